This is an optimization exercise on Yosys and OpenROAD, whose aim is small area, a short achievable clock period and few clock cycles, not a production implementation.
RTL that was checked went through simulation tests only; none was proved equivalent to the original.
Order is by start time. A run may have started before the one above it ended, and the first run may already hold edits.
Not every run is shown, and edits may drop behaviour that the tests do not exercise.
Function not checked in runs 15, 19, 20, 25 and 26: the RTL went through the layout flow alone.
The clock input has no modelled driver; a real chip could not lean on it and would need a root buffer or a full tree.
Power is estimated from default activity; no workload was simulated.

`design/flow/config.mk`:
```
export PLATFORM = sky130hd
export DESIGN_NAME = lcd_ctrl
export DESIGN_NICKNAME = lcd_ctrl
export VERILOG_FILES = /design/flow/design.v
export SDC_FILE = /design/flow/constraint.sdc
export NUM_CORES = 4
export LEC_CHECK = 0
export CAP_MARGIN = 20
export CORE_MARGIN = 2
export CORE_UTILIZATION = 40
export SLEW_MARGIN = 20
```
`design/flow/constraint.sdc`:
```
create_clock -name core_clock -period 4.5 [get_ports {clk}]
set_input_delay 0.9000 -clock core_clock [delete_from_list [all_inputs] [get_ports {clk}]]
set_output_delay 0.9000 -clock core_clock [all_outputs]
set_load 0.01 [all_outputs]
```
`design/flow/design.v`:
```
module lcd_ctrl(clk, reset, datain, cmd, cmd_valid, dataout, output_valid, busy);
input           clk;
input           reset;
input   [7:0]   datain;
input   [2:0]   cmd;
input           cmd_valid;
output reg [7:0]   dataout;
output reg         output_valid;
output reg         busy;
reg cur_state,next_state;  
reg [5:0] img_counter;     
reg [2:0] row,col;         
reg [2:0] row_t,col_t;         
reg [5:0] out_pos;          
reg [2:0] cmd_reg;         
reg [7:0] data_buff[35:0];  
localparam REFLASH     = 3'd0;
localparam LOAD_DATA   = 3'd1;
localparam SHIFT_RIGHT = 3'd2;
localparam SHIFT_LEFT  = 3'd3;
localparam SHIFT_UP    = 3'd4;
localparam SHIFT_DOWN  = 3'd5;
localparam WAIT_CMD = 1'b0;
localparam PROCESS  = 1'b1;
always @ ( posedge clk or posedge reset ) begin    
    if (reset)  
        cur_state <= WAIT_CMD;
    else
        cur_state <= next_state;
end 
always @ ( * ) begin     
    case ( cur_state )
        WAIT_CMD : begin
            if ( cmd_valid )
                next_state = PROCESS;
            else
                next_state = WAIT_CMD;
        end
        PROCESS : begin
            if ( ( cmd_reg == REFLASH ) && img_counter[5:3] == 3'd2 && img_counter[2:0] == 3'd2 )
                next_state = WAIT_CMD;
            else
                next_state = PROCESS;
        end
    endcase
end
always @ (*) begin   
    row_t = row + img_counter[5:3];
    col_t = col + img_counter[2:0];
    out_pos = row_t * 6'd6 + col_t;
end
always @ ( posedge clk or posedge reset ) begin   
    if (reset) begin
        row <= 3'd2;
        col <= 3'd2;
        dataout <= 8'd0;
        output_valid <= 1'd0;
        busy <= 1'd0;
        cmd_reg <= REFLASH;
        img_counter <= 6'd0;
    end
    else begin
        if ( cur_state == WAIT_CMD ) begin
            if ( cmd_valid ) begin
                cmd_reg <= cmd;
                busy <= 1'd1;
            end
            img_counter <= 6'd0;
            output_valid <= 1'd0;
        end
        else begin
            case ( cmd_reg )
                REFLASH : begin
                    dataout <= data_buff[out_pos];
                    if ( img_counter[2:0] == 3'd2 ) begin
                        img_counter[5:3] <= img_counter[5:3] + 1'd1;
                        img_counter[2:0] <= 3'd0;
                    end
                    else begin
                        img_counter <= img_counter + 6'd1;
                    end
                    if ( img_counter[5:3] == 3'd2 && img_counter[2:0] == 3'd2 ) begin
                        busy <= 1'd0;
                    end
                    output_valid <= 1'd1;
                end
                LOAD_DATA : begin
                    if (img_counter == 6'd35) begin
                        img_counter <= 6'd0;
                        cmd_reg <= REFLASH;
                    end
                    else
                        img_counter <= img_counter + 6'd1;
                    data_buff[img_counter] <= datain;
                    row <= 3'd2;
                    col <= 3'd2;
                end
                SHIFT_RIGHT : begin
                    if ( col != 3'd3 )
                        col <= col + 3'd1;
                    cmd_reg <= REFLASH;
                end
                SHIFT_LEFT : begin
                    if ( col != 3'd0 )
                        col <= col - 3'd1;
                    cmd_reg <= REFLASH;
                end
                SHIFT_UP : begin
                    if ( row != 3'd0 )
                        row <= row - 3'd1;
                    cmd_reg <= REFLASH;
                end
                default : begin  
                    if ( row != 3'd3 )
                        row <= row + 3'd1;
                    cmd_reg <= REFLASH;
                end
            endcase
        end
    end
end
endmodule
```
`design/flow/run.sh`:
```
#!/bin/bash
# synth_recipe.tcl (not shown) runs the flow's synth.tcl, then flattens the netlist and writes it again
# the make line also repeats each setting of config.mk as NAME=value (left out here)
make -C /OpenROAD-flow-scripts/flow DESIGN_CONFIG=/design/flow/config.mk WORK_HOME=/design/flow/orfs CLKGATE_MAP_FILE= SYNTH_SCRIPT=/design/flow/synth_recipe.tcl finish
```
==> out/metrics.cfg, run 1 <==
[flow_run]
drv_cap=0

[clocking]
clock_latency_ns=0.53
cts_buffers=35
cts_tree=built
cts-root-buf=clkbuf_16
clk_pin_slew_ns=0.06
h-tree-depth=2
clock_sinks=314
clock_path_buffers=3
ctsHoldBuffers=0

[detailed_routing]
vias=8573
routed_wl_um=39100
ant_nets=0
drt_iter0_drc=1042
vias_per_cell=5.78
wl_per_cell_um=26.4
drt_first_pass_iters=5
remaining_drc_errors=0

[synthesis]
syn-cell-area_mm2=0.0136
synth_edf_count=288
syn_nets=956
synth_top_cell_area_share_pct=63.4
ys_warn_count=2
syn_avg_cell_area_um2=14.8
synth_cell_type_count=77
seq_area_frac_synth_pct=68.2
synth-async-reset-ratio_pct=8.28
yosysTopAreaCell=edfxtp_1
ys_ff_latch=314
synth_cells=923
synth_ff_type=edfxtp_1
synth_area_leaders=edfxtp_1 (63%), dfrtp_1 (4.4%), mux4_2 (4.1%)

[floorplanning]
fp.dieH_um=189
coreArea_mm2=0.0335
dieArea_mm2=0.0356
row_count=67
start_util_pct=40.7
io_pins=24
die_w_um=189

[worst_setup_path]
reg2reg_from=img_counter[0]$_DFFE_PP0P_
critical-path-max-stage-delay_ns=0.66
worst-path-max-fanout=22
regToRegSetupSlack_ns=0.15
crit_slowest_cell=nor3b_1
crit_path_cell_trace=ha_4 > inv_1 > fa_1 > xor2_1 > xnor2_1 > fa_2 > buf_4 > nor3b_1 > a21boi_2 > a31o_1 > or4_4 > nor4b_1 > buf_4 > o21ai_1
rr_endpoint=dataout[7]$_DFFE_PP0P_
crit_path_end_kind=register
path_common_cell=buf_4
worstSetupPathType=reg2reg
r2r_cells=14
startpoint_type=register
crit_required_ns=4.90
critical_path_arrival_ns=4.75

[hold_path]
hp-class=reg2reg
hold-path-cell-count=1
hold_start=busy$_DFFE_PP0P_
hold_path_end=busy$_DFFE_PP0P_

[place]
dp_hpwl_um=26400
gp_congestion=0.930
portBuffers=23

[timing]
finalMaxSlewViolations=0
period_share_pct=96.7
rsz0062_at_grt=false
worst_clock_skew_ns=0.0208
setup_viol=0
final-hold-violation-count=0
max_freq_ghz=0.230
slew-limit-headroom_pct=39.5
tightest_slew_ns=0.905
period_minus_slack_ns=4.35

[global_routing]
grt_pass1_wl_um=57500
grt_pass1_vias=8386
track_usage_pct=22.2
antenna_found_initial=0
overflow=0
grt_start_max_net_pins=39

[layout]
area_growth_pct=17.5
final_util_pct=47.8
drive_above_1_share_pct=20.0
largest_reg_flops=288
diodes=0
reg.largest.list=data_buff (288), dataout (8), img_counter (6)
top_register=data_buff
nets=1046

[run_status]
status=no timing/DRC/antenna violations

## area by class of cell
type	instances	area, um^2
Timing Repair Buffer	98	831
Sequential cell	314	9300
Multi-Input combinational cell	547	4140
Tap cell	448	561
Clock buffer	43	958
Inverter	17	63.8
Clock inverter	16	164
Fill cell	2954	17500
## cells in the mapped netlist, drive strengths merged, types with 10 or more instances
cell type	n
mux2i	18
clkbuf	37
nand2	84
dfrtp	24
nand4	18
o21ai	46
mux2	21
ha	13
edfxtp	288
a22oi	17
and2	14
and3	18
a31oi	10
nor3	21
nand3	39
mux4	25
a21oi	28
inv	16
xnor2	11
nor2	46
## kinds of logic (layout without fill, tap and decap cells)
family	Yosys count	after routing	synth area share [%]
compound gates	165	165	8.28
xor+xnor	16	16	1.39
fa+ha+maj	19	19	2.07
buf+inv	62	174	2.05
flops	314	314	68.2
mux	64	64	7.21
simple gates	283	283	10.8
## how the worst max path moves through the flow
stage | startpoint | cells past startpoint | slack (ns) | endpoint
2_1_floorplan | row[1]$_DFFE_PP1P_ | 13 | 0.38 | dataout[1]$_DFFE_PP0P_
3_3_place_gp | row[1]$_DFFE_PP1P_ | 14 | -0.09 | dataout[3]$_DFFE_PP0P_
3_5_place_dp | row[1]$_DFFE_PP1P_ | 15 | -0.03 | dataout[3]$_DFFE_PP0P_
4_1_cts | row[1]$_DFFE_PP1P_ | 16 | 0.009 | dataout[2]$_DFFE_PP0P_
5_1_grt | img_counter[0]$_DFFE_PP0P_ | 14 | 0.02 | dataout[7]$_DFFE_PP0P_
6_report | img_counter[0]$_DFFE_PP0P_ | 14 | 0.15 | dataout[7]$_DFFE_PP0P_
## layout by cell type, fill, tap and decap left out, types with 7 or more instances in the layout
master and n:
a21oi_1 23, a22o_1 7, a22oi_1 16, a31oi_1 10, a32oi_1 8, and2_1 13
and3_1 18, buf_4 72, clkbuf_16 37, clkdlybuf4s50_1 23, clkinv_1 8, dfrtp_1 24
edfxtp_1 288, ha_1 11, inv_1 16, mux2_2 20, mux2i_1 18, mux4_2 25
nand2_1 84, nand3_1 37, nand4_1 17, nor2_1 43, nor2b_1 8, nor3_1 20
nor4_1 7, o21ai_0 26, o21ai_1 20, xnor2_1 8
## critical path, delay by kind of cell, from the launching register on
family | cells | cell delay, ns
simple gates | 3 | 1.13
fa+ha+maj | 3 | 1.09
xor+xnor | 2 | 0.60
compound gates | 3 | 0.49
flops | 1 | 0.46
buf+inv | 3 | 0.46
## through the flow
step	instances	hold WS (ns)	worst slack, ns	area [um^2]	setup TNS [ns]
after floorplan	923	0.488	0.377	13600	0
after global placement	1417	0.469	-0.0944	14800	-0.0944
after detailed placement	1417	0.487	-0.0312	14800	-0.0312
after CTS	1476	0.501	0.00870	15900	0
after global routing	1483	0.527	0.0161	16000	0
final	1483	0.498	0.147	16000	0
## metal layers
metal / vias up / track usage (%) / part of all wire [%]
met3: 70 / 3.67 / 8.2
met4: 0 / 6.52 / 2.6
li1: 3789 / - / -
met2: 425 / 34.3 / 46
met1: 4289 / 32.4 / 43
met5: - / 0 / 0
## timing repair
item | CTS | global route
setup buffers | 0 | 7
endpoints found under the setup margin | 1 | 8
pin swaps | 0 | 1
resized for setup | 1 | 10
Testbench counts, summed over its fixed seeds: cycles 184,460.
Power of run 1 is not shown: default switching activity piles up to over one toggle a cycle in this logic, so the estimate is an artifact.
==> run 2: changes to the inputs <==
==> design/flow/design.v (replaced) <==
module lcd_ctrl(clk, reset, datain, cmd, cmd_valid, dataout, output_valid, busy);
input           clk;
input           reset;
input   [7:0]   datain;
input   [2:0]   cmd;
input           cmd_valid;
output reg [7:0]   dataout;
output reg         output_valid;
output reg         busy;
localparam REFLASH     = 3'd0;
localparam LOAD_DATA   = 3'd1;
localparam SHIFT_RIGHT = 3'd2;
localparam SHIFT_LEFT  = 3'd3;
localparam SHIFT_UP    = 3'd4;
localparam SHIFT_DOWN  = 3'd5;
reg [7:0] ring [0:35];
reg       loading;       
reg [5:0] wpos;          
reg [1:0] row, col;      
reg       active;        
reg [1:0] jr, jc;        
reg [5:0] rd;            
reg       pend;          
reg       lpend;         
wire accept  = cmd_valid & ~busy;
wire is_load = accept & (cmd == LOAD_DATA);
wire is_move = accept & (cmd != LOAD_DATA);
reg [6:0] wadd;
always @(*) begin
    wadd = 7'd35;
    if (is_move) begin
        case (cmd)
            SHIFT_RIGHT: if (col != 2'd3) wadd = 7'd36;
            SHIFT_LEFT : if (col != 2'd0) wadd = 7'd34;
            SHIFT_UP   : if (row != 2'd0) wadd = 7'd29;
            SHIFT_DOWN : if (row != 2'd3) wadd = 7'd41;
            default    : wadd = 7'd35;
        endcase
    end
end
wire [6:0] wsum = {1'b0, wpos} + wadd;
reg [5:0] wpos_next;
always @(*) begin
    if (is_load)
        wpos_next = 6'd14;
    else if (wsum >= 7'd72)
        wpos_next = wsum - 7'd72;
    else if (wsum >= 7'd36)
        wpos_next = wsum - 7'd36;
    else
        wpos_next = wsum[5:0];
end
wire last    = active & (jr == 2'd2) & (jc == 2'd2);
wire free    = ~active | last;
wire ld_rdy  = lpend & (wpos == 6'd30);
wire start   = free & (pend | ld_rdy | is_move);
reg       active_n;
reg [1:0] jr_n, jc_n;
reg [5:0] rd_n;
always @(*) begin
    active_n = active;
    jr_n = jr;
    jc_n = jc;
    rd_n = rd;
    if (active) begin
        if (jc == 2'd2) begin
            jc_n = 2'd0;
            jr_n = jr + 2'd1;
            rd_n = (rd >= 6'd33) ? rd - 6'd33 : rd + 6'd3;
        end else
            jc_n = jc + 2'd1;
        if (last)
            active_n = 1'b0;
    end
    if (start) begin
        active_n = 1'b1;
        jr_n = 2'd0;
        jc_n = 2'd0;
        rd_n = wpos_next;
    end
end
function safe_f(input [1:0] r, input [1:0] c, input [5:0] p);
    reg [6:0] q;
    reg [3:0] k;
    integer d;
    begin
        safe_f = 1'b1;
        for (d = 0; d < 3; d = d + 1) begin
            if (r + d <= 2) begin
                k = 3 * d + 2 - c;
                q = p + 3 * d;
                if (q >= 36) q = q - 36;
                if (k >= 1 && q + k > 36) safe_f = 1'b0;
            end
        end
    end
endfunction
wire pend_n  = (pend | (is_move & ~free)) & ~(free & pend);
wire lpend_n = is_load | (lpend & ~(free & ld_rdy));
wire loading_n = is_load | (loading & (wpos != 6'd15));
wire busy_n  = accept | loading_n | pend_n | lpend_n |
               (active_n & ~safe_f(jr_n, jc_n, rd_n));
always @(posedge clk or posedge reset) begin
    if (reset) begin
        active       <= 1'b0;
        pend         <= 1'b0;
        lpend        <= 1'b0;
        loading      <= 1'b0;
        busy         <= 1'b0;
        output_valid <= 1'b0;
    end else begin
        active       <= active_n;
        pend         <= pend_n;
        lpend        <= lpend_n;
        loading      <= loading_n;
        busy         <= busy_n;
        output_valid <= active;
    end
end
always @(posedge clk) begin
    jr   <= jr_n;
    jc   <= jc_n;
    rd   <= rd_n;
    wpos <= wpos_next;
    dataout <= ring[rd];
    if (is_load) begin
        row <= 2'd2;
        col <= 2'd2;
    end else if (is_move) begin
        case (cmd)
            SHIFT_RIGHT: if (col != 2'd3) col <= col + 2'd1;
            SHIFT_LEFT : if (col != 2'd0) col <= col - 2'd1;
            SHIFT_UP   : if (row != 2'd0) row <= row - 2'd1;
            SHIFT_DOWN : if (row != 2'd3) row <= row + 2'd1;
            default    : ;
        endcase
    end
end
integer i;
always @(posedge clk) begin
    for (i = 0; i < 35; i = i + 1)
        ring[i] <= ring[i + 1];
    ring[35] <= loading ? datain : ring[0];
end
endmodule
==> run 2 against run 1 <==
- now fails the layout checks on negative setup slack
- via count up 2.1%
- final cell count up 8.0%
- wire length down 19%
- first-iteration DRC count down 25%
- fmax down 32%
- critical endpoint is now busy$_DFF_PP0_
==> out/metrics.cfg, run 2 <==
[run_status]
status=complete, but fails checks
layout.failed_checks=negative setup slack

[worst_setup_path]
crit_required_ns=4.94
critical-path-max-stage-delay_ns=0.47
worst-path-max-fanout=5
crit_cells=32
startpoint_type=primary input
reg2reg_from=col[1]$_SDFFE_PP1P_
crit_end=busy$_DFF_PP0_
r2r_cells=31
rr_endpoint=busy$_DFF_PP0_
crit_slowest_cell=or4b_4
regToRegSetupSlack_ns=-1.82
crit_buf_inv=4
critical_path_arrival_ns=6.82
worstSetupPathType=in2reg
cpLargestDelayFamily=compound AO/OA/AOI/OAI gates
critPathLaunch=cmd_valid
crit_path_end_kind=register

[layout]
area_growth_pct=28.7
fillCellCount=2537
top_register=ring
design_area_mm2=0.0144
final_common_cell=dfxtp_1
drive_above_1_share_pct=25.3
largest_reg_flops=288
final_cell_mix=dfxtp_1 (314), buf_4 (181), nor2_1 (56)
nets=1266
reg.largest.list=ring (288), dataout (8)

[synthesis]
yosysMostFrequentCell=dfxtp_1
synth_edf_count=0
syn-cell-area_mm2=0.0112
synth-async-reset-ratio_pct=1.86
ys_warn_count=2
synth_ff_type=dfxtp_1
synth_top_cell_area_share_pct=56.6
syn_nets=1055
synth_area_leaders=dfxtp_1 (57%), ha_1 (4.5%), a22oi_1 (3.6%)
syn_avg_cell_area_um2=11.2
yosysTopAreaCell=dfxtp_1
synth_common_cells=dfxtp_1 (316), nor2_1 (60), a22oi_1 (54), nand2_1 (52), ha_1 (40)
seq_area_frac_synth_pct=57.9
synth_cells=997
synth_cell_type_count=78
ys_ff_latch=322

[global_routing]
grt_pass1_vias=8790
grt_start_max_net_pins=18
track_usage_pct=21.7
antenna_found_initial=0
grt_pass1_wl_um=48800
overflow=0

[floorplanning]
dieArea_mm2=0.0293
coreArea_mm2=0.0276
start_util_pct=40.4
row_count=61
die_w_um=171
io_pins=24
fp.dieH_um=171

[hold_path]
hp-class=reg2reg

[clocking]
clock_sinks=322
h-tree-depth=1
cts_buffers=29
clk_pin_slew_ns=0.07
clock_latency_ns=0.56
cts_tree=built
clock_path_buffers=3
cts-root-buf=clkbuf_16

[detailed_routing]
wl_per_cell_um=19.8
ant_nets=0
remaining_drc_errors=0
vias=8752
vias_per_cell=5.46
drt_first_pass_iters=5
routed_wl_um=31700
drt_iter0_drc=782

[timing]
finalMaxSlewViolations=0
slew-limit-headroom_pct=14.7
period_minus_slack_ns=6.38
setup_tns_ns=-1.88
setup_viol=1
worst_clock_skew_ns=0.0162
max_freq_ghz=0.157
setup_slack_ns=-1.88
period_share_pct=142
final-hold-violation-count=0
tightest_slew_ns=1.28
timing.hold.ws_ns=0.346
rsz0062_at_grt=true

[place]
gp_congestion=0.853
dp_hpwl_um=21900
portBuffers=23
place_area_mm2=0.0131

[flow_run]
drv_cap=0

==> run 2: metal layers <==
layer  vias to the layer above  share of wire, %  global-route usage [%]
met1                      4243                46                    30.0
met3                        62               7.1                    4.77
met2                       283                44                    34.1
met4                         0               2.3                    6.04
met5                         -                 0                       0
li1                       4164                 -                       -
==> run 2: timing repair <==
item,4_1_cts,5_1_grt
endpoints found under the setup margin,1,1
resized for setup,41,16
pin swaps,29,16
endpoints found under the hold margin,0,0
hold buffers,0,0
buffers inserted,11,3
==> run 2: logic make-up (layout without fill, tap and decap cells) <==
kind of cell             after synthesis  in the layout  share of synthesized area, %
AO/OA/AOI/OAI                        274            274                          19.2
adder cells (fa/ha/maj)               44             44                          5.19
AND/OR/NAND/NOR                      249            249                          11.3
flip-flops                           322            322                          57.9
other                                  0              1                             0
buffers and inverters                 63            289                          2.24
XOR/XNOR                              20             20                          1.63
multiplexers                          25             25                          2.49
==> run 2: stage by stage <==
stage	cells	utilization, %	worst slack (ns)
after floorplan	997	-	-2.28
after global placement	1540	47.6	-2.77
after detailed placement	1540	47.6	-2.96
after CTS	1597	51.6	-1.81
after global routing	1601	52.0	-2.17
final	1602	52.1	-1.88
==> run 2: worst min path at each step <==
stage	start	to	slack, ns	cells past startpoint
2_1_floorplan	ring[11][1]$_DFF_P_	ring[10][1]$_DFF_P_	0.33	0
3_3_place_gp	ring[29][6]$_DFF_P_	ring[28][6]$_DFF_P_	0.33	0
3_5_place_dp	ring[11][2]$_DFF_P_	ring[10][2]$_DFF_P_	0.34	0
4_1_cts	ring[4][5]$_DFF_P_	ring[3][5]$_DFF_P_	0.35	0
5_1_grt	ring[4][5]$_DFF_P_	ring[3][5]$_DFF_P_	0.35	0
6_report	ring[4][5]$_DFF_P_	ring[3][5]$_DFF_P_	0.35	0
==> run 2: final cells by class <==
cell class | instances | area (um^2) | area share (%)
Timing Repair Buffer | 207 | 1630 | 11.3
Antenna cell | 1 | 2.50 | 0.0174
Multi-Input combinational cell | 612 | 4730 | 32.9
Clock inverter | 9 | 139 | 0.966
Sequential cell | 322 | 6480 | 45.0
Clock buffer | 37 | 796 | 5.53
Inverter | 36 | 138 | 0.957
Tap cell | 378 | 473 | 3.29
==> run 2: worst register-to-register path: cells and delay by family, from the launching register on <==
family | cells | cell delay (ns)
AO/OA/AOI/OAI | 15 | 2.67
adder cells (fa/ha/maj) | 5 | 1.27
AND/OR/NAND/NOR | 5 | 1.16
buffers and inverters | 4 | 0.42
XOR/XNOR | 2 | 0.35
flip-flops | 1 | 0.34
Testbench counts for the RTL of run 2, summed over its fixed seeds: cycles 142,024.
Power of run 2 is not shown: the default activity estimate is doubtful for this run.
==> run 3: changes to the inputs <==
==> design/flow/design.v (replaced) <==
module lcd_ctrl(clk, reset, datain, cmd, cmd_valid, dataout, output_valid, busy);
input           clk;
input           reset;
input   [7:0]   datain;
input   [2:0]   cmd;
input           cmd_valid;
output reg [7:0]   dataout;
output reg         output_valid;
output reg         busy;
localparam REFLASH     = 3'd0;
localparam LOAD_DATA   = 3'd1;
localparam SHIFT_RIGHT = 3'd2;
localparam SHIFT_LEFT  = 3'd3;
localparam SHIFT_UP    = 3'd4;
localparam SHIFT_DOWN  = 3'd5;
reg [7:0] ring [0:35];
reg       loading;       
reg       mv_r;          
reg [2:0] cmd_r;         
reg [3:0] wq;            
reg [1:0] wm;            
reg [1:0] row, col;      
reg       active;        
reg [1:0] jr, jc;        
reg [3:0] rq;            
reg       pend;          
reg       lpend;         
wire [7:0] tap [0:11];
genvar t;
generate
    for (t = 0; t < 12; t = t + 1) begin : taps
        assign tap[t] = ring[3 * t];
    end
endgenerate
wire accept  = cmd_valid & ~busy;
wire is_load = accept & (cmd == LOAD_DATA);
function [3:0] qdec(input [3:0] q);
    qdec = (q == 4'd0) ? 4'd11 : q - 4'd1;
endfunction
function [3:0] qinc(input [3:0] q);
    qinc = (q == 4'd11) ? 4'd0 : q + 4'd1;
endfunction
wire [3:0] q_m2 = qdec(qdec(wq));
wire [3:0] q_p2 = qinc(qinc(wq));
reg  [3:0] nq;
reg  [1:0] nm;
always @(*) begin
    nq = (wm == 2'd0) ? qdec(wq) : wq;
    nm = (wm == 2'd0) ? 2'd2 : wm - 2'd1;
    if (mv_r) begin
        case (cmd_r)
            SHIFT_RIGHT: if (col != 2'd3) begin
                nq = wq;
                nm = wm;
            end
            SHIFT_LEFT : if (col != 2'd0) begin
                nq = (wm == 2'd2) ? wq : qdec(wq);
                nm = (wm == 2'd2) ? 2'd0 : wm + 2'd1;
            end
            SHIFT_UP   : if (row != 2'd0)
                nq = (wm == 2'd0) ? qdec(q_m2) : q_m2;
            SHIFT_DOWN : if (row != 2'd3)
                nq = (wm == 2'd0) ? qdec(q_p2) : q_p2;
            default    : ;
        endcase
    end
end
wire [3:0] wq_n = is_load ? 4'd4 : nq;    
wire [1:0] wm_n = is_load ? 2'd2 : nm;
wire last    = active & (jr == 2'd2) & (jc == 2'd2);
wire free    = ~active | last;
wire aligned = (nm == 2'd0);
wire ld_rdy  = lpend & (wq == 4'd9) & (wm == 2'd1);
wire ld_end  = (wq == 4'd5) & (wm == 2'd0);
wire start   = free & (ld_rdy | ((pend | mv_r) & aligned));
reg       active_n;
reg [1:0] jr_n, jc_n;
reg [3:0] rq_n;
always @(*) begin
    active_n = active;
    jr_n = jr;
    jc_n = jc;
    rq_n = rq;
    if (active) begin
        if (jc == 2'd2) begin
            jc_n = 2'd0;
            jr_n = jr + 2'd1;
            rq_n = qinc(rq);
        end else
            jc_n = jc + 2'd1;
        if (last)
            active_n = 1'b0;
    end
    if (start) begin
        active_n = 1'b1;
        jr_n = 2'd0;
        jc_n = 2'd0;
        rq_n = nq;
    end
end
function safe_f(input [1:0] r, input [1:0] c, input [3:0] q);
    reg [3:0] qq;
    reg [3:0] k;
    integer d;
    begin
        safe_f = 1'b1;
        qq = q;
        for (d = 0; d < 3; d = d + 1) begin
            if (r + d <= 2) begin
                k = 3 * d + 2 - c;
                if (k >= 1 && 3 * qq + k > 36) safe_f = 1'b0;
            end
            qq = qinc(qq);
        end
    end
endfunction
wire pend_n    = (pend | mv_r) & ~start;
wire lpend_n   = is_load | (lpend & ~ld_rdy);
wire loading_n = is_load | (loading & ~ld_end);
wire safe_start = ~((nq == 4'd8) | (nq == 4'd9) | (nq == 4'd10));
wire [1:0] jr_c = (jc == 2'd2) ? jr + 2'd1 : jr;
wire [1:0] jc_c = (jc == 2'd2) ? 2'd0 : jc + 2'd1;
wire [3:0] rq_c = (jc == 2'd2) ? qinc(rq) : rq;
wire safe_go = safe_f(jr_c, jc_c, rq_c);
wire busy_n    = accept | loading_n | pend_n | lpend_n |
                 (start ? ~safe_start : (active & ~last & ~safe_go));
always @(posedge clk or posedge reset) begin
    if (reset) begin
        active       <= 1'b0;
        pend         <= 1'b0;
        lpend        <= 1'b0;
        loading      <= 1'b0;
        mv_r         <= 1'b0;
        busy         <= 1'b0;
        output_valid <= 1'b0;
    end else begin
        active       <= active_n;
        pend         <= pend_n;
        lpend        <= lpend_n;
        loading      <= loading_n;
        mv_r         <= accept & (cmd != LOAD_DATA);
        busy         <= busy_n;
        output_valid <= active;
    end
end
always @(posedge clk) begin
    cmd_r <= cmd;
    jr    <= jr_n;
    jc    <= jc_n;
    rq    <= rq_n;
    wq    <= wq_n;
    wm    <= wm_n;
    dataout <= tap[rq];
    if (is_load) begin
        row <= 2'd2;
        col <= 2'd2;
    end else if (mv_r) begin
        case (cmd_r)
            SHIFT_RIGHT: if (col != 2'd3) col <= col + 2'd1;
            SHIFT_LEFT : if (col != 2'd0) col <= col - 2'd1;
            SHIFT_UP   : if (row != 2'd0) row <= row - 2'd1;
            SHIFT_DOWN : if (row != 2'd3) row <= row + 2'd1;
            default    : ;
        endcase
    end
end
integer i;
always @(posedge clk) begin
    for (i = 0; i < 35; i = i + 1)
        ring[i] <= ring[i + 1];
    ring[35] <= loading ? datain : ring[0];
end
endmodule
==> run 3 against run 2 <==
- now clean on timing, DRC and antenna
- clock skew up 0.0034 ns
- final cell count down 23%
- area after synthesis down 10%
- fmax up 49%
- critical path type is now reg2reg
==> out/metrics.cfg, run 3 <==
[layout]
diodes=0
largest_reg_flops=288
final_common_cell=dfxtp_1
multiInputGateArea_mm2=0.00329
seq_area_mm2=0.00656
fillCellCount=2289
final_cell_mix=dfxtp_1 (313), nand2_1 (50), ha_1 (38)
nets=938
reg.largest.list=ring (288), dataout (8)
drive_above_1_share_pct=12.8
area_growth_pct=18.3
top_register=ring

[worst_setup_path]
crit_path_end_kind=register
worstSetupPathType=reg2reg
crit_required_ns=4.92
startpoint_type=register
critical_path_arrival_ns=4.71
worst-path-max-fanout=5

[global_routing]
grt_pass1_vias=5703
grt_start_max_net_pins=24
grt_pass1_wl_um=30300
overflow=0
track_usage_pct=14.3
antenna_found_initial=0

[timing]
final-hold-violation-count=0
period_minus_slack_ns=4.29
worst_clock_skew_ns=0.0196
setup_viol=0
period_share_pct=95.3
max_freq_ghz=0.233
finalMaxSlewViolations=0
tightest_slew_ns=0.954
setup_slack_ns=0.211
slew-limit-headroom_pct=36.4

[place]
pre_cts_ws_ns=0.0249
gp_congestion=0.781
dp_hpwl_um=12000
portBuffers=23

[synthesis]
synth-async-reset-ratio_pct=2.16
synth_edf_count=4
synth_area_leaders=dfxtp_1 (62%), ha_1 (5.1%), a22oi_1 (2.0%)
synth_cell_type_count=75
synth_top_cell_area_share_pct=62.3
syn_avg_cell_area_um2=12.2
seq_area_frac_synth_pct=65.2
syn-cell-area_mm2=0.0101
synth_common_cells=dfxtp_1 (313), nand2_1 (50), ha_1 (41), a21oi_1 (35), nor2_1 (34)
ys_ff_latch=324
synth_ff_type=dfxtp_1
yosysMostFrequentCell=dfxtp_1
synth_cells=826
yosysTopAreaCell=dfxtp_1
ys_warn_count=2
syn_nets=891

[floorplanning]
die_w_um=163
coreArea_mm2=0.0250
dieArea_mm2=0.0264
fp.dieH_um=163
row_count=58
start_util_pct=40.3
io_pins=24

[clocking]
cts_buffers=30
clock_path_buffers=3
clock_sinks=324
clk_pin_slew_ns=0.07
post_cts_buffers=0
cts_tree=built
cts-root-buf=clkbuf_16
h-tree-depth=1
clock_latency_ns=0.55

[detailed_routing]
vias_per_cell=4.83
drt_iter0_drc=339
remaining_drc_errors=0
wl_per_cell_um=15.1
drt_first_pass_iters=4
routed_wl_um=18500
ant_nets=0
vias=5923

[flow_run]
drv_cap=0

[run_status]
status=no timing/DRC/antenna violations

[hold_path]
hp-class=reg2reg

==> run 3: cell types whose count changed in the layout (fill, tap and decap cells not counted), moves of 11 or more <==
| cell | before | now |
|---|---|---|
| nor2_1 | 56 | 34 |
| nor3_1 | 20 | 9 |
| nand4_1 | 17 | 4 |
| a221oi_1 | 38 | 6 |
| buf_4 | 181 | 26 |
| a22o_1 | 37 | 2 |
| nand3_1 | 28 | 13 |
| a22oi_1 | 54 | 27 |
==> run 3: through the flow <==
stage	cells	TNS, ns	cell area [um^2]	util [%]	hold WS (ns)
2_1_floorplan	826	0	10100	-	0.310
3_3_place_gp	1171	0	10800	43.2	0.310
3_5_place_dp	1171	0	10800	43.2	0.312
4_1_cts	1227	0	11900	47.5	0.305
5_1_grt	1227	-0.0167	11900	47.6	0.315
6_report	1227	0	11900	47.6	0.308
==> run 3: logic make-up (layout without fill, tap and decap cells) <==
logic type	Yosys count	in the layout	share of synthesized area (%)
compound gates	177	177	12.3
xor+xnor	15	15	1.31
fa+ha+maj	51	51	7.09
buf+inv	67	138	2.75
flops	324	324	65.2
mux	18	18	2.04
simple gates	174	174	9.23
==> run 3: critical path, stage by stage, from the launching register on <==
cell and delay, ns:
edfxtp_1 0.39, ha_2 0.23, nor2b_1 0.15, a211oi_1 0.25
a21o_1 0.17, ha_2 0.22, nand3b_1 0.13, o21ai_4 0.09
inv_1 0.08, ha_1 0.20, nand2b_1 0.16, mux2i_1 0.16
ha_1 0.29, ha_1 0.31, a21o_1 0.17, a21oi_2 0.15
xor2_1 0.15, a311oi_1 0.11, or4b_1 0.54, a21oi_2 0.15
o31ai_2 0.07
==> run 3: layout make-up <==
class	count	share of cell area (%)
clock buffer	40	7.40
clock inverter	16	1.70
inverter	33	1.04
multi-input combinational	435	27.6
sequential	324	55.2
tap	330	3.47
timing repair buffer	49	3.58
==> run 3: timing repair <==
| action | CTS | global route |
|---|---|---|
| endpoints found under the setup margin | 0 | 1 |
| endpoints found under the hold margin | 0 | 0 |
| resized for setup | 0 | 11 |
| hold buffers | 0 | 0 |
==> run 3: per-layer routing <==
metal,track usage (%),wire length (um),up-vias
li1,-,-,2985
met1,21.0,9660,2816
met2,21.5,7880,95
met3,2.44,696,27
met4,4.26,297,0
met5,0,0,-
==> run 3: worst paths after layout <==
kind | end | startpoint | cells past startpoint | slack, ns
max | busy$_DFF_PP0_ | rq[0]$_DFFE_PP_ | 20 | 0.21
min | ring[12][7]$_DFF_P_ | ring[13][7]$_DFF_P_ | 0 | 0.31
max reg2reg | busy$_DFF_PP0_ | rq[0]$_DFFE_PP_ | 20 | 0.21
min reg2reg | ring[12][7]$_DFF_P_ | ring[13][7]$_DFF_P_ | 0 | 0.31
max in group asynchronous | mv_r$_DFF_PP0_ | reset | 2 | 3.71
min in group asynchronous | output_valid$_DFF_PP0_ | reset | 2 | 0.58
Testbench counts for the RTL of run 3, summed over its fixed seeds: cycles 148,278.
Power of run 3 is not shown: the default activity estimate is doubtful for this run.
==> run 4: changes to the inputs <==
--- a/design/flow/design.v
+++ b/design/flow/design.v
@@ -99,20 +99,9 @@
     end
 end
 function safe_f(input [1:0] r, input [1:0] c, input [3:0] q);
-    reg [3:0] qq;
-    reg [3:0] k;
-    integer d;
-    begin
-        safe_f = 1'b1;
-        qq = q;
-        for (d = 0; d < 3; d = d + 1) begin
-            if (r + d <= 2) begin
-                k = 3 * d + 2 - c;
-                if (k >= 1 && 3 * qq + k > 36) safe_f = 1'b0;
-            end
-            qq = qinc(qq);
-        end
-    end
+    safe_f = ~(((r != 2'd2) & (c != 2'd2) & (q == 4'd10)) |
+               ((r == 2'd0) & (c != 2'd2) & (q == 4'd8)) |
+               ((r == 2'd0) & (q == 4'd9)));
 endfunction
 wire pend_n    = (pend | mv_r) & ~start;
 wire lpend_n   = is_load | (lpend & ~ld_rdy);
==> run 4 against run 3 <==
- still clean on timing, DRC and antenna
- utilization hardly changed
- largest cell class unchanged
- clock skew is 0.011 ns lower
- global-route usage about the same
- highest routed layer unchanged
- via count shrank 14%
==> out/metrics.cfg, run 4 <==
[place]
dp_hpwl_um=10400
portBuffers=23
place_area_mm2=0.00950
pre_cts_ws_ns=1.57
gp_congestion=0.828

[layout]
reg.largest.list=ring (288), dataout (8)
area_growth_pct=16.0
top_register=ring
multiInputGateArea_mm2=0.00228
design_area_mm2=0.0105
fillCellCount=1940
nets=762
final_cell_mix=dfxtp_1 (313), nor2_1 (40), nand2_1 (35)
final_util_pct=47.6
drive_above_1_share_pct=9.69
largest_reg_flops=288
final_common_cell=dfxtp_1
diodes=0
seq_area_mm2=0.00656

[synthesis]
syn_avg_cell_area_um2=12.9
synth_common_cells=dfxtp_1 (313), nor2_1 (40), nand2_1 (35), o21ai_0 (26), a21oi_1 (22)
ys_warn_count=2
synth_top_cell_area_share_pct=69.4
syn-cell-area_mm2=0.00903
yosysMostFrequentCell=dfxtp_1
synth_ff_type=dfxtp_1
ys_ff_latch=324
synth_cell_type_count=73
synth_edf_count=4
synth_area_leaders=dfxtp_1 (69%), ha_1 (2.4%), dfrtp_1 (1.9%)
syn_nets=734
synth-async-reset-ratio_pct=2.16
yosysTopAreaCell=dfxtp_1
synth_cells=703
seq_area_frac_synth_pct=72.6

[detailed_routing]
drt_first_pass_iters=7
drt_iter0_drc=444
wl_per_cell_um=16.2
routed_wl_um=16800
vias=5090
remaining_drc_errors=0
vias_per_cell=4.93
ant_nets=0

[clocking]
clk_pin_slew_ns=0.07
post_cts_buffers=0
clock_latency_ns=0.53
cts_buffers=29
clock_sinks=324
cts_tree=built
cts_resized=0
ctsHoldBuffers=0
clock_path_buffers=3
h-tree-depth=1
cts-root-buf=clkbuf_16

[worst_setup_path]
crit_path_cell_trace=inv_1 > ha_1 > o311ai_0 > o31a_1 > o21a_1 > a21oi_1 > nor3_2 > mux2i_1
crit_slowest_cell=dfxtp_1
crit_required_ns=4.78
cpLargestDelayFamily=compound AO/OA/AOI/OAI gates
crit_path_end_kind=register
crit_buf_inv=1
critical-path-max-stage-delay_ns=0.75
worstSetupPathType=reg2reg
critical_path_arrival_ns=3.23
startpoint_type=register
worst-path-max-fanout=20

[timing]
rsz0062_at_grt=false
setup_viol=0
final-hold-violation-count=0
period_share_pct=65.7
setup_slack_ns=1.54
tightest_slew_ns=0.923
period_minus_slack_ns=2.96
worst_clock_skew_ns=0.00891
setup_tns_ns=0
slew-limit-headroom_pct=38.4
max_freq_ghz=0.338
finalMaxSlewViolations=0

[floorplanning]
fp.dieH_um=154
row_count=54
coreArea_mm2=0.0220
dieArea_mm2=0.0238
die_w_um=154
start_util_pct=41.0
io_pins=24

[global_routing]
grt_pass1_vias=5109
grt_start_max_net_pins=26
overflow=0
grt_pass1_wl_um=27500
track_usage_pct=14.3
antenna_found_initial=0

[pwr]
total_power_mw=8.46
power.leakage_nw=4.20
ir_drop_mv=0.402
power.density_mw_per_mm2=807

[flow_run]
drv_cap=0

[run_status]
status=no timing/DRC/antenna violations

[hold_path]
hp-class=reg2reg

==> run 4: cell types whose count changed in the layout (fill, tap and decap cells not counted), sizes merged, moves of 6 or more <==
cell    delta
buf       -25
ha        -24
nand2     -15
a21oi     -14
a22oi     -13
a222oi    +12
fa        -10
inv        -8
xnor2      -8
a21o       -7
a32oi      -7
nand2b     -6
nor2       +6
nor3b      +6
==> run 4: kinds of logic (layout without fill, tap and decap cells) <==
kind of cell / after synthesis / count (layout) / synth area share, %
xor gates and xnor gates: 3 / 3 / 0.291
DFF: 324 / 324 / 72.6
buffers and inverters: 48 / 98 / 2.24
adders and majority gates: 17 / 17 / 2.35
and+or+nand+nor: 156 / 156 / 9.13
AOI/OAI and AO/OA: 142 / 142 / 11.8
muxes: 13 / 13 / 1.55
==> run 4: power by group <==
| group | internal [mW] | total [mW] | switching (mW) |
|---|---|---|---|
| clock network | 1.46 | 2.47 | 1.01 |
| logic | 0.691 | 1.71 | 1.02 |
| registers | 3.82 | 4.28 | 0.460 |
==> run 4: final cells by class <==
type | count | area share [%]
clock buffers | 40 | 7.89
clock inverters | 13 | 1.46
inverters | 21 | 0.752
multi-input cells | 331 | 21.7
flip-flops and latches | 324 | 62.6
well taps | 280 | 3.34
repair buffers | 24 | 2.27
==> run 4: path summary, 6_finish.rpt <==
| check | startpoint | endpoint | depth (start not counted) | slack, ns |
|---|---|---|---|---|
| hold reg to reg | ring[23][1]$_DFF_P_ | ring[22][1]$_DFF_P_ | 0 | 0.33 |
| setup / recovery | wq[0]$_SDFF_PP0_ | rq[3]$_DFFE_PP_ | 8 | 1.54 |
| setup reg to reg | wq[0]$_SDFF_PP0_ | rq[3]$_DFFE_PP_ | 8 | 1.54 |
| max in group asynchronous | reset | mv_r$_DFF_PP0_ | 2 | 3.69 |
| min in group asynchronous | reset | output_valid$_DFF_PP0_ | 2 | 0.59 |
| hold / removal | ring[23][1]$_DFF_P_ | ring[22][1]$_DFF_P_ | 0 | 0.33 |
==> run 4: through the flow <==
step	std cells	hold slack, ns
floorplan	703	0.310
global route	1033	0.330
CTS	1033	0.325
detailed placement	980	0.312
global placement	980	0.311
finish	1033	0.325
==> run 4: metal layers <==
layer / up-vias / wire length [um] / track usage, %
met5: - / 0 / 0
met4: 0 / 320 / 4.19
met2: 93 / 7390 / 21.9
met3: 24 / 661 / 2.55
li1: 2543 / - / -
met1: 2430 / 8400 / 20.7
Testbench counts for the RTL of run 4, summed over its fixed seeds: cycles 148,278.
==> run 5: changes to the inputs <==
--- a/design/flow/config.mk
+++ b/design/flow/config.mk
@@ -7,5 +7,6 @@
 export LEC_CHECK = 0
 export CAP_MARGIN = 20
 export CORE_MARGIN = 2
-export CORE_UTILIZATION = 40
+export CORE_UTILIZATION = 60
+export CTS_BUF_LIST = sky130_fd_sc_hd__clkbuf_4 sky130_fd_sc_hd__clkbuf_8
 export SLEW_MARGIN = 20
==> run 5 against run 4 <==
- non-clock buffer count is 2 higher
- critical path depth unchanged
- sequential share of layout area grew 0.76 points
- register-to-register slack better by 0.04 ns
- die area is 33% lower
- largest cell class unchanged
- largest power group unchanged
==> out/metrics.cfg, run 5 <==
[run_status]
status=no timing/DRC/antenna violations

[timing]
worst_clock_skew_ns=0.0187
setup_viol=0
finalMaxSlewViolations=0
setup_slack_ns=1.59
period_share_pct=64.7
slew-limit-headroom_pct=31.1
tightest_slew_ns=1.03
max_freq_ghz=0.343
setup_tns_ns=0
final-hold-violation-count=0
period_minus_slack_ns=2.91
rsz0062_at_grt=false

[global_routing]
grt_start_max_net_pins=25
grt_pass1_wl_um=27600
track_usage_pct=21.8
grt_pass1_vias=5454
overflow=0
antenna_found_initial=0

[detailed_routing]
drt_iter0_drc=472
routed_wl_um=16800
vias_per_cell=5.47
vias=5259
remaining_drc_errors=0
ant_nets=0
wl_per_cell_um=17.4
drt_first_pass_iters=6

[pwr]
power.density_mw_per_mm2=805
power.internal_mw=5.85
combPwrFrac_pct=20.6
pwr-share-clk_pct=28.1
power_switching_mw=2.49
ir_drop_mv=0.472
p_sw_share_pct=29.9
power.leakage_nw=4.23
seqPwrFrac_pct=51.3

[worst_setup_path]
worst-path-max-fanout=20
crit_path_end_kind=register
critical_path_arrival_ns=3.20
crit_required_ns=4.78
crit_path_cell_trace=inv_1 > ha_1 > o311ai_0 > o31a_1 > o21a_1 > a21oi_1 > nor3_2 > mux2i_1
startpoint_type=register
critical-path-max-stage-delay_ns=0.71
crit_slowest_cell=dfxtp_1
worstSetupPathType=reg2reg

[clocking]
ctsHoldBuffers=0
cts_buffers=46
clock_latency_ns=0.54
clock_sinks=324
h-tree-depth=2
post_cts_buffers=0
clk_pin_slew_ns=0.06
cts-root-buf=clkbuf_8
cts_tree=built
cts_resized=0
clock_path_buffers=3

[hold_path]
hp-class=reg2reg

[layout]
drive_above_1_share_pct=13.0
nets=781
final_cell_mix=dfxtp_1 (313), clkbuf_8 (56), nor2_1 (40)
fillCellCount=1020
reg.largest.list=ring (288), dataout (8)
final_common_cell=dfxtp_1
diodes=0
final_util_pct=70.7
top_register=ring
area_growth_pct=14.7
largest_reg_flops=288

[place]
dp_hpwl_um=10400
pre_cts_ws_ns=1.67
gp_congestion=0.897
portBuffers=23

[synthesis]
synth-async-reset-ratio_pct=2.16
yosysMostFrequentCell=dfxtp_1
synth_area_leaders=dfxtp_1 (69%), ha_1 (2.4%), dfrtp_1 (1.9%)
ys_ff_latch=324
syn_nets=734
seq_area_frac_synth_pct=72.6
synth_cells=703
synth_cell_type_count=73
synth_ff_type=dfxtp_1
synth_top_cell_area_share_pct=69.4
synth_common_cells=dfxtp_1 (313), nor2_1 (40), nand2_1 (35), o21ai_0 (26), a21oi_1 (22)
synth_edf_count=4
yosysTopAreaCell=dfxtp_1
ys_warn_count=2
syn_avg_cell_area_um2=12.9
syn-cell-area_mm2=0.00903

[flow_run]
drv_cap=0

[floorplanning]
fp.dieH_um=127
row_count=44
die_w_um=127
coreArea_mm2=0.0146
io_pins=24
start_util_pct=61.7
dieArea_mm2=0.0161

## run 5: cell counts after synthesis
No cell type changed its count.
## run 5: path summary, 6_finish.rpt
kind / slack (ns) / depth (start not counted) / to / startpoint
setup / recovery: 1.59 / 8 / rq[3]$_DFFE_PP_ / wq[0]$_SDFF_PP0_
hold / removal: 0.32 / 0 / ring[22][3]$_DFF_P_ / ring[23][3]$_DFF_P_
setup reg to reg: 1.59 / 8 / rq[3]$_DFFE_PP_ / wq[0]$_SDFF_PP0_
hold reg to reg: 0.32 / 0 / ring[22][3]$_DFF_P_ / ring[23][3]$_DFF_P_
max in group asynchronous: 3.68 / 2 / active$_DFF_PP0_ / reset
min in group asynchronous: 0.59 / 2 / pend$_DFF_PP0_ / reset
## run 5: kinds of logic after synthesis
group / Yosys count / synth area share [%]
flops: 324 / 72.6
xor+xnor: 3 / 0.291
buf+inv: 48 / 2.24
mux: 13 / 1.55
simple gates: 156 / 9.13
compound gates: 142 / 11.8
fa+ha+maj: 17 / 2.35
## run 5: area by class of cell
class / count / area, um^2 / share of cell area, %
Sequential cell: 324 / 6560 / 63.3
Tap cell: 184 / 230 / 2.22
Clock buffer: 67 / 853 / 8.24
Inverter: 21 / 78.8 / 0.761
Multi-Input combinational cell: 331 / 2270 / 21.9
Timing Repair Buffer: 26 / 253 / 2.44
Clock inverter: 9 / 111 / 1.08
## run 5: per-layer routing
| layer | global-route usage, % | up-vias | share of wire [%] |
|---|---|---|---|
| li1 | - | 2583 | - |
| met2 | 35.0 | 129 | 47 |
| met1 | 30.1 | 2525 | 47 |
| met5 | 0 | - | 0 |
| met3 | 4.22 | 22 | 4.7 |
| met4 | 7.11 | 0 | 1.6 |
## run 5: per-stage QoR
| stage | area (um^2) | std cells | hold WS [ns] | total power [mW] |
|---|---|---|---|---|
| after global routing | 10400 | 962 | 0.305 | 8.81 |
| final | 10400 | 962 | 0.317 | 8.34 |
| after floorplan | 9030 | 703 | 0.310 | 5.38 |
| after detailed placement | 9390 | 886 | 0.312 | 6.03 |
| after global placement | 9390 | 886 | 0.311 | 5.98 |
| after CTS | 10400 | 962 | 0.314 | 8.40 |
## run 5: power by group through the flow
stage	Combinational, mW	Clock [mW]	Sequential [mW]
floorplan	1.27	0	4.11
global placement	1.69	0	4.29
detailed placement	1.71	0	4.32
CTS	1.73	2.39	4.28
global route	1.91	2.52	4.38
finish	1.72	2.34	4.28
## run 5: critical path, delay by kind of cell (launching register included)
kind	cells	cell delay (ns)
AO/OA/AOI/OAI	4	1.10
adder cells (fa/ha/maj)	1	0.28
buffers and inverters	1	0.18
flip-flops	1	0.71
multiplexers	1	0.10
AND/OR/NAND/NOR	1	0.26
==> run 6: changes to the inputs <==
==> design/flow/config.mk (replaced) <==
export PLATFORM = sky130hd
export DESIGN_NAME = lcd_ctrl
export DESIGN_NICKNAME = lcd_ctrl
export VERILOG_FILES = /design/flow/design.v
export SDC_FILE = /design/flow/constraint.sdc
export NUM_CORES = 4
export LEC_CHECK = 0
export ABC_CLOCK_PERIOD_IN_PS = 2000
export CAP_MARGIN = 20
export CORE_MARGIN = 2
export CORE_UTILIZATION = 60
export CTS_CLUSTER_DIAMETER = 100
export CTS_CLUSTER_SIZE = 30
export SETUP_SLACK_MARGIN = 2.5
export SLEW_MARGIN = 20
==> run 6 against run 5 <==
- clock-buffer cell count decreased by 49
- non-clock buffer count increased by 38
- power decreased by 2.0%
- wire length increased by 5.5%
- final area increased by 1.3%
- critical path depth unchanged
- synthesized cell count unchanged
- utilization increased by 0.91 points
- clock skew decreased by 0.0024 ns
- clock power decreased by 38%
- combinational power increased by 44%
- critical endpoint unchanged
- largest power group unchanged
==> out/metrics.cfg, run 6 <==
[synthesis]
syn-cell-area_mm2=0.00903
syn_nets=734
synth_cells=703
syn_avg_cell_area_um2=12.9
yosysMostFrequentCell=dfxtp_1
yosysTopAreaCell=dfxtp_1
synth_area_leaders=dfxtp_1 (69%), ha_1 (2.4%), dfrtp_1 (1.9%)
synth_top_cell_area_share_pct=69.4
synth_cell_type_count=73
synth_edf_count=4
synth_ff_type=dfxtp_1
seq_area_frac_synth_pct=72.6
ys_warn_count=2
ys_ff_latch=324
synth-async-reset-ratio_pct=2.16
synth_common_cells=dfxtp_1 (313), nor2_1 (40), nand2_1 (35), o21ai_0 (26), a21oi_1 (22)

[global_routing]
track_usage_pct=21.7
overflow=0
antenna_found_initial=0
grt_pass1_vias=5344
grt_pass1_wl_um=27900
grt_start_max_net_pins=32

[hold_path]
hold_path_end=ring[3][6]$_DFF_P_
hold-path-cell-count=0
hp-class=reg2reg
hold_start=ring[4][6]$_DFF_P_

[pwr]
power.leakage_nw=4.17
ir_drop_mv=0.511
power.density_mw_per_mm2=779
total_power_mw=8.17

[worst_setup_path]
rr_endpoint=rq[3]$_DFFE_PP_
crit_required_ns=4.74
reg2reg_from=wq[1]$_SDFF_PP0_
worst-path-max-fanout=9
startpoint_type=register
crit_path_end_kind=register
r2r_cells=8
worstSetupPathType=reg2reg
critical_path_arrival_ns=2.46
regToRegSetupSlack_ns=2.28

[floorplanning]
io_pins=24
row_count=44
fp.dieH_um=127
start_util_pct=61.7
die_w_um=127
dieArea_mm2=0.0161
coreArea_mm2=0.0146

[timing]
rsz0062_at_grt=true
setup_slack_ns=2.28
tightest_slew_ns=0.707
worst_clock_skew_ns=0.0163
timing.hold.ws_ns=0.330
setup_viol=0
setup_tns_ns=0
finalMaxSlewViolations=0
slew-limit-headroom_pct=52.9
period_share_pct=49.4
period_minus_slack_ns=2.22
final-hold-violation-count=0
max_freq_ghz=0.450

[detailed_routing]
wl_per_cell_um=18.8
drt_first_pass_iters=6
remaining_drc_errors=0
routed_wl_um=17700
drt_iter0_drc=510
vias=5464
ant_nets=0
vias_per_cell=5.80

[layout]
diodes=0
area_growth_pct=16.1
drive_above_1_share_pct=20.2
final_util_pct=71.7
fillCellCount=1027
final_common_cell=dfxtp_1
largest_reg_flops=288
top_register=ring
nets=787
reg.largest.list=ring (288), dataout (8)
final_cell_mix=dfxtp_1 (302), nor2_1 (39), nand2_1 (35)

[clocking]
clk_pin_slew_ns=0.11
clock_path_buffers=3
h-tree-depth=1
ctsHoldBuffers=0
clock_latency_ns=0.49
clock_sinks=324
cts-root-buf=clkbuf_16
cts_buffers=14
cts_tree=built

[run_status]
status=no timing/DRC/antenna violations

[place]
dp_hpwl_um=10600
pre_cts_ws_ns=1.79
portBuffers=23
gp_congestion=0.891

[flow_run]
drv_cap=0

-- run 6: final cells by class --
type,count,area [um^2],area share [%]
timing repair buffer,64,548,5.22
multi-input combinational,331,2610,24.9
tap,184,230,2.19
inverter,21,92.6,0.882
clock buffer,18,418,3.98
sequential,324,6590,62.8
-- run 6: cells by family after synthesis --
family          share of synthesized area (%)
compound gates                           11.8
flops                                    72.6
simple gates                             9.13
xor+xnor                                0.291
mux                                      1.55
fa+ha+maj                                2.35
buf+inv                                  2.24
-- run 6: worst max path at each step --
stage	depth (start not counted)	startpoint	to	slack [ns]
finish	8	wq[1]$_SDFF_PP0_	rq[3]$_DFFE_PP_	2.28
global route	8	wq[1]$_SDFF_PP0_	rq[3]$_DFFE_PP_	2.16
CTS	7	wq[0]$_SDFF_PP0_	rq[2]$_DFFE_PP_	2.29
detailed placement	6	rq[0]$_DFFE_PP_	dataout[2]$_DFF_P_	1.79
global placement	9	wq[1]$_SDFF_PP0_	busy$_DFF_PP0_	1.88
floorplan	11	wq[0]$_SDFF_PP0_	rq[3]$_DFFE_PP_	2.37
-- run 6: repair_timing --
item | CTS | global route
setup buffers | 29 | 12
pin swaps | 18 | 12
setup endpoints to repair | 34 | 26
resized for setup | 82 | 34
gates cloned | 0 | 0
-- run 6: routing by layer --
metal  up-vias  track usage (%)  part of all wire, %
li1       2561                -                    -
met3        37             2.87                  5.8
met4         0             4.65                  2.3
met5         -                0                    0
met1      2671             31.1                   46
met2       195             35.7                   46
-- run 6: where the power goes --
group	leakage, nW	internal (mW)	switching, mW	total, mW
sequential	2.74	3.82	0.432	4.25
combinational	1.23	1.12	1.35	2.47
clock	0.206	0.659	0.789	1.45
-- run 6: through the flow --
stage	instance area, um^2	cells
final	10500	942
after global routing	10500	942
after CTS	10300	930
after detailed placement	9420	883
after global placement	9420	883
after floorplan	9100	703
-- run 6: worst max-delay path, cell delays in order, from the launching register on --
cell,delay (ns)
dfxtp_4,0.40
clkinvlp_4,0.17
ha_2,0.28
xor2_1,0.17
o31a_1,0.34
o31ai_1,0.24
a21oi_1,0.08
nor3_2,0.19
mux2i_1,0.11
==> run 7: changes to the inputs <==
==> design/flow/design.v (replaced) <==
module lcd_ctrl(clk, reset, datain, cmd, cmd_valid, dataout, output_valid, busy);
input           clk;
input           reset;
input   [7:0]   datain;
input   [2:0]   cmd;
input           cmd_valid;
output reg [7:0]   dataout;
output reg         output_valid;
output reg         busy;
localparam REFLASH     = 3'd0;
localparam LOAD_DATA   = 3'd1;
localparam SHIFT_RIGHT = 3'd2;
localparam SHIFT_LEFT  = 3'd3;
localparam SHIFT_UP    = 3'd4;
localparam SHIFT_DOWN  = 3'd5;
reg [7:0] ring [0:35];
reg       loading;       
reg       mv_r;          
reg [2:0] cmd_r;         
reg [1:0] wa;            
reg [1:0] wb1, wb0;      
reg [1:0] row, col;      
reg       active;        
reg [1:0] jr, jc;        
reg [1:0] ra, rb;        
reg       pend;          
reg       lpend;         
wire accept  = cmd_valid & ~busy;
wire is_load = accept & (cmd == LOAD_DATA);
function [1:0] inc3(input [1:0] x);
    inc3 = (x == 2'd2) ? 2'd0 : x + 2'd1;
endfunction
reg [1:0] ka, k1, k0;
always @(*) begin
    ka = 2'd3; k1 = 2'd2; k0 = 2'd2;
    if (mv_r) begin
        case (cmd_r)
            SHIFT_RIGHT: if (col != 2'd3) begin ka = 2'd0; k1 = 2'd0; k0 = 2'd0; end
            SHIFT_LEFT : if (col != 2'd0) begin ka = 2'd2; k1 = 2'd2; k0 = 2'd1; end
            SHIFT_UP   : if (row != 2'd0) begin ka = 2'd1; k1 = 2'd0; k0 = 2'd2; end
            SHIFT_DOWN : if (row != 2'd3) begin ka = 2'd1; k1 = 2'd1; k0 = 2'd2; end
            default    : ;
        endcase
    end
end
wire [2:0] s0 = wb0 + k0;                        
wire       c0 = (s0 >= 3'd3);
wire [1:0] na  = wa + ka;
wire [1:0] nb0 = c0 ? s0[1:0] - 2'd3 : s0[1:0];
wire [2:0] s1 = wb1 + k1 + c0;                   
wire [1:0] nb1 = (s1 >= 3'd3) ? s1[1:0] - 2'd3 : s1[1:0];
wire [1:0] wa_n  = is_load ? 2'd2 : na;
wire [1:0] wb1_n = is_load ? 2'd1 : nb1;
wire [1:0] wb0_n = is_load ? 2'd2 : nb0;
wire last    = active & (jr == 2'd2) & (jc == 2'd2);
wire free    = ~active | last;
wire aligned = (nb0 == 2'd0);
wire ld_rdy  = lpend & (wa == 2'd0) & (wb1 == 2'd0) & (wb0 == 2'd1);
wire ld_end  = (wa == 2'd3) & (wb1 == 2'd2) & (wb0 == 2'd0);
wire start   = free & (ld_rdy | ((pend | mv_r) & aligned));
wire       nxt_row = (jc == 2'd2);
wire [1:0] jr_c = nxt_row ? jr + 2'd1 : jr;
wire [1:0] jc_c = nxt_row ? 2'd0 : jc + 2'd1;
wire [1:0] ra_c = nxt_row ? ra - 2'd1 : ra;       
wire [1:0] rb_c = nxt_row ? inc3(rb) : rb;        
wire t8_c  = (ra_c == 2'd0) & (rb_c == 2'd2);
wire t9_c  = (ra_c == 2'd3) & (rb_c == 2'd0);
wire t10_c = (ra_c == 2'd2) & (rb_c == 2'd1);
wire unsafe_go = ((jr_c != 2'd2) & (jc_c != 2'd2) & t10_c) |
                 ((jr_c == 2'd0) & (jc_c != 2'd2) & t8_c) |
                 ((jr_c == 2'd0) & t9_c);
wire unsafe_start = ((na == 2'd0) & (nb1 == 2'd2)) |
                    ((na == 2'd3) & (nb1 == 2'd0)) |
                    ((na == 2'd2) & (nb1 == 2'd1));
wire pend_n    = (pend | mv_r) & ~start;
wire lpend_n   = is_load | (lpend & ~ld_rdy);
wire loading_n = is_load | (loading & ~ld_end);
wire busy_n    = accept | loading_n | pend_n | lpend_n |
                 (start ? unsafe_start : (active & ~last & unsafe_go));
always @(posedge clk or posedge reset) begin
    if (reset) begin
        active       <= 1'b0;
        pend         <= 1'b0;
        lpend        <= 1'b0;
        loading      <= 1'b0;
        mv_r         <= 1'b0;
        busy         <= 1'b0;
        output_valid <= 1'b0;
    end else begin
        active       <= start | (active & ~last);
        pend         <= pend_n;
        lpend        <= lpend_n;
        loading      <= loading_n;
        mv_r         <= accept & (cmd != LOAD_DATA);
        busy         <= busy_n;
        output_valid <= active;
    end
end
reg [7:0] rdata;
integer t;
always @(*) begin
    rdata = 8'd0;
    for (t = 0; t < 12; t = t + 1)
        if (ra == ((3 * t) % 4) && rb == (t % 3))
            rdata = rdata | ring[3 * t];
end
always @(posedge clk) begin
    cmd_r <= cmd;
    wa    <= wa_n;
    wb1   <= wb1_n;
    wb0   <= wb0_n;
    dataout <= rdata;
    if (start) begin
        jr <= 2'd0;
        jc <= 2'd0;
        ra <= na;
        rb <= nb1;
    end else if (active) begin
        jr <= jr_c;
        jc <= jc_c;
        ra <= ra_c;
        rb <= rb_c;
    end
    if (is_load) begin
        row <= 2'd2;
        col <= 2'd2;
    end else if (mv_r) begin
        case (cmd_r)
            SHIFT_RIGHT: if (col != 2'd3) col <= col + 2'd1;
            SHIFT_LEFT : if (col != 2'd0) col <= col - 2'd1;
            SHIFT_UP   : if (row != 2'd0) row <= row - 2'd1;
            SHIFT_DOWN : if (row != 2'd3) row <= row + 2'd1;
            default    : ;
        endcase
    end
end
integer i;
always @(posedge clk) begin
    for (i = 0; i < 35; i = i + 1)
        ring[i] <= ring[i + 1];
    ring[35] <= loading ? datain : ring[0];
end
endmodule
==> run 7 against run 6 <==
- clock power shrank 3%
- non-clock buffer count grew 5
- die area shrank 7.6%
- critical path type unchanged
- via count shrank 19%
- synthesized cell count shrank 18%
- flip-flop and latch count is the same
- wire length shrank 18%
- clock skew shrank 0.0055 ns
==> out/metrics.cfg, run 7 <==
[place]
dp_hpwl_um=8510
place_area_mm2=0.00877
portBuffers=23
place_inst=762
gp_congestion=0.872
pre_cts_ws_ns=0.0628

[clocking]
clk_pin_slew_ns=0.11
clock_sinks=324
cts_tree=built
clock_path_buffers=3
clock_latency_ns=0.48
cts-root-buf=clkbuf_16
ctsHoldBuffers=0
h-tree-depth=1
cts_buffers=14

[layout]
fillCellCount=982
largest_reg_flops=288
top_register=ring
final_util_pct=70.0
final_common_cell=dfxtp_1
final_cell_mix=dfxtp_1 (310), buf_4 (37), nand2_1 (25)
nets=668
reg.largest.list=ring (288), dataout (8), cmd_r (3)
design_area_mm2=0.00961
fin_cells=824
diodes=0
area_growth_pct=15.4
drive_above_1_share_pct=17.4

[global_routing]
antenna_found_initial=0
grt_pass1_wl_um=23300
track_usage_pct=20.2
grt_pass1_vias=4405
grt_start_max_net_pins=32
overflow=0

[synthesis]
synth_cell_type_count=57
syn_nets=600
ys_warn_count=2
ys_ff_latch=324
synth_common_cells=dfxtp_1 (313), nand2_1 (26), inv_1 (14), mux2_2 (14), o21ai_0 (14)
syn-cell-area_mm2=0.00833
synth_ff_type=dfxtp_1
synth_top_cell_area_share_pct=75.2
synth_cells=574
seq_area_frac_synth_pct=78.8
synth_edf_count=4
synth_area_leaders=dfxtp_1 (75%), dfrtp_1 (2.1%), mux2_2 (1.9%)
synth-async-reset-ratio_pct=2.16
syn_avg_cell_area_um2=14.5
yosysTopAreaCell=dfxtp_1
yosysMostFrequentCell=dfxtp_1

[timing]
period_minus_slack_ns=4.19
finalMaxSlewViolations=0
timing.hold.ws_ns=0.328
max_freq_ghz=0.239
rsz0062_at_grt=true
slew-limit-headroom_pct=53.9
final-hold-violation-count=0
setup_viol=0
worst_clock_skew_ns=0.0108
setup_slack_ns=0.309
setup_tns_ns=0
period_share_pct=93.1
tightest_slew_ns=0.690

[worst_setup_path]
crit_cells=15
crit_buf_inv=1
startpoint_type=register
crit_slowest_cell=fa_1
crit_end=busy$_DFF_PP0_
critPathLaunch=col[1]$_SDFFE_PP1P_
regToRegSetupSlack_ns=0.31
worst-path-max-fanout=5
crit_path_end_kind=register
rr_endpoint=busy$_DFF_PP0_
critical_path_arrival_ns=4.61
reg2reg_from=col[1]$_SDFFE_PP1P_
crit_path_cell_trace=nor2_1 > nor2_2 > ha_2 > fa_1 > ha_2 > a211oi_2 > fa_2 > fa_1 > inv_2 > ha_4 > and3b_2 > o2bb2ai_2 > or3b_4 > or4b_1 > nand4_1
cpLargestDelayFamily=adder cells
critical-path-max-stage-delay_ns=0.56
r2r_cells=15
crit_required_ns=4.92
worstSetupPathType=reg2reg

[pwr]
ir_drop_mv=0.464
seqPwrFrac_pct=56.8
combPwrFrac_pct=24.4
power.density_mw_per_mm2=781
power_switching_mw=2.15
power.leakage_nw=3.89
pwr-share-clk_pct=18.8
power.internal_mw=5.36
p_sw_share_pct=28.6
total_power_mw=7.51

[floorplanning]
io_pins=24
coreArea_mm2=0.0137
dieArea_mm2=0.0148
die_w_um=122
row_count=43
fp.dieH_um=122
start_util_pct=60.7

[detailed_routing]
wl_per_cell_um=17.6
vias_per_cell=5.34
drt_iter0_drc=333
routed_wl_um=14500
vias=4399
remaining_drc_errors=0
ant_nets=0
drt_first_pass_iters=7

[run_status]
status=no timing/DRC/antenna violations

[hold_path]
hp-class=reg2reg
hold_start=ring[28][4]$_DFF_P_

[flow_run]
drv_cap=0

[run 7: cell count changes in the layout (fill, tap and decap cells not counted), moves of 5 or more]
cell,before,now
nor2_1,39,12
a21oi_1,18,7
nand2_1,35,25
o21ai_0,20,11
dfxtp_1,302,310
a221oi_1,2,8
dfxtp_4,6,0
mux2_2,8,14
a222oi_1,17,12
nor3_1,8,3
nor3_2,5,0
nor3b_1,7,2
[run 7: worst min path at each step]
stage | end | slack [ns] | depth (start not counted)
floorplan | ring[0][0]$_DFF_P_ | 0.31 | 0
global placement | ring[3][1]$_DFF_P_ | 0.31 | 0
detailed placement | ring[10][1]$_DFF_P_ | 0.31 | 0
CTS | ring[27][4]$_DFF_P_ | 0.33 | 0
global route | ring[12][3]$_DFF_P_ | 0.34 | 0
finish | ring[27][4]$_DFF_P_ | 0.33 | 0
[run 7: logic make-up after synthesis]
kind of cell	Yosys count	share of synthesized area, %
adders and majority gates	12	2.07
buffers and inverters	31	1.41
AOI/OAI and AO/OA	93	8.47
and+or+nand+nor	87	5.72
muxes	22	3.00
xor gates and xnor gates	5	0.526
DFF	324	78.8
[run 7: what timing repair did]
item                       4_1_cts  5_1_grt
setup endpoints to repair       37       29
resized for setup               32       23
gates cloned                     0        1
buffers inserted                40        3
pin swaps                        5        4
[run 7: final cells by class]
| cell class | instances | area [um^2] | area share [%] |
|---|---|---|---|
| clock buffers | 17 | 383 | 3.99 |
| repair buffers | 69 | 598 | 6.23 |
| inverters | 14 | 55.1 | 0.573 |
| multi-input cells | 219 | 1770 | 18.4 |
| well taps | 180 | 225 | 2.34 |
| flip-flops and latches | 324 | 6570 | 68.3 |
| clock inverters | 1 | 8.76 | 0.0912 |
[run 7: routing by layer]
| layer | vias to the layer above | track usage [%] | wire length (um) |
|---|---|---|---|
| met5 | - | 0 | 0 |
| met4 | 0 | 6.54 | 478 |
| met3 | 42 | 2.43 | 499 |
| met2 | 105 | 31.7 | 6520 |
| met1 | 2131 | 29.5 | 6980 |
| li1 | 2121 | - | - |
[run 7: power groups by stage]
| stage | Combinational, mW | Sequential [mW] | Clock (mW) |
|---|---|---|---|
| 3_5_place_dp | 1.47 | 4.37 | 0 |
| 2_1_floorplan | 1.13 | 4.14 | 0 |
| 5_1_grt | 2.00 | 4.36 | 1.56 |
| 3_3_place_gp | 1.42 | 4.33 | 0 |
| 6_report | 1.83 | 4.27 | 1.41 |
| 4_1_cts | 1.74 | 4.27 | 1.45 |
Testbench counts for the RTL of run 7, summed over its fixed seeds: cycles 148,278.
==> run 8: changes to the inputs <==
--- a/design/flow/config.mk
+++ b/design/flow/config.mk
@@ -5,7 +5,7 @@
 export SDC_FILE = /design/flow/constraint.sdc
 export NUM_CORES = 4
 export LEC_CHECK = 0
-export ABC_CLOCK_PERIOD_IN_PS = 2000
+export ABC_AREA = 1
 export CAP_MARGIN = 20
 export CORE_MARGIN = 2
 export CORE_UTILIZATION = 60
==> run 8 against run 7 <==
- first-iteration DRC count shrank 32%
- via count grew 1.2%
- power rose by 6.6%
- utilization down 1.0 points
- clock skew grew 0.0069 ns
- synthesized cell count up 16%
- flip-flop and latch count stayed put
- global-route usage about the same
- fmax increased by 17%
- critical path type unchanged
- largest cell class unchanged
- largest power group unchanged
==> out/metrics.cfg, run 8 <==
[timing]
finalMaxSlewViolations=0
period_share_pct=79.4
max_freq_ghz=0.280
setup_tns_ns=0
tightest_slew_ns=0.741
worst_clock_skew_ns=0.0178
setup_slack_ns=0.926
final-hold-violation-count=0
timing.hold.ws_ns=0.332
slew-limit-headroom_pct=50.6
setup_viol=0
period_minus_slack_ns=3.57
rsz0062_at_grt=true

[layout]
largest_reg_flops=288
final_cell_mix=dfxtp_1 (308), nand2_1 (97), inv_1 (52)
seq_area_mm2=0.00657
final_common_cell=dfxtp_1
top_register=ring
final_util_pct=69.0
diodes=0
multiInputGateArea_mm2=0.00165
reg.largest.list=ring (288), dataout (8), cmd_r (3)
area_growth_pct=13.5
fillCellCount=999
nets=748
fin_cells=903
drive_above_1_share_pct=14.1

[synthesis]
synth_cells=665
yosysTopAreaCell=dfxtp_1
synth_common_cells=dfxtp_1 (313), nand2_1 (109), inv_1 (59), nor2_1 (28), nand3_1 (24)
syn-cell-area_mm2=0.00834
ys_ff_latch=324
seq_area_frac_synth_pct=78.7
synth-async-reset-ratio_pct=2.16
synth_ff_type=dfxtp_1
synth_area_leaders=dfxtp_1 (75%), nand2_1 (4.9%), inv_1 (2.7%)
synth_edf_count=4
ys_warn_count=2
synth_top_cell_area_share_pct=75.1
syn_avg_cell_area_um2=12.5
yosysMostFrequentCell=dfxtp_1
syn_nets=691
synth_cell_type_count=37

[worst_setup_path]
startpoint_type=register
critical_path_arrival_ns=3.96
worstSetupPathType=reg2reg
crit_path_end_kind=register
worst-path-max-fanout=3
crit_required_ns=4.89

[detailed_routing]
vias_per_cell=4.93
vias=4450
drt_iter0_drc=228
wl_per_cell_um=15.9
remaining_drc_errors=0
routed_wl_um=14300
drt_first_pass_iters=4
ant_nets=0

[clocking]
clock_sinks=324
clk_pin_slew_ns=0.11
ctsHoldBuffers=0
clock_path_buffers=3
cts_buffers=14
clock_latency_ns=0.48
cts_tree=built
h-tree-depth=1
cts-root-buf=clkbuf_16

[place]
pre_cts_ws_ns=0.666
gp_congestion=0.827
place_inst=866
dp_hpwl_um=8860
portBuffers=23

[floorplanning]
io_pins=24
start_util_pct=60.8
dieArea_mm2=0.0149
row_count=43
fp.dieH_um=122
die_w_um=122
coreArea_mm2=0.0137

[global_routing]
grt_pass1_vias=4564
overflow=0
track_usage_pct=20.2
grt_pass1_wl_um=23200
antenna_found_initial=0
grt_start_max_net_pins=32

[pwr]
ir_drop_mv=0.436
power.density_mw_per_mm2=846
power.leakage_nw=4.14

[flow_run]
drv_cap=0

[run_status]
status=no timing/DRC/antenna violations

[hold_path]
hp-class=reg2reg

run 8: worst max-delay path, cell delays in order (launching register included):
cell and delay [ns]:
dfxtp_2 0.35, or2_4 0.25, nand2_2 0.07, nor2_1 0.04, ha_2 0.16, fa_2 0.58, ha_4 0.17, nor2_4 0.04
nand2_2 0.07, inv_2 0.04, fa_2 0.35, fa_1 0.50, inv_1 0.05, ha_2 0.17, inv_2 0.07, nand3_2 0.09
nand2_2 0.12, nand2_4 0.06, nand2_2 0.07, inv_2 0.03, nand2_1 0.06, nand2_1 0.05, nand2_1 0.06, nand2_1 0.05
run 8: final timing paths:
kind	slack, ns	end	start	cells after the start
worst max-delay path	0.93	busy$_DFF_PP0_	col[1]$_SDFFE_PP1P_	23
worst min-delay path	0.33	ring[31][7]$_DFF_P_	ring[32][7]$_DFF_P_	0
worst max register to register	0.93	busy$_DFF_PP0_	col[1]$_SDFFE_PP1P_	23
worst min register to register	0.33	ring[31][7]$_DFF_P_	ring[32][7]$_DFF_P_	0
max in group asynchronous	3.61	mv_r$_DFF_PP0_	reset	2
min in group asynchronous	0.65	loading$_DFF_PP0_	reset	2
run 8: cells by family after synthesis:
| family | share of synthesized area (%) |
|---|---|
| DFF | 78.7 |
| and+or+nand+nor | 9.45 |
| AOI/OAI and AO/OA | 6.14 |
| buffers and inverters | 3.06 |
| adders and majority gates | 2.07 |
| xor gates and xnor gates | 0.615 |
run 8: metal layers:
metal	GRT usage, %	up-vias	wire length, um
met5	0	-	0
met4	5.24	0	183
met3	2.67	18	541
met2	33.1	69	6850
met1	28.6	2126	6770
li1	-	2237	-
run 8: report_power, final:
part	internal, mW	total (mW)	switching [mW]
combinational	0.739	1.72	0.980
sequential	4.33	4.89	0.561
clock	0.608	1.39	0.783
run 8: cell type report:
cell class,count,area share (%)
clock buffers,16,4.00
multi-input cells,275,17.5
inverters,64,2.67
repair buffers,43,3.96
flip-flops and latches,324,69.4
clock inverters,1,0.0925
well taps,180,2.38
run 8: per-stage QoR:
step	power (mW)	area (um^2)
after floorplan	5.76	8380
after global placement	6.29	8820
after detailed placement	6.36	8820
after CTS	7.94	9370
after global routing	8.51	9470
final	8.01	9470
run 8: repair_timing:
action / in CTS / in global routing
resized for setup: 40 / 22
cloned: 0 / 0
pin swaps: 14 / 2
endpoints found under the setup margin: 41 / 28
setup buffers: 16 / 4
==> run 9: changes to the inputs <==
--- a/design/flow/design.v
+++ b/design/flow/design.v
@@ -16,7 +16,7 @@
 reg [7:0] ring [0:35];
 reg       loading;       
 reg       mv_r;          
-reg [2:0] cmd_r;         
+reg       mr, ml, mu, md;  
 reg [1:0] wa;            
 reg [1:0] wb1, wb0;      
 reg [1:0] row, col;      
@@ -30,31 +30,34 @@
 function [1:0] inc3(input [1:0] x);
     inc3 = (x == 2'd2) ? 2'd0 : x + 2'd1;
 endfunction
-reg [1:0] ka, k1, k0;
-always @(*) begin
-    ka = 2'd3; k1 = 2'd2; k0 = 2'd2;
-    if (mv_r) begin
-        case (cmd_r)
-            SHIFT_RIGHT: if (col != 2'd3) begin ka = 2'd0; k1 = 2'd0; k0 = 2'd0; end
-            SHIFT_LEFT : if (col != 2'd0) begin ka = 2'd2; k1 = 2'd2; k0 = 2'd1; end
-            SHIFT_UP   : if (row != 2'd0) begin ka = 2'd1; k1 = 2'd0; k0 = 2'd2; end
-            SHIFT_DOWN : if (row != 2'd3) begin ka = 2'd1; k1 = 2'd1; k0 = 2'd2; end
-            default    : ;
-        endcase
-    end
-end
-wire [2:0] s0 = wb0 + k0;                        
-wire       c0 = (s0 >= 3'd3);
-wire [1:0] na  = wa + ka;
-wire [1:0] nb0 = c0 ? s0[1:0] - 2'd3 : s0[1:0];
-wire [2:0] s1 = wb1 + k1 + c0;                   
-wire [1:0] nb1 = (s1 >= 3'd3) ? s1[1:0] - 2'd3 : s1[1:0];
+function [1:0] dec3(input [1:0] x);
+    dec3 = (x == 2'd0) ? 2'd2 : x - 2'd1;
+endfunction
+wire acc_mv = accept & (cmd != LOAD_DATA);
+wire mr_n = acc_mv & (cmd == SHIFT_RIGHT) & (col != 2'd3);
+wire ml_n = acc_mv & (cmd == SHIFT_LEFT)  & (col != 2'd0);
+wire mu_n = acc_mv & (cmd == SHIFT_UP)    & (row != 2'd0);
+wire md_n = acc_mv & (cmd == SHIFT_DOWN)  & (row != 2'd3);
+wire mv_n = mu | md;      
+wire m0   = ~(mr | ml | mu | md);
+wire       b0z = (wb0 == 2'd0);
+wire [1:0] wb1_dec = dec3(wb1);
+wire [1:0] wb1_inc = inc3(wb1);
+wire [1:0] na  = ({2{m0}} & (wa - 2'd1)) | ({2{mr}} & wa) |
+                 ({2{ml}} & (wa - 2'd2)) | ({2{mv_n}} & (wa + 2'd1));
+wire [1:0] nb0 = ({2{mr}} & wb0) | ({2{ml}} & inc3(wb0)) |
+                 ({2{~(mr | ml)}} & dec3(wb0));
+wire [1:0] nb1 = ({2{m0}} & (b0z ? wb1_dec : wb1)) |
+                 ({2{mr}} & wb1) |
+                 ({2{ml}} & ((wb0 == 2'd2) ? wb1 : wb1_dec)) |
+                 ({2{mu}} & (b0z ? wb1 : wb1_inc)) |
+                 ({2{md}} & (b0z ? wb1_inc : wb1_dec));
 wire [1:0] wa_n  = is_load ? 2'd2 : na;
 wire [1:0] wb1_n = is_load ? 2'd1 : nb1;
 wire [1:0] wb0_n = is_load ? 2'd2 : nb0;
 wire last    = active & (jr == 2'd2) & (jc == 2'd2);
 wire free    = ~active | last;
-wire aligned = (nb0 == 2'd0);
+wire aligned = mr ? (wb0 == 2'd0) : ml ? (wb0 == 2'd2) : (wb0 == 2'd1);
 wire ld_rdy  = lpend & (wa == 2'd0) & (wb1 == 2'd0) & (wb0 == 2'd1);
 wire ld_end  = (wa == 2'd3) & (wb1 == 2'd2) & (wb0 == 2'd0);
 wire start   = free & (ld_rdy | ((pend | mv_r) & aligned));
@@ -91,7 +94,7 @@
         pend         <= pend_n;
         lpend        <= lpend_n;
         loading      <= loading_n;
-        mv_r         <= accept & (cmd != LOAD_DATA);
+        mv_r         <= acc_mv;
         busy         <= busy_n;
         output_valid <= active;
     end
@@ -105,7 +108,10 @@
             rdata = rdata | ring[3 * t];
 end
 always @(posedge clk) begin
-    cmd_r <= cmd;
+    mr    <= mr_n;
+    ml    <= ml_n;
+    mu    <= mu_n;
+    md    <= md_n;
     wa    <= wa_n;
     wb1   <= wb1_n;
     wb0   <= wb0_n;
@@ -115,7 +121,7 @@
         jc <= 2'd0;
         ra <= na;
         rb <= nb1;
-    end else if (active) begin
+    end else begin
         jr <= jr_c;
         jc <= jc_c;
         ra <= ra_c;
@@ -124,14 +130,11 @@
     if (is_load) begin
         row <= 2'd2;
         col <= 2'd2;
-    end else if (mv_r) begin
-        case (cmd_r)
-            SHIFT_RIGHT: if (col != 2'd3) col <= col + 2'd1;
-            SHIFT_LEFT : if (col != 2'd0) col <= col - 2'd1;
-            SHIFT_UP   : if (row != 2'd0) row <= row - 2'd1;
-            SHIFT_DOWN : if (row != 2'd3) row <= row + 2'd1;
-            default    : ;
-        endcase
+    end else begin
+        if (mr) col <= col + 2'd1;
+        if (ml) col <= col - 2'd1;
+        if (mu) row <= row - 2'd1;
+        if (md) row <= row + 2'd1;
     end
 end
 integer i;
--- a/design/flow/config.mk
+++ b/design/flow/config.mk
@@ -5,7 +5,7 @@
 export SDC_FILE = /design/flow/constraint.sdc
 export NUM_CORES = 4
 export LEC_CHECK = 0
-export ABC_AREA = 1
+export ABC_CLOCK_PERIOD_IN_PS = 2000
 export CAP_MARGIN = 20
 export CORE_MARGIN = 2
 export CORE_UTILIZATION = 60
==> run 9 against run 8 <==
- still clean on timing, DRC and antenna
- critical endpoint is now dataout[3]
- sequential share of layout area up 1.3 points
- final area shrank 2.1%
- fmax grew 84%
- worst hold slack got worse by 0.0055 ns
- flip-flop and latch count is 1 higher
- critical path depth fell by 22
- first-iteration DRC count grew 36%
- largest power group unchanged
- clock-buffer cell count is 1 higher
==> out/metrics.cfg, run 9 <==
[synthesis]
synth_edf_count=0
syn_avg_cell_area_um2=14.2
synth_area_leaders=dfxtp_1 (76%), ha_1 (2.4%), dfrtp_1 (2.1%)
synth_common_cells=dfxtp_1 (318), nand2_1 (33), nor2_1 (20), ha_1 (16), inv_1 (16)
seq_area_frac_synth_pct=77.8
synth_ff_type=dfxtp_1
yosysMostFrequentCell=dfxtp_1
syn_nets=622
ys_ff_latch=325
synth_cell_type_count=58
synth_cells=592
synth_top_cell_area_share_pct=75.7
ys_warn_count=2
syn-cell-area_mm2=0.00841
yosysTopAreaCell=dfxtp_1
synth-async-reset-ratio_pct=2.15

[global_routing]
grt_start_max_net_pins=31
track_usage_pct=19.2
overflow=0
antenna_found_initial=0
grt_pass1_wl_um=22400
grt_pass1_vias=4355

[worst_setup_path]
cpLargestDelayFamily=flip-flops
crit_buf_inv=1
critical-path-max-stage-delay_ns=0.34
worst-path-max-fanout=1
startpoint_type=register
crit_path_end_kind=output pin
crit_slowest_cell=dfxtp_2
crit_required_ns=3.60
crit_path_cell_trace=clkdlybuf4s15_2
worstSetupPathType=reg2out
critical_path_arrival_ns=1.04

[timing]
finalMaxSlewViolations=0
final-hold-violation-count=0
period_minus_slack_ns=1.94
slew-limit-headroom_pct=54.3
tightest_slew_ns=0.686
timing.hold.ws_ns=0.327
max_freq_ghz=0.516
setup_viol=0
period_share_pct=43.1
rsz0062_at_grt=false
worst_clock_skew_ns=0.0109
setup_slack_ns=2.56
setup_tns_ns=0

[detailed_routing]
drt_first_pass_iters=8
drt_iter0_drc=310
wl_met3_um=471
wl_met1_um=6780
vias=4296
remaining_drc_errors=0
wl_met2_um=6260
wl_per_cell_um=17.3
top_layer_used=met4
vias_per_cell=5.38
routed_wl_um=13800
ant_nets=0

[clocking]
cts-root-buf=clkbuf_16
clock_path_buffers=3
h-tree-depth=1
clock_latency_ns=0.48
clock_sinks=325
ctsHoldBuffers=0
cts_buffers=14
clk_pin_slew_ns=0.10
cts_tree=built

[place]
place_area_mm2=0.00874
place_inst=774
pre_cts_ws_ns=2.20
dp_hpwl_um=8340
gp_congestion=0.808
portBuffers=23

[layout]
design_area_mm2=0.00927
reg.largest.list=ring (288), dataout (8)
final_common_cell=dfxtp_1
drive_above_1_share_pct=11.3
nets=648
area_growth_pct=10.2
diodes=0
final_cell_mix=dfxtp_1 (309), nand2_1 (33), nor2_1 (20)
largest_reg_flops=288
fin_cells=799
top_register=ring

[pwr]
power.leakage_nw=3.73
ir_drop_mv=0.452
power.density_mw_per_mm2=771

[run_status]
status=no timing/DRC/antenna violations

[floorplanning]
die_w_um=122
io_pins=24
coreArea_mm2=0.0138
fp.dieH_um=122
start_util_pct=61.0
dieArea_mm2=0.0150
row_count=43

[hold_path]
hp-class=reg2reg

[flow_run]
drv_cap=0

run 9: changes by cell type after synthesis, sizes merged, moves of 10 or more:
cell,previous run,this run
nand2,112,33
inv,64,16
o21ai,29,10
nor2,35,20
a22oi,0,14
clkbuf,1,13
nand3,24,12
a221oi,19,8
a222oi,0,10
mux2,0,10
run 9: power breakdown:
group	internal [mW]	switching (mW)	total (mW)
registers	3.85	0.494	4.35
clock network	0.641	0.786	1.43
logic	0.644	0.730	1.37
total	5.14	2.01	7.15
run 9: what timing repair did:
item,4_1_cts,5_1_grt
pin swaps,2,2
cloned,0,0
endpoints found under the hold margin,0,0
endpoints found under the setup margin,27,24
gates resized for setup,21,31
buffers inserted,6,2
run 9: path summary, 6_finish.rpt:
path,start,end,slack [ns],cells past startpoint
min in group asynchronous,reset,active$_DFF_PP0_,0.64,2
max in group asynchronous,reset,lpend$_DFF_PP0_,3.64,2
worst max register to register,ra[0]$_DFF_P_,dataout[7]$_DFF_P_,2.64,5
worst min-delay path,ring[19][3]$_DFF_P_,ring[18][3]$_DFF_P_,0.33,0
worst max-delay path,dataout[3]$_DFF_P_,dataout[3],2.56,1
worst min register to register,ring[19][3]$_DFF_P_,ring[18][3]$_DFF_P_,0.33,0
run 9: area by class of cell:
class / instances / area [um^2]
flip-flops and latches: 325 / 6560
well taps: 180 / 225
fillers: 1019 / 4510
repair buffers: 31 / 272
clock buffers: 17 / 404
inverters: 16 / 60.1
multi-input cells: 230 / 1750
run 9: per-stage QoR:
step	power (mW)	utilization (%)
final	7.15	67.3
after global routing	7.55	67.3
after CTS	7.11	66.8
after detailed placement	5.65	63.5
after global placement	5.59	63.5
after floorplan	5.14	-
run 9: logic make-up after synthesis:
logic type                 share of synthesized area (%)
and+or+nand+nor                                     5.98
adders and majority gates                           2.38
AOI/OAI and AO/OA                                   9.24
muxes                                               1.93
buffers and inverters                               2.14
DFF                                                 77.8
xor gates and xnor gates                           0.521
run 9: per-layer routing:
layer,up-vias,global-route usage [%]
li1,2080,-
met1,2119,27.4
met2,72,30.8
met3,25,2.65
met4,0,5.53
met5,-,0
Testbench counts for the RTL of run 9, summed over its fixed seeds: cycles 148,278.
==> run 10: changes to the inputs <==
--- a/design/flow/config.mk
+++ b/design/flow/config.mk
@@ -5,7 +5,7 @@
 export SDC_FILE = /design/flow/constraint.sdc
 export NUM_CORES = 4
 export LEC_CHECK = 0
-export ABC_CLOCK_PERIOD_IN_PS = 2000
+export ABC_AREA = 1
 export CAP_MARGIN = 20
 export CORE_MARGIN = 2
 export CORE_UTILIZATION = 60
==> run 10 against run 9 <==
- register-to-register slack worse by 0.05 ns
- combinational power down 4%
- largest cell class unchanged
- critical path type unchanged
- first-iteration DRC count shrank 16%
- final area grew 0.89%
- synthesized cell count is 20% higher
- non-clock buffer count rose by 1
- wire length is 5.5% higher
==> out/metrics.cfg, run 10 <==
[place]
portBuffers=23
gp_congestion=0.826
dp_hpwl_um=9040
pre_cts_ws_ns=1.84

[synthesis]
synth_ff_type=dfxtp_1
synth_cell_type_count=34
synth_area_leaders=dfxtp_1 (75%), nand2_1 (4.8%), nand3_1 (3.4%)
yosysTopAreaCell=dfxtp_1
ys_warn_count=2
synth-async-reset-ratio_pct=2.15
seq_area_frac_synth_pct=77.1
ys_ff_latch=325
synth_edf_count=0
syn_nets=741
yosysMostFrequentCell=dfxtp_1
syn_avg_cell_area_um2=11.9
syn-cell-area_mm2=0.00848
synth_top_cell_area_share_pct=75.1
synth_cells=711
synth_common_cells=dfxtp_1 (318), nand2_1 (108), inv_1 (63), nand3_1 (58), o21ai_0 (32)

[floorplanning]
row_count=43
coreArea_mm2=0.0138
die_w_um=123
fp.dieH_um=123
io_pins=24
dieArea_mm2=0.0151
start_util_pct=61.3

[layout]
reg.largest.list=ring (288), dataout (8)
top_register=ring
diodes=0
area_growth_pct=10.2
fillCellCount=1021
drive_above_1_share_pct=7.21
largest_reg_flops=288
nets=778
final_cell_mix=dfxtp_1 (318), nand2_1 (108), inv_1 (62)
final_common_cell=dfxtp_1
final_util_pct=67.6

[pwr]
power.density_mw_per_mm2=813
ir_drop_mv=0.428
power_switching_mw=2.20
pwr-share-clk_pct=18.5
p_sw_share_pct=28.9
power.internal_mw=5.40
total_power_mw=7.60
power.leakage_nw=4.08
combPwrFrac_pct=17.3
seqPwrFrac_pct=64.2

[worst_setup_path]
worst-path-max-fanout=1
critical_path_arrival_ns=1.06
crit_slowest_cell=dfxtp_1
critical-path-max-stage-delay_ns=0.34
critPathLaunch=dataout[0]$_DFF_P_
crit_required_ns=3.60
startpoint_type=register
r2r_cells=8
crit_path_cell_trace=clkdlybuf4s15_1
crit_end=dataout[0]
regToRegSetupSlack_ns=2.59
cpLargestDelayFamily=flip-flops
rr_endpoint=dataout[3]$_DFF_P_
worstSetupPathType=reg2out
crit_buf_inv=1
reg2reg_from=ra[0]$_DFF_P_
crit_cells=1
crit_path_end_kind=output pin

[timing]
setup_viol=0
rsz0062_at_grt=true
max_freq_ghz=0.509
setup_slack_ns=2.54
finalMaxSlewViolations=0
tightest_slew_ns=0.722
final-hold-violation-count=0
timing.hold.ws_ns=0.328
slew-limit-headroom_pct=51.8
setup_tns_ns=0
worst_clock_skew_ns=0.0123
period_share_pct=43.7
period_minus_slack_ns=1.96

[clocking]
h-tree-depth=1
cts-root-buf=clkbuf_16
clock_sinks=325
clock_latency_ns=0.49
ctsHoldBuffers=0
cts_tree=built
clk_pin_slew_ns=0.11
clock_path_buffers=3
cts_buffers=14

[detailed_routing]
wl_met3_um=704
drt_iter0_drc=259
drt_first_pass_iters=4
vias=4683
wl_per_cell_um=15.7
top_layer_used=met4
ant_nets=0
wl_met2_um=6320
routed_wl_um=14600
wl_met1_um=7160
remaining_drc_errors=0
vias_per_cell=5.04

[flow_run]
drv_cap=0

[global_routing]
grt_pass1_vias=4491
grt_start_max_net_pins=32
track_usage_pct=19.6
overflow=0
grt_pass1_wl_um=22900
antenna_found_initial=0

[run_status]
status=no timing/DRC/antenna violations

[hold_path]
hp-class=reg2reg
hold-path-cell-count=0

-- run 10: cell count changes after synthesis, sizes merged, moves of 8 or more --
cell,before,now
a22o,8,0
mux2,10,0
nand2,33,109
a222oi,10,0
clkbuf,13,3
a22oi,14,0
inv,16,67
o21ai,10,37
nor2,20,35
nand3,12,58
-- run 10: through the flow --
step | cell area, um^2 | cells
final | 9350 | 929
after detailed placement | 8880 | 903
after global routing | 9350 | 929
after floorplan | 8480 | 711
after global placement | 8880 | 903
after CTS | 9290 | 921
-- run 10: how the worst min path moves through the flow --
stage / startpoint / endpoint
final: ring[19][0]$_DFF_P_ / ring[18][0]$_DFF_P_
after global routing: ring[23][0]$_DFF_P_ / ring[22][0]$_DFF_P_
after CTS: ring[19][0]$_DFF_P_ / ring[18][0]$_DFF_P_
after detailed placement: ring[17][4]$_DFF_P_ / ring[16][4]$_DFF_P_
after global placement: ring[2][3]$_DFF_P_ / ring[1][3]$_DFF_P_
after floorplan: ring[1][0]$_DFF_P_ / ring[0][0]$_DFF_P_
-- run 10: layout make-up --
type	count	area [um^2]	area share (%)
clock buffers	16	379	4.06
clock inverters	1	6.26	0.0669
inverters	67	255	2.73
multi-input cells	308	1670	17.9
flip-flops and latches	325	6540	70.0
well taps	180	225	2.41
repair buffers	32	270	2.89
-- run 10: timing repair --
action	4_1_cts	5_1_grt
setup buffers	1	8
pin swaps	0	2
gates resized for setup	25	12
endpoints found under the setup margin	26	16
-- run 10: kinds of logic (layout without fill, tap and decap cells) --
kind of cell | count (synthesis) | count (layout) | synth area share [%]
DFF | 325 | 325 | 77.1
and+or+nand+nor | 219 | 219 | 11.3
buffers and inverters | 78 | 116 | 3.63
AOI/OAI and AO/OA | 71 | 71 | 5.36
adders and majority gates | 16 | 16 | 2.36
xor gates and xnor gates | 2 | 2 | 0.207
-- run 10: power by group through the flow --
stage	registers (mW)	logic (mW)	clock network, mW
CTS	4.89	1.28	1.43
floorplan	4.71	0.894	0
detailed placement	4.93	1.28	0
finish	4.88	1.32	1.40
global route	5.02	1.48	1.54
global placement	4.91	1.24	0
-- run 10: worst register-to-register path, cell delays in order (launching register included) --
cell	delay, ns
dfxtp_1	0.43
inv_1	0.11
ha_2	0.31
nand3_1	0.17
clkinvlp_4	0.25
buf_4	0.22
nand2_1	0.05
o2111a_1	0.17
nand3_1	0.07
-- run 10: routing by layer --
metal / up-vias / global-route usage (%)
met5: - / 0
met4: 0 / 6.39
met3: 24 / 3.64
met2: 90 / 30.0
met1: 2224 / 28.4
li1: 2345 / -
==> run 11: changes to the inputs <==
==> design/flow/config.mk (replaced) <==
export PLATFORM = sky130hd
export DESIGN_NAME = lcd_ctrl
export DESIGN_NICKNAME = lcd_ctrl
export VERILOG_FILES = /design/flow/design.v
export SDC_FILE = /design/flow/constraint.sdc
export NUM_CORES = 4
export LEC_CHECK = 0
export ABC_CLOCK_PERIOD_IN_PS = 1700
export CAP_MARGIN = 20
export CORE_MARGIN = 2
export CORE_UTILIZATION = 60
export CTS_CLUSTER_DIAMETER = 100
export CTS_CLUSTER_SIZE = 30
export SETUP_SLACK_MARGIN = 2.8
export SLEW_MARGIN = 20
==> run 11 against run 10 <==
- flip-flop and latch count stayed put
- clock skew rose by 0.00079 ns
- still clean
- power grew 0.58%
- sequential power down 11%
- clock power about the same
- non-clock buffer count increased by 26
- register-to-register slack improved by 0.09 ns
- first-iteration DRC count rose by 27%
- sequential share of layout area is 2.7 points lower
- synthesized cell count fell by 17%
- clock-buffer cell count increased by 1
==> out/metrics.cfg, run 11 <==
[worst_setup_path]
crit_path_end_kind=output pin
crit_buf_inv=1
critical_path_arrival_ns=1.04
startpoint_type=register
cpLargestDelayFamily=flip-flops
crit_path_cell_trace=buf_2
crit_slowest_cell=dfrtp_1
worst-path-max-fanout=3
critical-path-max-stage-delay_ns=0.41
worstSetupPathType=reg2out
crit_required_ns=3.60

[clocking]
cts-root-buf=clkbuf_16
cts_tree=built
clock_latency_ns=0.48
clock_path_buffers=3
clk_pin_slew_ns=0.11
clock_sinks=325
h-tree-depth=1
cts_buffers=14

[synthesis]
synth_cells=592
yosysMostFrequentCell=dfxtp_1
syn-cell-area_mm2=0.00841
synth_common_cells=dfxtp_1 (318), nand2_1 (33), nor2_1 (20), ha_1 (16), inv_1 (16)
syn_nets=622
synth_area_leaders=dfxtp_1 (76%), ha_1 (2.4%), dfrtp_1 (2.1%)
ys_ff_latch=325
synth-async-reset-ratio_pct=2.15
ys_warn_count=2
seq_area_frac_synth_pct=77.8
synth_cell_type_count=58
synth_edf_count=0
synth_ff_type=dfxtp_1
syn_avg_cell_area_um2=14.2
yosysTopAreaCell=dfxtp_1
synth_top_cell_area_share_pct=75.7

[timing]
max_freq_ghz=0.514
period_share_pct=43.2
timing.hold.ws_ns=0.322
tightest_slew_ns=0.621
period_minus_slack_ns=1.94
rsz0062_at_grt=true
setup_tns_ns=0
final-hold-violation-count=0
worst_clock_skew_ns=0.0131
finalMaxSlewViolations=0
setup_viol=0
slew-limit-headroom_pct=58.4

[detailed_routing]
drt_iter0_drc=330
remaining_drc_errors=0
wl_per_cell_um=17.8
ant_nets=0
vias_per_cell=5.22
vias=4318
routed_wl_um=14800
drt_first_pass_iters=5

[run_status]
status=no timing/DRC/antenna violations

[global_routing]
track_usage_pct=19.2
grt_pass1_vias=4209
antenna_found_initial=0
grt_start_max_net_pins=32
grt_pass1_wl_um=22100
overflow=0

[floorplanning]
coreArea_mm2=0.0138
io_pins=24
row_count=43
die_w_um=122
dieArea_mm2=0.0150
start_util_pct=61.0
fp.dieH_um=122

[layout]
design_area_mm2=0.00976
final_common_cell=dfxtp_1
final_util_pct=70.9
top_register=ring
area_growth_pct=16.1
fillCellCount=954
nets=675
final_cell_mix=dfxtp_1 (303), nand2_1 (32), buf_4 (21)
reg.largest.list=ring (288), dataout (8)
diodes=0
largest_reg_flops=288
drive_above_1_share_pct=20.2

[pwr]
ir_drop_mv=0.437
power.density_mw_per_mm2=783
total_power_mw=7.64
power.leakage_nw=3.92

[place]
portBuffers=23
dp_hpwl_um=8410
gp_congestion=0.800
place_area_mm2=0.00879

[flow_run]
drv_cap=0

[hold_path]
hp-class=reg2reg

run 11: cells by family (layout without fill, tap and decap cells):
| kind of cell | count (synthesis) | count (layout) | synth area share, % |
|---|---|---|---|
| AOI/OAI and AO/OA | 94 | 94 | 9.24 |
| xor gates and xnor gates | 5 | 5 | 0.521 |
| adders and majority gates | 16 | 16 | 2.38 |
| buffers and inverters | 37 | 92 | 2.14 |
| DFF | 325 | 325 | 77.8 |
| muxes | 15 | 15 | 1.93 |
| and+or+nand+nor | 100 | 100 | 5.98 |
run 11: stage by stage:
step	setup slack, ns	instances
6_report	2.56	827
5_1_grt	2.52	827
4_1_cts	2.54	812
3_5_place_dp	2.28	776
3_3_place_gp	2.31	776
2_1_floorplan	2.82	592
run 11: metal layers:
layer	track usage, %	wire length [um]	vias to the layer above	part of all wire [%]
li1	-	-	2134	-
met1	26.3	6850	2072	46
met5	0	0	-	0
met4	4.96	356	0	2.4
met3	3.44	658	26	4.5
met2	31.7	6890	86	47
run 11: repair_timing:
action / in CTS / in global routing
hold buffers: 0 / 0
endpoints found under the setup margin: 29 / 28
pin swaps: 10 / 20
gates resized for setup: 85 / 33
setup buffers: 18 / 15
run 11: layout make-up:
class	instances	area [um^2]	area share (%)
clock inverter	1	5.00	0.0513
multi-input combinational	230	1940	19.9
inverter	16	71.3	0.730
timing repair buffer	58	556	5.69
clock buffer	17	393	4.02
tap	180	225	2.31
sequential	325	6570	67.3
run 11: worst paths after layout:
path | endpoint | cells past startpoint | slack [ns] | from
setup reg to reg | dataout[6]$_DFF_P_ | 7 | 2.68 | ra[0]$_DFF_P_
max in group asynchronous | active$_DFF_PP0_ | 2 | 3.65 | reset
hold / removal | ring[22][3]$_DFF_P_ | 0 | 0.32 | ring[23][3]$_DFF_P_
hold reg to reg | ring[22][3]$_DFF_P_ | 0 | 0.32 | ring[23][3]$_DFF_P_
setup / recovery | busy | 1 | 2.56 | busy$_DFF_PP0_
min in group asynchronous | lpend$_DFF_PP0_ | 2 | 0.63 | reset
run 11: power breakdown:
group / internal, mW / leakage [nW] / switching, mW
sequential: 3.86 / 2.76 / 0.495
combinational: 0.952 / 0.967 / 0.921
clock: 0.625 / 0.197 / 0.789
total: 5.44 / 3.92 / 2.21
==> run 12: changes to the inputs <==
==> design/flow/flow/run.sh (new file) <==
#!/bin/bash
# The standard layout (standard.sh: standard synthesis, floorplan,
# placement, CTS, routing), with two settings changed:
#  - port buffers are buf_2 cells instead of the default delay-buffer choice;
#  - CTS clusters sinks 30 at a time within 100 um and adds no dummy loads.
# All of standard.sh's output goes to standard.log in this folder.
set -euo pipefail
export BUFFER_PORTS_ARGS="-buffer_cell sky130_fd_sc_hd__buf_2"
export CTS_ARGS="-sink_clustering_enable -repair_clock_nets -sink_clustering_size 30 -sink_clustering_max_diameter 100 -dont_use_dummy_load"
bash standard.sh > standard.log 2>&1
==> design/flow/standard.sh (new file) <==
#!/bin/bash
# synth_recipe.tcl (not shown) runs the flow's synth.tcl, then flattens the netlist and writes it again
# the make line also repeats each setting of config.mk as NAME=value (left out here)
make -C /OpenROAD-flow-scripts/flow DESIGN_CONFIG=/design/flow/config.mk WORK_HOME=/design/flow/orfs CLKGATE_MAP_FILE= SYNTH_SCRIPT=/design/flow/synth_recipe.tcl "${@:-finish}"
==> design/flow/config.mk (replaced) <==
export PLATFORM = sky130hd
export DESIGN_NAME = lcd_ctrl
export DESIGN_NICKNAME = lcd_ctrl
export VERILOG_FILES = /design/flow/design.v
export SDC_FILE = /design/flow/constraint.sdc
export NUM_CORES = 4
export LEC_CHECK = 0
export ABC_CLOCK_PERIOD_IN_PS = 2000
export CAP_MARGIN = 20
export CORE_MARGIN = 2
export CORE_UTILIZATION = 60
export CTS_CLUSTER_DIAMETER = 100
export CTS_CLUSTER_SIZE = 30
export SETUP_SLACK_MARGIN = 2.65
export SLEW_MARGIN = 20
removed: design/flow/run.sh
==> run 12 against run 11 <==
- critical path depth unchanged
- flip-flop and latch count unchanged
- clock-buffer cell count decreased by 3
- utilization decreased by 3.7 points
- combinational power decreased by 23%
- wire length decreased by 6.0%
- still clean
- final area decreased by 5.2%
- fmax increased by 1.9%
==> out/metrics.cfg, run 12 <==
[layout]
largest_reg_flops=288
seq_area_mm2=0.00657
top_register=ring
final_cell_mix=dfxtp_1 (302), nand2_1 (33), nor2_1 (20)
final_common_cell=dfxtp_1
drive_above_1_share_pct=16.3
multiInputGateArea_mm2=0.00176
reg.largest.list=ring (288), dataout (8)
area_growth_pct=10.0
diodes=0
fillCellCount=1032
nets=652

[floorplanning]
start_util_pct=61.0
io_pins=24
dieArea_mm2=0.0150
row_count=43
fp.dieH_um=122
coreArea_mm2=0.0138
die_w_um=122

[synthesis]
synth_cell_type_count=58
seq_area_frac_synth_pct=77.8
synth-async-reset-ratio_pct=2.15
synth_ff_type=dfxtp_1
synth_common_cells=dfxtp_1 (318), nand2_1 (33), nor2_1 (20), ha_1 (16), inv_1 (16)
ys_warn_count=2
synth_cells=592
syn_nets=622
yosysTopAreaCell=dfxtp_1
yosysMostFrequentCell=dfxtp_1
syn_avg_cell_area_um2=14.2
synth_edf_count=0
ys_ff_latch=325
synth_area_leaders=dfxtp_1 (76%), ha_1 (2.4%), dfrtp_1 (2.1%)
syn-cell-area_mm2=0.00841
synth_top_cell_area_share_pct=75.7

[worst_setup_path]
critPathLaunch=busy$_DFF_PP0_
crit_cells=1
crit_slowest_cell=dfrtp_1
rr_endpoint=busy$_DFF_PP0_
regToRegSetupSlack_ns=2.67
crit_buf_inv=1
crit_end=busy
worst-path-max-fanout=2
crit_required_ns=3.60
crit_path_cell_trace=buf_2
reg2reg_from=ra[1]$_DFF_P_
crit_path_end_kind=output pin
critical-path-max-stage-delay_ns=0.40
critical_path_arrival_ns=1.01
r2r_cells=7
startpoint_type=register
cpLargestDelayFamily=flip-flops
worstSetupPathType=reg2out

[timing]
setup_tns_ns=0
final-hold-violation-count=0
max_freq_ghz=0.524
period_minus_slack_ns=1.91
period_share_pct=42.4
setup_viol=0
finalMaxSlewViolations=0
slew-limit-headroom_pct=55.3
rsz0062_at_grt=true
timing.hold.ws_ns=0.314
tightest_slew_ns=0.671
worst_clock_skew_ns=0.0193

[pwr]
power.density_mw_per_mm2=770
total_power_mw=7.13
power.leakage_nw=3.75
ir_drop_mv=0.414

[detailed_routing]
drt_first_pass_iters=5
vias_per_cell=5.40
wl_per_cell_um=17.3
vias=4318
routed_wl_um=13900
remaining_drc_errors=0
drt_iter0_drc=305
ant_nets=0

[global_routing]
grt_start_max_net_pins=31
track_usage_pct=18.7
grt_pass1_vias=4326
grt_util_met3_pct=2.70
grt_pass1_wl_um=22000
grt_use_met1_pct=26.9
grt_util_met2_pct=30.1
antenna_found_initial=0
overflow=0
grt-busiest-layer=met2

[clocking]
clock_latency_ns=0.47
clock_sinks=325
cts_tree=built
clk_pin_slew_ns=0.11
cts-root-buf=clkbuf_16
cts_buffers=14
h-tree-depth=1
clock_path_buffers=3

[place]
gp_congestion=0.815
dp_hpwl_um=8510
portBuffers=23

[flow_run]
drv_cap=0

[hold_path]
hp-class=reg2reg

[run_status]
status=no timing/DRC/antenna violations

[run 12: metrics by stage]
stage	instances	util, %	cell area, um^2	setup WS [ns]
after floorplan	592	-	8410	2.69
final	800	67.2	9250	2.59
after detailed placement	776	62.8	8640	2.37
after CTS	794	65.9	9080	2.50
after global routing	800	67.2	9250	2.55
after global placement	776	62.8	8640	2.44
[run 12: power breakdown]
part           switching (mW)  internal [mW]  leakage [nW]
registers               0.493           3.86          2.76
logic                   0.748          0.693         0.818
clock network           0.767          0.564         0.173
[run 12: cell type report]
cell class,count,area share (%)
clock buffer,14,3.79
timing repair buffer,35,3.06
sequential,325,71.0
inverter,16,0.703
tap,180,2.43
multi-input combinational,230,19.0
[run 12: repair_timing]
item / 4_1_cts / 5_1_grt
hold endpoints to repair: 0 / 0
hold buffers: 0 / 0
gates cloned: 0 / 1
setup endpoints to repair: 25 / 23
setup buffers: 4 / 5
pin swaps: 2 / 8
gates resized for setup: 14 / 36
[run 12: cells by family (layout without fill, tap and decap cells)]
family,count (synthesis),in the layout,synth area share (%)
flip-flops,325,325,77.8
AO/OA/AOI/OAI,94,94,9.24
multiplexers,15,15,1.93
adder cells (fa/ha/maj),16,16,2.38
XOR/XNOR,5,5,0.521
AND/OR/NAND/NOR,100,100,5.98
buffers and inverters,37,65,2.14
[run 12: how the worst min path moves through the flow]
stage	cells after the start	startpoint	slack [ns]	endpoint
2_1_floorplan	0	ring[1][0]$_DFF_P_	0.31	ring[0][0]$_DFF_P_
3_3_place_gp	0	ring[31][1]$_DFF_P_	0.31	ring[30][1]$_DFF_P_
3_5_place_dp	0	ring[34][0]$_DFF_P_	0.31	ring[33][0]$_DFF_P_
4_1_cts	2	reset	0.32	active$_DFF_PP0_
5_1_grt	0	ring[5][4]$_DFF_P_	0.32	ring[4][4]$_DFF_P_
6_report	0	ring[10][4]$_DFF_P_	0.31	ring[9][4]$_DFF_P_
[run 12: metal layers]
layer / vias to the layer above / share of wire (%)
met4: 0 / 1.4
met1: 2115 / 49
met3: 22 / 3.9
li1: 2081 / -
met2: 100 / 46
met5: - / 0
==> run 13: changes to the inputs <==
==> design/flow/flow/run.sh (replaced) <==
#!/bin/bash
# The standard layout (standard.sh: standard synthesis, floorplan,
# placement, CTS, routing), with two settings changed:
#  - port buffers are buf_4 cells instead of the default delay-buffer choice;
#  - CTS clusters sinks 30 at a time within 100 um and adds no dummy loads.
# All of standard.sh's output goes to standard.log in this folder.
set -euo pipefail
export BUFFER_PORTS_ARGS="-buffer_cell sky130_fd_sc_hd__buf_4"
export CTS_ARGS="-sink_clustering_enable -repair_clock_nets -sink_clustering_size 30 -sink_clustering_max_diameter 100 -dont_use_dummy_load"
bash standard.sh > standard.log 2>&1
--- a/design/flow/config.mk
+++ b/design/flow/config.mk
@@ -11,5 +11,5 @@
 export CORE_UTILIZATION = 60
 export CTS_CLUSTER_DIAMETER = 100
 export CTS_CLUSTER_SIZE = 30
-export SETUP_SLACK_MARGIN = 2.65
+export SETUP_SLACK_MARGIN = 2.75
 export SLEW_MARGIN = 20
==> run 13 against run 12 <==
- worst hold slack improved by 0.0020 ns
- utilization increased by 2.7 points
- via count increased by 0.97%
- register-to-register slack got worse by 0.06 ns
- clock power about the same
- global-route usage increased by 0.82 points
- flip-flop and latch count unchanged
- wire length increased by 5.1%
- non-clock buffer count increased by 21
- largest cell class unchanged
- still clean on timing, DRC and antenna
- area after synthesis unchanged
- combinational power increased by 21%
- critical endpoint unchanged
==> out/metrics.cfg, run 13 <==
[synthesis]
syn-cell-area_mm2=0.00841
synth_edf_count=0
ys_warn_count=2
synth_ff_type=dfxtp_1
synth-async-reset-ratio_pct=2.15
seq_area_frac_synth_pct=77.8
synth_top_cell_area_share_pct=75.7
yosysMostFrequentCell=dfxtp_1
syn_avg_cell_area_um2=14.2
synth_cells=592
ys_ff_latch=325
synth_common_cells=dfxtp_1 (318), nand2_1 (33), nor2_1 (20), ha_1 (16), inv_1 (16)
syn_nets=622
synth_area_leaders=dfxtp_1 (76%), ha_1 (2.4%), dfrtp_1 (2.1%)
synth_cell_type_count=58
yosysTopAreaCell=dfxtp_1

[timing]
finalMaxSlewViolations=0
tightest_slew_ns=0.676
final-hold-violation-count=0
setup_viol=0
max_freq_ghz=0.522
period_share_pct=42.6
period_minus_slack_ns=1.92
setup_tns_ns=0
worst_clock_skew_ns=0.0186
setup_slack_ns=2.58
rsz0062_at_grt=true
slew-limit-headroom_pct=54.9

[place]
pre_cts_ws_ns=2.34
gp_congestion=0.791
dp_hpwl_um=8410
place_area_mm2=0.00870
portBuffers=23

[detailed_routing]
routed_wl_um=14600
vias_per_cell=5.31
remaining_drc_errors=0
wl_per_cell_um=17.8
ant_nets=0
drt_iter0_drc=358
drt_first_pass_iters=4
vias=4360

[worst_setup_path]
crit_buf_inv=1
crit_path_end_kind=output pin
regToRegSetupSlack_ns=2.61
crit_required_ns=3.60
rr_endpoint=busy$_DFF_PP0_
crit_path_cell_trace=buf_6
crit_slowest_cell=dfrtp_1
critical_path_arrival_ns=1.02
worst-path-max-fanout=3
r2r_cells=8
worstSetupPathType=reg2out
critical-path-max-stage-delay_ns=0.42
cpLargestDelayFamily=flip-flops
startpoint_type=register
reg2reg_from=wb0[0]$_SDFF_PP0_

[clocking]
cts_buffers=14
h-tree-depth=1
clock_path_buffers=3
cts-root-buf=clkbuf_16
clock_sinks=325
clock_latency_ns=0.48
clk_pin_slew_ns=0.11
cts_tree=built
ctsHoldBuffers=0

[pwr]
seqPwrFrac_pct=58.4
power.leakage_nw=3.90
power.internal_mw=5.30
power_switching_mw=2.12
combPwrFrac_pct=23.5
pwr-share-clk_pct=18.1
ir_drop_mv=0.368
p_sw_share_pct=28.5
power.density_mw_per_mm2=771

[layout]
largest_reg_flops=288
design_area_mm2=0.00962
final_cell_mix=dfxtp_1 (302), buf_4 (37), nand2_1 (33)
drive_above_1_share_pct=20.6
diodes=0
reg.largest.list=ring (288), dataout (8)
final_common_cell=dfxtp_1
nets=673
area_growth_pct=14.4
top_register=ring
final_util_pct=69.8

[floorplanning]
coreArea_mm2=0.0138
dieArea_mm2=0.0150
start_util_pct=61.0
fp.dieH_um=122
io_pins=24
die_w_um=122
row_count=43

[global_routing]
grt_pass1_wl_um=22900
track_usage_pct=19.5
antenna_found_initial=0
grt_pass1_vias=4422
overflow=0
grt_start_max_net_pins=31

[hold_path]
hold-path-cell-count=0
hold_path_end=ring[9][4]$_DFF_P_
hold_start=ring[10][4]$_DFF_P_
hp-class=reg2reg

[flow_run]
drv_cap=0

[run_status]
status=no timing/DRC/antenna violations

## run 13: cell counts after synthesis
No cell type changed its count.
## run 13: cells by family (layout without fill, tap and decap cells)
kind of cell | Yosys count | count (layout) | share of synthesized area, %
adder cells (fa/ha/maj) | 16 | 16 | 2.38
AND/OR/NAND/NOR | 100 | 100 | 5.98
multiplexers | 15 | 15 | 1.93
buffers and inverters | 37 | 86 | 2.14
XOR/XNOR | 5 | 5 | 0.521
AO/OA/AOI/OAI | 94 | 94 | 9.24
flip-flops | 325 | 325 | 77.8
## run 13: stage by stage
step	hold WS, ns	power, mW	std cells
after floorplan	0.310	5.15	592
after global placement	0.310	5.56	776
after detailed placement	0.312	5.64	776
after CTS	0.317	7.35	813
after global routing	0.326	7.82	821
final	0.316	7.41	821
## run 13: area by class of cell
type                       count  area (um^2)
tap                          180          225
inverter                      16         71.3
timing repair buffer          56          528
sequential                   325         6570
multi-input combinational    230         1870
fill                        1006         4160
clock buffer                  14          350
## run 13: worst max path at each step
stage                            from                 end  slack, ns  cells after the start
floorplan           wb0[1]$_SDFF_PP1_       ra[1]$_DFF_P_       2.76                      8
global placement    wb0[1]$_SDFF_PP1_      busy$_DFF_PP0_       2.44                      7
detailed placement      ra[0]$_DFF_P_  dataout[1]$_DFF_P_       2.34                      5
CTS                    busy$_DFF_PP0_                busy       2.56                      1
global route           busy$_DFF_PP0_                busy       2.53                      1
finish                 busy$_DFF_PP0_                busy       2.58                      1
## run 13: routing by layer
metal / global-route usage [%] / vias to the layer above / part of all wire [%]
met5: 0 / - / 0
met3: 3.58 / 17 / 4.3
met2: 30.9 / 79 / 46
met1: 28.2 / 2141 / 49
met4: 4.60 / 0 / 1.2
li1: - / 2123 / -
## run 13: repair_timing
| item | in CTS | in global routing |
|---|---|---|
| buffers inserted | 22 | 8 |
| endpoints found under the setup margin | 29 | 24 |
| gates cloned | 1 | 0 |
| resized for setup | 65 | 9 |
| pin swaps | 13 | 7 |
## run 13: power by group through the flow
stage / clock network (mW) / registers (mW) / logic [mW]
after detailed placement: 0 / 4.36 / 1.28
final: 1.34 / 4.33 / 1.74
after floorplan: 0 / 4.16 / 0.987
after global routing: 1.49 / 4.43 / 1.90
after global placement: 0 / 4.34 / 1.22
after CTS: 1.38 / 4.34 / 1.63
==> run 14: changes to the inputs <==
--- a/design/flow/design.v
+++ b/design/flow/design.v
@@ -25,7 +25,8 @@
 reg [1:0] ra, rb;        
 reg       pend;          
 reg       lpend;         
-wire accept  = cmd_valid & ~busy;
+reg       rdy;           
+wire accept  = cmd_valid & rdy;
 wire is_load = accept & (cmd == LOAD_DATA);
 function [1:0] inc3(input [1:0] x);
     inc3 = (x == 2'd2) ? 2'd0 : x + 2'd1;
@@ -72,9 +73,11 @@
 wire unsafe_go = ((jr_c != 2'd2) & (jc_c != 2'd2) & t10_c) |
                  ((jr_c == 2'd0) & (jc_c != 2'd2) & t8_c) |
                  ((jr_c == 2'd0) & t9_c);
-wire unsafe_start = ((na == 2'd0) & (nb1 == 2'd2)) |
-                    ((na == 2'd3) & (nb1 == 2'd0)) |
-                    ((na == 2'd2) & (nb1 == 2'd1));
+wire [1:0] pb1 = b0z ? wb1_dec : wb1;
+wire unsafe_start = mv_r |
+                    ((wa == 2'd1) & (pb1 == 2'd2)) |
+                    ((wa == 2'd0) & (pb1 == 2'd0)) |
+                    ((wa == 2'd3) & (pb1 == 2'd1));
 wire pend_n    = (pend | mv_r) & ~start;
 wire lpend_n   = is_load | (lpend & ~ld_rdy);
 wire loading_n = is_load | (loading & ~ld_end);
@@ -88,6 +91,7 @@
         loading      <= 1'b0;
         mv_r         <= 1'b0;
         busy         <= 1'b0;
+        rdy          <= 1'b1;
         output_valid <= 1'b0;
     end else begin
         active       <= start | (active & ~last);
@@ -96,6 +100,7 @@
         loading      <= loading_n;
         mv_r         <= acc_mv;
         busy         <= busy_n;
+        rdy          <= ~busy_n;
         output_valid <= active;
     end
 end
==> design/flow/flow/run.sh (replaced) <==
#!/bin/bash
# The standard layout (standard.sh: standard synthesis, floorplan,
# placement, CTS, routing), with two settings changed:
#  - port buffers are buf_2 cells instead of the default delay-buffer choice;
#  - CTS clusters sinks 30 at a time within 100 um and adds no dummy loads.
# All of standard.sh's output goes to standard.log in this folder.
set -euo pipefail
export BUFFER_PORTS_ARGS="-buffer_cell sky130_fd_sc_hd__buf_2"
export CTS_ARGS="-sink_clustering_enable -repair_clock_nets -sink_clustering_size 30 -sink_clustering_max_diameter 100 -dont_use_dummy_load"
bash standard.sh > standard.log 2>&1
--- a/design/flow/config.mk
+++ b/design/flow/config.mk
@@ -11,5 +11,5 @@
 export CORE_UTILIZATION = 60
 export CTS_CLUSTER_DIAMETER = 100
 export CTS_CLUSTER_SIZE = 30
-export SETUP_SLACK_MARGIN = 2.75
+export SETUP_SLACK_MARGIN = 2.5
 export SLEW_MARGIN = 20
==> run 14 against run 13 <==
- global-route usage is 0.24 points lower
- utilization fell by 4.1 points
- critical path type is now reg2reg
- sequential power shrank 22%
- combinational power decreased by 34%
- clock-buffer cell count did not move
- sequential share of layout area rose by 4.2 points
- critical endpoint is now dataout[4]$_DFF_P_
- power shrank 21%
==> out/metrics.cfg, run 14 <==
[run_status]
status=no timing/DRC/antenna violations

[timing]
period_minus_slack_ns=1.91
worst_clock_skew_ns=0.0290
setup_viol=0
period_share_pct=42.4
final-hold-violation-count=0
setup_tns_ns=0
max_freq_ghz=0.524
slew-limit-headroom_pct=55.6
timing.hold.ws_ns=0.323
tightest_slew_ns=0.665
rsz0062_at_grt=true
finalMaxSlewViolations=0
setup_slack_ns=2.59

[layout]
largest_reg_flops=288
nets=648
area_growth_pct=7.87
final_common_cell=dfxtp_1
drive_above_1_share_pct=11.5
final_cell_mix=dfxtp_1 (317), nor2_1 (28), buf_2 (23)
top_register=ring
fin_cells=796
final_util_pct=65.8
diodes=0
reg.largest.list=ring (288), dataout (8)

[clocking]
cts-root-buf=clkbuf_16
clock_sinks=326
cts_buffers=14
cts_tree=built
clock_latency_ns=0.49
clk_pin_slew_ns=0.11
h-tree-depth=1
clock_path_buffers=3

[worst_setup_path]
crit_path_end_kind=register
regToRegSetupSlack_ns=2.59
crit_required_ns=4.87
critical_path_arrival_ns=2.27
reg2reg_from=rb[0]$_DFF_P_
startpoint_type=register
worst-path-max-fanout=12
rr_endpoint=dataout[4]$_DFF_P_
worstSetupPathType=reg2reg
r2r_cells=6

[place]
gp_congestion=0.803
pre_cts_ws_ns=2.33
dp_hpwl_um=9030
portBuffers=23
place_inst=780

[floorplanning]
dieArea_mm2=0.0150
io_pins=24
start_util_pct=61.0
row_count=43
fp.dieH_um=122
die_w_um=122
coreArea_mm2=0.0138

[synthesis]
synth_ff_type=dfxtp_1
syn-cell-area_mm2=0.00840
synth_area_leaders=dfxtp_1 (76%), ha_1 (2.4%), dfrtp_1 (2.1%)
yosysTopAreaCell=dfxtp_1
ys_warn_count=2
synth_cells=596
synth_top_cell_area_share_pct=75.8
seq_area_frac_synth_pct=78.2
syn_nets=626
synth-async-reset-ratio_pct=2.45
ys_ff_latch=326
syn_avg_cell_area_um2=14.1
synth_cell_type_count=55
synth_edf_count=0
synth_common_cells=dfxtp_1 (318), nor2_1 (28), nand2_1 (21), a21oi_1 (20)
yosysMostFrequentCell=dfxtp_1

[detailed_routing]
routed_wl_um=14100
remaining_drc_errors=0
drt_iter0_drc=279
vias_per_cell=5.32
ant_nets=0
drt_first_pass_iters=5
vias=4238
wl_per_cell_um=17.7

[hold_path]
hp-class=reg2reg
hold_path_end=ring[10][4]$_DFF_P_
hold_start=ring[11][4]$_DFF_P_
hold-path-cell-count=0

[global_routing]
track_usage_pct=19.3
overflow=0
antenna_found_initial=0
grt_pass1_vias=4205
grt_pass1_wl_um=22200
grt_start_max_net_pins=31

[pwr]
power.leakage_nw=3.61
power.density_mw_per_mm2=646
ir_drop_mv=0.362

[flow_run]
drv_cap=0

==> run 14: cell count changes in the layout (fill, tap and decap cells not counted), sizes merged, moves of 5 or more <==
cell / change
buf: -29
nand2: -12
a21oi: +8
nor2: +8
o21ai: +6
nand3: -5
==> run 14: through the flow <==
step / instance area [um^2] / power (mW)
after global routing: 9060 / 6.14
after detailed placement: 8640 / 4.51
after floorplan: 8400 / 4.16
final: 9060 / 5.85
after CTS: 9020 / 5.86
after global placement: 8640 / 4.45
==> run 14: cell families (layout without fill, tap and decap cells) <==
kind of cell	count (synthesis)	after routing	share of synthesized area, %
AO/OA/AOI/OAI	108	108	9.42
XOR/XNOR	6	6	0.626
adder cells (fa/ha/maj)	16	16	2.38
buffers and inverters	38	58	2.13
flip-flops	326	326	78.2
multiplexers	19	19	2.61
AND/OR/NAND/NOR	83	83	4.63
==> run 14: repair_timing <==
action,in CTS,in global routing
resized for setup,8,6
pin swaps,0,1
hold buffers,0,0
endpoints found under the setup margin,13,11
buffers inserted,0,2
==> run 14: layout make-up <==
| class | instances | area (um^2) |
|---|---|---|
| multi-input cells | 232 | 1710 |
| well taps | 180 | 225 |
| fillers | 1067 | 4710 |
| repair buffers | 27 | 145 |
| flip-flops and latches | 326 | 6570 |
| clock buffers | 14 | 350 |
| inverters | 17 | 63.8 |
==> run 14: how the worst max path moves through the flow <==
stage,to,startpoint,slack [ns]
3_3_place_gp,rdy$_DFF_PP1_,rb[0]$_DFF_P_,2.39
5_1_grt,dataout[7]$_DFF_P_,ra[1]$_DFF_P_,2.48
6_report,dataout[4]$_DFF_P_,rb[0]$_DFF_P_,2.59
3_5_place_dp,dataout[1]$_DFF_P_,ra[0]$_DFF_P_,2.33
2_1_floorplan,dataout[6]$_DFF_P_,ra[0]$_DFF_P_,2.74
4_1_cts,rb[1]$_DFF_P_,wb0[1]$_SDFF_PP1_,2.51
==> run 14: power breakdown <==
part           switching [mW]  leakage, nW  internal, mW  total [mW]
Combinational           0.687        0.739         0.460        1.15
Sequential              0.202         2.69          3.16        3.36
Clock                   0.784        0.173         0.564        1.35
==> run 14: critical path, cell delays in order (launching register included) <==
cell	delay, ns
dfxtp_2	0.51
buf_4	0.27
inv_1	0.27
a22o_1	0.28
a21oi_1	0.21
a21o_1	0.15
o21ai_0	0.08
==> run 14: metal layers <==
metal	global-route usage [%]	wire length, um	up-vias
li1	-	-	2073
met3	2.97	459	30
met1	27.7	6860	2054
met4	5.03	311	0
met2	30.9	6490	81
met5	0	0	-
Testbench counts for the RTL of run 14, summed over its fixed seeds: cycles 148,377.
==> run 15: changes to the inputs <==
--- a/design/flow/design.v
+++ b/design/flow/design.v
@@ -73,11 +73,9 @@
 wire unsafe_go = ((jr_c != 2'd2) & (jc_c != 2'd2) & t10_c) |
                  ((jr_c == 2'd0) & (jc_c != 2'd2) & t8_c) |
                  ((jr_c == 2'd0) & t9_c);
-wire [1:0] pb1 = b0z ? wb1_dec : wb1;
-wire unsafe_start = mv_r |
-                    ((wa == 2'd1) & (pb1 == 2'd2)) |
-                    ((wa == 2'd0) & (pb1 == 2'd0)) |
-                    ((wa == 2'd3) & (pb1 == 2'd1));
+wire unsafe_start = ((na == 2'd0) & (nb1 == 2'd2)) |
+                    ((na == 2'd3) & (nb1 == 2'd0)) |
+                    ((na == 2'd2) & (nb1 == 2'd1));
 wire pend_n    = (pend | mv_r) & ~start;
 wire lpend_n   = is_load | (lpend & ~ld_rdy);
 wire loading_n = is_load | (loading & ~ld_end);
==> run 15 against run 14 <==
- critical endpoint is now rdy$_DFF_PP1_
- die area is essentially flat
- critical path type unchanged
- synthesized cell count grew 0.50%
- utilization grew 0.92 points
==> out/metrics.cfg, run 15 <==
[layout]
largest_reg_flops=288
area_growth_pct=9.31
top_register=ring
drive_above_1_share_pct=13.9
nets=657
reg.largest.list=ring (288), dataout (8)
fillCellCount=1076
final_cell_mix=dfxtp_1 (312), nand2_1 (28), buf_2 (23)
final_common_cell=dfxtp_1
seq_area_mm2=0.00658
diodes=0
multiInputGateArea_mm2=0.00177

[synthesis]
synth_common_cells=dfxtp_1 (318), nand2_1 (28), a21oi_1 (20), a22oi_1 (20), nor2_1 (20)
synth_ff_type=dfxtp_1
synth-async-reset-ratio_pct=2.45
synth_area_leaders=dfxtp_1 (76%), ha_1 (2.4%), dfrtp_1 (2.1%)
syn-cell-area_mm2=0.00840
yosysMostFrequentCell=dfxtp_1
ys_ff_latch=326
seq_area_frac_synth_pct=78.2
ys_warn_count=2
synth_cell_type_count=51
syn_nets=629
syn_avg_cell_area_um2=14.0
yosysTopAreaCell=dfxtp_1
synth_top_cell_area_share_pct=75.8
synth_edf_count=0
synth_cells=599

[timing]
setup_tns_ns=0
max_freq_ghz=0.485
slew-limit-headroom_pct=57.7
period_minus_slack_ns=2.06
finalMaxSlewViolations=0
setup_viol=0
final-hold-violation-count=0
period_share_pct=45.8
tightest_slew_ns=0.635
worst_clock_skew_ns=0.0130
rsz0062_at_grt=true
timing.hold.ws_ns=0.319

[floorplanning]
coreArea_mm2=0.0138
fp.dieH_um=122
io_pins=24
dieArea_mm2=0.0150
row_count=43
start_util_pct=61.0
die_w_um=122

[clocking]
cts-root-buf=clkbuf_16
cts_buffers=14
clk_pin_slew_ns=0.10
clock_latency_ns=0.48
clock_sinks=326
h-tree-depth=1
cts_tree=built
clock_path_buffers=3

[worst_setup_path]
worstSetupPathType=reg2reg
crit_path_end_kind=register
crit_required_ns=4.91
startpoint_type=register
worst-path-max-fanout=5
critical_path_arrival_ns=2.47

[place]
dp_hpwl_um=8430
gp_congestion=0.830
portBuffers=23

[global_routing]
grt_start_max_net_pins=31
track_usage_pct=18.8
antenna_found_initial=0
overflow=0
grt_pass1_vias=4188
grt_pass1_wl_um=21900

[pwr]
ir_drop_mv=0.410
total_power_mw=5.66
power.leakage_nw=3.67
power.density_mw_per_mm2=616

[run_status]
status=no timing/DRC/antenna violations

[detailed_routing]
wl_per_cell_um=16.8
vias=4200
routed_wl_um=13500
drt_first_pass_iters=4
vias_per_cell=5.22
drt_iter0_drc=292
ant_nets=0
remaining_drc_errors=0

[flow_run]
drv_cap=0

[hold_path]
hp-class=reg2reg

## run 15: area by class of cell
cell class,instances,area share [%]
clock buffer,14,3.81
sequential,326,71.6
inverter,15,0.667
tap,180,2.45
timing repair buffer,34,2.15
multi-input combinational,236,19.3
## run 15: power by group
part / total, mW / leakage, nW / internal [mW] / switching (mW)
combinational: 1.08 / 0.791 / 0.465 / 0.610
clock: 1.33 / 0.173 / 0.564 / 0.771
sequential: 3.25 / 2.71 / 3.08 / 0.169
## run 15: repair_timing
action | 4_1_cts | 5_1_grt
pin swaps | 5 | 5
setup buffers | 9 | 1
hold buffers | 0 | 0
hold endpoints to repair | 0 | 0
gates resized for setup | 16 | 8
setup endpoints to repair | 11 | 12
## run 15: metrics by stage
| stage | instances | util (%) | area [um^2] | worst slack [ns] |
|---|---|---|---|---|
| 2_1_floorplan | 599 | - | 8420 | 2.44 |
| 3_3_place_gp | 781 | 62.9 | 8670 | 2.23 |
| 3_5_place_dp | 781 | 62.9 | 8670 | 2.23 |
| 4_1_cts | 804 | 66.4 | 9150 | 2.37 |
| 5_1_grt | 805 | 66.7 | 9190 | 2.32 |
| 6_report | 805 | 66.7 | 9190 | 2.44 |
## run 15: path summary, 6_finish.rpt
kind	end	startpoint	cells past startpoint	slack [ns]
worst max-delay path	rdy$_DFF_PP1_	wb0[0]$_SDFF_PP0_	8	2.44
min in group asynchronous	pend$_DFF_PP0_	reset	2	0.34
worst min-delay path	ring[34][2]$_DFF_P_	ring[35][2]$_DFF_P_	0	0.32
worst max register to register	rdy$_DFF_PP1_	wb0[0]$_SDFF_PP0_	8	2.44
worst min register to register	ring[34][2]$_DFF_P_	ring[35][2]$_DFF_P_	0	0.32
max in group asynchronous	rdy$_DFF_PP1_	reset	2	3.88
## run 15: kinds of logic (layout without fill, tap and decap cells)
group / count (synthesis) / in the layout / share of synthesized area, %
AND/OR/NAND/NOR: 92 / 92 / 5.67
flip-flops: 326 / 326 / 78.2
adder cells (fa/ha/maj): 16 / 16 / 2.38
buffers and inverters: 37 / 63 / 1.85
AO/OA/AOI/OAI: 107 / 107 / 9.35
XOR/XNOR: 5 / 5 / 0.521
multiplexers: 16 / 16 / 2.07
## run 15: layer usage
| layer | share of wire, % | wire [um] | GRT usage (%) |
|---|---|---|---|
| met1 | 49 | 6570 | 27.0 |
| met2 | 46 | 6160 | 30.1 |
| met3 | 4.2 | 563 | 2.74 |
| met4 | 1.8 | 239 | 5.39 |
| met5 | 0 | 0 | 0 |
## run 15: worst max-delay path, cell delays in order (launching register included)
cell,delay [ns]
dfxtp_2,0.37
inv_4,0.06
ha_4,0.16
a221oi_4,0.29
o41ai_4,0.15
a2111oi_4,0.43
nor4b_4,0.29
nor3b_2,0.08
o21a_1,0.17
==> run 16: changes to the inputs <==
--- a/design/flow/design.v
+++ b/design/flow/design.v
@@ -73,9 +73,11 @@
 wire unsafe_go = ((jr_c != 2'd2) & (jc_c != 2'd2) & t10_c) |
                  ((jr_c == 2'd0) & (jc_c != 2'd2) & t8_c) |
                  ((jr_c == 2'd0) & t9_c);
-wire unsafe_start = ((na == 2'd0) & (nb1 == 2'd2)) |
-                    ((na == 2'd3) & (nb1 == 2'd0)) |
-                    ((na == 2'd2) & (nb1 == 2'd1));
+wire [1:0] pb1 = b0z ? wb1_dec : wb1;
+wire unsafe_start = mv_r |
+                    ((wa == 2'd1) & (pb1 == 2'd2)) |
+                    ((wa == 2'd0) & (pb1 == 2'd0)) |
+                    ((wa == 2'd3) & (pb1 == 2'd1));
 wire pend_n    = (pend | mv_r) & ~start;
 wire lpend_n   = is_load | (lpend & ~ld_rdy);
 wire loading_n = is_load | (loading & ~ld_end);
--- a/design/flow/config.mk
+++ b/design/flow/config.mk
@@ -11,5 +11,5 @@
 export CORE_UTILIZATION = 60
 export CTS_CLUSTER_DIAMETER = 100
 export CTS_CLUSTER_SIZE = 30
-export SETUP_SLACK_MARGIN = 2.5
+export SETUP_SLACK_MARGIN = 2.7
 export SLEW_MARGIN = 20
==> run 16 against run 15 <==
- still clean
- fmax increased by 8.3%
- power increased by 7.3%
- sequential share of layout area decreased by 0.50 points
- register-to-register slack improved by 0.33 ns
- final area increased by 0.94%
- clock-buffer cell count unchanged
- combinational power increased by 23%
- largest power group unchanged
- highest routed layer unchanged
==> out/metrics.cfg, run 16 <==
[run_status]
status=no timing/DRC/antenna violations

[pwr]
ir_drop_mv=0.362
power.internal_mw=4.32
total_power_mw=6.07
power.leakage_nw=3.66
p_sw_share_pct=28.9
power_switching_mw=1.76
seqPwrFrac_pct=55.8
pwr-share-clk_pct=22.3
combPwrFrac_pct=22.0
power.density_mw_per_mm2=655

[flow_run]
drv_cap=0

[synthesis]
synth_ff_type=dfxtp_1
synth_cells=596
synth_edf_count=0
synth-async-reset-ratio_pct=2.45
synth_cell_type_count=55
ys_ff_latch=326
synth_top_cell_area_share_pct=75.8
syn_nets=626
synth_area_leaders=dfxtp_1 (76%), ha_1 (2.4%), dfrtp_1 (2.1%)
syn_avg_cell_area_um2=14.1
yosysTopAreaCell=dfxtp_1
yosysMostFrequentCell=dfxtp_1
ys_warn_count=2
synth_common_cells=dfxtp_1 (318), nor2_1 (28), nand2_1 (21), a21oi_1 (20)
syn-cell-area_mm2=0.00840
seq_area_frac_synth_pct=78.2

[timing]
rsz0062_at_grt=true
slew-limit-headroom_pct=54.2
final-hold-violation-count=0
tightest_slew_ns=0.687
setup_viol=0
max_freq_ghz=0.526
worst_clock_skew_ns=0.0272
finalMaxSlewViolations=0
setup_tns_ns=0
period_share_pct=42.3
period_minus_slack_ns=1.90

[global_routing]
grt_pass1_vias=4246
antenna_found_initial=0
track_usage_pct=19.6
overflow=0
grt_pass1_wl_um=22500
grt_start_max_net_pins=31

[worst_setup_path]
critical-path-max-stage-delay_ns=0.38
critical_path_arrival_ns=1.00
crit_required_ns=3.60
cpLargestDelayFamily=flip-flops
worstSetupPathType=reg2out
startpoint_type=register
crit_buf_inv=1
crit_slowest_cell=dfrtp_1
crit_path_cell_trace=buf_2
worst-path-max-fanout=1
crit_path_end_kind=output pin

[place]
place_area_mm2=0.00864
place_inst=780
portBuffers=23
gp_congestion=0.803
dp_hpwl_um=9030

[layout]
multiInputGateArea_mm2=0.00178
diodes=0
fillCellCount=1043
reg.largest.list=ring (288), dataout (8)
drive_above_1_share_pct=15.1
final_cell_mix=dfxtp_1 (304), nor2_1 (28), nand2_1 (21)
largest_reg_flops=288
final_common_cell=dfxtp_1
nets=655
seq_area_mm2=0.00659
fin_cells=803
top_register=ring
final_util_pct=67.3
design_area_mm2=0.00927
area_growth_pct=10.4

[floorplanning]
io_pins=24
row_count=43
dieArea_mm2=0.0150
coreArea_mm2=0.0138
die_w_um=122
start_util_pct=61.0
fp.dieH_um=122

[clocking]
clk_pin_slew_ns=0.11
h-tree-depth=1
ctsHoldBuffers=0
cts-root-buf=clkbuf_16
cts_buffers=14
clock_latency_ns=0.49
cts_tree=built
clock_path_buffers=3
clock_sinks=326

[detailed_routing]
drt_first_pass_iters=4
ant_nets=0
vias_per_cell=5.33
wl_per_cell_um=18.5
remaining_drc_errors=0
routed_wl_um=14800
drt_iter0_drc=269
vias=4283

[hold_path]
hp-class=in2async

## run 16: logic make-up after synthesis
family | Yosys count | synth area share [%]
xor gates and xnor gates | 6 | 0.626
adders and majority gates | 16 | 2.38
DFF | 326 | 78.2
and+or+nand+nor | 83 | 4.63
AOI/OAI and AO/OA | 108 | 9.42
muxes | 19 | 2.61
buffers and inverters | 38 | 2.13
## run 16: what timing repair did
item | in CTS | in global routing
gates cloned | 0 | 0
setup endpoints to repair | 29 | 28
gates resized for setup | 31 | 19
pin swaps | 1 | 3
buffers inserted | 5 | 4
## run 16: power groups by stage
stage,Sequential (mW),Clock [mW],Combinational [mW]
floorplan,3.35,0,0.819
global placement,3.41,0,1.05
detailed placement,3.42,0,1.09
CTS,3.38,1.39,1.21
global route,3.42,1.48,1.46
finish,3.39,1.35,1.33
## run 16: metrics by stage
step,hold WS (ns),worst slack [ns]
4_1_cts,0.329,2.58
6_report,0.328,2.60
5_1_grt,0.335,2.56
3_3_place_gp,0.310,2.39
2_1_floorplan,0.310,2.74
3_5_place_dp,0.312,2.33
## run 16: worst reg2reg max path, stage by stage (launching register included)
cell     delay [ns]
dfxtp_4        0.39
inv_1          0.17
ha_4           0.32
buf_6          0.21
a22oi_1        0.09
o22ai_1        0.14
a31oi_1        0.06
a21o_1         0.18
o21ai_0        0.08
## run 16: worst paths after layout
check | from | to | slack [ns] | depth (start not counted)
max reg2reg | ra[1]$_DFF_P_ | dataout[4]$_DFF_P_ | 2.77 | 8
min in group core_clock | ring[25][1]$_DFF_P_ | ring[24][1]$_DFF_P_ | 0.33 | 0
max in group asynchronous | reset | rdy$_DFF_PP1_ | 3.88 | 2
max | busy$_DFF_PP0_ | busy | 2.60 | 1
min reg2reg | ring[25][1]$_DFF_P_ | ring[24][1]$_DFF_P_ | 0.33 | 0
min | reset | mv_r$_DFF_PP0_ | 0.33 | 2
## run 16: layer usage
layer  global-route usage, %  routed length (um)
met3                    3.02                 642
met5                       0                   0
met2                    31.1                6860
met1                    28.1                7020
met4                    5.24                 296
## run 16: area by class of cell
class	count	area share (%)
flip-flops and latches	326	71.1
multi-input cells	232	19.2
clock buffers	14	3.78
repair buffers	34	2.77
well taps	180	2.43
inverters	17	0.729
Testbench counts for the RTL of run 16, summed over its fixed seeds: cycles 148,377.
==> run 17: changes to the inputs <==
--- a/design/flow/config.mk
+++ b/design/flow/config.mk
@@ -11,5 +11,5 @@
 export CORE_UTILIZATION = 60
 export CTS_CLUSTER_DIAMETER = 100
 export CTS_CLUSTER_SIZE = 30
-export SETUP_SLACK_MARGIN = 2.7
+export SETUP_SLACK_MARGIN = 2.9
 export SLEW_MARGIN = 20
==> run 17 against run 16 <==
- still clean
- clock power is essentially flat
- global-route usage grew 0.12 points
- worst hold slack gained 0.0013 ns
- utilization grew 3.5 points
- combinational power grew about 30%
- largest cell class unchanged
- highest routed layer unchanged
==> out/metrics.cfg, run 17 <==
[run_status]
status=no timing/DRC/antenna violations

[global_routing]
grt_pass1_vias=4236
track_usage_pct=19.7
grt_start_max_net_pins=31
overflow=0
grt_pass1_wl_um=22500
antenna_found_initial=0

[timing]
tightest_slew_ns=0.671
rsz0062_at_grt=true
finalMaxSlewViolations=0
final-hold-violation-count=0
period_share_pct=42.1
slew-limit-headroom_pct=55.3
period_minus_slack_ns=1.89
setup_slack_ns=2.61
max_freq_ghz=0.528
setup_tns_ns=0
setup_viol=0
worst_clock_skew_ns=0.0139

[synthesis]
ys_ff_latch=326
synth_ff_type=dfxtp_1
synth-async-reset-ratio_pct=2.45
synth_area_leaders=dfxtp_1 (76%), ha_1 (2.4%), dfrtp_1 (2.1%)
synth_common_cells=dfxtp_1 (318), nor2_1 (28), nand2_1 (21), a21oi_1 (20)
synth_edf_count=0
seq_area_frac_synth_pct=78.2
synth_top_cell_area_share_pct=75.8
syn-cell-area_mm2=0.00840
syn_avg_cell_area_um2=14.1
syn_nets=626
synth_cell_type_count=55
yosysMostFrequentCell=dfxtp_1
yosysTopAreaCell=dfxtp_1
synth_cells=596
ys_warn_count=2

[layout]
diodes=0
design_area_mm2=0.00975
nets=686
final_common_cell=dfxtp_1
area_growth_pct=16.1
reg.largest.list=ring (288), dataout (8)
drive_above_1_share_pct=23.9
final_cell_mix=dfxtp_1 (301), buf_4 (25), nor2_1 (24)
top_register=ring
fin_cells=834
largest_reg_flops=288

[place]
place_area_mm2=0.00868
dp_hpwl_um=8910
place_inst=780
gp_congestion=0.777
portBuffers=23
pre_cts_ws_ns=2.15

[pwr]
power.internal_mw=4.59
power.leakage_nw=3.87
power.density_mw_per_mm2=664
pwr-share-clk_pct=20.9
ir_drop_mv=0.346
combPwrFrac_pct=26.7
p_sw_share_pct=29.1
power_switching_mw=1.88
seqPwrFrac_pct=52.4

[floorplanning]
dieArea_mm2=0.0150
start_util_pct=61.0
coreArea_mm2=0.0138
row_count=43
fp.dieH_um=122
die_w_um=122
io_pins=24

[clocking]
h-tree-depth=1
cts_buffers=14
cts_tree=built
clk_pin_slew_ns=0.10
clock_latency_ns=0.48
ctsHoldBuffers=0
clock_sinks=326
cts-root-buf=clkbuf_16
clock_path_buffers=3

[detailed_routing]
wl_per_cell_um=17.8
vias=4327
drt_iter0_drc=215
routed_wl_um=14900
vias_per_cell=5.19
drt_first_pass_iters=4
remaining_drc_errors=0
ant_nets=0

[hold_path]
hp-class=reg2reg

[worst_setup_path]
crit_path_end_kind=output pin
cpLargestDelayFamily=flip-flops
crit_path_cell_trace=buf_2
critical-path-max-stage-delay_ns=0.38
worst-path-max-fanout=1
worstSetupPathType=reg2out
crit_required_ns=3.60
crit_slowest_cell=dfrtp_1
crit_buf_inv=1
critical_path_arrival_ns=0.99
startpoint_type=register

[flow_run]
drv_cap=0

==> run 17: cell counts after synthesis <==
Identical to the previous run, type by type.
==> run 17: stage by stage <==
stage / utilization [%] / hold slack, ns / total power [mW]
2_1_floorplan: - / 0.310 / 4.21
3_3_place_gp: 63.0 / 0.310 / 4.49
3_5_place_dp: 63.0 / 0.312 / 4.55
4_1_cts: 69.2 / 0.328 / 6.31
5_1_grt: 70.8 / 0.329 / 6.77
6_report: 70.8 / 0.329 / 6.48
==> run 17: cell families (layout without fill, tap and decap cells) <==
kind of cell / count (synthesis) / after routing / synth area share (%)
AO/OA/AOI/OAI: 108 / 108 / 9.42
XOR/XNOR: 6 / 6 / 0.626
AND/OR/NAND/NOR: 83 / 83 / 4.63
flip-flops: 326 / 326 / 78.2
adder cells (fa/ha/maj): 16 / 16 / 2.38
multiplexers: 19 / 19 / 2.61
buffers and inverters: 38 / 96 / 2.13
==> run 17: metal layers <==
metal | global-route usage (%) | wire [um] | share of wire [%] | vias to the layer above
li1 | - | - | - | 2161
met1 | 28.5 | 7210 | 49 | 2078
met2 | 31.6 | 6840 | 46 | 71
met3 | 3.16 | 610 | 4.1 | 17
met4 | 3.88 | 204 | 1.4 | 0
met5 | 0 | 0 | 0 | -
==> run 17: power by group through the flow <==
| stage | logic (mW) | registers (mW) | clock network (mW) |
|---|---|---|---|
| 2_1_floorplan | 0.855 | 3.35 | 0 |
| 3_3_place_gp | 1.08 | 3.42 | 0 |
| 3_5_place_dp | 1.12 | 3.43 | 0 |
| 4_1_cts | 1.54 | 3.40 | 1.38 |
| 5_1_grt | 1.86 | 3.43 | 1.48 |
| 6_report | 1.73 | 3.40 | 1.35 |
==> run 17: final cells by class <==
cell class | count | area (um^2)
clock buffers | 14 | 350
fillers | 980 | 4020
inverters | 17 | 80.1
multi-input cells | 232 | 1930
flip-flops and latches | 326 | 6600
well taps | 180 | 225
repair buffers | 65 | 573
==> run 17: final timing paths <==
kind / slack, ns / start / depth (start not counted) / end
hold / removal: 0.33 / ring[14][4]$_DFF_P_ / 0 / ring[13][4]$_DFF_P_
setup / recovery: 2.61 / busy$_DFF_PP0_ / 1 / busy
max in group asynchronous: 3.87 / reset / 2 / rdy$_DFF_PP1_
setup reg to reg: 2.77 / wb0[1]$_SDFF_PP1_ / 8 / rb[0]$_DFF_P_
hold reg to reg: 0.33 / ring[14][4]$_DFF_P_ / 0 / ring[13][4]$_DFF_P_
min in group asynchronous: 0.35 / reset / 2 / busy$_DFF_PP0_
==> run 17: timing repair <==
item	CTS	global route
gates resized for setup	69	33
setup endpoints to repair	30	30
pin swaps	19	22
setup buffers	29	11
==> run 18: changes to the inputs <==
--- a/design/flow/design.v
+++ b/design/flow/design.v
@@ -25,8 +25,7 @@
 reg [1:0] ra, rb;        
 reg       pend;          
 reg       lpend;         
-reg       rdy;           
-wire accept  = cmd_valid & rdy;
+wire accept  = cmd_valid & ~busy;
 wire is_load = accept & (cmd == LOAD_DATA);
 function [1:0] inc3(input [1:0] x);
     inc3 = (x == 2'd2) ? 2'd0 : x + 2'd1;
@@ -73,11 +72,9 @@
 wire unsafe_go = ((jr_c != 2'd2) & (jc_c != 2'd2) & t10_c) |
                  ((jr_c == 2'd0) & (jc_c != 2'd2) & t8_c) |
                  ((jr_c == 2'd0) & t9_c);
-wire [1:0] pb1 = b0z ? wb1_dec : wb1;
-wire unsafe_start = mv_r |
-                    ((wa == 2'd1) & (pb1 == 2'd2)) |
-                    ((wa == 2'd0) & (pb1 == 2'd0)) |
-                    ((wa == 2'd3) & (pb1 == 2'd1));
+wire unsafe_start = ((na == 2'd0) & (nb1 == 2'd2)) |
+                    ((na == 2'd3) & (nb1 == 2'd0)) |
+                    ((na == 2'd2) & (nb1 == 2'd1));
 wire pend_n    = (pend | mv_r) & ~start;
 wire lpend_n   = is_load | (lpend & ~ld_rdy);
 wire loading_n = is_load | (loading & ~ld_end);
@@ -91,7 +88,6 @@
         loading      <= 1'b0;
         mv_r         <= 1'b0;
         busy         <= 1'b0;
-        rdy          <= 1'b1;
         output_valid <= 1'b0;
     end else begin
         active       <= start | (active & ~last);
@@ -100,7 +96,6 @@
         loading      <= loading_n;
         mv_r         <= acc_mv;
         busy         <= busy_n;
-        rdy          <= ~busy_n;
         output_valid <= active;
     end
 end
--- a/design/flow/config.mk
+++ b/design/flow/config.mk
@@ -11,5 +11,5 @@
 export CORE_UTILIZATION = 60
 export CTS_CLUSTER_DIAMETER = 100
 export CTS_CLUSTER_SIZE = 30
-export SETUP_SLACK_MARGIN = 2.9
+export SETUP_SLACK_MARGIN = 2.5
 export SLEW_MARGIN = 20
==> run 18 against run 17 <==
- still clean
- fmax decreased by 1.5%
- final area down 6.7%
- worst hold slack worse by 0.014 ns
- wire length down 8.0%
- register-to-register slack worse by 0.16 ns
- die area increased by 0.12%
- non-clock buffer count fell by 34
- first-iteration DRC count increased by 28%
- sequential power grew 28%
- global-route usage fell by 0.98 points
- flip-flop and latch count down 1
- clock power is essentially flat
==> out/metrics.cfg, run 18 <==
[run_status]
status=no timing/DRC/antenna violations

[clocking]
clock_latency_ns=0.47
cts_buffers=14
clk_pin_slew_ns=0.11
cts-root-buf=clkbuf_16
clock_path_buffers=3
ctsHoldBuffers=0
cts_tree=built
h-tree-depth=1
clock_sinks=325

[hold_path]
hp-class=reg2reg
hold_start=ring[10][4]$_DFF_P_

[timing]
slew-limit-headroom_pct=55.9
final-hold-violation-count=0
tightest_slew_ns=0.661
finalMaxSlewViolations=0
setup_tns_ns=0
period_minus_slack_ns=1.92
max_freq_ghz=0.520
setup_slack_ns=2.58
rsz0062_at_grt=false
setup_viol=0
period_share_pct=42.7
worst_clock_skew_ns=0.0186

[synthesis]
seq_area_frac_synth_pct=77.8
synth-async-reset-ratio_pct=2.15
ys_ff_latch=325
synth_ff_type=dfxtp_1
synth_cell_type_count=58
synth_edf_count=0
synth_common_cells=dfxtp_1 (318), nand2_1 (33), nor2_1 (20), ha_1 (16), inv_1 (16)
yosysTopAreaCell=dfxtp_1
syn_avg_cell_area_um2=14.2
synth_top_cell_area_share_pct=75.7
syn-cell-area_mm2=0.00841
synth_cells=592
syn_nets=622
ys_warn_count=2
synth_area_leaders=dfxtp_1 (76%), ha_1 (2.4%), dfrtp_1 (2.1%)
yosysMostFrequentCell=dfxtp_1

[floorplanning]
die_w_um=122
start_util_pct=61.0
io_pins=24
coreArea_mm2=0.0138
dieArea_mm2=0.0150
row_count=43
fp.dieH_um=122

[worst_setup_path]
worst-path-max-fanout=3
critical_path_arrival_ns=1.02
critical-path-max-stage-delay_ns=0.41
crit_buf_inv=1
crit_required_ns=3.60
reg2reg_from=wb0[0]$_SDFF_PP0_
crit_path_cell_trace=buf_2
cpLargestDelayFamily=flip-flops
crit_slowest_cell=dfrtp_1
startpoint_type=register
crit_path_end_kind=output pin
critPathLaunch=busy$_DFF_PP0_
worstSetupPathType=reg2out

[detailed_routing]
drt_iter0_drc=276
remaining_drc_errors=0
wl_met1_um=6700
routed_wl_um=13700
top_layer_used=met4
wl_met2_um=6230
ant_nets=0
drt_first_pass_iters=5
wl_met3_um=557
vias_per_cell=5.38
vias=4282
wl_per_cell_um=17.2

[global_routing]
grt_start_max_net_pins=31
track_usage_pct=18.7
grt_pass1_wl_um=21900
overflow=0
antenna_found_initial=0
grt_pass1_vias=4305

[pwr]
power.density_mw_per_mm2=769
power.leakage_nw=3.70
ir_drop_mv=0.414

[layout]
drive_above_1_share_pct=13.5
reg.largest.list=ring (288), dataout (8)
final_cell_mix=dfxtp_1 (310), nand2_1 (33), buf_2 (23)
fin_cells=796
largest_reg_flops=288
final_common_cell=dfxtp_1
diodes=0
nets=648
area_growth_pct=8.21
top_register=ring
fillCellCount=1054

[place]
place_inst=776
pre_cts_ws_ns=2.37
portBuffers=23
dp_hpwl_um=8510
gp_congestion=0.815

[flow_run]
drv_cap=0

==> run 18: cell types whose count changed after synthesis, moves of 3 or more <==
cell      before  now
a21oi_1       20   11
nor2_1        28   20
mux2i_1        8    5
nand2_1       21   33
a211oi_1       2    5
o21ai_0       15    9
a221oi_1      10    7
nand3_1        7   12
buf_2          8    2
clkbuf_1       7   12
==> run 18: where the power goes <==
part / total (mW) / switching, mW / leakage, nW / internal [mW]
Combinational: 1.33 / 0.719 / 0.776 / 0.613
Sequential: 4.34 / 0.483 / 2.75 / 3.85
Clock: 1.33 / 0.763 / 0.173 / 0.564
Total: 6.99 / 1.97 / 3.70 / 5.03
==> run 18: kinds of logic after synthesis <==
group	after synthesis	share of synthesized area (%)
XOR/XNOR	5	0.521
flip-flops	325	77.8
adder cells (fa/ha/maj)	16	2.38
buffers and inverters	37	2.14
multiplexers	15	1.93
AND/OR/NAND/NOR	100	5.98
AO/OA/AOI/OAI	94	9.24
==> run 18: worst paths after layout <==
kind / endpoint / slack (ns) / depth (start not counted)
worst max register to register: busy$_DFF_PP0_ / 2.61 / 8
worst min-delay path: ring[9][4]$_DFF_P_ / 0.32 / 0
worst min register to register: ring[9][4]$_DFF_P_ / 0.32 / 0
min in group asynchronous: output_valid$_DFF_PP0_ / 0.33 / 2
max in group asynchronous: lpend$_DFF_PP0_ / 3.97 / 2
worst max-delay path: busy / 2.58 / 1
==> run 18: layout make-up <==
| type | instances | area [um^2] | area share, % |
|---|---|---|---|
| multi-input combinational | 230 | 1720 | 18.9 |
| tap | 180 | 225 | 2.48 |
| clock buffer | 14 | 350 | 3.85 |
| timing repair buffer | 31 | 188 | 2.06 |
| sequential | 325 | 6550 | 72.0 |
| inverter | 16 | 60.1 | 0.660 |
==> run 18: repair_timing <==
action                     CTS  global route
resized for setup            4            17
pin swaps                    2             3
setup endpoints to repair   17             5
buffers inserted             2             4
==> run 18: layer usage <==
layer | vias to the layer above | track usage (%)
li1 | 2071 | -
met4 | 0 | 4.53
met5 | - | 0
met2 | 95 | 30.3
met1 | 2094 | 26.8
met3 | 22 | 2.60
==> run 18: stage by stage <==
step                hold slack (ns)  total power, mW  util [%]  instance area (um^2)
finish                        0.316             6.99      66.1                  9100
global route                  0.321             7.39      66.1                  9100
CTS                           0.321             6.98      65.6                  9030
detailed placement            0.312             5.62      62.8                  8640
global placement              0.310             5.54      62.8                  8640
floorplan                     0.310             5.14         -                  8410
Testbench counts for the RTL of run 18, summed over its fixed seeds: cycles 148,278.
==> run 19: changes to the inputs <==
--- a/design/flow/design.v
+++ b/design/flow/design.v
@@ -15,8 +15,6 @@
 localparam SHIFT_DOWN  = 3'd5;
 reg [7:0] ring [0:35];
 reg       loading;       
-reg       mv_r;          
-reg       mr, ml, mu, md;  
 reg [1:0] wa;            
 reg [1:0] wb1, wb0;      
 reg [1:0] row, col;      
@@ -25,7 +23,8 @@
 reg [1:0] ra, rb;        
 reg       pend;          
 reg       lpend;         
-wire accept  = cmd_valid & ~busy;
+reg       rdy;           
+wire accept  = cmd_valid & rdy;
 wire is_load = accept & (cmd == LOAD_DATA);
 function [1:0] inc3(input [1:0] x);
     inc3 = (x == 2'd2) ? 2'd0 : x + 2'd1;
@@ -33,11 +32,11 @@
 function [1:0] dec3(input [1:0] x);
     dec3 = (x == 2'd0) ? 2'd2 : x - 2'd1;
 endfunction
-wire acc_mv = accept & (cmd != LOAD_DATA);
-wire mr_n = acc_mv & (cmd == SHIFT_RIGHT) & (col != 2'd3);
-wire ml_n = acc_mv & (cmd == SHIFT_LEFT)  & (col != 2'd0);
-wire mu_n = acc_mv & (cmd == SHIFT_UP)    & (row != 2'd0);
-wire md_n = acc_mv & (cmd == SHIFT_DOWN)  & (row != 2'd3);
+wire mv_r = accept & (cmd != LOAD_DATA);
+wire mr = mv_r & (cmd == SHIFT_RIGHT) & (col != 2'd3);
+wire ml = mv_r & (cmd == SHIFT_LEFT)  & (col != 2'd0);
+wire mu = mv_r & (cmd == SHIFT_UP)    & (row != 2'd0);
+wire md = mv_r & (cmd == SHIFT_DOWN)  & (row != 2'd3);
 wire mv_n = mu | md;      
 wire m0   = ~(mr | ml | mu | md);
 wire       b0z = (wb0 == 2'd0);
@@ -57,8 +56,8 @@
 wire [1:0] wb0_n = is_load ? 2'd2 : nb0;
 wire last    = active & (jr == 2'd2) & (jc == 2'd2);
 wire free    = ~active | last;
-wire aligned = mr ? (wb0 == 2'd0) : ml ? (wb0 == 2'd2) : (wb0 == 2'd1);
-wire ld_rdy  = lpend & (wa == 2'd0) & (wb1 == 2'd0) & (wb0 == 2'd1);
+wire aligned = mr ? (wb0 == 2'd1) : ml ? (wb0 == 2'd0) : (wb0 == 2'd2);
+wire ld_rdy  = lpend & (wa == 2'd1) & (wb1 == 2'd0) & (wb0 == 2'd2);
 wire ld_end  = (wa == 2'd3) & (wb1 == 2'd2) & (wb0 == 2'd0);
 wire start   = free & (ld_rdy | ((pend | mv_r) & aligned));
 wire       nxt_row = (jc == 2'd2);
@@ -66,15 +65,16 @@
 wire [1:0] jc_c = nxt_row ? 2'd0 : jc + 2'd1;
 wire [1:0] ra_c = nxt_row ? ra - 2'd1 : ra;       
 wire [1:0] rb_c = nxt_row ? inc3(rb) : rb;        
-wire t8_c  = (ra_c == 2'd0) & (rb_c == 2'd2);
-wire t9_c  = (ra_c == 2'd3) & (rb_c == 2'd0);
-wire t10_c = (ra_c == 2'd2) & (rb_c == 2'd1);
-wire unsafe_go = ((jr_c != 2'd2) & (jc_c != 2'd2) & t10_c) |
-                 ((jr_c == 2'd0) & (jc_c != 2'd2) & t8_c) |
-                 ((jr_c == 2'd0) & t9_c);
-wire unsafe_start = ((na == 2'd0) & (nb1 == 2'd2)) |
-                    ((na == 2'd3) & (nb1 == 2'd0)) |
-                    ((na == 2'd2) & (nb1 == 2'd1));
+wire t8_c  = (ra_c == 2'd1) & (rb_c == 2'd2);
+wire t9_c  = (ra_c == 2'd0) & (rb_c == 2'd0);
+wire t10_c = (ra_c == 2'd3) & (rb_c == 2'd1);
+wire unsafe_go = ((jr_c != 2'd2) & t10_c) |
+                 ((jr_c == 2'd0) & (t8_c | t9_c));
+wire [1:0] pb1 = b0z ? wb1_dec : wb1;
+wire unsafe_start =
+                    ((wa == 2'd2) & (pb1 == 2'd2)) |
+                    ((wa == 2'd1) & (pb1 == 2'd0)) |
+                    ((wa == 2'd0) & (pb1 == 2'd1));
 wire pend_n    = (pend | mv_r) & ~start;
 wire lpend_n   = is_load | (lpend & ~ld_rdy);
 wire loading_n = is_load | (loading & ~ld_end);
@@ -86,16 +86,16 @@
         pend         <= 1'b0;
         lpend        <= 1'b0;
         loading      <= 1'b0;
-        mv_r         <= 1'b0;
         busy         <= 1'b0;
+        rdy          <= 1'b1;
         output_valid <= 1'b0;
     end else begin
         active       <= start | (active & ~last);
         pend         <= pend_n;
         lpend        <= lpend_n;
         loading      <= loading_n;
-        mv_r         <= acc_mv;
         busy         <= busy_n;
+        rdy          <= ~busy_n;
         output_valid <= active;
     end
 end
@@ -104,14 +104,10 @@
 always @(*) begin
     rdata = 8'd0;
     for (t = 0; t < 12; t = t + 1)
-        if (ra == ((3 * t) % 4) && rb == (t % 3))
-            rdata = rdata | ring[3 * t];
+        if (ra == ((3 * t + 1) % 4) && rb == (t % 3))
+            rdata = rdata | ring[3 * t + 1];
 end
 always @(posedge clk) begin
-    mr    <= mr_n;
-    ml    <= ml_n;
-    mu    <= mu_n;
-    md    <= md_n;
     wa    <= wa_n;
     wb1   <= wb1_n;
     wb0   <= wb0_n;
==> run 19 against run 18 <==
- still clean
- final area up 0.98%
- largest power group unchanged
- critical endpoint is now ra[1]$_DFF_P_
- power is 8.3% lower
- synthesized cell count is 2.9% higher
- largest cell class unchanged
==> out/metrics.cfg, run 19 <==
[detailed_routing]
routed_wl_um=13900
wl_per_cell_um=17.2
remaining_drc_errors=0
drt_first_pass_iters=5
ant_nets=0
drt_iter0_drc=425
vias=4413
vias_per_cell=5.43

[clocking]
clock_latency_ns=0.49
clk_pin_slew_ns=0.12
clock_path_buffers=3
ctsHoldBuffers=0
clock_sinks=321
h-tree-depth=1
cts_buffers=14
cts_tree=built
cts-root-buf=clkbuf_16

[synthesis]
synth_edf_count=0
seq_area_frac_synth_pct=76.5
synth_ff_type=dfxtp_1
yosysTopAreaCell=dfxtp_1
syn-cell-area_mm2=0.00845
syn_avg_cell_area_um2=13.9
synth_cell_type_count=56
ys_warn_count=2
syn_nets=642
synth_top_cell_area_share_pct=74.4
synth_common_cells=dfxtp_1 (314), nand2_1 (28), a22oi_1 (19), clkbuf_1 (19), ha_1 (19)
yosysMostFrequentCell=dfxtp_1
synth-async-reset-ratio_pct=2.18
ys_ff_latch=321
synth_area_leaders=dfxtp_1 (74%), ha_1 (2.8%), dfrtp_1 (1.8%)
synth_cells=609

[floorplanning]
coreArea_mm2=0.0138
start_util_pct=61.1
row_count=43
fp.dieH_um=123
dieArea_mm2=0.0150
die_w_um=123
io_pins=24

[worst_setup_path]
critical-path-max-stage-delay_ns=0.39
critPathLaunch=cmd[2]
crit_slowest_cell=or3b_1
worstSetupPathType=in2reg
crit_path_cell_trace=buf_4 > nand4b_4 > or3b_1 > a21oi_2 > o21a_4 > mux2_4
crit_required_ns=4.87
critical_path_arrival_ns=2.34
startpoint_type=primary input
crit_path_end_kind=register
worst-path-max-fanout=10
reg2reg_from=rdy$_DFF_PP1_

[pwr]
total_power_mw=6.41
ir_drop_mv=0.404
power.density_mw_per_mm2=698
power.leakage_nw=3.74

[layout]
reg.largest.list=ring (288), dataout (8)
multiInputGateArea_mm2=0.00189
final_common_cell=dfxtp_1
fillCellCount=1036
drive_above_1_share_pct=13.4
final_cell_mix=dfxtp_1 (306), nand2_1 (28), buf_2 (21)
diodes=0
area_growth_pct=8.79
top_register=ring
fin_cells=812
seq_area_mm2=0.00647
nets=667
largest_reg_flops=288

[global_routing]
track_usage_pct=18.9
antenna_found_initial=0
overflow=0
grt_pass1_wl_um=22200
grt_start_max_net_pins=31
grt_pass1_vias=4415

[timing]
period_minus_slack_ns=1.97
setup_tns_ns=0
rsz0062_at_grt=true
final-hold-violation-count=0
setup_viol=0
slew-limit-headroom_pct=52.0
period_share_pct=43.9
worst_clock_skew_ns=0.0351
setup_slack_ns=2.53
finalMaxSlewViolations=0
max_freq_ghz=0.507
tightest_slew_ns=0.715

[run_status]
status=no timing/DRC/antenna violations

[flow_run]
drv_cap=0

[place]
portBuffers=23
dp_hpwl_um=8740
place_inst=789
pre_cts_ws_ns=1.75
gp_congestion=0.847

[hold_path]
hold_start=ring[20][0]$_DFF_P_
hp-class=reg2reg

run 19: cell types whose count changed after synthesis, moves of 5 or more:
cell / before / now
o21ai_0: 9 / 17
clkbuf_1: 12 / 19
o2111ai_1: 0 / 5
nand2_1: 33 / 28
nor2_1: 20 / 13
a22oi_1: 14 / 19
run 19: cell type report:
type,instances,share of cell area (%)
Timing Repair Buffer,32,2.04
Inverter,17,0.695
Tap cell,180,2.45
Sequential cell,321,70.5
Multi-Input combinational cell,248,20.5
Clock buffer,14,3.81
run 19: per-layer routing:
metal  vias up  wire length, um  track usage (%)
li1       2156                -                -
met1      2133             6790             27.0
met2       104             6310             30.7
met3        20              673             3.02
met4         0              163             4.02
met5         -                0                0
run 19: worst paths after layout:
check / endpoint / slack, ns / cells after the start
worst max-delay path: ra[1]$_DFF_P_ / 2.53 / 6
worst min-delay path: ring[19][0]$_DFF_P_ / 0.31 / 0
worst max register to register: ra[1]$_DFF_P_ / 2.57 / 5
worst min register to register: ring[19][0]$_DFF_P_ / 0.31 / 0
max in group asynchronous: rdy$_DFF_PP1_ / 3.90 / 2
min in group asynchronous: lpend$_DFF_PP0_ / 0.33 / 2
run 19: stage by stage:
stage | instance area, um^2 | hold WS [ns] | util, %
after floorplan | 8460 | 0.310 | -
after global placement | 8690 | 0.310 | 62.8
after detailed placement | 8690 | 0.312 | 62.8
after CTS | 9100 | 0.307 | 65.8
after global routing | 9190 | 0.309 | 66.4
final | 9190 | 0.307 | 66.4
run 19: what timing repair did:
item,in CTS,in global routing
resized for setup,12,13
pin swaps,1,3
setup buffers,3,5
cloned,0,1
endpoints found under the setup margin,19,14
hold endpoints to repair,0,0
run 19: cells by family after synthesis:
logic type,share of synthesized area [%]
multiplexers,2.49
adder cells (fa/ha/maj),2.81
flip-flops,76.5
buffers and inverters,2.03
AND/OR/NAND/NOR,5.84
AO/OA/AOI/OAI,9.79
XOR/XNOR,0.518
run 19: critical path: cells and delay by family:
kind / cells / cell delay (ns)
AO/OA/AOI/OAI: 2 / 0.38
buffers and inverters: 1 / 0.15
multiplexers: 1 / 0.30
AND/OR/NAND/NOR: 2 / 0.60
run 19: power by group:
part / switching [mW] / internal, mW
registers: 0.351 / 3.38
logic: 0.732 / 0.621
clock network: 0.765 / 0.563
total: 1.85 / 4.56
==> run 20: changes to the inputs <==
--- a/design/flow/design.v
+++ b/design/flow/design.v
@@ -26,24 +26,33 @@
 reg       rdy;           
 wire accept  = cmd_valid & rdy;
 wire is_load = accept & (cmd == LOAD_DATA);
-function [1:0] inc3(input [1:0] x);
-    inc3 = (x == 2'd2) ? 2'd0 : x + 2'd1;
+function [1:0] g(input [1:0] v);        
+    g = v ^ (v >> 1);
 endfunction
-function [1:0] dec3(input [1:0] x);
-    dec3 = (x == 2'd0) ? 2'd2 : x - 2'd1;
+function [1:0] inc4(input [1:0] x);      
+    inc4 = {x[0], ~x[1]};
+endfunction
+function [1:0] dec4(input [1:0] x);      
+    dec4 = {~x[0], x[1]};
+endfunction
+function [1:0] inc3(input [1:0] x);      
+    inc3 = {x[0], ~(x[1] | x[0])};
+endfunction
+function [1:0] dec3(input [1:0] x);      
+    dec3 = {~(x[1] | x[0]), x[1]};
 endfunction
 wire mv_r = accept & (cmd != LOAD_DATA);
-wire mr = mv_r & (cmd == SHIFT_RIGHT) & (col != 2'd3);
-wire ml = mv_r & (cmd == SHIFT_LEFT)  & (col != 2'd0);
-wire mu = mv_r & (cmd == SHIFT_UP)    & (row != 2'd0);
-wire md = mv_r & (cmd == SHIFT_DOWN)  & (row != 2'd3);
+wire mr = mv_r & (cmd == SHIFT_RIGHT) & (col != g(2'd3));
+wire ml = mv_r & (cmd == SHIFT_LEFT)  & (col != g(2'd0));
+wire mu = mv_r & (cmd == SHIFT_UP)    & (row != g(2'd0));
+wire md = mv_r & (cmd == SHIFT_DOWN)  & (row != g(2'd3));
 wire mv_n = mu | md;      
 wire m0   = ~(mr | ml | mu | md);
 wire       b0z = (wb0 == 2'd0);
 wire [1:0] wb1_dec = dec3(wb1);
 wire [1:0] wb1_inc = inc3(wb1);
-wire [1:0] na  = ({2{m0}} & (wa - 2'd1)) | ({2{mr}} & wa) |
-                 ({2{ml}} & (wa - 2'd2)) | ({2{mv_n}} & (wa + 2'd1));
+wire [1:0] na  = ({2{m0}} & dec4(wa)) | ({2{mr}} & wa) |
+                 ({2{ml}} & ~wa) | ({2{mv_n}} & inc4(wa));
 wire [1:0] nb0 = ({2{mr}} & wb0) | ({2{ml}} & inc3(wb0)) |
                  ({2{~(mr | ml)}} & dec3(wb0));
 wire [1:0] nb1 = ({2{m0}} & (b0z ? wb1_dec : wb1)) |
@@ -51,30 +60,30 @@
                  ({2{ml}} & ((wb0 == 2'd2) ? wb1 : wb1_dec)) |
                  ({2{mu}} & (b0z ? wb1 : wb1_inc)) |
                  ({2{md}} & (b0z ? wb1_inc : wb1_dec));
-wire [1:0] wa_n  = is_load ? 2'd2 : na;
+wire [1:0] wa_n  = is_load ? g(2'd2) : na;
 wire [1:0] wb1_n = is_load ? 2'd1 : nb1;
 wire [1:0] wb0_n = is_load ? 2'd2 : nb0;
 wire last    = active & (jr == 2'd2) & (jc == 2'd2);
 wire free    = ~active | last;
 wire aligned = mr ? (wb0 == 2'd1) : ml ? (wb0 == 2'd0) : (wb0 == 2'd2);
-wire ld_rdy  = lpend & (wa == 2'd1) & (wb1 == 2'd0) & (wb0 == 2'd2);
-wire ld_end  = (wa == 2'd3) & (wb1 == 2'd2) & (wb0 == 2'd0);
+wire ld_rdy  = lpend & (wa == g(2'd1)) & (wb1 == 2'd0) & (wb0 == 2'd2);
+wire ld_end  = (wa == g(2'd3)) & (wb1 == 2'd2) & (wb0 == 2'd0);
 wire start   = free & (ld_rdy | ((pend | mv_r) & aligned));
 wire       nxt_row = (jc == 2'd2);
-wire [1:0] jr_c = nxt_row ? jr + 2'd1 : jr;
-wire [1:0] jc_c = nxt_row ? 2'd0 : jc + 2'd1;
-wire [1:0] ra_c = nxt_row ? ra - 2'd1 : ra;       
+wire [1:0] jr_c = nxt_row ? inc3(jr) : jr;
+wire [1:0] jc_c = inc3(jc);
+wire [1:0] ra_c = nxt_row ? dec4(ra) : ra;        
 wire [1:0] rb_c = nxt_row ? inc3(rb) : rb;        
-wire t8_c  = (ra_c == 2'd1) & (rb_c == 2'd2);
-wire t9_c  = (ra_c == 2'd0) & (rb_c == 2'd0);
-wire t10_c = (ra_c == 2'd3) & (rb_c == 2'd1);
+wire t8_c  = (ra_c == g(2'd1)) & (rb_c == 2'd2);
+wire t9_c  = (ra_c == g(2'd0)) & (rb_c == 2'd0);
+wire t10_c = (ra_c == g(2'd3)) & (rb_c == 2'd1);
 wire unsafe_go = ((jr_c != 2'd2) & t10_c) |
                  ((jr_c == 2'd0) & (t8_c | t9_c));
 wire [1:0] pb1 = b0z ? wb1_dec : wb1;
 wire unsafe_start =
-                    ((wa == 2'd2) & (pb1 == 2'd2)) |
-                    ((wa == 2'd1) & (pb1 == 2'd0)) |
-                    ((wa == 2'd0) & (pb1 == 2'd1));
+                    ((wa == g(2'd2)) & (pb1 == 2'd2)) |
+                    ((wa == g(2'd1)) & (pb1 == 2'd0)) |
+                    ((wa == g(2'd0)) & (pb1 == 2'd1));
 wire pend_n    = (pend | mv_r) & ~start;
 wire lpend_n   = is_load | (lpend & ~ld_rdy);
 wire loading_n = is_load | (loading & ~ld_end);
@@ -104,7 +113,7 @@
 always @(*) begin
     rdata = 8'd0;
     for (t = 0; t < 12; t = t + 1)
-        if (ra == ((3 * t + 1) % 4) && rb == (t % 3))
+        if (ra == g((3 * t + 1) % 4) && rb == (t % 3))
             rdata = rdata | ring[3 * t + 1];
 end
 always @(posedge clk) begin
@@ -124,13 +133,13 @@
         rb <= rb_c;
     end
     if (is_load) begin
-        row <= 2'd2;
-        col <= 2'd2;
+        row <= g(2'd2);
+        col <= g(2'd2);
     end else begin
-        if (mr) col <= col + 2'd1;
-        if (ml) col <= col - 2'd1;
-        if (mu) row <= row - 2'd1;
-        if (md) row <= row + 2'd1;
+        if (mr) col <= inc4(col);
+        if (ml) col <= dec4(col);
+        if (mu) row <= dec4(row);
+        if (md) row <= inc4(row);
     end
 end
 integer i;
==> run 20 against run 19 <==
- still clean on timing, DRC and antenna
- worst hold slack better by 0.013 ns
- combinational power is 9.6% lower
- die area is 2.1% lower
- power is 0.35% lower
- critical path type unchanged
==> out/metrics.cfg, run 20 <==
[timing]
tightest_slew_ns=0.697
period_share_pct=43.6
setup_tns_ns=0
setup_slack_ns=2.54
setup_viol=0
max_freq_ghz=0.510
worst_clock_skew_ns=0.0217
period_minus_slack_ns=1.96
slew-limit-headroom_pct=53.6
finalMaxSlewViolations=0
final-hold-violation-count=0
rsz0062_at_grt=true

[synthesis]
synth_xor_area_share_pct=0.318
synth_top_cell_area_share_pct=76.1
ys_ff_latch=321
synth_adder_area_share_pct=0
syn-cell-area_mm2=0.00826
synth_area_leaders=dfxtp_1 (76%), a22oi_1 (2.8%), mux2_2 (2.5%)
synth_top_family_by_area=compound AO/OA/AOI/OAI gates
synth_common_cells=dfxtp_1 (314), nor2_1 (42), a22oi_1 (31), nand2_1 (21)
synth_compound_area_share_pct=9.16
synth_ff_type=dfxtp_1
synth_cell_type_count=58
yosys.area_share.simple_pct=6.19
synth-async-reset-ratio_pct=2.18
syn_nets=612
synth_cells=598
syn_avg_cell_area_um2=13.8
synth_edf_count=0
yosysMostFrequentCell=dfxtp_1
synthMuxAreaShare_pct=4.30
seq_area_frac_synth_pct=78.2
yosysTopAreaCell=dfxtp_1
ys_warn_count=2

[layout]
area_growth_pct=9.69
largest_reg_flops=288
diodes=0
final_common_cell=dfxtp_1
top_register=ring
nets=640
fillCellCount=1005
design_area_mm2=0.00906
reg.largest.list=ring (288), dataout (8)
drive_above_1_share_pct=16.5
final_cell_mix=dfxtp_1 (310), nor2_1 (38), a22oi_1 (31)

[global_routing]
antenna_found_initial=0
grt_pass1_wl_um=22000
grt_pass1_vias=4049
track_usage_pct=19.6
overflow=0
grt_start_max_net_pins=31

[floorplanning]
io_pins=24
die_w_um=121
fp.dieH_um=121
coreArea_mm2=0.0133
start_util_pct=61.9
dieArea_mm2=0.0147
row_count=42

[clocking]
cts-root-buf=clkbuf_16
clock_sinks=321
clk_pin_slew_ns=0.10
clock_latency_ns=0.48
clock_path_buffers=3
h-tree-depth=1
cts_buffers=14
cts_tree=built

[worst_setup_path]
startpoint_type=primary input
worstSetupPathType=in2reg
crit_path_cell_trace=buf_2 > or3b_4 > a31oi_4 > nand3b_4 > a31oi_4 > buf_12 > a211oi_2 > a21oi_1
path_common_cell=a31oi_4
crit_required_ns=4.86
crit_path_end_kind=register
critical-path-max-stage-delay_ns=0.41
critical_path_arrival_ns=2.32
crit_slowest_cell=or3b_4
worst-path-max-fanout=10

[place]
dp_hpwl_um=8750
place_area_mm2=0.00855
gp_congestion=0.860
pre_cts_ws_ns=1.85
portBuffers=23

[detailed_routing]
remaining_drc_errors=0
ant_nets=0
wl_per_cell_um=17.7
vias_per_cell=5.34
routed_wl_um=14200
vias=4273
drt_first_pass_iters=5
drt_iter0_drc=369

[pwr]
power.leakage_nw=3.66
ir_drop_mv=0.494
power.density_mw_per_mm2=705

[hold_path]
hp-class=reg2reg

[run_status]
status=no timing/DRC/antenna violations

[flow_run]
drv_cap=0

run 20: cell types whose count changed after synthesis, moves of 7 or more:
cell      previous run  this run
nand2_1             28        21
nand3_1             12         2
nor2_1              13        42
a22oi_1             19        31
a21oi_1              9        18
mux2i_1              6        13
ha_1                19         0
a222oi_1             9         1
inv_1               17         9
run 20: cell type report:
cell class | count | area [um^2] | area share [%]
clock buffer | 14 | 350 | 3.87
inverter | 9 | 33.8 | 0.373
multi-input combinational | 245 | 1760 | 19.4
sequential | 321 | 6470 | 71.4
tap | 176 | 220 | 2.43
timing repair buffer | 35 | 224 | 2.47
run 20: where the power goes:
| group | internal [mW] | switching (mW) | leakage, nW |
|---|---|---|---|
| registers | 3.43 | 0.398 | 2.69 |
| logic | 0.536 | 0.688 | 0.793 |
| clock network | 0.564 | 0.774 | 0.173 |
run 20: stage by stage:
stage	hold slack [ns]	utilization, %	total power, mW	instances
final	0.320	67.9	6.39	800
after global placement	0.310	64.0	4.98	776
after global routing	0.328	67.9	6.69	800
after floorplan	0.310	-	4.58	598
after detailed placement	0.312	64.1	5.01	776
after CTS	0.323	67.4	6.39	795
run 20: what timing repair did:
action                                  CTS  global route
gates resized for setup                  14             9
endpoints found under the setup margin   15            17
setup buffers                             5             5
pin swaps                                 1             5
hold buffers                              0             0
run 20: critical path: cells and delay by family:
family,cells,cell delay [ns]
buffers and inverters,2,0.31
AO/OA/AOI/OAI,4,0.51
AND/OR/NAND/NOR,2,0.58
run 20: metal layers:
| layer | vias to the layer above | track usage [%] | wire length (um) |
|---|---|---|---|
| met5 | - | 0 | 0 |
| met4 | 0 | 5.68 | 301 |
| met3 | 20 | 2.58 | 479 |
| met2 | 71 | 31.4 | 6460 |
| met1 | 2091 | 28.2 | 6940 |
| li1 | 2091 | - | - |
run 20: final timing paths:
check,start,endpoint,slack [ns],cells past startpoint
worst max-delay path,cmd[2],rb[0]$_DFF_P_,2.54,8
worst min-delay path,ring[29][0]$_DFF_P_,ring[28][0]$_DFF_P_,0.32,0
worst max register to register,rdy$_DFF_PP1_,jc[1]$_SDFF_PP0_,2.57,6
worst min register to register,ring[29][0]$_DFF_P_,ring[28][0]$_DFF_P_,0.32,0
max in group asynchronous,reset,rdy$_DFF_PP1_,3.90,2
min in group asynchronous,reset,pend$_DFF_PP0_,0.33,2
run 20: cells by family after synthesis:
| group | after synthesis |
|---|---|
| AND/OR/NAND/NOR | 102 |
| XOR/XNOR | 3 |
| multiplexers | 32 |
| buffers and inverters | 32 |
| AO/OA/AOI/OAI | 108 |
| flip-flops | 321 |
==> run 21: changes to the inputs <==
==> design/flow/design.v: back to that of run 9 <==
==> design/flow/flow/run.sh (replaced) <==
#!/bin/bash
# The standard layout (standard.sh: standard synthesis, floorplan,
# placement, CTS, routing), with these changes:
#  - port buffers are buf_2 cells instead of the default delay-buffer choice;
#  - CTS clusters sinks 30 at a time within 100 um and adds no dummy loads;
#  - after CTS, the middle level of the clock tree is removed, so the root
#    clock buffer drives the leaf clock buffers directly (flatten_clock.tcl).
# Each tool's output goes to its own log in this folder.
set -euo pipefail
export BUFFER_PORTS_ARGS="-buffer_cell sky130_fd_sc_hd__buf_2"
export CTS_ARGS="-sink_clustering_enable -repair_clock_nets -sink_clustering_size 30 -sink_clustering_max_diameter 100 -dont_use_dummy_load"
bash standard.sh cts > standard_cts.log 2>&1
CTS_ODB=$PWD/orfs/results/sky130hd/lcd_ctrl/base/4_cts.odb \
  openroad -no_init -exit flow/flatten_clock.tcl > flatten_clock.log 2>&1
bash standard.sh > standard.log 2>&1
==> design/flow/flow/flatten_clock.tcl (new file) <==
# Remove the middle level of the clock tree that CTS built: every clock
# buffer that is driven by the root clock buffer (the one the clock port
# drives) and drives only clock buffers is taken out, and its loads are
# driven by the root buffer directly.  All registers stay at the same depth
# (port -> root buffer -> leaf buffer -> register), so the tree stays
# balanced; it only gets one stage shorter.
read_db $::env(CTS_ODB)
set block [ord::get_db_block]
proc is_clkbuf {inst} {
  return [string match "sky130_fd_sc_hd__clkbuf_*" [[$inst getMaster] getName]]
}
set removed 0
foreach inst [$block getInsts] {
  if {![is_clkbuf $inst]} { continue }
  set a [$inst findITerm A]
  set x [$inst findITerm X]
  set in [$a getNet]
  set out [$x getNet]
  if {$in == "NULL" || $out == "NULL"} { continue }
  set drv ""
  foreach it [$in getITerms] {
    if {[$it isOutputSignal]} { set drv [$it getInst] }
  }
  if {$drv == "" || ![is_clkbuf $drv]} { continue }
  set dnet [[$drv findITerm A] getNet]
  if {$dnet == "NULL" || [llength [$dnet getBTerms]] == 0} { continue }
  set ok 1
  foreach it [$out getITerms] {
    if {$it != $x && ![is_clkbuf [$it getInst]]} { set ok 0 }
  }
  if {!$ok} { continue }
  puts "bypass [$inst getName]: loads of [$out getName] move to [$in getName]"
  foreach it [$out getITerms] {
    if {$it != $x} {
      $it disconnect
      $it connect $in
    }
  }
  $a disconnect
  $x disconnect
  odb::dbInst_destroy $inst
  odb::dbNet_destroy $out
  incr removed
}
puts "removed $removed clock buffers"
write_db $::env(CTS_ODB)
==> run 21 against run 20 <==
- clock-buffer cell count decreased by 2
- power is 8.1% higher
- clock power down 7%
- worst setup slack better by 0.077 ns
- wire length down 3.4%
- global-route usage down 0.14 points
- fmax is 4.1% higher
- non-clock buffer count down 4
- die area up 1.7%
- clock skew down 0.0028 ns
- critical path type is now reg2reg
==> out/metrics.cfg, run 21 <==
[worst_setup_path]
cpLargestDelayFamily=simple AND/OR/NAND/NOR gates
crit_slowest_cell=or4_1
crit_required_ns=4.85
crit_cells=8
critical-path-max-stage-delay_ns=0.45
startpoint_type=register
worst-path-max-fanout=8
crit_path_cell_trace=inv_2 > ha_4 > or4_1 > a21oi_2 > a2111oi_4 > buf_4 > nand4bb_1 > nand4_1
crit_path_end_kind=register
critical_path_arrival_ns=2.24
r2r_cells=8
worstSetupPathType=reg2reg
crit_buf_inv=2

[timing]
max_freq_ghz=0.530
worst_clock_skew_ns=0.0189
setup_tns_ns=0
period_minus_slack_ns=1.89
finalMaxSlewViolations=0
tightest_slew_ns=0.659
period_share_pct=41.9
slew-limit-headroom_pct=56.1
setup_viol=0
setup_slack_ns=2.61
rsz0062_at_grt=false
final-hold-violation-count=0

[run_status]
status=no timing/DRC/antenna violations

[hold_path]
hold-path-cell-count=0
hp-class=reg2reg

[layout]
drive_above_1_share_pct=13.2
fillCellCount=1058
top_register=ring
final_util_pct=65.7
area_growth_pct=7.62
reg.largest.list=ring (288), dataout (8)
final_cell_mix=dfxtp_1 (310), nand2_1 (33), buf_2 (23)
largest_reg_flops=288
diodes=0
nets=646
final_common_cell=dfxtp_1
design_area_mm2=0.00905
fin_cells=794

[detailed_routing]
drt_iter0_drc=328
vias_per_cell=5.36
remaining_drc_errors=0
routed_wl_um=13700
drt_first_pass_iters=4
vias=4255
wl_per_cell_um=17.2
ant_nets=0

[place]
place_inst=776
gp_congestion=0.815
place_area_mm2=0.00864
portBuffers=23
pre_cts_ws_ns=2.37
dp_hpwl_um=8510

[synthesis]
synth_ff_type=dfxtp_1
synth_common_cells=dfxtp_1 (318), nand2_1 (33), nor2_1 (20), ha_1 (16), inv_1 (16)
yosysTopAreaCell=dfxtp_1
synth_area_leaders=dfxtp_1 (76%), ha_1 (2.4%), dfrtp_1 (2.1%)
syn_nets=622
ys_ff_latch=325
synth_cells=592
synth_top_cell_area_share_pct=75.7
syn-cell-area_mm2=0.00841
synth_edf_count=0
ys_warn_count=2
yosysMostFrequentCell=dfxtp_1
synth-async-reset-ratio_pct=2.15
synth_cell_type_count=58
syn_avg_cell_area_um2=14.2
seq_area_frac_synth_pct=77.8

[floorplanning]
die_w_um=122
row_count=43
dieArea_mm2=0.0150
fp.dieH_um=122
io_pins=24
coreArea_mm2=0.0138
start_util_pct=61.0

[global_routing]
overflow=0
antenna_found_initial=0
track_usage_pct=19.5
grt_start_max_net_pins=31
grt_pass1_wl_um=21900
grt_pass1_vias=4277

[pwr]
power.leakage_nw=3.68
power.density_mw_per_mm2=763
ir_drop_mv=0.412

[flow_run]
drv_cap=0

[clocking]
ctsHoldBuffers=0
clock_sinks=325
clock_latency_ns=0.41
clk_pin_slew_ns=0.11

run 21: cell types whose count changed in the layout (fill, tap and decap cells not counted), sizes merged, moves of 7 or more:
cell	change
o21ai	-7
a22o	+8
nand3	+10
mux2	-8
a221oi	+7
ha	+16
mux2i	-8
or3	-7
nand2	+12
a222oi	+9
a22oi	-17
nor2	-25
inv	+7
run 21: repair_timing:
action,CTS,global route
buffers inserted,2,4
setup endpoints to repair,17,5
pin swaps,2,3
gates resized for setup,4,17
endpoints found under the hold margin,0,0
run 21: worst paths after layout:
path,start,endpoint,slack (ns)
min in group asynchronous,reset,output_valid$_DFF_PP0_,0.38
min reg2reg,ring[10][4]$_DFF_P_,ring[9][4]$_DFF_P_,0.32
max reg2reg,wb0[0]$_SDFF_PP0_,busy$_DFF_PP0_,2.61
max,wb0[0]$_SDFF_PP0_,busy$_DFF_PP0_,2.61
max in group asynchronous,reset,lpend$_DFF_PP0_,3.92
min,ring[10][4]$_DFF_P_,ring[9][4]$_DFF_P_,0.32
run 21: cell type report:
cell class                      instances  area, um^2  area share [%]
Multi-Input combinational cell        230        1720            19.0
Clock buffer                           12         300            3.32
Inverter                               16        60.1           0.664
Tap cell                              180         225            2.49
Sequential cell                       325        6550            72.4
Timing Repair Buffer                   31         188            2.07
run 21: per-stage QoR:
step	power [mW]	hold slack [ns]
2_1_floorplan	5.14	0.310
3_3_place_gp	5.54	0.310
3_5_place_dp	5.62	0.312
4_1_cts	6.98	0.321
5_1_grt	7.29	0.321
6_report	6.90	0.315
run 21: metal layers:
layer  routed length [um]  vias up  global-route usage [%]
li1                     -     2069                       -
met1                 6740     2083                    26.8
met2                 6220       81                    30.3
met3                  529       22                    5.30
met4                  205        0                    6.03
met5                    0        -                       0
run 21: kinds of logic after synthesis:
kind of cell / count (synthesis) / share of synthesized area, %
AO/OA/AOI/OAI: 94 / 9.24
XOR/XNOR: 5 / 0.521
adder cells (fa/ha/maj): 16 / 2.38
buffers and inverters: 37 / 2.14
flip-flops: 325 / 77.8
multiplexers: 15 / 1.93
AND/OR/NAND/NOR: 100 / 5.98
run 21: worst reg2reg max path, cell delays in order (launching register included):
cell,delay (ns)
dfxtp_2,0.38
inv_2,0.08
ha_4,0.19
or4_1,0.45
a21oi_2,0.21
a2111oi_4,0.07
buf_4,0.16
nand4bb_1,0.16
nand4_1,0.12
run 21: where the power goes:
part           switching [mW]  total, mW  leakage [nW]  internal [mW]
logic                   0.720       1.33         0.776          0.613
registers               0.483       4.34          2.75           3.85
clock network           0.753       1.24         0.148          0.482
Testbench counts for the RTL of run 21, summed over its fixed seeds: cycles 148,278.
==> run 22: changes to the inputs <==
--- a/design/flow/config.mk
+++ b/design/flow/config.mk
@@ -11,5 +11,5 @@
 export CORE_UTILIZATION = 60
 export CTS_CLUSTER_DIAMETER = 100
 export CTS_CLUSTER_SIZE = 30
-export SETUP_SLACK_MARGIN = 2.5
+export SETUP_SLACK_MARGIN = 2.65
 export SLEW_MARGIN = 20
==> run 22 against run 21 <==
- global-route usage about the same
- largest cell class unchanged
- clock skew rose by 0.0011 ns
- die area did not move
- clock power is essentially flat
- via count rose by 0.61%
- flip-flop and latch count did not move
- worst setup slack gained 0.027 ns
- critical path depth decreased by 7
- highest routed layer unchanged
- final area increased by 1.4%
- worst hold slack got worse by 0.0017 ns
- utilization up 0.94 points
- fmax grew 1.5%
==> out/metrics.cfg, run 22 <==
[synthesis]
synth_cell_type_count=58
synth_ff_type=dfxtp_1
syn_nets=622
yosysTopAreaCell=dfxtp_1
synth_cells=592
synth_edf_count=0
yosysMostFrequentCell=dfxtp_1
yosys.area_share.simple_pct=5.98
synth_compound_area_share_pct=9.24
synth_area_leaders=dfxtp_1 (76%), ha_1 (2.4%), dfrtp_1 (2.1%)
synth_adder_area_share_pct=2.38
synth_top_cell_area_share_pct=75.7
ys_ff_latch=325
synth-async-reset-ratio_pct=2.15
syn-cell-area_mm2=0.00841
synth_xor_area_share_pct=0.521
synthMuxAreaShare_pct=1.93
synth_common_cells=dfxtp_1 (318), nand2_1 (33), nor2_1 (20), ha_1 (16), inv_1 (16)
seq_area_frac_synth_pct=77.8
synth_top_family_by_area=compound AO/OA/AOI/OAI gates
ys_warn_count=2
syn_avg_cell_area_um2=14.2

[layout]
seq_area_mm2=0.00657
top_register=ring
multiInputGateArea_mm2=0.00178
largest_reg_flops=288
final_common_cell=dfxtp_1
diodes=0
area_growth_pct=9.15
reg.largest.list=ring (288), dataout (8)
drive_above_1_share_pct=16.0
final_util_pct=66.6
final_cell_mix=dfxtp_1 (305), nand2_1 (33), buf_2 (23)
nets=650
fillCellCount=1039

[detailed_routing]
wl_met3_um=507
drt_iter0_drc=304
vias=4281
wl_per_cell_um=17.3
ant_nets=0
routed_wl_um=13800
vias_per_cell=5.36
wl_met1_um=6830
drt_first_pass_iters=5
top_layer_used=met4
remaining_drc_errors=0
wl_met2_um=6370

[pwr]
power.density_mw_per_mm2=763
power.leakage_nw=3.71
ir_drop_mv=0.412

[timing]
final-hold-violation-count=0
setup_tns_ns=0
tightest_slew_ns=0.670
worst_clock_skew_ns=0.0200
slew-limit-headroom_pct=55.3
setup_viol=0
rsz0062_at_grt=true
period_share_pct=41.3
finalMaxSlewViolations=0
period_minus_slack_ns=1.86
max_freq_ghz=0.538

[worst_setup_path]
crit_path_end_kind=output pin
r2r_cells=7
crit_path_cell_trace=buf_2
worstSetupPathType=reg2out
regToRegSetupSlack_ns=2.66
cpLargestDelayFamily=flip-flops
crit_slowest_cell=dfrtp_1
crit_required_ns=3.60
crit_cells=1
critical-path-max-stage-delay_ns=0.40
crit_buf_inv=1
critPathLaunch=busy$_DFF_PP0_
reg2reg_from=wb0[1]$_SDFF_PP1_
crit_end=busy
rr_endpoint=busy$_DFF_PP0_
critical_path_arrival_ns=0.96
worst-path-max-fanout=2
startpoint_type=register

[clocking]
clock_sinks=325
ctsHoldBuffers=0
clock_latency_ns=0.42
clk_pin_slew_ns=0.11

[floorplanning]
start_util_pct=61.0
fp.dieH_um=122
coreArea_mm2=0.0138
die_w_um=122
dieArea_mm2=0.0150
row_count=43
io_pins=24

[global_routing]
antenna_found_initial=0
overflow=0
track_usage_pct=19.5
grt_start_max_net_pins=31
grt_pass1_vias=4299
grt_pass1_wl_um=21900

[flow_run]
drv_cap=0

[place]
dp_hpwl_um=8510
portBuffers=23
gp_congestion=0.815

[hold_path]
hp-class=reg2reg

[run_status]
status=no timing/DRC/antenna violations

[run 22: changes by cell type in the layout (fill, tap and decap cells not counted), moves of 2 or more]
cell      before  now
a211oi_1       5    2
dfxtp_1      310  305
dfxtp_2        7    9
a211oi_2       0    3
buf_4          7    9
dfxtp_4        1    4
mux2i_1        5    3
inv_4          0    2
[run 22: cell type report]
class,instances,share of cell area [%]
clock buffer,12,3.27
inverter,16,0.709
multi-input combinational,230,19.4
sequential,325,71.6
timing repair buffer,35,2.60
tap,180,2.45
[run 22: worst min path at each step]
| stage | startpoint | endpoint | slack, ns | depth (start not counted) |
|---|---|---|---|---|
| 3_3_place_gp | ring[31][1]$_DFF_P_ | ring[30][1]$_DFF_P_ | 0.31 | 0 |
| 3_5_place_dp | ring[34][0]$_DFF_P_ | ring[33][0]$_DFF_P_ | 0.31 | 0 |
| 4_1_cts | reset | active$_DFF_PP0_ | 0.32 | 2 |
| 6_report | ring[10][4]$_DFF_P_ | ring[9][4]$_DFF_P_ | 0.31 | 0 |
| 2_1_floorplan | ring[1][0]$_DFF_P_ | ring[0][0]$_DFF_P_ | 0.31 | 0 |
| 5_1_grt | ring[5][4]$_DFF_P_ | ring[4][4]$_DFF_P_ | 0.32 | 0 |
[run 22: kinds of logic (layout without fill, tap and decap cells)]
group                      Yosys count  after routing
and+or+nand+nor                    100            100
DFF                                325            325
xor gates and xnor gates             5              5
muxes                               15             15
AOI/OAI and AO/OA                   94             94
buffers and inverters               37             63
adders and majority gates           16             16
[run 22: routing by layer]
layer	track usage (%)	vias up
li1	-	2079
met1	26.9	2114
met2	30.1	72
met3	5.39	16
met4	6.18	0
met5	0	-
[run 22: metrics by stage]
stage | instance area, um^2 | hold slack (ns) | worst slack (ns) | total power [mW] | instances
2_1_floorplan | 8410 | 0.310 | 2.69 | 5.14 | 592
3_3_place_gp | 8640 | 0.310 | 2.44 | 5.54 | 776
3_5_place_dp | 8640 | 0.312 | 2.37 | 5.62 | 776
4_1_cts | 9080 | 0.321 | 2.50 | 7.04 | 794
5_1_grt | 9180 | 0.321 | 2.56 | 7.40 | 798
6_report | 9180 | 0.314 | 2.64 | 7.00 | 798
[run 22: repair_timing]
item,4_1_cts,5_1_grt
resized for setup,14,31
cloned,0,1
setup buffers,4,5
pin swaps,2,9
endpoints found under the setup margin,25,16
[run 22: report_power, final]
group          switching (mW)  internal (mW)
combinational           0.754          0.668
sequential              0.485           3.86
clock                   0.754          0.482
total                    1.99           5.01
==> run 23: changes to the inputs <==
--- a/design/flow/design.v
+++ b/design/flow/design.v
@@ -25,7 +25,8 @@
 reg [1:0] ra, rb;        
 reg       pend;          
 reg       lpend;         
-wire accept  = cmd_valid & ~busy;
+reg       rdy;           
+wire accept  = cmd_valid & rdy;
 wire is_load = accept & (cmd == LOAD_DATA);
 function [1:0] inc3(input [1:0] x);
     inc3 = (x == 2'd2) ? 2'd0 : x + 2'd1;
@@ -72,9 +73,11 @@
 wire unsafe_go = ((jr_c != 2'd2) & (jc_c != 2'd2) & t10_c) |
                  ((jr_c == 2'd0) & (jc_c != 2'd2) & t8_c) |
                  ((jr_c == 2'd0) & t9_c);
-wire unsafe_start = ((na == 2'd0) & (nb1 == 2'd2)) |
-                    ((na == 2'd3) & (nb1 == 2'd0)) |
-                    ((na == 2'd2) & (nb1 == 2'd1));
+wire [1:0] pb1 = b0z ? wb1_dec : wb1;
+wire unsafe_start = mv_r |
+                    ((wa == 2'd1) & (pb1 == 2'd2)) |
+                    ((wa == 2'd0) & (pb1 == 2'd0)) |
+                    ((wa == 2'd3) & (pb1 == 2'd1));
 wire pend_n    = (pend | mv_r) & ~start;
 wire lpend_n   = is_load | (lpend & ~ld_rdy);
 wire loading_n = is_load | (loading & ~ld_end);
@@ -88,6 +91,7 @@
         loading      <= 1'b0;
         mv_r         <= 1'b0;
         busy         <= 1'b0;
+        rdy          <= 1'b1;
         output_valid <= 1'b0;
     end else begin
         active       <= start | (active & ~last);
@@ -96,6 +100,7 @@
         loading      <= loading_n;
         mv_r         <= acc_mv;
         busy         <= busy_n;
+        rdy          <= ~busy_n;
         output_valid <= active;
     end
 end
--- a/design/flow/config.mk
+++ b/design/flow/config.mk
@@ -11,5 +11,5 @@
 export CORE_UTILIZATION = 60
 export CTS_CLUSTER_DIAMETER = 100
 export CTS_CLUSTER_SIZE = 30
-export SETUP_SLACK_MARGIN = 2.65
+export SETUP_SLACK_MARGIN = 2.7
 export SLEW_MARGIN = 20
==> run 23 against run 22 <==
- still clean
- clock-buffer cell count unchanged
- final cell count rose by 0.38%
- clock power is essentially flat
- wire length up 6.2%
- combinational power shrank 6%
- utilization grew 0.30 points
- sequential share of layout area hardly changed
- largest power group unchanged
==> out/metrics.cfg, run 23 <==
[run_status]
status=no timing/DRC/antenna violations

[place]
portBuffers=23
place_inst=780
gp_congestion=0.803
dp_hpwl_um=9030

[timing]
period_share_pct=40.7
rsz0062_at_grt=true
setup_viol=0
max_freq_ghz=0.546
tightest_slew_ns=0.700
worst_clock_skew_ns=0.0150
final-hold-violation-count=0
finalMaxSlewViolations=0
setup_tns_ns=0
slew-limit-headroom_pct=53.4
period_minus_slack_ns=1.83

[worst_setup_path]
critical-path-max-stage-delay_ns=0.38
rr_endpoint=rdy$_DFF_PP1_
critical_path_arrival_ns=0.93
startpoint_type=register
critPathLaunch=busy$_DFF_PP0_
regToRegSetupSlack_ns=2.78
worst-path-max-fanout=1
crit_path_cell_trace=buf_2
crit_slowest_cell=dfrtp_1
crit_path_end_kind=output pin
crit_buf_inv=1
crit_required_ns=3.60
worstSetupPathType=reg2out
cpLargestDelayFamily=flip-flops
r2r_cells=7
reg2reg_from=wb0[1]$_SDFF_PP1_

[detailed_routing]
drt_first_pass_iters=5
drt_iter0_drc=323
vias_per_cell=5.33
routed_wl_um=14700
wl_per_cell_um=18.4
ant_nets=0
remaining_drc_errors=0
vias=4269

[synthesis]
yosysTopAreaCell=dfxtp_1
syn-cell-area_mm2=0.00840
ys_ff_latch=326
synth_cell_type_count=55
yosysMostFrequentCell=dfxtp_1
synth_ff_type=dfxtp_1
syn_avg_cell_area_um2=14.1
seq_area_frac_synth_pct=78.2
synth_cells=596
synth_area_leaders=dfxtp_1 (76%), ha_1 (2.4%), dfrtp_1 (2.1%)
synth_edf_count=0
synth-async-reset-ratio_pct=2.45
synth_common_cells=dfxtp_1 (318), nor2_1 (28), nand2_1 (21), a21oi_1 (20)
syn_nets=626
synth_top_cell_area_share_pct=75.8
ys_warn_count=2

[layout]
largest_reg_flops=288
fin_cells=801
diodes=0
final_common_cell=dfxtp_1
fillCellCount=1055
area_growth_pct=9.77
top_register=ring
final_cell_mix=dfxtp_1 (303), nor2_1 (28), nand2_1 (21)
drive_above_1_share_pct=15.0
final_util_pct=66.9
nets=653
reg.largest.list=ring (288), dataout (8)

[clocking]
clock_latency_ns=0.42
clock_sinks=326
clk_pin_slew_ns=0.11
ctsHoldBuffers=0

[floorplanning]
fp.dieH_um=122
row_count=43
die_w_um=122
coreArea_mm2=0.0138
io_pins=24
dieArea_mm2=0.0150
start_util_pct=61.0

[pwr]
ir_drop_mv=0.361
power.density_mw_per_mm2=648
power.leakage_nw=3.64

[hold_path]
hold_start=ring[25][1]$_DFF_P_
hp-class=reg2reg
hold_path_end=ring[24][1]$_DFF_P_
hold-path-cell-count=0

[flow_run]
drv_cap=0

[global_routing]
overflow=0
grt_pass1_wl_um=22300
track_usage_pct=20.2
grt_start_max_net_pins=31
antenna_found_initial=0
grt_pass1_vias=4224

## run 23: cell families after synthesis
| kind of cell | after synthesis | share of synthesized area [%] |
|---|---|---|
| DFF | 326 | 78.2 |
| AOI/OAI and AO/OA | 108 | 9.42 |
| and+or+nand+nor | 83 | 4.63 |
| buffers and inverters | 38 | 2.13 |
| muxes | 19 | 2.61 |
| adders and majority gates | 16 | 2.38 |
| xor gates and xnor gates | 6 | 0.626 |
## run 23: per-layer routing
layer  GRT usage, %  up-vias  share of wire (%)
met5              0        -                  0
met4           8.41        0                1.9
met3           3.86       23                3.6
met2           31.1       86                 46
met1           28.1     2072                 49
li1               -     2088                  -
## run 23: repair_timing
item,4_1_cts,5_1_grt
setup buffers,5,4
cloned,0,0
setup endpoints to repair,29,23
gates resized for setup,31,19
pin swaps,1,4
endpoints found under the hold margin,0,0
## run 23: cell type report
class | instances | area, um^2 | area share [%]
sequential | 326 | 6590 | 71.5
multi-input combinational | 232 | 1770 | 19.2
clock buffer | 12 | 300 | 3.26
timing repair buffer | 34 | 263 | 2.85
tap | 180 | 225 | 2.44
inverter | 17 | 67.6 | 0.733
## run 23: worst max-delay path by stage
stage                    endpoint  slack [ns]  cells after the start
5_1_grt              output_valid        2.63                      1
3_3_place_gp        rdy$_DFF_PP1_        2.39                      5
4_1_cts                      busy        2.58                      1
2_1_floorplan  dataout[6]$_DFF_P_        2.74                      6
6_report                     busy        2.67                      1
3_5_place_dp   dataout[1]$_DFF_P_        2.33                      5
## run 23: through the flow
step	setup slack, ns	power (mW)	hold slack [ns]	area [um^2]
2_1_floorplan	2.74	4.16	0.310	8400
3_3_place_gp	2.39	4.45	0.310	8640
3_5_place_dp	2.33	4.51	0.312	8640
4_1_cts	2.58	5.98	0.329	9150
5_1_grt	2.63	6.25	0.335	9220
6_report	2.67	5.98	0.327	9220
## run 23: report_power, final
part / switching [mW] / internal [mW] / leakage (nW)
logic: 0.745 / 0.583 / 0.791
registers: 0.220 / 3.18 / 2.70
clock network: 0.771 / 0.483 / 0.148
Testbench counts for the RTL of run 23, summed over its fixed seeds: cycles 148,377.
==> run 24: changes to the inputs <==
--- a/design/flow/config.mk
+++ b/design/flow/config.mk
@@ -8,7 +8,7 @@
 export ABC_CLOCK_PERIOD_IN_PS = 2000
 export CAP_MARGIN = 20
 export CORE_MARGIN = 2
-export CORE_UTILIZATION = 60
+export CORE_UTILIZATION = 70
 export CTS_CLUSTER_DIAMETER = 100
 export CTS_CLUSTER_SIZE = 30
 export SETUP_SLACK_MARGIN = 2.7
==> run 24 against run 23 <==
- sequential share of layout area fell by 0.21 points
- wire length decreased by 1.2%
- clock power barely moved
- first-iteration DRC count up 6.5%
==> out/metrics.cfg, run 24 <==
[clocking]
clock_latency_ns=0.42
clock_sinks=326
clk_pin_slew_ns=0.11
ctsHoldBuffers=0

[timing]
period_minus_slack_ns=1.84
setup_slack_ns=2.66
slew-limit-headroom_pct=52.9
rsz0062_at_grt=true
max_freq_ghz=0.543
tightest_slew_ns=0.706
finalMaxSlewViolations=0
final-hold-violation-count=0
timing.hold.ws_ns=0.327
setup_tns_ns=0
period_share_pct=41.0
worst_clock_skew_ns=0.0120
setup_viol=0

[detailed_routing]
drt_iter0_drc=344
routed_wl_um=14500
wl_per_cell_um=18.8
ant_nets=0
vias=4282
vias_per_cell=5.53
remaining_drc_errors=0
drt_first_pass_iters=5

[global_routing]
grt_start_max_net_pins=31
overflow=0
grt_pass1_wl_um=22000
track_usage_pct=22.9
antenna_found_initial=0
grt_pass1_vias=4172

[worst_setup_path]
crit_path_cell_trace=clkinvlp_4 > ha_4 > buf_12 > a221oi_2 > a311o_1 > o21ai_0 > a311o_1
path_common_cell=a311o_1
crit_path_end_kind=register
startpoint_type=register
worst-path-max-fanout=6
crit_required_ns=4.81
worstSetupPathType=reg2reg
critical_path_arrival_ns=2.15
crit_slowest_cell=dfxtp_4
critical-path-max-stage-delay_ns=0.40

[synthesis]
syn_nets=626
synth_cells=596
synth_area_leaders=dfxtp_1 (76%), ha_1 (2.4%), dfrtp_1 (2.1%)
synth_ff_type=dfxtp_1
yosysTopAreaCell=dfxtp_1
ys_warn_count=2
syn_avg_cell_area_um2=14.1
synth_cell_type_count=55
yosysMostFrequentCell=dfxtp_1
synth_top_cell_area_share_pct=75.8
synth-async-reset-ratio_pct=2.45
ys_ff_latch=326
seq_area_frac_synth_pct=78.2
synth_edf_count=0
syn-cell-area_mm2=0.00840
synth_common_cells=dfxtp_1 (318), nor2_1 (28), nand2_1 (21), a21oi_1 (20)

[place]
portBuffers=23
gp_congestion=0.812
dp_hpwl_um=8600
place_area_mm2=0.00859
pre_cts_ws_ns=2.12

[layout]
top_register=ring
reg.largest.list=ring (288), dataout (8)
diodes=0
area_growth_pct=10.1
final_cell_mix=dfxtp_1 (303), nor2_1 (28), nand2_1 (21)
nets=659
design_area_mm2=0.00925
final_common_cell=dfxtp_1
largest_reg_flops=288
drive_above_1_share_pct=16.4

[pwr]
ir_drop_mv=0.401
power.density_mw_per_mm2=651
power.leakage_nw=3.68

[floorplanning]
dieArea_mm2=0.0129
start_util_pct=70.8
row_count=40
io_pins=24
die_w_um=114
coreArea_mm2=0.0119
fp.dieH_um=114

[run_status]
status=no timing/DRC/antenna violations

[flow_run]
drv_cap=0

[hold_path]
hp-class=reg2reg

==> run 24: cell counts after synthesis <==
No cell type changed its count.
==> run 24: timing repair <==
item                       in CTS  in global routing
pin swaps                       0                  9
setup endpoints to repair      30                 20
resized for setup              32                 23
gates cloned                    0                  0
setup buffers                   1                 15
==> run 24: kinds of logic (layout without fill, tap and decap cells) <==
kind of cell | count (synthesis) | in the layout | share of synthesized area, %
AO/OA/AOI/OAI | 108 | 108 | 9.42
AND/OR/NAND/NOR | 83 | 83 | 4.63
multiplexers | 19 | 19 | 2.61
buffers and inverters | 38 | 69 | 2.13
XOR/XNOR | 6 | 6 | 0.626
adder cells (fa/ha/maj) | 16 | 16 | 2.38
flip-flops | 326 | 326 | 78.2
==> run 24: power breakdown <==
group	internal, mW	switching [mW]	leakage, nW	total, mW
sequential	3.18	0.247	2.70	3.42
clock	0.482	0.761	0.148	1.24
combinational	0.618	0.740	0.831	1.36
==> run 24: path summary, 6_finish.rpt <==
| kind | startpoint | end | slack [ns] | cells after the start |
|---|---|---|---|---|
| max | ra[0]$_DFF_P_ | dataout[5]$_DFF_P_ | 2.66 | 7 |
| max reg2reg | ra[0]$_DFF_P_ | dataout[5]$_DFF_P_ | 2.66 | 7 |
| min in group asynchronous | reset | busy$_DFF_PP0_ | 0.39 | 2 |
| max in group asynchronous | reset | rdy$_DFF_PP1_ | 3.83 | 2 |
| min reg2reg | ring[13][0]$_DFF_P_ | ring[12][0]$_DFF_P_ | 0.33 | 0 |
| min | ring[13][0]$_DFF_P_ | ring[12][0]$_DFF_P_ | 0.33 | 0 |
==> run 24: cell type report <==
cell class / instances / area [um^2]
well taps: 147 / 184
fillers: 706 / 2610
flip-flops and latches: 326 / 6600
multi-input cells: 232 / 1800
repair buffers: 40 / 302
clock buffers: 12 / 300
inverters: 17 / 67.6
==> run 24: worst max-delay path, delay by kind of cell (launching register included) <==
family          cells  cell delay, ns
buf+inv             2            0.29
compound gates      4            0.84
fa+ha+maj           1            0.21
flops               1            0.40
==> run 24: through the flow <==
| step | util [%] | instances | total power, mW |
|---|---|---|---|
| floorplan | - | 596 | 4.16 |
| global placement | 72.4 | 746 | 4.44 |
| detailed placement | 72.4 | 746 | 4.49 |
| CTS | 76.5 | 761 | 5.91 |
| global route | 78.0 | 774 | 6.30 |
| finish | 78.0 | 774 | 6.03 |
==> run 24: layer usage <==
layer  GRT usage (%)  share of wire (%)  vias up
li1                -                  -     2096
met1            31.6                 48     2072
met2            35.2                 47       89
met3            5.74                3.5       25
met4            9.19                2.1        0
met5               0                  0        -
==> run 25: changes to the inputs <==
==> design/flow/design.v: back to that of run 20 <==
--- a/design/flow/config.mk
+++ b/design/flow/config.mk
@@ -8,7 +8,7 @@
 export ABC_CLOCK_PERIOD_IN_PS = 2000
 export CAP_MARGIN = 20
 export CORE_MARGIN = 2
-export CORE_UTILIZATION = 70
+export CORE_UTILIZATION = 60
 export CTS_CLUSTER_DIAMETER = 100
 export CTS_CLUSTER_SIZE = 30
 export SETUP_SLACK_MARGIN = 2.7
==> run 25 against run 24 <==
- die area rose by 14%
- largest cell class unchanged
- critical path type is now in2reg
- fmax fell by 4.0%
- worst setup slack got worse by 0.076 ns
- global-route usage fell by 1.9 points
- largest power group unchanged
- utilization fell by 8.1 points
==> out/metrics.cfg, run 25 <==
[worst_setup_path]
worstSetupPathType=in2reg
r2r_cells=6
crit_path_cell_trace=buf_12 > and4b_2 > o21ai_4 > a211o_1 > a31oi_4 > buf_4 > and2b_2
crit_path_end_kind=register
critical_path_arrival_ns=2.25
crit_slowest_cell=and4b_2
crit_required_ns=4.83
startpoint_type=primary input
critical-path-max-stage-delay_ns=0.31
regToRegSetupSlack_ns=2.61
worst-path-max-fanout=6

[timing]
slew-limit-headroom_pct=52.6
rsz0062_at_grt=true
finalMaxSlewViolations=0
tightest_slew_ns=0.711
period_minus_slack_ns=1.92
period_share_pct=42.7
setup_viol=0
worst_clock_skew_ns=0.0184
setup_slack_ns=2.58
final-hold-violation-count=0
max_freq_ghz=0.521
setup_tns_ns=0

[layout]
final_util_pct=69.9
area_growth_pct=12.9
nets=658
diodes=0
final_common_cell=dfxtp_1
seq_area_mm2=0.00648
multiInputGateArea_mm2=0.00181
drive_above_1_share_pct=20.9
reg.largest.list=ring (288), dataout (8)
top_register=ring
final_cell_mix=dfxtp_1 (306), nor2_1 (35), a22oi_1 (31)
largest_reg_flops=288
design_area_mm2=0.00932
fillCellCount=934

[synthesis]
syn_avg_cell_area_um2=13.8
synth_common_cells=dfxtp_1 (314), nor2_1 (42), a22oi_1 (31), nand2_1 (21)
synth-async-reset-ratio_pct=2.18
ys_ff_latch=321
yosysMostFrequentCell=dfxtp_1
synth_area_leaders=dfxtp_1 (76%), a22oi_1 (2.8%), mux2_2 (2.5%)
syn_nets=612
yosysTopAreaCell=dfxtp_1
synth_cells=598
synth_top_cell_area_share_pct=76.1
synth_edf_count=0
syn-cell-area_mm2=0.00826
seq_area_frac_synth_pct=78.2
synth_ff_type=dfxtp_1
synth_cell_type_count=58
ys_warn_count=2

[place]
gp_congestion=0.852
portBuffers=23
dp_hpwl_um=8830
pre_cts_ws_ns=1.86
place_area_mm2=0.00855

[global_routing]
track_usage_pct=21.0
grt_pass1_wl_um=22500
grt_pass1_vias=4194
antenna_found_initial=0
overflow=0
grt_start_max_net_pins=31

[detailed_routing]
ant_nets=0
drt_iter0_drc=241
wl_per_cell_um=18.0
remaining_drc_errors=0
drt_first_pass_iters=4
routed_wl_um=14700
vias_per_cell=5.31
vias=4346

[clocking]
ctsHoldBuffers=0
clock_sinks=321
clock_latency_ns=0.42
clk_pin_slew_ns=0.11

[pwr]
power_switching_mw=1.92
combPwrFrac_pct=22.0
p_sw_share_pct=29.5
pwr-share-clk_pct=19.1
power.internal_mw=4.57
power.leakage_nw=3.77
ir_drop_mv=0.497
power.density_mw_per_mm2=695
seqPwrFrac_pct=58.9

[floorplanning]
row_count=42
start_util_pct=61.9
dieArea_mm2=0.0147
io_pins=24
die_w_um=121
fp.dieH_um=121
coreArea_mm2=0.0133

[flow_run]
drv_cap=0

[hold_path]
hold-path-cell-count=0
hp-class=reg2reg

[run_status]
status=no timing/DRC/antenna violations

-- run 25: cell count changes after synthesis, moves of 7 or more --
cell / previous run / this run
a222oi_1: 8 / 1
a221oi_1: 10 / 1
ha_1: 16 / 0
inv_1: 16 / 9
nor2_1: 28 / 42
mux2_2: 9 / 18
or3_1: 0 / 7
clkbuf_1: 7 / 16
a22oi_1: 13 / 31
nand2b_1: 8 / 1
a22o_1: 7 / 0
-- run 25: worst paths after layout --
path | endpoint | start
setup / recovery | jc[1]$_SDFF_PP0_ | cmd[2]
hold / removal | ring[19][7]$_DFF_P_ | ring[20][7]$_DFF_P_
setup reg to reg | jc[1]$_SDFF_PP0_ | rdy$_DFF_PP1_
hold reg to reg | ring[19][7]$_DFF_P_ | ring[20][7]$_DFF_P_
max in group asynchronous | rdy$_DFF_PP1_ | reset
min in group asynchronous | active$_DFF_PP0_ | reset
-- run 25: stage by stage --
stage                     hold slack (ns)  total power [mW]  cells
after detailed placement            0.312              5.02    776
after global placement              0.310              4.98    776
after floorplan                     0.310              4.58    598
after global routing                0.330              6.79    818
final                               0.316              6.48    818
after CTS                           0.302              6.48    801
-- run 25: cells by family (layout without fill, tap and decap cells) --
family / Yosys count / after routing / share of synthesized area, %
DFF: 321 / 321 / 78.2
AOI/OAI and AO/OA: 108 / 108 / 9.16
and+or+nand+nor: 102 / 102 / 6.19
muxes: 32 / 32 / 4.30
buffers and inverters: 32 / 76 / 1.80
xor gates and xnor gates: 3 / 3 / 0.318
-- run 25: worst max-delay path: cells and delay by family --
family	cells	cell delay [ns]
and+or+nand+nor	2	0.52
buffers and inverters	2	0.27
AOI/OAI and AO/OA	3	0.56
-- run 25: what timing repair did --
action                                  4_1_cts  5_1_grt
pin swaps                                     9       12
setup buffers                                11       19
endpoints found under the setup margin       32       28
gates resized for setup                      40       28
-- run 25: layout make-up --
cell class	instances	share of cell area (%)
sequential	321	69.5
multi-input combinational	245	19.4
tap	176	2.36
timing repair buffer	55	5.07
inverter	9	0.403
clock buffer	12	3.22
-- run 25: layer usage --
| metal | share of wire, % | GRT usage (%) |
|---|---|---|
| met5 | 0 | 0 |
| met2 | 47 | 32.9 |
| met4 | 1.9 | 6.97 |
| met1 | 48 | 28.5 |
| met3 | 4.0 | 5.59 |
-- run 25: power by group through the flow --
stage                     clock network (mW)  logic (mW)  registers [mW]
after CTS                               1.36        1.30            3.82
after global routing                    1.37        1.54            3.89
after detailed placement                   0        1.17            3.85
after floorplan                            0       0.923            3.66
after global placement                     0        1.15            3.84
final                                   1.24        1.43            3.82
==> run 26: changes to the inputs <==
==> design/flow/design.v: back to that of run 15 <==
==> run 26 against run 25 <==
- die area is 1.7% higher
- critical path depth grew 1
- first-iteration DRC count increased by 13%
- clock skew decreased by 0.0045 ns
- clock power is essentially flat
- via count is 1.7% lower
- worst setup slack got worse by 0.14 ns
- critical endpoint is now rdy$_DFF_PP1_
- sequential power is 14% lower
==> out/metrics.cfg, run 26 <==
[synthesis]
synth_common_cells=dfxtp_1 (318), nand2_1 (28), a21oi_1 (20), a22oi_1 (20), nor2_1 (20)
synth_cell_type_count=51
syn-cell-area_mm2=0.00840
synth_area_leaders=dfxtp_1 (76%), ha_1 (2.4%), dfrtp_1 (2.1%)
synth_top_cell_area_share_pct=75.8
synth_edf_count=0
syn_avg_cell_area_um2=14.0
seq_area_frac_synth_pct=78.2
synth_ff_type=dfxtp_1
yosysMostFrequentCell=dfxtp_1
ys_ff_latch=326
synth_cells=599
synth-async-reset-ratio_pct=2.45
ys_warn_count=2
syn_nets=629
yosysTopAreaCell=dfxtp_1

[place]
place_area_mm2=0.00867
portBuffers=23
pre_cts_ws_ns=2.24
gp_congestion=0.825
place_inst=781
dp_hpwl_um=8450

[timing]
setup_tns_ns=0
setup_viol=0
rsz0062_at_grt=true
period_minus_slack_ns=2.06
max_freq_ghz=0.486
timing.hold.ws_ns=0.323
final-hold-violation-count=0
tightest_slew_ns=0.673
worst_clock_skew_ns=0.0139
setup_slack_ns=2.44
finalMaxSlewViolations=0
period_share_pct=45.7
slew-limit-headroom_pct=55.2

[clocking]
clk_pin_slew_ns=0.11
clock_sinks=326
clock_latency_ns=0.42
ctsHoldBuffers=0

[floorplanning]
io_pins=24
dieArea_mm2=0.0150
die_w_um=122
coreArea_mm2=0.0138
start_util_pct=61.0
row_count=43
fp.dieH_um=122

[detailed_routing]
ant_nets=0
routed_wl_um=14100
drt_iter0_drc=272
wl_per_cell_um=17.3
vias=4274
drt_first_pass_iters=5
remaining_drc_errors=0
vias_per_cell=5.26

[layout]
final_common_cell=dfxtp_1
nets=665
drive_above_1_share_pct=17.2
area_growth_pct=11.6
fin_cells=813
reg.largest.list=ring (288), dataout (8)
largest_reg_flops=288
top_register=ring
seq_area_mm2=0.00659
fillCellCount=1039
design_area_mm2=0.00937
final_cell_mix=dfxtp_1 (305), nand2_1 (28), a22oi_1 (20)
diodes=0
final_util_pct=68.1
multiInputGateArea_mm2=0.00184

[pwr]
power.leakage_nw=3.73
ir_drop_mv=0.387
total_power_mw=5.77
power.density_mw_per_mm2=615

[worst_setup_path]
worst-path-max-fanout=5
r2r_cells=8
crit_path_end_kind=register
critical_path_arrival_ns=2.42
startpoint_type=register
worstSetupPathType=reg2reg
crit_required_ns=4.86

[flow_run]
drv_cap=0

[global_routing]
grt_pass1_wl_um=21800
antenna_found_initial=0
overflow=0
grt_pass1_vias=4260
grt_start_max_net_pins=31
track_usage_pct=19.5

[hold_path]
hold-path-cell-count=0
hp-class=reg2reg

[run_status]
status=no timing/DRC/antenna violations

==> run 26: logic make-up after synthesis <==
kind of cell	Yosys count	synth area share [%]
AO/OA/AOI/OAI	107	9.35
AND/OR/NAND/NOR	92	5.67
adder cells (fa/ha/maj)	16	2.38
XOR/XNOR	5	0.521
buffers and inverters	37	1.85
flip-flops	326	78.2
multiplexers	16	2.07
==> run 26: final timing paths <==
kind	slack (ns)	endpoint	start
max in group asynchronous	3.80	rdy$_DFF_PP1_	reset
worst min register to register	0.32	ring[21][3]$_DFF_P_	ring[22][3]$_DFF_P_
worst max register to register	2.44	rdy$_DFF_PP1_	wb0[0]$_SDFF_PP0_
min in group asynchronous	0.41	busy$_DFF_PP0_	reset
worst max-delay path	2.44	rdy$_DFF_PP1_	wb0[0]$_SDFF_PP0_
worst min-delay path	0.32	ring[21][3]$_DFF_P_	ring[22][3]$_DFF_P_
==> run 26: power by group <==
group | switching (mW) | internal (mW) | leakage, nW
clock network | 0.760 | 0.482 | 0.148
registers | 0.186 | 3.09 | 2.71
logic | 0.656 | 0.592 | 0.874
==> run 26: cell type report <==
type | count | area share, %
timing repair buffer | 43 | 3.84
sequential | 326 | 70.3
clock buffer | 12 | 3.20
multi-input combinational | 237 | 19.6
tap | 180 | 2.40
inverter | 15 | 0.627
==> run 26: routing by layer <==
layer | global-route usage (%) | wire length, um | vias to the layer above
li1 | - | - | 2110
met1 | 26.6 | 6870 | 2070
met2 | 29.8 | 6420 | 74
met3 | 5.53 | 525 | 20
met4 | 7.61 | 259 | 0
met5 | 0 | 0 | -
==> run 26: critical path, cell delays in order (launching register included) <==
cell and delay (ns):
dfxtp_2 0.37, inv_4 0.06, ha_4 0.16, a221oi_4 0.30, o41ai_4 0.15, a221o_2 0.45
nor4b_4 0.28, nor3b_2 0.08, o21a_1 0.17
==> run 26: timing repair <==
action,4_1_cts,5_1_grt
buffers inserted,8,11
cloned,1,0
pin swaps,5,10
endpoints found under the setup margin,29,24
gates resized for setup,34,15
==> run 27: changes to the inputs <==
--- a/design/flow/design.v
+++ b/design/flow/design.v
@@ -28,24 +28,33 @@
 reg       rdy;           
 wire accept  = cmd_valid & rdy;
 wire is_load = accept & (cmd == LOAD_DATA);
-function [1:0] inc3(input [1:0] x);
-    inc3 = (x == 2'd2) ? 2'd0 : x + 2'd1;
+function [1:0] g(input [1:0] v);        
+    g = v ^ (v >> 1);
 endfunction
-function [1:0] dec3(input [1:0] x);
-    dec3 = (x == 2'd0) ? 2'd2 : x - 2'd1;
+function [1:0] inc4(input [1:0] x);      
+    inc4 = {x[0], ~x[1]};
+endfunction
+function [1:0] dec4(input [1:0] x);      
+    dec4 = {~x[0], x[1]};
+endfunction
+function [1:0] inc3(input [1:0] x);      
+    inc3 = {x[0], ~(x[1] | x[0])};
+endfunction
+function [1:0] dec3(input [1:0] x);      
+    dec3 = {~(x[1] | x[0]), x[1]};
 endfunction
 wire acc_mv = accept & (cmd != LOAD_DATA);
-wire mr_n = acc_mv & (cmd == SHIFT_RIGHT) & (col != 2'd3);
-wire ml_n = acc_mv & (cmd == SHIFT_LEFT)  & (col != 2'd0);
-wire mu_n = acc_mv & (cmd == SHIFT_UP)    & (row != 2'd0);
-wire md_n = acc_mv & (cmd == SHIFT_DOWN)  & (row != 2'd3);
+wire mr_n = acc_mv & (cmd == SHIFT_RIGHT) & (col != g(2'd3));
+wire ml_n = acc_mv & (cmd == SHIFT_LEFT)  & (col != g(2'd0));
+wire mu_n = acc_mv & (cmd == SHIFT_UP)    & (row != g(2'd0));
+wire md_n = acc_mv & (cmd == SHIFT_DOWN)  & (row != g(2'd3));
 wire mv_n = mu | md;      
 wire m0   = ~(mr | ml | mu | md);
 wire       b0z = (wb0 == 2'd0);
 wire [1:0] wb1_dec = dec3(wb1);
 wire [1:0] wb1_inc = inc3(wb1);
-wire [1:0] na  = ({2{m0}} & (wa - 2'd1)) | ({2{mr}} & wa) |
-                 ({2{ml}} & (wa - 2'd2)) | ({2{mv_n}} & (wa + 2'd1));
+wire [1:0] na  = ({2{m0}} & dec4(wa)) | ({2{mr}} & wa) |
+                 ({2{ml}} & ~wa) | ({2{mv_n}} & inc4(wa));
 wire [1:0] nb0 = ({2{mr}} & wb0) | ({2{ml}} & inc3(wb0)) |
                  ({2{~(mr | ml)}} & dec3(wb0));
 wire [1:0] nb1 = ({2{m0}} & (b0z ? wb1_dec : wb1)) |
@@ -53,29 +62,31 @@
                  ({2{ml}} & ((wb0 == 2'd2) ? wb1 : wb1_dec)) |
                  ({2{mu}} & (b0z ? wb1 : wb1_inc)) |
                  ({2{md}} & (b0z ? wb1_inc : wb1_dec));
-wire [1:0] wa_n  = is_load ? 2'd2 : na;
+wire [1:0] wa_n  = is_load ? g(2'd2) : na;
 wire [1:0] wb1_n = is_load ? 2'd1 : nb1;
 wire [1:0] wb0_n = is_load ? 2'd2 : nb0;
 wire last    = active & (jr == 2'd2) & (jc == 2'd2);
 wire free    = ~active | last;
 wire aligned = mr ? (wb0 == 2'd0) : ml ? (wb0 == 2'd2) : (wb0 == 2'd1);
-wire ld_rdy  = lpend & (wa == 2'd0) & (wb1 == 2'd0) & (wb0 == 2'd1);
-wire ld_end  = (wa == 2'd3) & (wb1 == 2'd2) & (wb0 == 2'd0);
+wire ld_rdy  = lpend & (wa == g(2'd0)) & (wb1 == 2'd0) & (wb0 == 2'd1);
+wire ld_end  = (wa == g(2'd3)) & (wb1 == 2'd2) & (wb0 == 2'd0);
 wire start   = free & (ld_rdy | ((pend | mv_r) & aligned));
 wire       nxt_row = (jc == 2'd2);
-wire [1:0] jr_c = nxt_row ? jr + 2'd1 : jr;
-wire [1:0] jc_c = nxt_row ? 2'd0 : jc + 2'd1;
-wire [1:0] ra_c = nxt_row ? ra - 2'd1 : ra;       
+wire [1:0] jr_c = nxt_row ? inc3(jr) : jr;
+wire [1:0] jc_c = inc3(jc);
+wire [1:0] ra_c = nxt_row ? dec4(ra) : ra;        
 wire [1:0] rb_c = nxt_row ? inc3(rb) : rb;        
-wire t8_c  = (ra_c == 2'd0) & (rb_c == 2'd2);
-wire t9_c  = (ra_c == 2'd3) & (rb_c == 2'd0);
-wire t10_c = (ra_c == 2'd2) & (rb_c == 2'd1);
+wire t8_c  = (ra_c == g(2'd0)) & (rb_c == 2'd2);
+wire t9_c  = (ra_c == g(2'd3)) & (rb_c == 2'd0);
+wire t10_c = (ra_c == g(2'd2)) & (rb_c == 2'd1);
 wire unsafe_go = ((jr_c != 2'd2) & (jc_c != 2'd2) & t10_c) |
                  ((jr_c == 2'd0) & (jc_c != 2'd2) & t8_c) |
                  ((jr_c == 2'd0) & t9_c);
-wire unsafe_start = ((na == 2'd0) & (nb1 == 2'd2)) |
-                    ((na == 2'd3) & (nb1 == 2'd0)) |
-                    ((na == 2'd2) & (nb1 == 2'd1));
+wire [1:0] pb1 = b0z ? wb1_dec : wb1;
+wire unsafe_start = mv_r |
+                    ((wa == g(2'd1)) & (pb1 == 2'd2)) |
+                    ((wa == g(2'd0)) & (pb1 == 2'd0)) |
+                    ((wa == g(2'd3)) & (pb1 == 2'd1));
 wire pend_n    = (pend | mv_r) & ~start;
 wire lpend_n   = is_load | (lpend & ~ld_rdy);
 wire loading_n = is_load | (loading & ~ld_end);
@@ -107,7 +118,7 @@
 always @(*) begin
     rdata = 8'd0;
     for (t = 0; t < 12; t = t + 1)
-        if (ra == ((3 * t) % 4) && rb == (t % 3))
+        if (ra == g((3 * t) % 4) && rb == (t % 3))
             rdata = rdata | ring[3 * t];
 end
 always @(posedge clk) begin
@@ -131,13 +142,13 @@
         rb <= rb_c;
     end
     if (is_load) begin
-        row <= 2'd2;
-        col <= 2'd2;
+        row <= g(2'd2);
+        col <= g(2'd2);
     end else begin
-        if (mr) col <= col + 2'd1;
-        if (ml) col <= col - 2'd1;
-        if (mu) row <= row - 2'd1;
-        if (md) row <= row + 2'd1;
+        if (mr) col <= inc4(col);
+        if (ml) col <= dec4(col);
+        if (mu) row <= dec4(row);
+        if (md) row <= inc4(row);
     end
 end
 integer i;
==> run 27 against run 26 <==
- non-clock buffer count is 11 lower
- global-route usage grew 0.99 points
- flip-flop and latch count did not move
==> out/metrics.cfg, run 27 <==
[layout]
top_register=ring
final_cell_mix=dfxtp_1 (303), nand2_1 (31), mux2_2 (27)
final_common_cell=dfxtp_1
fin_cells=792
diodes=0
final_util_pct=66.1
reg.largest.list=ring (288), dataout (8)
drive_above_1_share_pct=17.0
nets=628
area_growth_pct=8.32
largest_reg_flops=288
fillCellCount=1076

[pwr]
power.density_mw_per_mm2=662
power.leakage_nw=3.70
ir_drop_mv=0.376
total_power_mw=6.02

[worst_setup_path]
crit_buf_inv=1
critical-path-max-stage-delay_ns=0.39
cpLargestDelayFamily=flip-flops
startpoint_type=register
crit_path_end_kind=output pin
crit_required_ns=3.60
critical_path_arrival_ns=0.92
crit_slowest_cell=dfxtp_2
worstSetupPathType=reg2out
crit_path_cell_trace=buf_6
worst-path-max-fanout=1

[run_status]
status=no timing/DRC/antenna violations

[timing]
period_share_pct=40.4
final-hold-violation-count=0
period_minus_slack_ns=1.82
tightest_slew_ns=0.773
finalMaxSlewViolations=0
worst_clock_skew_ns=0.00874
max_freq_ghz=0.550
setup_tns_ns=0
slew-limit-headroom_pct=48.5
setup_viol=0
rsz0062_at_grt=true

[flow_run]
drv_cap=0

[place]
portBuffers=23
dp_hpwl_um=9060
gp_congestion=0.792
place_inst=774

[synthesis]
syn_avg_cell_area_um2=14.1
synth_cells=595
syn_nets=609
seq_area_frac_synth_pct=78.1
ys_ff_latch=326
yosysTopAreaCell=dfxtp_1
synth_cell_type_count=55
synth_area_leaders=dfxtp_1 (76%), mux2_2 (3.6%), dfrtp_1 (2.1%)
synth_top_cell_area_share_pct=75.7
synth_edf_count=0
synth_ff_type=dfxtp_1
syn-cell-area_mm2=0.00840
yosysMostFrequentCell=dfxtp_1
ys_warn_count=2
synth_common_cells=dfxtp_1 (318), nand2_1 (31), mux2_2 (27), a22oi_1 (20), nor2_1 (20)
synth-async-reset-ratio_pct=2.45

[detailed_routing]
vias=4207
vias_per_cell=5.31
ant_nets=0
drt_iter0_drc=231
wl_per_cell_um=18.0
routed_wl_um=14300
drt_first_pass_iters=5
remaining_drc_errors=0

[floorplanning]
io_pins=24
coreArea_mm2=0.0138
row_count=43
fp.dieH_um=122
dieArea_mm2=0.0150
start_util_pct=61.0
die_w_um=122

[clocking]
clock_sinks=326
ctsHoldBuffers=0
clock_latency_ns=0.42
clk_pin_slew_ns=0.11

[global_routing]
track_usage_pct=20.5
grt_start_max_net_pins=31
antenna_found_initial=0
grt_pass1_wl_um=22700
overflow=0
grt_pass1_vias=4239

[hold_path]
hp-class=reg2reg

-- run 27: timing repair --
| action | in CTS | in global routing |
|---|---|---|
| cloned | 0 | 0 |
| buffers inserted | 2 | 4 |
| gates resized for setup | 29 | 11 |
| endpoints found under the hold margin | 0 | 0 |
| setup endpoints to repair | 30 | 26 |
| pin swaps | 1 | 2 |
-- run 27: layout make-up --
cell class                 count  area (um^2)  share of cell area, %
tap                          180          225                   2.47
inverter                       5         18.8                  0.206
multi-input combinational    237         1730                   19.0
timing repair buffer          32          236                   2.60
sequential                   326         6590                   72.4
clock buffer                  12          300                   3.30
-- run 27: path summary, 6_finish.rpt --
kind / from / to / slack [ns] / depth (start not counted)
max: dataout[4]$_DFF_P_ / dataout[4] / 2.68 / 1
min: ring[16][5]$_DFF_P_ / ring[15][5]$_DFF_P_ / 0.33 / 0
max reg2reg: ra[1]$_DFF_P_ / dataout[0]$_DFF_P_ / 2.74 / 4
min reg2reg: ring[16][5]$_DFF_P_ / ring[15][5]$_DFF_P_ / 0.33 / 0
max in group asynchronous: reset / rdy$_DFF_PP1_ / 3.81 / 2
min in group asynchronous: reset / loading$_DFF_PP0_ / 0.40 / 2
-- run 27: layer usage --
layer / GRT usage (%) / share of wire [%]
met1: 28.9 / 50
met4: 7.04 / 1.5
met5: 0 / 0
met2: 31.7 / 45
met3: 4.46 / 3.2
-- run 27: power breakdown --
group          internal (mW)  leakage (nW)  switching [mW]
Combinational          0.613         0.770           0.631
Clock                  0.483         0.148           0.764
Sequential              3.22          2.78           0.309
Total                   4.32          3.70            1.70
-- run 27: cell families after synthesis --
group | after synthesis | share of synthesized area, %
and+or+nand+nor | 104 | 6.43
buffers and inverters | 32 | 1.82
AOI/OAI and AO/OA | 100 | 9.32
DFF | 326 | 78.1
xor gates and xnor gates | 3 | 0.313
muxes | 30 | 3.97
-- run 27: through the flow --
step	cell area, um^2	hold WS [ns]	setup WS, ns
floorplan	8400	0.310	2.74
global placement	8630	0.310	2.26
detailed placement	8630	0.312	2.11
CTS	9090	0.334	2.62
global route	9100	0.341	2.64
finish	9100	0.330	2.68
Testbench counts for the RTL of run 27, summed over its fixed seeds: cycles 148,377.
==> run 28: changes to the inputs <==
--- a/design/flow/config.mk
+++ b/design/flow/config.mk
@@ -11,5 +11,5 @@
 export CORE_UTILIZATION = 60
 export CTS_CLUSTER_DIAMETER = 100
 export CTS_CLUSTER_SIZE = 30
-export SETUP_SLACK_MARGIN = 2.7
+export SETUP_SLACK_MARGIN = 2.75
 export SLEW_MARGIN = 20
==> run 28 against run 27 <==
- clock skew rose by 0.0032 ns
- critical path depth stayed put
- critical endpoint is now busy
- clock-buffer cell count unchanged
- worst setup slack worse by 0.0062 ns
- still clean
- die area stayed put
- critical path type unchanged
==> out/metrics.cfg, run 28 <==
[timing]
finalMaxSlewViolations=0
slew-limit-headroom_pct=48.7
rsz0062_at_grt=true
period_share_pct=40.5
final-hold-violation-count=0
max_freq_ghz=0.549
period_minus_slack_ns=1.82
setup_viol=0
setup_tns_ns=0
worst_clock_skew_ns=0.0119
tightest_slew_ns=0.770

[worst_setup_path]
worstSetupPathType=reg2out
cpLargestDelayFamily=flip-flops
worst-path-max-fanout=1
critical_path_arrival_ns=0.92
reg2reg_from=ra[1]$_DFF_P_
crit_slowest_cell=dfrtp_1
crit_path_end_kind=output pin
critical-path-max-stage-delay_ns=0.37
critPathLaunch=busy$_DFF_PP0_
crit_buf_inv=1
startpoint_type=register
crit_required_ns=3.60
crit_path_cell_trace=buf_2

[place]
gp_congestion=0.823
place_area_mm2=0.00864
portBuffers=23
dp_hpwl_um=9220

[global_routing]
track_usage_pct=20.3
grt_start_max_net_pins=31
antenna_found_initial=0
grt_pass1_wl_um=22000
grt_pass1_vias=3988
overflow=0

[pwr]
power.density_mw_per_mm2=659
pwr-share-clk_pct=20.7
combPwrFrac_pct=21.0
power_switching_mw=1.69
seqPwrFrac_pct=58.3
p_sw_share_pct=27.9
ir_drop_mv=0.331
power.leakage_nw=3.74
power.internal_mw=4.35

[layout]
fillCellCount=1054
reg.largest.list=ring (288), dataout (8)
final_util_pct=66.5
final_cell_mix=dfxtp_1 (302), nand2_1 (31), mux2_2 (27)
largest_reg_flops=288
diodes=0
area_growth_pct=9.04
nets=634
top_register=ring
final_common_cell=dfxtp_1
design_area_mm2=0.00916
drive_above_1_share_pct=18.0

[detailed_routing]
vias_per_cell=5.20
drt_iter0_drc=298
drt_first_pass_iters=4
remaining_drc_errors=0
vias=4150
ant_nets=0
routed_wl_um=14200
wl_per_cell_um=17.8

[floorplanning]
die_w_um=122
row_count=43
start_util_pct=61.0
dieArea_mm2=0.0150
io_pins=24
coreArea_mm2=0.0138
fp.dieH_um=122

[hold_path]
hp-class=reg2reg
hold_start=ring[17][6]$_DFF_P_

[synthesis]
syn_avg_cell_area_um2=14.1
synth_cells=595
synth_top_cell_area_share_pct=75.7
synth_edf_count=0
ys_ff_latch=326
synth_common_cells=dfxtp_1 (318), nand2_1 (31), mux2_2 (27), a22oi_1 (20), nor2_1 (20)
yosysTopAreaCell=dfxtp_1
synth_area_leaders=dfxtp_1 (76%), mux2_2 (3.6%), dfrtp_1 (2.1%)
synth_ff_type=dfxtp_1
synth-async-reset-ratio_pct=2.45
ys_warn_count=2
synth_cell_type_count=55
syn-cell-area_mm2=0.00840
yosysMostFrequentCell=dfxtp_1
seq_area_frac_synth_pct=78.1
syn_nets=609

[run_status]
status=no timing/DRC/antenna violations

[clocking]
clk_pin_slew_ns=0.11
clock_latency_ns=0.42
clock_sinks=326
ctsHoldBuffers=0

[flow_run]
drv_cap=0

## run 28: changes by cell type in the layout (fill, tap and decap cells not counted), sizes merged
cell  previous run  this run
buf             32        38
## run 28: layout make-up
class                      instances  area (um^2)  area share [%]
multi-input combinational        237         1730            18.9
timing repair buffer              38          290            3.17
clock buffer                      12          300            3.28
tap                              180          225            2.46
inverter                           5         18.8           0.205
sequential                       326         6600            72.0
## run 28: per-stage QoR
step | hold WS [ns] | setup WS (ns) | power [mW] | std cells
floorplan | 0.310 | 2.84 | 4.35 | 595
global placement | 0.310 | 2.38 | 4.65 | 774
detailed placement | 0.312 | 2.23 | 4.67 | 774
CTS | 0.327 | 2.61 | 6.10 | 790
global route | 0.337 | 2.62 | 6.35 | 798
finish | 0.334 | 2.68 | 6.04 | 798
## run 28: final timing paths
check,to,slack [ns],cells after the start
max,busy,2.68,1
min,ring[16][6]$_DFF_P_,0.33,0
max reg2reg,dataout[6]$_DFF_P_,2.82,6
min reg2reg,ring[16][6]$_DFF_P_,0.33,0
max in group asynchronous,rdy$_DFF_PP1_,3.80,2
min in group asynchronous,output_valid$_DFF_PP0_,0.41,2
## run 28: power by group through the flow
stage / registers [mW] / clock network (mW) / logic, mW
floorplan: 3.38 / 0 / 0.970
global placement: 3.54 / 0 / 1.10
detailed placement: 3.55 / 0 / 1.12
CTS: 3.52 / 1.39 / 1.18
global route: 3.56 / 1.39 / 1.40
finish: 3.52 / 1.25 / 1.27
## run 28: timing repair
action	4_1_cts	5_1_grt
buffers inserted	2	10
endpoints found under the setup margin	31	28
resized for setup	29	16
cloned	0	0
pin swaps	1	4
## run 28: cells by family (layout without fill, tap and decap cells)
kind of cell / count (synthesis) / count (layout) / share of synthesized area, %
compound gates: 100 / 100 / 9.32
xor+xnor: 3 / 3 / 0.313
mux: 30 / 30 / 3.97
simple gates: 104 / 104 / 6.43
flops: 326 / 326 / 78.1
buf+inv: 32 / 55 / 1.82
## run 28: per-layer routing
metal	global-route usage, %	part of all wire (%)
met5	0	0
met1	29.5	51
met4	7.83	1.3
met3	4.60	3.2
met2	29.5	44
==> run 29: changes to the inputs <==
--- a/design/flow/flow/run.sh
+++ b/design/flow/flow/run.sh
@@ -3,8 +3,9 @@
 # placement, CTS, routing), with these changes:
 #  - port buffers are buf_2 cells instead of the default delay-buffer choice;
 #  - CTS clusters sinks 30 at a time within 100 um and adds no dummy loads;
-#  - after CTS, the middle level of the clock tree is removed, so the root
-#    clock buffer drives the leaf clock buffers directly (flatten_clock.tcl).
+#  - after CTS, the middle level of the clock tree is removed and the root
+#    buffer is split in two, each driving half of the leaf clock buffers
+#    from the middle of them (flatten_clock.tcl).
 # Each tool's output goes to its own log in this folder.
 set -euo pipefail
 export BUFFER_PORTS_ARGS="-buffer_cell sky130_fd_sc_hd__buf_2"
--- a/design/flow/flow/flatten_clock.tcl
+++ b/design/flow/flow/flatten_clock.tcl
@@ -1,14 +1,19 @@
-# Remove the middle level of the clock tree that CTS built: every clock
-# buffer that is driven by the root clock buffer (the one the clock port
-# drives) and drives only clock buffers is taken out, and its loads are
-# driven by the root buffer directly.  All registers stay at the same depth
-# (port -> root buffer -> leaf buffer -> register), so the tree stays
-# balanced; it only gets one stage shorter.
+# Reshape the clock tree that CTS built, keeping every register at the same
+# depth (port -> root buffer -> leaf buffer -> register):
+#  1. every clock buffer that is driven by the root clock buffer (the one the
+#     clock port drives) and drives only clock buffers is taken out, and its
+#     loads are driven by the root buffer directly;
+#  2. the root buffer's loads are split in two halves by x position, a second
+#     root buffer (same cell) drives one half, and each root buffer is moved
+#     to the middle of its loads; the clock port then drives the two root
+#     buffers.  Detailed placement legalizes the moved and added cells.
 read_db $::env(CTS_ODB)
 set block [ord::get_db_block]
 proc is_clkbuf {inst} {
   return [string match "sky130_fd_sc_hd__clkbuf_*" [[$inst getMaster] getName]]
 }
+
+# 1. remove the middle level
 set removed 0
 foreach inst [$block getInsts] {
   if {![is_clkbuf $inst]} { continue }
@@ -43,4 +48,54 @@
   incr removed
 }
 puts "removed $removed clock buffers"
+
+# 2. split the root
+set root ""
+foreach inst [$block getInsts] {
+  if {![is_clkbuf $inst]} { continue }
+  set n [[$inst findITerm A] getNet]
+  if {$n != "NULL" && [llength [$n getBTerms]] > 0} { set root $inst }
+}
+if {$root == ""} { error "no root clock buffer found" }
+set rx [$root findITerm X]
+set rnet [$rx getNet]
+set pnet [[$root findITerm A] getNet]
+set loads {}
+foreach it [$rnet getITerms] {
+  if {$it != $rx} {
+    set b [[$it getInst] getBBox]
+    lappend loads [list [expr {([$b xMin] + [$b xMax]) / 2}] [expr {([$b yMin] + [$b yMax]) / 2}] $it]
+  }
+}
+set loads [lsort -integer -index 0 $loads]
+set half [expr {[llength $loads] / 2}]
+puts "root [$root getName] drives [llength $loads] loads; moving $half... to a second root"
+if {[llength $loads] >= 4} {
+  set nb [odb::dbInst_create $block [$root getMaster] clkbuf_0b_clk]
+  set nn [odb::dbNet_create $block clknet_0b_clk]
+  $nn setSigType CLOCK
+  [$nb findITerm A] connect $pnet
+  [$nb findITerm X] connect $nn
+  proc centre {items} {
+    set sx 0; set sy 0
+    foreach e $items { incr sx [lindex $e 0]; incr sy [lindex $e 1] }
+    return [list [expr {$sx / [llength $items]}] [expr {$sy / [llength $items]}]]
+  }
+  set g1 [lrange $loads 0 [expr {$half - 1}]]
+  set g2 [lrange $loads $half end]
+  foreach e $g2 {
+    set it [lindex $e 2]
+    $it disconnect
+    $it connect $nn
+  }
+  foreach {inst grp} [list $root $g1 $nb $g2] {
+    lassign [centre $grp] cx cy
+    set m [$inst getMaster]
+    $inst setLocation [expr {$cx - [$m getWidth] / 2}] [expr {$cy - [$m getHeight] / 2}]
+    $inst setPlacementStatus PLACED
+    puts "[$inst getName] at $cx $cy drives [llength $grp]"
+  }
+  detailed_placement
+  check_placement -verbose
+}
 write_db $::env(CTS_ODB)
--- a/design/flow/config.mk
+++ b/design/flow/config.mk
@@ -11,5 +11,5 @@
 export CORE_UTILIZATION = 60
 export CTS_CLUSTER_DIAMETER = 100
 export CTS_CLUSTER_SIZE = 30
-export SETUP_SLACK_MARGIN = 2.75
+export SETUP_SLACK_MARGIN = 2.7
 export SLEW_MARGIN = 20
==> run 29 against run 28 <==
- still clean on timing, DRC and antenna
- die area stayed put
- final cell count fell by 0.63%
- combinational power about the same
- synthesized cell count stayed put
- sequential power is essentially flat
==> out/metrics.cfg, run 29 <==
[floorplanning]
io_pins=24
start_util_pct=61.0
dieArea_mm2=0.0150
row_count=43
die_w_um=122
coreArea_mm2=0.0138
fp.dieH_um=122

[synthesis]
yosysMostFrequentCell=dfxtp_1
ys_ff_latch=326
synth_ff_type=dfxtp_1
yosysTopAreaCell=dfxtp_1
synth_top_cell_area_share_pct=75.7
syn_avg_cell_area_um2=14.1
synth_edf_count=0
ys_warn_count=2
syn-cell-area_mm2=0.00840
synth_cell_type_count=55
synth_cells=595
synth-async-reset-ratio_pct=2.45
syn_nets=609
synth_area_leaders=dfxtp_1 (76%), mux2_2 (3.6%), dfrtp_1 (2.1%)
seq_area_frac_synth_pct=78.1
synth_common_cells=dfxtp_1 (318), nand2_1 (31), mux2_2 (27), a22oi_1 (20), nor2_1 (20)

[worst_setup_path]
crit_required_ns=4.70
worstSetupPathType=reg2reg
crit_buf_inv=1
crit_path_cell_trace=buf_8 > mux2_2 > a222oi_1 > o211ai_1
critical_path_arrival_ns=1.97
worst-path-max-fanout=22
startpoint_type=register
cpLargestDelayFamily=compound AO/OA/AOI/OAI gates
critical-path-max-stage-delay_ns=0.44
crit_path_end_kind=register
crit_slowest_cell=dfxtp_1

[global_routing]
track_usage_pct=20.1
grt_pass1_wl_um=22700
overflow=0
antenna_found_initial=0
grt_pass1_vias=4278
grt_start_max_net_pins=31

[detailed_routing]
remaining_drc_errors=0
ant_nets=0
wl_per_cell_um=17.9
vias_per_cell=5.32
drt_first_pass_iters=6
vias=4222
drt_iter0_drc=273
routed_wl_um=14200

[layout]
largest_reg_flops=288
final_cell_mix=dfxtp_1 (303), nand2_1 (31), mux2_2 (27)
nets=629
reg.largest.list=ring (288), dataout (8)
final_common_cell=dfxtp_1
top_register=ring
diodes=0
design_area_mm2=0.00913
area_growth_pct=8.60
drive_above_1_share_pct=17.1

[timing]
period_minus_slack_ns=1.77
rsz0062_at_grt=true
setup_tns_ns=0
final-hold-violation-count=0
finalMaxSlewViolations=0
tightest_slew_ns=0.777
period_share_pct=39.3
max_freq_ghz=0.565
timing.hold.ws_ns=0.329
slew-limit-headroom_pct=48.2
worst_clock_skew_ns=0.0248
setup_viol=0

[place]
place_area_mm2=0.00863
dp_hpwl_um=9060
portBuffers=23
gp_congestion=0.792

[clocking]
clock_latency_ns=0.35
ctsHoldBuffers=0
clock_sinks=326
clk_pin_slew_ns=0.10

[pwr]
ir_drop_mv=0.377
power.density_mw_per_mm2=663
total_power_mw=6.05
power.leakage_nw=3.71

[run_status]
status=no timing/DRC/antenna violations

[flow_run]
drv_cap=0

[hold_path]
hp-class=reg2reg

[run 29: cells by family after synthesis]
| family | share of synthesized area, % |
|---|---|
| AO/OA/AOI/OAI | 9.32 |
| multiplexers | 3.97 |
| buffers and inverters | 1.82 |
| AND/OR/NAND/NOR | 6.43 |
| flip-flops | 78.1 |
| XOR/XNOR | 0.313 |
[run 29: what timing repair did]
item	CTS	global route
resized for setup	29	11
buffers inserted	2	4
cloned	0	0
endpoints found under the setup margin	30	21
pin swaps	1	2
[run 29: path summary, 6_finish.rpt]
path	from	cells after the start	slack (ns)	end
setup reg to reg	ra[1]$_DFF_P_	4	2.73	dataout[0]$_DFF_P_
min in group asynchronous	reset	2	0.49	loading$_DFF_PP0_
hold reg to reg	ring[10][4]$_DFF_P_	0	0.33	ring[9][4]$_DFF_P_
hold / removal	ring[10][4]$_DFF_P_	0	0.33	ring[9][4]$_DFF_P_
setup / recovery	ra[1]$_DFF_P_	4	2.73	dataout[0]$_DFF_P_
max in group asynchronous	reset	2	3.72	rdy$_DFF_PP1_
[run 29: area by class of cell]
type / count / area [um^2]
buffer: 1 / 25.0
clock buffer: 12 / 300
fill: 1072 / 4650
inverter: 5 / 18.8
multi-input combinational: 237 / 1720
sequential: 326 / 6590
tap: 180 / 225
timing repair buffer: 32 / 240
[run 29: where the power goes]
group | switching (mW) | total (mW) | internal, mW
Sequential | 0.306 | 3.53 | 3.22
Combinational | 0.626 | 1.24 | 0.612
Clock | 0.754 | 1.28 | 0.526
Total | 1.69 | 6.05 | 4.36
[run 29: metrics by stage]
step / utilization [%] / setup WS, ns / instances
2_1_floorplan: - / 2.74 / 595
3_3_place_gp: 62.7 / 2.26 / 774
3_5_place_dp: 62.7 / 2.11 / 774
4_1_cts: 66.0 / 2.62 / 790
5_1_grt: 66.3 / 2.64 / 793
6_report: 66.3 / 2.73 / 793
[run 29: worst register-to-register path, delay by kind of cell (launching register included)]
kind	cells	cell delay [ns]
multiplexers	1	0.40
flip-flops	1	0.44
AO/OA/AOI/OAI	2	0.54
buffers and inverters	1	0.25
[run 29: layer usage]
metal	GRT usage (%)	wire length [um]	vias to the layer above
li1	-	-	2089
met1	29.2	6930	2040
met2	31.8	6550	79
met3	3.39	514	14
met4	4.96	182	0
met5	0	0	-
==> run 30: changes to the inputs <==
--- a/design/flow/config.mk
+++ b/design/flow/config.mk
@@ -11,5 +11,5 @@
 export CORE_UTILIZATION = 60
 export CTS_CLUSTER_DIAMETER = 100
 export CTS_CLUSTER_SIZE = 30
-export SETUP_SLACK_MARGIN = 2.7
+export SETUP_SLACK_MARGIN = 2.85
 export SLEW_MARGIN = 20
==> run 30 against run 29 <==
- register-to-register slack gained 0.14 ns
- combinational power grew 19%
- utilization grew 2.0 points
- worst setup slack gained 0.020 ns
- synthesized cell count is the same
- clock power is essentially flat
- global-route usage grew 0.35 points
- sequential power is essentially flat
- still clean on timing, DRC and antenna
- power grew 4.0%
- largest power group unchanged
- clock-buffer cell count is the same
- flip-flop and latch count is the same
==> out/metrics.cfg, run 30 <==
[clocking]
clk_pin_slew_ns=0.10
clock_latency_ns=0.35
clock_sinks=326

[global_routing]
grt_pass1_wl_um=23100
antenna_found_initial=0
grt_start_max_net_pins=31
track_usage_pct=20.5
grt_pass1_vias=4311
overflow=0

[synthesis]
ys_warn_count=2
seq_area_frac_synth_pct=78.1
synth_area_leaders=dfxtp_1 (76%), mux2_2 (3.6%), dfrtp_1 (2.1%)
yosysTopAreaCell=dfxtp_1
yosysMostFrequentCell=dfxtp_1
synth_cell_type_count=55
synth_top_cell_area_share_pct=75.7
syn-cell-area_mm2=0.00840
synth_common_cells=dfxtp_1 (318), nand2_1 (31), mux2_2 (27), a22oi_1 (20), nor2_1 (20)
syn_nets=609
synth_edf_count=0
ys_ff_latch=326
syn_avg_cell_area_um2=14.1
synth_ff_type=dfxtp_1
synth_cells=595
synth-async-reset-ratio_pct=2.45

[timing]
rsz0062_at_grt=true
setup_tns_ns=0
setup_viol=0
slew-limit-headroom_pct=49.6
period_share_pct=38.9
worst_clock_skew_ns=0.0264
max_freq_ghz=0.572
tightest_slew_ns=0.756
final-hold-violation-count=0
finalMaxSlewViolations=0
setup_slack_ns=2.75
period_minus_slack_ns=1.75

[hold_path]
hp-class=reg2reg

[pwr]
total_power_mw=6.29
power.leakage_nw=3.84
ir_drop_mv=0.409
power.density_mw_per_mm2=669

[worst_setup_path]
crit_slowest_cell=dfrtp_1
crit_path_cell_trace=buf_2
worstSetupPathType=reg2out
crit_buf_inv=1
worst-path-max-fanout=1
critical_path_arrival_ns=0.85
crit_required_ns=3.60
startpoint_type=register
crit_path_end_kind=output pin
cpLargestDelayFamily=flip-flops
critical-path-max-stage-delay_ns=0.37

[detailed_routing]
drt_first_pass_iters=5
remaining_drc_errors=0
ant_nets=0
drt_iter0_drc=286
vias_per_cell=5.37
wl_per_cell_um=18.4
routed_wl_um=14900
vias=4359

[run_status]
status=no timing/DRC/antenna violations

[place]
portBuffers=23
dp_hpwl_um=9340
pre_cts_ws_ns=2.23
gp_congestion=0.815

[layout]
final_util_pct=68.2
final_common_cell=dfxtp_1
final_cell_mix=dfxtp_1 (299), nand2_1 (31), mux2_2 (27)
reg.largest.list=ring (288), dataout (8)
diodes=0
area_growth_pct=11.8
seq_area_mm2=0.00661
drive_above_1_share_pct=21.4
fillCellCount=1027
largest_reg_flops=288
multiInputGateArea_mm2=0.00180
top_register=ring
nets=648

[floorplanning]
start_util_pct=61.0
io_pins=24
fp.dieH_um=122
row_count=43
coreArea_mm2=0.0138
die_w_um=122
dieArea_mm2=0.0150

[flow_run]
drv_cap=0

## run 30: per-stage QoR
stage	hold slack [ns]	instance area (um^2)	std cells
floorplan	0.310	8410	595
global placement	0.310	8640	774
detailed placement	0.312	8640	774
CTS	0.333	9200	797
global route	0.323	9400	812
finish	0.318	9400	812
## run 30: logic make-up (layout without fill, tap and decap cells)
family                 after synthesis  after routing  share of synthesized area (%)
AO/OA/AOI/OAI                      100            100                           9.32
XOR/XNOR                             3              3                          0.313
buffers and inverters               32             69                           1.82
flip-flops                         326            326                           78.1
multiplexers                        30             30                           3.97
AND/OR/NAND/NOR                    104            104                           6.43
## run 30: area by class of cell
type	instances	area share [%]
flip-flops and latches	326	70.3
multi-input cells	237	19.2
repair buffers	51	4.49
clock buffers	12	3.20
well taps	180	2.40
plain buffers	1	0.266
inverters	5	0.200
## run 30: final timing paths
path | startpoint | to | slack [ns] | depth (start not counted)
max | output_valid$_DFF_PP0_ | output_valid | 2.75 | 1
min | ring[19][0]$_DFF_P_ | ring[18][0]$_DFF_P_ | 0.32 | 0
max reg2reg | wb0[0]$_SDFF_PP0_ | rdy$_DFF_PP1_ | 2.87 | 5
min reg2reg | ring[19][0]$_DFF_P_ | ring[18][0]$_DFF_P_ | 0.32 | 0
max in group asynchronous | reset | rdy$_DFF_PP1_ | 3.73 | 2
min in group asynchronous | reset | output_valid$_DFF_PP0_ | 0.48 | 2
## run 30: power breakdown
| part | switching [mW] | internal [mW] | leakage, nW |
|---|---|---|---|
| registers | 0.290 | 3.23 | 2.78 |
| logic | 0.713 | 0.770 | 0.899 |
| clock network | 0.760 | 0.526 | 0.160 |
## run 30: worst reg2reg max path, delay by kind of cell, from the launching register on
| kind | cells | cell delay, ns |
|---|---|---|
| AO/OA/AOI/OAI | 2 | 0.44 |
| flip-flops | 1 | 0.39 |
| AND/OR/NAND/NOR | 3 | 0.78 |
## run 30: repair_timing
item / in CTS / in global routing
endpoints found under the hold margin: 0 / 0
resized for setup: 46 / 18
gates cloned: 0 / 1
pin swaps: 5 / 2
hold buffers: 0 / 0
buffers inserted: 9 / 15
endpoints found under the setup margin: 31 / 37
## run 30: per-layer routing
layer	routed length (um)	vias to the layer above	share of wire [%]	GRT usage, %
met4	263	0	1.8	4.89
met1	7410	2141	50	29.3
met5	0	-	0	0
met2	6820	79	46	32.5
met3	437	23	2.9	3.76
li1	-	2116	-	-
==> run 31: changes to the inputs <==
--- a/design/flow/config.mk
+++ b/design/flow/config.mk
@@ -11,5 +11,5 @@
 export CORE_UTILIZATION = 60
 export CTS_CLUSTER_DIAMETER = 100
 export CTS_CLUSTER_SIZE = 30
-export SETUP_SLACK_MARGIN = 2.85
+export SETUP_SLACK_MARGIN = 2.8
 export SLEW_MARGIN = 20
==> run 31 against run 30 <==
- critical path depth unchanged
- non-clock buffer count decreased by 7
- combinational power decreased by 9%
- clock-buffer cell count unchanged
- final cell count decreased by 0.86%
- synthesized cell count unchanged
- sequential power about the same
- clock power about the same
- critical path type unchanged
- critical endpoint is now busy
==> out/metrics.cfg, run 31 <==
[synthesis]
ys_warn_count=2
yosysMostFrequentCell=dfxtp_1
syn_avg_cell_area_um2=14.1
yosysTopAreaCell=dfxtp_1
synth_area_leaders=dfxtp_1 (76%), mux2_2 (3.6%), dfrtp_1 (2.1%)
synth-async-reset-ratio_pct=2.45
seq_area_frac_synth_pct=78.1
ys_ff_latch=326
syn-cell-area_mm2=0.00840
syn_nets=609
synth_ff_type=dfxtp_1
synth_cell_type_count=55
synth_cells=595
synth_edf_count=0
synth_top_cell_area_share_pct=75.7
synth_common_cells=dfxtp_1 (318), nand2_1 (31), mux2_2 (27), a22oi_1 (20), nor2_1 (20)

[hold_path]
hold_path_end=ring[18][1]$_DFF_P_
hold_start=ring[19][1]$_DFF_P_
hp-class=reg2reg
hold-path-cell-count=0

[flow_run]
drv_cap=0

[clocking]
clock_sinks=326
clock_latency_ns=0.35
clk_pin_slew_ns=0.10
ctsHoldBuffers=0

[pwr]
power.leakage_nw=3.80
ir_drop_mv=0.339
power.density_mw_per_mm2=663

[layout]
fillCellCount=1045
final_cell_mix=dfxtp_1 (300), nand2_1 (31), mux2_2 (27)
area_growth_pct=10.6
reg.largest.list=ring (288), dataout (8)
largest_reg_flops=288
design_area_mm2=0.00930
final_util_pct=67.5
drive_above_1_share_pct=19.7
nets=641
diodes=0
final_common_cell=dfxtp_1
top_register=ring

[global_routing]
grt_start_max_net_pins=31
overflow=0
antenna_found_initial=0
grt_pass1_wl_um=22000
grt_pass1_vias=3949
track_usage_pct=19.7

[floorplanning]
die_w_um=122
io_pins=24
dieArea_mm2=0.0150
coreArea_mm2=0.0138
start_util_pct=61.0
row_count=43
fp.dieH_um=122

[timing]
max_freq_ghz=0.571
slew-limit-headroom_pct=49.1
finalMaxSlewViolations=0
setup_tns_ns=0
final-hold-violation-count=0
setup_viol=0
period_share_pct=38.9
rsz0062_at_grt=true
worst_clock_skew_ns=0.0179
period_minus_slack_ns=1.75
tightest_slew_ns=0.763

[detailed_routing]
ant_nets=0
routed_wl_um=14300
remaining_drc_errors=0
wl_per_cell_um=17.7
vias_per_cell=5.23
drt_iter0_drc=294
drt_first_pass_iters=4
vias=4209

[worst_setup_path]
worstSetupPathType=reg2out
crit_buf_inv=1
reg2reg_from=wb0[0]$_SDFF_PP0_
rr_endpoint=rb[0]$_DFF_P_
crit_path_cell_trace=buf_2
r2r_cells=6
worst-path-max-fanout=1
cpLargestDelayFamily=flip-flops
crit_required_ns=3.60
startpoint_type=register
regToRegSetupSlack_ns=2.85
crit_slowest_cell=dfrtp_1
critical-path-max-stage-delay_ns=0.37
critical_path_arrival_ns=0.85
crit_path_end_kind=output pin

[place]
place_area_mm2=0.00864
dp_hpwl_um=9220
portBuffers=23
gp_congestion=0.823

[run_status]
status=no timing/DRC/antenna violations

-- run 31: cells by family (layout without fill, tap and decap cells) --
logic type,Yosys count,count (layout),synth area share (%)
xor gates and xnor gates,3,3,0.313
buffers and inverters,32,62,1.82
AOI/OAI and AO/OA,100,100,9.32
and+or+nand+nor,104,104,6.43
DFF,326,326,78.1
muxes,30,30,3.97
-- run 31: how the worst max path moves through the flow --
stage	from	endpoint	slack (ns)	cells past startpoint
2_1_floorplan	cmd[2]	wb0[0]$_SDFF_PP0_	2.84	4
3_3_place_gp	ra[1]$_DFF_P_	dataout[7]$_DFF_P_	2.38	6
3_5_place_dp	rb[0]$_DFF_P_	dataout[6]$_DFF_P_	2.23	4
4_1_cts	output_valid$_DFF_PP0_	output_valid	2.61	1
5_1_grt	busy$_DFF_PP0_	busy	2.70	1
6_report	busy$_DFF_PP0_	busy	2.75	1
-- run 31: per-stage QoR --
stage	power [mW]	hold WS (ns)	cells	setup WS, ns
finish	6.17	0.320	805	2.75
global route	6.48	0.331	805	2.70
CTS	6.11	0.327	790	2.61
detailed placement	4.67	0.312	774	2.23
global placement	4.65	0.310	774	2.38
floorplan	4.35	0.310	595	2.84
-- run 31: where the power goes --
| group | switching [mW] | total [mW] | leakage, nW | internal [mW] |
|---|---|---|---|---|
| clock network | 0.761 | 1.29 | 0.160 | 0.526 |
| logic | 0.645 | 1.35 | 0.856 | 0.707 |
| registers | 0.294 | 3.53 | 2.78 | 3.23 |
-- run 31: metal layers --
layer,vias to the layer above,track usage (%),part of all wire [%]
met2,68,29.2,44
met1,2020,29.8,52
met5,-,0,0
met3,16,3.49,2.8
met4,0,5.32,1.3
li1,2105,-,-
-- run 31: worst reg2reg max path, stage by stage, from the launching register on --
cell and delay (ns):
dfxtp_4 0.41, or3b_1 0.37, a211oi_2 0.27, buf_4 0.16
o31ai_2 0.10, and3_1 0.18, a21oi_1 0.10
-- run 31: cell type report --
type                    count  area (um^2)  area share [%]
plain buffers               1         25.0           0.269
inverters                   5         18.8           0.202
well taps                 180          225            2.42
repair buffers             44          379            4.08
flip-flops and latches    326         6610            71.1
multi-input cells         237         1740            18.7
clock buffers              12          300            3.23
-- run 31: repair_timing --
| item | in CTS | in global routing |
|---|---|---|
| buffers inserted | 2 | 15 |
| gates cloned | 0 | 1 |
| gates resized for setup | 34 | 19 |
| pin swaps | 2 | 5 |
| endpoints found under the setup margin | 31 | 29 |
==> run 32: changes to the inputs <==
--- a/design/flow/flow/run.sh
+++ b/design/flow/flow/run.sh
@@ -4,8 +4,8 @@
 #  - port buffers are buf_2 cells instead of the default delay-buffer choice;
 #  - CTS clusters sinks 30 at a time within 100 um and adds no dummy loads;
 #  - after CTS, the middle level of the clock tree is removed and the root
-#    buffer is split in two, each driving half of the leaf clock buffers
-#    from the middle of them (flatten_clock.tcl).
+#    buffer is split in three, each driving a third of the leaf clock
+#    buffers from the middle of them (flatten_clock.tcl).
 # Each tool's output goes to its own log in this folder.
 set -euo pipefail
 export BUFFER_PORTS_ARGS="-buffer_cell sky130_fd_sc_hd__buf_2"
==> design/flow/flow/flatten_clock.tcl (replaced) <==
# Reshape the clock tree that CTS built, keeping every register at the same
# depth (port -> root buffer -> leaf buffer -> register):
#  1. every clock buffer that is driven by the root clock buffer (the one the
#     clock port drives) and drives only clock buffers is taken out, and its
#     loads are driven by the root buffer directly;
#  2. the root buffer's loads are split in three groups by their direction
#     from the middle of them, two more root buffers (same cell) drive two of
#     the groups, and each root buffer is moved to the middle of its group;
#     the clock port then drives the three root buffers.  Detailed placement
#     legalizes the moved and added cells.
read_db $::env(CTS_ODB)
set block [ord::get_db_block]
proc is_clkbuf {inst} {
  return [string match "sky130_fd_sc_hd__clkbuf_*" [[$inst getMaster] getName]]
}

# 1. remove the middle level
set removed 0
foreach inst [$block getInsts] {
  if {![is_clkbuf $inst]} { continue }
  set a [$inst findITerm A]
  set x [$inst findITerm X]
  set in [$a getNet]
  set out [$x getNet]
  if {$in == "NULL" || $out == "NULL"} { continue }
  set drv ""
  foreach it [$in getITerms] {
    if {[$it isOutputSignal]} { set drv [$it getInst] }
  }
  if {$drv == "" || ![is_clkbuf $drv]} { continue }
  set dnet [[$drv findITerm A] getNet]
  if {$dnet == "NULL" || [llength [$dnet getBTerms]] == 0} { continue }
  set ok 1
  foreach it [$out getITerms] {
    if {$it != $x && ![is_clkbuf [$it getInst]]} { set ok 0 }
  }
  if {!$ok} { continue }
  puts "bypass [$inst getName]: loads of [$out getName] move to [$in getName]"
  foreach it [$out getITerms] {
    if {$it != $x} {
      $it disconnect
      $it connect $in
    }
  }
  $a disconnect
  $x disconnect
  odb::dbInst_destroy $inst
  odb::dbNet_destroy $out
  incr removed
}
puts "removed $removed clock buffers"

# 2. split the root
set nroots 3
set root ""
foreach inst [$block getInsts] {
  if {![is_clkbuf $inst]} { continue }
  set n [[$inst findITerm A] getNet]
  if {$n != "NULL" && [llength [$n getBTerms]] > 0} { set root $inst }
}
if {$root == ""} { error "no root clock buffer found" }
set rx [$root findITerm X]
set rnet [$rx getNet]
set pnet [[$root findITerm A] getNet]
set loads {}
foreach it [$rnet getITerms] {
  if {$it != $rx} {
    set b [[$it getInst] getBBox]
    lappend loads [list [expr {([$b xMin] + [$b xMax]) / 2}] [expr {([$b yMin] + [$b yMax]) / 2}] $it]
  }
}
set n [llength $loads]
puts "root [$root getName] drives $n loads"
if {$n >= 2 * $nroots} {
  set cx 0
  set cy 0
  foreach e $loads {
    incr cx [lindex $e 0]
    incr cy [lindex $e 1]
  }
  set cx [expr {$cx / $n}]
  set cy [expr {$cy / $n}]
  set byangle {}
  foreach e $loads {
    lappend byangle [list [expr {atan2([lindex $e 1] - $cy, [lindex $e 0] - $cx)}] $e]
  }
  set byangle [lsort -real -index 0 $byangle]
  set roots [list $root]
  for {set k 1} {$k < $nroots} {incr k} {
    set nb [odb::dbInst_create $block [$root getMaster] clkbuf_0_${k}_clk]
    set nn [odb::dbNet_create $block clknet_0_${k}_clk]
    $nn setSigType CLOCK
    [$nb findITerm A] connect $pnet
    [$nb findITerm X] connect $nn
    lappend roots $nb
  }
  for {set k 0} {$k < $nroots} {incr k} {
    set lo [expr {$k * $n / $nroots}]
    set hi [expr {($k + 1) * $n / $nroots - 1}]
    set r [lindex $roots $k]
    set net [[$r findITerm X] getNet]
    set sx 0
    set sy 0
    set c 0
    foreach a [lrange $byangle $lo $hi] {
      set e [lindex $a 1]
      incr sx [lindex $e 0]
      incr sy [lindex $e 1]
      incr c
      if {$k > 0} {
        set it [lindex $e 2]
        $it disconnect
        $it connect $net
      }
    }
    set m [$r getMaster]
    set x [expr {$sx / $c - [$m getWidth] / 2}]
    set y [expr {$sy / $c - [$m getHeight] / 2}]
    $r setLocation $x $y
    $r setPlacementStatus PLACED
    puts "[$r getName] drives $c loads from ($x, $y)"
  }
  detailed_placement
  check_placement -verbose
}
write_db $::env(CTS_ODB)
--- a/design/flow/config.mk
+++ b/design/flow/config.mk
@@ -11,5 +11,5 @@
 export CORE_UTILIZATION = 60
 export CTS_CLUSTER_DIAMETER = 100
 export CTS_CLUSTER_SIZE = 30
-export SETUP_SLACK_MARGIN = 2.8
+export SETUP_SLACK_MARGIN = 2.82
 export SLEW_MARGIN = 20
==> run 32 against run 31 <==
- area after synthesis did not move
- clock-buffer cell count did not move
- final area rose by 0.48%
- clock skew rose by 0.0052 ns
- still clean on timing, DRC and antenna
- non-clock buffer count rose by 2
- via count rose by 0.40%
==> out/metrics.cfg, run 32 <==
[clocking]
clock_sinks=326
clock_latency_ns=0.33
ctsHoldBuffers=0
clk_pin_slew_ns=0.11

[synthesis]
syn-cell-area_mm2=0.00840
synth-async-reset-ratio_pct=2.45
synth_cells=595
seq_area_frac_synth_pct=78.1
synth_common_cells=dfxtp_1 (318), nand2_1 (31), mux2_2 (27), a22oi_1 (20), nor2_1 (20)
ys_warn_count=2
synth_top_cell_area_share_pct=75.7
syn_avg_cell_area_um2=14.1
synth_ff_type=dfxtp_1
syn_nets=609
synth_edf_count=0
ys_ff_latch=326
yosysMostFrequentCell=dfxtp_1
synth_cell_type_count=55
synth_area_leaders=dfxtp_1 (76%), mux2_2 (3.6%), dfrtp_1 (2.1%)
yosysTopAreaCell=dfxtp_1

[detailed_routing]
drt_iter0_drc=272
vias_per_cell=5.24
remaining_drc_errors=0
routed_wl_um=14400
drt_first_pass_iters=4
wl_per_cell_um=17.9
ant_nets=0
vias=4226

[worst_setup_path]
r2r_cells=5
crit_slowest_cell=dfxtp_2
crit_path_cell_trace=buf_6
worst-path-max-fanout=1
startpoint_type=register
crit_path_end_kind=output pin
crit_required_ns=3.60
worstSetupPathType=reg2out
cpLargestDelayFamily=flip-flops
critical_path_arrival_ns=0.82
crit_buf_inv=1
crit_cells=1
critical-path-max-stage-delay_ns=0.38

[global_routing]
grt_start_max_net_pins=31
grt_pass1_vias=3993
overflow=0
antenna_found_initial=0
grt_pass1_wl_um=22100
track_usage_pct=19.7

[pwr]
pwr-share-clk_pct=21.3
power.density_mw_per_mm2=668
combPwrFrac_pct=22.2
p_sw_share_pct=27.5
power_switching_mw=1.72
seqPwrFrac_pct=56.5
power.internal_mw=4.52
ir_drop_mv=0.332
power.leakage_nw=3.81

[timing]
max_freq_ghz=0.583
final-hold-violation-count=0
finalMaxSlewViolations=0
tightest_slew_ns=0.762
period_share_pct=38.1
period_minus_slack_ns=1.72
worst_clock_skew_ns=0.0231
rsz0062_at_grt=true
slew-limit-headroom_pct=49.2
setup_tns_ns=0
setup_viol=0

[floorplanning]
dieArea_mm2=0.0150
coreArea_mm2=0.0138
die_w_um=122
fp.dieH_um=122
start_util_pct=61.0
row_count=43
io_pins=24

[layout]
diodes=0
area_growth_pct=11.1
nets=643
final_common_cell=dfxtp_1
top_register=ring
largest_reg_flops=288
design_area_mm2=0.00934
final_cell_mix=dfxtp_1 (301), nand2_1 (31), mux2_2 (27)
drive_above_1_share_pct=20.1
reg.largest.list=ring (288), dataout (8)

[hold_path]
hold-path-cell-count=0
hp-class=reg2reg

[place]
dp_hpwl_um=9220
gp_congestion=0.823
portBuffers=23
place_area_mm2=0.00864

[flow_run]
drv_cap=0

[run_status]
status=no timing/DRC/antenna violations

==> run 32: layout make-up <==
type | count | area (um^2)
Timing Repair Buffer | 45 | 390
Clock buffer | 12 | 300
Sequential cell | 326 | 6600
Fill cell | 1038 | 4430
Inverter | 5 | 18.8
Multi-Input combinational cell | 237 | 1750
Tap cell | 180 | 225
Buffer | 2 | 50.0
==> run 32: worst paths after layout <==
kind                                          from                     end  slack [ns]
worst min register to register  ring[5][0]$_DFF_P_      ring[4][0]$_DFF_P_        0.32
worst min-delay path            ring[5][0]$_DFF_P_      ring[4][0]$_DFF_P_        0.32
worst max register to register   wb0[1]$_SDFF_PP1_           rdy$_DFF_PP1_        2.84
max in group asynchronous                    reset           rdy$_DFF_PP1_        3.70
worst max-delay path            dataout[3]$_DFF_P_              dataout[3]        2.78
min in group asynchronous                    reset  output_valid$_DFF_PP0_        0.52
==> run 32: cell families (layout without fill, tap and decap cells) <==
kind of cell    count (synthesis)  in the layout  share of synthesized area, %
compound gates                100            100                          9.32
simple gates                  104            104                          6.43
mux                            30             30                          3.97
xor+xnor                        3              3                         0.313
buf+inv                        32             64                          1.82
flops                         326            326                          78.1
==> run 32: per-layer routing <==
metal	vias up	GRT usage (%)	part of all wire, %
li1	2115	-	-
met1	2051	29.8	52
met2	46	29.3	45
met3	14	3.95	2.5
met4	0	4.74	1.3
met5	-	0	0
==> run 32: repair_timing <==
action | in CTS | in global routing
endpoints found under the setup margin | 31 | 32
pin swaps | 3 | 4
setup buffers | 4 | 14
gates cloned | 0 | 1
resized for setup | 38 | 17
==> run 32: through the flow <==
stage | worst slack [ns] | hold WS (ns) | util (%) | total power [mW] | instances
5_1_grt | 2.70 | 0.336 | 67.8 | 6.55 | 807
3_5_place_dp | 2.23 | 0.312 | 62.7 | 4.67 | 774
3_3_place_gp | 2.38 | 0.310 | 62.7 | 4.65 | 774
6_report | 2.78 | 0.316 | 67.8 | 6.24 | 807
2_1_floorplan | 2.84 | 0.310 | - | 4.35 | 595
4_1_cts | 2.61 | 0.327 | 66.3 | 6.13 | 792
==> run 32: power groups by stage <==
stage          sequential, mW  clock, mW  combinational (mW)
2_1_floorplan            3.38          0               0.970
3_3_place_gp             3.54          0                1.10
3_5_place_dp             3.55          0                1.12
4_1_cts                  3.53       1.39                1.21
5_1_grt                  3.57       1.47                1.52
6_report                 3.52       1.33                1.38
==> run 33: changes to the inputs <==
--- a/design/flow/flow/run.sh
+++ b/design/flow/flow/run.sh
@@ -4,7 +4,7 @@
 #  - port buffers are buf_2 cells instead of the default delay-buffer choice;
 #  - CTS clusters sinks 30 at a time within 100 um and adds no dummy loads;
 #  - after CTS, the middle level of the clock tree is removed and the root
-#    buffer is split in three, each driving a third of the leaf clock
+#    buffer is split in four, each driving a quarter of the leaf clock
 #    buffers from the middle of them (flatten_clock.tcl).
 # Each tool's output goes to its own log in this folder.
 set -euo pipefail
--- a/design/flow/flow/flatten_clock.tcl
+++ b/design/flow/flow/flatten_clock.tcl
@@ -3,10 +3,10 @@
 #  1. every clock buffer that is driven by the root clock buffer (the one the
 #     clock port drives) and drives only clock buffers is taken out, and its
 #     loads are driven by the root buffer directly;
-#  2. the root buffer's loads are split in three groups by their direction
-#     from the middle of them, two more root buffers (same cell) drive two of
+#  2. the root buffer's loads are split in four groups by their direction
+#     from the middle of them, three more root buffers (same cell) drive three of
 #     the groups, and each root buffer is moved to the middle of its group;
-#     the clock port then drives the three root buffers.  Detailed placement
+#     the clock port then drives the four root buffers.  Detailed placement
 #     legalizes the moved and added cells.
 read_db $::env(CTS_ODB)
 set block [ord::get_db_block]
@@ -51,7 +51,7 @@
 puts "removed $removed clock buffers"
 
 # 2. split the root
-set nroots 3
+set nroots 4
 set root ""
 foreach inst [$block getInsts] {
   if {![is_clkbuf $inst]} { continue }
--- a/design/flow/config.mk
+++ b/design/flow/config.mk
@@ -11,5 +11,5 @@
 export CORE_UTILIZATION = 60
 export CTS_CLUSTER_DIAMETER = 100
 export CTS_CLUSTER_SIZE = 30
-export SETUP_SLACK_MARGIN = 2.82
+export SETUP_SLACK_MARGIN = 2.84
 export SLEW_MARGIN = 20
==> run 33 against run 32 <==
- wire length is 2.9% higher
- register-to-register slack got worse by 0.02 ns
- first-iteration DRC count increased by 15%
- utilization up 0.57 points
- clock power about the same
- global-route usage increased by 0.69 points
- still clean
- critical path depth unchanged
- die area unchanged
- combinational power increased by 6%
==> out/metrics.cfg, run 33 <==
[run_status]
status=no timing/DRC/antenna violations

[detailed_routing]
vias_per_cell=5.30
vias=4289
ant_nets=0
wl_met2_um=6890
wl_met1_um=7340
wl_per_cell_um=18.3
remaining_drc_errors=0
routed_wl_um=14900
drt_first_pass_iters=5
drt_iter0_drc=314
wl_met3_um=379
top_layer_used=met4

[layout]
final_cell_mix=dfxtp_1 (299), nand2_1 (31), mux2_2 (27)
fin_cells=810
final_common_cell=dfxtp_1
reg.largest.list=ring (288), dataout (8)
area_growth_pct=12.1
largest_reg_flops=288
drive_above_1_share_pct=20.6
diodes=0
nets=646
top_register=ring

[timing]
final-hold-violation-count=0
rsz0062_at_grt=true
max_freq_ghz=0.586
tightest_slew_ns=0.757
finalMaxSlewViolations=0
period_minus_slack_ns=1.71
setup_viol=0
slew-limit-headroom_pct=49.5
setup_slack_ns=2.79
period_share_pct=37.9
setup_tns_ns=0
worst_clock_skew_ns=0.0270

[hold_path]
hold_start=ring[2][2]$_DFF_P_
hp-class=reg2reg

[floorplanning]
start_util_pct=61.0
fp.dieH_um=122
row_count=43
die_w_um=122
io_pins=24
dieArea_mm2=0.0150
coreArea_mm2=0.0138

[worst_setup_path]
crit_required_ns=3.60
worstSetupPathType=reg2out
critical_path_arrival_ns=0.81
crit_path_end_kind=output pin
crit_path_cell_trace=buf_2
startpoint_type=register
critical-path-max-stage-delay_ns=0.37
critPathLaunch=output_valid$_DFF_PP0_
worst-path-max-fanout=1
reg2reg_from=wb0[0]$_SDFF_PP0_
cpLargestDelayFamily=flip-flops
crit_slowest_cell=dfrtp_1
crit_buf_inv=1

[synthesis]
yosysTopAreaCell=dfxtp_1
synth_area_leaders=dfxtp_1 (76%), mux2_2 (3.6%), dfrtp_1 (2.1%)
seq_area_frac_synth_pct=78.1
yosys.area_share.simple_pct=6.43
synth_top_cell_area_share_pct=75.7
synth_xor_area_share_pct=0.313
synth_top_family_by_area=compound AO/OA/AOI/OAI gates
syn-cell-area_mm2=0.00840
syn_avg_cell_area_um2=14.1
synthMuxAreaShare_pct=3.97
syn_nets=609
ys_warn_count=2
synth_edf_count=0
synth-async-reset-ratio_pct=2.45
synth_common_cells=dfxtp_1 (318), nand2_1 (31), mux2_2 (27), a22oi_1 (20), nor2_1 (20)
synth_cells=595
ys_ff_latch=326
synth_cell_type_count=55
synth_adder_area_share_pct=0
yosysMostFrequentCell=dfxtp_1
synth_ff_type=dfxtp_1
synth_compound_area_share_pct=9.32

[clocking]
clock_latency_ns=0.30
clock_sinks=326
clk_pin_slew_ns=0.11

[pwr]
ir_drop_mv=0.408
power.density_mw_per_mm2=673
power.leakage_nw=3.85
total_power_mw=6.34

[global_routing]
grt_pass1_wl_um=22900
grt_pass1_vias=4297
grt_start_max_net_pins=31
antenna_found_initial=0
track_usage_pct=20.4
overflow=0

[flow_run]
drv_cap=0

[place]
portBuffers=23
pre_cts_ws_ns=2.23
place_inst=774
gp_congestion=0.815
dp_hpwl_um=9340

==> run 33: cell count changes in the layout (fill, tap and decap cells not counted), moves of 2 or more <==
| cell | before | now |
|---|---|---|
| dfxtp_4 | 6 | 8 |
| nor2_4 | 1 | 3 |
| buf_4 | 15 | 17 |
| dfxtp_1 | 301 | 299 |
| nor2_2 | 5 | 2 |
==> run 33: logic make-up after synthesis <==
group           after synthesis
flops                       326
mux                          30
compound gates              100
xor+xnor                      3
simple gates                104
buf+inv                      32
==> run 33: worst paths after layout <==
check / slack [ns] / endpoint / depth (start not counted)
setup / recovery: 2.79 / output_valid / 1
hold / removal: 0.33 / ring[1][2]$_DFF_P_ / 0
setup reg to reg: 2.82 / rdy$_DFF_PP1_ / 6
hold reg to reg: 0.33 / ring[1][2]$_DFF_P_ / 0
max in group asynchronous: 3.69 / rdy$_DFF_PP1_ / 2
min in group asynchronous: 0.52 / output_valid$_DFF_PP0_ / 2
==> run 33: timing repair <==
item / CTS / global route
gates resized for setup: 44 / 16
cloned: 0 / 1
buffers inserted: 5 / 15
hold buffers: 0 / 0
pin swaps: 3 / 5
endpoints found under the setup margin: 31 / 41
==> run 33: area by class of cell <==
cell class | instances | area, um^2
clock buffer | 12 | 300
buffer | 3 | 75.1
timing repair buffer | 47 | 420
multi-input combinational | 237 | 1770
inverter | 5 | 18.8
tap | 180 | 225
sequential | 326 | 6610
fill | 1011 | 4350
==> run 33: per-stage QoR <==
step / hold slack, ns / cell area (um^2) / util [%]
after CTS: 0.333 / 9170 / 66.5
after detailed placement: 0.312 / 8640 / 62.7
after floorplan: 0.310 / 8410 / -
final: 0.330 / 9420 / 68.4
after global routing: 0.329 / 9420 / 68.4
after global placement: 0.310 / 8640 / 62.7
==> run 33: power by group <==
group / leakage, nW / internal (mW) / switching [mW]
logic: 0.881 / 0.755 / 0.703
registers: 2.78 / 3.24 / 0.282
clock network: 0.185 / 0.605 / 0.756
==> run 33: metal layers <==
| metal | GRT usage, % | vias to the layer above |
|---|---|---|
| li1 | - | 2118 |
| met3 | 2.97 | 16 |
| met1 | 29.1 | 2091 |
| met4 | 6.11 | 0 |
| met5 | 0 | - |
| met2 | 32.5 | 64 |
==> run 34: changes to the inputs <==
--- a/design/flow/flow/run.sh
+++ b/design/flow/flow/run.sh
@@ -4,7 +4,7 @@
 #  - port buffers are buf_2 cells instead of the default delay-buffer choice;
 #  - CTS clusters sinks 30 at a time within 100 um and adds no dummy loads;
 #  - after CTS, the middle level of the clock tree is removed and the root
-#    buffer is split in four, each driving a quarter of the leaf clock
+#    buffer is split in three, each driving a third of the leaf clock
 #    buffers from the middle of them (flatten_clock.tcl).
 # Each tool's output goes to its own log in this folder.
 set -euo pipefail
--- a/design/flow/flow/flatten_clock.tcl
+++ b/design/flow/flow/flatten_clock.tcl
@@ -3,10 +3,10 @@
 #  1. every clock buffer that is driven by the root clock buffer (the one the
 #     clock port drives) and drives only clock buffers is taken out, and its
 #     loads are driven by the root buffer directly;
-#  2. the root buffer's loads are split in four groups by their direction
-#     from the middle of them, three more root buffers (same cell) drive three of
+#  2. the root buffer's loads are split in three groups by their direction
+#     from the middle of them, two more root buffers (same cell) drive two of
 #     the groups, and each root buffer is moved to the middle of its group;
-#     the clock port then drives the four root buffers.  Detailed placement
+#     the clock port then drives the three root buffers.  Detailed placement
 #     legalizes the moved and added cells.
 read_db $::env(CTS_ODB)
 set block [ord::get_db_block]
@@ -51,7 +51,7 @@
 puts "removed $removed clock buffers"
 
 # 2. split the root
-set nroots 4
+set nroots 3
 set root ""
 foreach inst [$block getInsts] {
   if {![is_clkbuf $inst]} { continue }
--- a/design/flow/config.mk
+++ b/design/flow/config.mk
@@ -11,5 +11,5 @@
 export CORE_UTILIZATION = 60
 export CTS_CLUSTER_DIAMETER = 100
 export CTS_CLUSTER_SIZE = 30
-export SETUP_SLACK_MARGIN = 2.84
+export SETUP_SLACK_MARGIN = 2.76
 export SLEW_MARGIN = 20
==> run 34 against run 33 <==
- still clean
- clock power hardly changed
- final cell count is 1.1% lower
- sequential power hardly changed
- utilization is 1.4 points lower
- clock skew is 0.0059 ns lower
- sequential share of layout area is 1.3 points higher
- power is 3.2% lower
- critical endpoint is now dataout[3]
- largest cell class unchanged
==> out/metrics.cfg, run 34 <==
[worst_setup_path]
cpLargestDelayFamily=flip-flops
worstSetupPathType=reg2out
crit_slowest_cell=dfxtp_2
critical_path_arrival_ns=0.81
reg2reg_from=wb0[0]$_SDFF_PP0_
r2r_cells=6
crit_buf_inv=1
crit_path_cell_trace=buf_6
crit_required_ns=3.60
regToRegSetupSlack_ns=2.85
crit_path_end_kind=output pin
rr_endpoint=rb[0]$_DFF_P_
startpoint_type=register
worst-path-max-fanout=1
critical-path-max-stage-delay_ns=0.38

[synthesis]
synth_cell_type_count=55
synth-async-reset-ratio_pct=2.45
syn_nets=609
synth_area_leaders=dfxtp_1 (76%), mux2_2 (3.6%), dfrtp_1 (2.1%)
synth_cells=595
yosysMostFrequentCell=dfxtp_1
synth_ff_type=dfxtp_1
syn-cell-area_mm2=0.00840
seq_area_frac_synth_pct=78.1
synth_edf_count=0
synth_top_cell_area_share_pct=75.7
ys_warn_count=2
syn_avg_cell_area_um2=14.1
synth_common_cells=dfxtp_1 (318), nand2_1 (31), mux2_2 (27), a22oi_1 (20), nor2_1 (20)
ys_ff_latch=326
yosysTopAreaCell=dfxtp_1

[hold_path]
hold_start=ring[5][0]$_DFF_P_
hold-path-cell-count=0
hold_path_end=ring[4][0]$_DFF_P_
hp-class=reg2reg

[pwr]
ir_drop_mv=0.334
power.internal_mw=4.44
total_power_mw=6.13
pwr-share-clk_pct=21.7
p_sw_share_pct=27.6
power.leakage_nw=3.77
power.density_mw_per_mm2=665
power_switching_mw=1.69
seqPwrFrac_pct=57.5
combPwrFrac_pct=20.9

[detailed_routing]
drt_first_pass_iters=4
remaining_drc_errors=0
vias_per_cell=5.24
vias=4198
routed_wl_um=14400
drt_iter0_drc=256
ant_nets=0
wl_per_cell_um=17.9

[timing]
max_freq_ghz=0.583
setup_tns_ns=0
finalMaxSlewViolations=0
tightest_slew_ns=0.761
worst_clock_skew_ns=0.0211
slew-limit-headroom_pct=49.3
rsz0062_at_grt=true
period_minus_slack_ns=1.71
period_share_pct=38.1
final-hold-violation-count=0
setup_viol=0

[layout]
final_util_pct=67.0
diodes=0
fin_cells=801
largest_reg_flops=288
area_growth_pct=9.81
reg.largest.list=ring (288), dataout (8)
final_common_cell=dfxtp_1
nets=637
top_register=ring
final_cell_mix=dfxtp_1 (302), nand2_1 (31), mux2_2 (27)
drive_above_1_share_pct=18.5

[global_routing]
grt_start_max_net_pins=31
antenna_found_initial=0
grt_pass1_wl_um=22100
track_usage_pct=19.7
overflow=0
grt_pass1_vias=4022

[clocking]
ctsHoldBuffers=0
clock_sinks=326
clk_pin_slew_ns=0.11
clock_latency_ns=0.33

[place]
dp_hpwl_um=9220
place_inst=774
portBuffers=23
gp_congestion=0.823

[floorplanning]
die_w_um=122
row_count=43
start_util_pct=61.0
coreArea_mm2=0.0138
fp.dieH_um=122
io_pins=24
dieArea_mm2=0.0150

[run_status]
status=no timing/DRC/antenna violations

[flow_run]
drv_cap=0

[run 34: cell counts after synthesis]
No cell type changed its count.
[run 34: cells by family (layout without fill, tap and decap cells)]
logic type      count (synthesis)  count (layout)  synth area share (%)
compound gates                100             100                  9.32
xor+xnor                        3               3                 0.313
buf+inv                        32              58                  1.82
flops                         326             326                  78.1
mux                            30              30                  3.97
simple gates                  104             104                  6.43
[run 34: cell type report]
cell class                      instances  area, um^2
Sequential cell                       326        6600
Fill cell                            1049        4540
Multi-Input combinational cell        237        1730
Clock buffer                           12         300
Timing Repair Buffer                   39         300
Tap cell                              180         225
Buffer                                  2        50.0
Inverter                                5        18.8
[run 34: how the worst max path moves through the flow]
stage                      startpoint                 end  slack [ns]  cells past startpoint
3_5_place_dp            rb[0]$_DFF_P_  dataout[6]$_DFF_P_        2.23                      4
6_report           dataout[3]$_DFF_P_          dataout[3]        2.79                      1
5_1_grt                 ra[1]$_DFF_P_  dataout[6]$_DFF_P_        2.73                      6
3_3_place_gp            ra[1]$_DFF_P_  dataout[7]$_DFF_P_        2.38                      6
2_1_floorplan                  cmd[2]   wb0[0]$_SDFF_PP0_        2.84                      4
4_1_cts        output_valid$_DFF_PP0_        output_valid        2.61                      1
[run 34: metal layers]
layer  global-route usage [%]  wire length (um)  up-vias
met4                     4.67               204        0
met3                     3.95               518       18
li1                         -                 -     2098
met1                     29.6              7320     2003
met5                        0                 0        -
met2                     29.7              6320       79
[run 34: metrics by stage]
stage / hold slack, ns / area (um^2) / setup WS, ns
6_report: 0.320 / 9230 / 2.79
5_1_grt: 0.335 / 9230 / 2.73
4_1_cts: 0.327 / 9100 / 2.61
3_5_place_dp: 0.312 / 8640 / 2.23
3_3_place_gp: 0.310 / 8640 / 2.38
2_1_floorplan: 0.310 / 8410 / 2.84
[run 34: power groups by stage]
stage                     combinational, mW  clock, mW  sequential (mW)
after global placement                 1.10          0             3.54
after CTS                              1.19       1.39             3.52
after floorplan                       0.970          0             3.38
after global routing                   1.41       1.47             3.56
after detailed placement               1.12          0             3.55
final                                  1.28       1.33             3.52
[run 34: what timing repair did]
item	in CTS	in global routing
endpoints found under the setup margin	31	23
buffers inserted	2	10
gates cloned	0	1
pin swaps	1	4
resized for setup	30	14
==> run 35: changes to the inputs <==
--- a/design/flow/config.mk
+++ b/design/flow/config.mk
@@ -11,5 +11,5 @@
 export CORE_UTILIZATION = 60
 export CTS_CLUSTER_DIAMETER = 100
 export CTS_CLUSTER_SIZE = 30
-export SETUP_SLACK_MARGIN = 2.76
+export SETUP_SLACK_MARGIN = 2.72
 export SLEW_MARGIN = 20
==> run 35 against run 34 <==
- register-to-register slack worse by 0.08 ns
- flip-flop and latch count stayed put
- critical path depth is 5 higher
- still clean on timing, DRC and antenna
- worst hold slack better by 0.0073 ns
- wire length is 0.88% lower
- fmax is 0.94% lower
- sequential share of layout area is 0.36 points higher
- first-iteration DRC count is 22% higher
- final cell count is 0.75% lower
==> out/metrics.cfg, run 35 <==
[synthesis]
synth_ff_type=dfxtp_1
synth_area_leaders=dfxtp_1 (76%), mux2_2 (3.6%), dfrtp_1 (2.1%)
synth_top_cell_area_share_pct=75.7
syn_nets=609
synth_cell_type_count=55
synth_cells=595
synth_edf_count=0
syn-cell-area_mm2=0.00840
synth-async-reset-ratio_pct=2.45
synth_common_cells=dfxtp_1 (318), nand2_1 (31), mux2_2 (27), a22oi_1 (20), nor2_1 (20)
ys_ff_latch=326
yosysTopAreaCell=dfxtp_1
ys_warn_count=2
yosysMostFrequentCell=dfxtp_1
syn_avg_cell_area_um2=14.1
seq_area_frac_synth_pct=78.1

[hold_path]
hp-class=reg2reg
hold-path-cell-count=0

[floorplanning]
start_util_pct=61.0
fp.dieH_um=122
coreArea_mm2=0.0138
dieArea_mm2=0.0150
die_w_um=122
io_pins=24
row_count=43

[timing]
period_minus_slack_ns=1.73
setup_viol=0
max_freq_ghz=0.578
slew-limit-headroom_pct=49.8
period_share_pct=38.5
rsz0062_at_grt=true
worst_clock_skew_ns=0.0188
setup_tns_ns=0
final-hold-violation-count=0
finalMaxSlewViolations=0
timing.hold.ws_ns=0.327
tightest_slew_ns=0.754

[worst_setup_path]
crit_cells=6
critical-path-max-stage-delay_ns=0.44
critical_path_arrival_ns=1.97
startpoint_type=register
worstSetupPathType=reg2reg
crit_path_cell_trace=or3b_1 > a211oi_4 > o31a_1 > buf_4 > nand2_1 > o21ai_0
crit_buf_inv=1
worst-path-max-fanout=16
crit_path_end_kind=register
crit_slowest_cell=or3b_1
cpLargestDelayFamily=compound AO/OA/AOI/OAI gates
r2r_cells=6
crit_required_ns=4.73

[layout]
top_register=ring
final_cell_mix=dfxtp_1 (302), nand2_1 (31), mux2_2 (27)
area_growth_pct=9.22
nets=631
fin_cells=795
design_area_mm2=0.00918
reg.largest.list=ring (288), dataout (8)
drive_above_1_share_pct=17.7
largest_reg_flops=288
diodes=0
final_common_cell=dfxtp_1

[place]
place_area_mm2=0.00863
portBuffers=23
gp_congestion=0.792
place_inst=774
dp_hpwl_um=9060

[detailed_routing]
drt_iter0_drc=313
wl_per_cell_um=17.9
remaining_drc_errors=0
ant_nets=0
vias_per_cell=5.33
drt_first_pass_iters=5
routed_wl_um=14200
vias=4235

[pwr]
power.leakage_nw=3.73
total_power_mw=6.11
power.density_mw_per_mm2=666
ir_drop_mv=0.382

[clocking]
clock_latency_ns=0.32
clock_sinks=326
clk_pin_slew_ns=0.10

[global_routing]
grt_start_max_net_pins=31
grt_pass1_wl_um=22800
overflow=0
track_usage_pct=20.1
antenna_found_initial=0
grt_pass1_vias=4280

[flow_run]
drv_cap=0

[run_status]
status=no timing/DRC/antenna violations

## run 35: cells by family (layout without fill, tap and decap cells)
kind of cell	Yosys count	after routing	synth area share (%)
AND/OR/NAND/NOR	104	104	6.43
multiplexers	30	30	3.97
buffers and inverters	32	52	1.82
XOR/XNOR	3	3	0.313
AO/OA/AOI/OAI	100	100	9.32
flip-flops	326	326	78.1
## run 35: layout make-up
class	instances	area, um^2
timing repair buffer	33	253
inverter	5	18.8
multi-input combinational	237	1730
buffer	2	50.0
tap	180	225
fill	1061	4590
clock buffer	12	300
sequential	326	6600
## run 35: through the flow
stage          setup WS (ns)  utilization [%]
2_1_floorplan           2.74                -
3_3_place_gp            2.26             62.7
3_5_place_dp            2.11             62.7
4_1_cts                 2.62             66.1
5_1_grt                 2.68             66.6
6_report                2.77             66.6
## run 35: worst paths after layout
check / from / to / slack, ns
setup / recovery: ml$_DFF_P_ / ra[1]$_DFF_P_ / 2.77
hold / removal: ring[17][6]$_DFF_P_ / ring[16][6]$_DFF_P_ / 0.33
setup reg to reg: ml$_DFF_P_ / ra[1]$_DFF_P_ / 2.77
hold reg to reg: ring[17][6]$_DFF_P_ / ring[16][6]$_DFF_P_ / 0.33
max in group asynchronous: reset / rdy$_DFF_PP1_ / 3.70
min in group asynchronous: reset / mv_r$_DFF_PP0_ / 0.52
## run 35: power by group
| group | switching [mW] | internal [mW] | total (mW) |
|---|---|---|---|
| sequential | 0.308 | 3.23 | 3.54 |
| clock | 0.750 | 0.565 | 1.32 |
| combinational | 0.635 | 0.627 | 1.26 |
| total | 1.69 | 4.42 | 6.11 |
## run 35: repair_timing
action	in CTS	in global routing
pin swaps	1	2
resized for setup	31	14
hold buffers	0	0
endpoints found under the setup margin	30	29
buffers inserted	2	5
## run 35: per-layer routing
metal	share of wire [%]	vias to the layer above	routed length (um)	track usage (%)
li1	-	2089	-	-
met1	49	2057	6990	28.8
met2	46	72	6560	32.0
met3	3.4	17	490	3.62
met4	1.3	0	191	4.67
met5	0	-	0	0

==> separate check: timing with driven ports <==
The flow's constraints put no driver on any port. The routed layouts listed below were extracted and timed again, unchanged, in two steps. Step 1, drivers: a clkbuf_16 drives clk and a buf_2 each remaining input, both assumed. Step 2, shift: input delay + t, output delay - t, t = (earliest + latest rising clock arrival at the registers) / 2. This alone moves slack from input paths to output paths. Three values: ideal ports, drivers, drivers and shift; two values: the first two.
run | t, ns | setup WS [ns] | latest minus earliest clock arrival (ns) | worst data-port slew with drivers (ns)
run 1 | 0.569 | 0.147 / 0.147 / 0.147 | 0.028 / 0.028 | 0.04
run 2 | 0.601 | -1.881 / -1.855 / -2.456 | 0.020 / 0.019 | 0.05
run 3 | 0.589 | 0.211 / 0.211 / 0.211 | 0.021 / 0.021 | 0.03
run 4 | 0.576 | 1.543 / 1.543 / 1.543 | 0.014 / 0.014 | 0.04
run 5 | 0.571 | 1.587 / 1.587 / 1.587 | 0.021 / 0.021 | 0.04
run 6 | 0.522 | 2.278 / 2.278 / 2.172 | 0.020 / 0.020 | 0.03
run 7 | 0.517 | 0.309 / 0.309 / 0.309 | 0.015 / 0.016 | 0.03
run 8 | 0.519 | 0.926 / 0.926 / 0.926 | 0.018 / 0.018 | 0.03
run 9 | 0.518 | 2.561 / 2.519 / 2.188 | 0.015 / 0.016 | 0.03
run 10 | 0.524 | 2.535 / 2.491 / 2.138 | 0.015 / 0.016 | 0.03
run 11 | 0.518 | 2.556 / 2.516 / 2.330 | 0.014 / 0.014 | 0.03
run 12 | 0.497 | 2.593 / 2.554 / 2.629 | 0.020 / 0.021 | 0.03
run 13 | 0.508 | 2.585 / 2.543 / 2.564 | 0.022 / 0.022 | 0.03
run 14 | 0.518 | 2.593 / 2.556 / 2.465 | 0.029 / 0.029 | 0.03
run 15 | 0.512 | 2.439 / 2.439 / 2.430 | 0.016 / 0.016 | 0.03
run 16 | 0.520 | 2.598 / 2.555 / 2.456 | 0.027 / 0.027 | 0.03
run 17 | 0.516 | 2.607 / 2.563 / 2.614 | 0.016 / 0.017 | 0.04
run 18 | 0.497 | 2.578 / 2.540 / 2.613 | 0.019 / 0.019 | 0.03
run 19 | 0.510 | 2.526 / 2.542 / 2.033 | 0.043 / 0.043 | 0.03
run 20 | 0.508 | 2.538 / 2.548 / 2.040 | 0.026 / 0.027 | 0.04
run 21 | 0.444 | 2.615 / 2.590 / 2.615 | 0.025 / 0.024 | 0.03
run 22 | 0.444 | 2.642 / 2.604 / 2.634 | 0.027 / 0.026 | 0.03
run 23 | 0.454 | 2.669 / 2.628 / 2.445 | 0.015 / 0.015 | 0.03
run 24 | 0.456 | 2.657 / 2.628 / 2.454 | 0.015 / 0.014 | 0.03
run 25 | 0.459 | 2.581 / 2.569 / 2.110 | 0.019 / 0.019 | 0.07
run 26 | 0.456 | 2.441 / 2.441 / 2.441 | 0.016 / 0.015 | 0.03
run 27 | 0.453 | 2.683 / 2.642 / 2.374 | 0.010 / 0.010 | 0.03
run 28 | 0.459 | 2.677 / 2.636 / 2.449 | 0.013 / 0.013 | 0.03
run 29 | 0.390 | 2.731 / 2.718 / 2.480 | 0.024 / 0.024 | 0.03
run 30 | 0.393 | 2.751 / 2.694 / 2.560 | 0.030 / 0.030 | 0.03
run 31 | 0.396 | 2.748 / 2.691 / 2.592 | 0.025 / 0.024 | 0.03
run 32 | 0.386 | 2.784 / 2.713 / 2.593 | 0.025 / 0.025 | 0.03
run 33 | 0.379 | 2.793 / 2.707 / 2.586 | 0.030 / 0.030 | 0.03
run 34 | 0.387 | 2.785 / 2.715 / 2.589 | 0.024 / 0.024 | 0.03
run 35 | 0.379 | 2.769 / 2.731 / 2.490 | 0.020 / 0.020 | 0.03
For run 2, which loses most, drivers alone change the setup slack by +0.026 ns; drivers and shift together by -0.575 ns.
